This design comes from an exercise in tuning for small area and a short achievable clock period on the open sky130 flow, not from production work. The RTL was checked by simulation tests, not by an equivalence proof against the original design. Runs are listed by start time; runs that overlapped did not see each other's results, and the first one shown may already differ from the original design. The series may have gaps, and a smaller design here may also do less where the tests do not look.

File: flow/config.mk
export PLATFORM = sky130hd
export DESIGN_NAME = wide_alu
export DESIGN_NICKNAME = wide_alu
export VERILOG_FILES = /design/flow/design.v
export SDC_FILE = /design/flow/constraint.sdc
export NUM_CORES = 4
export LEC_CHECK = 0
export CAP_MARGIN = 20
export CORE_MARGIN = 2
export CORE_UTILIZATION = 40
export SETUP_SLACK_MARGIN = 0.3
export SLEW_MARGIN = 20
export SYNTH_HIERARCHICAL = 1
File: flow/run.sh
#!/bin/bash
# synth_recipe.tcl (not shown) runs the flow's synth.tcl, then flattens the netlist and writes it again
# the make line also repeats each setting of config.mk as NAME=value (left out here)
make -C /OpenROAD-flow-scripts/flow DESIGN_CONFIG=/design/flow/config.mk WORK_HOME=/design/flow/orfs CLKGATE_MAP_FILE= SYNTH_SCRIPT=/design/flow/synth_recipe.tcl finish
File: flow/constraint.sdc
create_clock -name core_clock -period 12.5 [get_ports {clk_i}]
set_input_delay 2.5000 -clock core_clock [delete_from_list [all_inputs] [get_ports {clk_i}]]
set_output_delay 2.5000 -clock core_clock [all_outputs]
set_load 0.01 [all_outputs]
File: flow/design.v
package wide_alu_pkg;
    typedef enum logic[2:0] {
                             ADD = 0,
                             SUB = 1,
                             MUL = 2,
                             XOR = 3,
                             AND = 4,
                             OR  = 5
                             } optype_e;
    typedef enum logic[1:0] {IDLE         = 0,
                             PENDING      = 1,
                             ERROR_WRITE  = 2,
                             ERROR_OPCODE = 3} status_e;
endpackage : wide_alu_pkg
module wide_alu
    (
     input logic                              clk_i,
     input logic                              rst_ni,
     input logic                              trigger_i,
     input logic                              clear_err_i,
     input logic [63:0]                       op_a_i,
     input logic [63:0]                       op_b_i,
     output logic [127:0]                     result_o,
     input logic                              deaccel_factor_we_i,
     input logic [7:0]                        deaccel_factor_i,
     output logic [7:0]                       deaccel_factor_o,
     input logic                              op_sel_we_i,
     input logic [2:0]                        op_sel_i,
     output logic [2:0]                       op_sel_o,
     output logic [1:0]                       status_o
     );
    logic [1:0]   state_d, state_q;
    logic [127:0] result_d, result_q;
    logic [7:0]   delay_cntr_d, delay_cntr_q;
    logic [7:0]   deaccel_factor_q;
    logic [2:0]   op_sel_q;
    logic [95:0]  p1_q;
    assign result_o         = result_q;
    assign status_o         = state_q;
    assign deaccel_factor_o = deaccel_factor_q;
    assign op_sel_o         = op_sel_q;
    wire pend   = (state_q == 2'd1);
    wire hit    = (delay_cntr_q == deaccel_factor_q);
    wire s2     = pend & hit;                  
    wire addsub = (op_sel_q[2:1] == 2'b00);
    wire sub    = (op_sel_q == 3'd1);
    wire [63:0] a = op_a_i;
    wire [31:0] y = s2 ? (addsub ? 32'd1 : op_b_i[63:32]) : op_b_i[31:0];
    wire [63:0] x = s2 ? (addsub ? (op_b_i ^ {64{sub}}) : p1_q[95:32]) : 64'd0;
    wire        cin = s2 & sub;
    wire [95:0] t;
    wire [63:0] na = ~a;
    wire bo0 = y[0] ^ 1'b0;
    wire bt0 = (y[1] & ~y[0] & ~1'b0) | (~y[1] & y[0] & 1'b0);
    wire bn0 = y[1];
    wire [64:0] pp0, pm0;
    wire nbo0 = ~bo0;
    wire nbt0 = ~bt0;
    wide_alu_bsel u_pm0_0 (.na1(na[0]), .none(nbo0), .na0(1'b1), .ntwo(nbt0), .m(pm0[0]));
    wide_alu_xor u_pp0_0 (.x(pm0[0]), .y(bn0), .s(pp0[0]));
    wide_alu_bsel u_pm0_1 (.na1(na[1]), .none(nbo0), .na0(na[0]), .ntwo(nbt0), .m(pm0[1]));
    wide_alu_xor u_pp0_1 (.x(pm0[1]), .y(bn0), .s(pp0[1]));
    wide_alu_bsel u_pm0_2 (.na1(na[2]), .none(nbo0), .na0(na[1]), .ntwo(nbt0), .m(pm0[2]));
    wide_alu_xor u_pp0_2 (.x(pm0[2]), .y(bn0), .s(pp0[2]));
    wide_alu_bsel u_pm0_3 (.na1(na[3]), .none(nbo0), .na0(na[2]), .ntwo(nbt0), .m(pm0[3]));
    wide_alu_xor u_pp0_3 (.x(pm0[3]), .y(bn0), .s(pp0[3]));
    wide_alu_bsel u_pm0_4 (.na1(na[4]), .none(nbo0), .na0(na[3]), .ntwo(nbt0), .m(pm0[4]));
    wide_alu_xor u_pp0_4 (.x(pm0[4]), .y(bn0), .s(pp0[4]));
    wide_alu_bsel u_pm0_5 (.na1(na[5]), .none(nbo0), .na0(na[4]), .ntwo(nbt0), .m(pm0[5]));
    wide_alu_xor u_pp0_5 (.x(pm0[5]), .y(bn0), .s(pp0[5]));
    wide_alu_bsel u_pm0_6 (.na1(na[6]), .none(nbo0), .na0(na[5]), .ntwo(nbt0), .m(pm0[6]));
    wide_alu_xor u_pp0_6 (.x(pm0[6]), .y(bn0), .s(pp0[6]));
    wide_alu_bsel u_pm0_7 (.na1(na[7]), .none(nbo0), .na0(na[6]), .ntwo(nbt0), .m(pm0[7]));
    wide_alu_xor u_pp0_7 (.x(pm0[7]), .y(bn0), .s(pp0[7]));
    wide_alu_bsel u_pm0_8 (.na1(na[8]), .none(nbo0), .na0(na[7]), .ntwo(nbt0), .m(pm0[8]));
    wide_alu_xor u_pp0_8 (.x(pm0[8]), .y(bn0), .s(pp0[8]));
    wide_alu_bsel u_pm0_9 (.na1(na[9]), .none(nbo0), .na0(na[8]), .ntwo(nbt0), .m(pm0[9]));
    wide_alu_xor u_pp0_9 (.x(pm0[9]), .y(bn0), .s(pp0[9]));
    wide_alu_bsel u_pm0_10 (.na1(na[10]), .none(nbo0), .na0(na[9]), .ntwo(nbt0), .m(pm0[10]));
    wide_alu_xor u_pp0_10 (.x(pm0[10]), .y(bn0), .s(pp0[10]));
    wide_alu_bsel u_pm0_11 (.na1(na[11]), .none(nbo0), .na0(na[10]), .ntwo(nbt0), .m(pm0[11]));
    wide_alu_xor u_pp0_11 (.x(pm0[11]), .y(bn0), .s(pp0[11]));
    wide_alu_bsel u_pm0_12 (.na1(na[12]), .none(nbo0), .na0(na[11]), .ntwo(nbt0), .m(pm0[12]));
    wide_alu_xor u_pp0_12 (.x(pm0[12]), .y(bn0), .s(pp0[12]));
    wide_alu_bsel u_pm0_13 (.na1(na[13]), .none(nbo0), .na0(na[12]), .ntwo(nbt0), .m(pm0[13]));
    wide_alu_xor u_pp0_13 (.x(pm0[13]), .y(bn0), .s(pp0[13]));
    wide_alu_bsel u_pm0_14 (.na1(na[14]), .none(nbo0), .na0(na[13]), .ntwo(nbt0), .m(pm0[14]));
    wide_alu_xor u_pp0_14 (.x(pm0[14]), .y(bn0), .s(pp0[14]));
    wide_alu_bsel u_pm0_15 (.na1(na[15]), .none(nbo0), .na0(na[14]), .ntwo(nbt0), .m(pm0[15]));
    wide_alu_xor u_pp0_15 (.x(pm0[15]), .y(bn0), .s(pp0[15]));
    wide_alu_bsel u_pm0_16 (.na1(na[16]), .none(nbo0), .na0(na[15]), .ntwo(nbt0), .m(pm0[16]));
    wide_alu_xor u_pp0_16 (.x(pm0[16]), .y(bn0), .s(pp0[16]));
    wide_alu_bsel u_pm0_17 (.na1(na[17]), .none(nbo0), .na0(na[16]), .ntwo(nbt0), .m(pm0[17]));
    wide_alu_xor u_pp0_17 (.x(pm0[17]), .y(bn0), .s(pp0[17]));
    wide_alu_bsel u_pm0_18 (.na1(na[18]), .none(nbo0), .na0(na[17]), .ntwo(nbt0), .m(pm0[18]));
    wide_alu_xor u_pp0_18 (.x(pm0[18]), .y(bn0), .s(pp0[18]));
    wide_alu_bsel u_pm0_19 (.na1(na[19]), .none(nbo0), .na0(na[18]), .ntwo(nbt0), .m(pm0[19]));
    wide_alu_xor u_pp0_19 (.x(pm0[19]), .y(bn0), .s(pp0[19]));
    wide_alu_bsel u_pm0_20 (.na1(na[20]), .none(nbo0), .na0(na[19]), .ntwo(nbt0), .m(pm0[20]));
    wide_alu_xor u_pp0_20 (.x(pm0[20]), .y(bn0), .s(pp0[20]));
    wide_alu_bsel u_pm0_21 (.na1(na[21]), .none(nbo0), .na0(na[20]), .ntwo(nbt0), .m(pm0[21]));
    wide_alu_xor u_pp0_21 (.x(pm0[21]), .y(bn0), .s(pp0[21]));
    wide_alu_bsel u_pm0_22 (.na1(na[22]), .none(nbo0), .na0(na[21]), .ntwo(nbt0), .m(pm0[22]));
    wide_alu_xor u_pp0_22 (.x(pm0[22]), .y(bn0), .s(pp0[22]));
    wide_alu_bsel u_pm0_23 (.na1(na[23]), .none(nbo0), .na0(na[22]), .ntwo(nbt0), .m(pm0[23]));
    wide_alu_xor u_pp0_23 (.x(pm0[23]), .y(bn0), .s(pp0[23]));
    wide_alu_bsel u_pm0_24 (.na1(na[24]), .none(nbo0), .na0(na[23]), .ntwo(nbt0), .m(pm0[24]));
    wide_alu_xor u_pp0_24 (.x(pm0[24]), .y(bn0), .s(pp0[24]));
    wide_alu_bsel u_pm0_25 (.na1(na[25]), .none(nbo0), .na0(na[24]), .ntwo(nbt0), .m(pm0[25]));
    wide_alu_xor u_pp0_25 (.x(pm0[25]), .y(bn0), .s(pp0[25]));
    wide_alu_bsel u_pm0_26 (.na1(na[26]), .none(nbo0), .na0(na[25]), .ntwo(nbt0), .m(pm0[26]));
    wide_alu_xor u_pp0_26 (.x(pm0[26]), .y(bn0), .s(pp0[26]));
    wide_alu_bsel u_pm0_27 (.na1(na[27]), .none(nbo0), .na0(na[26]), .ntwo(nbt0), .m(pm0[27]));
    wide_alu_xor u_pp0_27 (.x(pm0[27]), .y(bn0), .s(pp0[27]));
    wide_alu_bsel u_pm0_28 (.na1(na[28]), .none(nbo0), .na0(na[27]), .ntwo(nbt0), .m(pm0[28]));
    wide_alu_xor u_pp0_28 (.x(pm0[28]), .y(bn0), .s(pp0[28]));
    wide_alu_bsel u_pm0_29 (.na1(na[29]), .none(nbo0), .na0(na[28]), .ntwo(nbt0), .m(pm0[29]));
    wide_alu_xor u_pp0_29 (.x(pm0[29]), .y(bn0), .s(pp0[29]));
    wide_alu_bsel u_pm0_30 (.na1(na[30]), .none(nbo0), .na0(na[29]), .ntwo(nbt0), .m(pm0[30]));
    wide_alu_xor u_pp0_30 (.x(pm0[30]), .y(bn0), .s(pp0[30]));
    wide_alu_bsel u_pm0_31 (.na1(na[31]), .none(nbo0), .na0(na[30]), .ntwo(nbt0), .m(pm0[31]));
    wide_alu_xor u_pp0_31 (.x(pm0[31]), .y(bn0), .s(pp0[31]));
    wide_alu_bsel u_pm0_32 (.na1(na[32]), .none(nbo0), .na0(na[31]), .ntwo(nbt0), .m(pm0[32]));
    wide_alu_xor u_pp0_32 (.x(pm0[32]), .y(bn0), .s(pp0[32]));
    wide_alu_bsel u_pm0_33 (.na1(na[33]), .none(nbo0), .na0(na[32]), .ntwo(nbt0), .m(pm0[33]));
    wide_alu_xor u_pp0_33 (.x(pm0[33]), .y(bn0), .s(pp0[33]));
    wide_alu_bsel u_pm0_34 (.na1(na[34]), .none(nbo0), .na0(na[33]), .ntwo(nbt0), .m(pm0[34]));
    wide_alu_xor u_pp0_34 (.x(pm0[34]), .y(bn0), .s(pp0[34]));
    wide_alu_bsel u_pm0_35 (.na1(na[35]), .none(nbo0), .na0(na[34]), .ntwo(nbt0), .m(pm0[35]));
    wide_alu_xor u_pp0_35 (.x(pm0[35]), .y(bn0), .s(pp0[35]));
    wide_alu_bsel u_pm0_36 (.na1(na[36]), .none(nbo0), .na0(na[35]), .ntwo(nbt0), .m(pm0[36]));
    wide_alu_xor u_pp0_36 (.x(pm0[36]), .y(bn0), .s(pp0[36]));
    wide_alu_bsel u_pm0_37 (.na1(na[37]), .none(nbo0), .na0(na[36]), .ntwo(nbt0), .m(pm0[37]));
    wide_alu_xor u_pp0_37 (.x(pm0[37]), .y(bn0), .s(pp0[37]));
    wide_alu_bsel u_pm0_38 (.na1(na[38]), .none(nbo0), .na0(na[37]), .ntwo(nbt0), .m(pm0[38]));
    wide_alu_xor u_pp0_38 (.x(pm0[38]), .y(bn0), .s(pp0[38]));
    wide_alu_bsel u_pm0_39 (.na1(na[39]), .none(nbo0), .na0(na[38]), .ntwo(nbt0), .m(pm0[39]));
    wide_alu_xor u_pp0_39 (.x(pm0[39]), .y(bn0), .s(pp0[39]));
    wide_alu_bsel u_pm0_40 (.na1(na[40]), .none(nbo0), .na0(na[39]), .ntwo(nbt0), .m(pm0[40]));
    wide_alu_xor u_pp0_40 (.x(pm0[40]), .y(bn0), .s(pp0[40]));
    wide_alu_bsel u_pm0_41 (.na1(na[41]), .none(nbo0), .na0(na[40]), .ntwo(nbt0), .m(pm0[41]));
    wide_alu_xor u_pp0_41 (.x(pm0[41]), .y(bn0), .s(pp0[41]));
    wide_alu_bsel u_pm0_42 (.na1(na[42]), .none(nbo0), .na0(na[41]), .ntwo(nbt0), .m(pm0[42]));
    wide_alu_xor u_pp0_42 (.x(pm0[42]), .y(bn0), .s(pp0[42]));
    wide_alu_bsel u_pm0_43 (.na1(na[43]), .none(nbo0), .na0(na[42]), .ntwo(nbt0), .m(pm0[43]));
    wide_alu_xor u_pp0_43 (.x(pm0[43]), .y(bn0), .s(pp0[43]));
    wide_alu_bsel u_pm0_44 (.na1(na[44]), .none(nbo0), .na0(na[43]), .ntwo(nbt0), .m(pm0[44]));
    wide_alu_xor u_pp0_44 (.x(pm0[44]), .y(bn0), .s(pp0[44]));
    wide_alu_bsel u_pm0_45 (.na1(na[45]), .none(nbo0), .na0(na[44]), .ntwo(nbt0), .m(pm0[45]));
    wide_alu_xor u_pp0_45 (.x(pm0[45]), .y(bn0), .s(pp0[45]));
    wide_alu_bsel u_pm0_46 (.na1(na[46]), .none(nbo0), .na0(na[45]), .ntwo(nbt0), .m(pm0[46]));
    wide_alu_xor u_pp0_46 (.x(pm0[46]), .y(bn0), .s(pp0[46]));
    wide_alu_bsel u_pm0_47 (.na1(na[47]), .none(nbo0), .na0(na[46]), .ntwo(nbt0), .m(pm0[47]));
    wide_alu_xor u_pp0_47 (.x(pm0[47]), .y(bn0), .s(pp0[47]));
    wide_alu_bsel u_pm0_48 (.na1(na[48]), .none(nbo0), .na0(na[47]), .ntwo(nbt0), .m(pm0[48]));
    wide_alu_xor u_pp0_48 (.x(pm0[48]), .y(bn0), .s(pp0[48]));
    wide_alu_bsel u_pm0_49 (.na1(na[49]), .none(nbo0), .na0(na[48]), .ntwo(nbt0), .m(pm0[49]));
    wide_alu_xor u_pp0_49 (.x(pm0[49]), .y(bn0), .s(pp0[49]));
    wide_alu_bsel u_pm0_50 (.na1(na[50]), .none(nbo0), .na0(na[49]), .ntwo(nbt0), .m(pm0[50]));
    wide_alu_xor u_pp0_50 (.x(pm0[50]), .y(bn0), .s(pp0[50]));
    wide_alu_bsel u_pm0_51 (.na1(na[51]), .none(nbo0), .na0(na[50]), .ntwo(nbt0), .m(pm0[51]));
    wide_alu_xor u_pp0_51 (.x(pm0[51]), .y(bn0), .s(pp0[51]));
    wide_alu_bsel u_pm0_52 (.na1(na[52]), .none(nbo0), .na0(na[51]), .ntwo(nbt0), .m(pm0[52]));
    wide_alu_xor u_pp0_52 (.x(pm0[52]), .y(bn0), .s(pp0[52]));
    wide_alu_bsel u_pm0_53 (.na1(na[53]), .none(nbo0), .na0(na[52]), .ntwo(nbt0), .m(pm0[53]));
    wide_alu_xor u_pp0_53 (.x(pm0[53]), .y(bn0), .s(pp0[53]));
    wide_alu_bsel u_pm0_54 (.na1(na[54]), .none(nbo0), .na0(na[53]), .ntwo(nbt0), .m(pm0[54]));
    wide_alu_xor u_pp0_54 (.x(pm0[54]), .y(bn0), .s(pp0[54]));
    wide_alu_bsel u_pm0_55 (.na1(na[55]), .none(nbo0), .na0(na[54]), .ntwo(nbt0), .m(pm0[55]));
    wide_alu_xor u_pp0_55 (.x(pm0[55]), .y(bn0), .s(pp0[55]));
    wide_alu_bsel u_pm0_56 (.na1(na[56]), .none(nbo0), .na0(na[55]), .ntwo(nbt0), .m(pm0[56]));
    wide_alu_xor u_pp0_56 (.x(pm0[56]), .y(bn0), .s(pp0[56]));
    wide_alu_bsel u_pm0_57 (.na1(na[57]), .none(nbo0), .na0(na[56]), .ntwo(nbt0), .m(pm0[57]));
    wide_alu_xor u_pp0_57 (.x(pm0[57]), .y(bn0), .s(pp0[57]));
    wide_alu_bsel u_pm0_58 (.na1(na[58]), .none(nbo0), .na0(na[57]), .ntwo(nbt0), .m(pm0[58]));
    wide_alu_xor u_pp0_58 (.x(pm0[58]), .y(bn0), .s(pp0[58]));
    wide_alu_bsel u_pm0_59 (.na1(na[59]), .none(nbo0), .na0(na[58]), .ntwo(nbt0), .m(pm0[59]));
    wide_alu_xor u_pp0_59 (.x(pm0[59]), .y(bn0), .s(pp0[59]));
    wide_alu_bsel u_pm0_60 (.na1(na[60]), .none(nbo0), .na0(na[59]), .ntwo(nbt0), .m(pm0[60]));
    wide_alu_xor u_pp0_60 (.x(pm0[60]), .y(bn0), .s(pp0[60]));
    wide_alu_bsel u_pm0_61 (.na1(na[61]), .none(nbo0), .na0(na[60]), .ntwo(nbt0), .m(pm0[61]));
    wide_alu_xor u_pp0_61 (.x(pm0[61]), .y(bn0), .s(pp0[61]));
    wide_alu_bsel u_pm0_62 (.na1(na[62]), .none(nbo0), .na0(na[61]), .ntwo(nbt0), .m(pm0[62]));
    wide_alu_xor u_pp0_62 (.x(pm0[62]), .y(bn0), .s(pp0[62]));
    wide_alu_bsel u_pm0_63 (.na1(na[63]), .none(nbo0), .na0(na[62]), .ntwo(nbt0), .m(pm0[63]));
    wide_alu_xor u_pp0_63 (.x(pm0[63]), .y(bn0), .s(pp0[63]));
    wide_alu_bsel u_pm0_64 (.na1(1'b1), .none(nbo0), .na0(na[63]), .ntwo(nbt0), .m(pm0[64]));
    wide_alu_xor u_pp0_64 (.x(pm0[64]), .y(bn0), .s(pp0[64]));
    wire bo1 = y[2] ^ y[1];
    wire bt1 = (y[3] & ~y[2] & ~y[1]) | (~y[3] & y[2] & y[1]);
    wire bn1 = y[3];
    wire [64:0] pp1, pm1;
    wire nbo1 = ~bo1;
    wire nbt1 = ~bt1;
    wide_alu_bsel u_pm1_0 (.na1(na[0]), .none(nbo1), .na0(1'b1), .ntwo(nbt1), .m(pm1[0]));
    wide_alu_xor u_pp1_0 (.x(pm1[0]), .y(bn1), .s(pp1[0]));
    wide_alu_bsel u_pm1_1 (.na1(na[1]), .none(nbo1), .na0(na[0]), .ntwo(nbt1), .m(pm1[1]));
    wide_alu_xor u_pp1_1 (.x(pm1[1]), .y(bn1), .s(pp1[1]));
    wide_alu_bsel u_pm1_2 (.na1(na[2]), .none(nbo1), .na0(na[1]), .ntwo(nbt1), .m(pm1[2]));
    wide_alu_xor u_pp1_2 (.x(pm1[2]), .y(bn1), .s(pp1[2]));
    wide_alu_bsel u_pm1_3 (.na1(na[3]), .none(nbo1), .na0(na[2]), .ntwo(nbt1), .m(pm1[3]));
    wide_alu_xor u_pp1_3 (.x(pm1[3]), .y(bn1), .s(pp1[3]));
    wide_alu_bsel u_pm1_4 (.na1(na[4]), .none(nbo1), .na0(na[3]), .ntwo(nbt1), .m(pm1[4]));
    wide_alu_xor u_pp1_4 (.x(pm1[4]), .y(bn1), .s(pp1[4]));
    wide_alu_bsel u_pm1_5 (.na1(na[5]), .none(nbo1), .na0(na[4]), .ntwo(nbt1), .m(pm1[5]));
    wide_alu_xor u_pp1_5 (.x(pm1[5]), .y(bn1), .s(pp1[5]));
    wide_alu_bsel u_pm1_6 (.na1(na[6]), .none(nbo1), .na0(na[5]), .ntwo(nbt1), .m(pm1[6]));
    wide_alu_xor u_pp1_6 (.x(pm1[6]), .y(bn1), .s(pp1[6]));
    wide_alu_bsel u_pm1_7 (.na1(na[7]), .none(nbo1), .na0(na[6]), .ntwo(nbt1), .m(pm1[7]));
    wide_alu_xor u_pp1_7 (.x(pm1[7]), .y(bn1), .s(pp1[7]));
    wide_alu_bsel u_pm1_8 (.na1(na[8]), .none(nbo1), .na0(na[7]), .ntwo(nbt1), .m(pm1[8]));
    wide_alu_xor u_pp1_8 (.x(pm1[8]), .y(bn1), .s(pp1[8]));
    wide_alu_bsel u_pm1_9 (.na1(na[9]), .none(nbo1), .na0(na[8]), .ntwo(nbt1), .m(pm1[9]));
    wide_alu_xor u_pp1_9 (.x(pm1[9]), .y(bn1), .s(pp1[9]));
    wide_alu_bsel u_pm1_10 (.na1(na[10]), .none(nbo1), .na0(na[9]), .ntwo(nbt1), .m(pm1[10]));
    wide_alu_xor u_pp1_10 (.x(pm1[10]), .y(bn1), .s(pp1[10]));
    wide_alu_bsel u_pm1_11 (.na1(na[11]), .none(nbo1), .na0(na[10]), .ntwo(nbt1), .m(pm1[11]));
    wide_alu_xor u_pp1_11 (.x(pm1[11]), .y(bn1), .s(pp1[11]));
    wide_alu_bsel u_pm1_12 (.na1(na[12]), .none(nbo1), .na0(na[11]), .ntwo(nbt1), .m(pm1[12]));
    wide_alu_xor u_pp1_12 (.x(pm1[12]), .y(bn1), .s(pp1[12]));
    wide_alu_bsel u_pm1_13 (.na1(na[13]), .none(nbo1), .na0(na[12]), .ntwo(nbt1), .m(pm1[13]));
    wide_alu_xor u_pp1_13 (.x(pm1[13]), .y(bn1), .s(pp1[13]));
    wide_alu_bsel u_pm1_14 (.na1(na[14]), .none(nbo1), .na0(na[13]), .ntwo(nbt1), .m(pm1[14]));
    wide_alu_xor u_pp1_14 (.x(pm1[14]), .y(bn1), .s(pp1[14]));
    wide_alu_bsel u_pm1_15 (.na1(na[15]), .none(nbo1), .na0(na[14]), .ntwo(nbt1), .m(pm1[15]));
    wide_alu_xor u_pp1_15 (.x(pm1[15]), .y(bn1), .s(pp1[15]));
    wide_alu_bsel u_pm1_16 (.na1(na[16]), .none(nbo1), .na0(na[15]), .ntwo(nbt1), .m(pm1[16]));
    wide_alu_xor u_pp1_16 (.x(pm1[16]), .y(bn1), .s(pp1[16]));
    wide_alu_bsel u_pm1_17 (.na1(na[17]), .none(nbo1), .na0(na[16]), .ntwo(nbt1), .m(pm1[17]));
    wide_alu_xor u_pp1_17 (.x(pm1[17]), .y(bn1), .s(pp1[17]));
    wide_alu_bsel u_pm1_18 (.na1(na[18]), .none(nbo1), .na0(na[17]), .ntwo(nbt1), .m(pm1[18]));
    wide_alu_xor u_pp1_18 (.x(pm1[18]), .y(bn1), .s(pp1[18]));
    wide_alu_bsel u_pm1_19 (.na1(na[19]), .none(nbo1), .na0(na[18]), .ntwo(nbt1), .m(pm1[19]));
    wide_alu_xor u_pp1_19 (.x(pm1[19]), .y(bn1), .s(pp1[19]));
    wide_alu_bsel u_pm1_20 (.na1(na[20]), .none(nbo1), .na0(na[19]), .ntwo(nbt1), .m(pm1[20]));
    wide_alu_xor u_pp1_20 (.x(pm1[20]), .y(bn1), .s(pp1[20]));
    wide_alu_bsel u_pm1_21 (.na1(na[21]), .none(nbo1), .na0(na[20]), .ntwo(nbt1), .m(pm1[21]));
    wide_alu_xor u_pp1_21 (.x(pm1[21]), .y(bn1), .s(pp1[21]));
    wide_alu_bsel u_pm1_22 (.na1(na[22]), .none(nbo1), .na0(na[21]), .ntwo(nbt1), .m(pm1[22]));
    wide_alu_xor u_pp1_22 (.x(pm1[22]), .y(bn1), .s(pp1[22]));
    wide_alu_bsel u_pm1_23 (.na1(na[23]), .none(nbo1), .na0(na[22]), .ntwo(nbt1), .m(pm1[23]));
    wide_alu_xor u_pp1_23 (.x(pm1[23]), .y(bn1), .s(pp1[23]));
    wide_alu_bsel u_pm1_24 (.na1(na[24]), .none(nbo1), .na0(na[23]), .ntwo(nbt1), .m(pm1[24]));
    wide_alu_xor u_pp1_24 (.x(pm1[24]), .y(bn1), .s(pp1[24]));
    wide_alu_bsel u_pm1_25 (.na1(na[25]), .none(nbo1), .na0(na[24]), .ntwo(nbt1), .m(pm1[25]));
    wide_alu_xor u_pp1_25 (.x(pm1[25]), .y(bn1), .s(pp1[25]));
    wide_alu_bsel u_pm1_26 (.na1(na[26]), .none(nbo1), .na0(na[25]), .ntwo(nbt1), .m(pm1[26]));
    wide_alu_xor u_pp1_26 (.x(pm1[26]), .y(bn1), .s(pp1[26]));
    wide_alu_bsel u_pm1_27 (.na1(na[27]), .none(nbo1), .na0(na[26]), .ntwo(nbt1), .m(pm1[27]));
    wide_alu_xor u_pp1_27 (.x(pm1[27]), .y(bn1), .s(pp1[27]));
    wide_alu_bsel u_pm1_28 (.na1(na[28]), .none(nbo1), .na0(na[27]), .ntwo(nbt1), .m(pm1[28]));
    wide_alu_xor u_pp1_28 (.x(pm1[28]), .y(bn1), .s(pp1[28]));
    wide_alu_bsel u_pm1_29 (.na1(na[29]), .none(nbo1), .na0(na[28]), .ntwo(nbt1), .m(pm1[29]));
    wide_alu_xor u_pp1_29 (.x(pm1[29]), .y(bn1), .s(pp1[29]));
    wide_alu_bsel u_pm1_30 (.na1(na[30]), .none(nbo1), .na0(na[29]), .ntwo(nbt1), .m(pm1[30]));
    wide_alu_xor u_pp1_30 (.x(pm1[30]), .y(bn1), .s(pp1[30]));
    wide_alu_bsel u_pm1_31 (.na1(na[31]), .none(nbo1), .na0(na[30]), .ntwo(nbt1), .m(pm1[31]));
    wide_alu_xor u_pp1_31 (.x(pm1[31]), .y(bn1), .s(pp1[31]));
    wide_alu_bsel u_pm1_32 (.na1(na[32]), .none(nbo1), .na0(na[31]), .ntwo(nbt1), .m(pm1[32]));
    wide_alu_xor u_pp1_32 (.x(pm1[32]), .y(bn1), .s(pp1[32]));
    wide_alu_bsel u_pm1_33 (.na1(na[33]), .none(nbo1), .na0(na[32]), .ntwo(nbt1), .m(pm1[33]));
    wide_alu_xor u_pp1_33 (.x(pm1[33]), .y(bn1), .s(pp1[33]));
    wide_alu_bsel u_pm1_34 (.na1(na[34]), .none(nbo1), .na0(na[33]), .ntwo(nbt1), .m(pm1[34]));
    wide_alu_xor u_pp1_34 (.x(pm1[34]), .y(bn1), .s(pp1[34]));
    wide_alu_bsel u_pm1_35 (.na1(na[35]), .none(nbo1), .na0(na[34]), .ntwo(nbt1), .m(pm1[35]));
    wide_alu_xor u_pp1_35 (.x(pm1[35]), .y(bn1), .s(pp1[35]));
    wide_alu_bsel u_pm1_36 (.na1(na[36]), .none(nbo1), .na0(na[35]), .ntwo(nbt1), .m(pm1[36]));
    wide_alu_xor u_pp1_36 (.x(pm1[36]), .y(bn1), .s(pp1[36]));
    wide_alu_bsel u_pm1_37 (.na1(na[37]), .none(nbo1), .na0(na[36]), .ntwo(nbt1), .m(pm1[37]));
    wide_alu_xor u_pp1_37 (.x(pm1[37]), .y(bn1), .s(pp1[37]));
    wide_alu_bsel u_pm1_38 (.na1(na[38]), .none(nbo1), .na0(na[37]), .ntwo(nbt1), .m(pm1[38]));
    wide_alu_xor u_pp1_38 (.x(pm1[38]), .y(bn1), .s(pp1[38]));
    wide_alu_bsel u_pm1_39 (.na1(na[39]), .none(nbo1), .na0(na[38]), .ntwo(nbt1), .m(pm1[39]));
    wide_alu_xor u_pp1_39 (.x(pm1[39]), .y(bn1), .s(pp1[39]));
    wide_alu_bsel u_pm1_40 (.na1(na[40]), .none(nbo1), .na0(na[39]), .ntwo(nbt1), .m(pm1[40]));
    wide_alu_xor u_pp1_40 (.x(pm1[40]), .y(bn1), .s(pp1[40]));
    wide_alu_bsel u_pm1_41 (.na1(na[41]), .none(nbo1), .na0(na[40]), .ntwo(nbt1), .m(pm1[41]));
    wide_alu_xor u_pp1_41 (.x(pm1[41]), .y(bn1), .s(pp1[41]));
    wide_alu_bsel u_pm1_42 (.na1(na[42]), .none(nbo1), .na0(na[41]), .ntwo(nbt1), .m(pm1[42]));
    wide_alu_xor u_pp1_42 (.x(pm1[42]), .y(bn1), .s(pp1[42]));
    wide_alu_bsel u_pm1_43 (.na1(na[43]), .none(nbo1), .na0(na[42]), .ntwo(nbt1), .m(pm1[43]));
    wide_alu_xor u_pp1_43 (.x(pm1[43]), .y(bn1), .s(pp1[43]));
    wide_alu_bsel u_pm1_44 (.na1(na[44]), .none(nbo1), .na0(na[43]), .ntwo(nbt1), .m(pm1[44]));
    wide_alu_xor u_pp1_44 (.x(pm1[44]), .y(bn1), .s(pp1[44]));
    wide_alu_bsel u_pm1_45 (.na1(na[45]), .none(nbo1), .na0(na[44]), .ntwo(nbt1), .m(pm1[45]));
    wide_alu_xor u_pp1_45 (.x(pm1[45]), .y(bn1), .s(pp1[45]));
    wide_alu_bsel u_pm1_46 (.na1(na[46]), .none(nbo1), .na0(na[45]), .ntwo(nbt1), .m(pm1[46]));
    wide_alu_xor u_pp1_46 (.x(pm1[46]), .y(bn1), .s(pp1[46]));
    wide_alu_bsel u_pm1_47 (.na1(na[47]), .none(nbo1), .na0(na[46]), .ntwo(nbt1), .m(pm1[47]));
    wide_alu_xor u_pp1_47 (.x(pm1[47]), .y(bn1), .s(pp1[47]));
    wide_alu_bsel u_pm1_48 (.na1(na[48]), .none(nbo1), .na0(na[47]), .ntwo(nbt1), .m(pm1[48]));
    wide_alu_xor u_pp1_48 (.x(pm1[48]), .y(bn1), .s(pp1[48]));
    wide_alu_bsel u_pm1_49 (.na1(na[49]), .none(nbo1), .na0(na[48]), .ntwo(nbt1), .m(pm1[49]));
    wide_alu_xor u_pp1_49 (.x(pm1[49]), .y(bn1), .s(pp1[49]));
    wide_alu_bsel u_pm1_50 (.na1(na[50]), .none(nbo1), .na0(na[49]), .ntwo(nbt1), .m(pm1[50]));
    wide_alu_xor u_pp1_50 (.x(pm1[50]), .y(bn1), .s(pp1[50]));
    wide_alu_bsel u_pm1_51 (.na1(na[51]), .none(nbo1), .na0(na[50]), .ntwo(nbt1), .m(pm1[51]));
    wide_alu_xor u_pp1_51 (.x(pm1[51]), .y(bn1), .s(pp1[51]));
    wide_alu_bsel u_pm1_52 (.na1(na[52]), .none(nbo1), .na0(na[51]), .ntwo(nbt1), .m(pm1[52]));
    wide_alu_xor u_pp1_52 (.x(pm1[52]), .y(bn1), .s(pp1[52]));
    wide_alu_bsel u_pm1_53 (.na1(na[53]), .none(nbo1), .na0(na[52]), .ntwo(nbt1), .m(pm1[53]));
    wide_alu_xor u_pp1_53 (.x(pm1[53]), .y(bn1), .s(pp1[53]));
    wide_alu_bsel u_pm1_54 (.na1(na[54]), .none(nbo1), .na0(na[53]), .ntwo(nbt1), .m(pm1[54]));
    wide_alu_xor u_pp1_54 (.x(pm1[54]), .y(bn1), .s(pp1[54]));
    wide_alu_bsel u_pm1_55 (.na1(na[55]), .none(nbo1), .na0(na[54]), .ntwo(nbt1), .m(pm1[55]));
    wide_alu_xor u_pp1_55 (.x(pm1[55]), .y(bn1), .s(pp1[55]));
    wide_alu_bsel u_pm1_56 (.na1(na[56]), .none(nbo1), .na0(na[55]), .ntwo(nbt1), .m(pm1[56]));
    wide_alu_xor u_pp1_56 (.x(pm1[56]), .y(bn1), .s(pp1[56]));
    wide_alu_bsel u_pm1_57 (.na1(na[57]), .none(nbo1), .na0(na[56]), .ntwo(nbt1), .m(pm1[57]));
    wide_alu_xor u_pp1_57 (.x(pm1[57]), .y(bn1), .s(pp1[57]));
    wide_alu_bsel u_pm1_58 (.na1(na[58]), .none(nbo1), .na0(na[57]), .ntwo(nbt1), .m(pm1[58]));
    wide_alu_xor u_pp1_58 (.x(pm1[58]), .y(bn1), .s(pp1[58]));
    wide_alu_bsel u_pm1_59 (.na1(na[59]), .none(nbo1), .na0(na[58]), .ntwo(nbt1), .m(pm1[59]));
    wide_alu_xor u_pp1_59 (.x(pm1[59]), .y(bn1), .s(pp1[59]));
    wide_alu_bsel u_pm1_60 (.na1(na[60]), .none(nbo1), .na0(na[59]), .ntwo(nbt1), .m(pm1[60]));
    wide_alu_xor u_pp1_60 (.x(pm1[60]), .y(bn1), .s(pp1[60]));
    wide_alu_bsel u_pm1_61 (.na1(na[61]), .none(nbo1), .na0(na[60]), .ntwo(nbt1), .m(pm1[61]));
    wide_alu_xor u_pp1_61 (.x(pm1[61]), .y(bn1), .s(pp1[61]));
    wide_alu_bsel u_pm1_62 (.na1(na[62]), .none(nbo1), .na0(na[61]), .ntwo(nbt1), .m(pm1[62]));
    wide_alu_xor u_pp1_62 (.x(pm1[62]), .y(bn1), .s(pp1[62]));
    wide_alu_bsel u_pm1_63 (.na1(na[63]), .none(nbo1), .na0(na[62]), .ntwo(nbt1), .m(pm1[63]));
    wide_alu_xor u_pp1_63 (.x(pm1[63]), .y(bn1), .s(pp1[63]));
    wide_alu_bsel u_pm1_64 (.na1(1'b1), .none(nbo1), .na0(na[63]), .ntwo(nbt1), .m(pm1[64]));
    wide_alu_xor u_pp1_64 (.x(pm1[64]), .y(bn1), .s(pp1[64]));
    wire bo2 = y[4] ^ y[3];
    wire bt2 = (y[5] & ~y[4] & ~y[3]) | (~y[5] & y[4] & y[3]);
    wire bn2 = y[5];
    wire [64:0] pp2, pm2;
    wire nbo2 = ~bo2;
    wire nbt2 = ~bt2;
    wide_alu_bsel u_pm2_0 (.na1(na[0]), .none(nbo2), .na0(1'b1), .ntwo(nbt2), .m(pm2[0]));
    wide_alu_xor u_pp2_0 (.x(pm2[0]), .y(bn2), .s(pp2[0]));
    wide_alu_bsel u_pm2_1 (.na1(na[1]), .none(nbo2), .na0(na[0]), .ntwo(nbt2), .m(pm2[1]));
    wide_alu_xor u_pp2_1 (.x(pm2[1]), .y(bn2), .s(pp2[1]));
    wide_alu_bsel u_pm2_2 (.na1(na[2]), .none(nbo2), .na0(na[1]), .ntwo(nbt2), .m(pm2[2]));
    wide_alu_xor u_pp2_2 (.x(pm2[2]), .y(bn2), .s(pp2[2]));
    wide_alu_bsel u_pm2_3 (.na1(na[3]), .none(nbo2), .na0(na[2]), .ntwo(nbt2), .m(pm2[3]));
    wide_alu_xor u_pp2_3 (.x(pm2[3]), .y(bn2), .s(pp2[3]));
    wide_alu_bsel u_pm2_4 (.na1(na[4]), .none(nbo2), .na0(na[3]), .ntwo(nbt2), .m(pm2[4]));
    wide_alu_xor u_pp2_4 (.x(pm2[4]), .y(bn2), .s(pp2[4]));
    wide_alu_bsel u_pm2_5 (.na1(na[5]), .none(nbo2), .na0(na[4]), .ntwo(nbt2), .m(pm2[5]));
    wide_alu_xor u_pp2_5 (.x(pm2[5]), .y(bn2), .s(pp2[5]));
    wide_alu_bsel u_pm2_6 (.na1(na[6]), .none(nbo2), .na0(na[5]), .ntwo(nbt2), .m(pm2[6]));
    wide_alu_xor u_pp2_6 (.x(pm2[6]), .y(bn2), .s(pp2[6]));
    wide_alu_bsel u_pm2_7 (.na1(na[7]), .none(nbo2), .na0(na[6]), .ntwo(nbt2), .m(pm2[7]));
    wide_alu_xor u_pp2_7 (.x(pm2[7]), .y(bn2), .s(pp2[7]));
    wide_alu_bsel u_pm2_8 (.na1(na[8]), .none(nbo2), .na0(na[7]), .ntwo(nbt2), .m(pm2[8]));
    wide_alu_xor u_pp2_8 (.x(pm2[8]), .y(bn2), .s(pp2[8]));
    wide_alu_bsel u_pm2_9 (.na1(na[9]), .none(nbo2), .na0(na[8]), .ntwo(nbt2), .m(pm2[9]));
    wide_alu_xor u_pp2_9 (.x(pm2[9]), .y(bn2), .s(pp2[9]));
    wide_alu_bsel u_pm2_10 (.na1(na[10]), .none(nbo2), .na0(na[9]), .ntwo(nbt2), .m(pm2[10]));
    wide_alu_xor u_pp2_10 (.x(pm2[10]), .y(bn2), .s(pp2[10]));
    wide_alu_bsel u_pm2_11 (.na1(na[11]), .none(nbo2), .na0(na[10]), .ntwo(nbt2), .m(pm2[11]));
    wide_alu_xor u_pp2_11 (.x(pm2[11]), .y(bn2), .s(pp2[11]));
    wide_alu_bsel u_pm2_12 (.na1(na[12]), .none(nbo2), .na0(na[11]), .ntwo(nbt2), .m(pm2[12]));
    wide_alu_xor u_pp2_12 (.x(pm2[12]), .y(bn2), .s(pp2[12]));
    wide_alu_bsel u_pm2_13 (.na1(na[13]), .none(nbo2), .na0(na[12]), .ntwo(nbt2), .m(pm2[13]));
    wide_alu_xor u_pp2_13 (.x(pm2[13]), .y(bn2), .s(pp2[13]));
    wide_alu_bsel u_pm2_14 (.na1(na[14]), .none(nbo2), .na0(na[13]), .ntwo(nbt2), .m(pm2[14]));
    wide_alu_xor u_pp2_14 (.x(pm2[14]), .y(bn2), .s(pp2[14]));
    wide_alu_bsel u_pm2_15 (.na1(na[15]), .none(nbo2), .na0(na[14]), .ntwo(nbt2), .m(pm2[15]));
    wide_alu_xor u_pp2_15 (.x(pm2[15]), .y(bn2), .s(pp2[15]));
    wide_alu_bsel u_pm2_16 (.na1(na[16]), .none(nbo2), .na0(na[15]), .ntwo(nbt2), .m(pm2[16]));
    wide_alu_xor u_pp2_16 (.x(pm2[16]), .y(bn2), .s(pp2[16]));
    wide_alu_bsel u_pm2_17 (.na1(na[17]), .none(nbo2), .na0(na[16]), .ntwo(nbt2), .m(pm2[17]));
    wide_alu_xor u_pp2_17 (.x(pm2[17]), .y(bn2), .s(pp2[17]));
    wide_alu_bsel u_pm2_18 (.na1(na[18]), .none(nbo2), .na0(na[17]), .ntwo(nbt2), .m(pm2[18]));
    wide_alu_xor u_pp2_18 (.x(pm2[18]), .y(bn2), .s(pp2[18]));
    wide_alu_bsel u_pm2_19 (.na1(na[19]), .none(nbo2), .na0(na[18]), .ntwo(nbt2), .m(pm2[19]));
    wide_alu_xor u_pp2_19 (.x(pm2[19]), .y(bn2), .s(pp2[19]));
    wide_alu_bsel u_pm2_20 (.na1(na[20]), .none(nbo2), .na0(na[19]), .ntwo(nbt2), .m(pm2[20]));
    wide_alu_xor u_pp2_20 (.x(pm2[20]), .y(bn2), .s(pp2[20]));
    wide_alu_bsel u_pm2_21 (.na1(na[21]), .none(nbo2), .na0(na[20]), .ntwo(nbt2), .m(pm2[21]));
    wide_alu_xor u_pp2_21 (.x(pm2[21]), .y(bn2), .s(pp2[21]));
    wide_alu_bsel u_pm2_22 (.na1(na[22]), .none(nbo2), .na0(na[21]), .ntwo(nbt2), .m(pm2[22]));
    wide_alu_xor u_pp2_22 (.x(pm2[22]), .y(bn2), .s(pp2[22]));
    wide_alu_bsel u_pm2_23 (.na1(na[23]), .none(nbo2), .na0(na[22]), .ntwo(nbt2), .m(pm2[23]));
    wide_alu_xor u_pp2_23 (.x(pm2[23]), .y(bn2), .s(pp2[23]));
    wide_alu_bsel u_pm2_24 (.na1(na[24]), .none(nbo2), .na0(na[23]), .ntwo(nbt2), .m(pm2[24]));
    wide_alu_xor u_pp2_24 (.x(pm2[24]), .y(bn2), .s(pp2[24]));
    wide_alu_bsel u_pm2_25 (.na1(na[25]), .none(nbo2), .na0(na[24]), .ntwo(nbt2), .m(pm2[25]));
    wide_alu_xor u_pp2_25 (.x(pm2[25]), .y(bn2), .s(pp2[25]));
    wide_alu_bsel u_pm2_26 (.na1(na[26]), .none(nbo2), .na0(na[25]), .ntwo(nbt2), .m(pm2[26]));
    wide_alu_xor u_pp2_26 (.x(pm2[26]), .y(bn2), .s(pp2[26]));
    wide_alu_bsel u_pm2_27 (.na1(na[27]), .none(nbo2), .na0(na[26]), .ntwo(nbt2), .m(pm2[27]));
    wide_alu_xor u_pp2_27 (.x(pm2[27]), .y(bn2), .s(pp2[27]));
    wide_alu_bsel u_pm2_28 (.na1(na[28]), .none(nbo2), .na0(na[27]), .ntwo(nbt2), .m(pm2[28]));
    wide_alu_xor u_pp2_28 (.x(pm2[28]), .y(bn2), .s(pp2[28]));
    wide_alu_bsel u_pm2_29 (.na1(na[29]), .none(nbo2), .na0(na[28]), .ntwo(nbt2), .m(pm2[29]));
    wide_alu_xor u_pp2_29 (.x(pm2[29]), .y(bn2), .s(pp2[29]));
    wide_alu_bsel u_pm2_30 (.na1(na[30]), .none(nbo2), .na0(na[29]), .ntwo(nbt2), .m(pm2[30]));
    wide_alu_xor u_pp2_30 (.x(pm2[30]), .y(bn2), .s(pp2[30]));
    wide_alu_bsel u_pm2_31 (.na1(na[31]), .none(nbo2), .na0(na[30]), .ntwo(nbt2), .m(pm2[31]));
    wide_alu_xor u_pp2_31 (.x(pm2[31]), .y(bn2), .s(pp2[31]));
    wide_alu_bsel u_pm2_32 (.na1(na[32]), .none(nbo2), .na0(na[31]), .ntwo(nbt2), .m(pm2[32]));
    wide_alu_xor u_pp2_32 (.x(pm2[32]), .y(bn2), .s(pp2[32]));
    wide_alu_bsel u_pm2_33 (.na1(na[33]), .none(nbo2), .na0(na[32]), .ntwo(nbt2), .m(pm2[33]));
    wide_alu_xor u_pp2_33 (.x(pm2[33]), .y(bn2), .s(pp2[33]));
    wide_alu_bsel u_pm2_34 (.na1(na[34]), .none(nbo2), .na0(na[33]), .ntwo(nbt2), .m(pm2[34]));
    wide_alu_xor u_pp2_34 (.x(pm2[34]), .y(bn2), .s(pp2[34]));
    wide_alu_bsel u_pm2_35 (.na1(na[35]), .none(nbo2), .na0(na[34]), .ntwo(nbt2), .m(pm2[35]));
    wide_alu_xor u_pp2_35 (.x(pm2[35]), .y(bn2), .s(pp2[35]));
    wide_alu_bsel u_pm2_36 (.na1(na[36]), .none(nbo2), .na0(na[35]), .ntwo(nbt2), .m(pm2[36]));
    wide_alu_xor u_pp2_36 (.x(pm2[36]), .y(bn2), .s(pp2[36]));
    wide_alu_bsel u_pm2_37 (.na1(na[37]), .none(nbo2), .na0(na[36]), .ntwo(nbt2), .m(pm2[37]));
    wide_alu_xor u_pp2_37 (.x(pm2[37]), .y(bn2), .s(pp2[37]));
    wide_alu_bsel u_pm2_38 (.na1(na[38]), .none(nbo2), .na0(na[37]), .ntwo(nbt2), .m(pm2[38]));
    wide_alu_xor u_pp2_38 (.x(pm2[38]), .y(bn2), .s(pp2[38]));
    wide_alu_bsel u_pm2_39 (.na1(na[39]), .none(nbo2), .na0(na[38]), .ntwo(nbt2), .m(pm2[39]));
    wide_alu_xor u_pp2_39 (.x(pm2[39]), .y(bn2), .s(pp2[39]));
    wide_alu_bsel u_pm2_40 (.na1(na[40]), .none(nbo2), .na0(na[39]), .ntwo(nbt2), .m(pm2[40]));
    wide_alu_xor u_pp2_40 (.x(pm2[40]), .y(bn2), .s(pp2[40]));
    wide_alu_bsel u_pm2_41 (.na1(na[41]), .none(nbo2), .na0(na[40]), .ntwo(nbt2), .m(pm2[41]));
    wide_alu_xor u_pp2_41 (.x(pm2[41]), .y(bn2), .s(pp2[41]));
    wide_alu_bsel u_pm2_42 (.na1(na[42]), .none(nbo2), .na0(na[41]), .ntwo(nbt2), .m(pm2[42]));
    wide_alu_xor u_pp2_42 (.x(pm2[42]), .y(bn2), .s(pp2[42]));
    wide_alu_bsel u_pm2_43 (.na1(na[43]), .none(nbo2), .na0(na[42]), .ntwo(nbt2), .m(pm2[43]));
    wide_alu_xor u_pp2_43 (.x(pm2[43]), .y(bn2), .s(pp2[43]));
    wide_alu_bsel u_pm2_44 (.na1(na[44]), .none(nbo2), .na0(na[43]), .ntwo(nbt2), .m(pm2[44]));
    wide_alu_xor u_pp2_44 (.x(pm2[44]), .y(bn2), .s(pp2[44]));
    wide_alu_bsel u_pm2_45 (.na1(na[45]), .none(nbo2), .na0(na[44]), .ntwo(nbt2), .m(pm2[45]));
    wide_alu_xor u_pp2_45 (.x(pm2[45]), .y(bn2), .s(pp2[45]));
    wide_alu_bsel u_pm2_46 (.na1(na[46]), .none(nbo2), .na0(na[45]), .ntwo(nbt2), .m(pm2[46]));
    wide_alu_xor u_pp2_46 (.x(pm2[46]), .y(bn2), .s(pp2[46]));
    wide_alu_bsel u_pm2_47 (.na1(na[47]), .none(nbo2), .na0(na[46]), .ntwo(nbt2), .m(pm2[47]));
    wide_alu_xor u_pp2_47 (.x(pm2[47]), .y(bn2), .s(pp2[47]));
    wide_alu_bsel u_pm2_48 (.na1(na[48]), .none(nbo2), .na0(na[47]), .ntwo(nbt2), .m(pm2[48]));
    wide_alu_xor u_pp2_48 (.x(pm2[48]), .y(bn2), .s(pp2[48]));
    wide_alu_bsel u_pm2_49 (.na1(na[49]), .none(nbo2), .na0(na[48]), .ntwo(nbt2), .m(pm2[49]));
    wide_alu_xor u_pp2_49 (.x(pm2[49]), .y(bn2), .s(pp2[49]));
    wide_alu_bsel u_pm2_50 (.na1(na[50]), .none(nbo2), .na0(na[49]), .ntwo(nbt2), .m(pm2[50]));
    wide_alu_xor u_pp2_50 (.x(pm2[50]), .y(bn2), .s(pp2[50]));
    wide_alu_bsel u_pm2_51 (.na1(na[51]), .none(nbo2), .na0(na[50]), .ntwo(nbt2), .m(pm2[51]));
    wide_alu_xor u_pp2_51 (.x(pm2[51]), .y(bn2), .s(pp2[51]));
    wide_alu_bsel u_pm2_52 (.na1(na[52]), .none(nbo2), .na0(na[51]), .ntwo(nbt2), .m(pm2[52]));
    wide_alu_xor u_pp2_52 (.x(pm2[52]), .y(bn2), .s(pp2[52]));
    wide_alu_bsel u_pm2_53 (.na1(na[53]), .none(nbo2), .na0(na[52]), .ntwo(nbt2), .m(pm2[53]));
    wide_alu_xor u_pp2_53 (.x(pm2[53]), .y(bn2), .s(pp2[53]));
    wide_alu_bsel u_pm2_54 (.na1(na[54]), .none(nbo2), .na0(na[53]), .ntwo(nbt2), .m(pm2[54]));
    wide_alu_xor u_pp2_54 (.x(pm2[54]), .y(bn2), .s(pp2[54]));
    wide_alu_bsel u_pm2_55 (.na1(na[55]), .none(nbo2), .na0(na[54]), .ntwo(nbt2), .m(pm2[55]));
    wide_alu_xor u_pp2_55 (.x(pm2[55]), .y(bn2), .s(pp2[55]));
    wide_alu_bsel u_pm2_56 (.na1(na[56]), .none(nbo2), .na0(na[55]), .ntwo(nbt2), .m(pm2[56]));
    wide_alu_xor u_pp2_56 (.x(pm2[56]), .y(bn2), .s(pp2[56]));
    wide_alu_bsel u_pm2_57 (.na1(na[57]), .none(nbo2), .na0(na[56]), .ntwo(nbt2), .m(pm2[57]));
    wide_alu_xor u_pp2_57 (.x(pm2[57]), .y(bn2), .s(pp2[57]));
    wide_alu_bsel u_pm2_58 (.na1(na[58]), .none(nbo2), .na0(na[57]), .ntwo(nbt2), .m(pm2[58]));
    wide_alu_xor u_pp2_58 (.x(pm2[58]), .y(bn2), .s(pp2[58]));
    wide_alu_bsel u_pm2_59 (.na1(na[59]), .none(nbo2), .na0(na[58]), .ntwo(nbt2), .m(pm2[59]));
    wide_alu_xor u_pp2_59 (.x(pm2[59]), .y(bn2), .s(pp2[59]));
    wide_alu_bsel u_pm2_60 (.na1(na[60]), .none(nbo2), .na0(na[59]), .ntwo(nbt2), .m(pm2[60]));
    wide_alu_xor u_pp2_60 (.x(pm2[60]), .y(bn2), .s(pp2[60]));
    wide_alu_bsel u_pm2_61 (.na1(na[61]), .none(nbo2), .na0(na[60]), .ntwo(nbt2), .m(pm2[61]));
    wide_alu_xor u_pp2_61 (.x(pm2[61]), .y(bn2), .s(pp2[61]));
    wide_alu_bsel u_pm2_62 (.na1(na[62]), .none(nbo2), .na0(na[61]), .ntwo(nbt2), .m(pm2[62]));
    wide_alu_xor u_pp2_62 (.x(pm2[62]), .y(bn2), .s(pp2[62]));
    wide_alu_bsel u_pm2_63 (.na1(na[63]), .none(nbo2), .na0(na[62]), .ntwo(nbt2), .m(pm2[63]));
    wide_alu_xor u_pp2_63 (.x(pm2[63]), .y(bn2), .s(pp2[63]));
    wide_alu_bsel u_pm2_64 (.na1(1'b1), .none(nbo2), .na0(na[63]), .ntwo(nbt2), .m(pm2[64]));
    wide_alu_xor u_pp2_64 (.x(pm2[64]), .y(bn2), .s(pp2[64]));
    wire bo3 = y[6] ^ y[5];
    wire bt3 = (y[7] & ~y[6] & ~y[5]) | (~y[7] & y[6] & y[5]);
    wire bn3 = y[7];
    wire [64:0] pp3, pm3;
    wire nbo3 = ~bo3;
    wire nbt3 = ~bt3;
    wide_alu_bsel u_pm3_0 (.na1(na[0]), .none(nbo3), .na0(1'b1), .ntwo(nbt3), .m(pm3[0]));
    wide_alu_xor u_pp3_0 (.x(pm3[0]), .y(bn3), .s(pp3[0]));
    wide_alu_bsel u_pm3_1 (.na1(na[1]), .none(nbo3), .na0(na[0]), .ntwo(nbt3), .m(pm3[1]));
    wide_alu_xor u_pp3_1 (.x(pm3[1]), .y(bn3), .s(pp3[1]));
    wide_alu_bsel u_pm3_2 (.na1(na[2]), .none(nbo3), .na0(na[1]), .ntwo(nbt3), .m(pm3[2]));
    wide_alu_xor u_pp3_2 (.x(pm3[2]), .y(bn3), .s(pp3[2]));
    wide_alu_bsel u_pm3_3 (.na1(na[3]), .none(nbo3), .na0(na[2]), .ntwo(nbt3), .m(pm3[3]));
    wide_alu_xor u_pp3_3 (.x(pm3[3]), .y(bn3), .s(pp3[3]));
    wide_alu_bsel u_pm3_4 (.na1(na[4]), .none(nbo3), .na0(na[3]), .ntwo(nbt3), .m(pm3[4]));
    wide_alu_xor u_pp3_4 (.x(pm3[4]), .y(bn3), .s(pp3[4]));
    wide_alu_bsel u_pm3_5 (.na1(na[5]), .none(nbo3), .na0(na[4]), .ntwo(nbt3), .m(pm3[5]));
    wide_alu_xor u_pp3_5 (.x(pm3[5]), .y(bn3), .s(pp3[5]));
    wide_alu_bsel u_pm3_6 (.na1(na[6]), .none(nbo3), .na0(na[5]), .ntwo(nbt3), .m(pm3[6]));
    wide_alu_xor u_pp3_6 (.x(pm3[6]), .y(bn3), .s(pp3[6]));
    wide_alu_bsel u_pm3_7 (.na1(na[7]), .none(nbo3), .na0(na[6]), .ntwo(nbt3), .m(pm3[7]));
    wide_alu_xor u_pp3_7 (.x(pm3[7]), .y(bn3), .s(pp3[7]));
    wide_alu_bsel u_pm3_8 (.na1(na[8]), .none(nbo3), .na0(na[7]), .ntwo(nbt3), .m(pm3[8]));
    wide_alu_xor u_pp3_8 (.x(pm3[8]), .y(bn3), .s(pp3[8]));
    wide_alu_bsel u_pm3_9 (.na1(na[9]), .none(nbo3), .na0(na[8]), .ntwo(nbt3), .m(pm3[9]));
    wide_alu_xor u_pp3_9 (.x(pm3[9]), .y(bn3), .s(pp3[9]));
    wide_alu_bsel u_pm3_10 (.na1(na[10]), .none(nbo3), .na0(na[9]), .ntwo(nbt3), .m(pm3[10]));
    wide_alu_xor u_pp3_10 (.x(pm3[10]), .y(bn3), .s(pp3[10]));
    wide_alu_bsel u_pm3_11 (.na1(na[11]), .none(nbo3), .na0(na[10]), .ntwo(nbt3), .m(pm3[11]));
    wide_alu_xor u_pp3_11 (.x(pm3[11]), .y(bn3), .s(pp3[11]));
    wide_alu_bsel u_pm3_12 (.na1(na[12]), .none(nbo3), .na0(na[11]), .ntwo(nbt3), .m(pm3[12]));
    wide_alu_xor u_pp3_12 (.x(pm3[12]), .y(bn3), .s(pp3[12]));
    wide_alu_bsel u_pm3_13 (.na1(na[13]), .none(nbo3), .na0(na[12]), .ntwo(nbt3), .m(pm3[13]));
    wide_alu_xor u_pp3_13 (.x(pm3[13]), .y(bn3), .s(pp3[13]));
    wide_alu_bsel u_pm3_14 (.na1(na[14]), .none(nbo3), .na0(na[13]), .ntwo(nbt3), .m(pm3[14]));
    wide_alu_xor u_pp3_14 (.x(pm3[14]), .y(bn3), .s(pp3[14]));
    wide_alu_bsel u_pm3_15 (.na1(na[15]), .none(nbo3), .na0(na[14]), .ntwo(nbt3), .m(pm3[15]));
    wide_alu_xor u_pp3_15 (.x(pm3[15]), .y(bn3), .s(pp3[15]));
    wide_alu_bsel u_pm3_16 (.na1(na[16]), .none(nbo3), .na0(na[15]), .ntwo(nbt3), .m(pm3[16]));
    wide_alu_xor u_pp3_16 (.x(pm3[16]), .y(bn3), .s(pp3[16]));
    wide_alu_bsel u_pm3_17 (.na1(na[17]), .none(nbo3), .na0(na[16]), .ntwo(nbt3), .m(pm3[17]));
    wide_alu_xor u_pp3_17 (.x(pm3[17]), .y(bn3), .s(pp3[17]));
    wide_alu_bsel u_pm3_18 (.na1(na[18]), .none(nbo3), .na0(na[17]), .ntwo(nbt3), .m(pm3[18]));
    wide_alu_xor u_pp3_18 (.x(pm3[18]), .y(bn3), .s(pp3[18]));
    wide_alu_bsel u_pm3_19 (.na1(na[19]), .none(nbo3), .na0(na[18]), .ntwo(nbt3), .m(pm3[19]));
    wide_alu_xor u_pp3_19 (.x(pm3[19]), .y(bn3), .s(pp3[19]));
    wide_alu_bsel u_pm3_20 (.na1(na[20]), .none(nbo3), .na0(na[19]), .ntwo(nbt3), .m(pm3[20]));
    wide_alu_xor u_pp3_20 (.x(pm3[20]), .y(bn3), .s(pp3[20]));
    wide_alu_bsel u_pm3_21 (.na1(na[21]), .none(nbo3), .na0(na[20]), .ntwo(nbt3), .m(pm3[21]));
    wide_alu_xor u_pp3_21 (.x(pm3[21]), .y(bn3), .s(pp3[21]));
    wide_alu_bsel u_pm3_22 (.na1(na[22]), .none(nbo3), .na0(na[21]), .ntwo(nbt3), .m(pm3[22]));
    wide_alu_xor u_pp3_22 (.x(pm3[22]), .y(bn3), .s(pp3[22]));
    wide_alu_bsel u_pm3_23 (.na1(na[23]), .none(nbo3), .na0(na[22]), .ntwo(nbt3), .m(pm3[23]));
    wide_alu_xor u_pp3_23 (.x(pm3[23]), .y(bn3), .s(pp3[23]));
    wide_alu_bsel u_pm3_24 (.na1(na[24]), .none(nbo3), .na0(na[23]), .ntwo(nbt3), .m(pm3[24]));
    wide_alu_xor u_pp3_24 (.x(pm3[24]), .y(bn3), .s(pp3[24]));
    wide_alu_bsel u_pm3_25 (.na1(na[25]), .none(nbo3), .na0(na[24]), .ntwo(nbt3), .m(pm3[25]));
    wide_alu_xor u_pp3_25 (.x(pm3[25]), .y(bn3), .s(pp3[25]));
    wide_alu_bsel u_pm3_26 (.na1(na[26]), .none(nbo3), .na0(na[25]), .ntwo(nbt3), .m(pm3[26]));
    wide_alu_xor u_pp3_26 (.x(pm3[26]), .y(bn3), .s(pp3[26]));
    wide_alu_bsel u_pm3_27 (.na1(na[27]), .none(nbo3), .na0(na[26]), .ntwo(nbt3), .m(pm3[27]));
    wide_alu_xor u_pp3_27 (.x(pm3[27]), .y(bn3), .s(pp3[27]));
    wide_alu_bsel u_pm3_28 (.na1(na[28]), .none(nbo3), .na0(na[27]), .ntwo(nbt3), .m(pm3[28]));
    wide_alu_xor u_pp3_28 (.x(pm3[28]), .y(bn3), .s(pp3[28]));
    wide_alu_bsel u_pm3_29 (.na1(na[29]), .none(nbo3), .na0(na[28]), .ntwo(nbt3), .m(pm3[29]));
    wide_alu_xor u_pp3_29 (.x(pm3[29]), .y(bn3), .s(pp3[29]));
    wide_alu_bsel u_pm3_30 (.na1(na[30]), .none(nbo3), .na0(na[29]), .ntwo(nbt3), .m(pm3[30]));
    wide_alu_xor u_pp3_30 (.x(pm3[30]), .y(bn3), .s(pp3[30]));
    wide_alu_bsel u_pm3_31 (.na1(na[31]), .none(nbo3), .na0(na[30]), .ntwo(nbt3), .m(pm3[31]));
    wide_alu_xor u_pp3_31 (.x(pm3[31]), .y(bn3), .s(pp3[31]));
    wide_alu_bsel u_pm3_32 (.na1(na[32]), .none(nbo3), .na0(na[31]), .ntwo(nbt3), .m(pm3[32]));
    wide_alu_xor u_pp3_32 (.x(pm3[32]), .y(bn3), .s(pp3[32]));
    wide_alu_bsel u_pm3_33 (.na1(na[33]), .none(nbo3), .na0(na[32]), .ntwo(nbt3), .m(pm3[33]));
    wide_alu_xor u_pp3_33 (.x(pm3[33]), .y(bn3), .s(pp3[33]));
    wide_alu_bsel u_pm3_34 (.na1(na[34]), .none(nbo3), .na0(na[33]), .ntwo(nbt3), .m(pm3[34]));
    wide_alu_xor u_pp3_34 (.x(pm3[34]), .y(bn3), .s(pp3[34]));
    wide_alu_bsel u_pm3_35 (.na1(na[35]), .none(nbo3), .na0(na[34]), .ntwo(nbt3), .m(pm3[35]));
    wide_alu_xor u_pp3_35 (.x(pm3[35]), .y(bn3), .s(pp3[35]));
    wide_alu_bsel u_pm3_36 (.na1(na[36]), .none(nbo3), .na0(na[35]), .ntwo(nbt3), .m(pm3[36]));
    wide_alu_xor u_pp3_36 (.x(pm3[36]), .y(bn3), .s(pp3[36]));
    wide_alu_bsel u_pm3_37 (.na1(na[37]), .none(nbo3), .na0(na[36]), .ntwo(nbt3), .m(pm3[37]));
    wide_alu_xor u_pp3_37 (.x(pm3[37]), .y(bn3), .s(pp3[37]));
    wide_alu_bsel u_pm3_38 (.na1(na[38]), .none(nbo3), .na0(na[37]), .ntwo(nbt3), .m(pm3[38]));
    wide_alu_xor u_pp3_38 (.x(pm3[38]), .y(bn3), .s(pp3[38]));
    wide_alu_bsel u_pm3_39 (.na1(na[39]), .none(nbo3), .na0(na[38]), .ntwo(nbt3), .m(pm3[39]));
    wide_alu_xor u_pp3_39 (.x(pm3[39]), .y(bn3), .s(pp3[39]));
    wide_alu_bsel u_pm3_40 (.na1(na[40]), .none(nbo3), .na0(na[39]), .ntwo(nbt3), .m(pm3[40]));
    wide_alu_xor u_pp3_40 (.x(pm3[40]), .y(bn3), .s(pp3[40]));
    wide_alu_bsel u_pm3_41 (.na1(na[41]), .none(nbo3), .na0(na[40]), .ntwo(nbt3), .m(pm3[41]));
    wide_alu_xor u_pp3_41 (.x(pm3[41]), .y(bn3), .s(pp3[41]));
    wide_alu_bsel u_pm3_42 (.na1(na[42]), .none(nbo3), .na0(na[41]), .ntwo(nbt3), .m(pm3[42]));
    wide_alu_xor u_pp3_42 (.x(pm3[42]), .y(bn3), .s(pp3[42]));
    wide_alu_bsel u_pm3_43 (.na1(na[43]), .none(nbo3), .na0(na[42]), .ntwo(nbt3), .m(pm3[43]));
    wide_alu_xor u_pp3_43 (.x(pm3[43]), .y(bn3), .s(pp3[43]));
    wide_alu_bsel u_pm3_44 (.na1(na[44]), .none(nbo3), .na0(na[43]), .ntwo(nbt3), .m(pm3[44]));
    wide_alu_xor u_pp3_44 (.x(pm3[44]), .y(bn3), .s(pp3[44]));
    wide_alu_bsel u_pm3_45 (.na1(na[45]), .none(nbo3), .na0(na[44]), .ntwo(nbt3), .m(pm3[45]));
    wide_alu_xor u_pp3_45 (.x(pm3[45]), .y(bn3), .s(pp3[45]));
    wide_alu_bsel u_pm3_46 (.na1(na[46]), .none(nbo3), .na0(na[45]), .ntwo(nbt3), .m(pm3[46]));
    wide_alu_xor u_pp3_46 (.x(pm3[46]), .y(bn3), .s(pp3[46]));
    wide_alu_bsel u_pm3_47 (.na1(na[47]), .none(nbo3), .na0(na[46]), .ntwo(nbt3), .m(pm3[47]));
    wide_alu_xor u_pp3_47 (.x(pm3[47]), .y(bn3), .s(pp3[47]));
    wide_alu_bsel u_pm3_48 (.na1(na[48]), .none(nbo3), .na0(na[47]), .ntwo(nbt3), .m(pm3[48]));
    wide_alu_xor u_pp3_48 (.x(pm3[48]), .y(bn3), .s(pp3[48]));
    wide_alu_bsel u_pm3_49 (.na1(na[49]), .none(nbo3), .na0(na[48]), .ntwo(nbt3), .m(pm3[49]));
    wide_alu_xor u_pp3_49 (.x(pm3[49]), .y(bn3), .s(pp3[49]));
    wide_alu_bsel u_pm3_50 (.na1(na[50]), .none(nbo3), .na0(na[49]), .ntwo(nbt3), .m(pm3[50]));
    wide_alu_xor u_pp3_50 (.x(pm3[50]), .y(bn3), .s(pp3[50]));
    wide_alu_bsel u_pm3_51 (.na1(na[51]), .none(nbo3), .na0(na[50]), .ntwo(nbt3), .m(pm3[51]));
    wide_alu_xor u_pp3_51 (.x(pm3[51]), .y(bn3), .s(pp3[51]));
    wide_alu_bsel u_pm3_52 (.na1(na[52]), .none(nbo3), .na0(na[51]), .ntwo(nbt3), .m(pm3[52]));
    wide_alu_xor u_pp3_52 (.x(pm3[52]), .y(bn3), .s(pp3[52]));
    wide_alu_bsel u_pm3_53 (.na1(na[53]), .none(nbo3), .na0(na[52]), .ntwo(nbt3), .m(pm3[53]));
    wide_alu_xor u_pp3_53 (.x(pm3[53]), .y(bn3), .s(pp3[53]));
    wide_alu_bsel u_pm3_54 (.na1(na[54]), .none(nbo3), .na0(na[53]), .ntwo(nbt3), .m(pm3[54]));
    wide_alu_xor u_pp3_54 (.x(pm3[54]), .y(bn3), .s(pp3[54]));
    wide_alu_bsel u_pm3_55 (.na1(na[55]), .none(nbo3), .na0(na[54]), .ntwo(nbt3), .m(pm3[55]));
    wide_alu_xor u_pp3_55 (.x(pm3[55]), .y(bn3), .s(pp3[55]));
    wide_alu_bsel u_pm3_56 (.na1(na[56]), .none(nbo3), .na0(na[55]), .ntwo(nbt3), .m(pm3[56]));
    wide_alu_xor u_pp3_56 (.x(pm3[56]), .y(bn3), .s(pp3[56]));
    wide_alu_bsel u_pm3_57 (.na1(na[57]), .none(nbo3), .na0(na[56]), .ntwo(nbt3), .m(pm3[57]));
    wide_alu_xor u_pp3_57 (.x(pm3[57]), .y(bn3), .s(pp3[57]));
    wide_alu_bsel u_pm3_58 (.na1(na[58]), .none(nbo3), .na0(na[57]), .ntwo(nbt3), .m(pm3[58]));
    wide_alu_xor u_pp3_58 (.x(pm3[58]), .y(bn3), .s(pp3[58]));
    wide_alu_bsel u_pm3_59 (.na1(na[59]), .none(nbo3), .na0(na[58]), .ntwo(nbt3), .m(pm3[59]));
    wide_alu_xor u_pp3_59 (.x(pm3[59]), .y(bn3), .s(pp3[59]));
    wide_alu_bsel u_pm3_60 (.na1(na[60]), .none(nbo3), .na0(na[59]), .ntwo(nbt3), .m(pm3[60]));
    wide_alu_xor u_pp3_60 (.x(pm3[60]), .y(bn3), .s(pp3[60]));
    wide_alu_bsel u_pm3_61 (.na1(na[61]), .none(nbo3), .na0(na[60]), .ntwo(nbt3), .m(pm3[61]));
    wide_alu_xor u_pp3_61 (.x(pm3[61]), .y(bn3), .s(pp3[61]));
    wide_alu_bsel u_pm3_62 (.na1(na[62]), .none(nbo3), .na0(na[61]), .ntwo(nbt3), .m(pm3[62]));
    wide_alu_xor u_pp3_62 (.x(pm3[62]), .y(bn3), .s(pp3[62]));
    wide_alu_bsel u_pm3_63 (.na1(na[63]), .none(nbo3), .na0(na[62]), .ntwo(nbt3), .m(pm3[63]));
    wide_alu_xor u_pp3_63 (.x(pm3[63]), .y(bn3), .s(pp3[63]));
    wide_alu_bsel u_pm3_64 (.na1(1'b1), .none(nbo3), .na0(na[63]), .ntwo(nbt3), .m(pm3[64]));
    wide_alu_xor u_pp3_64 (.x(pm3[64]), .y(bn3), .s(pp3[64]));
    wire bo4 = y[8] ^ y[7];
    wire bt4 = (y[9] & ~y[8] & ~y[7]) | (~y[9] & y[8] & y[7]);
    wire bn4 = y[9];
    wire [64:0] pp4, pm4;
    wire nbo4 = ~bo4;
    wire nbt4 = ~bt4;
    wide_alu_bsel u_pm4_0 (.na1(na[0]), .none(nbo4), .na0(1'b1), .ntwo(nbt4), .m(pm4[0]));
    wide_alu_xor u_pp4_0 (.x(pm4[0]), .y(bn4), .s(pp4[0]));
    wide_alu_bsel u_pm4_1 (.na1(na[1]), .none(nbo4), .na0(na[0]), .ntwo(nbt4), .m(pm4[1]));
    wide_alu_xor u_pp4_1 (.x(pm4[1]), .y(bn4), .s(pp4[1]));
    wide_alu_bsel u_pm4_2 (.na1(na[2]), .none(nbo4), .na0(na[1]), .ntwo(nbt4), .m(pm4[2]));
    wide_alu_xor u_pp4_2 (.x(pm4[2]), .y(bn4), .s(pp4[2]));
    wide_alu_bsel u_pm4_3 (.na1(na[3]), .none(nbo4), .na0(na[2]), .ntwo(nbt4), .m(pm4[3]));
    wide_alu_xor u_pp4_3 (.x(pm4[3]), .y(bn4), .s(pp4[3]));
    wide_alu_bsel u_pm4_4 (.na1(na[4]), .none(nbo4), .na0(na[3]), .ntwo(nbt4), .m(pm4[4]));
    wide_alu_xor u_pp4_4 (.x(pm4[4]), .y(bn4), .s(pp4[4]));
    wide_alu_bsel u_pm4_5 (.na1(na[5]), .none(nbo4), .na0(na[4]), .ntwo(nbt4), .m(pm4[5]));
    wide_alu_xor u_pp4_5 (.x(pm4[5]), .y(bn4), .s(pp4[5]));
    wide_alu_bsel u_pm4_6 (.na1(na[6]), .none(nbo4), .na0(na[5]), .ntwo(nbt4), .m(pm4[6]));
    wide_alu_xor u_pp4_6 (.x(pm4[6]), .y(bn4), .s(pp4[6]));
    wide_alu_bsel u_pm4_7 (.na1(na[7]), .none(nbo4), .na0(na[6]), .ntwo(nbt4), .m(pm4[7]));
    wide_alu_xor u_pp4_7 (.x(pm4[7]), .y(bn4), .s(pp4[7]));
    wide_alu_bsel u_pm4_8 (.na1(na[8]), .none(nbo4), .na0(na[7]), .ntwo(nbt4), .m(pm4[8]));
    wide_alu_xor u_pp4_8 (.x(pm4[8]), .y(bn4), .s(pp4[8]));
    wide_alu_bsel u_pm4_9 (.na1(na[9]), .none(nbo4), .na0(na[8]), .ntwo(nbt4), .m(pm4[9]));
    wide_alu_xor u_pp4_9 (.x(pm4[9]), .y(bn4), .s(pp4[9]));
    wide_alu_bsel u_pm4_10 (.na1(na[10]), .none(nbo4), .na0(na[9]), .ntwo(nbt4), .m(pm4[10]));
    wide_alu_xor u_pp4_10 (.x(pm4[10]), .y(bn4), .s(pp4[10]));
    wide_alu_bsel u_pm4_11 (.na1(na[11]), .none(nbo4), .na0(na[10]), .ntwo(nbt4), .m(pm4[11]));
    wide_alu_xor u_pp4_11 (.x(pm4[11]), .y(bn4), .s(pp4[11]));
    wide_alu_bsel u_pm4_12 (.na1(na[12]), .none(nbo4), .na0(na[11]), .ntwo(nbt4), .m(pm4[12]));
    wide_alu_xor u_pp4_12 (.x(pm4[12]), .y(bn4), .s(pp4[12]));
    wide_alu_bsel u_pm4_13 (.na1(na[13]), .none(nbo4), .na0(na[12]), .ntwo(nbt4), .m(pm4[13]));
    wide_alu_xor u_pp4_13 (.x(pm4[13]), .y(bn4), .s(pp4[13]));
    wide_alu_bsel u_pm4_14 (.na1(na[14]), .none(nbo4), .na0(na[13]), .ntwo(nbt4), .m(pm4[14]));
    wide_alu_xor u_pp4_14 (.x(pm4[14]), .y(bn4), .s(pp4[14]));
    wide_alu_bsel u_pm4_15 (.na1(na[15]), .none(nbo4), .na0(na[14]), .ntwo(nbt4), .m(pm4[15]));
    wide_alu_xor u_pp4_15 (.x(pm4[15]), .y(bn4), .s(pp4[15]));
    wide_alu_bsel u_pm4_16 (.na1(na[16]), .none(nbo4), .na0(na[15]), .ntwo(nbt4), .m(pm4[16]));
    wide_alu_xor u_pp4_16 (.x(pm4[16]), .y(bn4), .s(pp4[16]));
    wide_alu_bsel u_pm4_17 (.na1(na[17]), .none(nbo4), .na0(na[16]), .ntwo(nbt4), .m(pm4[17]));
    wide_alu_xor u_pp4_17 (.x(pm4[17]), .y(bn4), .s(pp4[17]));
    wide_alu_bsel u_pm4_18 (.na1(na[18]), .none(nbo4), .na0(na[17]), .ntwo(nbt4), .m(pm4[18]));
    wide_alu_xor u_pp4_18 (.x(pm4[18]), .y(bn4), .s(pp4[18]));
    wide_alu_bsel u_pm4_19 (.na1(na[19]), .none(nbo4), .na0(na[18]), .ntwo(nbt4), .m(pm4[19]));
    wide_alu_xor u_pp4_19 (.x(pm4[19]), .y(bn4), .s(pp4[19]));
    wide_alu_bsel u_pm4_20 (.na1(na[20]), .none(nbo4), .na0(na[19]), .ntwo(nbt4), .m(pm4[20]));
    wide_alu_xor u_pp4_20 (.x(pm4[20]), .y(bn4), .s(pp4[20]));
    wide_alu_bsel u_pm4_21 (.na1(na[21]), .none(nbo4), .na0(na[20]), .ntwo(nbt4), .m(pm4[21]));
    wide_alu_xor u_pp4_21 (.x(pm4[21]), .y(bn4), .s(pp4[21]));
    wide_alu_bsel u_pm4_22 (.na1(na[22]), .none(nbo4), .na0(na[21]), .ntwo(nbt4), .m(pm4[22]));
    wide_alu_xor u_pp4_22 (.x(pm4[22]), .y(bn4), .s(pp4[22]));
    wide_alu_bsel u_pm4_23 (.na1(na[23]), .none(nbo4), .na0(na[22]), .ntwo(nbt4), .m(pm4[23]));
    wide_alu_xor u_pp4_23 (.x(pm4[23]), .y(bn4), .s(pp4[23]));
    wide_alu_bsel u_pm4_24 (.na1(na[24]), .none(nbo4), .na0(na[23]), .ntwo(nbt4), .m(pm4[24]));
    wide_alu_xor u_pp4_24 (.x(pm4[24]), .y(bn4), .s(pp4[24]));
    wide_alu_bsel u_pm4_25 (.na1(na[25]), .none(nbo4), .na0(na[24]), .ntwo(nbt4), .m(pm4[25]));
    wide_alu_xor u_pp4_25 (.x(pm4[25]), .y(bn4), .s(pp4[25]));
    wide_alu_bsel u_pm4_26 (.na1(na[26]), .none(nbo4), .na0(na[25]), .ntwo(nbt4), .m(pm4[26]));
    wide_alu_xor u_pp4_26 (.x(pm4[26]), .y(bn4), .s(pp4[26]));
    wide_alu_bsel u_pm4_27 (.na1(na[27]), .none(nbo4), .na0(na[26]), .ntwo(nbt4), .m(pm4[27]));
    wide_alu_xor u_pp4_27 (.x(pm4[27]), .y(bn4), .s(pp4[27]));
    wide_alu_bsel u_pm4_28 (.na1(na[28]), .none(nbo4), .na0(na[27]), .ntwo(nbt4), .m(pm4[28]));
    wide_alu_xor u_pp4_28 (.x(pm4[28]), .y(bn4), .s(pp4[28]));
    wide_alu_bsel u_pm4_29 (.na1(na[29]), .none(nbo4), .na0(na[28]), .ntwo(nbt4), .m(pm4[29]));
    wide_alu_xor u_pp4_29 (.x(pm4[29]), .y(bn4), .s(pp4[29]));
    wide_alu_bsel u_pm4_30 (.na1(na[30]), .none(nbo4), .na0(na[29]), .ntwo(nbt4), .m(pm4[30]));
    wide_alu_xor u_pp4_30 (.x(pm4[30]), .y(bn4), .s(pp4[30]));
    wide_alu_bsel u_pm4_31 (.na1(na[31]), .none(nbo4), .na0(na[30]), .ntwo(nbt4), .m(pm4[31]));
    wide_alu_xor u_pp4_31 (.x(pm4[31]), .y(bn4), .s(pp4[31]));
    wide_alu_bsel u_pm4_32 (.na1(na[32]), .none(nbo4), .na0(na[31]), .ntwo(nbt4), .m(pm4[32]));
    wide_alu_xor u_pp4_32 (.x(pm4[32]), .y(bn4), .s(pp4[32]));
    wide_alu_bsel u_pm4_33 (.na1(na[33]), .none(nbo4), .na0(na[32]), .ntwo(nbt4), .m(pm4[33]));
    wide_alu_xor u_pp4_33 (.x(pm4[33]), .y(bn4), .s(pp4[33]));
    wide_alu_bsel u_pm4_34 (.na1(na[34]), .none(nbo4), .na0(na[33]), .ntwo(nbt4), .m(pm4[34]));
    wide_alu_xor u_pp4_34 (.x(pm4[34]), .y(bn4), .s(pp4[34]));
    wide_alu_bsel u_pm4_35 (.na1(na[35]), .none(nbo4), .na0(na[34]), .ntwo(nbt4), .m(pm4[35]));
    wide_alu_xor u_pp4_35 (.x(pm4[35]), .y(bn4), .s(pp4[35]));
    wide_alu_bsel u_pm4_36 (.na1(na[36]), .none(nbo4), .na0(na[35]), .ntwo(nbt4), .m(pm4[36]));
    wide_alu_xor u_pp4_36 (.x(pm4[36]), .y(bn4), .s(pp4[36]));
    wide_alu_bsel u_pm4_37 (.na1(na[37]), .none(nbo4), .na0(na[36]), .ntwo(nbt4), .m(pm4[37]));
    wide_alu_xor u_pp4_37 (.x(pm4[37]), .y(bn4), .s(pp4[37]));
    wide_alu_bsel u_pm4_38 (.na1(na[38]), .none(nbo4), .na0(na[37]), .ntwo(nbt4), .m(pm4[38]));
    wide_alu_xor u_pp4_38 (.x(pm4[38]), .y(bn4), .s(pp4[38]));
    wide_alu_bsel u_pm4_39 (.na1(na[39]), .none(nbo4), .na0(na[38]), .ntwo(nbt4), .m(pm4[39]));
    wide_alu_xor u_pp4_39 (.x(pm4[39]), .y(bn4), .s(pp4[39]));
    wide_alu_bsel u_pm4_40 (.na1(na[40]), .none(nbo4), .na0(na[39]), .ntwo(nbt4), .m(pm4[40]));
    wide_alu_xor u_pp4_40 (.x(pm4[40]), .y(bn4), .s(pp4[40]));
    wide_alu_bsel u_pm4_41 (.na1(na[41]), .none(nbo4), .na0(na[40]), .ntwo(nbt4), .m(pm4[41]));
    wide_alu_xor u_pp4_41 (.x(pm4[41]), .y(bn4), .s(pp4[41]));
    wide_alu_bsel u_pm4_42 (.na1(na[42]), .none(nbo4), .na0(na[41]), .ntwo(nbt4), .m(pm4[42]));
    wide_alu_xor u_pp4_42 (.x(pm4[42]), .y(bn4), .s(pp4[42]));
    wide_alu_bsel u_pm4_43 (.na1(na[43]), .none(nbo4), .na0(na[42]), .ntwo(nbt4), .m(pm4[43]));
    wide_alu_xor u_pp4_43 (.x(pm4[43]), .y(bn4), .s(pp4[43]));
    wide_alu_bsel u_pm4_44 (.na1(na[44]), .none(nbo4), .na0(na[43]), .ntwo(nbt4), .m(pm4[44]));
    wide_alu_xor u_pp4_44 (.x(pm4[44]), .y(bn4), .s(pp4[44]));
    wide_alu_bsel u_pm4_45 (.na1(na[45]), .none(nbo4), .na0(na[44]), .ntwo(nbt4), .m(pm4[45]));
    wide_alu_xor u_pp4_45 (.x(pm4[45]), .y(bn4), .s(pp4[45]));
    wide_alu_bsel u_pm4_46 (.na1(na[46]), .none(nbo4), .na0(na[45]), .ntwo(nbt4), .m(pm4[46]));
    wide_alu_xor u_pp4_46 (.x(pm4[46]), .y(bn4), .s(pp4[46]));
    wide_alu_bsel u_pm4_47 (.na1(na[47]), .none(nbo4), .na0(na[46]), .ntwo(nbt4), .m(pm4[47]));
    wide_alu_xor u_pp4_47 (.x(pm4[47]), .y(bn4), .s(pp4[47]));
    wide_alu_bsel u_pm4_48 (.na1(na[48]), .none(nbo4), .na0(na[47]), .ntwo(nbt4), .m(pm4[48]));
    wide_alu_xor u_pp4_48 (.x(pm4[48]), .y(bn4), .s(pp4[48]));
    wide_alu_bsel u_pm4_49 (.na1(na[49]), .none(nbo4), .na0(na[48]), .ntwo(nbt4), .m(pm4[49]));
    wide_alu_xor u_pp4_49 (.x(pm4[49]), .y(bn4), .s(pp4[49]));
    wide_alu_bsel u_pm4_50 (.na1(na[50]), .none(nbo4), .na0(na[49]), .ntwo(nbt4), .m(pm4[50]));
    wide_alu_xor u_pp4_50 (.x(pm4[50]), .y(bn4), .s(pp4[50]));
    wide_alu_bsel u_pm4_51 (.na1(na[51]), .none(nbo4), .na0(na[50]), .ntwo(nbt4), .m(pm4[51]));
    wide_alu_xor u_pp4_51 (.x(pm4[51]), .y(bn4), .s(pp4[51]));
    wide_alu_bsel u_pm4_52 (.na1(na[52]), .none(nbo4), .na0(na[51]), .ntwo(nbt4), .m(pm4[52]));
    wide_alu_xor u_pp4_52 (.x(pm4[52]), .y(bn4), .s(pp4[52]));
    wide_alu_bsel u_pm4_53 (.na1(na[53]), .none(nbo4), .na0(na[52]), .ntwo(nbt4), .m(pm4[53]));
    wide_alu_xor u_pp4_53 (.x(pm4[53]), .y(bn4), .s(pp4[53]));
    wide_alu_bsel u_pm4_54 (.na1(na[54]), .none(nbo4), .na0(na[53]), .ntwo(nbt4), .m(pm4[54]));
    wide_alu_xor u_pp4_54 (.x(pm4[54]), .y(bn4), .s(pp4[54]));
    wide_alu_bsel u_pm4_55 (.na1(na[55]), .none(nbo4), .na0(na[54]), .ntwo(nbt4), .m(pm4[55]));
    wide_alu_xor u_pp4_55 (.x(pm4[55]), .y(bn4), .s(pp4[55]));
    wide_alu_bsel u_pm4_56 (.na1(na[56]), .none(nbo4), .na0(na[55]), .ntwo(nbt4), .m(pm4[56]));
    wide_alu_xor u_pp4_56 (.x(pm4[56]), .y(bn4), .s(pp4[56]));
    wide_alu_bsel u_pm4_57 (.na1(na[57]), .none(nbo4), .na0(na[56]), .ntwo(nbt4), .m(pm4[57]));
    wide_alu_xor u_pp4_57 (.x(pm4[57]), .y(bn4), .s(pp4[57]));
    wide_alu_bsel u_pm4_58 (.na1(na[58]), .none(nbo4), .na0(na[57]), .ntwo(nbt4), .m(pm4[58]));
    wide_alu_xor u_pp4_58 (.x(pm4[58]), .y(bn4), .s(pp4[58]));
    wide_alu_bsel u_pm4_59 (.na1(na[59]), .none(nbo4), .na0(na[58]), .ntwo(nbt4), .m(pm4[59]));
    wide_alu_xor u_pp4_59 (.x(pm4[59]), .y(bn4), .s(pp4[59]));
    wide_alu_bsel u_pm4_60 (.na1(na[60]), .none(nbo4), .na0(na[59]), .ntwo(nbt4), .m(pm4[60]));
    wide_alu_xor u_pp4_60 (.x(pm4[60]), .y(bn4), .s(pp4[60]));
    wide_alu_bsel u_pm4_61 (.na1(na[61]), .none(nbo4), .na0(na[60]), .ntwo(nbt4), .m(pm4[61]));
    wide_alu_xor u_pp4_61 (.x(pm4[61]), .y(bn4), .s(pp4[61]));
    wide_alu_bsel u_pm4_62 (.na1(na[62]), .none(nbo4), .na0(na[61]), .ntwo(nbt4), .m(pm4[62]));
    wide_alu_xor u_pp4_62 (.x(pm4[62]), .y(bn4), .s(pp4[62]));
    wide_alu_bsel u_pm4_63 (.na1(na[63]), .none(nbo4), .na0(na[62]), .ntwo(nbt4), .m(pm4[63]));
    wide_alu_xor u_pp4_63 (.x(pm4[63]), .y(bn4), .s(pp4[63]));
    wide_alu_bsel u_pm4_64 (.na1(1'b1), .none(nbo4), .na0(na[63]), .ntwo(nbt4), .m(pm4[64]));
    wide_alu_xor u_pp4_64 (.x(pm4[64]), .y(bn4), .s(pp4[64]));
    wire bo5 = y[10] ^ y[9];
    wire bt5 = (y[11] & ~y[10] & ~y[9]) | (~y[11] & y[10] & y[9]);
    wire bn5 = y[11];
    wire [64:0] pp5, pm5;
    wire nbo5 = ~bo5;
    wire nbt5 = ~bt5;
    wide_alu_bsel u_pm5_0 (.na1(na[0]), .none(nbo5), .na0(1'b1), .ntwo(nbt5), .m(pm5[0]));
    wide_alu_xor u_pp5_0 (.x(pm5[0]), .y(bn5), .s(pp5[0]));
    wide_alu_bsel u_pm5_1 (.na1(na[1]), .none(nbo5), .na0(na[0]), .ntwo(nbt5), .m(pm5[1]));
    wide_alu_xor u_pp5_1 (.x(pm5[1]), .y(bn5), .s(pp5[1]));
    wide_alu_bsel u_pm5_2 (.na1(na[2]), .none(nbo5), .na0(na[1]), .ntwo(nbt5), .m(pm5[2]));
    wide_alu_xor u_pp5_2 (.x(pm5[2]), .y(bn5), .s(pp5[2]));
    wide_alu_bsel u_pm5_3 (.na1(na[3]), .none(nbo5), .na0(na[2]), .ntwo(nbt5), .m(pm5[3]));
    wide_alu_xor u_pp5_3 (.x(pm5[3]), .y(bn5), .s(pp5[3]));
    wide_alu_bsel u_pm5_4 (.na1(na[4]), .none(nbo5), .na0(na[3]), .ntwo(nbt5), .m(pm5[4]));
    wide_alu_xor u_pp5_4 (.x(pm5[4]), .y(bn5), .s(pp5[4]));
    wide_alu_bsel u_pm5_5 (.na1(na[5]), .none(nbo5), .na0(na[4]), .ntwo(nbt5), .m(pm5[5]));
    wide_alu_xor u_pp5_5 (.x(pm5[5]), .y(bn5), .s(pp5[5]));
    wide_alu_bsel u_pm5_6 (.na1(na[6]), .none(nbo5), .na0(na[5]), .ntwo(nbt5), .m(pm5[6]));
    wide_alu_xor u_pp5_6 (.x(pm5[6]), .y(bn5), .s(pp5[6]));
    wide_alu_bsel u_pm5_7 (.na1(na[7]), .none(nbo5), .na0(na[6]), .ntwo(nbt5), .m(pm5[7]));
    wide_alu_xor u_pp5_7 (.x(pm5[7]), .y(bn5), .s(pp5[7]));
    wide_alu_bsel u_pm5_8 (.na1(na[8]), .none(nbo5), .na0(na[7]), .ntwo(nbt5), .m(pm5[8]));
    wide_alu_xor u_pp5_8 (.x(pm5[8]), .y(bn5), .s(pp5[8]));
    wide_alu_bsel u_pm5_9 (.na1(na[9]), .none(nbo5), .na0(na[8]), .ntwo(nbt5), .m(pm5[9]));
    wide_alu_xor u_pp5_9 (.x(pm5[9]), .y(bn5), .s(pp5[9]));
    wide_alu_bsel u_pm5_10 (.na1(na[10]), .none(nbo5), .na0(na[9]), .ntwo(nbt5), .m(pm5[10]));
    wide_alu_xor u_pp5_10 (.x(pm5[10]), .y(bn5), .s(pp5[10]));
    wide_alu_bsel u_pm5_11 (.na1(na[11]), .none(nbo5), .na0(na[10]), .ntwo(nbt5), .m(pm5[11]));
    wide_alu_xor u_pp5_11 (.x(pm5[11]), .y(bn5), .s(pp5[11]));
    wide_alu_bsel u_pm5_12 (.na1(na[12]), .none(nbo5), .na0(na[11]), .ntwo(nbt5), .m(pm5[12]));
    wide_alu_xor u_pp5_12 (.x(pm5[12]), .y(bn5), .s(pp5[12]));
    wide_alu_bsel u_pm5_13 (.na1(na[13]), .none(nbo5), .na0(na[12]), .ntwo(nbt5), .m(pm5[13]));
    wide_alu_xor u_pp5_13 (.x(pm5[13]), .y(bn5), .s(pp5[13]));
    wide_alu_bsel u_pm5_14 (.na1(na[14]), .none(nbo5), .na0(na[13]), .ntwo(nbt5), .m(pm5[14]));
    wide_alu_xor u_pp5_14 (.x(pm5[14]), .y(bn5), .s(pp5[14]));
    wide_alu_bsel u_pm5_15 (.na1(na[15]), .none(nbo5), .na0(na[14]), .ntwo(nbt5), .m(pm5[15]));
    wide_alu_xor u_pp5_15 (.x(pm5[15]), .y(bn5), .s(pp5[15]));
    wide_alu_bsel u_pm5_16 (.na1(na[16]), .none(nbo5), .na0(na[15]), .ntwo(nbt5), .m(pm5[16]));
    wide_alu_xor u_pp5_16 (.x(pm5[16]), .y(bn5), .s(pp5[16]));
    wide_alu_bsel u_pm5_17 (.na1(na[17]), .none(nbo5), .na0(na[16]), .ntwo(nbt5), .m(pm5[17]));
    wide_alu_xor u_pp5_17 (.x(pm5[17]), .y(bn5), .s(pp5[17]));
    wide_alu_bsel u_pm5_18 (.na1(na[18]), .none(nbo5), .na0(na[17]), .ntwo(nbt5), .m(pm5[18]));
    wide_alu_xor u_pp5_18 (.x(pm5[18]), .y(bn5), .s(pp5[18]));
    wide_alu_bsel u_pm5_19 (.na1(na[19]), .none(nbo5), .na0(na[18]), .ntwo(nbt5), .m(pm5[19]));
    wide_alu_xor u_pp5_19 (.x(pm5[19]), .y(bn5), .s(pp5[19]));
    wide_alu_bsel u_pm5_20 (.na1(na[20]), .none(nbo5), .na0(na[19]), .ntwo(nbt5), .m(pm5[20]));
    wide_alu_xor u_pp5_20 (.x(pm5[20]), .y(bn5), .s(pp5[20]));
    wide_alu_bsel u_pm5_21 (.na1(na[21]), .none(nbo5), .na0(na[20]), .ntwo(nbt5), .m(pm5[21]));
    wide_alu_xor u_pp5_21 (.x(pm5[21]), .y(bn5), .s(pp5[21]));
    wide_alu_bsel u_pm5_22 (.na1(na[22]), .none(nbo5), .na0(na[21]), .ntwo(nbt5), .m(pm5[22]));
    wide_alu_xor u_pp5_22 (.x(pm5[22]), .y(bn5), .s(pp5[22]));
    wide_alu_bsel u_pm5_23 (.na1(na[23]), .none(nbo5), .na0(na[22]), .ntwo(nbt5), .m(pm5[23]));
    wide_alu_xor u_pp5_23 (.x(pm5[23]), .y(bn5), .s(pp5[23]));
    wide_alu_bsel u_pm5_24 (.na1(na[24]), .none(nbo5), .na0(na[23]), .ntwo(nbt5), .m(pm5[24]));
    wide_alu_xor u_pp5_24 (.x(pm5[24]), .y(bn5), .s(pp5[24]));
    wide_alu_bsel u_pm5_25 (.na1(na[25]), .none(nbo5), .na0(na[24]), .ntwo(nbt5), .m(pm5[25]));
    wide_alu_xor u_pp5_25 (.x(pm5[25]), .y(bn5), .s(pp5[25]));
    wide_alu_bsel u_pm5_26 (.na1(na[26]), .none(nbo5), .na0(na[25]), .ntwo(nbt5), .m(pm5[26]));
    wide_alu_xor u_pp5_26 (.x(pm5[26]), .y(bn5), .s(pp5[26]));
    wide_alu_bsel u_pm5_27 (.na1(na[27]), .none(nbo5), .na0(na[26]), .ntwo(nbt5), .m(pm5[27]));
    wide_alu_xor u_pp5_27 (.x(pm5[27]), .y(bn5), .s(pp5[27]));
    wide_alu_bsel u_pm5_28 (.na1(na[28]), .none(nbo5), .na0(na[27]), .ntwo(nbt5), .m(pm5[28]));
    wide_alu_xor u_pp5_28 (.x(pm5[28]), .y(bn5), .s(pp5[28]));
    wide_alu_bsel u_pm5_29 (.na1(na[29]), .none(nbo5), .na0(na[28]), .ntwo(nbt5), .m(pm5[29]));
    wide_alu_xor u_pp5_29 (.x(pm5[29]), .y(bn5), .s(pp5[29]));
    wide_alu_bsel u_pm5_30 (.na1(na[30]), .none(nbo5), .na0(na[29]), .ntwo(nbt5), .m(pm5[30]));
    wide_alu_xor u_pp5_30 (.x(pm5[30]), .y(bn5), .s(pp5[30]));
    wide_alu_bsel u_pm5_31 (.na1(na[31]), .none(nbo5), .na0(na[30]), .ntwo(nbt5), .m(pm5[31]));
    wide_alu_xor u_pp5_31 (.x(pm5[31]), .y(bn5), .s(pp5[31]));
    wide_alu_bsel u_pm5_32 (.na1(na[32]), .none(nbo5), .na0(na[31]), .ntwo(nbt5), .m(pm5[32]));
    wide_alu_xor u_pp5_32 (.x(pm5[32]), .y(bn5), .s(pp5[32]));
    wide_alu_bsel u_pm5_33 (.na1(na[33]), .none(nbo5), .na0(na[32]), .ntwo(nbt5), .m(pm5[33]));
    wide_alu_xor u_pp5_33 (.x(pm5[33]), .y(bn5), .s(pp5[33]));
    wide_alu_bsel u_pm5_34 (.na1(na[34]), .none(nbo5), .na0(na[33]), .ntwo(nbt5), .m(pm5[34]));
    wide_alu_xor u_pp5_34 (.x(pm5[34]), .y(bn5), .s(pp5[34]));
    wide_alu_bsel u_pm5_35 (.na1(na[35]), .none(nbo5), .na0(na[34]), .ntwo(nbt5), .m(pm5[35]));
    wide_alu_xor u_pp5_35 (.x(pm5[35]), .y(bn5), .s(pp5[35]));
    wide_alu_bsel u_pm5_36 (.na1(na[36]), .none(nbo5), .na0(na[35]), .ntwo(nbt5), .m(pm5[36]));
    wide_alu_xor u_pp5_36 (.x(pm5[36]), .y(bn5), .s(pp5[36]));
    wide_alu_bsel u_pm5_37 (.na1(na[37]), .none(nbo5), .na0(na[36]), .ntwo(nbt5), .m(pm5[37]));
    wide_alu_xor u_pp5_37 (.x(pm5[37]), .y(bn5), .s(pp5[37]));
    wide_alu_bsel u_pm5_38 (.na1(na[38]), .none(nbo5), .na0(na[37]), .ntwo(nbt5), .m(pm5[38]));
    wide_alu_xor u_pp5_38 (.x(pm5[38]), .y(bn5), .s(pp5[38]));
    wide_alu_bsel u_pm5_39 (.na1(na[39]), .none(nbo5), .na0(na[38]), .ntwo(nbt5), .m(pm5[39]));
    wide_alu_xor u_pp5_39 (.x(pm5[39]), .y(bn5), .s(pp5[39]));
    wide_alu_bsel u_pm5_40 (.na1(na[40]), .none(nbo5), .na0(na[39]), .ntwo(nbt5), .m(pm5[40]));
    wide_alu_xor u_pp5_40 (.x(pm5[40]), .y(bn5), .s(pp5[40]));
    wide_alu_bsel u_pm5_41 (.na1(na[41]), .none(nbo5), .na0(na[40]), .ntwo(nbt5), .m(pm5[41]));
    wide_alu_xor u_pp5_41 (.x(pm5[41]), .y(bn5), .s(pp5[41]));
    wide_alu_bsel u_pm5_42 (.na1(na[42]), .none(nbo5), .na0(na[41]), .ntwo(nbt5), .m(pm5[42]));
    wide_alu_xor u_pp5_42 (.x(pm5[42]), .y(bn5), .s(pp5[42]));
    wide_alu_bsel u_pm5_43 (.na1(na[43]), .none(nbo5), .na0(na[42]), .ntwo(nbt5), .m(pm5[43]));
    wide_alu_xor u_pp5_43 (.x(pm5[43]), .y(bn5), .s(pp5[43]));
    wide_alu_bsel u_pm5_44 (.na1(na[44]), .none(nbo5), .na0(na[43]), .ntwo(nbt5), .m(pm5[44]));
    wide_alu_xor u_pp5_44 (.x(pm5[44]), .y(bn5), .s(pp5[44]));
    wide_alu_bsel u_pm5_45 (.na1(na[45]), .none(nbo5), .na0(na[44]), .ntwo(nbt5), .m(pm5[45]));
    wide_alu_xor u_pp5_45 (.x(pm5[45]), .y(bn5), .s(pp5[45]));
    wide_alu_bsel u_pm5_46 (.na1(na[46]), .none(nbo5), .na0(na[45]), .ntwo(nbt5), .m(pm5[46]));
    wide_alu_xor u_pp5_46 (.x(pm5[46]), .y(bn5), .s(pp5[46]));
    wide_alu_bsel u_pm5_47 (.na1(na[47]), .none(nbo5), .na0(na[46]), .ntwo(nbt5), .m(pm5[47]));
    wide_alu_xor u_pp5_47 (.x(pm5[47]), .y(bn5), .s(pp5[47]));
    wide_alu_bsel u_pm5_48 (.na1(na[48]), .none(nbo5), .na0(na[47]), .ntwo(nbt5), .m(pm5[48]));
    wide_alu_xor u_pp5_48 (.x(pm5[48]), .y(bn5), .s(pp5[48]));
    wide_alu_bsel u_pm5_49 (.na1(na[49]), .none(nbo5), .na0(na[48]), .ntwo(nbt5), .m(pm5[49]));
    wide_alu_xor u_pp5_49 (.x(pm5[49]), .y(bn5), .s(pp5[49]));
    wide_alu_bsel u_pm5_50 (.na1(na[50]), .none(nbo5), .na0(na[49]), .ntwo(nbt5), .m(pm5[50]));
    wide_alu_xor u_pp5_50 (.x(pm5[50]), .y(bn5), .s(pp5[50]));
    wide_alu_bsel u_pm5_51 (.na1(na[51]), .none(nbo5), .na0(na[50]), .ntwo(nbt5), .m(pm5[51]));
    wide_alu_xor u_pp5_51 (.x(pm5[51]), .y(bn5), .s(pp5[51]));
    wide_alu_bsel u_pm5_52 (.na1(na[52]), .none(nbo5), .na0(na[51]), .ntwo(nbt5), .m(pm5[52]));
    wide_alu_xor u_pp5_52 (.x(pm5[52]), .y(bn5), .s(pp5[52]));
    wide_alu_bsel u_pm5_53 (.na1(na[53]), .none(nbo5), .na0(na[52]), .ntwo(nbt5), .m(pm5[53]));
    wide_alu_xor u_pp5_53 (.x(pm5[53]), .y(bn5), .s(pp5[53]));
    wide_alu_bsel u_pm5_54 (.na1(na[54]), .none(nbo5), .na0(na[53]), .ntwo(nbt5), .m(pm5[54]));
    wide_alu_xor u_pp5_54 (.x(pm5[54]), .y(bn5), .s(pp5[54]));
    wide_alu_bsel u_pm5_55 (.na1(na[55]), .none(nbo5), .na0(na[54]), .ntwo(nbt5), .m(pm5[55]));
    wide_alu_xor u_pp5_55 (.x(pm5[55]), .y(bn5), .s(pp5[55]));
    wide_alu_bsel u_pm5_56 (.na1(na[56]), .none(nbo5), .na0(na[55]), .ntwo(nbt5), .m(pm5[56]));
    wide_alu_xor u_pp5_56 (.x(pm5[56]), .y(bn5), .s(pp5[56]));
    wide_alu_bsel u_pm5_57 (.na1(na[57]), .none(nbo5), .na0(na[56]), .ntwo(nbt5), .m(pm5[57]));
    wide_alu_xor u_pp5_57 (.x(pm5[57]), .y(bn5), .s(pp5[57]));
    wide_alu_bsel u_pm5_58 (.na1(na[58]), .none(nbo5), .na0(na[57]), .ntwo(nbt5), .m(pm5[58]));
    wide_alu_xor u_pp5_58 (.x(pm5[58]), .y(bn5), .s(pp5[58]));
    wide_alu_bsel u_pm5_59 (.na1(na[59]), .none(nbo5), .na0(na[58]), .ntwo(nbt5), .m(pm5[59]));
    wide_alu_xor u_pp5_59 (.x(pm5[59]), .y(bn5), .s(pp5[59]));
    wide_alu_bsel u_pm5_60 (.na1(na[60]), .none(nbo5), .na0(na[59]), .ntwo(nbt5), .m(pm5[60]));
    wide_alu_xor u_pp5_60 (.x(pm5[60]), .y(bn5), .s(pp5[60]));
    wide_alu_bsel u_pm5_61 (.na1(na[61]), .none(nbo5), .na0(na[60]), .ntwo(nbt5), .m(pm5[61]));
    wide_alu_xor u_pp5_61 (.x(pm5[61]), .y(bn5), .s(pp5[61]));
    wide_alu_bsel u_pm5_62 (.na1(na[62]), .none(nbo5), .na0(na[61]), .ntwo(nbt5), .m(pm5[62]));
    wide_alu_xor u_pp5_62 (.x(pm5[62]), .y(bn5), .s(pp5[62]));
    wide_alu_bsel u_pm5_63 (.na1(na[63]), .none(nbo5), .na0(na[62]), .ntwo(nbt5), .m(pm5[63]));
    wide_alu_xor u_pp5_63 (.x(pm5[63]), .y(bn5), .s(pp5[63]));
    wide_alu_bsel u_pm5_64 (.na1(1'b1), .none(nbo5), .na0(na[63]), .ntwo(nbt5), .m(pm5[64]));
    wide_alu_xor u_pp5_64 (.x(pm5[64]), .y(bn5), .s(pp5[64]));
    wire bo6 = y[12] ^ y[11];
    wire bt6 = (y[13] & ~y[12] & ~y[11]) | (~y[13] & y[12] & y[11]);
    wire bn6 = y[13];
    wire [64:0] pp6, pm6;
    wire nbo6 = ~bo6;
    wire nbt6 = ~bt6;
    wide_alu_bsel u_pm6_0 (.na1(na[0]), .none(nbo6), .na0(1'b1), .ntwo(nbt6), .m(pm6[0]));
    wide_alu_xor u_pp6_0 (.x(pm6[0]), .y(bn6), .s(pp6[0]));
    wide_alu_bsel u_pm6_1 (.na1(na[1]), .none(nbo6), .na0(na[0]), .ntwo(nbt6), .m(pm6[1]));
    wide_alu_xor u_pp6_1 (.x(pm6[1]), .y(bn6), .s(pp6[1]));
    wide_alu_bsel u_pm6_2 (.na1(na[2]), .none(nbo6), .na0(na[1]), .ntwo(nbt6), .m(pm6[2]));
    wide_alu_xor u_pp6_2 (.x(pm6[2]), .y(bn6), .s(pp6[2]));
    wide_alu_bsel u_pm6_3 (.na1(na[3]), .none(nbo6), .na0(na[2]), .ntwo(nbt6), .m(pm6[3]));
    wide_alu_xor u_pp6_3 (.x(pm6[3]), .y(bn6), .s(pp6[3]));
    wide_alu_bsel u_pm6_4 (.na1(na[4]), .none(nbo6), .na0(na[3]), .ntwo(nbt6), .m(pm6[4]));
    wide_alu_xor u_pp6_4 (.x(pm6[4]), .y(bn6), .s(pp6[4]));
    wide_alu_bsel u_pm6_5 (.na1(na[5]), .none(nbo6), .na0(na[4]), .ntwo(nbt6), .m(pm6[5]));
    wide_alu_xor u_pp6_5 (.x(pm6[5]), .y(bn6), .s(pp6[5]));
    wide_alu_bsel u_pm6_6 (.na1(na[6]), .none(nbo6), .na0(na[5]), .ntwo(nbt6), .m(pm6[6]));
    wide_alu_xor u_pp6_6 (.x(pm6[6]), .y(bn6), .s(pp6[6]));
    wide_alu_bsel u_pm6_7 (.na1(na[7]), .none(nbo6), .na0(na[6]), .ntwo(nbt6), .m(pm6[7]));
    wide_alu_xor u_pp6_7 (.x(pm6[7]), .y(bn6), .s(pp6[7]));
    wide_alu_bsel u_pm6_8 (.na1(na[8]), .none(nbo6), .na0(na[7]), .ntwo(nbt6), .m(pm6[8]));
    wide_alu_xor u_pp6_8 (.x(pm6[8]), .y(bn6), .s(pp6[8]));
    wide_alu_bsel u_pm6_9 (.na1(na[9]), .none(nbo6), .na0(na[8]), .ntwo(nbt6), .m(pm6[9]));
    wide_alu_xor u_pp6_9 (.x(pm6[9]), .y(bn6), .s(pp6[9]));
    wide_alu_bsel u_pm6_10 (.na1(na[10]), .none(nbo6), .na0(na[9]), .ntwo(nbt6), .m(pm6[10]));
    wide_alu_xor u_pp6_10 (.x(pm6[10]), .y(bn6), .s(pp6[10]));
    wide_alu_bsel u_pm6_11 (.na1(na[11]), .none(nbo6), .na0(na[10]), .ntwo(nbt6), .m(pm6[11]));
    wide_alu_xor u_pp6_11 (.x(pm6[11]), .y(bn6), .s(pp6[11]));
    wide_alu_bsel u_pm6_12 (.na1(na[12]), .none(nbo6), .na0(na[11]), .ntwo(nbt6), .m(pm6[12]));
    wide_alu_xor u_pp6_12 (.x(pm6[12]), .y(bn6), .s(pp6[12]));
    wide_alu_bsel u_pm6_13 (.na1(na[13]), .none(nbo6), .na0(na[12]), .ntwo(nbt6), .m(pm6[13]));
    wide_alu_xor u_pp6_13 (.x(pm6[13]), .y(bn6), .s(pp6[13]));
    wide_alu_bsel u_pm6_14 (.na1(na[14]), .none(nbo6), .na0(na[13]), .ntwo(nbt6), .m(pm6[14]));
    wide_alu_xor u_pp6_14 (.x(pm6[14]), .y(bn6), .s(pp6[14]));
    wide_alu_bsel u_pm6_15 (.na1(na[15]), .none(nbo6), .na0(na[14]), .ntwo(nbt6), .m(pm6[15]));
    wide_alu_xor u_pp6_15 (.x(pm6[15]), .y(bn6), .s(pp6[15]));
    wide_alu_bsel u_pm6_16 (.na1(na[16]), .none(nbo6), .na0(na[15]), .ntwo(nbt6), .m(pm6[16]));
    wide_alu_xor u_pp6_16 (.x(pm6[16]), .y(bn6), .s(pp6[16]));
    wide_alu_bsel u_pm6_17 (.na1(na[17]), .none(nbo6), .na0(na[16]), .ntwo(nbt6), .m(pm6[17]));
    wide_alu_xor u_pp6_17 (.x(pm6[17]), .y(bn6), .s(pp6[17]));
    wide_alu_bsel u_pm6_18 (.na1(na[18]), .none(nbo6), .na0(na[17]), .ntwo(nbt6), .m(pm6[18]));
    wide_alu_xor u_pp6_18 (.x(pm6[18]), .y(bn6), .s(pp6[18]));
    wide_alu_bsel u_pm6_19 (.na1(na[19]), .none(nbo6), .na0(na[18]), .ntwo(nbt6), .m(pm6[19]));
    wide_alu_xor u_pp6_19 (.x(pm6[19]), .y(bn6), .s(pp6[19]));
    wide_alu_bsel u_pm6_20 (.na1(na[20]), .none(nbo6), .na0(na[19]), .ntwo(nbt6), .m(pm6[20]));
    wide_alu_xor u_pp6_20 (.x(pm6[20]), .y(bn6), .s(pp6[20]));
    wide_alu_bsel u_pm6_21 (.na1(na[21]), .none(nbo6), .na0(na[20]), .ntwo(nbt6), .m(pm6[21]));
    wide_alu_xor u_pp6_21 (.x(pm6[21]), .y(bn6), .s(pp6[21]));
    wide_alu_bsel u_pm6_22 (.na1(na[22]), .none(nbo6), .na0(na[21]), .ntwo(nbt6), .m(pm6[22]));
    wide_alu_xor u_pp6_22 (.x(pm6[22]), .y(bn6), .s(pp6[22]));
    wide_alu_bsel u_pm6_23 (.na1(na[23]), .none(nbo6), .na0(na[22]), .ntwo(nbt6), .m(pm6[23]));
    wide_alu_xor u_pp6_23 (.x(pm6[23]), .y(bn6), .s(pp6[23]));
    wide_alu_bsel u_pm6_24 (.na1(na[24]), .none(nbo6), .na0(na[23]), .ntwo(nbt6), .m(pm6[24]));
    wide_alu_xor u_pp6_24 (.x(pm6[24]), .y(bn6), .s(pp6[24]));
    wide_alu_bsel u_pm6_25 (.na1(na[25]), .none(nbo6), .na0(na[24]), .ntwo(nbt6), .m(pm6[25]));
    wide_alu_xor u_pp6_25 (.x(pm6[25]), .y(bn6), .s(pp6[25]));
    wide_alu_bsel u_pm6_26 (.na1(na[26]), .none(nbo6), .na0(na[25]), .ntwo(nbt6), .m(pm6[26]));
    wide_alu_xor u_pp6_26 (.x(pm6[26]), .y(bn6), .s(pp6[26]));
    wide_alu_bsel u_pm6_27 (.na1(na[27]), .none(nbo6), .na0(na[26]), .ntwo(nbt6), .m(pm6[27]));
    wide_alu_xor u_pp6_27 (.x(pm6[27]), .y(bn6), .s(pp6[27]));
    wide_alu_bsel u_pm6_28 (.na1(na[28]), .none(nbo6), .na0(na[27]), .ntwo(nbt6), .m(pm6[28]));
    wide_alu_xor u_pp6_28 (.x(pm6[28]), .y(bn6), .s(pp6[28]));
    wide_alu_bsel u_pm6_29 (.na1(na[29]), .none(nbo6), .na0(na[28]), .ntwo(nbt6), .m(pm6[29]));
    wide_alu_xor u_pp6_29 (.x(pm6[29]), .y(bn6), .s(pp6[29]));
    wide_alu_bsel u_pm6_30 (.na1(na[30]), .none(nbo6), .na0(na[29]), .ntwo(nbt6), .m(pm6[30]));
    wide_alu_xor u_pp6_30 (.x(pm6[30]), .y(bn6), .s(pp6[30]));
    wide_alu_bsel u_pm6_31 (.na1(na[31]), .none(nbo6), .na0(na[30]), .ntwo(nbt6), .m(pm6[31]));
    wide_alu_xor u_pp6_31 (.x(pm6[31]), .y(bn6), .s(pp6[31]));
    wide_alu_bsel u_pm6_32 (.na1(na[32]), .none(nbo6), .na0(na[31]), .ntwo(nbt6), .m(pm6[32]));
    wide_alu_xor u_pp6_32 (.x(pm6[32]), .y(bn6), .s(pp6[32]));
    wide_alu_bsel u_pm6_33 (.na1(na[33]), .none(nbo6), .na0(na[32]), .ntwo(nbt6), .m(pm6[33]));
    wide_alu_xor u_pp6_33 (.x(pm6[33]), .y(bn6), .s(pp6[33]));
    wide_alu_bsel u_pm6_34 (.na1(na[34]), .none(nbo6), .na0(na[33]), .ntwo(nbt6), .m(pm6[34]));
    wide_alu_xor u_pp6_34 (.x(pm6[34]), .y(bn6), .s(pp6[34]));
    wide_alu_bsel u_pm6_35 (.na1(na[35]), .none(nbo6), .na0(na[34]), .ntwo(nbt6), .m(pm6[35]));
    wide_alu_xor u_pp6_35 (.x(pm6[35]), .y(bn6), .s(pp6[35]));
    wide_alu_bsel u_pm6_36 (.na1(na[36]), .none(nbo6), .na0(na[35]), .ntwo(nbt6), .m(pm6[36]));
    wide_alu_xor u_pp6_36 (.x(pm6[36]), .y(bn6), .s(pp6[36]));
    wide_alu_bsel u_pm6_37 (.na1(na[37]), .none(nbo6), .na0(na[36]), .ntwo(nbt6), .m(pm6[37]));
    wide_alu_xor u_pp6_37 (.x(pm6[37]), .y(bn6), .s(pp6[37]));
    wide_alu_bsel u_pm6_38 (.na1(na[38]), .none(nbo6), .na0(na[37]), .ntwo(nbt6), .m(pm6[38]));
    wide_alu_xor u_pp6_38 (.x(pm6[38]), .y(bn6), .s(pp6[38]));
    wide_alu_bsel u_pm6_39 (.na1(na[39]), .none(nbo6), .na0(na[38]), .ntwo(nbt6), .m(pm6[39]));
    wide_alu_xor u_pp6_39 (.x(pm6[39]), .y(bn6), .s(pp6[39]));
    wide_alu_bsel u_pm6_40 (.na1(na[40]), .none(nbo6), .na0(na[39]), .ntwo(nbt6), .m(pm6[40]));
    wide_alu_xor u_pp6_40 (.x(pm6[40]), .y(bn6), .s(pp6[40]));
    wide_alu_bsel u_pm6_41 (.na1(na[41]), .none(nbo6), .na0(na[40]), .ntwo(nbt6), .m(pm6[41]));
    wide_alu_xor u_pp6_41 (.x(pm6[41]), .y(bn6), .s(pp6[41]));
    wide_alu_bsel u_pm6_42 (.na1(na[42]), .none(nbo6), .na0(na[41]), .ntwo(nbt6), .m(pm6[42]));
    wide_alu_xor u_pp6_42 (.x(pm6[42]), .y(bn6), .s(pp6[42]));
    wide_alu_bsel u_pm6_43 (.na1(na[43]), .none(nbo6), .na0(na[42]), .ntwo(nbt6), .m(pm6[43]));
    wide_alu_xor u_pp6_43 (.x(pm6[43]), .y(bn6), .s(pp6[43]));
    wide_alu_bsel u_pm6_44 (.na1(na[44]), .none(nbo6), .na0(na[43]), .ntwo(nbt6), .m(pm6[44]));
    wide_alu_xor u_pp6_44 (.x(pm6[44]), .y(bn6), .s(pp6[44]));
    wide_alu_bsel u_pm6_45 (.na1(na[45]), .none(nbo6), .na0(na[44]), .ntwo(nbt6), .m(pm6[45]));
    wide_alu_xor u_pp6_45 (.x(pm6[45]), .y(bn6), .s(pp6[45]));
    wide_alu_bsel u_pm6_46 (.na1(na[46]), .none(nbo6), .na0(na[45]), .ntwo(nbt6), .m(pm6[46]));
    wide_alu_xor u_pp6_46 (.x(pm6[46]), .y(bn6), .s(pp6[46]));
    wide_alu_bsel u_pm6_47 (.na1(na[47]), .none(nbo6), .na0(na[46]), .ntwo(nbt6), .m(pm6[47]));
    wide_alu_xor u_pp6_47 (.x(pm6[47]), .y(bn6), .s(pp6[47]));
    wide_alu_bsel u_pm6_48 (.na1(na[48]), .none(nbo6), .na0(na[47]), .ntwo(nbt6), .m(pm6[48]));
    wide_alu_xor u_pp6_48 (.x(pm6[48]), .y(bn6), .s(pp6[48]));
    wide_alu_bsel u_pm6_49 (.na1(na[49]), .none(nbo6), .na0(na[48]), .ntwo(nbt6), .m(pm6[49]));
    wide_alu_xor u_pp6_49 (.x(pm6[49]), .y(bn6), .s(pp6[49]));
    wide_alu_bsel u_pm6_50 (.na1(na[50]), .none(nbo6), .na0(na[49]), .ntwo(nbt6), .m(pm6[50]));
    wide_alu_xor u_pp6_50 (.x(pm6[50]), .y(bn6), .s(pp6[50]));
    wide_alu_bsel u_pm6_51 (.na1(na[51]), .none(nbo6), .na0(na[50]), .ntwo(nbt6), .m(pm6[51]));
    wide_alu_xor u_pp6_51 (.x(pm6[51]), .y(bn6), .s(pp6[51]));
    wide_alu_bsel u_pm6_52 (.na1(na[52]), .none(nbo6), .na0(na[51]), .ntwo(nbt6), .m(pm6[52]));
    wide_alu_xor u_pp6_52 (.x(pm6[52]), .y(bn6), .s(pp6[52]));
    wide_alu_bsel u_pm6_53 (.na1(na[53]), .none(nbo6), .na0(na[52]), .ntwo(nbt6), .m(pm6[53]));
    wide_alu_xor u_pp6_53 (.x(pm6[53]), .y(bn6), .s(pp6[53]));
    wide_alu_bsel u_pm6_54 (.na1(na[54]), .none(nbo6), .na0(na[53]), .ntwo(nbt6), .m(pm6[54]));
    wide_alu_xor u_pp6_54 (.x(pm6[54]), .y(bn6), .s(pp6[54]));
    wide_alu_bsel u_pm6_55 (.na1(na[55]), .none(nbo6), .na0(na[54]), .ntwo(nbt6), .m(pm6[55]));
    wide_alu_xor u_pp6_55 (.x(pm6[55]), .y(bn6), .s(pp6[55]));
    wide_alu_bsel u_pm6_56 (.na1(na[56]), .none(nbo6), .na0(na[55]), .ntwo(nbt6), .m(pm6[56]));
    wide_alu_xor u_pp6_56 (.x(pm6[56]), .y(bn6), .s(pp6[56]));
    wide_alu_bsel u_pm6_57 (.na1(na[57]), .none(nbo6), .na0(na[56]), .ntwo(nbt6), .m(pm6[57]));
    wide_alu_xor u_pp6_57 (.x(pm6[57]), .y(bn6), .s(pp6[57]));
    wide_alu_bsel u_pm6_58 (.na1(na[58]), .none(nbo6), .na0(na[57]), .ntwo(nbt6), .m(pm6[58]));
    wide_alu_xor u_pp6_58 (.x(pm6[58]), .y(bn6), .s(pp6[58]));
    wide_alu_bsel u_pm6_59 (.na1(na[59]), .none(nbo6), .na0(na[58]), .ntwo(nbt6), .m(pm6[59]));
    wide_alu_xor u_pp6_59 (.x(pm6[59]), .y(bn6), .s(pp6[59]));
    wide_alu_bsel u_pm6_60 (.na1(na[60]), .none(nbo6), .na0(na[59]), .ntwo(nbt6), .m(pm6[60]));
    wide_alu_xor u_pp6_60 (.x(pm6[60]), .y(bn6), .s(pp6[60]));
    wide_alu_bsel u_pm6_61 (.na1(na[61]), .none(nbo6), .na0(na[60]), .ntwo(nbt6), .m(pm6[61]));
    wide_alu_xor u_pp6_61 (.x(pm6[61]), .y(bn6), .s(pp6[61]));
    wide_alu_bsel u_pm6_62 (.na1(na[62]), .none(nbo6), .na0(na[61]), .ntwo(nbt6), .m(pm6[62]));
    wide_alu_xor u_pp6_62 (.x(pm6[62]), .y(bn6), .s(pp6[62]));
    wide_alu_bsel u_pm6_63 (.na1(na[63]), .none(nbo6), .na0(na[62]), .ntwo(nbt6), .m(pm6[63]));
    wide_alu_xor u_pp6_63 (.x(pm6[63]), .y(bn6), .s(pp6[63]));
    wide_alu_bsel u_pm6_64 (.na1(1'b1), .none(nbo6), .na0(na[63]), .ntwo(nbt6), .m(pm6[64]));
    wide_alu_xor u_pp6_64 (.x(pm6[64]), .y(bn6), .s(pp6[64]));
    wire bo7 = y[14] ^ y[13];
    wire bt7 = (y[15] & ~y[14] & ~y[13]) | (~y[15] & y[14] & y[13]);
    wire bn7 = y[15];
    wire [64:0] pp7, pm7;
    wire nbo7 = ~bo7;
    wire nbt7 = ~bt7;
    wide_alu_bsel u_pm7_0 (.na1(na[0]), .none(nbo7), .na0(1'b1), .ntwo(nbt7), .m(pm7[0]));
    wide_alu_xor u_pp7_0 (.x(pm7[0]), .y(bn7), .s(pp7[0]));
    wide_alu_bsel u_pm7_1 (.na1(na[1]), .none(nbo7), .na0(na[0]), .ntwo(nbt7), .m(pm7[1]));
    wide_alu_xor u_pp7_1 (.x(pm7[1]), .y(bn7), .s(pp7[1]));
    wide_alu_bsel u_pm7_2 (.na1(na[2]), .none(nbo7), .na0(na[1]), .ntwo(nbt7), .m(pm7[2]));
    wide_alu_xor u_pp7_2 (.x(pm7[2]), .y(bn7), .s(pp7[2]));
    wide_alu_bsel u_pm7_3 (.na1(na[3]), .none(nbo7), .na0(na[2]), .ntwo(nbt7), .m(pm7[3]));
    wide_alu_xor u_pp7_3 (.x(pm7[3]), .y(bn7), .s(pp7[3]));
    wide_alu_bsel u_pm7_4 (.na1(na[4]), .none(nbo7), .na0(na[3]), .ntwo(nbt7), .m(pm7[4]));
    wide_alu_xor u_pp7_4 (.x(pm7[4]), .y(bn7), .s(pp7[4]));
    wide_alu_bsel u_pm7_5 (.na1(na[5]), .none(nbo7), .na0(na[4]), .ntwo(nbt7), .m(pm7[5]));
    wide_alu_xor u_pp7_5 (.x(pm7[5]), .y(bn7), .s(pp7[5]));
    wide_alu_bsel u_pm7_6 (.na1(na[6]), .none(nbo7), .na0(na[5]), .ntwo(nbt7), .m(pm7[6]));
    wide_alu_xor u_pp7_6 (.x(pm7[6]), .y(bn7), .s(pp7[6]));
    wide_alu_bsel u_pm7_7 (.na1(na[7]), .none(nbo7), .na0(na[6]), .ntwo(nbt7), .m(pm7[7]));
    wide_alu_xor u_pp7_7 (.x(pm7[7]), .y(bn7), .s(pp7[7]));
    wide_alu_bsel u_pm7_8 (.na1(na[8]), .none(nbo7), .na0(na[7]), .ntwo(nbt7), .m(pm7[8]));
    wide_alu_xor u_pp7_8 (.x(pm7[8]), .y(bn7), .s(pp7[8]));
    wide_alu_bsel u_pm7_9 (.na1(na[9]), .none(nbo7), .na0(na[8]), .ntwo(nbt7), .m(pm7[9]));
    wide_alu_xor u_pp7_9 (.x(pm7[9]), .y(bn7), .s(pp7[9]));
    wide_alu_bsel u_pm7_10 (.na1(na[10]), .none(nbo7), .na0(na[9]), .ntwo(nbt7), .m(pm7[10]));
    wide_alu_xor u_pp7_10 (.x(pm7[10]), .y(bn7), .s(pp7[10]));
    wide_alu_bsel u_pm7_11 (.na1(na[11]), .none(nbo7), .na0(na[10]), .ntwo(nbt7), .m(pm7[11]));
    wide_alu_xor u_pp7_11 (.x(pm7[11]), .y(bn7), .s(pp7[11]));
    wide_alu_bsel u_pm7_12 (.na1(na[12]), .none(nbo7), .na0(na[11]), .ntwo(nbt7), .m(pm7[12]));
    wide_alu_xor u_pp7_12 (.x(pm7[12]), .y(bn7), .s(pp7[12]));
    wide_alu_bsel u_pm7_13 (.na1(na[13]), .none(nbo7), .na0(na[12]), .ntwo(nbt7), .m(pm7[13]));
    wide_alu_xor u_pp7_13 (.x(pm7[13]), .y(bn7), .s(pp7[13]));
    wide_alu_bsel u_pm7_14 (.na1(na[14]), .none(nbo7), .na0(na[13]), .ntwo(nbt7), .m(pm7[14]));
    wide_alu_xor u_pp7_14 (.x(pm7[14]), .y(bn7), .s(pp7[14]));
    wide_alu_bsel u_pm7_15 (.na1(na[15]), .none(nbo7), .na0(na[14]), .ntwo(nbt7), .m(pm7[15]));
    wide_alu_xor u_pp7_15 (.x(pm7[15]), .y(bn7), .s(pp7[15]));
    wide_alu_bsel u_pm7_16 (.na1(na[16]), .none(nbo7), .na0(na[15]), .ntwo(nbt7), .m(pm7[16]));
    wide_alu_xor u_pp7_16 (.x(pm7[16]), .y(bn7), .s(pp7[16]));
    wide_alu_bsel u_pm7_17 (.na1(na[17]), .none(nbo7), .na0(na[16]), .ntwo(nbt7), .m(pm7[17]));
    wide_alu_xor u_pp7_17 (.x(pm7[17]), .y(bn7), .s(pp7[17]));
    wide_alu_bsel u_pm7_18 (.na1(na[18]), .none(nbo7), .na0(na[17]), .ntwo(nbt7), .m(pm7[18]));
    wide_alu_xor u_pp7_18 (.x(pm7[18]), .y(bn7), .s(pp7[18]));
    wide_alu_bsel u_pm7_19 (.na1(na[19]), .none(nbo7), .na0(na[18]), .ntwo(nbt7), .m(pm7[19]));
    wide_alu_xor u_pp7_19 (.x(pm7[19]), .y(bn7), .s(pp7[19]));
    wide_alu_bsel u_pm7_20 (.na1(na[20]), .none(nbo7), .na0(na[19]), .ntwo(nbt7), .m(pm7[20]));
    wide_alu_xor u_pp7_20 (.x(pm7[20]), .y(bn7), .s(pp7[20]));
    wide_alu_bsel u_pm7_21 (.na1(na[21]), .none(nbo7), .na0(na[20]), .ntwo(nbt7), .m(pm7[21]));
    wide_alu_xor u_pp7_21 (.x(pm7[21]), .y(bn7), .s(pp7[21]));
    wide_alu_bsel u_pm7_22 (.na1(na[22]), .none(nbo7), .na0(na[21]), .ntwo(nbt7), .m(pm7[22]));
    wide_alu_xor u_pp7_22 (.x(pm7[22]), .y(bn7), .s(pp7[22]));
    wide_alu_bsel u_pm7_23 (.na1(na[23]), .none(nbo7), .na0(na[22]), .ntwo(nbt7), .m(pm7[23]));
    wide_alu_xor u_pp7_23 (.x(pm7[23]), .y(bn7), .s(pp7[23]));
    wide_alu_bsel u_pm7_24 (.na1(na[24]), .none(nbo7), .na0(na[23]), .ntwo(nbt7), .m(pm7[24]));
    wide_alu_xor u_pp7_24 (.x(pm7[24]), .y(bn7), .s(pp7[24]));
    wide_alu_bsel u_pm7_25 (.na1(na[25]), .none(nbo7), .na0(na[24]), .ntwo(nbt7), .m(pm7[25]));
    wide_alu_xor u_pp7_25 (.x(pm7[25]), .y(bn7), .s(pp7[25]));
    wide_alu_bsel u_pm7_26 (.na1(na[26]), .none(nbo7), .na0(na[25]), .ntwo(nbt7), .m(pm7[26]));
    wide_alu_xor u_pp7_26 (.x(pm7[26]), .y(bn7), .s(pp7[26]));
    wide_alu_bsel u_pm7_27 (.na1(na[27]), .none(nbo7), .na0(na[26]), .ntwo(nbt7), .m(pm7[27]));
    wide_alu_xor u_pp7_27 (.x(pm7[27]), .y(bn7), .s(pp7[27]));
    wide_alu_bsel u_pm7_28 (.na1(na[28]), .none(nbo7), .na0(na[27]), .ntwo(nbt7), .m(pm7[28]));
    wide_alu_xor u_pp7_28 (.x(pm7[28]), .y(bn7), .s(pp7[28]));
    wide_alu_bsel u_pm7_29 (.na1(na[29]), .none(nbo7), .na0(na[28]), .ntwo(nbt7), .m(pm7[29]));
    wide_alu_xor u_pp7_29 (.x(pm7[29]), .y(bn7), .s(pp7[29]));
    wide_alu_bsel u_pm7_30 (.na1(na[30]), .none(nbo7), .na0(na[29]), .ntwo(nbt7), .m(pm7[30]));
    wide_alu_xor u_pp7_30 (.x(pm7[30]), .y(bn7), .s(pp7[30]));
    wide_alu_bsel u_pm7_31 (.na1(na[31]), .none(nbo7), .na0(na[30]), .ntwo(nbt7), .m(pm7[31]));
    wide_alu_xor u_pp7_31 (.x(pm7[31]), .y(bn7), .s(pp7[31]));
    wide_alu_bsel u_pm7_32 (.na1(na[32]), .none(nbo7), .na0(na[31]), .ntwo(nbt7), .m(pm7[32]));
    wide_alu_xor u_pp7_32 (.x(pm7[32]), .y(bn7), .s(pp7[32]));
    wide_alu_bsel u_pm7_33 (.na1(na[33]), .none(nbo7), .na0(na[32]), .ntwo(nbt7), .m(pm7[33]));
    wide_alu_xor u_pp7_33 (.x(pm7[33]), .y(bn7), .s(pp7[33]));
    wide_alu_bsel u_pm7_34 (.na1(na[34]), .none(nbo7), .na0(na[33]), .ntwo(nbt7), .m(pm7[34]));
    wide_alu_xor u_pp7_34 (.x(pm7[34]), .y(bn7), .s(pp7[34]));
    wide_alu_bsel u_pm7_35 (.na1(na[35]), .none(nbo7), .na0(na[34]), .ntwo(nbt7), .m(pm7[35]));
    wide_alu_xor u_pp7_35 (.x(pm7[35]), .y(bn7), .s(pp7[35]));
    wide_alu_bsel u_pm7_36 (.na1(na[36]), .none(nbo7), .na0(na[35]), .ntwo(nbt7), .m(pm7[36]));
    wide_alu_xor u_pp7_36 (.x(pm7[36]), .y(bn7), .s(pp7[36]));
    wide_alu_bsel u_pm7_37 (.na1(na[37]), .none(nbo7), .na0(na[36]), .ntwo(nbt7), .m(pm7[37]));
    wide_alu_xor u_pp7_37 (.x(pm7[37]), .y(bn7), .s(pp7[37]));
    wide_alu_bsel u_pm7_38 (.na1(na[38]), .none(nbo7), .na0(na[37]), .ntwo(nbt7), .m(pm7[38]));
    wide_alu_xor u_pp7_38 (.x(pm7[38]), .y(bn7), .s(pp7[38]));
    wide_alu_bsel u_pm7_39 (.na1(na[39]), .none(nbo7), .na0(na[38]), .ntwo(nbt7), .m(pm7[39]));
    wide_alu_xor u_pp7_39 (.x(pm7[39]), .y(bn7), .s(pp7[39]));
    wide_alu_bsel u_pm7_40 (.na1(na[40]), .none(nbo7), .na0(na[39]), .ntwo(nbt7), .m(pm7[40]));
    wide_alu_xor u_pp7_40 (.x(pm7[40]), .y(bn7), .s(pp7[40]));
    wide_alu_bsel u_pm7_41 (.na1(na[41]), .none(nbo7), .na0(na[40]), .ntwo(nbt7), .m(pm7[41]));
    wide_alu_xor u_pp7_41 (.x(pm7[41]), .y(bn7), .s(pp7[41]));
    wide_alu_bsel u_pm7_42 (.na1(na[42]), .none(nbo7), .na0(na[41]), .ntwo(nbt7), .m(pm7[42]));
    wide_alu_xor u_pp7_42 (.x(pm7[42]), .y(bn7), .s(pp7[42]));
    wide_alu_bsel u_pm7_43 (.na1(na[43]), .none(nbo7), .na0(na[42]), .ntwo(nbt7), .m(pm7[43]));
    wide_alu_xor u_pp7_43 (.x(pm7[43]), .y(bn7), .s(pp7[43]));
    wide_alu_bsel u_pm7_44 (.na1(na[44]), .none(nbo7), .na0(na[43]), .ntwo(nbt7), .m(pm7[44]));
    wide_alu_xor u_pp7_44 (.x(pm7[44]), .y(bn7), .s(pp7[44]));
    wide_alu_bsel u_pm7_45 (.na1(na[45]), .none(nbo7), .na0(na[44]), .ntwo(nbt7), .m(pm7[45]));
    wide_alu_xor u_pp7_45 (.x(pm7[45]), .y(bn7), .s(pp7[45]));
    wide_alu_bsel u_pm7_46 (.na1(na[46]), .none(nbo7), .na0(na[45]), .ntwo(nbt7), .m(pm7[46]));
    wide_alu_xor u_pp7_46 (.x(pm7[46]), .y(bn7), .s(pp7[46]));
    wide_alu_bsel u_pm7_47 (.na1(na[47]), .none(nbo7), .na0(na[46]), .ntwo(nbt7), .m(pm7[47]));
    wide_alu_xor u_pp7_47 (.x(pm7[47]), .y(bn7), .s(pp7[47]));
    wide_alu_bsel u_pm7_48 (.na1(na[48]), .none(nbo7), .na0(na[47]), .ntwo(nbt7), .m(pm7[48]));
    wide_alu_xor u_pp7_48 (.x(pm7[48]), .y(bn7), .s(pp7[48]));
    wide_alu_bsel u_pm7_49 (.na1(na[49]), .none(nbo7), .na0(na[48]), .ntwo(nbt7), .m(pm7[49]));
    wide_alu_xor u_pp7_49 (.x(pm7[49]), .y(bn7), .s(pp7[49]));
    wide_alu_bsel u_pm7_50 (.na1(na[50]), .none(nbo7), .na0(na[49]), .ntwo(nbt7), .m(pm7[50]));
    wide_alu_xor u_pp7_50 (.x(pm7[50]), .y(bn7), .s(pp7[50]));
    wide_alu_bsel u_pm7_51 (.na1(na[51]), .none(nbo7), .na0(na[50]), .ntwo(nbt7), .m(pm7[51]));
    wide_alu_xor u_pp7_51 (.x(pm7[51]), .y(bn7), .s(pp7[51]));
    wide_alu_bsel u_pm7_52 (.na1(na[52]), .none(nbo7), .na0(na[51]), .ntwo(nbt7), .m(pm7[52]));
    wide_alu_xor u_pp7_52 (.x(pm7[52]), .y(bn7), .s(pp7[52]));
    wide_alu_bsel u_pm7_53 (.na1(na[53]), .none(nbo7), .na0(na[52]), .ntwo(nbt7), .m(pm7[53]));
    wide_alu_xor u_pp7_53 (.x(pm7[53]), .y(bn7), .s(pp7[53]));
    wide_alu_bsel u_pm7_54 (.na1(na[54]), .none(nbo7), .na0(na[53]), .ntwo(nbt7), .m(pm7[54]));
    wide_alu_xor u_pp7_54 (.x(pm7[54]), .y(bn7), .s(pp7[54]));
    wide_alu_bsel u_pm7_55 (.na1(na[55]), .none(nbo7), .na0(na[54]), .ntwo(nbt7), .m(pm7[55]));
    wide_alu_xor u_pp7_55 (.x(pm7[55]), .y(bn7), .s(pp7[55]));
    wide_alu_bsel u_pm7_56 (.na1(na[56]), .none(nbo7), .na0(na[55]), .ntwo(nbt7), .m(pm7[56]));
    wide_alu_xor u_pp7_56 (.x(pm7[56]), .y(bn7), .s(pp7[56]));
    wide_alu_bsel u_pm7_57 (.na1(na[57]), .none(nbo7), .na0(na[56]), .ntwo(nbt7), .m(pm7[57]));
    wide_alu_xor u_pp7_57 (.x(pm7[57]), .y(bn7), .s(pp7[57]));
    wide_alu_bsel u_pm7_58 (.na1(na[58]), .none(nbo7), .na0(na[57]), .ntwo(nbt7), .m(pm7[58]));
    wide_alu_xor u_pp7_58 (.x(pm7[58]), .y(bn7), .s(pp7[58]));
    wide_alu_bsel u_pm7_59 (.na1(na[59]), .none(nbo7), .na0(na[58]), .ntwo(nbt7), .m(pm7[59]));
    wide_alu_xor u_pp7_59 (.x(pm7[59]), .y(bn7), .s(pp7[59]));
    wide_alu_bsel u_pm7_60 (.na1(na[60]), .none(nbo7), .na0(na[59]), .ntwo(nbt7), .m(pm7[60]));
    wide_alu_xor u_pp7_60 (.x(pm7[60]), .y(bn7), .s(pp7[60]));
    wide_alu_bsel u_pm7_61 (.na1(na[61]), .none(nbo7), .na0(na[60]), .ntwo(nbt7), .m(pm7[61]));
    wide_alu_xor u_pp7_61 (.x(pm7[61]), .y(bn7), .s(pp7[61]));
    wide_alu_bsel u_pm7_62 (.na1(na[62]), .none(nbo7), .na0(na[61]), .ntwo(nbt7), .m(pm7[62]));
    wide_alu_xor u_pp7_62 (.x(pm7[62]), .y(bn7), .s(pp7[62]));
    wide_alu_bsel u_pm7_63 (.na1(na[63]), .none(nbo7), .na0(na[62]), .ntwo(nbt7), .m(pm7[63]));
    wide_alu_xor u_pp7_63 (.x(pm7[63]), .y(bn7), .s(pp7[63]));
    wide_alu_bsel u_pm7_64 (.na1(1'b1), .none(nbo7), .na0(na[63]), .ntwo(nbt7), .m(pm7[64]));
    wide_alu_xor u_pp7_64 (.x(pm7[64]), .y(bn7), .s(pp7[64]));
    wire bo8 = y[16] ^ y[15];
    wire bt8 = (y[17] & ~y[16] & ~y[15]) | (~y[17] & y[16] & y[15]);
    wire bn8 = y[17];
    wire [64:0] pp8, pm8;
    wire nbo8 = ~bo8;
    wire nbt8 = ~bt8;
    wide_alu_bsel u_pm8_0 (.na1(na[0]), .none(nbo8), .na0(1'b1), .ntwo(nbt8), .m(pm8[0]));
    wide_alu_xor u_pp8_0 (.x(pm8[0]), .y(bn8), .s(pp8[0]));
    wide_alu_bsel u_pm8_1 (.na1(na[1]), .none(nbo8), .na0(na[0]), .ntwo(nbt8), .m(pm8[1]));
    wide_alu_xor u_pp8_1 (.x(pm8[1]), .y(bn8), .s(pp8[1]));
    wide_alu_bsel u_pm8_2 (.na1(na[2]), .none(nbo8), .na0(na[1]), .ntwo(nbt8), .m(pm8[2]));
    wide_alu_xor u_pp8_2 (.x(pm8[2]), .y(bn8), .s(pp8[2]));
    wide_alu_bsel u_pm8_3 (.na1(na[3]), .none(nbo8), .na0(na[2]), .ntwo(nbt8), .m(pm8[3]));
    wide_alu_xor u_pp8_3 (.x(pm8[3]), .y(bn8), .s(pp8[3]));
    wide_alu_bsel u_pm8_4 (.na1(na[4]), .none(nbo8), .na0(na[3]), .ntwo(nbt8), .m(pm8[4]));
    wide_alu_xor u_pp8_4 (.x(pm8[4]), .y(bn8), .s(pp8[4]));
    wide_alu_bsel u_pm8_5 (.na1(na[5]), .none(nbo8), .na0(na[4]), .ntwo(nbt8), .m(pm8[5]));
    wide_alu_xor u_pp8_5 (.x(pm8[5]), .y(bn8), .s(pp8[5]));
    wide_alu_bsel u_pm8_6 (.na1(na[6]), .none(nbo8), .na0(na[5]), .ntwo(nbt8), .m(pm8[6]));
    wide_alu_xor u_pp8_6 (.x(pm8[6]), .y(bn8), .s(pp8[6]));
    wide_alu_bsel u_pm8_7 (.na1(na[7]), .none(nbo8), .na0(na[6]), .ntwo(nbt8), .m(pm8[7]));
    wide_alu_xor u_pp8_7 (.x(pm8[7]), .y(bn8), .s(pp8[7]));
    wide_alu_bsel u_pm8_8 (.na1(na[8]), .none(nbo8), .na0(na[7]), .ntwo(nbt8), .m(pm8[8]));
    wide_alu_xor u_pp8_8 (.x(pm8[8]), .y(bn8), .s(pp8[8]));
    wide_alu_bsel u_pm8_9 (.na1(na[9]), .none(nbo8), .na0(na[8]), .ntwo(nbt8), .m(pm8[9]));
    wide_alu_xor u_pp8_9 (.x(pm8[9]), .y(bn8), .s(pp8[9]));
    wide_alu_bsel u_pm8_10 (.na1(na[10]), .none(nbo8), .na0(na[9]), .ntwo(nbt8), .m(pm8[10]));
    wide_alu_xor u_pp8_10 (.x(pm8[10]), .y(bn8), .s(pp8[10]));
    wide_alu_bsel u_pm8_11 (.na1(na[11]), .none(nbo8), .na0(na[10]), .ntwo(nbt8), .m(pm8[11]));
    wide_alu_xor u_pp8_11 (.x(pm8[11]), .y(bn8), .s(pp8[11]));
    wide_alu_bsel u_pm8_12 (.na1(na[12]), .none(nbo8), .na0(na[11]), .ntwo(nbt8), .m(pm8[12]));
    wide_alu_xor u_pp8_12 (.x(pm8[12]), .y(bn8), .s(pp8[12]));
    wide_alu_bsel u_pm8_13 (.na1(na[13]), .none(nbo8), .na0(na[12]), .ntwo(nbt8), .m(pm8[13]));
    wide_alu_xor u_pp8_13 (.x(pm8[13]), .y(bn8), .s(pp8[13]));
    wide_alu_bsel u_pm8_14 (.na1(na[14]), .none(nbo8), .na0(na[13]), .ntwo(nbt8), .m(pm8[14]));
    wide_alu_xor u_pp8_14 (.x(pm8[14]), .y(bn8), .s(pp8[14]));
    wide_alu_bsel u_pm8_15 (.na1(na[15]), .none(nbo8), .na0(na[14]), .ntwo(nbt8), .m(pm8[15]));
    wide_alu_xor u_pp8_15 (.x(pm8[15]), .y(bn8), .s(pp8[15]));
    wide_alu_bsel u_pm8_16 (.na1(na[16]), .none(nbo8), .na0(na[15]), .ntwo(nbt8), .m(pm8[16]));
    wide_alu_xor u_pp8_16 (.x(pm8[16]), .y(bn8), .s(pp8[16]));
    wide_alu_bsel u_pm8_17 (.na1(na[17]), .none(nbo8), .na0(na[16]), .ntwo(nbt8), .m(pm8[17]));
    wide_alu_xor u_pp8_17 (.x(pm8[17]), .y(bn8), .s(pp8[17]));
    wide_alu_bsel u_pm8_18 (.na1(na[18]), .none(nbo8), .na0(na[17]), .ntwo(nbt8), .m(pm8[18]));
    wide_alu_xor u_pp8_18 (.x(pm8[18]), .y(bn8), .s(pp8[18]));
    wide_alu_bsel u_pm8_19 (.na1(na[19]), .none(nbo8), .na0(na[18]), .ntwo(nbt8), .m(pm8[19]));
    wide_alu_xor u_pp8_19 (.x(pm8[19]), .y(bn8), .s(pp8[19]));
    wide_alu_bsel u_pm8_20 (.na1(na[20]), .none(nbo8), .na0(na[19]), .ntwo(nbt8), .m(pm8[20]));
    wide_alu_xor u_pp8_20 (.x(pm8[20]), .y(bn8), .s(pp8[20]));
    wide_alu_bsel u_pm8_21 (.na1(na[21]), .none(nbo8), .na0(na[20]), .ntwo(nbt8), .m(pm8[21]));
    wide_alu_xor u_pp8_21 (.x(pm8[21]), .y(bn8), .s(pp8[21]));
    wide_alu_bsel u_pm8_22 (.na1(na[22]), .none(nbo8), .na0(na[21]), .ntwo(nbt8), .m(pm8[22]));
    wide_alu_xor u_pp8_22 (.x(pm8[22]), .y(bn8), .s(pp8[22]));
    wide_alu_bsel u_pm8_23 (.na1(na[23]), .none(nbo8), .na0(na[22]), .ntwo(nbt8), .m(pm8[23]));
    wide_alu_xor u_pp8_23 (.x(pm8[23]), .y(bn8), .s(pp8[23]));
    wide_alu_bsel u_pm8_24 (.na1(na[24]), .none(nbo8), .na0(na[23]), .ntwo(nbt8), .m(pm8[24]));
    wide_alu_xor u_pp8_24 (.x(pm8[24]), .y(bn8), .s(pp8[24]));
    wide_alu_bsel u_pm8_25 (.na1(na[25]), .none(nbo8), .na0(na[24]), .ntwo(nbt8), .m(pm8[25]));
    wide_alu_xor u_pp8_25 (.x(pm8[25]), .y(bn8), .s(pp8[25]));
    wide_alu_bsel u_pm8_26 (.na1(na[26]), .none(nbo8), .na0(na[25]), .ntwo(nbt8), .m(pm8[26]));
    wide_alu_xor u_pp8_26 (.x(pm8[26]), .y(bn8), .s(pp8[26]));
    wide_alu_bsel u_pm8_27 (.na1(na[27]), .none(nbo8), .na0(na[26]), .ntwo(nbt8), .m(pm8[27]));
    wide_alu_xor u_pp8_27 (.x(pm8[27]), .y(bn8), .s(pp8[27]));
    wide_alu_bsel u_pm8_28 (.na1(na[28]), .none(nbo8), .na0(na[27]), .ntwo(nbt8), .m(pm8[28]));
    wide_alu_xor u_pp8_28 (.x(pm8[28]), .y(bn8), .s(pp8[28]));
    wide_alu_bsel u_pm8_29 (.na1(na[29]), .none(nbo8), .na0(na[28]), .ntwo(nbt8), .m(pm8[29]));
    wide_alu_xor u_pp8_29 (.x(pm8[29]), .y(bn8), .s(pp8[29]));
    wide_alu_bsel u_pm8_30 (.na1(na[30]), .none(nbo8), .na0(na[29]), .ntwo(nbt8), .m(pm8[30]));
    wide_alu_xor u_pp8_30 (.x(pm8[30]), .y(bn8), .s(pp8[30]));
    wide_alu_bsel u_pm8_31 (.na1(na[31]), .none(nbo8), .na0(na[30]), .ntwo(nbt8), .m(pm8[31]));
    wide_alu_xor u_pp8_31 (.x(pm8[31]), .y(bn8), .s(pp8[31]));
    wide_alu_bsel u_pm8_32 (.na1(na[32]), .none(nbo8), .na0(na[31]), .ntwo(nbt8), .m(pm8[32]));
    wide_alu_xor u_pp8_32 (.x(pm8[32]), .y(bn8), .s(pp8[32]));
    wide_alu_bsel u_pm8_33 (.na1(na[33]), .none(nbo8), .na0(na[32]), .ntwo(nbt8), .m(pm8[33]));
    wide_alu_xor u_pp8_33 (.x(pm8[33]), .y(bn8), .s(pp8[33]));
    wide_alu_bsel u_pm8_34 (.na1(na[34]), .none(nbo8), .na0(na[33]), .ntwo(nbt8), .m(pm8[34]));
    wide_alu_xor u_pp8_34 (.x(pm8[34]), .y(bn8), .s(pp8[34]));
    wide_alu_bsel u_pm8_35 (.na1(na[35]), .none(nbo8), .na0(na[34]), .ntwo(nbt8), .m(pm8[35]));
    wide_alu_xor u_pp8_35 (.x(pm8[35]), .y(bn8), .s(pp8[35]));
    wide_alu_bsel u_pm8_36 (.na1(na[36]), .none(nbo8), .na0(na[35]), .ntwo(nbt8), .m(pm8[36]));
    wide_alu_xor u_pp8_36 (.x(pm8[36]), .y(bn8), .s(pp8[36]));
    wide_alu_bsel u_pm8_37 (.na1(na[37]), .none(nbo8), .na0(na[36]), .ntwo(nbt8), .m(pm8[37]));
    wide_alu_xor u_pp8_37 (.x(pm8[37]), .y(bn8), .s(pp8[37]));
    wide_alu_bsel u_pm8_38 (.na1(na[38]), .none(nbo8), .na0(na[37]), .ntwo(nbt8), .m(pm8[38]));
    wide_alu_xor u_pp8_38 (.x(pm8[38]), .y(bn8), .s(pp8[38]));
    wide_alu_bsel u_pm8_39 (.na1(na[39]), .none(nbo8), .na0(na[38]), .ntwo(nbt8), .m(pm8[39]));
    wide_alu_xor u_pp8_39 (.x(pm8[39]), .y(bn8), .s(pp8[39]));
    wide_alu_bsel u_pm8_40 (.na1(na[40]), .none(nbo8), .na0(na[39]), .ntwo(nbt8), .m(pm8[40]));
    wide_alu_xor u_pp8_40 (.x(pm8[40]), .y(bn8), .s(pp8[40]));
    wide_alu_bsel u_pm8_41 (.na1(na[41]), .none(nbo8), .na0(na[40]), .ntwo(nbt8), .m(pm8[41]));
    wide_alu_xor u_pp8_41 (.x(pm8[41]), .y(bn8), .s(pp8[41]));
    wide_alu_bsel u_pm8_42 (.na1(na[42]), .none(nbo8), .na0(na[41]), .ntwo(nbt8), .m(pm8[42]));
    wide_alu_xor u_pp8_42 (.x(pm8[42]), .y(bn8), .s(pp8[42]));
    wide_alu_bsel u_pm8_43 (.na1(na[43]), .none(nbo8), .na0(na[42]), .ntwo(nbt8), .m(pm8[43]));
    wide_alu_xor u_pp8_43 (.x(pm8[43]), .y(bn8), .s(pp8[43]));
    wide_alu_bsel u_pm8_44 (.na1(na[44]), .none(nbo8), .na0(na[43]), .ntwo(nbt8), .m(pm8[44]));
    wide_alu_xor u_pp8_44 (.x(pm8[44]), .y(bn8), .s(pp8[44]));
    wide_alu_bsel u_pm8_45 (.na1(na[45]), .none(nbo8), .na0(na[44]), .ntwo(nbt8), .m(pm8[45]));
    wide_alu_xor u_pp8_45 (.x(pm8[45]), .y(bn8), .s(pp8[45]));
    wide_alu_bsel u_pm8_46 (.na1(na[46]), .none(nbo8), .na0(na[45]), .ntwo(nbt8), .m(pm8[46]));
    wide_alu_xor u_pp8_46 (.x(pm8[46]), .y(bn8), .s(pp8[46]));
    wide_alu_bsel u_pm8_47 (.na1(na[47]), .none(nbo8), .na0(na[46]), .ntwo(nbt8), .m(pm8[47]));
    wide_alu_xor u_pp8_47 (.x(pm8[47]), .y(bn8), .s(pp8[47]));
    wide_alu_bsel u_pm8_48 (.na1(na[48]), .none(nbo8), .na0(na[47]), .ntwo(nbt8), .m(pm8[48]));
    wide_alu_xor u_pp8_48 (.x(pm8[48]), .y(bn8), .s(pp8[48]));
    wide_alu_bsel u_pm8_49 (.na1(na[49]), .none(nbo8), .na0(na[48]), .ntwo(nbt8), .m(pm8[49]));
    wide_alu_xor u_pp8_49 (.x(pm8[49]), .y(bn8), .s(pp8[49]));
    wide_alu_bsel u_pm8_50 (.na1(na[50]), .none(nbo8), .na0(na[49]), .ntwo(nbt8), .m(pm8[50]));
    wide_alu_xor u_pp8_50 (.x(pm8[50]), .y(bn8), .s(pp8[50]));
    wide_alu_bsel u_pm8_51 (.na1(na[51]), .none(nbo8), .na0(na[50]), .ntwo(nbt8), .m(pm8[51]));
    wide_alu_xor u_pp8_51 (.x(pm8[51]), .y(bn8), .s(pp8[51]));
    wide_alu_bsel u_pm8_52 (.na1(na[52]), .none(nbo8), .na0(na[51]), .ntwo(nbt8), .m(pm8[52]));
    wide_alu_xor u_pp8_52 (.x(pm8[52]), .y(bn8), .s(pp8[52]));
    wide_alu_bsel u_pm8_53 (.na1(na[53]), .none(nbo8), .na0(na[52]), .ntwo(nbt8), .m(pm8[53]));
    wide_alu_xor u_pp8_53 (.x(pm8[53]), .y(bn8), .s(pp8[53]));
    wide_alu_bsel u_pm8_54 (.na1(na[54]), .none(nbo8), .na0(na[53]), .ntwo(nbt8), .m(pm8[54]));
    wide_alu_xor u_pp8_54 (.x(pm8[54]), .y(bn8), .s(pp8[54]));
    wide_alu_bsel u_pm8_55 (.na1(na[55]), .none(nbo8), .na0(na[54]), .ntwo(nbt8), .m(pm8[55]));
    wide_alu_xor u_pp8_55 (.x(pm8[55]), .y(bn8), .s(pp8[55]));
    wide_alu_bsel u_pm8_56 (.na1(na[56]), .none(nbo8), .na0(na[55]), .ntwo(nbt8), .m(pm8[56]));
    wide_alu_xor u_pp8_56 (.x(pm8[56]), .y(bn8), .s(pp8[56]));
    wide_alu_bsel u_pm8_57 (.na1(na[57]), .none(nbo8), .na0(na[56]), .ntwo(nbt8), .m(pm8[57]));
    wide_alu_xor u_pp8_57 (.x(pm8[57]), .y(bn8), .s(pp8[57]));
    wide_alu_bsel u_pm8_58 (.na1(na[58]), .none(nbo8), .na0(na[57]), .ntwo(nbt8), .m(pm8[58]));
    wide_alu_xor u_pp8_58 (.x(pm8[58]), .y(bn8), .s(pp8[58]));
    wide_alu_bsel u_pm8_59 (.na1(na[59]), .none(nbo8), .na0(na[58]), .ntwo(nbt8), .m(pm8[59]));
    wide_alu_xor u_pp8_59 (.x(pm8[59]), .y(bn8), .s(pp8[59]));
    wide_alu_bsel u_pm8_60 (.na1(na[60]), .none(nbo8), .na0(na[59]), .ntwo(nbt8), .m(pm8[60]));
    wide_alu_xor u_pp8_60 (.x(pm8[60]), .y(bn8), .s(pp8[60]));
    wide_alu_bsel u_pm8_61 (.na1(na[61]), .none(nbo8), .na0(na[60]), .ntwo(nbt8), .m(pm8[61]));
    wide_alu_xor u_pp8_61 (.x(pm8[61]), .y(bn8), .s(pp8[61]));
    wide_alu_bsel u_pm8_62 (.na1(na[62]), .none(nbo8), .na0(na[61]), .ntwo(nbt8), .m(pm8[62]));
    wide_alu_xor u_pp8_62 (.x(pm8[62]), .y(bn8), .s(pp8[62]));
    wide_alu_bsel u_pm8_63 (.na1(na[63]), .none(nbo8), .na0(na[62]), .ntwo(nbt8), .m(pm8[63]));
    wide_alu_xor u_pp8_63 (.x(pm8[63]), .y(bn8), .s(pp8[63]));
    wide_alu_bsel u_pm8_64 (.na1(1'b1), .none(nbo8), .na0(na[63]), .ntwo(nbt8), .m(pm8[64]));
    wide_alu_xor u_pp8_64 (.x(pm8[64]), .y(bn8), .s(pp8[64]));
    wire bo9 = y[18] ^ y[17];
    wire bt9 = (y[19] & ~y[18] & ~y[17]) | (~y[19] & y[18] & y[17]);
    wire bn9 = y[19];
    wire [64:0] pp9, pm9;
    wire nbo9 = ~bo9;
    wire nbt9 = ~bt9;
    wide_alu_bsel u_pm9_0 (.na1(na[0]), .none(nbo9), .na0(1'b1), .ntwo(nbt9), .m(pm9[0]));
    wide_alu_xor u_pp9_0 (.x(pm9[0]), .y(bn9), .s(pp9[0]));
    wide_alu_bsel u_pm9_1 (.na1(na[1]), .none(nbo9), .na0(na[0]), .ntwo(nbt9), .m(pm9[1]));
    wide_alu_xor u_pp9_1 (.x(pm9[1]), .y(bn9), .s(pp9[1]));
    wide_alu_bsel u_pm9_2 (.na1(na[2]), .none(nbo9), .na0(na[1]), .ntwo(nbt9), .m(pm9[2]));
    wide_alu_xor u_pp9_2 (.x(pm9[2]), .y(bn9), .s(pp9[2]));
    wide_alu_bsel u_pm9_3 (.na1(na[3]), .none(nbo9), .na0(na[2]), .ntwo(nbt9), .m(pm9[3]));
    wide_alu_xor u_pp9_3 (.x(pm9[3]), .y(bn9), .s(pp9[3]));
    wide_alu_bsel u_pm9_4 (.na1(na[4]), .none(nbo9), .na0(na[3]), .ntwo(nbt9), .m(pm9[4]));
    wide_alu_xor u_pp9_4 (.x(pm9[4]), .y(bn9), .s(pp9[4]));
    wide_alu_bsel u_pm9_5 (.na1(na[5]), .none(nbo9), .na0(na[4]), .ntwo(nbt9), .m(pm9[5]));
    wide_alu_xor u_pp9_5 (.x(pm9[5]), .y(bn9), .s(pp9[5]));
    wide_alu_bsel u_pm9_6 (.na1(na[6]), .none(nbo9), .na0(na[5]), .ntwo(nbt9), .m(pm9[6]));
    wide_alu_xor u_pp9_6 (.x(pm9[6]), .y(bn9), .s(pp9[6]));
    wide_alu_bsel u_pm9_7 (.na1(na[7]), .none(nbo9), .na0(na[6]), .ntwo(nbt9), .m(pm9[7]));
    wide_alu_xor u_pp9_7 (.x(pm9[7]), .y(bn9), .s(pp9[7]));
    wide_alu_bsel u_pm9_8 (.na1(na[8]), .none(nbo9), .na0(na[7]), .ntwo(nbt9), .m(pm9[8]));
    wide_alu_xor u_pp9_8 (.x(pm9[8]), .y(bn9), .s(pp9[8]));
    wide_alu_bsel u_pm9_9 (.na1(na[9]), .none(nbo9), .na0(na[8]), .ntwo(nbt9), .m(pm9[9]));
    wide_alu_xor u_pp9_9 (.x(pm9[9]), .y(bn9), .s(pp9[9]));
    wide_alu_bsel u_pm9_10 (.na1(na[10]), .none(nbo9), .na0(na[9]), .ntwo(nbt9), .m(pm9[10]));
    wide_alu_xor u_pp9_10 (.x(pm9[10]), .y(bn9), .s(pp9[10]));
    wide_alu_bsel u_pm9_11 (.na1(na[11]), .none(nbo9), .na0(na[10]), .ntwo(nbt9), .m(pm9[11]));
    wide_alu_xor u_pp9_11 (.x(pm9[11]), .y(bn9), .s(pp9[11]));
    wide_alu_bsel u_pm9_12 (.na1(na[12]), .none(nbo9), .na0(na[11]), .ntwo(nbt9), .m(pm9[12]));
    wide_alu_xor u_pp9_12 (.x(pm9[12]), .y(bn9), .s(pp9[12]));
    wide_alu_bsel u_pm9_13 (.na1(na[13]), .none(nbo9), .na0(na[12]), .ntwo(nbt9), .m(pm9[13]));
    wide_alu_xor u_pp9_13 (.x(pm9[13]), .y(bn9), .s(pp9[13]));
    wide_alu_bsel u_pm9_14 (.na1(na[14]), .none(nbo9), .na0(na[13]), .ntwo(nbt9), .m(pm9[14]));
    wide_alu_xor u_pp9_14 (.x(pm9[14]), .y(bn9), .s(pp9[14]));
    wide_alu_bsel u_pm9_15 (.na1(na[15]), .none(nbo9), .na0(na[14]), .ntwo(nbt9), .m(pm9[15]));
    wide_alu_xor u_pp9_15 (.x(pm9[15]), .y(bn9), .s(pp9[15]));
    wide_alu_bsel u_pm9_16 (.na1(na[16]), .none(nbo9), .na0(na[15]), .ntwo(nbt9), .m(pm9[16]));
    wide_alu_xor u_pp9_16 (.x(pm9[16]), .y(bn9), .s(pp9[16]));
    wide_alu_bsel u_pm9_17 (.na1(na[17]), .none(nbo9), .na0(na[16]), .ntwo(nbt9), .m(pm9[17]));
    wide_alu_xor u_pp9_17 (.x(pm9[17]), .y(bn9), .s(pp9[17]));
    wide_alu_bsel u_pm9_18 (.na1(na[18]), .none(nbo9), .na0(na[17]), .ntwo(nbt9), .m(pm9[18]));
    wide_alu_xor u_pp9_18 (.x(pm9[18]), .y(bn9), .s(pp9[18]));
    wide_alu_bsel u_pm9_19 (.na1(na[19]), .none(nbo9), .na0(na[18]), .ntwo(nbt9), .m(pm9[19]));
    wide_alu_xor u_pp9_19 (.x(pm9[19]), .y(bn9), .s(pp9[19]));
    wide_alu_bsel u_pm9_20 (.na1(na[20]), .none(nbo9), .na0(na[19]), .ntwo(nbt9), .m(pm9[20]));
    wide_alu_xor u_pp9_20 (.x(pm9[20]), .y(bn9), .s(pp9[20]));
    wide_alu_bsel u_pm9_21 (.na1(na[21]), .none(nbo9), .na0(na[20]), .ntwo(nbt9), .m(pm9[21]));
    wide_alu_xor u_pp9_21 (.x(pm9[21]), .y(bn9), .s(pp9[21]));
    wide_alu_bsel u_pm9_22 (.na1(na[22]), .none(nbo9), .na0(na[21]), .ntwo(nbt9), .m(pm9[22]));
    wide_alu_xor u_pp9_22 (.x(pm9[22]), .y(bn9), .s(pp9[22]));
    wide_alu_bsel u_pm9_23 (.na1(na[23]), .none(nbo9), .na0(na[22]), .ntwo(nbt9), .m(pm9[23]));
    wide_alu_xor u_pp9_23 (.x(pm9[23]), .y(bn9), .s(pp9[23]));
    wide_alu_bsel u_pm9_24 (.na1(na[24]), .none(nbo9), .na0(na[23]), .ntwo(nbt9), .m(pm9[24]));
    wide_alu_xor u_pp9_24 (.x(pm9[24]), .y(bn9), .s(pp9[24]));
    wide_alu_bsel u_pm9_25 (.na1(na[25]), .none(nbo9), .na0(na[24]), .ntwo(nbt9), .m(pm9[25]));
    wide_alu_xor u_pp9_25 (.x(pm9[25]), .y(bn9), .s(pp9[25]));
    wide_alu_bsel u_pm9_26 (.na1(na[26]), .none(nbo9), .na0(na[25]), .ntwo(nbt9), .m(pm9[26]));
    wide_alu_xor u_pp9_26 (.x(pm9[26]), .y(bn9), .s(pp9[26]));
    wide_alu_bsel u_pm9_27 (.na1(na[27]), .none(nbo9), .na0(na[26]), .ntwo(nbt9), .m(pm9[27]));
    wide_alu_xor u_pp9_27 (.x(pm9[27]), .y(bn9), .s(pp9[27]));
    wide_alu_bsel u_pm9_28 (.na1(na[28]), .none(nbo9), .na0(na[27]), .ntwo(nbt9), .m(pm9[28]));
    wide_alu_xor u_pp9_28 (.x(pm9[28]), .y(bn9), .s(pp9[28]));
    wide_alu_bsel u_pm9_29 (.na1(na[29]), .none(nbo9), .na0(na[28]), .ntwo(nbt9), .m(pm9[29]));
    wide_alu_xor u_pp9_29 (.x(pm9[29]), .y(bn9), .s(pp9[29]));
    wide_alu_bsel u_pm9_30 (.na1(na[30]), .none(nbo9), .na0(na[29]), .ntwo(nbt9), .m(pm9[30]));
    wide_alu_xor u_pp9_30 (.x(pm9[30]), .y(bn9), .s(pp9[30]));
    wide_alu_bsel u_pm9_31 (.na1(na[31]), .none(nbo9), .na0(na[30]), .ntwo(nbt9), .m(pm9[31]));
    wide_alu_xor u_pp9_31 (.x(pm9[31]), .y(bn9), .s(pp9[31]));
    wide_alu_bsel u_pm9_32 (.na1(na[32]), .none(nbo9), .na0(na[31]), .ntwo(nbt9), .m(pm9[32]));
    wide_alu_xor u_pp9_32 (.x(pm9[32]), .y(bn9), .s(pp9[32]));
    wide_alu_bsel u_pm9_33 (.na1(na[33]), .none(nbo9), .na0(na[32]), .ntwo(nbt9), .m(pm9[33]));
    wide_alu_xor u_pp9_33 (.x(pm9[33]), .y(bn9), .s(pp9[33]));
    wide_alu_bsel u_pm9_34 (.na1(na[34]), .none(nbo9), .na0(na[33]), .ntwo(nbt9), .m(pm9[34]));
    wide_alu_xor u_pp9_34 (.x(pm9[34]), .y(bn9), .s(pp9[34]));
    wide_alu_bsel u_pm9_35 (.na1(na[35]), .none(nbo9), .na0(na[34]), .ntwo(nbt9), .m(pm9[35]));
    wide_alu_xor u_pp9_35 (.x(pm9[35]), .y(bn9), .s(pp9[35]));
    wide_alu_bsel u_pm9_36 (.na1(na[36]), .none(nbo9), .na0(na[35]), .ntwo(nbt9), .m(pm9[36]));
    wide_alu_xor u_pp9_36 (.x(pm9[36]), .y(bn9), .s(pp9[36]));
    wide_alu_bsel u_pm9_37 (.na1(na[37]), .none(nbo9), .na0(na[36]), .ntwo(nbt9), .m(pm9[37]));
    wide_alu_xor u_pp9_37 (.x(pm9[37]), .y(bn9), .s(pp9[37]));
    wide_alu_bsel u_pm9_38 (.na1(na[38]), .none(nbo9), .na0(na[37]), .ntwo(nbt9), .m(pm9[38]));
    wide_alu_xor u_pp9_38 (.x(pm9[38]), .y(bn9), .s(pp9[38]));
    wide_alu_bsel u_pm9_39 (.na1(na[39]), .none(nbo9), .na0(na[38]), .ntwo(nbt9), .m(pm9[39]));
    wide_alu_xor u_pp9_39 (.x(pm9[39]), .y(bn9), .s(pp9[39]));
    wide_alu_bsel u_pm9_40 (.na1(na[40]), .none(nbo9), .na0(na[39]), .ntwo(nbt9), .m(pm9[40]));
    wide_alu_xor u_pp9_40 (.x(pm9[40]), .y(bn9), .s(pp9[40]));
    wide_alu_bsel u_pm9_41 (.na1(na[41]), .none(nbo9), .na0(na[40]), .ntwo(nbt9), .m(pm9[41]));
    wide_alu_xor u_pp9_41 (.x(pm9[41]), .y(bn9), .s(pp9[41]));
    wide_alu_bsel u_pm9_42 (.na1(na[42]), .none(nbo9), .na0(na[41]), .ntwo(nbt9), .m(pm9[42]));
    wide_alu_xor u_pp9_42 (.x(pm9[42]), .y(bn9), .s(pp9[42]));
    wide_alu_bsel u_pm9_43 (.na1(na[43]), .none(nbo9), .na0(na[42]), .ntwo(nbt9), .m(pm9[43]));
    wide_alu_xor u_pp9_43 (.x(pm9[43]), .y(bn9), .s(pp9[43]));
    wide_alu_bsel u_pm9_44 (.na1(na[44]), .none(nbo9), .na0(na[43]), .ntwo(nbt9), .m(pm9[44]));
    wide_alu_xor u_pp9_44 (.x(pm9[44]), .y(bn9), .s(pp9[44]));
    wide_alu_bsel u_pm9_45 (.na1(na[45]), .none(nbo9), .na0(na[44]), .ntwo(nbt9), .m(pm9[45]));
    wide_alu_xor u_pp9_45 (.x(pm9[45]), .y(bn9), .s(pp9[45]));
    wide_alu_bsel u_pm9_46 (.na1(na[46]), .none(nbo9), .na0(na[45]), .ntwo(nbt9), .m(pm9[46]));
    wide_alu_xor u_pp9_46 (.x(pm9[46]), .y(bn9), .s(pp9[46]));
    wide_alu_bsel u_pm9_47 (.na1(na[47]), .none(nbo9), .na0(na[46]), .ntwo(nbt9), .m(pm9[47]));
    wide_alu_xor u_pp9_47 (.x(pm9[47]), .y(bn9), .s(pp9[47]));
    wide_alu_bsel u_pm9_48 (.na1(na[48]), .none(nbo9), .na0(na[47]), .ntwo(nbt9), .m(pm9[48]));
    wide_alu_xor u_pp9_48 (.x(pm9[48]), .y(bn9), .s(pp9[48]));
    wide_alu_bsel u_pm9_49 (.na1(na[49]), .none(nbo9), .na0(na[48]), .ntwo(nbt9), .m(pm9[49]));
    wide_alu_xor u_pp9_49 (.x(pm9[49]), .y(bn9), .s(pp9[49]));
    wide_alu_bsel u_pm9_50 (.na1(na[50]), .none(nbo9), .na0(na[49]), .ntwo(nbt9), .m(pm9[50]));
    wide_alu_xor u_pp9_50 (.x(pm9[50]), .y(bn9), .s(pp9[50]));
    wide_alu_bsel u_pm9_51 (.na1(na[51]), .none(nbo9), .na0(na[50]), .ntwo(nbt9), .m(pm9[51]));
    wide_alu_xor u_pp9_51 (.x(pm9[51]), .y(bn9), .s(pp9[51]));
    wide_alu_bsel u_pm9_52 (.na1(na[52]), .none(nbo9), .na0(na[51]), .ntwo(nbt9), .m(pm9[52]));
    wide_alu_xor u_pp9_52 (.x(pm9[52]), .y(bn9), .s(pp9[52]));
    wide_alu_bsel u_pm9_53 (.na1(na[53]), .none(nbo9), .na0(na[52]), .ntwo(nbt9), .m(pm9[53]));
    wide_alu_xor u_pp9_53 (.x(pm9[53]), .y(bn9), .s(pp9[53]));
    wide_alu_bsel u_pm9_54 (.na1(na[54]), .none(nbo9), .na0(na[53]), .ntwo(nbt9), .m(pm9[54]));
    wide_alu_xor u_pp9_54 (.x(pm9[54]), .y(bn9), .s(pp9[54]));
    wide_alu_bsel u_pm9_55 (.na1(na[55]), .none(nbo9), .na0(na[54]), .ntwo(nbt9), .m(pm9[55]));
    wide_alu_xor u_pp9_55 (.x(pm9[55]), .y(bn9), .s(pp9[55]));
    wide_alu_bsel u_pm9_56 (.na1(na[56]), .none(nbo9), .na0(na[55]), .ntwo(nbt9), .m(pm9[56]));
    wide_alu_xor u_pp9_56 (.x(pm9[56]), .y(bn9), .s(pp9[56]));
    wide_alu_bsel u_pm9_57 (.na1(na[57]), .none(nbo9), .na0(na[56]), .ntwo(nbt9), .m(pm9[57]));
    wide_alu_xor u_pp9_57 (.x(pm9[57]), .y(bn9), .s(pp9[57]));
    wide_alu_bsel u_pm9_58 (.na1(na[58]), .none(nbo9), .na0(na[57]), .ntwo(nbt9), .m(pm9[58]));
    wide_alu_xor u_pp9_58 (.x(pm9[58]), .y(bn9), .s(pp9[58]));
    wide_alu_bsel u_pm9_59 (.na1(na[59]), .none(nbo9), .na0(na[58]), .ntwo(nbt9), .m(pm9[59]));
    wide_alu_xor u_pp9_59 (.x(pm9[59]), .y(bn9), .s(pp9[59]));
    wide_alu_bsel u_pm9_60 (.na1(na[60]), .none(nbo9), .na0(na[59]), .ntwo(nbt9), .m(pm9[60]));
    wide_alu_xor u_pp9_60 (.x(pm9[60]), .y(bn9), .s(pp9[60]));
    wide_alu_bsel u_pm9_61 (.na1(na[61]), .none(nbo9), .na0(na[60]), .ntwo(nbt9), .m(pm9[61]));
    wide_alu_xor u_pp9_61 (.x(pm9[61]), .y(bn9), .s(pp9[61]));
    wide_alu_bsel u_pm9_62 (.na1(na[62]), .none(nbo9), .na0(na[61]), .ntwo(nbt9), .m(pm9[62]));
    wide_alu_xor u_pp9_62 (.x(pm9[62]), .y(bn9), .s(pp9[62]));
    wide_alu_bsel u_pm9_63 (.na1(na[63]), .none(nbo9), .na0(na[62]), .ntwo(nbt9), .m(pm9[63]));
    wide_alu_xor u_pp9_63 (.x(pm9[63]), .y(bn9), .s(pp9[63]));
    wide_alu_bsel u_pm9_64 (.na1(1'b1), .none(nbo9), .na0(na[63]), .ntwo(nbt9), .m(pm9[64]));
    wide_alu_xor u_pp9_64 (.x(pm9[64]), .y(bn9), .s(pp9[64]));
    wire bo10 = y[20] ^ y[19];
    wire bt10 = (y[21] & ~y[20] & ~y[19]) | (~y[21] & y[20] & y[19]);
    wire bn10 = y[21];
    wire [64:0] pp10, pm10;
    wire nbo10 = ~bo10;
    wire nbt10 = ~bt10;
    wide_alu_bsel u_pm10_0 (.na1(na[0]), .none(nbo10), .na0(1'b1), .ntwo(nbt10), .m(pm10[0]));
    wide_alu_xor u_pp10_0 (.x(pm10[0]), .y(bn10), .s(pp10[0]));
    wide_alu_bsel u_pm10_1 (.na1(na[1]), .none(nbo10), .na0(na[0]), .ntwo(nbt10), .m(pm10[1]));
    wide_alu_xor u_pp10_1 (.x(pm10[1]), .y(bn10), .s(pp10[1]));
    wide_alu_bsel u_pm10_2 (.na1(na[2]), .none(nbo10), .na0(na[1]), .ntwo(nbt10), .m(pm10[2]));
    wide_alu_xor u_pp10_2 (.x(pm10[2]), .y(bn10), .s(pp10[2]));
    wide_alu_bsel u_pm10_3 (.na1(na[3]), .none(nbo10), .na0(na[2]), .ntwo(nbt10), .m(pm10[3]));
    wide_alu_xor u_pp10_3 (.x(pm10[3]), .y(bn10), .s(pp10[3]));
    wide_alu_bsel u_pm10_4 (.na1(na[4]), .none(nbo10), .na0(na[3]), .ntwo(nbt10), .m(pm10[4]));
    wide_alu_xor u_pp10_4 (.x(pm10[4]), .y(bn10), .s(pp10[4]));
    wide_alu_bsel u_pm10_5 (.na1(na[5]), .none(nbo10), .na0(na[4]), .ntwo(nbt10), .m(pm10[5]));
    wide_alu_xor u_pp10_5 (.x(pm10[5]), .y(bn10), .s(pp10[5]));
    wide_alu_bsel u_pm10_6 (.na1(na[6]), .none(nbo10), .na0(na[5]), .ntwo(nbt10), .m(pm10[6]));
    wide_alu_xor u_pp10_6 (.x(pm10[6]), .y(bn10), .s(pp10[6]));
    wide_alu_bsel u_pm10_7 (.na1(na[7]), .none(nbo10), .na0(na[6]), .ntwo(nbt10), .m(pm10[7]));
    wide_alu_xor u_pp10_7 (.x(pm10[7]), .y(bn10), .s(pp10[7]));
    wide_alu_bsel u_pm10_8 (.na1(na[8]), .none(nbo10), .na0(na[7]), .ntwo(nbt10), .m(pm10[8]));
    wide_alu_xor u_pp10_8 (.x(pm10[8]), .y(bn10), .s(pp10[8]));
    wide_alu_bsel u_pm10_9 (.na1(na[9]), .none(nbo10), .na0(na[8]), .ntwo(nbt10), .m(pm10[9]));
    wide_alu_xor u_pp10_9 (.x(pm10[9]), .y(bn10), .s(pp10[9]));
    wide_alu_bsel u_pm10_10 (.na1(na[10]), .none(nbo10), .na0(na[9]), .ntwo(nbt10), .m(pm10[10]));
    wide_alu_xor u_pp10_10 (.x(pm10[10]), .y(bn10), .s(pp10[10]));
    wide_alu_bsel u_pm10_11 (.na1(na[11]), .none(nbo10), .na0(na[10]), .ntwo(nbt10), .m(pm10[11]));
    wide_alu_xor u_pp10_11 (.x(pm10[11]), .y(bn10), .s(pp10[11]));
    wide_alu_bsel u_pm10_12 (.na1(na[12]), .none(nbo10), .na0(na[11]), .ntwo(nbt10), .m(pm10[12]));
    wide_alu_xor u_pp10_12 (.x(pm10[12]), .y(bn10), .s(pp10[12]));
    wide_alu_bsel u_pm10_13 (.na1(na[13]), .none(nbo10), .na0(na[12]), .ntwo(nbt10), .m(pm10[13]));
    wide_alu_xor u_pp10_13 (.x(pm10[13]), .y(bn10), .s(pp10[13]));
    wide_alu_bsel u_pm10_14 (.na1(na[14]), .none(nbo10), .na0(na[13]), .ntwo(nbt10), .m(pm10[14]));
    wide_alu_xor u_pp10_14 (.x(pm10[14]), .y(bn10), .s(pp10[14]));
    wide_alu_bsel u_pm10_15 (.na1(na[15]), .none(nbo10), .na0(na[14]), .ntwo(nbt10), .m(pm10[15]));
    wide_alu_xor u_pp10_15 (.x(pm10[15]), .y(bn10), .s(pp10[15]));
    wide_alu_bsel u_pm10_16 (.na1(na[16]), .none(nbo10), .na0(na[15]), .ntwo(nbt10), .m(pm10[16]));
    wide_alu_xor u_pp10_16 (.x(pm10[16]), .y(bn10), .s(pp10[16]));
    wide_alu_bsel u_pm10_17 (.na1(na[17]), .none(nbo10), .na0(na[16]), .ntwo(nbt10), .m(pm10[17]));
    wide_alu_xor u_pp10_17 (.x(pm10[17]), .y(bn10), .s(pp10[17]));
    wide_alu_bsel u_pm10_18 (.na1(na[18]), .none(nbo10), .na0(na[17]), .ntwo(nbt10), .m(pm10[18]));
    wide_alu_xor u_pp10_18 (.x(pm10[18]), .y(bn10), .s(pp10[18]));
    wide_alu_bsel u_pm10_19 (.na1(na[19]), .none(nbo10), .na0(na[18]), .ntwo(nbt10), .m(pm10[19]));
    wide_alu_xor u_pp10_19 (.x(pm10[19]), .y(bn10), .s(pp10[19]));
    wide_alu_bsel u_pm10_20 (.na1(na[20]), .none(nbo10), .na0(na[19]), .ntwo(nbt10), .m(pm10[20]));
    wide_alu_xor u_pp10_20 (.x(pm10[20]), .y(bn10), .s(pp10[20]));
    wide_alu_bsel u_pm10_21 (.na1(na[21]), .none(nbo10), .na0(na[20]), .ntwo(nbt10), .m(pm10[21]));
    wide_alu_xor u_pp10_21 (.x(pm10[21]), .y(bn10), .s(pp10[21]));
    wide_alu_bsel u_pm10_22 (.na1(na[22]), .none(nbo10), .na0(na[21]), .ntwo(nbt10), .m(pm10[22]));
    wide_alu_xor u_pp10_22 (.x(pm10[22]), .y(bn10), .s(pp10[22]));
    wide_alu_bsel u_pm10_23 (.na1(na[23]), .none(nbo10), .na0(na[22]), .ntwo(nbt10), .m(pm10[23]));
    wide_alu_xor u_pp10_23 (.x(pm10[23]), .y(bn10), .s(pp10[23]));
    wide_alu_bsel u_pm10_24 (.na1(na[24]), .none(nbo10), .na0(na[23]), .ntwo(nbt10), .m(pm10[24]));
    wide_alu_xor u_pp10_24 (.x(pm10[24]), .y(bn10), .s(pp10[24]));
    wide_alu_bsel u_pm10_25 (.na1(na[25]), .none(nbo10), .na0(na[24]), .ntwo(nbt10), .m(pm10[25]));
    wide_alu_xor u_pp10_25 (.x(pm10[25]), .y(bn10), .s(pp10[25]));
    wide_alu_bsel u_pm10_26 (.na1(na[26]), .none(nbo10), .na0(na[25]), .ntwo(nbt10), .m(pm10[26]));
    wide_alu_xor u_pp10_26 (.x(pm10[26]), .y(bn10), .s(pp10[26]));
    wide_alu_bsel u_pm10_27 (.na1(na[27]), .none(nbo10), .na0(na[26]), .ntwo(nbt10), .m(pm10[27]));
    wide_alu_xor u_pp10_27 (.x(pm10[27]), .y(bn10), .s(pp10[27]));
    wide_alu_bsel u_pm10_28 (.na1(na[28]), .none(nbo10), .na0(na[27]), .ntwo(nbt10), .m(pm10[28]));
    wide_alu_xor u_pp10_28 (.x(pm10[28]), .y(bn10), .s(pp10[28]));
    wide_alu_bsel u_pm10_29 (.na1(na[29]), .none(nbo10), .na0(na[28]), .ntwo(nbt10), .m(pm10[29]));
    wide_alu_xor u_pp10_29 (.x(pm10[29]), .y(bn10), .s(pp10[29]));
    wide_alu_bsel u_pm10_30 (.na1(na[30]), .none(nbo10), .na0(na[29]), .ntwo(nbt10), .m(pm10[30]));
    wide_alu_xor u_pp10_30 (.x(pm10[30]), .y(bn10), .s(pp10[30]));
    wide_alu_bsel u_pm10_31 (.na1(na[31]), .none(nbo10), .na0(na[30]), .ntwo(nbt10), .m(pm10[31]));
    wide_alu_xor u_pp10_31 (.x(pm10[31]), .y(bn10), .s(pp10[31]));
    wide_alu_bsel u_pm10_32 (.na1(na[32]), .none(nbo10), .na0(na[31]), .ntwo(nbt10), .m(pm10[32]));
    wide_alu_xor u_pp10_32 (.x(pm10[32]), .y(bn10), .s(pp10[32]));
    wide_alu_bsel u_pm10_33 (.na1(na[33]), .none(nbo10), .na0(na[32]), .ntwo(nbt10), .m(pm10[33]));
    wide_alu_xor u_pp10_33 (.x(pm10[33]), .y(bn10), .s(pp10[33]));
    wide_alu_bsel u_pm10_34 (.na1(na[34]), .none(nbo10), .na0(na[33]), .ntwo(nbt10), .m(pm10[34]));
    wide_alu_xor u_pp10_34 (.x(pm10[34]), .y(bn10), .s(pp10[34]));
    wide_alu_bsel u_pm10_35 (.na1(na[35]), .none(nbo10), .na0(na[34]), .ntwo(nbt10), .m(pm10[35]));
    wide_alu_xor u_pp10_35 (.x(pm10[35]), .y(bn10), .s(pp10[35]));
    wide_alu_bsel u_pm10_36 (.na1(na[36]), .none(nbo10), .na0(na[35]), .ntwo(nbt10), .m(pm10[36]));
    wide_alu_xor u_pp10_36 (.x(pm10[36]), .y(bn10), .s(pp10[36]));
    wide_alu_bsel u_pm10_37 (.na1(na[37]), .none(nbo10), .na0(na[36]), .ntwo(nbt10), .m(pm10[37]));
    wide_alu_xor u_pp10_37 (.x(pm10[37]), .y(bn10), .s(pp10[37]));
    wide_alu_bsel u_pm10_38 (.na1(na[38]), .none(nbo10), .na0(na[37]), .ntwo(nbt10), .m(pm10[38]));
    wide_alu_xor u_pp10_38 (.x(pm10[38]), .y(bn10), .s(pp10[38]));
    wide_alu_bsel u_pm10_39 (.na1(na[39]), .none(nbo10), .na0(na[38]), .ntwo(nbt10), .m(pm10[39]));
    wide_alu_xor u_pp10_39 (.x(pm10[39]), .y(bn10), .s(pp10[39]));
    wide_alu_bsel u_pm10_40 (.na1(na[40]), .none(nbo10), .na0(na[39]), .ntwo(nbt10), .m(pm10[40]));
    wide_alu_xor u_pp10_40 (.x(pm10[40]), .y(bn10), .s(pp10[40]));
    wide_alu_bsel u_pm10_41 (.na1(na[41]), .none(nbo10), .na0(na[40]), .ntwo(nbt10), .m(pm10[41]));
    wide_alu_xor u_pp10_41 (.x(pm10[41]), .y(bn10), .s(pp10[41]));
    wide_alu_bsel u_pm10_42 (.na1(na[42]), .none(nbo10), .na0(na[41]), .ntwo(nbt10), .m(pm10[42]));
    wide_alu_xor u_pp10_42 (.x(pm10[42]), .y(bn10), .s(pp10[42]));
    wide_alu_bsel u_pm10_43 (.na1(na[43]), .none(nbo10), .na0(na[42]), .ntwo(nbt10), .m(pm10[43]));
    wide_alu_xor u_pp10_43 (.x(pm10[43]), .y(bn10), .s(pp10[43]));
    wide_alu_bsel u_pm10_44 (.na1(na[44]), .none(nbo10), .na0(na[43]), .ntwo(nbt10), .m(pm10[44]));
    wide_alu_xor u_pp10_44 (.x(pm10[44]), .y(bn10), .s(pp10[44]));
    wide_alu_bsel u_pm10_45 (.na1(na[45]), .none(nbo10), .na0(na[44]), .ntwo(nbt10), .m(pm10[45]));
    wide_alu_xor u_pp10_45 (.x(pm10[45]), .y(bn10), .s(pp10[45]));
    wide_alu_bsel u_pm10_46 (.na1(na[46]), .none(nbo10), .na0(na[45]), .ntwo(nbt10), .m(pm10[46]));
    wide_alu_xor u_pp10_46 (.x(pm10[46]), .y(bn10), .s(pp10[46]));
    wide_alu_bsel u_pm10_47 (.na1(na[47]), .none(nbo10), .na0(na[46]), .ntwo(nbt10), .m(pm10[47]));
    wide_alu_xor u_pp10_47 (.x(pm10[47]), .y(bn10), .s(pp10[47]));
    wide_alu_bsel u_pm10_48 (.na1(na[48]), .none(nbo10), .na0(na[47]), .ntwo(nbt10), .m(pm10[48]));
    wide_alu_xor u_pp10_48 (.x(pm10[48]), .y(bn10), .s(pp10[48]));
    wide_alu_bsel u_pm10_49 (.na1(na[49]), .none(nbo10), .na0(na[48]), .ntwo(nbt10), .m(pm10[49]));
    wide_alu_xor u_pp10_49 (.x(pm10[49]), .y(bn10), .s(pp10[49]));
    wide_alu_bsel u_pm10_50 (.na1(na[50]), .none(nbo10), .na0(na[49]), .ntwo(nbt10), .m(pm10[50]));
    wide_alu_xor u_pp10_50 (.x(pm10[50]), .y(bn10), .s(pp10[50]));
    wide_alu_bsel u_pm10_51 (.na1(na[51]), .none(nbo10), .na0(na[50]), .ntwo(nbt10), .m(pm10[51]));
    wide_alu_xor u_pp10_51 (.x(pm10[51]), .y(bn10), .s(pp10[51]));
    wide_alu_bsel u_pm10_52 (.na1(na[52]), .none(nbo10), .na0(na[51]), .ntwo(nbt10), .m(pm10[52]));
    wide_alu_xor u_pp10_52 (.x(pm10[52]), .y(bn10), .s(pp10[52]));
    wide_alu_bsel u_pm10_53 (.na1(na[53]), .none(nbo10), .na0(na[52]), .ntwo(nbt10), .m(pm10[53]));
    wide_alu_xor u_pp10_53 (.x(pm10[53]), .y(bn10), .s(pp10[53]));
    wide_alu_bsel u_pm10_54 (.na1(na[54]), .none(nbo10), .na0(na[53]), .ntwo(nbt10), .m(pm10[54]));
    wide_alu_xor u_pp10_54 (.x(pm10[54]), .y(bn10), .s(pp10[54]));
    wide_alu_bsel u_pm10_55 (.na1(na[55]), .none(nbo10), .na0(na[54]), .ntwo(nbt10), .m(pm10[55]));
    wide_alu_xor u_pp10_55 (.x(pm10[55]), .y(bn10), .s(pp10[55]));
    wide_alu_bsel u_pm10_56 (.na1(na[56]), .none(nbo10), .na0(na[55]), .ntwo(nbt10), .m(pm10[56]));
    wide_alu_xor u_pp10_56 (.x(pm10[56]), .y(bn10), .s(pp10[56]));
    wide_alu_bsel u_pm10_57 (.na1(na[57]), .none(nbo10), .na0(na[56]), .ntwo(nbt10), .m(pm10[57]));
    wide_alu_xor u_pp10_57 (.x(pm10[57]), .y(bn10), .s(pp10[57]));
    wide_alu_bsel u_pm10_58 (.na1(na[58]), .none(nbo10), .na0(na[57]), .ntwo(nbt10), .m(pm10[58]));
    wide_alu_xor u_pp10_58 (.x(pm10[58]), .y(bn10), .s(pp10[58]));
    wide_alu_bsel u_pm10_59 (.na1(na[59]), .none(nbo10), .na0(na[58]), .ntwo(nbt10), .m(pm10[59]));
    wide_alu_xor u_pp10_59 (.x(pm10[59]), .y(bn10), .s(pp10[59]));
    wide_alu_bsel u_pm10_60 (.na1(na[60]), .none(nbo10), .na0(na[59]), .ntwo(nbt10), .m(pm10[60]));
    wide_alu_xor u_pp10_60 (.x(pm10[60]), .y(bn10), .s(pp10[60]));
    wide_alu_bsel u_pm10_61 (.na1(na[61]), .none(nbo10), .na0(na[60]), .ntwo(nbt10), .m(pm10[61]));
    wide_alu_xor u_pp10_61 (.x(pm10[61]), .y(bn10), .s(pp10[61]));
    wide_alu_bsel u_pm10_62 (.na1(na[62]), .none(nbo10), .na0(na[61]), .ntwo(nbt10), .m(pm10[62]));
    wide_alu_xor u_pp10_62 (.x(pm10[62]), .y(bn10), .s(pp10[62]));
    wide_alu_bsel u_pm10_63 (.na1(na[63]), .none(nbo10), .na0(na[62]), .ntwo(nbt10), .m(pm10[63]));
    wide_alu_xor u_pp10_63 (.x(pm10[63]), .y(bn10), .s(pp10[63]));
    wide_alu_bsel u_pm10_64 (.na1(1'b1), .none(nbo10), .na0(na[63]), .ntwo(nbt10), .m(pm10[64]));
    wide_alu_xor u_pp10_64 (.x(pm10[64]), .y(bn10), .s(pp10[64]));
    wire bo11 = y[22] ^ y[21];
    wire bt11 = (y[23] & ~y[22] & ~y[21]) | (~y[23] & y[22] & y[21]);
    wire bn11 = y[23];
    wire [64:0] pp11, pm11;
    wire nbo11 = ~bo11;
    wire nbt11 = ~bt11;
    wide_alu_bsel u_pm11_0 (.na1(na[0]), .none(nbo11), .na0(1'b1), .ntwo(nbt11), .m(pm11[0]));
    wide_alu_xor u_pp11_0 (.x(pm11[0]), .y(bn11), .s(pp11[0]));
    wide_alu_bsel u_pm11_1 (.na1(na[1]), .none(nbo11), .na0(na[0]), .ntwo(nbt11), .m(pm11[1]));
    wide_alu_xor u_pp11_1 (.x(pm11[1]), .y(bn11), .s(pp11[1]));
    wide_alu_bsel u_pm11_2 (.na1(na[2]), .none(nbo11), .na0(na[1]), .ntwo(nbt11), .m(pm11[2]));
    wide_alu_xor u_pp11_2 (.x(pm11[2]), .y(bn11), .s(pp11[2]));
    wide_alu_bsel u_pm11_3 (.na1(na[3]), .none(nbo11), .na0(na[2]), .ntwo(nbt11), .m(pm11[3]));
    wide_alu_xor u_pp11_3 (.x(pm11[3]), .y(bn11), .s(pp11[3]));
    wide_alu_bsel u_pm11_4 (.na1(na[4]), .none(nbo11), .na0(na[3]), .ntwo(nbt11), .m(pm11[4]));
    wide_alu_xor u_pp11_4 (.x(pm11[4]), .y(bn11), .s(pp11[4]));
    wide_alu_bsel u_pm11_5 (.na1(na[5]), .none(nbo11), .na0(na[4]), .ntwo(nbt11), .m(pm11[5]));
    wide_alu_xor u_pp11_5 (.x(pm11[5]), .y(bn11), .s(pp11[5]));
    wide_alu_bsel u_pm11_6 (.na1(na[6]), .none(nbo11), .na0(na[5]), .ntwo(nbt11), .m(pm11[6]));
    wide_alu_xor u_pp11_6 (.x(pm11[6]), .y(bn11), .s(pp11[6]));
    wide_alu_bsel u_pm11_7 (.na1(na[7]), .none(nbo11), .na0(na[6]), .ntwo(nbt11), .m(pm11[7]));
    wide_alu_xor u_pp11_7 (.x(pm11[7]), .y(bn11), .s(pp11[7]));
    wide_alu_bsel u_pm11_8 (.na1(na[8]), .none(nbo11), .na0(na[7]), .ntwo(nbt11), .m(pm11[8]));
    wide_alu_xor u_pp11_8 (.x(pm11[8]), .y(bn11), .s(pp11[8]));
    wide_alu_bsel u_pm11_9 (.na1(na[9]), .none(nbo11), .na0(na[8]), .ntwo(nbt11), .m(pm11[9]));
    wide_alu_xor u_pp11_9 (.x(pm11[9]), .y(bn11), .s(pp11[9]));
    wide_alu_bsel u_pm11_10 (.na1(na[10]), .none(nbo11), .na0(na[9]), .ntwo(nbt11), .m(pm11[10]));
    wide_alu_xor u_pp11_10 (.x(pm11[10]), .y(bn11), .s(pp11[10]));
    wide_alu_bsel u_pm11_11 (.na1(na[11]), .none(nbo11), .na0(na[10]), .ntwo(nbt11), .m(pm11[11]));
    wide_alu_xor u_pp11_11 (.x(pm11[11]), .y(bn11), .s(pp11[11]));
    wide_alu_bsel u_pm11_12 (.na1(na[12]), .none(nbo11), .na0(na[11]), .ntwo(nbt11), .m(pm11[12]));
    wide_alu_xor u_pp11_12 (.x(pm11[12]), .y(bn11), .s(pp11[12]));
    wide_alu_bsel u_pm11_13 (.na1(na[13]), .none(nbo11), .na0(na[12]), .ntwo(nbt11), .m(pm11[13]));
    wide_alu_xor u_pp11_13 (.x(pm11[13]), .y(bn11), .s(pp11[13]));
    wide_alu_bsel u_pm11_14 (.na1(na[14]), .none(nbo11), .na0(na[13]), .ntwo(nbt11), .m(pm11[14]));
    wide_alu_xor u_pp11_14 (.x(pm11[14]), .y(bn11), .s(pp11[14]));
    wide_alu_bsel u_pm11_15 (.na1(na[15]), .none(nbo11), .na0(na[14]), .ntwo(nbt11), .m(pm11[15]));
    wide_alu_xor u_pp11_15 (.x(pm11[15]), .y(bn11), .s(pp11[15]));
    wide_alu_bsel u_pm11_16 (.na1(na[16]), .none(nbo11), .na0(na[15]), .ntwo(nbt11), .m(pm11[16]));
    wide_alu_xor u_pp11_16 (.x(pm11[16]), .y(bn11), .s(pp11[16]));
    wide_alu_bsel u_pm11_17 (.na1(na[17]), .none(nbo11), .na0(na[16]), .ntwo(nbt11), .m(pm11[17]));
    wide_alu_xor u_pp11_17 (.x(pm11[17]), .y(bn11), .s(pp11[17]));
    wide_alu_bsel u_pm11_18 (.na1(na[18]), .none(nbo11), .na0(na[17]), .ntwo(nbt11), .m(pm11[18]));
    wide_alu_xor u_pp11_18 (.x(pm11[18]), .y(bn11), .s(pp11[18]));
    wide_alu_bsel u_pm11_19 (.na1(na[19]), .none(nbo11), .na0(na[18]), .ntwo(nbt11), .m(pm11[19]));
    wide_alu_xor u_pp11_19 (.x(pm11[19]), .y(bn11), .s(pp11[19]));
    wide_alu_bsel u_pm11_20 (.na1(na[20]), .none(nbo11), .na0(na[19]), .ntwo(nbt11), .m(pm11[20]));
    wide_alu_xor u_pp11_20 (.x(pm11[20]), .y(bn11), .s(pp11[20]));
    wide_alu_bsel u_pm11_21 (.na1(na[21]), .none(nbo11), .na0(na[20]), .ntwo(nbt11), .m(pm11[21]));
    wide_alu_xor u_pp11_21 (.x(pm11[21]), .y(bn11), .s(pp11[21]));
    wide_alu_bsel u_pm11_22 (.na1(na[22]), .none(nbo11), .na0(na[21]), .ntwo(nbt11), .m(pm11[22]));
    wide_alu_xor u_pp11_22 (.x(pm11[22]), .y(bn11), .s(pp11[22]));
    wide_alu_bsel u_pm11_23 (.na1(na[23]), .none(nbo11), .na0(na[22]), .ntwo(nbt11), .m(pm11[23]));
    wide_alu_xor u_pp11_23 (.x(pm11[23]), .y(bn11), .s(pp11[23]));
    wide_alu_bsel u_pm11_24 (.na1(na[24]), .none(nbo11), .na0(na[23]), .ntwo(nbt11), .m(pm11[24]));
    wide_alu_xor u_pp11_24 (.x(pm11[24]), .y(bn11), .s(pp11[24]));
    wide_alu_bsel u_pm11_25 (.na1(na[25]), .none(nbo11), .na0(na[24]), .ntwo(nbt11), .m(pm11[25]));
    wide_alu_xor u_pp11_25 (.x(pm11[25]), .y(bn11), .s(pp11[25]));
    wide_alu_bsel u_pm11_26 (.na1(na[26]), .none(nbo11), .na0(na[25]), .ntwo(nbt11), .m(pm11[26]));
    wide_alu_xor u_pp11_26 (.x(pm11[26]), .y(bn11), .s(pp11[26]));
    wide_alu_bsel u_pm11_27 (.na1(na[27]), .none(nbo11), .na0(na[26]), .ntwo(nbt11), .m(pm11[27]));
    wide_alu_xor u_pp11_27 (.x(pm11[27]), .y(bn11), .s(pp11[27]));
    wide_alu_bsel u_pm11_28 (.na1(na[28]), .none(nbo11), .na0(na[27]), .ntwo(nbt11), .m(pm11[28]));
    wide_alu_xor u_pp11_28 (.x(pm11[28]), .y(bn11), .s(pp11[28]));
    wide_alu_bsel u_pm11_29 (.na1(na[29]), .none(nbo11), .na0(na[28]), .ntwo(nbt11), .m(pm11[29]));
    wide_alu_xor u_pp11_29 (.x(pm11[29]), .y(bn11), .s(pp11[29]));
    wide_alu_bsel u_pm11_30 (.na1(na[30]), .none(nbo11), .na0(na[29]), .ntwo(nbt11), .m(pm11[30]));
    wide_alu_xor u_pp11_30 (.x(pm11[30]), .y(bn11), .s(pp11[30]));
    wide_alu_bsel u_pm11_31 (.na1(na[31]), .none(nbo11), .na0(na[30]), .ntwo(nbt11), .m(pm11[31]));
    wide_alu_xor u_pp11_31 (.x(pm11[31]), .y(bn11), .s(pp11[31]));
    wide_alu_bsel u_pm11_32 (.na1(na[32]), .none(nbo11), .na0(na[31]), .ntwo(nbt11), .m(pm11[32]));
    wide_alu_xor u_pp11_32 (.x(pm11[32]), .y(bn11), .s(pp11[32]));
    wide_alu_bsel u_pm11_33 (.na1(na[33]), .none(nbo11), .na0(na[32]), .ntwo(nbt11), .m(pm11[33]));
    wide_alu_xor u_pp11_33 (.x(pm11[33]), .y(bn11), .s(pp11[33]));
    wide_alu_bsel u_pm11_34 (.na1(na[34]), .none(nbo11), .na0(na[33]), .ntwo(nbt11), .m(pm11[34]));
    wide_alu_xor u_pp11_34 (.x(pm11[34]), .y(bn11), .s(pp11[34]));
    wide_alu_bsel u_pm11_35 (.na1(na[35]), .none(nbo11), .na0(na[34]), .ntwo(nbt11), .m(pm11[35]));
    wide_alu_xor u_pp11_35 (.x(pm11[35]), .y(bn11), .s(pp11[35]));
    wide_alu_bsel u_pm11_36 (.na1(na[36]), .none(nbo11), .na0(na[35]), .ntwo(nbt11), .m(pm11[36]));
    wide_alu_xor u_pp11_36 (.x(pm11[36]), .y(bn11), .s(pp11[36]));
    wide_alu_bsel u_pm11_37 (.na1(na[37]), .none(nbo11), .na0(na[36]), .ntwo(nbt11), .m(pm11[37]));
    wide_alu_xor u_pp11_37 (.x(pm11[37]), .y(bn11), .s(pp11[37]));
    wide_alu_bsel u_pm11_38 (.na1(na[38]), .none(nbo11), .na0(na[37]), .ntwo(nbt11), .m(pm11[38]));
    wide_alu_xor u_pp11_38 (.x(pm11[38]), .y(bn11), .s(pp11[38]));
    wide_alu_bsel u_pm11_39 (.na1(na[39]), .none(nbo11), .na0(na[38]), .ntwo(nbt11), .m(pm11[39]));
    wide_alu_xor u_pp11_39 (.x(pm11[39]), .y(bn11), .s(pp11[39]));
    wide_alu_bsel u_pm11_40 (.na1(na[40]), .none(nbo11), .na0(na[39]), .ntwo(nbt11), .m(pm11[40]));
    wide_alu_xor u_pp11_40 (.x(pm11[40]), .y(bn11), .s(pp11[40]));
    wide_alu_bsel u_pm11_41 (.na1(na[41]), .none(nbo11), .na0(na[40]), .ntwo(nbt11), .m(pm11[41]));
    wide_alu_xor u_pp11_41 (.x(pm11[41]), .y(bn11), .s(pp11[41]));
    wide_alu_bsel u_pm11_42 (.na1(na[42]), .none(nbo11), .na0(na[41]), .ntwo(nbt11), .m(pm11[42]));
    wide_alu_xor u_pp11_42 (.x(pm11[42]), .y(bn11), .s(pp11[42]));
    wide_alu_bsel u_pm11_43 (.na1(na[43]), .none(nbo11), .na0(na[42]), .ntwo(nbt11), .m(pm11[43]));
    wide_alu_xor u_pp11_43 (.x(pm11[43]), .y(bn11), .s(pp11[43]));
    wide_alu_bsel u_pm11_44 (.na1(na[44]), .none(nbo11), .na0(na[43]), .ntwo(nbt11), .m(pm11[44]));
    wide_alu_xor u_pp11_44 (.x(pm11[44]), .y(bn11), .s(pp11[44]));
    wide_alu_bsel u_pm11_45 (.na1(na[45]), .none(nbo11), .na0(na[44]), .ntwo(nbt11), .m(pm11[45]));
    wide_alu_xor u_pp11_45 (.x(pm11[45]), .y(bn11), .s(pp11[45]));
    wide_alu_bsel u_pm11_46 (.na1(na[46]), .none(nbo11), .na0(na[45]), .ntwo(nbt11), .m(pm11[46]));
    wide_alu_xor u_pp11_46 (.x(pm11[46]), .y(bn11), .s(pp11[46]));
    wide_alu_bsel u_pm11_47 (.na1(na[47]), .none(nbo11), .na0(na[46]), .ntwo(nbt11), .m(pm11[47]));
    wide_alu_xor u_pp11_47 (.x(pm11[47]), .y(bn11), .s(pp11[47]));
    wide_alu_bsel u_pm11_48 (.na1(na[48]), .none(nbo11), .na0(na[47]), .ntwo(nbt11), .m(pm11[48]));
    wide_alu_xor u_pp11_48 (.x(pm11[48]), .y(bn11), .s(pp11[48]));
    wide_alu_bsel u_pm11_49 (.na1(na[49]), .none(nbo11), .na0(na[48]), .ntwo(nbt11), .m(pm11[49]));
    wide_alu_xor u_pp11_49 (.x(pm11[49]), .y(bn11), .s(pp11[49]));
    wide_alu_bsel u_pm11_50 (.na1(na[50]), .none(nbo11), .na0(na[49]), .ntwo(nbt11), .m(pm11[50]));
    wide_alu_xor u_pp11_50 (.x(pm11[50]), .y(bn11), .s(pp11[50]));
    wide_alu_bsel u_pm11_51 (.na1(na[51]), .none(nbo11), .na0(na[50]), .ntwo(nbt11), .m(pm11[51]));
    wide_alu_xor u_pp11_51 (.x(pm11[51]), .y(bn11), .s(pp11[51]));
    wide_alu_bsel u_pm11_52 (.na1(na[52]), .none(nbo11), .na0(na[51]), .ntwo(nbt11), .m(pm11[52]));
    wide_alu_xor u_pp11_52 (.x(pm11[52]), .y(bn11), .s(pp11[52]));
    wide_alu_bsel u_pm11_53 (.na1(na[53]), .none(nbo11), .na0(na[52]), .ntwo(nbt11), .m(pm11[53]));
    wide_alu_xor u_pp11_53 (.x(pm11[53]), .y(bn11), .s(pp11[53]));
    wide_alu_bsel u_pm11_54 (.na1(na[54]), .none(nbo11), .na0(na[53]), .ntwo(nbt11), .m(pm11[54]));
    wide_alu_xor u_pp11_54 (.x(pm11[54]), .y(bn11), .s(pp11[54]));
    wide_alu_bsel u_pm11_55 (.na1(na[55]), .none(nbo11), .na0(na[54]), .ntwo(nbt11), .m(pm11[55]));
    wide_alu_xor u_pp11_55 (.x(pm11[55]), .y(bn11), .s(pp11[55]));
    wide_alu_bsel u_pm11_56 (.na1(na[56]), .none(nbo11), .na0(na[55]), .ntwo(nbt11), .m(pm11[56]));
    wide_alu_xor u_pp11_56 (.x(pm11[56]), .y(bn11), .s(pp11[56]));
    wide_alu_bsel u_pm11_57 (.na1(na[57]), .none(nbo11), .na0(na[56]), .ntwo(nbt11), .m(pm11[57]));
    wide_alu_xor u_pp11_57 (.x(pm11[57]), .y(bn11), .s(pp11[57]));
    wide_alu_bsel u_pm11_58 (.na1(na[58]), .none(nbo11), .na0(na[57]), .ntwo(nbt11), .m(pm11[58]));
    wide_alu_xor u_pp11_58 (.x(pm11[58]), .y(bn11), .s(pp11[58]));
    wide_alu_bsel u_pm11_59 (.na1(na[59]), .none(nbo11), .na0(na[58]), .ntwo(nbt11), .m(pm11[59]));
    wide_alu_xor u_pp11_59 (.x(pm11[59]), .y(bn11), .s(pp11[59]));
    wide_alu_bsel u_pm11_60 (.na1(na[60]), .none(nbo11), .na0(na[59]), .ntwo(nbt11), .m(pm11[60]));
    wide_alu_xor u_pp11_60 (.x(pm11[60]), .y(bn11), .s(pp11[60]));
    wide_alu_bsel u_pm11_61 (.na1(na[61]), .none(nbo11), .na0(na[60]), .ntwo(nbt11), .m(pm11[61]));
    wide_alu_xor u_pp11_61 (.x(pm11[61]), .y(bn11), .s(pp11[61]));
    wide_alu_bsel u_pm11_62 (.na1(na[62]), .none(nbo11), .na0(na[61]), .ntwo(nbt11), .m(pm11[62]));
    wide_alu_xor u_pp11_62 (.x(pm11[62]), .y(bn11), .s(pp11[62]));
    wide_alu_bsel u_pm11_63 (.na1(na[63]), .none(nbo11), .na0(na[62]), .ntwo(nbt11), .m(pm11[63]));
    wide_alu_xor u_pp11_63 (.x(pm11[63]), .y(bn11), .s(pp11[63]));
    wide_alu_bsel u_pm11_64 (.na1(1'b1), .none(nbo11), .na0(na[63]), .ntwo(nbt11), .m(pm11[64]));
    wide_alu_xor u_pp11_64 (.x(pm11[64]), .y(bn11), .s(pp11[64]));
    wire bo12 = y[24] ^ y[23];
    wire bt12 = (y[25] & ~y[24] & ~y[23]) | (~y[25] & y[24] & y[23]);
    wire bn12 = y[25];
    wire [64:0] pp12, pm12;
    wire nbo12 = ~bo12;
    wire nbt12 = ~bt12;
    wide_alu_bsel u_pm12_0 (.na1(na[0]), .none(nbo12), .na0(1'b1), .ntwo(nbt12), .m(pm12[0]));
    wide_alu_xor u_pp12_0 (.x(pm12[0]), .y(bn12), .s(pp12[0]));
    wide_alu_bsel u_pm12_1 (.na1(na[1]), .none(nbo12), .na0(na[0]), .ntwo(nbt12), .m(pm12[1]));
    wide_alu_xor u_pp12_1 (.x(pm12[1]), .y(bn12), .s(pp12[1]));
    wide_alu_bsel u_pm12_2 (.na1(na[2]), .none(nbo12), .na0(na[1]), .ntwo(nbt12), .m(pm12[2]));
    wide_alu_xor u_pp12_2 (.x(pm12[2]), .y(bn12), .s(pp12[2]));
    wide_alu_bsel u_pm12_3 (.na1(na[3]), .none(nbo12), .na0(na[2]), .ntwo(nbt12), .m(pm12[3]));
    wide_alu_xor u_pp12_3 (.x(pm12[3]), .y(bn12), .s(pp12[3]));
    wide_alu_bsel u_pm12_4 (.na1(na[4]), .none(nbo12), .na0(na[3]), .ntwo(nbt12), .m(pm12[4]));
    wide_alu_xor u_pp12_4 (.x(pm12[4]), .y(bn12), .s(pp12[4]));
    wide_alu_bsel u_pm12_5 (.na1(na[5]), .none(nbo12), .na0(na[4]), .ntwo(nbt12), .m(pm12[5]));
    wide_alu_xor u_pp12_5 (.x(pm12[5]), .y(bn12), .s(pp12[5]));
    wide_alu_bsel u_pm12_6 (.na1(na[6]), .none(nbo12), .na0(na[5]), .ntwo(nbt12), .m(pm12[6]));
    wide_alu_xor u_pp12_6 (.x(pm12[6]), .y(bn12), .s(pp12[6]));
    wide_alu_bsel u_pm12_7 (.na1(na[7]), .none(nbo12), .na0(na[6]), .ntwo(nbt12), .m(pm12[7]));
    wide_alu_xor u_pp12_7 (.x(pm12[7]), .y(bn12), .s(pp12[7]));
    wide_alu_bsel u_pm12_8 (.na1(na[8]), .none(nbo12), .na0(na[7]), .ntwo(nbt12), .m(pm12[8]));
    wide_alu_xor u_pp12_8 (.x(pm12[8]), .y(bn12), .s(pp12[8]));
    wide_alu_bsel u_pm12_9 (.na1(na[9]), .none(nbo12), .na0(na[8]), .ntwo(nbt12), .m(pm12[9]));
    wide_alu_xor u_pp12_9 (.x(pm12[9]), .y(bn12), .s(pp12[9]));
    wide_alu_bsel u_pm12_10 (.na1(na[10]), .none(nbo12), .na0(na[9]), .ntwo(nbt12), .m(pm12[10]));
    wide_alu_xor u_pp12_10 (.x(pm12[10]), .y(bn12), .s(pp12[10]));
    wide_alu_bsel u_pm12_11 (.na1(na[11]), .none(nbo12), .na0(na[10]), .ntwo(nbt12), .m(pm12[11]));
    wide_alu_xor u_pp12_11 (.x(pm12[11]), .y(bn12), .s(pp12[11]));
    wide_alu_bsel u_pm12_12 (.na1(na[12]), .none(nbo12), .na0(na[11]), .ntwo(nbt12), .m(pm12[12]));
    wide_alu_xor u_pp12_12 (.x(pm12[12]), .y(bn12), .s(pp12[12]));
    wide_alu_bsel u_pm12_13 (.na1(na[13]), .none(nbo12), .na0(na[12]), .ntwo(nbt12), .m(pm12[13]));
    wide_alu_xor u_pp12_13 (.x(pm12[13]), .y(bn12), .s(pp12[13]));
    wide_alu_bsel u_pm12_14 (.na1(na[14]), .none(nbo12), .na0(na[13]), .ntwo(nbt12), .m(pm12[14]));
    wide_alu_xor u_pp12_14 (.x(pm12[14]), .y(bn12), .s(pp12[14]));
    wide_alu_bsel u_pm12_15 (.na1(na[15]), .none(nbo12), .na0(na[14]), .ntwo(nbt12), .m(pm12[15]));
    wide_alu_xor u_pp12_15 (.x(pm12[15]), .y(bn12), .s(pp12[15]));
    wide_alu_bsel u_pm12_16 (.na1(na[16]), .none(nbo12), .na0(na[15]), .ntwo(nbt12), .m(pm12[16]));
    wide_alu_xor u_pp12_16 (.x(pm12[16]), .y(bn12), .s(pp12[16]));
    wide_alu_bsel u_pm12_17 (.na1(na[17]), .none(nbo12), .na0(na[16]), .ntwo(nbt12), .m(pm12[17]));
    wide_alu_xor u_pp12_17 (.x(pm12[17]), .y(bn12), .s(pp12[17]));
    wide_alu_bsel u_pm12_18 (.na1(na[18]), .none(nbo12), .na0(na[17]), .ntwo(nbt12), .m(pm12[18]));
    wide_alu_xor u_pp12_18 (.x(pm12[18]), .y(bn12), .s(pp12[18]));
    wide_alu_bsel u_pm12_19 (.na1(na[19]), .none(nbo12), .na0(na[18]), .ntwo(nbt12), .m(pm12[19]));
    wide_alu_xor u_pp12_19 (.x(pm12[19]), .y(bn12), .s(pp12[19]));
    wide_alu_bsel u_pm12_20 (.na1(na[20]), .none(nbo12), .na0(na[19]), .ntwo(nbt12), .m(pm12[20]));
    wide_alu_xor u_pp12_20 (.x(pm12[20]), .y(bn12), .s(pp12[20]));
    wide_alu_bsel u_pm12_21 (.na1(na[21]), .none(nbo12), .na0(na[20]), .ntwo(nbt12), .m(pm12[21]));
    wide_alu_xor u_pp12_21 (.x(pm12[21]), .y(bn12), .s(pp12[21]));
    wide_alu_bsel u_pm12_22 (.na1(na[22]), .none(nbo12), .na0(na[21]), .ntwo(nbt12), .m(pm12[22]));
    wide_alu_xor u_pp12_22 (.x(pm12[22]), .y(bn12), .s(pp12[22]));
    wide_alu_bsel u_pm12_23 (.na1(na[23]), .none(nbo12), .na0(na[22]), .ntwo(nbt12), .m(pm12[23]));
    wide_alu_xor u_pp12_23 (.x(pm12[23]), .y(bn12), .s(pp12[23]));
    wide_alu_bsel u_pm12_24 (.na1(na[24]), .none(nbo12), .na0(na[23]), .ntwo(nbt12), .m(pm12[24]));
    wide_alu_xor u_pp12_24 (.x(pm12[24]), .y(bn12), .s(pp12[24]));
    wide_alu_bsel u_pm12_25 (.na1(na[25]), .none(nbo12), .na0(na[24]), .ntwo(nbt12), .m(pm12[25]));
    wide_alu_xor u_pp12_25 (.x(pm12[25]), .y(bn12), .s(pp12[25]));
    wide_alu_bsel u_pm12_26 (.na1(na[26]), .none(nbo12), .na0(na[25]), .ntwo(nbt12), .m(pm12[26]));
    wide_alu_xor u_pp12_26 (.x(pm12[26]), .y(bn12), .s(pp12[26]));
    wide_alu_bsel u_pm12_27 (.na1(na[27]), .none(nbo12), .na0(na[26]), .ntwo(nbt12), .m(pm12[27]));
    wide_alu_xor u_pp12_27 (.x(pm12[27]), .y(bn12), .s(pp12[27]));
    wide_alu_bsel u_pm12_28 (.na1(na[28]), .none(nbo12), .na0(na[27]), .ntwo(nbt12), .m(pm12[28]));
    wide_alu_xor u_pp12_28 (.x(pm12[28]), .y(bn12), .s(pp12[28]));
    wide_alu_bsel u_pm12_29 (.na1(na[29]), .none(nbo12), .na0(na[28]), .ntwo(nbt12), .m(pm12[29]));
    wide_alu_xor u_pp12_29 (.x(pm12[29]), .y(bn12), .s(pp12[29]));
    wide_alu_bsel u_pm12_30 (.na1(na[30]), .none(nbo12), .na0(na[29]), .ntwo(nbt12), .m(pm12[30]));
    wide_alu_xor u_pp12_30 (.x(pm12[30]), .y(bn12), .s(pp12[30]));
    wide_alu_bsel u_pm12_31 (.na1(na[31]), .none(nbo12), .na0(na[30]), .ntwo(nbt12), .m(pm12[31]));
    wide_alu_xor u_pp12_31 (.x(pm12[31]), .y(bn12), .s(pp12[31]));
    wide_alu_bsel u_pm12_32 (.na1(na[32]), .none(nbo12), .na0(na[31]), .ntwo(nbt12), .m(pm12[32]));
    wide_alu_xor u_pp12_32 (.x(pm12[32]), .y(bn12), .s(pp12[32]));
    wide_alu_bsel u_pm12_33 (.na1(na[33]), .none(nbo12), .na0(na[32]), .ntwo(nbt12), .m(pm12[33]));
    wide_alu_xor u_pp12_33 (.x(pm12[33]), .y(bn12), .s(pp12[33]));
    wide_alu_bsel u_pm12_34 (.na1(na[34]), .none(nbo12), .na0(na[33]), .ntwo(nbt12), .m(pm12[34]));
    wide_alu_xor u_pp12_34 (.x(pm12[34]), .y(bn12), .s(pp12[34]));
    wide_alu_bsel u_pm12_35 (.na1(na[35]), .none(nbo12), .na0(na[34]), .ntwo(nbt12), .m(pm12[35]));
    wide_alu_xor u_pp12_35 (.x(pm12[35]), .y(bn12), .s(pp12[35]));
    wide_alu_bsel u_pm12_36 (.na1(na[36]), .none(nbo12), .na0(na[35]), .ntwo(nbt12), .m(pm12[36]));
    wide_alu_xor u_pp12_36 (.x(pm12[36]), .y(bn12), .s(pp12[36]));
    wide_alu_bsel u_pm12_37 (.na1(na[37]), .none(nbo12), .na0(na[36]), .ntwo(nbt12), .m(pm12[37]));
    wide_alu_xor u_pp12_37 (.x(pm12[37]), .y(bn12), .s(pp12[37]));
    wide_alu_bsel u_pm12_38 (.na1(na[38]), .none(nbo12), .na0(na[37]), .ntwo(nbt12), .m(pm12[38]));
    wide_alu_xor u_pp12_38 (.x(pm12[38]), .y(bn12), .s(pp12[38]));
    wide_alu_bsel u_pm12_39 (.na1(na[39]), .none(nbo12), .na0(na[38]), .ntwo(nbt12), .m(pm12[39]));
    wide_alu_xor u_pp12_39 (.x(pm12[39]), .y(bn12), .s(pp12[39]));
    wide_alu_bsel u_pm12_40 (.na1(na[40]), .none(nbo12), .na0(na[39]), .ntwo(nbt12), .m(pm12[40]));
    wide_alu_xor u_pp12_40 (.x(pm12[40]), .y(bn12), .s(pp12[40]));
    wide_alu_bsel u_pm12_41 (.na1(na[41]), .none(nbo12), .na0(na[40]), .ntwo(nbt12), .m(pm12[41]));
    wide_alu_xor u_pp12_41 (.x(pm12[41]), .y(bn12), .s(pp12[41]));
    wide_alu_bsel u_pm12_42 (.na1(na[42]), .none(nbo12), .na0(na[41]), .ntwo(nbt12), .m(pm12[42]));
    wide_alu_xor u_pp12_42 (.x(pm12[42]), .y(bn12), .s(pp12[42]));
    wide_alu_bsel u_pm12_43 (.na1(na[43]), .none(nbo12), .na0(na[42]), .ntwo(nbt12), .m(pm12[43]));
    wide_alu_xor u_pp12_43 (.x(pm12[43]), .y(bn12), .s(pp12[43]));
    wide_alu_bsel u_pm12_44 (.na1(na[44]), .none(nbo12), .na0(na[43]), .ntwo(nbt12), .m(pm12[44]));
    wide_alu_xor u_pp12_44 (.x(pm12[44]), .y(bn12), .s(pp12[44]));
    wide_alu_bsel u_pm12_45 (.na1(na[45]), .none(nbo12), .na0(na[44]), .ntwo(nbt12), .m(pm12[45]));
    wide_alu_xor u_pp12_45 (.x(pm12[45]), .y(bn12), .s(pp12[45]));
    wide_alu_bsel u_pm12_46 (.na1(na[46]), .none(nbo12), .na0(na[45]), .ntwo(nbt12), .m(pm12[46]));
    wide_alu_xor u_pp12_46 (.x(pm12[46]), .y(bn12), .s(pp12[46]));
    wide_alu_bsel u_pm12_47 (.na1(na[47]), .none(nbo12), .na0(na[46]), .ntwo(nbt12), .m(pm12[47]));
    wide_alu_xor u_pp12_47 (.x(pm12[47]), .y(bn12), .s(pp12[47]));
    wide_alu_bsel u_pm12_48 (.na1(na[48]), .none(nbo12), .na0(na[47]), .ntwo(nbt12), .m(pm12[48]));
    wide_alu_xor u_pp12_48 (.x(pm12[48]), .y(bn12), .s(pp12[48]));
    wide_alu_bsel u_pm12_49 (.na1(na[49]), .none(nbo12), .na0(na[48]), .ntwo(nbt12), .m(pm12[49]));
    wide_alu_xor u_pp12_49 (.x(pm12[49]), .y(bn12), .s(pp12[49]));
    wide_alu_bsel u_pm12_50 (.na1(na[50]), .none(nbo12), .na0(na[49]), .ntwo(nbt12), .m(pm12[50]));
    wide_alu_xor u_pp12_50 (.x(pm12[50]), .y(bn12), .s(pp12[50]));
    wide_alu_bsel u_pm12_51 (.na1(na[51]), .none(nbo12), .na0(na[50]), .ntwo(nbt12), .m(pm12[51]));
    wide_alu_xor u_pp12_51 (.x(pm12[51]), .y(bn12), .s(pp12[51]));
    wide_alu_bsel u_pm12_52 (.na1(na[52]), .none(nbo12), .na0(na[51]), .ntwo(nbt12), .m(pm12[52]));
    wide_alu_xor u_pp12_52 (.x(pm12[52]), .y(bn12), .s(pp12[52]));
    wide_alu_bsel u_pm12_53 (.na1(na[53]), .none(nbo12), .na0(na[52]), .ntwo(nbt12), .m(pm12[53]));
    wide_alu_xor u_pp12_53 (.x(pm12[53]), .y(bn12), .s(pp12[53]));
    wide_alu_bsel u_pm12_54 (.na1(na[54]), .none(nbo12), .na0(na[53]), .ntwo(nbt12), .m(pm12[54]));
    wide_alu_xor u_pp12_54 (.x(pm12[54]), .y(bn12), .s(pp12[54]));
    wide_alu_bsel u_pm12_55 (.na1(na[55]), .none(nbo12), .na0(na[54]), .ntwo(nbt12), .m(pm12[55]));
    wide_alu_xor u_pp12_55 (.x(pm12[55]), .y(bn12), .s(pp12[55]));
    wide_alu_bsel u_pm12_56 (.na1(na[56]), .none(nbo12), .na0(na[55]), .ntwo(nbt12), .m(pm12[56]));
    wide_alu_xor u_pp12_56 (.x(pm12[56]), .y(bn12), .s(pp12[56]));
    wide_alu_bsel u_pm12_57 (.na1(na[57]), .none(nbo12), .na0(na[56]), .ntwo(nbt12), .m(pm12[57]));
    wide_alu_xor u_pp12_57 (.x(pm12[57]), .y(bn12), .s(pp12[57]));
    wide_alu_bsel u_pm12_58 (.na1(na[58]), .none(nbo12), .na0(na[57]), .ntwo(nbt12), .m(pm12[58]));
    wide_alu_xor u_pp12_58 (.x(pm12[58]), .y(bn12), .s(pp12[58]));
    wide_alu_bsel u_pm12_59 (.na1(na[59]), .none(nbo12), .na0(na[58]), .ntwo(nbt12), .m(pm12[59]));
    wide_alu_xor u_pp12_59 (.x(pm12[59]), .y(bn12), .s(pp12[59]));
    wide_alu_bsel u_pm12_60 (.na1(na[60]), .none(nbo12), .na0(na[59]), .ntwo(nbt12), .m(pm12[60]));
    wide_alu_xor u_pp12_60 (.x(pm12[60]), .y(bn12), .s(pp12[60]));
    wide_alu_bsel u_pm12_61 (.na1(na[61]), .none(nbo12), .na0(na[60]), .ntwo(nbt12), .m(pm12[61]));
    wide_alu_xor u_pp12_61 (.x(pm12[61]), .y(bn12), .s(pp12[61]));
    wide_alu_bsel u_pm12_62 (.na1(na[62]), .none(nbo12), .na0(na[61]), .ntwo(nbt12), .m(pm12[62]));
    wide_alu_xor u_pp12_62 (.x(pm12[62]), .y(bn12), .s(pp12[62]));
    wide_alu_bsel u_pm12_63 (.na1(na[63]), .none(nbo12), .na0(na[62]), .ntwo(nbt12), .m(pm12[63]));
    wide_alu_xor u_pp12_63 (.x(pm12[63]), .y(bn12), .s(pp12[63]));
    wide_alu_bsel u_pm12_64 (.na1(1'b1), .none(nbo12), .na0(na[63]), .ntwo(nbt12), .m(pm12[64]));
    wide_alu_xor u_pp12_64 (.x(pm12[64]), .y(bn12), .s(pp12[64]));
    wire bo13 = y[26] ^ y[25];
    wire bt13 = (y[27] & ~y[26] & ~y[25]) | (~y[27] & y[26] & y[25]);
    wire bn13 = y[27];
    wire [64:0] pp13, pm13;
    wire nbo13 = ~bo13;
    wire nbt13 = ~bt13;
    wide_alu_bsel u_pm13_0 (.na1(na[0]), .none(nbo13), .na0(1'b1), .ntwo(nbt13), .m(pm13[0]));
    wide_alu_xor u_pp13_0 (.x(pm13[0]), .y(bn13), .s(pp13[0]));
    wide_alu_bsel u_pm13_1 (.na1(na[1]), .none(nbo13), .na0(na[0]), .ntwo(nbt13), .m(pm13[1]));
    wide_alu_xor u_pp13_1 (.x(pm13[1]), .y(bn13), .s(pp13[1]));
    wide_alu_bsel u_pm13_2 (.na1(na[2]), .none(nbo13), .na0(na[1]), .ntwo(nbt13), .m(pm13[2]));
    wide_alu_xor u_pp13_2 (.x(pm13[2]), .y(bn13), .s(pp13[2]));
    wide_alu_bsel u_pm13_3 (.na1(na[3]), .none(nbo13), .na0(na[2]), .ntwo(nbt13), .m(pm13[3]));
    wide_alu_xor u_pp13_3 (.x(pm13[3]), .y(bn13), .s(pp13[3]));
    wide_alu_bsel u_pm13_4 (.na1(na[4]), .none(nbo13), .na0(na[3]), .ntwo(nbt13), .m(pm13[4]));
    wide_alu_xor u_pp13_4 (.x(pm13[4]), .y(bn13), .s(pp13[4]));
    wide_alu_bsel u_pm13_5 (.na1(na[5]), .none(nbo13), .na0(na[4]), .ntwo(nbt13), .m(pm13[5]));
    wide_alu_xor u_pp13_5 (.x(pm13[5]), .y(bn13), .s(pp13[5]));
    wide_alu_bsel u_pm13_6 (.na1(na[6]), .none(nbo13), .na0(na[5]), .ntwo(nbt13), .m(pm13[6]));
    wide_alu_xor u_pp13_6 (.x(pm13[6]), .y(bn13), .s(pp13[6]));
    wide_alu_bsel u_pm13_7 (.na1(na[7]), .none(nbo13), .na0(na[6]), .ntwo(nbt13), .m(pm13[7]));
    wide_alu_xor u_pp13_7 (.x(pm13[7]), .y(bn13), .s(pp13[7]));
    wide_alu_bsel u_pm13_8 (.na1(na[8]), .none(nbo13), .na0(na[7]), .ntwo(nbt13), .m(pm13[8]));
    wide_alu_xor u_pp13_8 (.x(pm13[8]), .y(bn13), .s(pp13[8]));
    wide_alu_bsel u_pm13_9 (.na1(na[9]), .none(nbo13), .na0(na[8]), .ntwo(nbt13), .m(pm13[9]));
    wide_alu_xor u_pp13_9 (.x(pm13[9]), .y(bn13), .s(pp13[9]));
    wide_alu_bsel u_pm13_10 (.na1(na[10]), .none(nbo13), .na0(na[9]), .ntwo(nbt13), .m(pm13[10]));
    wide_alu_xor u_pp13_10 (.x(pm13[10]), .y(bn13), .s(pp13[10]));
    wide_alu_bsel u_pm13_11 (.na1(na[11]), .none(nbo13), .na0(na[10]), .ntwo(nbt13), .m(pm13[11]));
    wide_alu_xor u_pp13_11 (.x(pm13[11]), .y(bn13), .s(pp13[11]));
    wide_alu_bsel u_pm13_12 (.na1(na[12]), .none(nbo13), .na0(na[11]), .ntwo(nbt13), .m(pm13[12]));
    wide_alu_xor u_pp13_12 (.x(pm13[12]), .y(bn13), .s(pp13[12]));
    wide_alu_bsel u_pm13_13 (.na1(na[13]), .none(nbo13), .na0(na[12]), .ntwo(nbt13), .m(pm13[13]));
    wide_alu_xor u_pp13_13 (.x(pm13[13]), .y(bn13), .s(pp13[13]));
    wide_alu_bsel u_pm13_14 (.na1(na[14]), .none(nbo13), .na0(na[13]), .ntwo(nbt13), .m(pm13[14]));
    wide_alu_xor u_pp13_14 (.x(pm13[14]), .y(bn13), .s(pp13[14]));
    wide_alu_bsel u_pm13_15 (.na1(na[15]), .none(nbo13), .na0(na[14]), .ntwo(nbt13), .m(pm13[15]));
    wide_alu_xor u_pp13_15 (.x(pm13[15]), .y(bn13), .s(pp13[15]));
    wide_alu_bsel u_pm13_16 (.na1(na[16]), .none(nbo13), .na0(na[15]), .ntwo(nbt13), .m(pm13[16]));
    wide_alu_xor u_pp13_16 (.x(pm13[16]), .y(bn13), .s(pp13[16]));
    wide_alu_bsel u_pm13_17 (.na1(na[17]), .none(nbo13), .na0(na[16]), .ntwo(nbt13), .m(pm13[17]));
    wide_alu_xor u_pp13_17 (.x(pm13[17]), .y(bn13), .s(pp13[17]));
    wide_alu_bsel u_pm13_18 (.na1(na[18]), .none(nbo13), .na0(na[17]), .ntwo(nbt13), .m(pm13[18]));
    wide_alu_xor u_pp13_18 (.x(pm13[18]), .y(bn13), .s(pp13[18]));
    wide_alu_bsel u_pm13_19 (.na1(na[19]), .none(nbo13), .na0(na[18]), .ntwo(nbt13), .m(pm13[19]));
    wide_alu_xor u_pp13_19 (.x(pm13[19]), .y(bn13), .s(pp13[19]));
    wide_alu_bsel u_pm13_20 (.na1(na[20]), .none(nbo13), .na0(na[19]), .ntwo(nbt13), .m(pm13[20]));
    wide_alu_xor u_pp13_20 (.x(pm13[20]), .y(bn13), .s(pp13[20]));
    wide_alu_bsel u_pm13_21 (.na1(na[21]), .none(nbo13), .na0(na[20]), .ntwo(nbt13), .m(pm13[21]));
    wide_alu_xor u_pp13_21 (.x(pm13[21]), .y(bn13), .s(pp13[21]));
    wide_alu_bsel u_pm13_22 (.na1(na[22]), .none(nbo13), .na0(na[21]), .ntwo(nbt13), .m(pm13[22]));
    wide_alu_xor u_pp13_22 (.x(pm13[22]), .y(bn13), .s(pp13[22]));
    wide_alu_bsel u_pm13_23 (.na1(na[23]), .none(nbo13), .na0(na[22]), .ntwo(nbt13), .m(pm13[23]));
    wide_alu_xor u_pp13_23 (.x(pm13[23]), .y(bn13), .s(pp13[23]));
    wide_alu_bsel u_pm13_24 (.na1(na[24]), .none(nbo13), .na0(na[23]), .ntwo(nbt13), .m(pm13[24]));
    wide_alu_xor u_pp13_24 (.x(pm13[24]), .y(bn13), .s(pp13[24]));
    wide_alu_bsel u_pm13_25 (.na1(na[25]), .none(nbo13), .na0(na[24]), .ntwo(nbt13), .m(pm13[25]));
    wide_alu_xor u_pp13_25 (.x(pm13[25]), .y(bn13), .s(pp13[25]));
    wide_alu_bsel u_pm13_26 (.na1(na[26]), .none(nbo13), .na0(na[25]), .ntwo(nbt13), .m(pm13[26]));
    wide_alu_xor u_pp13_26 (.x(pm13[26]), .y(bn13), .s(pp13[26]));
    wide_alu_bsel u_pm13_27 (.na1(na[27]), .none(nbo13), .na0(na[26]), .ntwo(nbt13), .m(pm13[27]));
    wide_alu_xor u_pp13_27 (.x(pm13[27]), .y(bn13), .s(pp13[27]));
    wide_alu_bsel u_pm13_28 (.na1(na[28]), .none(nbo13), .na0(na[27]), .ntwo(nbt13), .m(pm13[28]));
    wide_alu_xor u_pp13_28 (.x(pm13[28]), .y(bn13), .s(pp13[28]));
    wide_alu_bsel u_pm13_29 (.na1(na[29]), .none(nbo13), .na0(na[28]), .ntwo(nbt13), .m(pm13[29]));
    wide_alu_xor u_pp13_29 (.x(pm13[29]), .y(bn13), .s(pp13[29]));
    wide_alu_bsel u_pm13_30 (.na1(na[30]), .none(nbo13), .na0(na[29]), .ntwo(nbt13), .m(pm13[30]));
    wide_alu_xor u_pp13_30 (.x(pm13[30]), .y(bn13), .s(pp13[30]));
    wide_alu_bsel u_pm13_31 (.na1(na[31]), .none(nbo13), .na0(na[30]), .ntwo(nbt13), .m(pm13[31]));
    wide_alu_xor u_pp13_31 (.x(pm13[31]), .y(bn13), .s(pp13[31]));
    wide_alu_bsel u_pm13_32 (.na1(na[32]), .none(nbo13), .na0(na[31]), .ntwo(nbt13), .m(pm13[32]));
    wide_alu_xor u_pp13_32 (.x(pm13[32]), .y(bn13), .s(pp13[32]));
    wide_alu_bsel u_pm13_33 (.na1(na[33]), .none(nbo13), .na0(na[32]), .ntwo(nbt13), .m(pm13[33]));
    wide_alu_xor u_pp13_33 (.x(pm13[33]), .y(bn13), .s(pp13[33]));
    wide_alu_bsel u_pm13_34 (.na1(na[34]), .none(nbo13), .na0(na[33]), .ntwo(nbt13), .m(pm13[34]));
    wide_alu_xor u_pp13_34 (.x(pm13[34]), .y(bn13), .s(pp13[34]));
    wide_alu_bsel u_pm13_35 (.na1(na[35]), .none(nbo13), .na0(na[34]), .ntwo(nbt13), .m(pm13[35]));
    wide_alu_xor u_pp13_35 (.x(pm13[35]), .y(bn13), .s(pp13[35]));
    wide_alu_bsel u_pm13_36 (.na1(na[36]), .none(nbo13), .na0(na[35]), .ntwo(nbt13), .m(pm13[36]));
    wide_alu_xor u_pp13_36 (.x(pm13[36]), .y(bn13), .s(pp13[36]));
    wide_alu_bsel u_pm13_37 (.na1(na[37]), .none(nbo13), .na0(na[36]), .ntwo(nbt13), .m(pm13[37]));
    wide_alu_xor u_pp13_37 (.x(pm13[37]), .y(bn13), .s(pp13[37]));
    wide_alu_bsel u_pm13_38 (.na1(na[38]), .none(nbo13), .na0(na[37]), .ntwo(nbt13), .m(pm13[38]));
    wide_alu_xor u_pp13_38 (.x(pm13[38]), .y(bn13), .s(pp13[38]));
    wide_alu_bsel u_pm13_39 (.na1(na[39]), .none(nbo13), .na0(na[38]), .ntwo(nbt13), .m(pm13[39]));
    wide_alu_xor u_pp13_39 (.x(pm13[39]), .y(bn13), .s(pp13[39]));
    wide_alu_bsel u_pm13_40 (.na1(na[40]), .none(nbo13), .na0(na[39]), .ntwo(nbt13), .m(pm13[40]));
    wide_alu_xor u_pp13_40 (.x(pm13[40]), .y(bn13), .s(pp13[40]));
    wide_alu_bsel u_pm13_41 (.na1(na[41]), .none(nbo13), .na0(na[40]), .ntwo(nbt13), .m(pm13[41]));
    wide_alu_xor u_pp13_41 (.x(pm13[41]), .y(bn13), .s(pp13[41]));
    wide_alu_bsel u_pm13_42 (.na1(na[42]), .none(nbo13), .na0(na[41]), .ntwo(nbt13), .m(pm13[42]));
    wide_alu_xor u_pp13_42 (.x(pm13[42]), .y(bn13), .s(pp13[42]));
    wide_alu_bsel u_pm13_43 (.na1(na[43]), .none(nbo13), .na0(na[42]), .ntwo(nbt13), .m(pm13[43]));
    wide_alu_xor u_pp13_43 (.x(pm13[43]), .y(bn13), .s(pp13[43]));
    wide_alu_bsel u_pm13_44 (.na1(na[44]), .none(nbo13), .na0(na[43]), .ntwo(nbt13), .m(pm13[44]));
    wide_alu_xor u_pp13_44 (.x(pm13[44]), .y(bn13), .s(pp13[44]));
    wide_alu_bsel u_pm13_45 (.na1(na[45]), .none(nbo13), .na0(na[44]), .ntwo(nbt13), .m(pm13[45]));
    wide_alu_xor u_pp13_45 (.x(pm13[45]), .y(bn13), .s(pp13[45]));
    wide_alu_bsel u_pm13_46 (.na1(na[46]), .none(nbo13), .na0(na[45]), .ntwo(nbt13), .m(pm13[46]));
    wide_alu_xor u_pp13_46 (.x(pm13[46]), .y(bn13), .s(pp13[46]));
    wide_alu_bsel u_pm13_47 (.na1(na[47]), .none(nbo13), .na0(na[46]), .ntwo(nbt13), .m(pm13[47]));
    wide_alu_xor u_pp13_47 (.x(pm13[47]), .y(bn13), .s(pp13[47]));
    wide_alu_bsel u_pm13_48 (.na1(na[48]), .none(nbo13), .na0(na[47]), .ntwo(nbt13), .m(pm13[48]));
    wide_alu_xor u_pp13_48 (.x(pm13[48]), .y(bn13), .s(pp13[48]));
    wide_alu_bsel u_pm13_49 (.na1(na[49]), .none(nbo13), .na0(na[48]), .ntwo(nbt13), .m(pm13[49]));
    wide_alu_xor u_pp13_49 (.x(pm13[49]), .y(bn13), .s(pp13[49]));
    wide_alu_bsel u_pm13_50 (.na1(na[50]), .none(nbo13), .na0(na[49]), .ntwo(nbt13), .m(pm13[50]));
    wide_alu_xor u_pp13_50 (.x(pm13[50]), .y(bn13), .s(pp13[50]));
    wide_alu_bsel u_pm13_51 (.na1(na[51]), .none(nbo13), .na0(na[50]), .ntwo(nbt13), .m(pm13[51]));
    wide_alu_xor u_pp13_51 (.x(pm13[51]), .y(bn13), .s(pp13[51]));
    wide_alu_bsel u_pm13_52 (.na1(na[52]), .none(nbo13), .na0(na[51]), .ntwo(nbt13), .m(pm13[52]));
    wide_alu_xor u_pp13_52 (.x(pm13[52]), .y(bn13), .s(pp13[52]));
    wide_alu_bsel u_pm13_53 (.na1(na[53]), .none(nbo13), .na0(na[52]), .ntwo(nbt13), .m(pm13[53]));
    wide_alu_xor u_pp13_53 (.x(pm13[53]), .y(bn13), .s(pp13[53]));
    wide_alu_bsel u_pm13_54 (.na1(na[54]), .none(nbo13), .na0(na[53]), .ntwo(nbt13), .m(pm13[54]));
    wide_alu_xor u_pp13_54 (.x(pm13[54]), .y(bn13), .s(pp13[54]));
    wide_alu_bsel u_pm13_55 (.na1(na[55]), .none(nbo13), .na0(na[54]), .ntwo(nbt13), .m(pm13[55]));
    wide_alu_xor u_pp13_55 (.x(pm13[55]), .y(bn13), .s(pp13[55]));
    wide_alu_bsel u_pm13_56 (.na1(na[56]), .none(nbo13), .na0(na[55]), .ntwo(nbt13), .m(pm13[56]));
    wide_alu_xor u_pp13_56 (.x(pm13[56]), .y(bn13), .s(pp13[56]));
    wide_alu_bsel u_pm13_57 (.na1(na[57]), .none(nbo13), .na0(na[56]), .ntwo(nbt13), .m(pm13[57]));
    wide_alu_xor u_pp13_57 (.x(pm13[57]), .y(bn13), .s(pp13[57]));
    wide_alu_bsel u_pm13_58 (.na1(na[58]), .none(nbo13), .na0(na[57]), .ntwo(nbt13), .m(pm13[58]));
    wide_alu_xor u_pp13_58 (.x(pm13[58]), .y(bn13), .s(pp13[58]));
    wide_alu_bsel u_pm13_59 (.na1(na[59]), .none(nbo13), .na0(na[58]), .ntwo(nbt13), .m(pm13[59]));
    wide_alu_xor u_pp13_59 (.x(pm13[59]), .y(bn13), .s(pp13[59]));
    wide_alu_bsel u_pm13_60 (.na1(na[60]), .none(nbo13), .na0(na[59]), .ntwo(nbt13), .m(pm13[60]));
    wide_alu_xor u_pp13_60 (.x(pm13[60]), .y(bn13), .s(pp13[60]));
    wide_alu_bsel u_pm13_61 (.na1(na[61]), .none(nbo13), .na0(na[60]), .ntwo(nbt13), .m(pm13[61]));
    wide_alu_xor u_pp13_61 (.x(pm13[61]), .y(bn13), .s(pp13[61]));
    wide_alu_bsel u_pm13_62 (.na1(na[62]), .none(nbo13), .na0(na[61]), .ntwo(nbt13), .m(pm13[62]));
    wide_alu_xor u_pp13_62 (.x(pm13[62]), .y(bn13), .s(pp13[62]));
    wide_alu_bsel u_pm13_63 (.na1(na[63]), .none(nbo13), .na0(na[62]), .ntwo(nbt13), .m(pm13[63]));
    wide_alu_xor u_pp13_63 (.x(pm13[63]), .y(bn13), .s(pp13[63]));
    wide_alu_bsel u_pm13_64 (.na1(1'b1), .none(nbo13), .na0(na[63]), .ntwo(nbt13), .m(pm13[64]));
    wide_alu_xor u_pp13_64 (.x(pm13[64]), .y(bn13), .s(pp13[64]));
    wire bo14 = y[28] ^ y[27];
    wire bt14 = (y[29] & ~y[28] & ~y[27]) | (~y[29] & y[28] & y[27]);
    wire bn14 = y[29];
    wire [64:0] pp14, pm14;
    wire nbo14 = ~bo14;
    wire nbt14 = ~bt14;
    wide_alu_bsel u_pm14_0 (.na1(na[0]), .none(nbo14), .na0(1'b1), .ntwo(nbt14), .m(pm14[0]));
    wide_alu_xor u_pp14_0 (.x(pm14[0]), .y(bn14), .s(pp14[0]));
    wide_alu_bsel u_pm14_1 (.na1(na[1]), .none(nbo14), .na0(na[0]), .ntwo(nbt14), .m(pm14[1]));
    wide_alu_xor u_pp14_1 (.x(pm14[1]), .y(bn14), .s(pp14[1]));
    wide_alu_bsel u_pm14_2 (.na1(na[2]), .none(nbo14), .na0(na[1]), .ntwo(nbt14), .m(pm14[2]));
    wide_alu_xor u_pp14_2 (.x(pm14[2]), .y(bn14), .s(pp14[2]));
    wide_alu_bsel u_pm14_3 (.na1(na[3]), .none(nbo14), .na0(na[2]), .ntwo(nbt14), .m(pm14[3]));
    wide_alu_xor u_pp14_3 (.x(pm14[3]), .y(bn14), .s(pp14[3]));
    wide_alu_bsel u_pm14_4 (.na1(na[4]), .none(nbo14), .na0(na[3]), .ntwo(nbt14), .m(pm14[4]));
    wide_alu_xor u_pp14_4 (.x(pm14[4]), .y(bn14), .s(pp14[4]));
    wide_alu_bsel u_pm14_5 (.na1(na[5]), .none(nbo14), .na0(na[4]), .ntwo(nbt14), .m(pm14[5]));
    wide_alu_xor u_pp14_5 (.x(pm14[5]), .y(bn14), .s(pp14[5]));
    wide_alu_bsel u_pm14_6 (.na1(na[6]), .none(nbo14), .na0(na[5]), .ntwo(nbt14), .m(pm14[6]));
    wide_alu_xor u_pp14_6 (.x(pm14[6]), .y(bn14), .s(pp14[6]));
    wide_alu_bsel u_pm14_7 (.na1(na[7]), .none(nbo14), .na0(na[6]), .ntwo(nbt14), .m(pm14[7]));
    wide_alu_xor u_pp14_7 (.x(pm14[7]), .y(bn14), .s(pp14[7]));
    wide_alu_bsel u_pm14_8 (.na1(na[8]), .none(nbo14), .na0(na[7]), .ntwo(nbt14), .m(pm14[8]));
    wide_alu_xor u_pp14_8 (.x(pm14[8]), .y(bn14), .s(pp14[8]));
    wide_alu_bsel u_pm14_9 (.na1(na[9]), .none(nbo14), .na0(na[8]), .ntwo(nbt14), .m(pm14[9]));
    wide_alu_xor u_pp14_9 (.x(pm14[9]), .y(bn14), .s(pp14[9]));
    wide_alu_bsel u_pm14_10 (.na1(na[10]), .none(nbo14), .na0(na[9]), .ntwo(nbt14), .m(pm14[10]));
    wide_alu_xor u_pp14_10 (.x(pm14[10]), .y(bn14), .s(pp14[10]));
    wide_alu_bsel u_pm14_11 (.na1(na[11]), .none(nbo14), .na0(na[10]), .ntwo(nbt14), .m(pm14[11]));
    wide_alu_xor u_pp14_11 (.x(pm14[11]), .y(bn14), .s(pp14[11]));
    wide_alu_bsel u_pm14_12 (.na1(na[12]), .none(nbo14), .na0(na[11]), .ntwo(nbt14), .m(pm14[12]));
    wide_alu_xor u_pp14_12 (.x(pm14[12]), .y(bn14), .s(pp14[12]));
    wide_alu_bsel u_pm14_13 (.na1(na[13]), .none(nbo14), .na0(na[12]), .ntwo(nbt14), .m(pm14[13]));
    wide_alu_xor u_pp14_13 (.x(pm14[13]), .y(bn14), .s(pp14[13]));
    wide_alu_bsel u_pm14_14 (.na1(na[14]), .none(nbo14), .na0(na[13]), .ntwo(nbt14), .m(pm14[14]));
    wide_alu_xor u_pp14_14 (.x(pm14[14]), .y(bn14), .s(pp14[14]));
    wide_alu_bsel u_pm14_15 (.na1(na[15]), .none(nbo14), .na0(na[14]), .ntwo(nbt14), .m(pm14[15]));
    wide_alu_xor u_pp14_15 (.x(pm14[15]), .y(bn14), .s(pp14[15]));
    wide_alu_bsel u_pm14_16 (.na1(na[16]), .none(nbo14), .na0(na[15]), .ntwo(nbt14), .m(pm14[16]));
    wide_alu_xor u_pp14_16 (.x(pm14[16]), .y(bn14), .s(pp14[16]));
    wide_alu_bsel u_pm14_17 (.na1(na[17]), .none(nbo14), .na0(na[16]), .ntwo(nbt14), .m(pm14[17]));
    wide_alu_xor u_pp14_17 (.x(pm14[17]), .y(bn14), .s(pp14[17]));
    wide_alu_bsel u_pm14_18 (.na1(na[18]), .none(nbo14), .na0(na[17]), .ntwo(nbt14), .m(pm14[18]));
    wide_alu_xor u_pp14_18 (.x(pm14[18]), .y(bn14), .s(pp14[18]));
    wide_alu_bsel u_pm14_19 (.na1(na[19]), .none(nbo14), .na0(na[18]), .ntwo(nbt14), .m(pm14[19]));
    wide_alu_xor u_pp14_19 (.x(pm14[19]), .y(bn14), .s(pp14[19]));
    wide_alu_bsel u_pm14_20 (.na1(na[20]), .none(nbo14), .na0(na[19]), .ntwo(nbt14), .m(pm14[20]));
    wide_alu_xor u_pp14_20 (.x(pm14[20]), .y(bn14), .s(pp14[20]));
    wide_alu_bsel u_pm14_21 (.na1(na[21]), .none(nbo14), .na0(na[20]), .ntwo(nbt14), .m(pm14[21]));
    wide_alu_xor u_pp14_21 (.x(pm14[21]), .y(bn14), .s(pp14[21]));
    wide_alu_bsel u_pm14_22 (.na1(na[22]), .none(nbo14), .na0(na[21]), .ntwo(nbt14), .m(pm14[22]));
    wide_alu_xor u_pp14_22 (.x(pm14[22]), .y(bn14), .s(pp14[22]));
    wide_alu_bsel u_pm14_23 (.na1(na[23]), .none(nbo14), .na0(na[22]), .ntwo(nbt14), .m(pm14[23]));
    wide_alu_xor u_pp14_23 (.x(pm14[23]), .y(bn14), .s(pp14[23]));
    wide_alu_bsel u_pm14_24 (.na1(na[24]), .none(nbo14), .na0(na[23]), .ntwo(nbt14), .m(pm14[24]));
    wide_alu_xor u_pp14_24 (.x(pm14[24]), .y(bn14), .s(pp14[24]));
    wide_alu_bsel u_pm14_25 (.na1(na[25]), .none(nbo14), .na0(na[24]), .ntwo(nbt14), .m(pm14[25]));
    wide_alu_xor u_pp14_25 (.x(pm14[25]), .y(bn14), .s(pp14[25]));
    wide_alu_bsel u_pm14_26 (.na1(na[26]), .none(nbo14), .na0(na[25]), .ntwo(nbt14), .m(pm14[26]));
    wide_alu_xor u_pp14_26 (.x(pm14[26]), .y(bn14), .s(pp14[26]));
    wide_alu_bsel u_pm14_27 (.na1(na[27]), .none(nbo14), .na0(na[26]), .ntwo(nbt14), .m(pm14[27]));
    wide_alu_xor u_pp14_27 (.x(pm14[27]), .y(bn14), .s(pp14[27]));
    wide_alu_bsel u_pm14_28 (.na1(na[28]), .none(nbo14), .na0(na[27]), .ntwo(nbt14), .m(pm14[28]));
    wide_alu_xor u_pp14_28 (.x(pm14[28]), .y(bn14), .s(pp14[28]));
    wide_alu_bsel u_pm14_29 (.na1(na[29]), .none(nbo14), .na0(na[28]), .ntwo(nbt14), .m(pm14[29]));
    wide_alu_xor u_pp14_29 (.x(pm14[29]), .y(bn14), .s(pp14[29]));
    wide_alu_bsel u_pm14_30 (.na1(na[30]), .none(nbo14), .na0(na[29]), .ntwo(nbt14), .m(pm14[30]));
    wide_alu_xor u_pp14_30 (.x(pm14[30]), .y(bn14), .s(pp14[30]));
    wide_alu_bsel u_pm14_31 (.na1(na[31]), .none(nbo14), .na0(na[30]), .ntwo(nbt14), .m(pm14[31]));
    wide_alu_xor u_pp14_31 (.x(pm14[31]), .y(bn14), .s(pp14[31]));
    wide_alu_bsel u_pm14_32 (.na1(na[32]), .none(nbo14), .na0(na[31]), .ntwo(nbt14), .m(pm14[32]));
    wide_alu_xor u_pp14_32 (.x(pm14[32]), .y(bn14), .s(pp14[32]));
    wide_alu_bsel u_pm14_33 (.na1(na[33]), .none(nbo14), .na0(na[32]), .ntwo(nbt14), .m(pm14[33]));
    wide_alu_xor u_pp14_33 (.x(pm14[33]), .y(bn14), .s(pp14[33]));
    wide_alu_bsel u_pm14_34 (.na1(na[34]), .none(nbo14), .na0(na[33]), .ntwo(nbt14), .m(pm14[34]));
    wide_alu_xor u_pp14_34 (.x(pm14[34]), .y(bn14), .s(pp14[34]));
    wide_alu_bsel u_pm14_35 (.na1(na[35]), .none(nbo14), .na0(na[34]), .ntwo(nbt14), .m(pm14[35]));
    wide_alu_xor u_pp14_35 (.x(pm14[35]), .y(bn14), .s(pp14[35]));
    wide_alu_bsel u_pm14_36 (.na1(na[36]), .none(nbo14), .na0(na[35]), .ntwo(nbt14), .m(pm14[36]));
    wide_alu_xor u_pp14_36 (.x(pm14[36]), .y(bn14), .s(pp14[36]));
    wide_alu_bsel u_pm14_37 (.na1(na[37]), .none(nbo14), .na0(na[36]), .ntwo(nbt14), .m(pm14[37]));
    wide_alu_xor u_pp14_37 (.x(pm14[37]), .y(bn14), .s(pp14[37]));
    wide_alu_bsel u_pm14_38 (.na1(na[38]), .none(nbo14), .na0(na[37]), .ntwo(nbt14), .m(pm14[38]));
    wide_alu_xor u_pp14_38 (.x(pm14[38]), .y(bn14), .s(pp14[38]));
    wide_alu_bsel u_pm14_39 (.na1(na[39]), .none(nbo14), .na0(na[38]), .ntwo(nbt14), .m(pm14[39]));
    wide_alu_xor u_pp14_39 (.x(pm14[39]), .y(bn14), .s(pp14[39]));
    wide_alu_bsel u_pm14_40 (.na1(na[40]), .none(nbo14), .na0(na[39]), .ntwo(nbt14), .m(pm14[40]));
    wide_alu_xor u_pp14_40 (.x(pm14[40]), .y(bn14), .s(pp14[40]));
    wide_alu_bsel u_pm14_41 (.na1(na[41]), .none(nbo14), .na0(na[40]), .ntwo(nbt14), .m(pm14[41]));
    wide_alu_xor u_pp14_41 (.x(pm14[41]), .y(bn14), .s(pp14[41]));
    wide_alu_bsel u_pm14_42 (.na1(na[42]), .none(nbo14), .na0(na[41]), .ntwo(nbt14), .m(pm14[42]));
    wide_alu_xor u_pp14_42 (.x(pm14[42]), .y(bn14), .s(pp14[42]));
    wide_alu_bsel u_pm14_43 (.na1(na[43]), .none(nbo14), .na0(na[42]), .ntwo(nbt14), .m(pm14[43]));
    wide_alu_xor u_pp14_43 (.x(pm14[43]), .y(bn14), .s(pp14[43]));
    wide_alu_bsel u_pm14_44 (.na1(na[44]), .none(nbo14), .na0(na[43]), .ntwo(nbt14), .m(pm14[44]));
    wide_alu_xor u_pp14_44 (.x(pm14[44]), .y(bn14), .s(pp14[44]));
    wide_alu_bsel u_pm14_45 (.na1(na[45]), .none(nbo14), .na0(na[44]), .ntwo(nbt14), .m(pm14[45]));
    wide_alu_xor u_pp14_45 (.x(pm14[45]), .y(bn14), .s(pp14[45]));
    wide_alu_bsel u_pm14_46 (.na1(na[46]), .none(nbo14), .na0(na[45]), .ntwo(nbt14), .m(pm14[46]));
    wide_alu_xor u_pp14_46 (.x(pm14[46]), .y(bn14), .s(pp14[46]));
    wide_alu_bsel u_pm14_47 (.na1(na[47]), .none(nbo14), .na0(na[46]), .ntwo(nbt14), .m(pm14[47]));
    wide_alu_xor u_pp14_47 (.x(pm14[47]), .y(bn14), .s(pp14[47]));
    wide_alu_bsel u_pm14_48 (.na1(na[48]), .none(nbo14), .na0(na[47]), .ntwo(nbt14), .m(pm14[48]));
    wide_alu_xor u_pp14_48 (.x(pm14[48]), .y(bn14), .s(pp14[48]));
    wide_alu_bsel u_pm14_49 (.na1(na[49]), .none(nbo14), .na0(na[48]), .ntwo(nbt14), .m(pm14[49]));
    wide_alu_xor u_pp14_49 (.x(pm14[49]), .y(bn14), .s(pp14[49]));
    wide_alu_bsel u_pm14_50 (.na1(na[50]), .none(nbo14), .na0(na[49]), .ntwo(nbt14), .m(pm14[50]));
    wide_alu_xor u_pp14_50 (.x(pm14[50]), .y(bn14), .s(pp14[50]));
    wide_alu_bsel u_pm14_51 (.na1(na[51]), .none(nbo14), .na0(na[50]), .ntwo(nbt14), .m(pm14[51]));
    wide_alu_xor u_pp14_51 (.x(pm14[51]), .y(bn14), .s(pp14[51]));
    wide_alu_bsel u_pm14_52 (.na1(na[52]), .none(nbo14), .na0(na[51]), .ntwo(nbt14), .m(pm14[52]));
    wide_alu_xor u_pp14_52 (.x(pm14[52]), .y(bn14), .s(pp14[52]));
    wide_alu_bsel u_pm14_53 (.na1(na[53]), .none(nbo14), .na0(na[52]), .ntwo(nbt14), .m(pm14[53]));
    wide_alu_xor u_pp14_53 (.x(pm14[53]), .y(bn14), .s(pp14[53]));
    wide_alu_bsel u_pm14_54 (.na1(na[54]), .none(nbo14), .na0(na[53]), .ntwo(nbt14), .m(pm14[54]));
    wide_alu_xor u_pp14_54 (.x(pm14[54]), .y(bn14), .s(pp14[54]));
    wide_alu_bsel u_pm14_55 (.na1(na[55]), .none(nbo14), .na0(na[54]), .ntwo(nbt14), .m(pm14[55]));
    wide_alu_xor u_pp14_55 (.x(pm14[55]), .y(bn14), .s(pp14[55]));
    wide_alu_bsel u_pm14_56 (.na1(na[56]), .none(nbo14), .na0(na[55]), .ntwo(nbt14), .m(pm14[56]));
    wide_alu_xor u_pp14_56 (.x(pm14[56]), .y(bn14), .s(pp14[56]));
    wide_alu_bsel u_pm14_57 (.na1(na[57]), .none(nbo14), .na0(na[56]), .ntwo(nbt14), .m(pm14[57]));
    wide_alu_xor u_pp14_57 (.x(pm14[57]), .y(bn14), .s(pp14[57]));
    wide_alu_bsel u_pm14_58 (.na1(na[58]), .none(nbo14), .na0(na[57]), .ntwo(nbt14), .m(pm14[58]));
    wide_alu_xor u_pp14_58 (.x(pm14[58]), .y(bn14), .s(pp14[58]));
    wide_alu_bsel u_pm14_59 (.na1(na[59]), .none(nbo14), .na0(na[58]), .ntwo(nbt14), .m(pm14[59]));
    wide_alu_xor u_pp14_59 (.x(pm14[59]), .y(bn14), .s(pp14[59]));
    wide_alu_bsel u_pm14_60 (.na1(na[60]), .none(nbo14), .na0(na[59]), .ntwo(nbt14), .m(pm14[60]));
    wide_alu_xor u_pp14_60 (.x(pm14[60]), .y(bn14), .s(pp14[60]));
    wide_alu_bsel u_pm14_61 (.na1(na[61]), .none(nbo14), .na0(na[60]), .ntwo(nbt14), .m(pm14[61]));
    wide_alu_xor u_pp14_61 (.x(pm14[61]), .y(bn14), .s(pp14[61]));
    wide_alu_bsel u_pm14_62 (.na1(na[62]), .none(nbo14), .na0(na[61]), .ntwo(nbt14), .m(pm14[62]));
    wide_alu_xor u_pp14_62 (.x(pm14[62]), .y(bn14), .s(pp14[62]));
    wide_alu_bsel u_pm14_63 (.na1(na[63]), .none(nbo14), .na0(na[62]), .ntwo(nbt14), .m(pm14[63]));
    wide_alu_xor u_pp14_63 (.x(pm14[63]), .y(bn14), .s(pp14[63]));
    wide_alu_bsel u_pm14_64 (.na1(1'b1), .none(nbo14), .na0(na[63]), .ntwo(nbt14), .m(pm14[64]));
    wide_alu_xor u_pp14_64 (.x(pm14[64]), .y(bn14), .s(pp14[64]));
    wire bo15 = y[30] ^ y[29];
    wire bt15 = (y[31] & ~y[30] & ~y[29]) | (~y[31] & y[30] & y[29]);
    wire bn15 = y[31];
    wire [64:0] pp15, pm15;
    wire nbo15 = ~bo15;
    wire nbt15 = ~bt15;
    wide_alu_bsel u_pm15_0 (.na1(na[0]), .none(nbo15), .na0(1'b1), .ntwo(nbt15), .m(pm15[0]));
    wide_alu_xor u_pp15_0 (.x(pm15[0]), .y(bn15), .s(pp15[0]));
    wide_alu_bsel u_pm15_1 (.na1(na[1]), .none(nbo15), .na0(na[0]), .ntwo(nbt15), .m(pm15[1]));
    wide_alu_xor u_pp15_1 (.x(pm15[1]), .y(bn15), .s(pp15[1]));
    wide_alu_bsel u_pm15_2 (.na1(na[2]), .none(nbo15), .na0(na[1]), .ntwo(nbt15), .m(pm15[2]));
    wide_alu_xor u_pp15_2 (.x(pm15[2]), .y(bn15), .s(pp15[2]));
    wide_alu_bsel u_pm15_3 (.na1(na[3]), .none(nbo15), .na0(na[2]), .ntwo(nbt15), .m(pm15[3]));
    wide_alu_xor u_pp15_3 (.x(pm15[3]), .y(bn15), .s(pp15[3]));
    wide_alu_bsel u_pm15_4 (.na1(na[4]), .none(nbo15), .na0(na[3]), .ntwo(nbt15), .m(pm15[4]));
    wide_alu_xor u_pp15_4 (.x(pm15[4]), .y(bn15), .s(pp15[4]));
    wide_alu_bsel u_pm15_5 (.na1(na[5]), .none(nbo15), .na0(na[4]), .ntwo(nbt15), .m(pm15[5]));
    wide_alu_xor u_pp15_5 (.x(pm15[5]), .y(bn15), .s(pp15[5]));
    wide_alu_bsel u_pm15_6 (.na1(na[6]), .none(nbo15), .na0(na[5]), .ntwo(nbt15), .m(pm15[6]));
    wide_alu_xor u_pp15_6 (.x(pm15[6]), .y(bn15), .s(pp15[6]));
    wide_alu_bsel u_pm15_7 (.na1(na[7]), .none(nbo15), .na0(na[6]), .ntwo(nbt15), .m(pm15[7]));
    wide_alu_xor u_pp15_7 (.x(pm15[7]), .y(bn15), .s(pp15[7]));
    wide_alu_bsel u_pm15_8 (.na1(na[8]), .none(nbo15), .na0(na[7]), .ntwo(nbt15), .m(pm15[8]));
    wide_alu_xor u_pp15_8 (.x(pm15[8]), .y(bn15), .s(pp15[8]));
    wide_alu_bsel u_pm15_9 (.na1(na[9]), .none(nbo15), .na0(na[8]), .ntwo(nbt15), .m(pm15[9]));
    wide_alu_xor u_pp15_9 (.x(pm15[9]), .y(bn15), .s(pp15[9]));
    wide_alu_bsel u_pm15_10 (.na1(na[10]), .none(nbo15), .na0(na[9]), .ntwo(nbt15), .m(pm15[10]));
    wide_alu_xor u_pp15_10 (.x(pm15[10]), .y(bn15), .s(pp15[10]));
    wide_alu_bsel u_pm15_11 (.na1(na[11]), .none(nbo15), .na0(na[10]), .ntwo(nbt15), .m(pm15[11]));
    wide_alu_xor u_pp15_11 (.x(pm15[11]), .y(bn15), .s(pp15[11]));
    wide_alu_bsel u_pm15_12 (.na1(na[12]), .none(nbo15), .na0(na[11]), .ntwo(nbt15), .m(pm15[12]));
    wide_alu_xor u_pp15_12 (.x(pm15[12]), .y(bn15), .s(pp15[12]));
    wide_alu_bsel u_pm15_13 (.na1(na[13]), .none(nbo15), .na0(na[12]), .ntwo(nbt15), .m(pm15[13]));
    wide_alu_xor u_pp15_13 (.x(pm15[13]), .y(bn15), .s(pp15[13]));
    wide_alu_bsel u_pm15_14 (.na1(na[14]), .none(nbo15), .na0(na[13]), .ntwo(nbt15), .m(pm15[14]));
    wide_alu_xor u_pp15_14 (.x(pm15[14]), .y(bn15), .s(pp15[14]));
    wide_alu_bsel u_pm15_15 (.na1(na[15]), .none(nbo15), .na0(na[14]), .ntwo(nbt15), .m(pm15[15]));
    wide_alu_xor u_pp15_15 (.x(pm15[15]), .y(bn15), .s(pp15[15]));
    wide_alu_bsel u_pm15_16 (.na1(na[16]), .none(nbo15), .na0(na[15]), .ntwo(nbt15), .m(pm15[16]));
    wide_alu_xor u_pp15_16 (.x(pm15[16]), .y(bn15), .s(pp15[16]));
    wide_alu_bsel u_pm15_17 (.na1(na[17]), .none(nbo15), .na0(na[16]), .ntwo(nbt15), .m(pm15[17]));
    wide_alu_xor u_pp15_17 (.x(pm15[17]), .y(bn15), .s(pp15[17]));
    wide_alu_bsel u_pm15_18 (.na1(na[18]), .none(nbo15), .na0(na[17]), .ntwo(nbt15), .m(pm15[18]));
    wide_alu_xor u_pp15_18 (.x(pm15[18]), .y(bn15), .s(pp15[18]));
    wide_alu_bsel u_pm15_19 (.na1(na[19]), .none(nbo15), .na0(na[18]), .ntwo(nbt15), .m(pm15[19]));
    wide_alu_xor u_pp15_19 (.x(pm15[19]), .y(bn15), .s(pp15[19]));
    wide_alu_bsel u_pm15_20 (.na1(na[20]), .none(nbo15), .na0(na[19]), .ntwo(nbt15), .m(pm15[20]));
    wide_alu_xor u_pp15_20 (.x(pm15[20]), .y(bn15), .s(pp15[20]));
    wide_alu_bsel u_pm15_21 (.na1(na[21]), .none(nbo15), .na0(na[20]), .ntwo(nbt15), .m(pm15[21]));
    wide_alu_xor u_pp15_21 (.x(pm15[21]), .y(bn15), .s(pp15[21]));
    wide_alu_bsel u_pm15_22 (.na1(na[22]), .none(nbo15), .na0(na[21]), .ntwo(nbt15), .m(pm15[22]));
    wide_alu_xor u_pp15_22 (.x(pm15[22]), .y(bn15), .s(pp15[22]));
    wide_alu_bsel u_pm15_23 (.na1(na[23]), .none(nbo15), .na0(na[22]), .ntwo(nbt15), .m(pm15[23]));
    wide_alu_xor u_pp15_23 (.x(pm15[23]), .y(bn15), .s(pp15[23]));
    wide_alu_bsel u_pm15_24 (.na1(na[24]), .none(nbo15), .na0(na[23]), .ntwo(nbt15), .m(pm15[24]));
    wide_alu_xor u_pp15_24 (.x(pm15[24]), .y(bn15), .s(pp15[24]));
    wide_alu_bsel u_pm15_25 (.na1(na[25]), .none(nbo15), .na0(na[24]), .ntwo(nbt15), .m(pm15[25]));
    wide_alu_xor u_pp15_25 (.x(pm15[25]), .y(bn15), .s(pp15[25]));
    wide_alu_bsel u_pm15_26 (.na1(na[26]), .none(nbo15), .na0(na[25]), .ntwo(nbt15), .m(pm15[26]));
    wide_alu_xor u_pp15_26 (.x(pm15[26]), .y(bn15), .s(pp15[26]));
    wide_alu_bsel u_pm15_27 (.na1(na[27]), .none(nbo15), .na0(na[26]), .ntwo(nbt15), .m(pm15[27]));
    wide_alu_xor u_pp15_27 (.x(pm15[27]), .y(bn15), .s(pp15[27]));
    wide_alu_bsel u_pm15_28 (.na1(na[28]), .none(nbo15), .na0(na[27]), .ntwo(nbt15), .m(pm15[28]));
    wide_alu_xor u_pp15_28 (.x(pm15[28]), .y(bn15), .s(pp15[28]));
    wide_alu_bsel u_pm15_29 (.na1(na[29]), .none(nbo15), .na0(na[28]), .ntwo(nbt15), .m(pm15[29]));
    wide_alu_xor u_pp15_29 (.x(pm15[29]), .y(bn15), .s(pp15[29]));
    wide_alu_bsel u_pm15_30 (.na1(na[30]), .none(nbo15), .na0(na[29]), .ntwo(nbt15), .m(pm15[30]));
    wide_alu_xor u_pp15_30 (.x(pm15[30]), .y(bn15), .s(pp15[30]));
    wide_alu_bsel u_pm15_31 (.na1(na[31]), .none(nbo15), .na0(na[30]), .ntwo(nbt15), .m(pm15[31]));
    wide_alu_xor u_pp15_31 (.x(pm15[31]), .y(bn15), .s(pp15[31]));
    wide_alu_bsel u_pm15_32 (.na1(na[32]), .none(nbo15), .na0(na[31]), .ntwo(nbt15), .m(pm15[32]));
    wide_alu_xor u_pp15_32 (.x(pm15[32]), .y(bn15), .s(pp15[32]));
    wide_alu_bsel u_pm15_33 (.na1(na[33]), .none(nbo15), .na0(na[32]), .ntwo(nbt15), .m(pm15[33]));
    wide_alu_xor u_pp15_33 (.x(pm15[33]), .y(bn15), .s(pp15[33]));
    wide_alu_bsel u_pm15_34 (.na1(na[34]), .none(nbo15), .na0(na[33]), .ntwo(nbt15), .m(pm15[34]));
    wide_alu_xor u_pp15_34 (.x(pm15[34]), .y(bn15), .s(pp15[34]));
    wide_alu_bsel u_pm15_35 (.na1(na[35]), .none(nbo15), .na0(na[34]), .ntwo(nbt15), .m(pm15[35]));
    wide_alu_xor u_pp15_35 (.x(pm15[35]), .y(bn15), .s(pp15[35]));
    wide_alu_bsel u_pm15_36 (.na1(na[36]), .none(nbo15), .na0(na[35]), .ntwo(nbt15), .m(pm15[36]));
    wide_alu_xor u_pp15_36 (.x(pm15[36]), .y(bn15), .s(pp15[36]));
    wide_alu_bsel u_pm15_37 (.na1(na[37]), .none(nbo15), .na0(na[36]), .ntwo(nbt15), .m(pm15[37]));
    wide_alu_xor u_pp15_37 (.x(pm15[37]), .y(bn15), .s(pp15[37]));
    wide_alu_bsel u_pm15_38 (.na1(na[38]), .none(nbo15), .na0(na[37]), .ntwo(nbt15), .m(pm15[38]));
    wide_alu_xor u_pp15_38 (.x(pm15[38]), .y(bn15), .s(pp15[38]));
    wide_alu_bsel u_pm15_39 (.na1(na[39]), .none(nbo15), .na0(na[38]), .ntwo(nbt15), .m(pm15[39]));
    wide_alu_xor u_pp15_39 (.x(pm15[39]), .y(bn15), .s(pp15[39]));
    wide_alu_bsel u_pm15_40 (.na1(na[40]), .none(nbo15), .na0(na[39]), .ntwo(nbt15), .m(pm15[40]));
    wide_alu_xor u_pp15_40 (.x(pm15[40]), .y(bn15), .s(pp15[40]));
    wide_alu_bsel u_pm15_41 (.na1(na[41]), .none(nbo15), .na0(na[40]), .ntwo(nbt15), .m(pm15[41]));
    wide_alu_xor u_pp15_41 (.x(pm15[41]), .y(bn15), .s(pp15[41]));
    wide_alu_bsel u_pm15_42 (.na1(na[42]), .none(nbo15), .na0(na[41]), .ntwo(nbt15), .m(pm15[42]));
    wide_alu_xor u_pp15_42 (.x(pm15[42]), .y(bn15), .s(pp15[42]));
    wide_alu_bsel u_pm15_43 (.na1(na[43]), .none(nbo15), .na0(na[42]), .ntwo(nbt15), .m(pm15[43]));
    wide_alu_xor u_pp15_43 (.x(pm15[43]), .y(bn15), .s(pp15[43]));
    wide_alu_bsel u_pm15_44 (.na1(na[44]), .none(nbo15), .na0(na[43]), .ntwo(nbt15), .m(pm15[44]));
    wide_alu_xor u_pp15_44 (.x(pm15[44]), .y(bn15), .s(pp15[44]));
    wide_alu_bsel u_pm15_45 (.na1(na[45]), .none(nbo15), .na0(na[44]), .ntwo(nbt15), .m(pm15[45]));
    wide_alu_xor u_pp15_45 (.x(pm15[45]), .y(bn15), .s(pp15[45]));
    wide_alu_bsel u_pm15_46 (.na1(na[46]), .none(nbo15), .na0(na[45]), .ntwo(nbt15), .m(pm15[46]));
    wide_alu_xor u_pp15_46 (.x(pm15[46]), .y(bn15), .s(pp15[46]));
    wide_alu_bsel u_pm15_47 (.na1(na[47]), .none(nbo15), .na0(na[46]), .ntwo(nbt15), .m(pm15[47]));
    wide_alu_xor u_pp15_47 (.x(pm15[47]), .y(bn15), .s(pp15[47]));
    wide_alu_bsel u_pm15_48 (.na1(na[48]), .none(nbo15), .na0(na[47]), .ntwo(nbt15), .m(pm15[48]));
    wide_alu_xor u_pp15_48 (.x(pm15[48]), .y(bn15), .s(pp15[48]));
    wide_alu_bsel u_pm15_49 (.na1(na[49]), .none(nbo15), .na0(na[48]), .ntwo(nbt15), .m(pm15[49]));
    wide_alu_xor u_pp15_49 (.x(pm15[49]), .y(bn15), .s(pp15[49]));
    wide_alu_bsel u_pm15_50 (.na1(na[50]), .none(nbo15), .na0(na[49]), .ntwo(nbt15), .m(pm15[50]));
    wide_alu_xor u_pp15_50 (.x(pm15[50]), .y(bn15), .s(pp15[50]));
    wide_alu_bsel u_pm15_51 (.na1(na[51]), .none(nbo15), .na0(na[50]), .ntwo(nbt15), .m(pm15[51]));
    wide_alu_xor u_pp15_51 (.x(pm15[51]), .y(bn15), .s(pp15[51]));
    wide_alu_bsel u_pm15_52 (.na1(na[52]), .none(nbo15), .na0(na[51]), .ntwo(nbt15), .m(pm15[52]));
    wide_alu_xor u_pp15_52 (.x(pm15[52]), .y(bn15), .s(pp15[52]));
    wide_alu_bsel u_pm15_53 (.na1(na[53]), .none(nbo15), .na0(na[52]), .ntwo(nbt15), .m(pm15[53]));
    wide_alu_xor u_pp15_53 (.x(pm15[53]), .y(bn15), .s(pp15[53]));
    wide_alu_bsel u_pm15_54 (.na1(na[54]), .none(nbo15), .na0(na[53]), .ntwo(nbt15), .m(pm15[54]));
    wide_alu_xor u_pp15_54 (.x(pm15[54]), .y(bn15), .s(pp15[54]));
    wide_alu_bsel u_pm15_55 (.na1(na[55]), .none(nbo15), .na0(na[54]), .ntwo(nbt15), .m(pm15[55]));
    wide_alu_xor u_pp15_55 (.x(pm15[55]), .y(bn15), .s(pp15[55]));
    wide_alu_bsel u_pm15_56 (.na1(na[56]), .none(nbo15), .na0(na[55]), .ntwo(nbt15), .m(pm15[56]));
    wide_alu_xor u_pp15_56 (.x(pm15[56]), .y(bn15), .s(pp15[56]));
    wide_alu_bsel u_pm15_57 (.na1(na[57]), .none(nbo15), .na0(na[56]), .ntwo(nbt15), .m(pm15[57]));
    wide_alu_xor u_pp15_57 (.x(pm15[57]), .y(bn15), .s(pp15[57]));
    wide_alu_bsel u_pm15_58 (.na1(na[58]), .none(nbo15), .na0(na[57]), .ntwo(nbt15), .m(pm15[58]));
    wide_alu_xor u_pp15_58 (.x(pm15[58]), .y(bn15), .s(pp15[58]));
    wide_alu_bsel u_pm15_59 (.na1(na[59]), .none(nbo15), .na0(na[58]), .ntwo(nbt15), .m(pm15[59]));
    wide_alu_xor u_pp15_59 (.x(pm15[59]), .y(bn15), .s(pp15[59]));
    wide_alu_bsel u_pm15_60 (.na1(na[60]), .none(nbo15), .na0(na[59]), .ntwo(nbt15), .m(pm15[60]));
    wide_alu_xor u_pp15_60 (.x(pm15[60]), .y(bn15), .s(pp15[60]));
    wide_alu_bsel u_pm15_61 (.na1(na[61]), .none(nbo15), .na0(na[60]), .ntwo(nbt15), .m(pm15[61]));
    wide_alu_xor u_pp15_61 (.x(pm15[61]), .y(bn15), .s(pp15[61]));
    wide_alu_bsel u_pm15_62 (.na1(na[62]), .none(nbo15), .na0(na[61]), .ntwo(nbt15), .m(pm15[62]));
    wide_alu_xor u_pp15_62 (.x(pm15[62]), .y(bn15), .s(pp15[62]));
    wide_alu_bsel u_pm15_63 (.na1(na[63]), .none(nbo15), .na0(na[62]), .ntwo(nbt15), .m(pm15[63]));
    wide_alu_xor u_pp15_63 (.x(pm15[63]), .y(bn15), .s(pp15[63]));
    wide_alu_bsel u_pm15_64 (.na1(1'b1), .none(nbo15), .na0(na[63]), .ntwo(nbt15), .m(pm15[64]));
    wide_alu_xor u_pp15_64 (.x(pm15[64]), .y(bn15), .s(pp15[64]));
    wire [63:0] pp16 = a & {64{y[31]}};
    wire s1, c2;
    wide_alu_ha u_s1 (.x(pp0[22]), .y(pp1[20]), .s(s1), .c(c2));
    wire s3, c4;
    wide_alu_ha u_s3 (.x(pp0[23]), .y(pp1[21]), .s(s3), .c(c4));
    wire s5, c6;
    wide_alu_fa u_s5 (.x(pp0[24]), .y(pp1[22]), .z(pp2[20]), .s(s5), .c(c6));
    wire s7, c8;
    wide_alu_ha u_s7 (.x(pp3[18]), .y(pp4[16]), .s(s7), .c(c8));
    wire s9, c10;
    wide_alu_fa u_s9 (.x(pp0[25]), .y(pp1[23]), .z(pp2[21]), .s(s9), .c(c10));
    wire s11, c12;
    wide_alu_ha u_s11 (.x(pp3[19]), .y(pp4[17]), .s(s11), .c(c12));
    wire s13, c14;
    wide_alu_fa u_s13 (.x(pp0[26]), .y(pp1[24]), .z(pp2[22]), .s(s13), .c(c14));
    wire s15, c16;
    wide_alu_fa u_s15 (.x(pp3[20]), .y(pp4[18]), .z(pp5[16]), .s(s15), .c(c16));
    wire s17, c18;
    wide_alu_ha u_s17 (.x(pp6[14]), .y(pp7[12]), .s(s17), .c(c18));
    wire s19, c20;
    wide_alu_fa u_s19 (.x(pp0[27]), .y(pp1[25]), .z(pp2[23]), .s(s19), .c(c20));
    wire s21, c22;
    wide_alu_fa u_s21 (.x(pp3[21]), .y(pp4[19]), .z(pp5[17]), .s(s21), .c(c22));
    wire s23, c24;
    wide_alu_ha u_s23 (.x(pp6[15]), .y(pp7[13]), .s(s23), .c(c24));
    wire s25, c26;
    wide_alu_fa u_s25 (.x(pp0[28]), .y(pp1[26]), .z(pp2[24]), .s(s25), .c(c26));
    wire s27, c28;
    wide_alu_fa u_s27 (.x(pp3[22]), .y(pp4[20]), .z(pp5[18]), .s(s27), .c(c28));
    wire s29, c30;
    wide_alu_fa u_s29 (.x(pp6[16]), .y(pp7[14]), .z(pp8[12]), .s(s29), .c(c30));
    wire s31, c32;
    wide_alu_ha u_s31 (.x(pp9[10]), .y(pp10[8]), .s(s31), .c(c32));
    wire s33, c34;
    wide_alu_fa u_s33 (.x(pp0[29]), .y(pp1[27]), .z(pp2[25]), .s(s33), .c(c34));
    wire s35, c36;
    wide_alu_fa u_s35 (.x(pp3[23]), .y(pp4[21]), .z(pp5[19]), .s(s35), .c(c36));
    wire s37, c38;
    wide_alu_fa u_s37 (.x(pp6[17]), .y(pp7[15]), .z(pp8[13]), .s(s37), .c(c38));
    wire s39, c40;
    wide_alu_ha u_s39 (.x(pp9[11]), .y(pp10[9]), .s(s39), .c(c40));
    wire s41, c42;
    wide_alu_fa u_s41 (.x(pp0[30]), .y(pp1[28]), .z(pp2[26]), .s(s41), .c(c42));
    wire s43, c44;
    wide_alu_fa u_s43 (.x(pp3[24]), .y(pp4[22]), .z(pp5[20]), .s(s43), .c(c44));
    wire s45, c46;
    wide_alu_fa u_s45 (.x(pp6[18]), .y(pp7[16]), .z(pp8[14]), .s(s45), .c(c46));
    wire s47, c48;
    wide_alu_fa u_s47 (.x(pp9[12]), .y(pp10[10]), .z(pp11[8]), .s(s47), .c(c48));
    wire s49, c50;
    wide_alu_ha u_s49 (.x(pp12[6]), .y(pp13[4]), .s(s49), .c(c50));
    wire s51, c52;
    wide_alu_fa u_s51 (.x(pp0[31]), .y(pp1[29]), .z(pp2[27]), .s(s51), .c(c52));
    wire s53, c54;
    wide_alu_fa u_s53 (.x(pp3[25]), .y(pp4[23]), .z(pp5[21]), .s(s53), .c(c54));
    wire s55, c56;
    wide_alu_fa u_s55 (.x(pp6[19]), .y(pp7[17]), .z(pp8[15]), .s(s55), .c(c56));
    wire s57, c58;
    wide_alu_fa u_s57 (.x(pp9[13]), .y(pp10[11]), .z(pp11[9]), .s(s57), .c(c58));
    wire s59, c60;
    wide_alu_ha u_s59 (.x(pp12[7]), .y(pp13[5]), .s(s59), .c(c60));
    wire s61, c62;
    wide_alu_fa u_s61 (.x(pp0[32]), .y(pp1[30]), .z(pp2[28]), .s(s61), .c(c62));
    wire s63, c64;
    wide_alu_fa u_s63 (.x(pp3[26]), .y(pp4[24]), .z(pp5[22]), .s(s63), .c(c64));
    wire s65, c66;
    wide_alu_fa u_s65 (.x(pp6[20]), .y(pp7[18]), .z(pp8[16]), .s(s65), .c(c66));
    wire s67, c68;
    wide_alu_fa u_s67 (.x(pp9[14]), .y(pp10[12]), .z(pp11[10]), .s(s67), .c(c68));
    wire s69, c70;
    wide_alu_fa u_s69 (.x(pp12[8]), .y(pp13[6]), .z(pp14[4]), .s(s69), .c(c70));
    wire s71, c72;
    wide_alu_fa u_s71 (.x(pp0[33]), .y(pp1[31]), .z(pp2[29]), .s(s71), .c(c72));
    wire s73, c74;
    wide_alu_fa u_s73 (.x(pp3[27]), .y(pp4[25]), .z(pp5[23]), .s(s73), .c(c74));
    wire s75, c76;
    wide_alu_fa u_s75 (.x(pp6[21]), .y(pp7[19]), .z(pp8[17]), .s(s75), .c(c76));
    wire s77, c78;
    wide_alu_fa u_s77 (.x(pp9[15]), .y(pp10[13]), .z(pp11[11]), .s(s77), .c(c78));
    wire s79, c80;
    wide_alu_fa u_s79 (.x(pp12[9]), .y(pp13[7]), .z(pp14[5]), .s(s79), .c(c80));
    wire s81, c82;
    wide_alu_fa u_s81 (.x(pp0[34]), .y(pp1[32]), .z(pp2[30]), .s(s81), .c(c82));
    wire s83, c84;
    wide_alu_fa u_s83 (.x(pp3[28]), .y(pp4[26]), .z(pp5[24]), .s(s83), .c(c84));
    wire s85, c86;
    wide_alu_fa u_s85 (.x(pp6[22]), .y(pp7[20]), .z(pp8[18]), .s(s85), .c(c86));
    wire s87, c88;
    wide_alu_fa u_s87 (.x(pp9[16]), .y(pp10[14]), .z(pp11[12]), .s(s87), .c(c88));
    wire s89, c90;
    wide_alu_fa u_s89 (.x(pp12[10]), .y(pp13[8]), .z(pp14[6]), .s(s89), .c(c90));
    wire s91, c92;
    wide_alu_fa u_s91 (.x(pp0[35]), .y(pp1[33]), .z(pp2[31]), .s(s91), .c(c92));
    wire s93, c94;
    wide_alu_fa u_s93 (.x(pp3[29]), .y(pp4[27]), .z(pp5[25]), .s(s93), .c(c94));
    wire s95, c96;
    wide_alu_fa u_s95 (.x(pp6[23]), .y(pp7[21]), .z(pp8[19]), .s(s95), .c(c96));
    wire s97, c98;
    wide_alu_fa u_s97 (.x(pp9[17]), .y(pp10[15]), .z(pp11[13]), .s(s97), .c(c98));
    wire s99, c100;
    wide_alu_fa u_s99 (.x(pp12[11]), .y(pp13[9]), .z(pp14[7]), .s(s99), .c(c100));
    wire s101, c102;
    wide_alu_fa u_s101 (.x(pp0[36]), .y(pp1[34]), .z(pp2[32]), .s(s101), .c(c102));
    wire s103, c104;
    wide_alu_fa u_s103 (.x(pp3[30]), .y(pp4[28]), .z(pp5[26]), .s(s103), .c(c104));
    wire s105, c106;
    wide_alu_fa u_s105 (.x(pp6[24]), .y(pp7[22]), .z(pp8[20]), .s(s105), .c(c106));
    wire s107, c108;
    wide_alu_fa u_s107 (.x(pp9[18]), .y(pp10[16]), .z(pp11[14]), .s(s107), .c(c108));
    wire s109, c110;
    wide_alu_fa u_s109 (.x(pp12[12]), .y(pp13[10]), .z(pp14[8]), .s(s109), .c(c110));
    wire s111, c112;
    wide_alu_fa u_s111 (.x(pp0[37]), .y(pp1[35]), .z(pp2[33]), .s(s111), .c(c112));
    wire s113, c114;
    wide_alu_fa u_s113 (.x(pp3[31]), .y(pp4[29]), .z(pp5[27]), .s(s113), .c(c114));
    wire s115, c116;
    wide_alu_fa u_s115 (.x(pp6[25]), .y(pp7[23]), .z(pp8[21]), .s(s115), .c(c116));
    wire s117, c118;
    wide_alu_fa u_s117 (.x(pp9[19]), .y(pp10[17]), .z(pp11[15]), .s(s117), .c(c118));
    wire s119, c120;
    wide_alu_fa u_s119 (.x(pp12[13]), .y(pp13[11]), .z(pp14[9]), .s(s119), .c(c120));
    wire s121, c122;
    wide_alu_fa u_s121 (.x(pp0[38]), .y(pp1[36]), .z(pp2[34]), .s(s121), .c(c122));
    wire s123, c124;
    wide_alu_fa u_s123 (.x(pp3[32]), .y(pp4[30]), .z(pp5[28]), .s(s123), .c(c124));
    wire s125, c126;
    wide_alu_fa u_s125 (.x(pp6[26]), .y(pp7[24]), .z(pp8[22]), .s(s125), .c(c126));
    wire s127, c128;
    wide_alu_fa u_s127 (.x(pp9[20]), .y(pp10[18]), .z(pp11[16]), .s(s127), .c(c128));
    wire s129, c130;
    wide_alu_fa u_s129 (.x(pp12[14]), .y(pp13[12]), .z(pp14[10]), .s(s129), .c(c130));
    wire s131, c132;
    wide_alu_fa u_s131 (.x(pp0[39]), .y(pp1[37]), .z(pp2[35]), .s(s131), .c(c132));
    wire s133, c134;
    wide_alu_fa u_s133 (.x(pp3[33]), .y(pp4[31]), .z(pp5[29]), .s(s133), .c(c134));
    wire s135, c136;
    wide_alu_fa u_s135 (.x(pp6[27]), .y(pp7[25]), .z(pp8[23]), .s(s135), .c(c136));
    wire s137, c138;
    wide_alu_fa u_s137 (.x(pp9[21]), .y(pp10[19]), .z(pp11[17]), .s(s137), .c(c138));
    wire s139, c140;
    wide_alu_fa u_s139 (.x(pp12[15]), .y(pp13[13]), .z(pp14[11]), .s(s139), .c(c140));
    wire s141, c142;
    wide_alu_fa u_s141 (.x(pp0[40]), .y(pp1[38]), .z(pp2[36]), .s(s141), .c(c142));
    wire s143, c144;
    wide_alu_fa u_s143 (.x(pp3[34]), .y(pp4[32]), .z(pp5[30]), .s(s143), .c(c144));
    wire s145, c146;
    wide_alu_fa u_s145 (.x(pp6[28]), .y(pp7[26]), .z(pp8[24]), .s(s145), .c(c146));
    wire s147, c148;
    wide_alu_fa u_s147 (.x(pp9[22]), .y(pp10[20]), .z(pp11[18]), .s(s147), .c(c148));
    wire s149, c150;
    wide_alu_fa u_s149 (.x(pp12[16]), .y(pp13[14]), .z(pp14[12]), .s(s149), .c(c150));
    wire s151, c152;
    wide_alu_fa u_s151 (.x(pp0[41]), .y(pp1[39]), .z(pp2[37]), .s(s151), .c(c152));
    wire s153, c154;
    wide_alu_fa u_s153 (.x(pp3[35]), .y(pp4[33]), .z(pp5[31]), .s(s153), .c(c154));
    wire s155, c156;
    wide_alu_fa u_s155 (.x(pp6[29]), .y(pp7[27]), .z(pp8[25]), .s(s155), .c(c156));
    wire s157, c158;
    wide_alu_fa u_s157 (.x(pp9[23]), .y(pp10[21]), .z(pp11[19]), .s(s157), .c(c158));
    wire s159, c160;
    wide_alu_fa u_s159 (.x(pp12[17]), .y(pp13[15]), .z(pp14[13]), .s(s159), .c(c160));
    wire s161, c162;
    wide_alu_fa u_s161 (.x(pp0[42]), .y(pp1[40]), .z(pp2[38]), .s(s161), .c(c162));
    wire s163, c164;
    wide_alu_fa u_s163 (.x(pp3[36]), .y(pp4[34]), .z(pp5[32]), .s(s163), .c(c164));
    wire s165, c166;
    wide_alu_fa u_s165 (.x(pp6[30]), .y(pp7[28]), .z(pp8[26]), .s(s165), .c(c166));
    wire s167, c168;
    wide_alu_fa u_s167 (.x(pp9[24]), .y(pp10[22]), .z(pp11[20]), .s(s167), .c(c168));
    wire s169, c170;
    wide_alu_fa u_s169 (.x(pp12[18]), .y(pp13[16]), .z(pp14[14]), .s(s169), .c(c170));
    wire s171, c172;
    wide_alu_fa u_s171 (.x(pp0[43]), .y(pp1[41]), .z(pp2[39]), .s(s171), .c(c172));
    wire s173, c174;
    wide_alu_fa u_s173 (.x(pp3[37]), .y(pp4[35]), .z(pp5[33]), .s(s173), .c(c174));
    wire s175, c176;
    wide_alu_fa u_s175 (.x(pp6[31]), .y(pp7[29]), .z(pp8[27]), .s(s175), .c(c176));
    wire s177, c178;
    wide_alu_fa u_s177 (.x(pp9[25]), .y(pp10[23]), .z(pp11[21]), .s(s177), .c(c178));
    wire s179, c180;
    wide_alu_fa u_s179 (.x(pp12[19]), .y(pp13[17]), .z(pp14[15]), .s(s179), .c(c180));
    wire s181, c182;
    wide_alu_fa u_s181 (.x(pp0[44]), .y(pp1[42]), .z(pp2[40]), .s(s181), .c(c182));
    wire s183, c184;
    wide_alu_fa u_s183 (.x(pp3[38]), .y(pp4[36]), .z(pp5[34]), .s(s183), .c(c184));
    wire s185, c186;
    wide_alu_fa u_s185 (.x(pp6[32]), .y(pp7[30]), .z(pp8[28]), .s(s185), .c(c186));
    wire s187, c188;
    wide_alu_fa u_s187 (.x(pp9[26]), .y(pp10[24]), .z(pp11[22]), .s(s187), .c(c188));
    wire s189, c190;
    wide_alu_fa u_s189 (.x(pp12[20]), .y(pp13[18]), .z(pp14[16]), .s(s189), .c(c190));
    wire s191, c192;
    wide_alu_fa u_s191 (.x(pp0[45]), .y(pp1[43]), .z(pp2[41]), .s(s191), .c(c192));
    wire s193, c194;
    wide_alu_fa u_s193 (.x(pp3[39]), .y(pp4[37]), .z(pp5[35]), .s(s193), .c(c194));
    wire s195, c196;
    wide_alu_fa u_s195 (.x(pp6[33]), .y(pp7[31]), .z(pp8[29]), .s(s195), .c(c196));
    wire s197, c198;
    wide_alu_fa u_s197 (.x(pp9[27]), .y(pp10[25]), .z(pp11[23]), .s(s197), .c(c198));
    wire s199, c200;
    wide_alu_fa u_s199 (.x(pp12[21]), .y(pp13[19]), .z(pp14[17]), .s(s199), .c(c200));
    wire s201, c202;
    wide_alu_fa u_s201 (.x(pp0[46]), .y(pp1[44]), .z(pp2[42]), .s(s201), .c(c202));
    wire s203, c204;
    wide_alu_fa u_s203 (.x(pp3[40]), .y(pp4[38]), .z(pp5[36]), .s(s203), .c(c204));
    wire s205, c206;
    wide_alu_fa u_s205 (.x(pp6[34]), .y(pp7[32]), .z(pp8[30]), .s(s205), .c(c206));
    wire s207, c208;
    wide_alu_fa u_s207 (.x(pp9[28]), .y(pp10[26]), .z(pp11[24]), .s(s207), .c(c208));
    wire s209, c210;
    wide_alu_fa u_s209 (.x(pp12[22]), .y(pp13[20]), .z(pp14[18]), .s(s209), .c(c210));
    wire s211, c212;
    wide_alu_fa u_s211 (.x(pp0[47]), .y(pp1[45]), .z(pp2[43]), .s(s211), .c(c212));
    wire s213, c214;
    wide_alu_fa u_s213 (.x(pp3[41]), .y(pp4[39]), .z(pp5[37]), .s(s213), .c(c214));
    wire s215, c216;
    wide_alu_fa u_s215 (.x(pp6[35]), .y(pp7[33]), .z(pp8[31]), .s(s215), .c(c216));
    wire s217, c218;
    wide_alu_fa u_s217 (.x(pp9[29]), .y(pp10[27]), .z(pp11[25]), .s(s217), .c(c218));
    wire s219, c220;
    wide_alu_fa u_s219 (.x(pp12[23]), .y(pp13[21]), .z(pp14[19]), .s(s219), .c(c220));
    wire s221, c222;
    wide_alu_fa u_s221 (.x(pp0[48]), .y(pp1[46]), .z(pp2[44]), .s(s221), .c(c222));
    wire s223, c224;
    wide_alu_fa u_s223 (.x(pp3[42]), .y(pp4[40]), .z(pp5[38]), .s(s223), .c(c224));
    wire s225, c226;
    wide_alu_fa u_s225 (.x(pp6[36]), .y(pp7[34]), .z(pp8[32]), .s(s225), .c(c226));
    wire s227, c228;
    wide_alu_fa u_s227 (.x(pp9[30]), .y(pp10[28]), .z(pp11[26]), .s(s227), .c(c228));
    wire s229, c230;
    wide_alu_fa u_s229 (.x(pp12[24]), .y(pp13[22]), .z(pp14[20]), .s(s229), .c(c230));
    wire s231, c232;
    wide_alu_fa u_s231 (.x(pp0[49]), .y(pp1[47]), .z(pp2[45]), .s(s231), .c(c232));
    wire s233, c234;
    wide_alu_fa u_s233 (.x(pp3[43]), .y(pp4[41]), .z(pp5[39]), .s(s233), .c(c234));
    wire s235, c236;
    wide_alu_fa u_s235 (.x(pp6[37]), .y(pp7[35]), .z(pp8[33]), .s(s235), .c(c236));
    wire s237, c238;
    wide_alu_fa u_s237 (.x(pp9[31]), .y(pp10[29]), .z(pp11[27]), .s(s237), .c(c238));
    wire s239, c240;
    wide_alu_fa u_s239 (.x(pp12[25]), .y(pp13[23]), .z(pp14[21]), .s(s239), .c(c240));
    wire s241, c242;
    wide_alu_fa u_s241 (.x(pp0[50]), .y(pp1[48]), .z(pp2[46]), .s(s241), .c(c242));
    wire s243, c244;
    wide_alu_fa u_s243 (.x(pp3[44]), .y(pp4[42]), .z(pp5[40]), .s(s243), .c(c244));
    wire s245, c246;
    wide_alu_fa u_s245 (.x(pp6[38]), .y(pp7[36]), .z(pp8[34]), .s(s245), .c(c246));
    wire s247, c248;
    wide_alu_fa u_s247 (.x(pp9[32]), .y(pp10[30]), .z(pp11[28]), .s(s247), .c(c248));
    wire s249, c250;
    wide_alu_fa u_s249 (.x(pp12[26]), .y(pp13[24]), .z(pp14[22]), .s(s249), .c(c250));
    wire s251, c252;
    wide_alu_fa u_s251 (.x(pp0[51]), .y(pp1[49]), .z(pp2[47]), .s(s251), .c(c252));
    wire s253, c254;
    wide_alu_fa u_s253 (.x(pp3[45]), .y(pp4[43]), .z(pp5[41]), .s(s253), .c(c254));
    wire s255, c256;
    wide_alu_fa u_s255 (.x(pp6[39]), .y(pp7[37]), .z(pp8[35]), .s(s255), .c(c256));
    wire s257, c258;
    wide_alu_fa u_s257 (.x(pp9[33]), .y(pp10[31]), .z(pp11[29]), .s(s257), .c(c258));
    wire s259, c260;
    wide_alu_fa u_s259 (.x(pp12[27]), .y(pp13[25]), .z(pp14[23]), .s(s259), .c(c260));
    wire s261, c262;
    wide_alu_fa u_s261 (.x(pp0[52]), .y(pp1[50]), .z(pp2[48]), .s(s261), .c(c262));
    wire s263, c264;
    wide_alu_fa u_s263 (.x(pp3[46]), .y(pp4[44]), .z(pp5[42]), .s(s263), .c(c264));
    wire s265, c266;
    wide_alu_fa u_s265 (.x(pp6[40]), .y(pp7[38]), .z(pp8[36]), .s(s265), .c(c266));
    wire s267, c268;
    wide_alu_fa u_s267 (.x(pp9[34]), .y(pp10[32]), .z(pp11[30]), .s(s267), .c(c268));
    wire s269, c270;
    wide_alu_fa u_s269 (.x(pp12[28]), .y(pp13[26]), .z(pp14[24]), .s(s269), .c(c270));
    wire s271, c272;
    wide_alu_fa u_s271 (.x(pp0[53]), .y(pp1[51]), .z(pp2[49]), .s(s271), .c(c272));
    wire s273, c274;
    wide_alu_fa u_s273 (.x(pp3[47]), .y(pp4[45]), .z(pp5[43]), .s(s273), .c(c274));
    wire s275, c276;
    wide_alu_fa u_s275 (.x(pp6[41]), .y(pp7[39]), .z(pp8[37]), .s(s275), .c(c276));
    wire s277, c278;
    wide_alu_fa u_s277 (.x(pp9[35]), .y(pp10[33]), .z(pp11[31]), .s(s277), .c(c278));
    wire s279, c280;
    wide_alu_fa u_s279 (.x(pp12[29]), .y(pp13[27]), .z(pp14[25]), .s(s279), .c(c280));
    wire s281, c282;
    wide_alu_fa u_s281 (.x(pp0[54]), .y(pp1[52]), .z(pp2[50]), .s(s281), .c(c282));
    wire s283, c284;
    wide_alu_fa u_s283 (.x(pp3[48]), .y(pp4[46]), .z(pp5[44]), .s(s283), .c(c284));
    wire s285, c286;
    wide_alu_fa u_s285 (.x(pp6[42]), .y(pp7[40]), .z(pp8[38]), .s(s285), .c(c286));
    wire s287, c288;
    wide_alu_fa u_s287 (.x(pp9[36]), .y(pp10[34]), .z(pp11[32]), .s(s287), .c(c288));
    wire s289, c290;
    wide_alu_fa u_s289 (.x(pp12[30]), .y(pp13[28]), .z(pp14[26]), .s(s289), .c(c290));
    wire s291, c292;
    wide_alu_fa u_s291 (.x(pp0[55]), .y(pp1[53]), .z(pp2[51]), .s(s291), .c(c292));
    wire s293, c294;
    wide_alu_fa u_s293 (.x(pp3[49]), .y(pp4[47]), .z(pp5[45]), .s(s293), .c(c294));
    wire s295, c296;
    wide_alu_fa u_s295 (.x(pp6[43]), .y(pp7[41]), .z(pp8[39]), .s(s295), .c(c296));
    wire s297, c298;
    wide_alu_fa u_s297 (.x(pp9[37]), .y(pp10[35]), .z(pp11[33]), .s(s297), .c(c298));
    wire s299, c300;
    wide_alu_fa u_s299 (.x(pp12[31]), .y(pp13[29]), .z(pp14[27]), .s(s299), .c(c300));
    wire s301, c302;
    wide_alu_fa u_s301 (.x(pp0[56]), .y(pp1[54]), .z(pp2[52]), .s(s301), .c(c302));
    wire s303, c304;
    wide_alu_fa u_s303 (.x(pp3[50]), .y(pp4[48]), .z(pp5[46]), .s(s303), .c(c304));
    wire s305, c306;
    wide_alu_fa u_s305 (.x(pp6[44]), .y(pp7[42]), .z(pp8[40]), .s(s305), .c(c306));
    wire s307, c308;
    wide_alu_fa u_s307 (.x(pp9[38]), .y(pp10[36]), .z(pp11[34]), .s(s307), .c(c308));
    wire s309, c310;
    wide_alu_fa u_s309 (.x(pp12[32]), .y(pp13[30]), .z(pp14[28]), .s(s309), .c(c310));
    wire s311, c312;
    wide_alu_fa u_s311 (.x(pp0[57]), .y(pp1[55]), .z(pp2[53]), .s(s311), .c(c312));
    wire s313, c314;
    wide_alu_fa u_s313 (.x(pp3[51]), .y(pp4[49]), .z(pp5[47]), .s(s313), .c(c314));
    wire s315, c316;
    wide_alu_fa u_s315 (.x(pp6[45]), .y(pp7[43]), .z(pp8[41]), .s(s315), .c(c316));
    wire s317, c318;
    wide_alu_fa u_s317 (.x(pp9[39]), .y(pp10[37]), .z(pp11[35]), .s(s317), .c(c318));
    wire s319, c320;
    wide_alu_fa u_s319 (.x(pp12[33]), .y(pp13[31]), .z(pp14[29]), .s(s319), .c(c320));
    wire s321, c322;
    wide_alu_fa u_s321 (.x(pp0[58]), .y(pp1[56]), .z(pp2[54]), .s(s321), .c(c322));
    wire s323, c324;
    wide_alu_fa u_s323 (.x(pp3[52]), .y(pp4[50]), .z(pp5[48]), .s(s323), .c(c324));
    wire s325, c326;
    wide_alu_fa u_s325 (.x(pp6[46]), .y(pp7[44]), .z(pp8[42]), .s(s325), .c(c326));
    wire s327, c328;
    wide_alu_fa u_s327 (.x(pp9[40]), .y(pp10[38]), .z(pp11[36]), .s(s327), .c(c328));
    wire s329, c330;
    wide_alu_fa u_s329 (.x(pp12[34]), .y(pp13[32]), .z(pp14[30]), .s(s329), .c(c330));
    wire s331, c332;
    wide_alu_fa u_s331 (.x(pp0[59]), .y(pp1[57]), .z(pp2[55]), .s(s331), .c(c332));
    wire s333, c334;
    wide_alu_fa u_s333 (.x(pp3[53]), .y(pp4[51]), .z(pp5[49]), .s(s333), .c(c334));
    wire s335, c336;
    wide_alu_fa u_s335 (.x(pp6[47]), .y(pp7[45]), .z(pp8[43]), .s(s335), .c(c336));
    wire s337, c338;
    wide_alu_fa u_s337 (.x(pp9[41]), .y(pp10[39]), .z(pp11[37]), .s(s337), .c(c338));
    wire s339, c340;
    wide_alu_fa u_s339 (.x(pp12[35]), .y(pp13[33]), .z(pp14[31]), .s(s339), .c(c340));
    wire s341, c342;
    wide_alu_fa u_s341 (.x(pp0[60]), .y(pp1[58]), .z(pp2[56]), .s(s341), .c(c342));
    wire s343, c344;
    wide_alu_fa u_s343 (.x(pp3[54]), .y(pp4[52]), .z(pp5[50]), .s(s343), .c(c344));
    wire s345, c346;
    wide_alu_fa u_s345 (.x(pp6[48]), .y(pp7[46]), .z(pp8[44]), .s(s345), .c(c346));
    wire s347, c348;
    wide_alu_fa u_s347 (.x(pp9[42]), .y(pp10[40]), .z(pp11[38]), .s(s347), .c(c348));
    wire s349, c350;
    wide_alu_fa u_s349 (.x(pp12[36]), .y(pp13[34]), .z(pp14[32]), .s(s349), .c(c350));
    wire s351, c352;
    wide_alu_fa u_s351 (.x(pp0[61]), .y(pp1[59]), .z(pp2[57]), .s(s351), .c(c352));
    wire s353, c354;
    wide_alu_fa u_s353 (.x(pp3[55]), .y(pp4[53]), .z(pp5[51]), .s(s353), .c(c354));
    wire s355, c356;
    wide_alu_fa u_s355 (.x(pp6[49]), .y(pp7[47]), .z(pp8[45]), .s(s355), .c(c356));
    wire s357, c358;
    wide_alu_fa u_s357 (.x(pp9[43]), .y(pp10[41]), .z(pp11[39]), .s(s357), .c(c358));
    wire s359, c360;
    wide_alu_fa u_s359 (.x(pp12[37]), .y(pp13[35]), .z(pp14[33]), .s(s359), .c(c360));
    wire s361, c362;
    wide_alu_fa u_s361 (.x(pp0[62]), .y(pp1[60]), .z(pp2[58]), .s(s361), .c(c362));
    wire s363, c364;
    wide_alu_fa u_s363 (.x(pp3[56]), .y(pp4[54]), .z(pp5[52]), .s(s363), .c(c364));
    wire s365, c366;
    wide_alu_fa u_s365 (.x(pp6[50]), .y(pp7[48]), .z(pp8[46]), .s(s365), .c(c366));
    wire s367, c368;
    wide_alu_fa u_s367 (.x(pp9[44]), .y(pp10[42]), .z(pp11[40]), .s(s367), .c(c368));
    wire s369, c370;
    wide_alu_fa u_s369 (.x(pp12[38]), .y(pp13[36]), .z(pp14[34]), .s(s369), .c(c370));
    wire s371, c372;
    wide_alu_fa u_s371 (.x(pp0[63]), .y(pp1[61]), .z(pp2[59]), .s(s371), .c(c372));
    wire s373, c374;
    wide_alu_fa u_s373 (.x(pp3[57]), .y(pp4[55]), .z(pp5[53]), .s(s373), .c(c374));
    wire s375, c376;
    wide_alu_fa u_s375 (.x(pp6[51]), .y(pp7[49]), .z(pp8[47]), .s(s375), .c(c376));
    wire s377, c378;
    wide_alu_fa u_s377 (.x(pp9[45]), .y(pp10[43]), .z(pp11[41]), .s(s377), .c(c378));
    wire s379, c380;
    wide_alu_fa u_s379 (.x(pp12[39]), .y(pp13[37]), .z(pp14[35]), .s(s379), .c(c380));
    wire s381, c382;
    wide_alu_fa u_s381 (.x(pp0[64]), .y(pp1[62]), .z(pp2[60]), .s(s381), .c(c382));
    wire s383, c384;
    wide_alu_fa u_s383 (.x(pp3[58]), .y(pp4[56]), .z(pp5[54]), .s(s383), .c(c384));
    wire s385, c386;
    wide_alu_fa u_s385 (.x(pp6[52]), .y(pp7[50]), .z(pp8[48]), .s(s385), .c(c386));
    wire s387, c388;
    wide_alu_fa u_s387 (.x(pp9[46]), .y(pp10[44]), .z(pp11[42]), .s(s387), .c(c388));
    wire s389, c390;
    wide_alu_ha u_s389 (.x(pp12[40]), .y(pp13[38]), .s(s389), .c(c390));
    wire s391 = ~(~bn0 ^ pp1[63]);
    wire c392 = ~bn0 | pp1[63];
    wire s393, c394;
    wide_alu_fa u_s393 (.x(pp2[61]), .y(pp3[59]), .z(pp4[57]), .s(s393), .c(c394));
    wire s395, c396;
    wide_alu_fa u_s395 (.x(pp5[55]), .y(pp6[53]), .z(pp7[51]), .s(s395), .c(c396));
    wire s397, c398;
    wide_alu_fa u_s397 (.x(pp8[49]), .y(pp9[47]), .z(pp10[45]), .s(s397), .c(c398));
    wire s399, c400;
    wide_alu_fa u_s399 (.x(pp11[43]), .y(pp12[41]), .z(pp13[39]), .s(s399), .c(c400));
    wire s401 = ~(pp1[64] ^ pp2[62]);
    wire c402 = pp1[64] | pp2[62];
    wire s403, c404;
    wide_alu_fa u_s403 (.x(pp3[60]), .y(pp4[58]), .z(pp5[56]), .s(s403), .c(c404));
    wire s405, c406;
    wide_alu_fa u_s405 (.x(pp6[54]), .y(pp7[52]), .z(pp8[50]), .s(s405), .c(c406));
    wire s407, c408;
    wide_alu_fa u_s407 (.x(pp9[48]), .y(pp10[46]), .z(pp11[44]), .s(s407), .c(c408));
    wire s409, c410;
    wide_alu_ha u_s409 (.x(pp12[42]), .y(pp13[40]), .s(s409), .c(c410));
    wire s411, c412;
    wide_alu_fa u_s411 (.x(~bn1), .y(pp2[63]), .z(pp3[61]), .s(s411), .c(c412));
    wire s413, c414;
    wide_alu_fa u_s413 (.x(pp4[59]), .y(pp5[57]), .z(pp6[55]), .s(s413), .c(c414));
    wire s415, c416;
    wide_alu_fa u_s415 (.x(pp7[53]), .y(pp8[51]), .z(pp9[49]), .s(s415), .c(c416));
    wire s417, c418;
    wide_alu_fa u_s417 (.x(pp10[47]), .y(pp11[45]), .z(pp12[43]), .s(s417), .c(c418));
    wire s419 = ~(pp2[64] ^ pp3[62]);
    wire c420 = pp2[64] | pp3[62];
    wire s421, c422;
    wide_alu_fa u_s421 (.x(pp4[60]), .y(pp5[58]), .z(pp6[56]), .s(s421), .c(c422));
    wire s423, c424;
    wide_alu_fa u_s423 (.x(pp7[54]), .y(pp8[52]), .z(pp9[50]), .s(s423), .c(c424));
    wire s425, c426;
    wide_alu_ha u_s425 (.x(pp10[48]), .y(pp11[46]), .s(s425), .c(c426));
    wire s427, c428;
    wide_alu_fa u_s427 (.x(~bn2), .y(pp3[63]), .z(pp4[61]), .s(s427), .c(c428));
    wire s429, c430;
    wide_alu_fa u_s429 (.x(pp5[59]), .y(pp6[57]), .z(pp7[55]), .s(s429), .c(c430));
    wire s431, c432;
    wide_alu_fa u_s431 (.x(pp8[53]), .y(pp9[51]), .z(pp10[49]), .s(s431), .c(c432));
    wire s433 = ~(pp3[64] ^ pp4[62]);
    wire c434 = pp3[64] | pp4[62];
    wire s435, c436;
    wide_alu_fa u_s435 (.x(pp5[60]), .y(pp6[58]), .z(pp7[56]), .s(s435), .c(c436));
    wire s437, c438;
    wide_alu_ha u_s437 (.x(pp8[54]), .y(pp9[52]), .s(s437), .c(c438));
    wire s439, c440;
    wide_alu_fa u_s439 (.x(~bn3), .y(pp4[63]), .z(pp5[61]), .s(s439), .c(c440));
    wire s441, c442;
    wide_alu_fa u_s441 (.x(pp6[59]), .y(pp7[57]), .z(pp8[55]), .s(s441), .c(c442));
    wire s443 = ~(pp4[64] ^ pp5[62]);
    wire c444 = pp4[64] | pp5[62];
    wire s445, c446;
    wide_alu_ha u_s445 (.x(pp6[60]), .y(pp7[58]), .s(s445), .c(c446));
    wire s447, c448;
    wide_alu_fa u_s447 (.x(~bn4), .y(pp5[63]), .z(pp6[61]), .s(s447), .c(c448));
    wire s449 = ~pp5[64];
    wire c450 = pp5[64];
    wire s451, c452;
    wide_alu_ha u_s451 (.x(pp0[14]), .y(pp1[12]), .s(s451), .c(c452));
    wire s453, c454;
    wide_alu_ha u_s453 (.x(pp0[15]), .y(pp1[13]), .s(s453), .c(c454));
    wire s455, c456;
    wide_alu_fa u_s455 (.x(pp0[16]), .y(pp1[14]), .z(pp2[12]), .s(s455), .c(c456));
    wire s457, c458;
    wide_alu_ha u_s457 (.x(pp3[10]), .y(pp4[8]), .s(s457), .c(c458));
    wire s459, c460;
    wide_alu_fa u_s459 (.x(pp0[17]), .y(pp1[15]), .z(pp2[13]), .s(s459), .c(c460));
    wire s461, c462;
    wide_alu_ha u_s461 (.x(pp3[11]), .y(pp4[9]), .s(s461), .c(c462));
    wire s463, c464;
    wide_alu_fa u_s463 (.x(pp0[18]), .y(pp1[16]), .z(pp2[14]), .s(s463), .c(c464));
    wire s465, c466;
    wide_alu_fa u_s465 (.x(pp3[12]), .y(pp4[10]), .z(pp5[8]), .s(s465), .c(c466));
    wire s467, c468;
    wide_alu_ha u_s467 (.x(pp6[6]), .y(pp7[4]), .s(s467), .c(c468));
    wire s469, c470;
    wide_alu_fa u_s469 (.x(pp0[19]), .y(pp1[17]), .z(pp2[15]), .s(s469), .c(c470));
    wire s471, c472;
    wide_alu_fa u_s471 (.x(pp3[13]), .y(pp4[11]), .z(pp5[9]), .s(s471), .c(c472));
    wire s473, c474;
    wide_alu_ha u_s473 (.x(pp6[7]), .y(pp7[5]), .s(s473), .c(c474));
    wire s475, c476;
    wide_alu_fa u_s475 (.x(pp0[20]), .y(pp1[18]), .z(pp2[16]), .s(s475), .c(c476));
    wire s477, c478;
    wide_alu_fa u_s477 (.x(pp3[14]), .y(pp4[12]), .z(pp5[10]), .s(s477), .c(c478));
    wire s479, c480;
    wide_alu_fa u_s479 (.x(pp6[8]), .y(pp7[6]), .z(pp8[4]), .s(s479), .c(c480));
    wire s481, c482;
    wide_alu_ha u_s481 (.x(pp9[2]), .y(pp10[0]), .s(s481), .c(c482));
    wire s483, c484;
    wide_alu_fa u_s483 (.x(pp0[21]), .y(pp1[19]), .z(pp2[17]), .s(s483), .c(c484));
    wire s485, c486;
    wide_alu_fa u_s485 (.x(pp3[15]), .y(pp4[13]), .z(pp5[11]), .s(s485), .c(c486));
    wire s487, c488;
    wide_alu_fa u_s487 (.x(pp6[9]), .y(pp7[7]), .z(pp8[5]), .s(s487), .c(c488));
    wire s489, c490;
    wide_alu_ha u_s489 (.x(pp9[3]), .y(pp10[1]), .s(s489), .c(c490));
    wire s491, c492;
    wide_alu_fa u_s491 (.x(pp2[18]), .y(pp3[16]), .z(pp4[14]), .s(s491), .c(c492));
    wire s493, c494;
    wide_alu_fa u_s493 (.x(pp5[12]), .y(pp6[10]), .z(pp7[8]), .s(s493), .c(c494));
    wire s495, c496;
    wide_alu_fa u_s495 (.x(pp8[6]), .y(pp9[4]), .z(pp10[2]), .s(s495), .c(c496));
    wire s497, c498;
    wide_alu_fa u_s497 (.x(pp11[0]), .y(bn11), .z(x[22]), .s(s497), .c(c498));
    wire s499, c500;
    wide_alu_fa u_s499 (.x(pp2[19]), .y(pp3[17]), .z(pp4[15]), .s(s499), .c(c500));
    wire s501, c502;
    wide_alu_fa u_s501 (.x(pp5[13]), .y(pp6[11]), .z(pp7[9]), .s(s501), .c(c502));
    wire s503, c504;
    wide_alu_fa u_s503 (.x(pp8[7]), .y(pp9[5]), .z(pp10[3]), .s(s503), .c(c504));
    wire s505, c506;
    wide_alu_fa u_s505 (.x(pp11[1]), .y(x[23]), .z(c2), .s(s505), .c(c506));
    wire s507, c508;
    wide_alu_fa u_s507 (.x(pp5[14]), .y(pp6[12]), .z(pp7[10]), .s(s507), .c(c508));
    wire s509, c510;
    wide_alu_fa u_s509 (.x(pp8[8]), .y(pp9[6]), .z(pp10[4]), .s(s509), .c(c510));
    wire s511, c512;
    wide_alu_fa u_s511 (.x(pp11[2]), .y(pp12[0]), .z(bn12), .s(s511), .c(c512));
    wire s513, c514;
    wide_alu_fa u_s513 (.x(x[24]), .y(c4), .z(s5), .s(s513), .c(c514));
    wire s515, c516;
    wide_alu_fa u_s515 (.x(pp5[15]), .y(pp6[13]), .z(pp7[11]), .s(s515), .c(c516));
    wire s517, c518;
    wide_alu_fa u_s517 (.x(pp8[9]), .y(pp9[7]), .z(pp10[5]), .s(s517), .c(c518));
    wire s519, c520;
    wide_alu_fa u_s519 (.x(pp11[3]), .y(pp12[1]), .z(x[25]), .s(s519), .c(c520));
    wire s521, c522;
    wide_alu_fa u_s521 (.x(c6), .y(c8), .z(s9), .s(s521), .c(c522));
    wire s523, c524;
    wide_alu_fa u_s523 (.x(pp8[10]), .y(pp9[8]), .z(pp10[6]), .s(s523), .c(c524));
    wire s525, c526;
    wide_alu_fa u_s525 (.x(pp11[4]), .y(pp12[2]), .z(pp13[0]), .s(s525), .c(c526));
    wire s527, c528;
    wide_alu_fa u_s527 (.x(bn13), .y(x[26]), .z(c10), .s(s527), .c(c528));
    wire s529, c530;
    wide_alu_fa u_s529 (.x(c12), .y(s13), .z(s15), .s(s529), .c(c530));
    wire s531, c532;
    wide_alu_fa u_s531 (.x(pp8[11]), .y(pp9[9]), .z(pp10[7]), .s(s531), .c(c532));
    wire s533, c534;
    wide_alu_fa u_s533 (.x(pp11[5]), .y(pp12[3]), .z(pp13[1]), .s(s533), .c(c534));
    wire s535, c536;
    wide_alu_fa u_s535 (.x(x[27]), .y(c14), .z(c16), .s(s535), .c(c536));
    wire s537, c538;
    wide_alu_fa u_s537 (.x(c18), .y(s19), .z(s21), .s(s537), .c(c538));
    wire s539, c540;
    wide_alu_fa u_s539 (.x(pp11[6]), .y(pp12[4]), .z(pp13[2]), .s(s539), .c(c540));
    wire s541, c542;
    wide_alu_fa u_s541 (.x(pp14[0]), .y(bn14), .z(x[28]), .s(s541), .c(c542));
    wire s543, c544;
    wide_alu_fa u_s543 (.x(c20), .y(c22), .z(c24), .s(s543), .c(c544));
    wire s545, c546;
    wide_alu_fa u_s545 (.x(s25), .y(s27), .z(s29), .s(s545), .c(c546));
    wire s547, c548;
    wide_alu_fa u_s547 (.x(pp11[7]), .y(pp12[5]), .z(pp13[3]), .s(s547), .c(c548));
    wire s549, c550;
    wide_alu_fa u_s549 (.x(pp14[1]), .y(x[29]), .z(c26), .s(s549), .c(c550));
    wire s551, c552;
    wide_alu_fa u_s551 (.x(c28), .y(c30), .z(c32), .s(s551), .c(c552));
    wire s553, c554;
    wide_alu_fa u_s553 (.x(s33), .y(s35), .z(s37), .s(s553), .c(c554));
    wire s555, c556;
    wide_alu_fa u_s555 (.x(pp14[2]), .y(pp15[0]), .z(bn15), .s(s555), .c(c556));
    wire s557, c558;
    wide_alu_fa u_s557 (.x(x[30]), .y(c34), .z(c36), .s(s557), .c(c558));
    wire s559, c560;
    wide_alu_fa u_s559 (.x(c38), .y(c40), .z(s41), .s(s559), .c(c560));
    wire s561, c562;
    wide_alu_fa u_s561 (.x(s43), .y(s45), .z(s47), .s(s561), .c(c562));
    wire s563, c564;
    wide_alu_fa u_s563 (.x(pp14[3]), .y(pp15[1]), .z(x[31]), .s(s563), .c(c564));
    wire s565, c566;
    wide_alu_fa u_s565 (.x(c42), .y(c44), .z(c46), .s(s565), .c(c566));
    wire s567, c568;
    wide_alu_fa u_s567 (.x(c48), .y(c50), .z(s51), .s(s567), .c(c568));
    wire s569, c570;
    wide_alu_fa u_s569 (.x(s53), .y(s55), .z(s57), .s(s569), .c(c570));
    wire s571, c572;
    wide_alu_fa u_s571 (.x(pp15[2]), .y(pp16[0]), .z(x[32]), .s(s571), .c(c572));
    wire s573, c574;
    wide_alu_fa u_s573 (.x(c52), .y(c54), .z(c56), .s(s573), .c(c574));
    wire s575, c576;
    wide_alu_fa u_s575 (.x(c58), .y(c60), .z(s61), .s(s575), .c(c576));
    wire s577, c578;
    wide_alu_fa u_s577 (.x(s63), .y(s65), .z(s67), .s(s577), .c(c578));
    wire s579, c580;
    wide_alu_fa u_s579 (.x(pp15[3]), .y(pp16[1]), .z(x[33]), .s(s579), .c(c580));
    wire s581, c582;
    wide_alu_fa u_s581 (.x(c62), .y(c64), .z(c66), .s(s581), .c(c582));
    wire s583, c584;
    wide_alu_fa u_s583 (.x(c68), .y(c70), .z(s71), .s(s583), .c(c584));
    wire s585, c586;
    wide_alu_fa u_s585 (.x(s73), .y(s75), .z(s77), .s(s585), .c(c586));
    wire s587, c588;
    wide_alu_fa u_s587 (.x(pp15[4]), .y(pp16[2]), .z(x[34]), .s(s587), .c(c588));
    wire s589, c590;
    wide_alu_fa u_s589 (.x(c72), .y(c74), .z(c76), .s(s589), .c(c590));
    wire s591, c592;
    wide_alu_fa u_s591 (.x(c78), .y(c80), .z(s81), .s(s591), .c(c592));
    wire s593, c594;
    wide_alu_fa u_s593 (.x(s83), .y(s85), .z(s87), .s(s593), .c(c594));
    wire s595, c596;
    wide_alu_fa u_s595 (.x(pp15[5]), .y(pp16[3]), .z(x[35]), .s(s595), .c(c596));
    wire s597, c598;
    wide_alu_fa u_s597 (.x(c82), .y(c84), .z(c86), .s(s597), .c(c598));
    wire s599, c600;
    wide_alu_fa u_s599 (.x(c88), .y(c90), .z(s91), .s(s599), .c(c600));
    wire s601, c602;
    wide_alu_fa u_s601 (.x(s93), .y(s95), .z(s97), .s(s601), .c(c602));
    wire s603, c604;
    wide_alu_fa u_s603 (.x(pp15[6]), .y(pp16[4]), .z(x[36]), .s(s603), .c(c604));
    wire s605, c606;
    wide_alu_fa u_s605 (.x(c92), .y(c94), .z(c96), .s(s605), .c(c606));
    wire s607, c608;
    wide_alu_fa u_s607 (.x(c98), .y(c100), .z(s101), .s(s607), .c(c608));
    wire s609, c610;
    wide_alu_fa u_s609 (.x(s103), .y(s105), .z(s107), .s(s609), .c(c610));
    wire s611, c612;
    wide_alu_fa u_s611 (.x(pp15[7]), .y(pp16[5]), .z(x[37]), .s(s611), .c(c612));
    wire s613, c614;
    wide_alu_fa u_s613 (.x(c102), .y(c104), .z(c106), .s(s613), .c(c614));
    wire s615, c616;
    wide_alu_fa u_s615 (.x(c108), .y(c110), .z(s111), .s(s615), .c(c616));
    wire s617, c618;
    wide_alu_fa u_s617 (.x(s113), .y(s115), .z(s117), .s(s617), .c(c618));
    wire s619, c620;
    wide_alu_fa u_s619 (.x(pp15[8]), .y(pp16[6]), .z(x[38]), .s(s619), .c(c620));
    wire s621, c622;
    wide_alu_fa u_s621 (.x(c112), .y(c114), .z(c116), .s(s621), .c(c622));
    wire s623, c624;
    wide_alu_fa u_s623 (.x(c118), .y(c120), .z(s121), .s(s623), .c(c624));
    wire s625, c626;
    wide_alu_fa u_s625 (.x(s123), .y(s125), .z(s127), .s(s625), .c(c626));
    wire s627, c628;
    wide_alu_fa u_s627 (.x(pp15[9]), .y(pp16[7]), .z(x[39]), .s(s627), .c(c628));
    wire s629, c630;
    wide_alu_fa u_s629 (.x(c122), .y(c124), .z(c126), .s(s629), .c(c630));
    wire s631, c632;
    wide_alu_fa u_s631 (.x(c128), .y(c130), .z(s131), .s(s631), .c(c632));
    wire s633, c634;
    wide_alu_fa u_s633 (.x(s133), .y(s135), .z(s137), .s(s633), .c(c634));
    wire s635, c636;
    wide_alu_fa u_s635 (.x(pp15[10]), .y(pp16[8]), .z(x[40]), .s(s635), .c(c636));
    wire s637, c638;
    wide_alu_fa u_s637 (.x(c132), .y(c134), .z(c136), .s(s637), .c(c638));
    wire s639, c640;
    wide_alu_fa u_s639 (.x(c138), .y(c140), .z(s141), .s(s639), .c(c640));
    wire s641, c642;
    wide_alu_fa u_s641 (.x(s143), .y(s145), .z(s147), .s(s641), .c(c642));
    wire s643, c644;
    wide_alu_fa u_s643 (.x(pp15[11]), .y(pp16[9]), .z(x[41]), .s(s643), .c(c644));
    wire s645, c646;
    wide_alu_fa u_s645 (.x(c142), .y(c144), .z(c146), .s(s645), .c(c646));
    wire s647, c648;
    wide_alu_fa u_s647 (.x(c148), .y(c150), .z(s151), .s(s647), .c(c648));
    wire s649, c650;
    wide_alu_fa u_s649 (.x(s153), .y(s155), .z(s157), .s(s649), .c(c650));
    wire s651, c652;
    wide_alu_fa u_s651 (.x(pp15[12]), .y(pp16[10]), .z(x[42]), .s(s651), .c(c652));
    wire s653, c654;
    wide_alu_fa u_s653 (.x(c152), .y(c154), .z(c156), .s(s653), .c(c654));
    wire s655, c656;
    wide_alu_fa u_s655 (.x(c158), .y(c160), .z(s161), .s(s655), .c(c656));
    wire s657, c658;
    wide_alu_fa u_s657 (.x(s163), .y(s165), .z(s167), .s(s657), .c(c658));
    wire s659, c660;
    wide_alu_fa u_s659 (.x(pp15[13]), .y(pp16[11]), .z(x[43]), .s(s659), .c(c660));
    wire s661, c662;
    wide_alu_fa u_s661 (.x(c162), .y(c164), .z(c166), .s(s661), .c(c662));
    wire s663, c664;
    wide_alu_fa u_s663 (.x(c168), .y(c170), .z(s171), .s(s663), .c(c664));
    wire s665, c666;
    wide_alu_fa u_s665 (.x(s173), .y(s175), .z(s177), .s(s665), .c(c666));
    wire s667, c668;
    wide_alu_fa u_s667 (.x(pp15[14]), .y(pp16[12]), .z(x[44]), .s(s667), .c(c668));
    wire s669, c670;
    wide_alu_fa u_s669 (.x(c172), .y(c174), .z(c176), .s(s669), .c(c670));
    wire s671, c672;
    wide_alu_fa u_s671 (.x(c178), .y(c180), .z(s181), .s(s671), .c(c672));
    wire s673, c674;
    wide_alu_fa u_s673 (.x(s183), .y(s185), .z(s187), .s(s673), .c(c674));
    wire s675, c676;
    wide_alu_fa u_s675 (.x(pp15[15]), .y(pp16[13]), .z(x[45]), .s(s675), .c(c676));
    wire s677, c678;
    wide_alu_fa u_s677 (.x(c182), .y(c184), .z(c186), .s(s677), .c(c678));
    wire s679, c680;
    wide_alu_fa u_s679 (.x(c188), .y(c190), .z(s191), .s(s679), .c(c680));
    wire s681, c682;
    wide_alu_fa u_s681 (.x(s193), .y(s195), .z(s197), .s(s681), .c(c682));
    wire s683, c684;
    wide_alu_fa u_s683 (.x(pp15[16]), .y(pp16[14]), .z(x[46]), .s(s683), .c(c684));
    wire s685, c686;
    wide_alu_fa u_s685 (.x(c192), .y(c194), .z(c196), .s(s685), .c(c686));
    wire s687, c688;
    wide_alu_fa u_s687 (.x(c198), .y(c200), .z(s201), .s(s687), .c(c688));
    wire s689, c690;
    wide_alu_fa u_s689 (.x(s203), .y(s205), .z(s207), .s(s689), .c(c690));
    wire s691, c692;
    wide_alu_fa u_s691 (.x(pp15[17]), .y(pp16[15]), .z(x[47]), .s(s691), .c(c692));
    wire s693, c694;
    wide_alu_fa u_s693 (.x(c202), .y(c204), .z(c206), .s(s693), .c(c694));
    wire s695, c696;
    wide_alu_fa u_s695 (.x(c208), .y(c210), .z(s211), .s(s695), .c(c696));
    wire s697, c698;
    wide_alu_fa u_s697 (.x(s213), .y(s215), .z(s217), .s(s697), .c(c698));
    wire s699, c700;
    wide_alu_fa u_s699 (.x(pp15[18]), .y(pp16[16]), .z(x[48]), .s(s699), .c(c700));
    wire s701, c702;
    wide_alu_fa u_s701 (.x(c212), .y(c214), .z(c216), .s(s701), .c(c702));
    wire s703, c704;
    wide_alu_fa u_s703 (.x(c218), .y(c220), .z(s221), .s(s703), .c(c704));
    wire s705, c706;
    wide_alu_fa u_s705 (.x(s223), .y(s225), .z(s227), .s(s705), .c(c706));
    wire s707, c708;
    wide_alu_fa u_s707 (.x(pp15[19]), .y(pp16[17]), .z(x[49]), .s(s707), .c(c708));
    wire s709, c710;
    wide_alu_fa u_s709 (.x(c222), .y(c224), .z(c226), .s(s709), .c(c710));
    wire s711, c712;
    wide_alu_fa u_s711 (.x(c228), .y(c230), .z(s231), .s(s711), .c(c712));
    wire s713, c714;
    wide_alu_fa u_s713 (.x(s233), .y(s235), .z(s237), .s(s713), .c(c714));
    wire s715, c716;
    wide_alu_fa u_s715 (.x(pp15[20]), .y(pp16[18]), .z(x[50]), .s(s715), .c(c716));
    wire s717, c718;
    wide_alu_fa u_s717 (.x(c232), .y(c234), .z(c236), .s(s717), .c(c718));
    wire s719, c720;
    wide_alu_fa u_s719 (.x(c238), .y(c240), .z(s241), .s(s719), .c(c720));
    wire s721, c722;
    wide_alu_fa u_s721 (.x(s243), .y(s245), .z(s247), .s(s721), .c(c722));
    wire s723, c724;
    wide_alu_fa u_s723 (.x(pp15[21]), .y(pp16[19]), .z(x[51]), .s(s723), .c(c724));
    wire s725, c726;
    wide_alu_fa u_s725 (.x(c242), .y(c244), .z(c246), .s(s725), .c(c726));
    wire s727, c728;
    wide_alu_fa u_s727 (.x(c248), .y(c250), .z(s251), .s(s727), .c(c728));
    wire s729, c730;
    wide_alu_fa u_s729 (.x(s253), .y(s255), .z(s257), .s(s729), .c(c730));
    wire s731, c732;
    wide_alu_fa u_s731 (.x(pp15[22]), .y(pp16[20]), .z(x[52]), .s(s731), .c(c732));
    wire s733, c734;
    wide_alu_fa u_s733 (.x(c252), .y(c254), .z(c256), .s(s733), .c(c734));
    wire s735, c736;
    wide_alu_fa u_s735 (.x(c258), .y(c260), .z(s261), .s(s735), .c(c736));
    wire s737, c738;
    wide_alu_fa u_s737 (.x(s263), .y(s265), .z(s267), .s(s737), .c(c738));
    wire s739, c740;
    wide_alu_fa u_s739 (.x(pp15[23]), .y(pp16[21]), .z(x[53]), .s(s739), .c(c740));
    wire s741, c742;
    wide_alu_fa u_s741 (.x(c262), .y(c264), .z(c266), .s(s741), .c(c742));
    wire s743, c744;
    wide_alu_fa u_s743 (.x(c268), .y(c270), .z(s271), .s(s743), .c(c744));
    wire s745, c746;
    wide_alu_fa u_s745 (.x(s273), .y(s275), .z(s277), .s(s745), .c(c746));
    wire s747, c748;
    wide_alu_fa u_s747 (.x(pp15[24]), .y(pp16[22]), .z(x[54]), .s(s747), .c(c748));
    wire s749, c750;
    wide_alu_fa u_s749 (.x(c272), .y(c274), .z(c276), .s(s749), .c(c750));
    wire s751, c752;
    wide_alu_fa u_s751 (.x(c278), .y(c280), .z(s281), .s(s751), .c(c752));
    wire s753, c754;
    wide_alu_fa u_s753 (.x(s283), .y(s285), .z(s287), .s(s753), .c(c754));
    wire s755, c756;
    wide_alu_fa u_s755 (.x(pp15[25]), .y(pp16[23]), .z(x[55]), .s(s755), .c(c756));
    wire s757, c758;
    wide_alu_fa u_s757 (.x(c282), .y(c284), .z(c286), .s(s757), .c(c758));
    wire s759, c760;
    wide_alu_fa u_s759 (.x(c288), .y(c290), .z(s291), .s(s759), .c(c760));
    wire s761, c762;
    wide_alu_fa u_s761 (.x(s293), .y(s295), .z(s297), .s(s761), .c(c762));
    wire s763, c764;
    wide_alu_fa u_s763 (.x(pp15[26]), .y(pp16[24]), .z(x[56]), .s(s763), .c(c764));
    wire s765, c766;
    wide_alu_fa u_s765 (.x(c292), .y(c294), .z(c296), .s(s765), .c(c766));
    wire s767, c768;
    wide_alu_fa u_s767 (.x(c298), .y(c300), .z(s301), .s(s767), .c(c768));
    wire s769, c770;
    wide_alu_fa u_s769 (.x(s303), .y(s305), .z(s307), .s(s769), .c(c770));
    wire s771, c772;
    wide_alu_fa u_s771 (.x(pp15[27]), .y(pp16[25]), .z(x[57]), .s(s771), .c(c772));
    wire s773, c774;
    wide_alu_fa u_s773 (.x(c302), .y(c304), .z(c306), .s(s773), .c(c774));
    wire s775, c776;
    wide_alu_fa u_s775 (.x(c308), .y(c310), .z(s311), .s(s775), .c(c776));
    wire s777, c778;
    wide_alu_fa u_s777 (.x(s313), .y(s315), .z(s317), .s(s777), .c(c778));
    wire s779, c780;
    wide_alu_fa u_s779 (.x(pp15[28]), .y(pp16[26]), .z(x[58]), .s(s779), .c(c780));
    wire s781, c782;
    wide_alu_fa u_s781 (.x(c312), .y(c314), .z(c316), .s(s781), .c(c782));
    wire s783, c784;
    wide_alu_fa u_s783 (.x(c318), .y(c320), .z(s321), .s(s783), .c(c784));
    wire s785, c786;
    wide_alu_fa u_s785 (.x(s323), .y(s325), .z(s327), .s(s785), .c(c786));
    wire s787, c788;
    wide_alu_fa u_s787 (.x(pp15[29]), .y(pp16[27]), .z(x[59]), .s(s787), .c(c788));
    wire s789, c790;
    wide_alu_fa u_s789 (.x(c322), .y(c324), .z(c326), .s(s789), .c(c790));
    wire s791, c792;
    wide_alu_fa u_s791 (.x(c328), .y(c330), .z(s331), .s(s791), .c(c792));
    wire s793, c794;
    wide_alu_fa u_s793 (.x(s333), .y(s335), .z(s337), .s(s793), .c(c794));
    wire s795, c796;
    wide_alu_fa u_s795 (.x(pp15[30]), .y(pp16[28]), .z(x[60]), .s(s795), .c(c796));
    wire s797, c798;
    wide_alu_fa u_s797 (.x(c332), .y(c334), .z(c336), .s(s797), .c(c798));
    wire s799, c800;
    wide_alu_fa u_s799 (.x(c338), .y(c340), .z(s341), .s(s799), .c(c800));
    wire s801, c802;
    wide_alu_fa u_s801 (.x(s343), .y(s345), .z(s347), .s(s801), .c(c802));
    wire s803, c804;
    wide_alu_fa u_s803 (.x(pp15[31]), .y(pp16[29]), .z(x[61]), .s(s803), .c(c804));
    wire s805, c806;
    wide_alu_fa u_s805 (.x(c342), .y(c344), .z(c346), .s(s805), .c(c806));
    wire s807, c808;
    wide_alu_fa u_s807 (.x(c348), .y(c350), .z(s351), .s(s807), .c(c808));
    wire s809, c810;
    wide_alu_fa u_s809 (.x(s353), .y(s355), .z(s357), .s(s809), .c(c810));
    wire s811, c812;
    wide_alu_fa u_s811 (.x(pp15[32]), .y(pp16[30]), .z(x[62]), .s(s811), .c(c812));
    wire s813, c814;
    wide_alu_fa u_s813 (.x(c352), .y(c354), .z(c356), .s(s813), .c(c814));
    wire s815, c816;
    wide_alu_fa u_s815 (.x(c358), .y(c360), .z(s361), .s(s815), .c(c816));
    wire s817, c818;
    wide_alu_fa u_s817 (.x(s363), .y(s365), .z(s367), .s(s817), .c(c818));
    wire s819, c820;
    wide_alu_fa u_s819 (.x(pp15[33]), .y(pp16[31]), .z(x[63]), .s(s819), .c(c820));
    wire s821, c822;
    wide_alu_fa u_s821 (.x(c362), .y(c364), .z(c366), .s(s821), .c(c822));
    wire s823, c824;
    wide_alu_fa u_s823 (.x(c368), .y(c370), .z(s371), .s(s823), .c(c824));
    wire s825, c826;
    wide_alu_fa u_s825 (.x(s373), .y(s375), .z(s377), .s(s825), .c(c826));
    wire s827, c828;
    wide_alu_fa u_s827 (.x(pp14[36]), .y(pp15[34]), .z(pp16[32]), .s(s827), .c(c828));
    wire s829, c830;
    wide_alu_fa u_s829 (.x(c372), .y(c374), .z(c376), .s(s829), .c(c830));
    wire s831, c832;
    wide_alu_fa u_s831 (.x(c378), .y(c380), .z(s381), .s(s831), .c(c832));
    wire s833, c834;
    wide_alu_fa u_s833 (.x(s383), .y(s385), .z(s387), .s(s833), .c(c834));
    wire s835, c836;
    wide_alu_fa u_s835 (.x(pp14[37]), .y(pp15[35]), .z(pp16[33]), .s(s835), .c(c836));
    wire s837, c838;
    wide_alu_fa u_s837 (.x(c382), .y(c384), .z(c386), .s(s837), .c(c838));
    wire s839, c840;
    wide_alu_fa u_s839 (.x(c388), .y(c390), .z(s391), .s(s839), .c(c840));
    wire s841, c842;
    wide_alu_fa u_s841 (.x(s393), .y(s395), .z(s397), .s(s841), .c(c842));
    wire s843, c844;
    wide_alu_fa u_s843 (.x(pp14[38]), .y(pp15[36]), .z(pp16[34]), .s(s843), .c(c844));
    wire s845, c846;
    wide_alu_fa u_s845 (.x(c392), .y(c394), .z(c396), .s(s845), .c(c846));
    wire s847, c848;
    wide_alu_fa u_s847 (.x(c398), .y(c400), .z(s401), .s(s847), .c(c848));
    wire s849, c850;
    wide_alu_fa u_s849 (.x(s403), .y(s405), .z(s407), .s(s849), .c(c850));
    wire s851, c852;
    wide_alu_fa u_s851 (.x(pp13[41]), .y(pp14[39]), .z(pp15[37]), .s(s851), .c(c852));
    wire s853, c854;
    wide_alu_fa u_s853 (.x(pp16[35]), .y(c402), .z(c404), .s(s853), .c(c854));
    wire s855, c856;
    wide_alu_fa u_s855 (.x(c406), .y(c408), .z(c410), .s(s855), .c(c856));
    wire s857, c858;
    wide_alu_fa u_s857 (.x(s411), .y(s413), .z(s415), .s(s857), .c(c858));
    wire s859, c860;
    wide_alu_fa u_s859 (.x(pp12[44]), .y(pp13[42]), .z(pp14[40]), .s(s859), .c(c860));
    wire s861, c862;
    wide_alu_fa u_s861 (.x(pp15[38]), .y(pp16[36]), .z(c412), .s(s861), .c(c862));
    wire s863, c864;
    wide_alu_fa u_s863 (.x(c414), .y(c416), .z(c418), .s(s863), .c(c864));
    wire s865, c866;
    wide_alu_fa u_s865 (.x(s419), .y(s421), .z(s423), .s(s865), .c(c866));
    wire s867, c868;
    wide_alu_fa u_s867 (.x(pp11[47]), .y(pp12[45]), .z(pp13[43]), .s(s867), .c(c868));
    wire s869, c870;
    wide_alu_fa u_s869 (.x(pp14[41]), .y(pp15[39]), .z(pp16[37]), .s(s869), .c(c870));
    wire s871, c872;
    wide_alu_fa u_s871 (.x(c420), .y(c422), .z(c424), .s(s871), .c(c872));
    wire s873, c874;
    wide_alu_fa u_s873 (.x(c426), .y(s427), .z(s429), .s(s873), .c(c874));
    wire s875, c876;
    wide_alu_fa u_s875 (.x(pp10[50]), .y(pp11[48]), .z(pp12[46]), .s(s875), .c(c876));
    wire s877, c878;
    wide_alu_fa u_s877 (.x(pp13[44]), .y(pp14[42]), .z(pp15[40]), .s(s877), .c(c878));
    wire s879, c880;
    wide_alu_fa u_s879 (.x(pp16[38]), .y(c428), .z(c430), .s(s879), .c(c880));
    wire s881, c882;
    wide_alu_fa u_s881 (.x(c432), .y(s433), .z(s435), .s(s881), .c(c882));
    wire s883, c884;
    wide_alu_fa u_s883 (.x(pp9[53]), .y(pp10[51]), .z(pp11[49]), .s(s883), .c(c884));
    wire s885, c886;
    wide_alu_fa u_s885 (.x(pp12[47]), .y(pp13[45]), .z(pp14[43]), .s(s885), .c(c886));
    wire s887, c888;
    wide_alu_fa u_s887 (.x(pp15[41]), .y(pp16[39]), .z(c434), .s(s887), .c(c888));
    wire s889, c890;
    wide_alu_fa u_s889 (.x(c436), .y(c438), .z(s439), .s(s889), .c(c890));
    wire s891, c892;
    wide_alu_fa u_s891 (.x(pp8[56]), .y(pp9[54]), .z(pp10[52]), .s(s891), .c(c892));
    wire s893, c894;
    wide_alu_fa u_s893 (.x(pp11[50]), .y(pp12[48]), .z(pp13[46]), .s(s893), .c(c894));
    wire s895, c896;
    wide_alu_fa u_s895 (.x(pp14[44]), .y(pp15[42]), .z(pp16[40]), .s(s895), .c(c896));
    wire s897, c898;
    wide_alu_fa u_s897 (.x(c440), .y(c442), .z(s443), .s(s897), .c(c898));
    wire s899, c900;
    wide_alu_fa u_s899 (.x(pp7[59]), .y(pp8[57]), .z(pp9[55]), .s(s899), .c(c900));
    wire s901, c902;
    wide_alu_fa u_s901 (.x(pp10[53]), .y(pp11[51]), .z(pp12[49]), .s(s901), .c(c902));
    wire s903, c904;
    wide_alu_fa u_s903 (.x(pp13[47]), .y(pp14[45]), .z(pp15[43]), .s(s903), .c(c904));
    wire s905, c906;
    wide_alu_fa u_s905 (.x(pp16[41]), .y(c444), .z(c446), .s(s905), .c(c906));
    wire s907, c908;
    wide_alu_fa u_s907 (.x(pp6[62]), .y(pp7[60]), .z(pp8[58]), .s(s907), .c(c908));
    wire s909, c910;
    wide_alu_fa u_s909 (.x(pp9[56]), .y(pp10[54]), .z(pp11[52]), .s(s909), .c(c910));
    wire s911, c912;
    wide_alu_fa u_s911 (.x(pp12[50]), .y(pp13[48]), .z(pp14[46]), .s(s911), .c(c912));
    wire s913, c914;
    wide_alu_fa u_s913 (.x(pp15[44]), .y(pp16[42]), .z(c448), .s(s913), .c(c914));
    wire s915, c916;
    wide_alu_fa u_s915 (.x(~bn5), .y(pp6[63]), .z(pp7[61]), .s(s915), .c(c916));
    wire s917, c918;
    wide_alu_fa u_s917 (.x(pp8[59]), .y(pp9[57]), .z(pp10[55]), .s(s917), .c(c918));
    wire s919, c920;
    wide_alu_fa u_s919 (.x(pp11[53]), .y(pp12[51]), .z(pp13[49]), .s(s919), .c(c920));
    wire s921, c922;
    wide_alu_fa u_s921 (.x(pp14[47]), .y(pp15[45]), .z(pp16[43]), .s(s921), .c(c922));
    wire s923 = ~(pp6[64] ^ pp7[62]);
    wire c924 = pp6[64] | pp7[62];
    wire s925, c926;
    wide_alu_fa u_s925 (.x(pp8[60]), .y(pp9[58]), .z(pp10[56]), .s(s925), .c(c926));
    wire s927, c928;
    wide_alu_fa u_s927 (.x(pp11[54]), .y(pp12[52]), .z(pp13[50]), .s(s927), .c(c928));
    wire s929, c930;
    wide_alu_ha u_s929 (.x(pp14[48]), .y(pp15[46]), .s(s929), .c(c930));
    wire s931, c932;
    wide_alu_fa u_s931 (.x(~bn6), .y(pp7[63]), .z(pp8[61]), .s(s931), .c(c932));
    wire s933, c934;
    wide_alu_fa u_s933 (.x(pp9[59]), .y(pp10[57]), .z(pp11[55]), .s(s933), .c(c934));
    wire s935, c936;
    wide_alu_fa u_s935 (.x(pp12[53]), .y(pp13[51]), .z(pp14[49]), .s(s935), .c(c936));
    wire s937 = ~(pp7[64] ^ pp8[62]);
    wire c938 = pp7[64] | pp8[62];
    wire s939, c940;
    wide_alu_fa u_s939 (.x(pp9[60]), .y(pp10[58]), .z(pp11[56]), .s(s939), .c(c940));
    wire s941, c942;
    wide_alu_ha u_s941 (.x(pp12[54]), .y(pp13[52]), .s(s941), .c(c942));
    wire s943, c944;
    wide_alu_fa u_s943 (.x(~bn7), .y(pp8[63]), .z(pp9[61]), .s(s943), .c(c944));
    wire s945, c946;
    wide_alu_fa u_s945 (.x(pp10[59]), .y(pp11[57]), .z(pp12[55]), .s(s945), .c(c946));
    wire s947 = ~(pp8[64] ^ pp9[62]);
    wire c948 = pp8[64] | pp9[62];
    wire s949, c950;
    wide_alu_ha u_s949 (.x(pp10[60]), .y(pp11[58]), .s(s949), .c(c950));
    wire s951, c952;
    wide_alu_fa u_s951 (.x(~bn8), .y(pp9[63]), .z(pp10[61]), .s(s951), .c(c952));
    wire s953 = ~pp9[64];
    wire c954 = pp9[64];
    wire s955, c956;
    wide_alu_ha u_s955 (.x(pp0[8]), .y(pp1[6]), .s(s955), .c(c956));
    wire s957, c958;
    wide_alu_ha u_s957 (.x(pp0[9]), .y(pp1[7]), .s(s957), .c(c958));
    wire s959, c960;
    wide_alu_fa u_s959 (.x(pp0[10]), .y(pp1[8]), .z(pp2[6]), .s(s959), .c(c960));
    wire s961, c962;
    wide_alu_ha u_s961 (.x(pp3[4]), .y(pp4[2]), .s(s961), .c(c962));
    wire s963, c964;
    wide_alu_fa u_s963 (.x(pp0[11]), .y(pp1[9]), .z(pp2[7]), .s(s963), .c(c964));
    wire s965, c966;
    wide_alu_ha u_s965 (.x(pp3[5]), .y(pp4[3]), .s(s965), .c(c966));
    wire s967, c968;
    wide_alu_fa u_s967 (.x(pp0[12]), .y(pp1[10]), .z(pp2[8]), .s(s967), .c(c968));
    wire s969, c970;
    wide_alu_fa u_s969 (.x(pp3[6]), .y(pp4[4]), .z(pp5[2]), .s(s969), .c(c970));
    wire s971, c972;
    wide_alu_ha u_s971 (.x(pp6[0]), .y(bn6), .s(s971), .c(c972));
    wire s973, c974;
    wide_alu_fa u_s973 (.x(pp0[13]), .y(pp1[11]), .z(pp2[9]), .s(s973), .c(c974));
    wire s975, c976;
    wide_alu_fa u_s975 (.x(pp3[7]), .y(pp4[5]), .z(pp5[3]), .s(s975), .c(c976));
    wire s977, c978;
    wide_alu_ha u_s977 (.x(pp6[1]), .y(x[13]), .s(s977), .c(c978));
    wire s979, c980;
    wide_alu_fa u_s979 (.x(pp2[10]), .y(pp3[8]), .z(pp4[6]), .s(s979), .c(c980));
    wire s981, c982;
    wide_alu_fa u_s981 (.x(pp5[4]), .y(pp6[2]), .z(pp7[0]), .s(s981), .c(c982));
    wire s983, c984;
    wide_alu_fa u_s983 (.x(bn7), .y(x[14]), .z(s451), .s(s983), .c(c984));
    wire s985, c986;
    wide_alu_fa u_s985 (.x(pp2[11]), .y(pp3[9]), .z(pp4[7]), .s(s985), .c(c986));
    wire s987, c988;
    wide_alu_fa u_s987 (.x(pp5[5]), .y(pp6[3]), .z(pp7[1]), .s(s987), .c(c988));
    wire s989, c990;
    wide_alu_fa u_s989 (.x(x[15]), .y(c452), .z(s453), .s(s989), .c(c990));
    wire s991, c992;
    wide_alu_fa u_s991 (.x(pp5[6]), .y(pp6[4]), .z(pp7[2]), .s(s991), .c(c992));
    wire s993, c994;
    wide_alu_fa u_s993 (.x(pp8[0]), .y(bn8), .z(x[16]), .s(s993), .c(c994));
    wire s995, c996;
    wide_alu_fa u_s995 (.x(c454), .y(s455), .z(s457), .s(s995), .c(c996));
    wire s997, c998;
    wide_alu_fa u_s997 (.x(pp5[7]), .y(pp6[5]), .z(pp7[3]), .s(s997), .c(c998));
    wire s999, c1000;
    wide_alu_fa u_s999 (.x(pp8[1]), .y(x[17]), .z(c456), .s(s999), .c(c1000));
    wire s1001, c1002;
    wide_alu_fa u_s1001 (.x(c458), .y(s459), .z(s461), .s(s1001), .c(c1002));
    wire s1003, c1004;
    wide_alu_fa u_s1003 (.x(pp8[2]), .y(pp9[0]), .z(bn9), .s(s1003), .c(c1004));
    wire s1005, c1006;
    wide_alu_fa u_s1005 (.x(x[18]), .y(c460), .z(c462), .s(s1005), .c(c1006));
    wire s1007, c1008;
    wide_alu_fa u_s1007 (.x(s463), .y(s465), .z(s467), .s(s1007), .c(c1008));
    wire s1009, c1010;
    wide_alu_fa u_s1009 (.x(pp8[3]), .y(pp9[1]), .z(x[19]), .s(s1009), .c(c1010));
    wire s1011, c1012;
    wide_alu_fa u_s1011 (.x(c464), .y(c466), .z(c468), .s(s1011), .c(c1012));
    wire s1013, c1014;
    wide_alu_fa u_s1013 (.x(s469), .y(s471), .z(s473), .s(s1013), .c(c1014));
    wire s1015, c1016;
    wide_alu_fa u_s1015 (.x(bn10), .y(x[20]), .z(c470), .s(s1015), .c(c1016));
    wire s1017, c1018;
    wide_alu_fa u_s1017 (.x(c472), .y(c474), .z(s475), .s(s1017), .c(c1018));
    wire s1019, c1020;
    wide_alu_fa u_s1019 (.x(s477), .y(s479), .z(s481), .s(s1019), .c(c1020));
    wire s1021, c1022;
    wide_alu_fa u_s1021 (.x(x[21]), .y(c476), .z(c478), .s(s1021), .c(c1022));
    wire s1023, c1024;
    wide_alu_fa u_s1023 (.x(c480), .y(c482), .z(s483), .s(s1023), .c(c1024));
    wire s1025, c1026;
    wide_alu_fa u_s1025 (.x(s485), .y(s487), .z(s489), .s(s1025), .c(c1026));
    wire s1027, c1028;
    wide_alu_fa u_s1027 (.x(s1), .y(c484), .z(c486), .s(s1027), .c(c1028));
    wire s1029, c1030;
    wide_alu_fa u_s1029 (.x(c488), .y(c490), .z(s491), .s(s1029), .c(c1030));
    wire s1031, c1032;
    wide_alu_fa u_s1031 (.x(s493), .y(s495), .z(s497), .s(s1031), .c(c1032));
    wire s1033, c1034;
    wide_alu_fa u_s1033 (.x(s3), .y(c492), .z(c494), .s(s1033), .c(c1034));
    wire s1035, c1036;
    wide_alu_fa u_s1035 (.x(c496), .y(c498), .z(s499), .s(s1035), .c(c1036));
    wire s1037, c1038;
    wide_alu_fa u_s1037 (.x(s501), .y(s503), .z(s505), .s(s1037), .c(c1038));
    wire s1039, c1040;
    wide_alu_fa u_s1039 (.x(s7), .y(c500), .z(c502), .s(s1039), .c(c1040));
    wire s1041, c1042;
    wide_alu_fa u_s1041 (.x(c504), .y(c506), .z(s507), .s(s1041), .c(c1042));
    wire s1043, c1044;
    wide_alu_fa u_s1043 (.x(s509), .y(s511), .z(s513), .s(s1043), .c(c1044));
    wire s1045, c1046;
    wide_alu_fa u_s1045 (.x(s11), .y(c508), .z(c510), .s(s1045), .c(c1046));
    wire s1047, c1048;
    wide_alu_fa u_s1047 (.x(c512), .y(c514), .z(s515), .s(s1047), .c(c1048));
    wire s1049, c1050;
    wide_alu_fa u_s1049 (.x(s517), .y(s519), .z(s521), .s(s1049), .c(c1050));
    wire s1051, c1052;
    wide_alu_fa u_s1051 (.x(s17), .y(c516), .z(c518), .s(s1051), .c(c1052));
    wire s1053, c1054;
    wide_alu_fa u_s1053 (.x(c520), .y(c522), .z(s523), .s(s1053), .c(c1054));
    wire s1055, c1056;
    wide_alu_fa u_s1055 (.x(s525), .y(s527), .z(s529), .s(s1055), .c(c1056));
    wire s1057, c1058;
    wide_alu_fa u_s1057 (.x(s23), .y(c524), .z(c526), .s(s1057), .c(c1058));
    wire s1059, c1060;
    wide_alu_fa u_s1059 (.x(c528), .y(c530), .z(s531), .s(s1059), .c(c1060));
    wire s1061, c1062;
    wide_alu_fa u_s1061 (.x(s533), .y(s535), .z(s537), .s(s1061), .c(c1062));
    wire s1063, c1064;
    wide_alu_fa u_s1063 (.x(s31), .y(c532), .z(c534), .s(s1063), .c(c1064));
    wire s1065, c1066;
    wide_alu_fa u_s1065 (.x(c536), .y(c538), .z(s539), .s(s1065), .c(c1066));
    wire s1067, c1068;
    wide_alu_fa u_s1067 (.x(s541), .y(s543), .z(s545), .s(s1067), .c(c1068));
    wire s1069, c1070;
    wide_alu_fa u_s1069 (.x(s39), .y(c540), .z(c542), .s(s1069), .c(c1070));
    wire s1071, c1072;
    wide_alu_fa u_s1071 (.x(c544), .y(c546), .z(s547), .s(s1071), .c(c1072));
    wire s1073, c1074;
    wide_alu_fa u_s1073 (.x(s549), .y(s551), .z(s553), .s(s1073), .c(c1074));
    wire s1075, c1076;
    wide_alu_fa u_s1075 (.x(s49), .y(c548), .z(c550), .s(s1075), .c(c1076));
    wire s1077, c1078;
    wide_alu_fa u_s1077 (.x(c552), .y(c554), .z(s555), .s(s1077), .c(c1078));
    wire s1079, c1080;
    wide_alu_fa u_s1079 (.x(s557), .y(s559), .z(s561), .s(s1079), .c(c1080));
    wire s1081, c1082;
    wide_alu_fa u_s1081 (.x(s59), .y(c556), .z(c558), .s(s1081), .c(c1082));
    wire s1083, c1084;
    wide_alu_fa u_s1083 (.x(c560), .y(c562), .z(s563), .s(s1083), .c(c1084));
    wire s1085, c1086;
    wide_alu_fa u_s1085 (.x(s565), .y(s567), .z(s569), .s(s1085), .c(c1086));
    wire s1087, c1088;
    wide_alu_fa u_s1087 (.x(s69), .y(c564), .z(c566), .s(s1087), .c(c1088));
    wire s1089, c1090;
    wide_alu_fa u_s1089 (.x(c568), .y(c570), .z(s571), .s(s1089), .c(c1090));
    wire s1091, c1092;
    wide_alu_fa u_s1091 (.x(s573), .y(s575), .z(s577), .s(s1091), .c(c1092));
    wire s1093, c1094;
    wide_alu_fa u_s1093 (.x(s79), .y(c572), .z(c574), .s(s1093), .c(c1094));
    wire s1095, c1096;
    wide_alu_fa u_s1095 (.x(c576), .y(c578), .z(s579), .s(s1095), .c(c1096));
    wire s1097, c1098;
    wide_alu_fa u_s1097 (.x(s581), .y(s583), .z(s585), .s(s1097), .c(c1098));
    wire s1099, c1100;
    wide_alu_fa u_s1099 (.x(s89), .y(c580), .z(c582), .s(s1099), .c(c1100));
    wire s1101, c1102;
    wide_alu_fa u_s1101 (.x(c584), .y(c586), .z(s587), .s(s1101), .c(c1102));
    wire s1103, c1104;
    wide_alu_fa u_s1103 (.x(s589), .y(s591), .z(s593), .s(s1103), .c(c1104));
    wire s1105, c1106;
    wide_alu_fa u_s1105 (.x(s99), .y(c588), .z(c590), .s(s1105), .c(c1106));
    wire s1107, c1108;
    wide_alu_fa u_s1107 (.x(c592), .y(c594), .z(s595), .s(s1107), .c(c1108));
    wire s1109, c1110;
    wide_alu_fa u_s1109 (.x(s597), .y(s599), .z(s601), .s(s1109), .c(c1110));
    wire s1111, c1112;
    wide_alu_fa u_s1111 (.x(s109), .y(c596), .z(c598), .s(s1111), .c(c1112));
    wire s1113, c1114;
    wide_alu_fa u_s1113 (.x(c600), .y(c602), .z(s603), .s(s1113), .c(c1114));
    wire s1115, c1116;
    wide_alu_fa u_s1115 (.x(s605), .y(s607), .z(s609), .s(s1115), .c(c1116));
    wire s1117, c1118;
    wide_alu_fa u_s1117 (.x(s119), .y(c604), .z(c606), .s(s1117), .c(c1118));
    wire s1119, c1120;
    wide_alu_fa u_s1119 (.x(c608), .y(c610), .z(s611), .s(s1119), .c(c1120));
    wire s1121, c1122;
    wide_alu_fa u_s1121 (.x(s613), .y(s615), .z(s617), .s(s1121), .c(c1122));
    wire s1123, c1124;
    wide_alu_fa u_s1123 (.x(s129), .y(c612), .z(c614), .s(s1123), .c(c1124));
    wire s1125, c1126;
    wide_alu_fa u_s1125 (.x(c616), .y(c618), .z(s619), .s(s1125), .c(c1126));
    wire s1127, c1128;
    wide_alu_fa u_s1127 (.x(s621), .y(s623), .z(s625), .s(s1127), .c(c1128));
    wire s1129, c1130;
    wide_alu_fa u_s1129 (.x(s139), .y(c620), .z(c622), .s(s1129), .c(c1130));
    wire s1131, c1132;
    wide_alu_fa u_s1131 (.x(c624), .y(c626), .z(s627), .s(s1131), .c(c1132));
    wire s1133, c1134;
    wide_alu_fa u_s1133 (.x(s629), .y(s631), .z(s633), .s(s1133), .c(c1134));
    wire s1135, c1136;
    wide_alu_fa u_s1135 (.x(s149), .y(c628), .z(c630), .s(s1135), .c(c1136));
    wire s1137, c1138;
    wide_alu_fa u_s1137 (.x(c632), .y(c634), .z(s635), .s(s1137), .c(c1138));
    wire s1139, c1140;
    wide_alu_fa u_s1139 (.x(s637), .y(s639), .z(s641), .s(s1139), .c(c1140));
    wire s1141, c1142;
    wide_alu_fa u_s1141 (.x(s159), .y(c636), .z(c638), .s(s1141), .c(c1142));
    wire s1143, c1144;
    wide_alu_fa u_s1143 (.x(c640), .y(c642), .z(s643), .s(s1143), .c(c1144));
    wire s1145, c1146;
    wide_alu_fa u_s1145 (.x(s645), .y(s647), .z(s649), .s(s1145), .c(c1146));
    wire s1147, c1148;
    wide_alu_fa u_s1147 (.x(s169), .y(c644), .z(c646), .s(s1147), .c(c1148));
    wire s1149, c1150;
    wide_alu_fa u_s1149 (.x(c648), .y(c650), .z(s651), .s(s1149), .c(c1150));
    wire s1151, c1152;
    wide_alu_fa u_s1151 (.x(s653), .y(s655), .z(s657), .s(s1151), .c(c1152));
    wire s1153, c1154;
    wide_alu_fa u_s1153 (.x(s179), .y(c652), .z(c654), .s(s1153), .c(c1154));
    wire s1155, c1156;
    wide_alu_fa u_s1155 (.x(c656), .y(c658), .z(s659), .s(s1155), .c(c1156));
    wire s1157, c1158;
    wide_alu_fa u_s1157 (.x(s661), .y(s663), .z(s665), .s(s1157), .c(c1158));
    wire s1159, c1160;
    wide_alu_fa u_s1159 (.x(s189), .y(c660), .z(c662), .s(s1159), .c(c1160));
    wire s1161, c1162;
    wide_alu_fa u_s1161 (.x(c664), .y(c666), .z(s667), .s(s1161), .c(c1162));
    wire s1163, c1164;
    wide_alu_fa u_s1163 (.x(s669), .y(s671), .z(s673), .s(s1163), .c(c1164));
    wire s1165, c1166;
    wide_alu_fa u_s1165 (.x(s199), .y(c668), .z(c670), .s(s1165), .c(c1166));
    wire s1167, c1168;
    wide_alu_fa u_s1167 (.x(c672), .y(c674), .z(s675), .s(s1167), .c(c1168));
    wire s1169, c1170;
    wide_alu_fa u_s1169 (.x(s677), .y(s679), .z(s681), .s(s1169), .c(c1170));
    wire s1171, c1172;
    wide_alu_fa u_s1171 (.x(s209), .y(c676), .z(c678), .s(s1171), .c(c1172));
    wire s1173, c1174;
    wide_alu_fa u_s1173 (.x(c680), .y(c682), .z(s683), .s(s1173), .c(c1174));
    wire s1175, c1176;
    wide_alu_fa u_s1175 (.x(s685), .y(s687), .z(s689), .s(s1175), .c(c1176));
    wire s1177, c1178;
    wide_alu_fa u_s1177 (.x(s219), .y(c684), .z(c686), .s(s1177), .c(c1178));
    wire s1179, c1180;
    wide_alu_fa u_s1179 (.x(c688), .y(c690), .z(s691), .s(s1179), .c(c1180));
    wire s1181, c1182;
    wide_alu_fa u_s1181 (.x(s693), .y(s695), .z(s697), .s(s1181), .c(c1182));
    wire s1183, c1184;
    wide_alu_fa u_s1183 (.x(s229), .y(c692), .z(c694), .s(s1183), .c(c1184));
    wire s1185, c1186;
    wide_alu_fa u_s1185 (.x(c696), .y(c698), .z(s699), .s(s1185), .c(c1186));
    wire s1187, c1188;
    wide_alu_fa u_s1187 (.x(s701), .y(s703), .z(s705), .s(s1187), .c(c1188));
    wire s1189, c1190;
    wide_alu_fa u_s1189 (.x(s239), .y(c700), .z(c702), .s(s1189), .c(c1190));
    wire s1191, c1192;
    wide_alu_fa u_s1191 (.x(c704), .y(c706), .z(s707), .s(s1191), .c(c1192));
    wire s1193, c1194;
    wide_alu_fa u_s1193 (.x(s709), .y(s711), .z(s713), .s(s1193), .c(c1194));
    wire s1195, c1196;
    wide_alu_fa u_s1195 (.x(s249), .y(c708), .z(c710), .s(s1195), .c(c1196));
    wire s1197, c1198;
    wide_alu_fa u_s1197 (.x(c712), .y(c714), .z(s715), .s(s1197), .c(c1198));
    wire s1199, c1200;
    wide_alu_fa u_s1199 (.x(s717), .y(s719), .z(s721), .s(s1199), .c(c1200));
    wire s1201, c1202;
    wide_alu_fa u_s1201 (.x(s259), .y(c716), .z(c718), .s(s1201), .c(c1202));
    wire s1203, c1204;
    wide_alu_fa u_s1203 (.x(c720), .y(c722), .z(s723), .s(s1203), .c(c1204));
    wire s1205, c1206;
    wide_alu_fa u_s1205 (.x(s725), .y(s727), .z(s729), .s(s1205), .c(c1206));
    wire s1207, c1208;
    wide_alu_fa u_s1207 (.x(s269), .y(c724), .z(c726), .s(s1207), .c(c1208));
    wire s1209, c1210;
    wide_alu_fa u_s1209 (.x(c728), .y(c730), .z(s731), .s(s1209), .c(c1210));
    wire s1211, c1212;
    wide_alu_fa u_s1211 (.x(s733), .y(s735), .z(s737), .s(s1211), .c(c1212));
    wire s1213, c1214;
    wide_alu_fa u_s1213 (.x(s279), .y(c732), .z(c734), .s(s1213), .c(c1214));
    wire s1215, c1216;
    wide_alu_fa u_s1215 (.x(c736), .y(c738), .z(s739), .s(s1215), .c(c1216));
    wire s1217, c1218;
    wide_alu_fa u_s1217 (.x(s741), .y(s743), .z(s745), .s(s1217), .c(c1218));
    wire s1219, c1220;
    wide_alu_fa u_s1219 (.x(s289), .y(c740), .z(c742), .s(s1219), .c(c1220));
    wire s1221, c1222;
    wide_alu_fa u_s1221 (.x(c744), .y(c746), .z(s747), .s(s1221), .c(c1222));
    wire s1223, c1224;
    wide_alu_fa u_s1223 (.x(s749), .y(s751), .z(s753), .s(s1223), .c(c1224));
    wire s1225, c1226;
    wide_alu_fa u_s1225 (.x(s299), .y(c748), .z(c750), .s(s1225), .c(c1226));
    wire s1227, c1228;
    wide_alu_fa u_s1227 (.x(c752), .y(c754), .z(s755), .s(s1227), .c(c1228));
    wire s1229, c1230;
    wide_alu_fa u_s1229 (.x(s757), .y(s759), .z(s761), .s(s1229), .c(c1230));
    wire s1231, c1232;
    wide_alu_fa u_s1231 (.x(s309), .y(c756), .z(c758), .s(s1231), .c(c1232));
    wire s1233, c1234;
    wide_alu_fa u_s1233 (.x(c760), .y(c762), .z(s763), .s(s1233), .c(c1234));
    wire s1235, c1236;
    wide_alu_fa u_s1235 (.x(s765), .y(s767), .z(s769), .s(s1235), .c(c1236));
    wire s1237, c1238;
    wide_alu_fa u_s1237 (.x(s319), .y(c764), .z(c766), .s(s1237), .c(c1238));
    wire s1239, c1240;
    wide_alu_fa u_s1239 (.x(c768), .y(c770), .z(s771), .s(s1239), .c(c1240));
    wire s1241, c1242;
    wide_alu_fa u_s1241 (.x(s773), .y(s775), .z(s777), .s(s1241), .c(c1242));
    wire s1243, c1244;
    wide_alu_fa u_s1243 (.x(s329), .y(c772), .z(c774), .s(s1243), .c(c1244));
    wire s1245, c1246;
    wide_alu_fa u_s1245 (.x(c776), .y(c778), .z(s779), .s(s1245), .c(c1246));
    wire s1247, c1248;
    wide_alu_fa u_s1247 (.x(s781), .y(s783), .z(s785), .s(s1247), .c(c1248));
    wire s1249, c1250;
    wide_alu_fa u_s1249 (.x(s339), .y(c780), .z(c782), .s(s1249), .c(c1250));
    wire s1251, c1252;
    wide_alu_fa u_s1251 (.x(c784), .y(c786), .z(s787), .s(s1251), .c(c1252));
    wire s1253, c1254;
    wide_alu_fa u_s1253 (.x(s789), .y(s791), .z(s793), .s(s1253), .c(c1254));
    wire s1255, c1256;
    wide_alu_fa u_s1255 (.x(s349), .y(c788), .z(c790), .s(s1255), .c(c1256));
    wire s1257, c1258;
    wide_alu_fa u_s1257 (.x(c792), .y(c794), .z(s795), .s(s1257), .c(c1258));
    wire s1259, c1260;
    wide_alu_fa u_s1259 (.x(s797), .y(s799), .z(s801), .s(s1259), .c(c1260));
    wire s1261, c1262;
    wide_alu_fa u_s1261 (.x(s359), .y(c796), .z(c798), .s(s1261), .c(c1262));
    wire s1263, c1264;
    wide_alu_fa u_s1263 (.x(c800), .y(c802), .z(s803), .s(s1263), .c(c1264));
    wire s1265, c1266;
    wide_alu_fa u_s1265 (.x(s805), .y(s807), .z(s809), .s(s1265), .c(c1266));
    wire s1267, c1268;
    wide_alu_fa u_s1267 (.x(s369), .y(c804), .z(c806), .s(s1267), .c(c1268));
    wire s1269, c1270;
    wide_alu_fa u_s1269 (.x(c808), .y(c810), .z(s811), .s(s1269), .c(c1270));
    wire s1271, c1272;
    wide_alu_fa u_s1271 (.x(s813), .y(s815), .z(s817), .s(s1271), .c(c1272));
    wire s1273, c1274;
    wide_alu_fa u_s1273 (.x(s379), .y(c812), .z(c814), .s(s1273), .c(c1274));
    wire s1275, c1276;
    wide_alu_fa u_s1275 (.x(c816), .y(c818), .z(s819), .s(s1275), .c(c1276));
    wire s1277, c1278;
    wide_alu_fa u_s1277 (.x(s821), .y(s823), .z(s825), .s(s1277), .c(c1278));
    wire s1279, c1280;
    wide_alu_fa u_s1279 (.x(s389), .y(c820), .z(c822), .s(s1279), .c(c1280));
    wire s1281, c1282;
    wide_alu_fa u_s1281 (.x(c824), .y(c826), .z(s827), .s(s1281), .c(c1282));
    wire s1283, c1284;
    wide_alu_fa u_s1283 (.x(s829), .y(s831), .z(s833), .s(s1283), .c(c1284));
    wire s1285, c1286;
    wide_alu_fa u_s1285 (.x(s399), .y(c828), .z(c830), .s(s1285), .c(c1286));
    wire s1287, c1288;
    wide_alu_fa u_s1287 (.x(c832), .y(c834), .z(s835), .s(s1287), .c(c1288));
    wire s1289, c1290;
    wide_alu_fa u_s1289 (.x(s837), .y(s839), .z(s841), .s(s1289), .c(c1290));
    wire s1291, c1292;
    wide_alu_fa u_s1291 (.x(s409), .y(c836), .z(c838), .s(s1291), .c(c1292));
    wire s1293, c1294;
    wide_alu_fa u_s1293 (.x(c840), .y(c842), .z(s843), .s(s1293), .c(c1294));
    wire s1295, c1296;
    wide_alu_fa u_s1295 (.x(s845), .y(s847), .z(s849), .s(s1295), .c(c1296));
    wire s1297, c1298;
    wide_alu_fa u_s1297 (.x(s417), .y(c844), .z(c846), .s(s1297), .c(c1298));
    wire s1299, c1300;
    wide_alu_fa u_s1299 (.x(c848), .y(c850), .z(s851), .s(s1299), .c(c1300));
    wire s1301, c1302;
    wide_alu_fa u_s1301 (.x(s853), .y(s855), .z(s857), .s(s1301), .c(c1302));
    wire s1303, c1304;
    wide_alu_fa u_s1303 (.x(s425), .y(c852), .z(c854), .s(s1303), .c(c1304));
    wire s1305, c1306;
    wide_alu_fa u_s1305 (.x(c856), .y(c858), .z(s859), .s(s1305), .c(c1306));
    wire s1307, c1308;
    wide_alu_fa u_s1307 (.x(s861), .y(s863), .z(s865), .s(s1307), .c(c1308));
    wire s1309, c1310;
    wide_alu_fa u_s1309 (.x(s431), .y(c860), .z(c862), .s(s1309), .c(c1310));
    wire s1311, c1312;
    wide_alu_fa u_s1311 (.x(c864), .y(c866), .z(s867), .s(s1311), .c(c1312));
    wire s1313, c1314;
    wide_alu_fa u_s1313 (.x(s869), .y(s871), .z(s873), .s(s1313), .c(c1314));
    wire s1315, c1316;
    wide_alu_fa u_s1315 (.x(s437), .y(c868), .z(c870), .s(s1315), .c(c1316));
    wire s1317, c1318;
    wide_alu_fa u_s1317 (.x(c872), .y(c874), .z(s875), .s(s1317), .c(c1318));
    wire s1319, c1320;
    wide_alu_fa u_s1319 (.x(s877), .y(s879), .z(s881), .s(s1319), .c(c1320));
    wire s1321, c1322;
    wide_alu_fa u_s1321 (.x(s441), .y(c876), .z(c878), .s(s1321), .c(c1322));
    wire s1323, c1324;
    wide_alu_fa u_s1323 (.x(c880), .y(c882), .z(s883), .s(s1323), .c(c1324));
    wire s1325, c1326;
    wide_alu_fa u_s1325 (.x(s885), .y(s887), .z(s889), .s(s1325), .c(c1326));
    wire s1327, c1328;
    wide_alu_fa u_s1327 (.x(s445), .y(c884), .z(c886), .s(s1327), .c(c1328));
    wire s1329, c1330;
    wide_alu_fa u_s1329 (.x(c888), .y(c890), .z(s891), .s(s1329), .c(c1330));
    wire s1331, c1332;
    wide_alu_fa u_s1331 (.x(s893), .y(s895), .z(s897), .s(s1331), .c(c1332));
    wire s1333, c1334;
    wide_alu_fa u_s1333 (.x(s447), .y(c892), .z(c894), .s(s1333), .c(c1334));
    wire s1335, c1336;
    wide_alu_fa u_s1335 (.x(c896), .y(c898), .z(s899), .s(s1335), .c(c1336));
    wire s1337, c1338;
    wide_alu_fa u_s1337 (.x(s901), .y(s903), .z(s905), .s(s1337), .c(c1338));
    wire s1339, c1340;
    wide_alu_fa u_s1339 (.x(s449), .y(c900), .z(c902), .s(s1339), .c(c1340));
    wire s1341, c1342;
    wide_alu_fa u_s1341 (.x(c904), .y(c906), .z(s907), .s(s1341), .c(c1342));
    wire s1343, c1344;
    wide_alu_fa u_s1343 (.x(s909), .y(s911), .z(s913), .s(s1343), .c(c1344));
    wire s1345, c1346;
    wide_alu_fa u_s1345 (.x(c450), .y(c908), .z(c910), .s(s1345), .c(c1346));
    wire s1347, c1348;
    wide_alu_fa u_s1347 (.x(c912), .y(c914), .z(s915), .s(s1347), .c(c1348));
    wire s1349, c1350;
    wide_alu_fa u_s1349 (.x(s917), .y(s919), .z(s921), .s(s1349), .c(c1350));
    wire s1351, c1352;
    wide_alu_fa u_s1351 (.x(pp16[44]), .y(c916), .z(c918), .s(s1351), .c(c1352));
    wire s1353, c1354;
    wide_alu_fa u_s1353 (.x(c920), .y(c922), .z(s923), .s(s1353), .c(c1354));
    wire s1355, c1356;
    wide_alu_fa u_s1355 (.x(s925), .y(s927), .z(s929), .s(s1355), .c(c1356));
    wire s1357, c1358;
    wide_alu_fa u_s1357 (.x(pp15[47]), .y(pp16[45]), .z(c924), .s(s1357), .c(c1358));
    wire s1359, c1360;
    wide_alu_fa u_s1359 (.x(c926), .y(c928), .z(c930), .s(s1359), .c(c1360));
    wire s1361, c1362;
    wide_alu_fa u_s1361 (.x(s931), .y(s933), .z(s935), .s(s1361), .c(c1362));
    wire s1363, c1364;
    wide_alu_fa u_s1363 (.x(pp14[50]), .y(pp15[48]), .z(pp16[46]), .s(s1363), .c(c1364));
    wire s1365, c1366;
    wide_alu_fa u_s1365 (.x(c932), .y(c934), .z(c936), .s(s1365), .c(c1366));
    wire s1367, c1368;
    wide_alu_fa u_s1367 (.x(s937), .y(s939), .z(s941), .s(s1367), .c(c1368));
    wire s1369, c1370;
    wide_alu_fa u_s1369 (.x(pp13[53]), .y(pp14[51]), .z(pp15[49]), .s(s1369), .c(c1370));
    wire s1371, c1372;
    wide_alu_fa u_s1371 (.x(pp16[47]), .y(c938), .z(c940), .s(s1371), .c(c1372));
    wire s1373, c1374;
    wide_alu_fa u_s1373 (.x(c942), .y(s943), .z(s945), .s(s1373), .c(c1374));
    wire s1375, c1376;
    wide_alu_fa u_s1375 (.x(pp12[56]), .y(pp13[54]), .z(pp14[52]), .s(s1375), .c(c1376));
    wire s1377, c1378;
    wide_alu_fa u_s1377 (.x(pp15[50]), .y(pp16[48]), .z(c944), .s(s1377), .c(c1378));
    wire s1379, c1380;
    wide_alu_fa u_s1379 (.x(c946), .y(s947), .z(s949), .s(s1379), .c(c1380));
    wire s1381, c1382;
    wide_alu_fa u_s1381 (.x(pp11[59]), .y(pp12[57]), .z(pp13[55]), .s(s1381), .c(c1382));
    wire s1383, c1384;
    wide_alu_fa u_s1383 (.x(pp14[53]), .y(pp15[51]), .z(pp16[49]), .s(s1383), .c(c1384));
    wire s1385, c1386;
    wide_alu_fa u_s1385 (.x(c948), .y(c950), .z(s951), .s(s1385), .c(c1386));
    wire s1387, c1388;
    wide_alu_fa u_s1387 (.x(pp10[62]), .y(pp11[60]), .z(pp12[58]), .s(s1387), .c(c1388));
    wire s1389, c1390;
    wide_alu_fa u_s1389 (.x(pp13[56]), .y(pp14[54]), .z(pp15[52]), .s(s1389), .c(c1390));
    wire s1391, c1392;
    wide_alu_fa u_s1391 (.x(pp16[50]), .y(c952), .z(s953), .s(s1391), .c(c1392));
    wire s1393, c1394;
    wide_alu_fa u_s1393 (.x(~bn9), .y(pp10[63]), .z(pp11[61]), .s(s1393), .c(c1394));
    wire s1395, c1396;
    wide_alu_fa u_s1395 (.x(pp12[59]), .y(pp13[57]), .z(pp14[55]), .s(s1395), .c(c1396));
    wire s1397, c1398;
    wide_alu_fa u_s1397 (.x(pp15[53]), .y(pp16[51]), .z(c954), .s(s1397), .c(c1398));
    wire s1399 = ~(pp10[64] ^ pp11[62]);
    wire c1400 = pp10[64] | pp11[62];
    wire s1401, c1402;
    wide_alu_fa u_s1401 (.x(pp12[60]), .y(pp13[58]), .z(pp14[56]), .s(s1401), .c(c1402));
    wire s1403, c1404;
    wide_alu_ha u_s1403 (.x(pp15[54]), .y(pp16[52]), .s(s1403), .c(c1404));
    wire s1405, c1406;
    wide_alu_fa u_s1405 (.x(~bn10), .y(pp11[63]), .z(pp12[61]), .s(s1405), .c(c1406));
    wire s1407, c1408;
    wide_alu_fa u_s1407 (.x(pp13[59]), .y(pp14[57]), .z(pp15[55]), .s(s1407), .c(c1408));
    wire s1409 = ~(pp11[64] ^ pp12[62]);
    wire c1410 = pp11[64] | pp12[62];
    wire s1411, c1412;
    wide_alu_ha u_s1411 (.x(pp13[60]), .y(pp14[58]), .s(s1411), .c(c1412));
    wire s1413, c1414;
    wide_alu_fa u_s1413 (.x(~bn11), .y(pp12[63]), .z(pp13[61]), .s(s1413), .c(c1414));
    wire s1415 = ~pp12[64];
    wire c1416 = pp12[64];
    wire s1417, c1418;
    wide_alu_ha u_s1417 (.x(pp0[4]), .y(pp1[2]), .s(s1417), .c(c1418));
    wire s1419, c1420;
    wide_alu_ha u_s1419 (.x(pp0[5]), .y(pp1[3]), .s(s1419), .c(c1420));
    wire s1421, c1422;
    wide_alu_fa u_s1421 (.x(pp0[6]), .y(pp1[4]), .z(pp2[2]), .s(s1421), .c(c1422));
    wire s1423, c1424;
    wide_alu_ha u_s1423 (.x(pp3[0]), .y(bn3), .s(s1423), .c(c1424));
    wire s1425, c1426;
    wide_alu_fa u_s1425 (.x(pp0[7]), .y(pp1[5]), .z(pp2[3]), .s(s1425), .c(c1426));
    wire s1427, c1428;
    wide_alu_ha u_s1427 (.x(pp3[1]), .y(x[7]), .s(s1427), .c(c1428));
    wire s1429, c1430;
    wide_alu_fa u_s1429 (.x(pp2[4]), .y(pp3[2]), .z(pp4[0]), .s(s1429), .c(c1430));
    wire s1431, c1432;
    wide_alu_fa u_s1431 (.x(bn4), .y(x[8]), .z(s955), .s(s1431), .c(c1432));
    wire s1433, c1434;
    wide_alu_fa u_s1433 (.x(pp2[5]), .y(pp3[3]), .z(pp4[1]), .s(s1433), .c(c1434));
    wire s1435, c1436;
    wide_alu_fa u_s1435 (.x(x[9]), .y(c956), .z(s957), .s(s1435), .c(c1436));
    wire s1437, c1438;
    wide_alu_fa u_s1437 (.x(pp5[0]), .y(bn5), .z(x[10]), .s(s1437), .c(c1438));
    wire s1439, c1440;
    wide_alu_fa u_s1439 (.x(c958), .y(s959), .z(s961), .s(s1439), .c(c1440));
    wire s1441, c1442;
    wide_alu_fa u_s1441 (.x(pp5[1]), .y(x[11]), .z(c960), .s(s1441), .c(c1442));
    wire s1443, c1444;
    wide_alu_fa u_s1443 (.x(c962), .y(s963), .z(s965), .s(s1443), .c(c1444));
    wire s1445, c1446;
    wide_alu_fa u_s1445 (.x(x[12]), .y(c964), .z(c966), .s(s1445), .c(c1446));
    wire s1447, c1448;
    wide_alu_fa u_s1447 (.x(s967), .y(s969), .z(s971), .s(s1447), .c(c1448));
    wire s1449, c1450;
    wide_alu_fa u_s1449 (.x(c968), .y(c970), .z(c972), .s(s1449), .c(c1450));
    wire s1451, c1452;
    wide_alu_fa u_s1451 (.x(s973), .y(s975), .z(s977), .s(s1451), .c(c1452));
    wire s1453, c1454;
    wide_alu_fa u_s1453 (.x(c974), .y(c976), .z(c978), .s(s1453), .c(c1454));
    wire s1455, c1456;
    wide_alu_fa u_s1455 (.x(s979), .y(s981), .z(s983), .s(s1455), .c(c1456));
    wire s1457, c1458;
    wide_alu_fa u_s1457 (.x(c980), .y(c982), .z(c984), .s(s1457), .c(c1458));
    wire s1459, c1460;
    wide_alu_fa u_s1459 (.x(s985), .y(s987), .z(s989), .s(s1459), .c(c1460));
    wire s1461, c1462;
    wide_alu_fa u_s1461 (.x(c986), .y(c988), .z(c990), .s(s1461), .c(c1462));
    wire s1463, c1464;
    wide_alu_fa u_s1463 (.x(s991), .y(s993), .z(s995), .s(s1463), .c(c1464));
    wire s1465, c1466;
    wide_alu_fa u_s1465 (.x(c992), .y(c994), .z(c996), .s(s1465), .c(c1466));
    wire s1467, c1468;
    wide_alu_fa u_s1467 (.x(s997), .y(s999), .z(s1001), .s(s1467), .c(c1468));
    wire s1469, c1470;
    wide_alu_fa u_s1469 (.x(c998), .y(c1000), .z(c1002), .s(s1469), .c(c1470));
    wire s1471, c1472;
    wide_alu_fa u_s1471 (.x(s1003), .y(s1005), .z(s1007), .s(s1471), .c(c1472));
    wire s1473, c1474;
    wide_alu_fa u_s1473 (.x(c1004), .y(c1006), .z(c1008), .s(s1473), .c(c1474));
    wire s1475, c1476;
    wide_alu_fa u_s1475 (.x(s1009), .y(s1011), .z(s1013), .s(s1475), .c(c1476));
    wire s1477, c1478;
    wide_alu_fa u_s1477 (.x(c1010), .y(c1012), .z(c1014), .s(s1477), .c(c1478));
    wire s1479, c1480;
    wide_alu_fa u_s1479 (.x(s1015), .y(s1017), .z(s1019), .s(s1479), .c(c1480));
    wire s1481, c1482;
    wide_alu_fa u_s1481 (.x(c1016), .y(c1018), .z(c1020), .s(s1481), .c(c1482));
    wire s1483, c1484;
    wide_alu_fa u_s1483 (.x(s1021), .y(s1023), .z(s1025), .s(s1483), .c(c1484));
    wire s1485, c1486;
    wide_alu_fa u_s1485 (.x(c1022), .y(c1024), .z(c1026), .s(s1485), .c(c1486));
    wire s1487, c1488;
    wide_alu_fa u_s1487 (.x(s1027), .y(s1029), .z(s1031), .s(s1487), .c(c1488));
    wire s1489, c1490;
    wide_alu_fa u_s1489 (.x(c1028), .y(c1030), .z(c1032), .s(s1489), .c(c1490));
    wire s1491, c1492;
    wide_alu_fa u_s1491 (.x(s1033), .y(s1035), .z(s1037), .s(s1491), .c(c1492));
    wire s1493, c1494;
    wide_alu_fa u_s1493 (.x(c1034), .y(c1036), .z(c1038), .s(s1493), .c(c1494));
    wire s1495, c1496;
    wide_alu_fa u_s1495 (.x(s1039), .y(s1041), .z(s1043), .s(s1495), .c(c1496));
    wire s1497, c1498;
    wide_alu_fa u_s1497 (.x(c1040), .y(c1042), .z(c1044), .s(s1497), .c(c1498));
    wire s1499, c1500;
    wide_alu_fa u_s1499 (.x(s1045), .y(s1047), .z(s1049), .s(s1499), .c(c1500));
    wire s1501, c1502;
    wide_alu_fa u_s1501 (.x(c1046), .y(c1048), .z(c1050), .s(s1501), .c(c1502));
    wire s1503, c1504;
    wide_alu_fa u_s1503 (.x(s1051), .y(s1053), .z(s1055), .s(s1503), .c(c1504));
    wire s1505, c1506;
    wide_alu_fa u_s1505 (.x(c1052), .y(c1054), .z(c1056), .s(s1505), .c(c1506));
    wire s1507, c1508;
    wide_alu_fa u_s1507 (.x(s1057), .y(s1059), .z(s1061), .s(s1507), .c(c1508));
    wire s1509, c1510;
    wide_alu_fa u_s1509 (.x(c1058), .y(c1060), .z(c1062), .s(s1509), .c(c1510));
    wire s1511, c1512;
    wide_alu_fa u_s1511 (.x(s1063), .y(s1065), .z(s1067), .s(s1511), .c(c1512));
    wire s1513, c1514;
    wide_alu_fa u_s1513 (.x(c1064), .y(c1066), .z(c1068), .s(s1513), .c(c1514));
    wire s1515, c1516;
    wide_alu_fa u_s1515 (.x(s1069), .y(s1071), .z(s1073), .s(s1515), .c(c1516));
    wire s1517, c1518;
    wide_alu_fa u_s1517 (.x(c1070), .y(c1072), .z(c1074), .s(s1517), .c(c1518));
    wire s1519, c1520;
    wide_alu_fa u_s1519 (.x(s1075), .y(s1077), .z(s1079), .s(s1519), .c(c1520));
    wire s1521, c1522;
    wide_alu_fa u_s1521 (.x(c1076), .y(c1078), .z(c1080), .s(s1521), .c(c1522));
    wire s1523, c1524;
    wide_alu_fa u_s1523 (.x(s1081), .y(s1083), .z(s1085), .s(s1523), .c(c1524));
    wire s1525, c1526;
    wide_alu_fa u_s1525 (.x(c1082), .y(c1084), .z(c1086), .s(s1525), .c(c1526));
    wire s1527, c1528;
    wide_alu_fa u_s1527 (.x(s1087), .y(s1089), .z(s1091), .s(s1527), .c(c1528));
    wire s1529, c1530;
    wide_alu_fa u_s1529 (.x(c1088), .y(c1090), .z(c1092), .s(s1529), .c(c1530));
    wire s1531, c1532;
    wide_alu_fa u_s1531 (.x(s1093), .y(s1095), .z(s1097), .s(s1531), .c(c1532));
    wire s1533, c1534;
    wide_alu_fa u_s1533 (.x(c1094), .y(c1096), .z(c1098), .s(s1533), .c(c1534));
    wire s1535, c1536;
    wide_alu_fa u_s1535 (.x(s1099), .y(s1101), .z(s1103), .s(s1535), .c(c1536));
    wire s1537, c1538;
    wide_alu_fa u_s1537 (.x(c1100), .y(c1102), .z(c1104), .s(s1537), .c(c1538));
    wire s1539, c1540;
    wide_alu_fa u_s1539 (.x(s1105), .y(s1107), .z(s1109), .s(s1539), .c(c1540));
    wire s1541, c1542;
    wide_alu_fa u_s1541 (.x(c1106), .y(c1108), .z(c1110), .s(s1541), .c(c1542));
    wire s1543, c1544;
    wide_alu_fa u_s1543 (.x(s1111), .y(s1113), .z(s1115), .s(s1543), .c(c1544));
    wire s1545, c1546;
    wide_alu_fa u_s1545 (.x(c1112), .y(c1114), .z(c1116), .s(s1545), .c(c1546));
    wire s1547, c1548;
    wide_alu_fa u_s1547 (.x(s1117), .y(s1119), .z(s1121), .s(s1547), .c(c1548));
    wire s1549, c1550;
    wide_alu_fa u_s1549 (.x(c1118), .y(c1120), .z(c1122), .s(s1549), .c(c1550));
    wire s1551, c1552;
    wide_alu_fa u_s1551 (.x(s1123), .y(s1125), .z(s1127), .s(s1551), .c(c1552));
    wire s1553, c1554;
    wide_alu_fa u_s1553 (.x(c1124), .y(c1126), .z(c1128), .s(s1553), .c(c1554));
    wire s1555, c1556;
    wide_alu_fa u_s1555 (.x(s1129), .y(s1131), .z(s1133), .s(s1555), .c(c1556));
    wire s1557, c1558;
    wide_alu_fa u_s1557 (.x(c1130), .y(c1132), .z(c1134), .s(s1557), .c(c1558));
    wire s1559, c1560;
    wide_alu_fa u_s1559 (.x(s1135), .y(s1137), .z(s1139), .s(s1559), .c(c1560));
    wire s1561, c1562;
    wide_alu_fa u_s1561 (.x(c1136), .y(c1138), .z(c1140), .s(s1561), .c(c1562));
    wire s1563, c1564;
    wide_alu_fa u_s1563 (.x(s1141), .y(s1143), .z(s1145), .s(s1563), .c(c1564));
    wire s1565, c1566;
    wide_alu_fa u_s1565 (.x(c1142), .y(c1144), .z(c1146), .s(s1565), .c(c1566));
    wire s1567, c1568;
    wide_alu_fa u_s1567 (.x(s1147), .y(s1149), .z(s1151), .s(s1567), .c(c1568));
    wire s1569, c1570;
    wide_alu_fa u_s1569 (.x(c1148), .y(c1150), .z(c1152), .s(s1569), .c(c1570));
    wire s1571, c1572;
    wide_alu_fa u_s1571 (.x(s1153), .y(s1155), .z(s1157), .s(s1571), .c(c1572));
    wire s1573, c1574;
    wide_alu_fa u_s1573 (.x(c1154), .y(c1156), .z(c1158), .s(s1573), .c(c1574));
    wire s1575, c1576;
    wide_alu_fa u_s1575 (.x(s1159), .y(s1161), .z(s1163), .s(s1575), .c(c1576));
    wire s1577, c1578;
    wide_alu_fa u_s1577 (.x(c1160), .y(c1162), .z(c1164), .s(s1577), .c(c1578));
    wire s1579, c1580;
    wide_alu_fa u_s1579 (.x(s1165), .y(s1167), .z(s1169), .s(s1579), .c(c1580));
    wire s1581, c1582;
    wide_alu_fa u_s1581 (.x(c1166), .y(c1168), .z(c1170), .s(s1581), .c(c1582));
    wire s1583, c1584;
    wide_alu_fa u_s1583 (.x(s1171), .y(s1173), .z(s1175), .s(s1583), .c(c1584));
    wire s1585, c1586;
    wide_alu_fa u_s1585 (.x(c1172), .y(c1174), .z(c1176), .s(s1585), .c(c1586));
    wire s1587, c1588;
    wide_alu_fa u_s1587 (.x(s1177), .y(s1179), .z(s1181), .s(s1587), .c(c1588));
    wire s1589, c1590;
    wide_alu_fa u_s1589 (.x(c1178), .y(c1180), .z(c1182), .s(s1589), .c(c1590));
    wire s1591, c1592;
    wide_alu_fa u_s1591 (.x(s1183), .y(s1185), .z(s1187), .s(s1591), .c(c1592));
    wire s1593, c1594;
    wide_alu_fa u_s1593 (.x(c1184), .y(c1186), .z(c1188), .s(s1593), .c(c1594));
    wire s1595, c1596;
    wide_alu_fa u_s1595 (.x(s1189), .y(s1191), .z(s1193), .s(s1595), .c(c1596));
    wire s1597, c1598;
    wide_alu_fa u_s1597 (.x(c1190), .y(c1192), .z(c1194), .s(s1597), .c(c1598));
    wire s1599, c1600;
    wide_alu_fa u_s1599 (.x(s1195), .y(s1197), .z(s1199), .s(s1599), .c(c1600));
    wire s1601, c1602;
    wide_alu_fa u_s1601 (.x(c1196), .y(c1198), .z(c1200), .s(s1601), .c(c1602));
    wire s1603, c1604;
    wide_alu_fa u_s1603 (.x(s1201), .y(s1203), .z(s1205), .s(s1603), .c(c1604));
    wire s1605, c1606;
    wide_alu_fa u_s1605 (.x(c1202), .y(c1204), .z(c1206), .s(s1605), .c(c1606));
    wire s1607, c1608;
    wide_alu_fa u_s1607 (.x(s1207), .y(s1209), .z(s1211), .s(s1607), .c(c1608));
    wire s1609, c1610;
    wide_alu_fa u_s1609 (.x(c1208), .y(c1210), .z(c1212), .s(s1609), .c(c1610));
    wire s1611, c1612;
    wide_alu_fa u_s1611 (.x(s1213), .y(s1215), .z(s1217), .s(s1611), .c(c1612));
    wire s1613, c1614;
    wide_alu_fa u_s1613 (.x(c1214), .y(c1216), .z(c1218), .s(s1613), .c(c1614));
    wire s1615, c1616;
    wide_alu_fa u_s1615 (.x(s1219), .y(s1221), .z(s1223), .s(s1615), .c(c1616));
    wire s1617, c1618;
    wide_alu_fa u_s1617 (.x(c1220), .y(c1222), .z(c1224), .s(s1617), .c(c1618));
    wire s1619, c1620;
    wide_alu_fa u_s1619 (.x(s1225), .y(s1227), .z(s1229), .s(s1619), .c(c1620));
    wire s1621, c1622;
    wide_alu_fa u_s1621 (.x(c1226), .y(c1228), .z(c1230), .s(s1621), .c(c1622));
    wire s1623, c1624;
    wide_alu_fa u_s1623 (.x(s1231), .y(s1233), .z(s1235), .s(s1623), .c(c1624));
    wire s1625, c1626;
    wide_alu_fa u_s1625 (.x(c1232), .y(c1234), .z(c1236), .s(s1625), .c(c1626));
    wire s1627, c1628;
    wide_alu_fa u_s1627 (.x(s1237), .y(s1239), .z(s1241), .s(s1627), .c(c1628));
    wire s1629, c1630;
    wide_alu_fa u_s1629 (.x(c1238), .y(c1240), .z(c1242), .s(s1629), .c(c1630));
    wire s1631, c1632;
    wide_alu_fa u_s1631 (.x(s1243), .y(s1245), .z(s1247), .s(s1631), .c(c1632));
    wire s1633, c1634;
    wide_alu_fa u_s1633 (.x(c1244), .y(c1246), .z(c1248), .s(s1633), .c(c1634));
    wire s1635, c1636;
    wide_alu_fa u_s1635 (.x(s1249), .y(s1251), .z(s1253), .s(s1635), .c(c1636));
    wire s1637, c1638;
    wide_alu_fa u_s1637 (.x(c1250), .y(c1252), .z(c1254), .s(s1637), .c(c1638));
    wire s1639, c1640;
    wide_alu_fa u_s1639 (.x(s1255), .y(s1257), .z(s1259), .s(s1639), .c(c1640));
    wire s1641, c1642;
    wide_alu_fa u_s1641 (.x(c1256), .y(c1258), .z(c1260), .s(s1641), .c(c1642));
    wire s1643, c1644;
    wide_alu_fa u_s1643 (.x(s1261), .y(s1263), .z(s1265), .s(s1643), .c(c1644));
    wire s1645, c1646;
    wide_alu_fa u_s1645 (.x(c1262), .y(c1264), .z(c1266), .s(s1645), .c(c1646));
    wire s1647, c1648;
    wide_alu_fa u_s1647 (.x(s1267), .y(s1269), .z(s1271), .s(s1647), .c(c1648));
    wire s1649, c1650;
    wide_alu_fa u_s1649 (.x(c1268), .y(c1270), .z(c1272), .s(s1649), .c(c1650));
    wire s1651, c1652;
    wide_alu_fa u_s1651 (.x(s1273), .y(s1275), .z(s1277), .s(s1651), .c(c1652));
    wire s1653, c1654;
    wide_alu_fa u_s1653 (.x(c1274), .y(c1276), .z(c1278), .s(s1653), .c(c1654));
    wire s1655, c1656;
    wide_alu_fa u_s1655 (.x(s1279), .y(s1281), .z(s1283), .s(s1655), .c(c1656));
    wire s1657, c1658;
    wide_alu_fa u_s1657 (.x(c1280), .y(c1282), .z(c1284), .s(s1657), .c(c1658));
    wire s1659, c1660;
    wide_alu_fa u_s1659 (.x(s1285), .y(s1287), .z(s1289), .s(s1659), .c(c1660));
    wire s1661, c1662;
    wide_alu_fa u_s1661 (.x(c1286), .y(c1288), .z(c1290), .s(s1661), .c(c1662));
    wire s1663, c1664;
    wide_alu_fa u_s1663 (.x(s1291), .y(s1293), .z(s1295), .s(s1663), .c(c1664));
    wire s1665, c1666;
    wide_alu_fa u_s1665 (.x(c1292), .y(c1294), .z(c1296), .s(s1665), .c(c1666));
    wire s1667, c1668;
    wide_alu_fa u_s1667 (.x(s1297), .y(s1299), .z(s1301), .s(s1667), .c(c1668));
    wire s1669, c1670;
    wide_alu_fa u_s1669 (.x(c1298), .y(c1300), .z(c1302), .s(s1669), .c(c1670));
    wire s1671, c1672;
    wide_alu_fa u_s1671 (.x(s1303), .y(s1305), .z(s1307), .s(s1671), .c(c1672));
    wire s1673, c1674;
    wide_alu_fa u_s1673 (.x(c1304), .y(c1306), .z(c1308), .s(s1673), .c(c1674));
    wire s1675, c1676;
    wide_alu_fa u_s1675 (.x(s1309), .y(s1311), .z(s1313), .s(s1675), .c(c1676));
    wire s1677, c1678;
    wide_alu_fa u_s1677 (.x(c1310), .y(c1312), .z(c1314), .s(s1677), .c(c1678));
    wire s1679, c1680;
    wide_alu_fa u_s1679 (.x(s1315), .y(s1317), .z(s1319), .s(s1679), .c(c1680));
    wire s1681, c1682;
    wide_alu_fa u_s1681 (.x(c1316), .y(c1318), .z(c1320), .s(s1681), .c(c1682));
    wire s1683, c1684;
    wide_alu_fa u_s1683 (.x(s1321), .y(s1323), .z(s1325), .s(s1683), .c(c1684));
    wire s1685, c1686;
    wide_alu_fa u_s1685 (.x(c1322), .y(c1324), .z(c1326), .s(s1685), .c(c1686));
    wire s1687, c1688;
    wide_alu_fa u_s1687 (.x(s1327), .y(s1329), .z(s1331), .s(s1687), .c(c1688));
    wire s1689, c1690;
    wide_alu_fa u_s1689 (.x(c1328), .y(c1330), .z(c1332), .s(s1689), .c(c1690));
    wire s1691, c1692;
    wide_alu_fa u_s1691 (.x(s1333), .y(s1335), .z(s1337), .s(s1691), .c(c1692));
    wire s1693, c1694;
    wide_alu_fa u_s1693 (.x(c1334), .y(c1336), .z(c1338), .s(s1693), .c(c1694));
    wire s1695, c1696;
    wide_alu_fa u_s1695 (.x(s1339), .y(s1341), .z(s1343), .s(s1695), .c(c1696));
    wire s1697, c1698;
    wide_alu_fa u_s1697 (.x(c1340), .y(c1342), .z(c1344), .s(s1697), .c(c1698));
    wire s1699, c1700;
    wide_alu_fa u_s1699 (.x(s1345), .y(s1347), .z(s1349), .s(s1699), .c(c1700));
    wire s1701, c1702;
    wide_alu_fa u_s1701 (.x(c1346), .y(c1348), .z(c1350), .s(s1701), .c(c1702));
    wire s1703, c1704;
    wide_alu_fa u_s1703 (.x(s1351), .y(s1353), .z(s1355), .s(s1703), .c(c1704));
    wire s1705, c1706;
    wide_alu_fa u_s1705 (.x(c1352), .y(c1354), .z(c1356), .s(s1705), .c(c1706));
    wire s1707, c1708;
    wide_alu_fa u_s1707 (.x(s1357), .y(s1359), .z(s1361), .s(s1707), .c(c1708));
    wire s1709, c1710;
    wide_alu_fa u_s1709 (.x(c1358), .y(c1360), .z(c1362), .s(s1709), .c(c1710));
    wire s1711, c1712;
    wide_alu_fa u_s1711 (.x(s1363), .y(s1365), .z(s1367), .s(s1711), .c(c1712));
    wire s1713, c1714;
    wide_alu_fa u_s1713 (.x(c1364), .y(c1366), .z(c1368), .s(s1713), .c(c1714));
    wire s1715, c1716;
    wide_alu_fa u_s1715 (.x(s1369), .y(s1371), .z(s1373), .s(s1715), .c(c1716));
    wire s1717, c1718;
    wide_alu_fa u_s1717 (.x(c1370), .y(c1372), .z(c1374), .s(s1717), .c(c1718));
    wire s1719, c1720;
    wide_alu_fa u_s1719 (.x(s1375), .y(s1377), .z(s1379), .s(s1719), .c(c1720));
    wire s1721, c1722;
    wide_alu_fa u_s1721 (.x(c1376), .y(c1378), .z(c1380), .s(s1721), .c(c1722));
    wire s1723, c1724;
    wide_alu_fa u_s1723 (.x(s1381), .y(s1383), .z(s1385), .s(s1723), .c(c1724));
    wire s1725, c1726;
    wide_alu_fa u_s1725 (.x(c1382), .y(c1384), .z(c1386), .s(s1725), .c(c1726));
    wire s1727, c1728;
    wide_alu_fa u_s1727 (.x(s1387), .y(s1389), .z(s1391), .s(s1727), .c(c1728));
    wire s1729, c1730;
    wide_alu_fa u_s1729 (.x(c1388), .y(c1390), .z(c1392), .s(s1729), .c(c1730));
    wire s1731, c1732;
    wide_alu_fa u_s1731 (.x(s1393), .y(s1395), .z(s1397), .s(s1731), .c(c1732));
    wire s1733, c1734;
    wide_alu_fa u_s1733 (.x(c1394), .y(c1396), .z(c1398), .s(s1733), .c(c1734));
    wire s1735, c1736;
    wide_alu_fa u_s1735 (.x(s1399), .y(s1401), .z(s1403), .s(s1735), .c(c1736));
    wire s1737, c1738;
    wide_alu_fa u_s1737 (.x(pp16[53]), .y(c1400), .z(c1402), .s(s1737), .c(c1738));
    wire s1739, c1740;
    wide_alu_fa u_s1739 (.x(c1404), .y(s1405), .z(s1407), .s(s1739), .c(c1740));
    wire s1741, c1742;
    wide_alu_fa u_s1741 (.x(pp15[56]), .y(pp16[54]), .z(c1406), .s(s1741), .c(c1742));
    wire s1743, c1744;
    wide_alu_fa u_s1743 (.x(c1408), .y(s1409), .z(s1411), .s(s1743), .c(c1744));
    wire s1745, c1746;
    wide_alu_fa u_s1745 (.x(pp14[59]), .y(pp15[57]), .z(pp16[55]), .s(s1745), .c(c1746));
    wire s1747, c1748;
    wide_alu_fa u_s1747 (.x(c1410), .y(c1412), .z(s1413), .s(s1747), .c(c1748));
    wire s1749, c1750;
    wide_alu_fa u_s1749 (.x(pp13[62]), .y(pp14[60]), .z(pp15[58]), .s(s1749), .c(c1750));
    wire s1751, c1752;
    wide_alu_fa u_s1751 (.x(pp16[56]), .y(c1414), .z(s1415), .s(s1751), .c(c1752));
    wire s1753, c1754;
    wide_alu_fa u_s1753 (.x(~bn12), .y(pp13[63]), .z(pp14[61]), .s(s1753), .c(c1754));
    wire s1755, c1756;
    wide_alu_fa u_s1755 (.x(pp15[59]), .y(pp16[57]), .z(c1416), .s(s1755), .c(c1756));
    wire s1757 = ~(pp13[64] ^ pp14[62]);
    wire c1758 = pp13[64] | pp14[62];
    wire s1759, c1760;
    wide_alu_ha u_s1759 (.x(pp15[60]), .y(pp16[58]), .s(s1759), .c(c1760));
    wire s1761, c1762;
    wide_alu_fa u_s1761 (.x(~bn13), .y(pp14[63]), .z(pp15[61]), .s(s1761), .c(c1762));
    wire s1763 = ~pp14[64];
    wire c1764 = pp14[64];
    wire s1765, c1766;
    wide_alu_ha u_s1765 (.x(pp0[0]), .y(bn0), .s(s1765), .c(c1766));
    wire s1767, c1768;
    wide_alu_ha u_s1767 (.x(pp0[2]), .y(pp1[0]), .s(s1767), .c(c1768));
    wire s1769, c1770;
    wide_alu_ha u_s1769 (.x(pp0[3]), .y(pp1[1]), .s(s1769), .c(c1770));
    wire s1771, c1772;
    wide_alu_fa u_s1771 (.x(pp2[0]), .y(bn2), .z(x[4]), .s(s1771), .c(c1772));
    wire s1773, c1774;
    wide_alu_fa u_s1773 (.x(pp2[1]), .y(x[5]), .z(c1418), .s(s1773), .c(c1774));
    wire s1775, c1776;
    wide_alu_fa u_s1775 (.x(x[6]), .y(c1420), .z(s1421), .s(s1775), .c(c1776));
    wire s1777, c1778;
    wide_alu_fa u_s1777 (.x(c1422), .y(c1424), .z(s1425), .s(s1777), .c(c1778));
    wire s1779, c1780;
    wide_alu_fa u_s1779 (.x(c1426), .y(c1428), .z(s1429), .s(s1779), .c(c1780));
    wire s1781, c1782;
    wide_alu_fa u_s1781 (.x(c1430), .y(c1432), .z(s1433), .s(s1781), .c(c1782));
    wire s1783, c1784;
    wide_alu_fa u_s1783 (.x(c1434), .y(c1436), .z(s1437), .s(s1783), .c(c1784));
    wire s1785, c1786;
    wide_alu_fa u_s1785 (.x(c1438), .y(c1440), .z(s1441), .s(s1785), .c(c1786));
    wire s1787, c1788;
    wide_alu_fa u_s1787 (.x(c1442), .y(c1444), .z(s1445), .s(s1787), .c(c1788));
    wire s1789, c1790;
    wide_alu_fa u_s1789 (.x(c1446), .y(c1448), .z(s1449), .s(s1789), .c(c1790));
    wire s1791, c1792;
    wide_alu_fa u_s1791 (.x(c1450), .y(c1452), .z(s1453), .s(s1791), .c(c1792));
    wire s1793, c1794;
    wide_alu_fa u_s1793 (.x(c1454), .y(c1456), .z(s1457), .s(s1793), .c(c1794));
    wire s1795, c1796;
    wide_alu_fa u_s1795 (.x(c1458), .y(c1460), .z(s1461), .s(s1795), .c(c1796));
    wire s1797, c1798;
    wide_alu_fa u_s1797 (.x(c1462), .y(c1464), .z(s1465), .s(s1797), .c(c1798));
    wire s1799, c1800;
    wide_alu_fa u_s1799 (.x(c1466), .y(c1468), .z(s1469), .s(s1799), .c(c1800));
    wire s1801, c1802;
    wide_alu_fa u_s1801 (.x(c1470), .y(c1472), .z(s1473), .s(s1801), .c(c1802));
    wire s1803, c1804;
    wide_alu_fa u_s1803 (.x(c1474), .y(c1476), .z(s1477), .s(s1803), .c(c1804));
    wire s1805, c1806;
    wide_alu_fa u_s1805 (.x(c1478), .y(c1480), .z(s1481), .s(s1805), .c(c1806));
    wire s1807, c1808;
    wide_alu_fa u_s1807 (.x(c1482), .y(c1484), .z(s1485), .s(s1807), .c(c1808));
    wire s1809, c1810;
    wide_alu_fa u_s1809 (.x(c1486), .y(c1488), .z(s1489), .s(s1809), .c(c1810));
    wire s1811, c1812;
    wide_alu_fa u_s1811 (.x(c1490), .y(c1492), .z(s1493), .s(s1811), .c(c1812));
    wire s1813, c1814;
    wide_alu_fa u_s1813 (.x(c1494), .y(c1496), .z(s1497), .s(s1813), .c(c1814));
    wire s1815, c1816;
    wide_alu_fa u_s1815 (.x(c1498), .y(c1500), .z(s1501), .s(s1815), .c(c1816));
    wire s1817, c1818;
    wide_alu_fa u_s1817 (.x(c1502), .y(c1504), .z(s1505), .s(s1817), .c(c1818));
    wire s1819, c1820;
    wide_alu_fa u_s1819 (.x(c1506), .y(c1508), .z(s1509), .s(s1819), .c(c1820));
    wire s1821, c1822;
    wide_alu_fa u_s1821 (.x(c1510), .y(c1512), .z(s1513), .s(s1821), .c(c1822));
    wire s1823, c1824;
    wide_alu_fa u_s1823 (.x(c1514), .y(c1516), .z(s1517), .s(s1823), .c(c1824));
    wire s1825, c1826;
    wide_alu_fa u_s1825 (.x(c1518), .y(c1520), .z(s1521), .s(s1825), .c(c1826));
    wire s1827, c1828;
    wide_alu_fa u_s1827 (.x(c1522), .y(c1524), .z(s1525), .s(s1827), .c(c1828));
    wire s1829, c1830;
    wide_alu_fa u_s1829 (.x(c1526), .y(c1528), .z(s1529), .s(s1829), .c(c1830));
    wire s1831, c1832;
    wide_alu_fa u_s1831 (.x(c1530), .y(c1532), .z(s1533), .s(s1831), .c(c1832));
    wire s1833, c1834;
    wide_alu_fa u_s1833 (.x(c1534), .y(c1536), .z(s1537), .s(s1833), .c(c1834));
    wire s1835, c1836;
    wide_alu_fa u_s1835 (.x(c1538), .y(c1540), .z(s1541), .s(s1835), .c(c1836));
    wire s1837, c1838;
    wide_alu_fa u_s1837 (.x(c1542), .y(c1544), .z(s1545), .s(s1837), .c(c1838));
    wire s1839, c1840;
    wide_alu_fa u_s1839 (.x(c1546), .y(c1548), .z(s1549), .s(s1839), .c(c1840));
    wire s1841, c1842;
    wide_alu_fa u_s1841 (.x(c1550), .y(c1552), .z(s1553), .s(s1841), .c(c1842));
    wire s1843, c1844;
    wide_alu_fa u_s1843 (.x(c1554), .y(c1556), .z(s1557), .s(s1843), .c(c1844));
    wire s1845, c1846;
    wide_alu_fa u_s1845 (.x(c1558), .y(c1560), .z(s1561), .s(s1845), .c(c1846));
    wire s1847, c1848;
    wide_alu_fa u_s1847 (.x(c1562), .y(c1564), .z(s1565), .s(s1847), .c(c1848));
    wire s1849, c1850;
    wide_alu_fa u_s1849 (.x(c1566), .y(c1568), .z(s1569), .s(s1849), .c(c1850));
    wire s1851, c1852;
    wide_alu_fa u_s1851 (.x(c1570), .y(c1572), .z(s1573), .s(s1851), .c(c1852));
    wire s1853, c1854;
    wide_alu_fa u_s1853 (.x(c1574), .y(c1576), .z(s1577), .s(s1853), .c(c1854));
    wire s1855, c1856;
    wide_alu_fa u_s1855 (.x(c1578), .y(c1580), .z(s1581), .s(s1855), .c(c1856));
    wire s1857, c1858;
    wide_alu_fa u_s1857 (.x(c1582), .y(c1584), .z(s1585), .s(s1857), .c(c1858));
    wire s1859, c1860;
    wide_alu_fa u_s1859 (.x(c1586), .y(c1588), .z(s1589), .s(s1859), .c(c1860));
    wire s1861, c1862;
    wide_alu_fa u_s1861 (.x(c1590), .y(c1592), .z(s1593), .s(s1861), .c(c1862));
    wire s1863, c1864;
    wide_alu_fa u_s1863 (.x(c1594), .y(c1596), .z(s1597), .s(s1863), .c(c1864));
    wire s1865, c1866;
    wide_alu_fa u_s1865 (.x(c1598), .y(c1600), .z(s1601), .s(s1865), .c(c1866));
    wire s1867, c1868;
    wide_alu_fa u_s1867 (.x(c1602), .y(c1604), .z(s1605), .s(s1867), .c(c1868));
    wire s1869, c1870;
    wide_alu_fa u_s1869 (.x(c1606), .y(c1608), .z(s1609), .s(s1869), .c(c1870));
    wire s1871, c1872;
    wide_alu_fa u_s1871 (.x(c1610), .y(c1612), .z(s1613), .s(s1871), .c(c1872));
    wire s1873, c1874;
    wide_alu_fa u_s1873 (.x(c1614), .y(c1616), .z(s1617), .s(s1873), .c(c1874));
    wire s1875, c1876;
    wide_alu_fa u_s1875 (.x(c1618), .y(c1620), .z(s1621), .s(s1875), .c(c1876));
    wire s1877, c1878;
    wide_alu_fa u_s1877 (.x(c1622), .y(c1624), .z(s1625), .s(s1877), .c(c1878));
    wire s1879, c1880;
    wide_alu_fa u_s1879 (.x(c1626), .y(c1628), .z(s1629), .s(s1879), .c(c1880));
    wire s1881, c1882;
    wide_alu_fa u_s1881 (.x(c1630), .y(c1632), .z(s1633), .s(s1881), .c(c1882));
    wire s1883, c1884;
    wide_alu_fa u_s1883 (.x(c1634), .y(c1636), .z(s1637), .s(s1883), .c(c1884));
    wire s1885, c1886;
    wide_alu_fa u_s1885 (.x(c1638), .y(c1640), .z(s1641), .s(s1885), .c(c1886));
    wire s1887, c1888;
    wide_alu_fa u_s1887 (.x(c1642), .y(c1644), .z(s1645), .s(s1887), .c(c1888));
    wire s1889, c1890;
    wide_alu_fa u_s1889 (.x(c1646), .y(c1648), .z(s1649), .s(s1889), .c(c1890));
    wire s1891, c1892;
    wide_alu_fa u_s1891 (.x(c1650), .y(c1652), .z(s1653), .s(s1891), .c(c1892));
    wire s1893, c1894;
    wide_alu_fa u_s1893 (.x(c1654), .y(c1656), .z(s1657), .s(s1893), .c(c1894));
    wire s1895, c1896;
    wide_alu_fa u_s1895 (.x(c1658), .y(c1660), .z(s1661), .s(s1895), .c(c1896));
    wire s1897, c1898;
    wide_alu_fa u_s1897 (.x(c1662), .y(c1664), .z(s1665), .s(s1897), .c(c1898));
    wire s1899, c1900;
    wide_alu_fa u_s1899 (.x(c1666), .y(c1668), .z(s1669), .s(s1899), .c(c1900));
    wire s1901, c1902;
    wide_alu_fa u_s1901 (.x(c1670), .y(c1672), .z(s1673), .s(s1901), .c(c1902));
    wire s1903, c1904;
    wide_alu_fa u_s1903 (.x(c1674), .y(c1676), .z(s1677), .s(s1903), .c(c1904));
    wire s1905, c1906;
    wide_alu_fa u_s1905 (.x(c1678), .y(c1680), .z(s1681), .s(s1905), .c(c1906));
    wire s1907, c1908;
    wide_alu_fa u_s1907 (.x(c1682), .y(c1684), .z(s1685), .s(s1907), .c(c1908));
    wire s1909, c1910;
    wide_alu_fa u_s1909 (.x(c1686), .y(c1688), .z(s1689), .s(s1909), .c(c1910));
    wire s1911, c1912;
    wide_alu_fa u_s1911 (.x(c1690), .y(c1692), .z(s1693), .s(s1911), .c(c1912));
    wire s1913, c1914;
    wide_alu_fa u_s1913 (.x(c1694), .y(c1696), .z(s1697), .s(s1913), .c(c1914));
    wire s1915, c1916;
    wide_alu_fa u_s1915 (.x(c1698), .y(c1700), .z(s1701), .s(s1915), .c(c1916));
    wire s1917, c1918;
    wide_alu_fa u_s1917 (.x(c1702), .y(c1704), .z(s1705), .s(s1917), .c(c1918));
    wire s1919, c1920;
    wide_alu_fa u_s1919 (.x(c1706), .y(c1708), .z(s1709), .s(s1919), .c(c1920));
    wire s1921, c1922;
    wide_alu_fa u_s1921 (.x(c1710), .y(c1712), .z(s1713), .s(s1921), .c(c1922));
    wire s1923, c1924;
    wide_alu_fa u_s1923 (.x(c1714), .y(c1716), .z(s1717), .s(s1923), .c(c1924));
    wire s1925, c1926;
    wide_alu_fa u_s1925 (.x(c1718), .y(c1720), .z(s1721), .s(s1925), .c(c1926));
    wire s1927, c1928;
    wide_alu_fa u_s1927 (.x(c1722), .y(c1724), .z(s1725), .s(s1927), .c(c1928));
    wire s1929, c1930;
    wide_alu_fa u_s1929 (.x(c1726), .y(c1728), .z(s1729), .s(s1929), .c(c1930));
    wire s1931, c1932;
    wide_alu_fa u_s1931 (.x(c1730), .y(c1732), .z(s1733), .s(s1931), .c(c1932));
    wire s1933, c1934;
    wide_alu_fa u_s1933 (.x(c1734), .y(c1736), .z(s1737), .s(s1933), .c(c1934));
    wire s1935, c1936;
    wide_alu_fa u_s1935 (.x(c1738), .y(c1740), .z(s1741), .s(s1935), .c(c1936));
    wire s1937, c1938;
    wide_alu_fa u_s1937 (.x(c1742), .y(c1744), .z(s1745), .s(s1937), .c(c1938));
    wire s1939, c1940;
    wide_alu_fa u_s1939 (.x(c1746), .y(c1748), .z(s1749), .s(s1939), .c(c1940));
    wire s1941, c1942;
    wide_alu_fa u_s1941 (.x(c1750), .y(c1752), .z(s1753), .s(s1941), .c(c1942));
    wire s1943, c1944;
    wide_alu_fa u_s1943 (.x(c1754), .y(c1756), .z(s1757), .s(s1943), .c(c1944));
    wire s1945, c1946;
    wide_alu_fa u_s1945 (.x(pp16[59]), .y(c1758), .z(c1760), .s(s1945), .c(c1946));
    wire s1947, c1948;
    wide_alu_fa u_s1947 (.x(pp15[62]), .y(pp16[60]), .z(c1762), .s(s1947), .c(c1948));
    wire s1949, c1950;
    wide_alu_fa u_s1949 (.x(~bn14), .y(pp15[63]), .z(pp16[61]), .s(s1949), .c(c1950));
    wire s1951 = ~pp15[64];
    wire c1952 = pp15[64];
    wire s1953, c1954;
    wide_alu_ha u_s1953 (.x(x[0]), .y(cin), .s(s1953), .c(c1954));
    wire s1955, c1956;
    wide_alu_fa u_s1955 (.x(pp0[1]), .y(x[1]), .z(c1766), .s(s1955), .c(c1956));
    wire s1957, c1958;
    wide_alu_fa u_s1957 (.x(bn1), .y(x[2]), .z(s1767), .s(s1957), .c(c1958));
    wire s1959, c1960;
    wide_alu_fa u_s1959 (.x(x[3]), .y(c1768), .z(s1769), .s(s1959), .c(c1960));
    wire s1961, c1962;
    wide_alu_fa u_s1961 (.x(s1417), .y(c1770), .z(s1771), .s(s1961), .c(c1962));
    wire s1963, c1964;
    wide_alu_fa u_s1963 (.x(s1419), .y(c1772), .z(s1773), .s(s1963), .c(c1964));
    wire s1965, c1966;
    wide_alu_fa u_s1965 (.x(s1423), .y(c1774), .z(s1775), .s(s1965), .c(c1966));
    wire s1967, c1968;
    wide_alu_fa u_s1967 (.x(s1427), .y(c1776), .z(s1777), .s(s1967), .c(c1968));
    wire s1969, c1970;
    wide_alu_fa u_s1969 (.x(s1431), .y(c1778), .z(s1779), .s(s1969), .c(c1970));
    wire s1971, c1972;
    wide_alu_fa u_s1971 (.x(s1435), .y(c1780), .z(s1781), .s(s1971), .c(c1972));
    wire s1973, c1974;
    wide_alu_fa u_s1973 (.x(s1439), .y(c1782), .z(s1783), .s(s1973), .c(c1974));
    wire s1975, c1976;
    wide_alu_fa u_s1975 (.x(s1443), .y(c1784), .z(s1785), .s(s1975), .c(c1976));
    wire s1977, c1978;
    wide_alu_fa u_s1977 (.x(s1447), .y(c1786), .z(s1787), .s(s1977), .c(c1978));
    wire s1979, c1980;
    wide_alu_fa u_s1979 (.x(s1451), .y(c1788), .z(s1789), .s(s1979), .c(c1980));
    wire s1981, c1982;
    wide_alu_fa u_s1981 (.x(s1455), .y(c1790), .z(s1791), .s(s1981), .c(c1982));
    wire s1983, c1984;
    wide_alu_fa u_s1983 (.x(s1459), .y(c1792), .z(s1793), .s(s1983), .c(c1984));
    wire s1985, c1986;
    wide_alu_fa u_s1985 (.x(s1463), .y(c1794), .z(s1795), .s(s1985), .c(c1986));
    wire s1987, c1988;
    wide_alu_fa u_s1987 (.x(s1467), .y(c1796), .z(s1797), .s(s1987), .c(c1988));
    wire s1989, c1990;
    wide_alu_fa u_s1989 (.x(s1471), .y(c1798), .z(s1799), .s(s1989), .c(c1990));
    wire s1991, c1992;
    wide_alu_fa u_s1991 (.x(s1475), .y(c1800), .z(s1801), .s(s1991), .c(c1992));
    wire s1993, c1994;
    wide_alu_fa u_s1993 (.x(s1479), .y(c1802), .z(s1803), .s(s1993), .c(c1994));
    wire s1995, c1996;
    wide_alu_fa u_s1995 (.x(s1483), .y(c1804), .z(s1805), .s(s1995), .c(c1996));
    wire s1997, c1998;
    wide_alu_fa u_s1997 (.x(s1487), .y(c1806), .z(s1807), .s(s1997), .c(c1998));
    wire s1999, c2000;
    wide_alu_fa u_s1999 (.x(s1491), .y(c1808), .z(s1809), .s(s1999), .c(c2000));
    wire s2001, c2002;
    wide_alu_fa u_s2001 (.x(s1495), .y(c1810), .z(s1811), .s(s2001), .c(c2002));
    wire s2003, c2004;
    wide_alu_fa u_s2003 (.x(s1499), .y(c1812), .z(s1813), .s(s2003), .c(c2004));
    wire s2005, c2006;
    wide_alu_fa u_s2005 (.x(s1503), .y(c1814), .z(s1815), .s(s2005), .c(c2006));
    wire s2007, c2008;
    wide_alu_fa u_s2007 (.x(s1507), .y(c1816), .z(s1817), .s(s2007), .c(c2008));
    wire s2009, c2010;
    wide_alu_fa u_s2009 (.x(s1511), .y(c1818), .z(s1819), .s(s2009), .c(c2010));
    wire s2011, c2012;
    wide_alu_fa u_s2011 (.x(s1515), .y(c1820), .z(s1821), .s(s2011), .c(c2012));
    wire s2013, c2014;
    wide_alu_fa u_s2013 (.x(s1519), .y(c1822), .z(s1823), .s(s2013), .c(c2014));
    wire s2015, c2016;
    wide_alu_fa u_s2015 (.x(s1523), .y(c1824), .z(s1825), .s(s2015), .c(c2016));
    wire s2017, c2018;
    wide_alu_fa u_s2017 (.x(s1527), .y(c1826), .z(s1827), .s(s2017), .c(c2018));
    wire s2019, c2020;
    wide_alu_fa u_s2019 (.x(s1531), .y(c1828), .z(s1829), .s(s2019), .c(c2020));
    wire s2021, c2022;
    wide_alu_fa u_s2021 (.x(s1535), .y(c1830), .z(s1831), .s(s2021), .c(c2022));
    wire s2023, c2024;
    wide_alu_fa u_s2023 (.x(s1539), .y(c1832), .z(s1833), .s(s2023), .c(c2024));
    wire s2025, c2026;
    wide_alu_fa u_s2025 (.x(s1543), .y(c1834), .z(s1835), .s(s2025), .c(c2026));
    wire s2027, c2028;
    wide_alu_fa u_s2027 (.x(s1547), .y(c1836), .z(s1837), .s(s2027), .c(c2028));
    wire s2029, c2030;
    wide_alu_fa u_s2029 (.x(s1551), .y(c1838), .z(s1839), .s(s2029), .c(c2030));
    wire s2031, c2032;
    wide_alu_fa u_s2031 (.x(s1555), .y(c1840), .z(s1841), .s(s2031), .c(c2032));
    wire s2033, c2034;
    wide_alu_fa u_s2033 (.x(s1559), .y(c1842), .z(s1843), .s(s2033), .c(c2034));
    wire s2035, c2036;
    wide_alu_fa u_s2035 (.x(s1563), .y(c1844), .z(s1845), .s(s2035), .c(c2036));
    wire s2037, c2038;
    wide_alu_fa u_s2037 (.x(s1567), .y(c1846), .z(s1847), .s(s2037), .c(c2038));
    wire s2039, c2040;
    wide_alu_fa u_s2039 (.x(s1571), .y(c1848), .z(s1849), .s(s2039), .c(c2040));
    wire s2041, c2042;
    wide_alu_fa u_s2041 (.x(s1575), .y(c1850), .z(s1851), .s(s2041), .c(c2042));
    wire s2043, c2044;
    wide_alu_fa u_s2043 (.x(s1579), .y(c1852), .z(s1853), .s(s2043), .c(c2044));
    wire s2045, c2046;
    wide_alu_fa u_s2045 (.x(s1583), .y(c1854), .z(s1855), .s(s2045), .c(c2046));
    wire s2047, c2048;
    wide_alu_fa u_s2047 (.x(s1587), .y(c1856), .z(s1857), .s(s2047), .c(c2048));
    wire s2049, c2050;
    wide_alu_fa u_s2049 (.x(s1591), .y(c1858), .z(s1859), .s(s2049), .c(c2050));
    wire s2051, c2052;
    wide_alu_fa u_s2051 (.x(s1595), .y(c1860), .z(s1861), .s(s2051), .c(c2052));
    wire s2053, c2054;
    wide_alu_fa u_s2053 (.x(s1599), .y(c1862), .z(s1863), .s(s2053), .c(c2054));
    wire s2055, c2056;
    wide_alu_fa u_s2055 (.x(s1603), .y(c1864), .z(s1865), .s(s2055), .c(c2056));
    wire s2057, c2058;
    wide_alu_fa u_s2057 (.x(s1607), .y(c1866), .z(s1867), .s(s2057), .c(c2058));
    wire s2059, c2060;
    wide_alu_fa u_s2059 (.x(s1611), .y(c1868), .z(s1869), .s(s2059), .c(c2060));
    wire s2061, c2062;
    wide_alu_fa u_s2061 (.x(s1615), .y(c1870), .z(s1871), .s(s2061), .c(c2062));
    wire s2063, c2064;
    wide_alu_fa u_s2063 (.x(s1619), .y(c1872), .z(s1873), .s(s2063), .c(c2064));
    wire s2065, c2066;
    wide_alu_fa u_s2065 (.x(s1623), .y(c1874), .z(s1875), .s(s2065), .c(c2066));
    wire s2067, c2068;
    wide_alu_fa u_s2067 (.x(s1627), .y(c1876), .z(s1877), .s(s2067), .c(c2068));
    wire s2069, c2070;
    wide_alu_fa u_s2069 (.x(s1631), .y(c1878), .z(s1879), .s(s2069), .c(c2070));
    wire s2071, c2072;
    wide_alu_fa u_s2071 (.x(s1635), .y(c1880), .z(s1881), .s(s2071), .c(c2072));
    wire s2073, c2074;
    wide_alu_fa u_s2073 (.x(s1639), .y(c1882), .z(s1883), .s(s2073), .c(c2074));
    wire s2075, c2076;
    wide_alu_fa u_s2075 (.x(s1643), .y(c1884), .z(s1885), .s(s2075), .c(c2076));
    wire s2077, c2078;
    wide_alu_fa u_s2077 (.x(s1647), .y(c1886), .z(s1887), .s(s2077), .c(c2078));
    wire s2079, c2080;
    wide_alu_fa u_s2079 (.x(s1651), .y(c1888), .z(s1889), .s(s2079), .c(c2080));
    wire s2081, c2082;
    wide_alu_fa u_s2081 (.x(s1655), .y(c1890), .z(s1891), .s(s2081), .c(c2082));
    wire s2083, c2084;
    wide_alu_fa u_s2083 (.x(s1659), .y(c1892), .z(s1893), .s(s2083), .c(c2084));
    wire s2085, c2086;
    wide_alu_fa u_s2085 (.x(s1663), .y(c1894), .z(s1895), .s(s2085), .c(c2086));
    wire s2087, c2088;
    wide_alu_fa u_s2087 (.x(s1667), .y(c1896), .z(s1897), .s(s2087), .c(c2088));
    wire s2089, c2090;
    wide_alu_fa u_s2089 (.x(s1671), .y(c1898), .z(s1899), .s(s2089), .c(c2090));
    wire s2091, c2092;
    wide_alu_fa u_s2091 (.x(s1675), .y(c1900), .z(s1901), .s(s2091), .c(c2092));
    wire s2093, c2094;
    wide_alu_fa u_s2093 (.x(s1679), .y(c1902), .z(s1903), .s(s2093), .c(c2094));
    wire s2095, c2096;
    wide_alu_fa u_s2095 (.x(s1683), .y(c1904), .z(s1905), .s(s2095), .c(c2096));
    wire s2097, c2098;
    wide_alu_fa u_s2097 (.x(s1687), .y(c1906), .z(s1907), .s(s2097), .c(c2098));
    wire s2099, c2100;
    wide_alu_fa u_s2099 (.x(s1691), .y(c1908), .z(s1909), .s(s2099), .c(c2100));
    wire s2101, c2102;
    wide_alu_fa u_s2101 (.x(s1695), .y(c1910), .z(s1911), .s(s2101), .c(c2102));
    wire s2103, c2104;
    wide_alu_fa u_s2103 (.x(s1699), .y(c1912), .z(s1913), .s(s2103), .c(c2104));
    wire s2105, c2106;
    wide_alu_fa u_s2105 (.x(s1703), .y(c1914), .z(s1915), .s(s2105), .c(c2106));
    wire s2107, c2108;
    wide_alu_fa u_s2107 (.x(s1707), .y(c1916), .z(s1917), .s(s2107), .c(c2108));
    wire s2109, c2110;
    wide_alu_fa u_s2109 (.x(s1711), .y(c1918), .z(s1919), .s(s2109), .c(c2110));
    wire s2111, c2112;
    wide_alu_fa u_s2111 (.x(s1715), .y(c1920), .z(s1921), .s(s2111), .c(c2112));
    wire s2113, c2114;
    wide_alu_fa u_s2113 (.x(s1719), .y(c1922), .z(s1923), .s(s2113), .c(c2114));
    wire s2115, c2116;
    wide_alu_fa u_s2115 (.x(s1723), .y(c1924), .z(s1925), .s(s2115), .c(c2116));
    wire s2117, c2118;
    wide_alu_fa u_s2117 (.x(s1727), .y(c1926), .z(s1927), .s(s2117), .c(c2118));
    wire s2119, c2120;
    wide_alu_fa u_s2119 (.x(s1731), .y(c1928), .z(s1929), .s(s2119), .c(c2120));
    wire s2121, c2122;
    wide_alu_fa u_s2121 (.x(s1735), .y(c1930), .z(s1931), .s(s2121), .c(c2122));
    wire s2123, c2124;
    wide_alu_fa u_s2123 (.x(s1739), .y(c1932), .z(s1933), .s(s2123), .c(c2124));
    wire s2125, c2126;
    wide_alu_fa u_s2125 (.x(s1743), .y(c1934), .z(s1935), .s(s2125), .c(c2126));
    wire s2127, c2128;
    wide_alu_fa u_s2127 (.x(s1747), .y(c1936), .z(s1937), .s(s2127), .c(c2128));
    wire s2129, c2130;
    wide_alu_fa u_s2129 (.x(s1751), .y(c1938), .z(s1939), .s(s2129), .c(c2130));
    wire s2131, c2132;
    wide_alu_fa u_s2131 (.x(s1755), .y(c1940), .z(s1941), .s(s2131), .c(c2132));
    wire s2133, c2134;
    wide_alu_fa u_s2133 (.x(s1759), .y(c1942), .z(s1943), .s(s2133), .c(c2134));
    wire s2135, c2136;
    wide_alu_fa u_s2135 (.x(s1761), .y(c1944), .z(s1945), .s(s2135), .c(c2136));
    wire s2137, c2138;
    wide_alu_fa u_s2137 (.x(s1763), .y(c1946), .z(s1947), .s(s2137), .c(c2138));
    wire s2139, c2140;
    wide_alu_fa u_s2139 (.x(c1764), .y(c1948), .z(s1949), .s(s2139), .c(c2140));
    wire s2141, c2142;
    wide_alu_fa u_s2141 (.x(pp16[62]), .y(c1950), .z(s1951), .s(s2141), .c(c2142));
    wire s2143, c2144;
    wide_alu_fa u_s2143 (.x(~bn15), .y(pp16[63]), .z(c1952), .s(s2143), .c(c2144));
    wire [95:0] r0 = {c2142, c2140, c2138, c2136, c2134, c2132, c2130, c2128, c2126, c2124, c2122, c2120, c2118, c2116, c2114, c2112, c2110, c2108, c2106, c2104, c2102, c2100, c2098, c2096, c2094, c2092, c2090, c2088, c2086, c2084, c2082, c2080, c2078, c2076, c2074, c2072, c2070, c2068, c2066, c2064, c2062, c2060, c2058, c2056, c2054, c2052, c2050, c2048, c2046, c2044, c2042, c2040, c2038, c2036, c2034, c2032, c2030, c2028, c2026, c2024, c2022, c2020, c2018, c2016, c2014, c2012, c2010, c2008, c2006, c2004, c2002, c2000, c1998, c1996, c1994, c1992, c1990, c1988, c1986, c1984, c1982, c1980, c1978, c1976, c1974, c1972, c1970, c1968, c1966, c1964, c1962, c1960, c1958, c1956, c1954, s1765};
    wire [95:0] r1 = {s2143, s2141, s2139, s2137, s2135, s2133, s2131, s2129, s2127, s2125, s2123, s2121, s2119, s2117, s2115, s2113, s2111, s2109, s2107, s2105, s2103, s2101, s2099, s2097, s2095, s2093, s2091, s2089, s2087, s2085, s2083, s2081, s2079, s2077, s2075, s2073, s2071, s2069, s2067, s2065, s2063, s2061, s2059, s2057, s2055, s2053, s2051, s2049, s2047, s2045, s2043, s2041, s2039, s2037, s2035, s2033, s2031, s2029, s2027, s2025, s2023, s2021, s2019, s2017, s2015, s2013, s2011, s2009, s2007, s2005, s2003, s2001, s1999, s1997, s1995, s1993, s1991, s1989, s1987, s1985, s1983, s1981, s1979, s1977, s1975, s1973, s1971, s1969, s1967, s1965, s1963, s1961, s1959, s1957, s1955, s1953};
    assign t = r0 + r1;
    always_ff @(posedge clk_i) begin
        p1_q <= t;
    end
    always_comb begin
        case (op_sel_q)
            3'd0, 3'd1: result_d = {{63{sub & ~t[64]}}, t[64] ^ sub, t[63:0]};
            3'd2:       result_d = {t, p1_q[31:0]};
            3'd3:       result_d = {64'd0, op_a_i ^ op_b_i};
            3'd4:       result_d = {64'd0, op_a_i & op_b_i};
            default:    result_d = {64'd0, op_a_i | op_b_i};
        endcase
    end
    wire we_any = deaccel_factor_we_i | op_sel_we_i;
    wire load   = s2 & ~we_any & (op_sel_q[2:1] != 2'b11);
    always_ff @(posedge clk_i, negedge rst_ni) begin
        if (!rst_ni) begin
            op_sel_q         <= 3'd0;
            deaccel_factor_q <= 8'd1;
            result_q         <= '0;
            state_q          <= 2'd0;
            delay_cntr_q     <= '0;
        end else begin
            if (op_sel_we_i) op_sel_q <= op_sel_i;
            if (deaccel_factor_we_i) deaccel_factor_q <= deaccel_factor_i;
            if (load) result_q <= result_d;
            state_q      <= state_d;
            delay_cntr_q <= delay_cntr_d;
        end
    end
    always_comb begin
        state_d      = state_q;
        delay_cntr_d = delay_cntr_q;
        case (state_q)
            2'd0: begin
                if (trigger_i) begin
                    state_d      = 2'd1;
                    delay_cntr_d = delay_cntr_q + 8'd1;
                end
            end
            2'd1: begin
                if (we_any) begin
                    state_d = 2'd2;
                end else if (hit) begin
                    if (op_sel_q[2:1] == 2'b11) begin
                        state_d = 2'd3;
                    end else begin
                        state_d      = 2'd0;
                        delay_cntr_d = 8'd0;
                    end
                end else begin
                    delay_cntr_d = delay_cntr_q + 8'd1;
                end
            end
            default: begin
                if (clear_err_i) begin
                    state_d      = 2'd0;
                    delay_cntr_d = 8'd0;
                end
            end
        endcase
    end
endmodule
module wide_alu_fa (input logic x, input logic y, input logic z,
                    output logic s, output logic c);
    assign s = x ^ y ^ z;
    assign c = (x & y) | (x & z) | (y & z);
endmodule
module wide_alu_ha (input logic x, input logic y, output logic s, output logic c);
    assign s = x ^ y;
    assign c = x & y;
endmodule
module wide_alu_bsel (input logic na1, input logic none, input logic na0, input logic ntwo,
                      output logic m);
    assign m = ~((na1 | none) & (na0 | ntwo));
endmodule
module wide_alu_xor (input logic x, input logic y, output logic s);
    assign s = x ^ y;
endmodule
==> results of run 1 <==
## metrics by stage
stage,setup WS [ns],hold slack [ns]
4_1_cts,0.931,0.480
6_report,0.703,0.477
5_1_grt,0.539,0.498
3_3_place_gp,0.448,0.462
3_5_place_dp,0.358,0.466
2_1_floorplan,-0.501,0.469
## worst max path at each step
stage	cells past startpoint	to	slack, ns
6_report	28	result_q[125]	0.70
5_1_grt	29	result_q[122]	0.54
4_1_cts	27	result_q[125]	0.93
3_5_place_dp	27	result_q[125]	0.36
3_3_place_gp	29	result_q[122]	0.45
2_1_floorplan	28	result_q[120]	-0.50
## synth_stat cells, types with 14 or more instances
| master | n |
|---|---|
| ha_1 | 279 |
| o22ai_1 | 1094 |
| o21a_1 | 23 |
| a21oi_1 | 235 |
| xnor2_1 | 137 |
| a221o_1 | 45 |
| dfrtp_1 | 148 |
| a211oi_1 | 120 |
| a21o_1 | 70 |
| clkbuf_1 | 141 |
| nand4_1 | 35 |
| nor2_1 | 262 |
| a22oi_1 | 47 |
| dfxtp_1 | 96 |
| inv_1 | 210 |
| xor2_1 | 1082 |
| nor2b_1 | 14 |
| buf_1 | 25 |
| o21ai_0 | 181 |
| nor3_1 | 50 |
| fa_1 | 1014 |
| nand2_1 | 194 |
| nand3_1 | 44 |
| and3_1 | 17 |
## modules after synthesis, one instance, submodules excluded
| module | times used | flops+latches | cells inside | cell area [µm²] |
|---|---|---|---|---|
| wide_alu_ha | 43 | 0 | 1 | 12.5 |
| wide_alu_fa | 1013 | 0 | 1 | 20.0 |
| wide_alu | 1 | 245 | 2618 | 20600 |
| wide_alu_xor | 1040 | 0 | 1 | 8.76 |
| wide_alu_bsel | 1040 | 0 | 1 | 6.26 |
## registers in the layout, indices dropped and copies added, names as in the netlist
signal and flops:
delay_cntr_q 8, state_q 2, deaccel_factor_q 8, op_sel_q 3, result_q 128, p1_q 96
## kinds of logic (layout without fill, tap and decap cells)
family	after synthesis	after routing	share of synthesized area, %
buf+inv	387	973	2.57
flops	245	245	9.91
other cells	1	39	0.00658
xor+xnor	1220	1220	18.8
simple gates	654	654	5.02
mux	14	14	0.272
fa+ha+maj	1293	1293	41.7
compound gates	1940	1940	21.7
## worst max-delay path, stage by stage
cell             delay (ns)
clkdlybuf4s50_1        0.61
nand2_1                0.14
o21a_1                 0.61
nor2_1                 0.18
a21oi_4                0.55
buf_12                 0.22
buf_12                 0.19
buf_4                  0.24
o22ai_1                0.13
xor2_1                 0.22
fa_1                   0.55
fa_1                   0.59
fa_1                   0.45
fa_1                   0.43
fa_1                   0.60
fa_1                   0.46
ha_1                   0.36
a21oi_1                0.39
o21ai_0                0.46
nor2b_1                0.28
o21a_1                 0.20
a2111oi_0              0.33
o21bai_1               0.18
a32o_1                 0.29
a211oi_1               0.37
o21ai_1                0.12
xor2_1                 0.21
a221o_1                0.34
## layout make-up
cell class / count / area, µm²
repair buffers: 713 / 6580
inverters: 211 / 843
well taps: 1890 / 2360
diodes: 7 / 17.5
flip-flops and latches: 245 / 5660
clock buffers: 32 / 714
clock inverters: 17 / 203
multi-input cells: 5153 / 50600
fillers: 13500 / 74600
## routing by layer
| metal | routed length [µm] | global-route usage (%) |
|---|---|---|
| met1 | 111000 | 51.9 |
| met2 | 130000 | 60.5 |
| met3 | 43500 | 14.9 |
| met4 | 27100 | 29.0 |
| met5 | 185 | 0.165 |
==> impl_metrics.tcl, run 1 <==
set metrics [dict create \
    startpoint "op_b_i[9]" \
    synth-edff-count 0 \
    wl_per_cell_um 37.6 \
    synth_top_area_share_pct 35.6 \
    tns_ns 0 \
    cts-root-buf "clkbuf_16" \
    worstPathMaxFanout 14 \
    rsz0062_at_grt "false" \
    whs_endpoint "result_q[47]" \
    clkLatencyLatePin_ns 0.61 \
    holdPathStages 1 \
    layout_commonest_cell "o22ai_1" \
    synth.largest_area_cell "fa_1" \
    worstSetupPathType "in2reg" \
    timing.final.crit_share_pct 94.4 \
    antenna_found_initial 22 \
    drtAntennaViolNets 0 \
    cts_setup_buffers 0 \
    synth_area_per_cell_um2 9.91 \
    overflow 0 \
    io_buffers 285 \
    grt_start_max_net_pins 146 \
    cts_tree "built" \
    synth_async_sr_flop_share_pct 60.8 \
    design.core.area_um2 142000 \
    hold_path.startpoint "result_q[47]" \
    drive_gt1_share_pct 9.65 \
    row_count 138 \
    grt_pass1_vias 59000 \
    rrSetupSlack_ns 1.26 \
    finalClockSkew_ns 0.0316 \
    ys_warn_count 7 \
    reg2reg_depth 32 \
    vias 57700 \
    hp-class "reg2reg" \
    instances_no_fill 8268 \
    finalInstanceArea_um2 67000 \
    drt_iter0_markers 9155 \
    holdBufCountCts 0 \
    clock-sinks 245 \
    clock_path_buffers 3 \
    ys.flop_type "dfrtp_1" \
    grt_usage_pct 41.8 \
    final_cell_mix "1094 x o22ai_1, 1081 x xor2_1, 985 x fa_1" \
    vias_per_cell 6.98 \
    htree_levels 1 \
    start_util_pct 40.3 \
    dr.pass1.iters 10 \
    wirelength_mm 311 \
    run_status "finished clean" \
    clk_pin_slew_ns 0.06 \
    syn-cell-area_um2 57000 \
    synthTopCellsByArea "fa_1 36%, xor2_1 17%, o22ai_1 12%" \
    drcViolationCount 0 \
    hpwl_mm 225 \
    placed_area_um2 65900 \
    cts_resized 0 \
    start_kind "input port" \
    max_slew_margin_pct 12.2 \
    io_pins 286 \
    fmax_ghz 0.0848 \
    place.gp.congestion 1.03 \
    nets 7789 \
    fin_crit_ns 11.80 \
    die_area_um2 146000 \
    max-cap-violations 0 \
    worst_pin_slew_ns 1.31 \
    synth_cells 5754 \
    worstPathArrival_ns 12.27 \
    endpoint_kind "register" \
    syn2layout_area_growth_pct 17.4 \
    setup_violations 0 \
    cts_made_buffers 27 \
    timing.rr.end "result_q[127]" \
    yosys.cell_types.count 78 \
    hold_viol 0 \
    grt_pass1_wl_mm 439 \
    placed_cells 8210 \
    die_w_um 382 \
    slew_viol_final 0 \
    yosysSeqAreaShare_pct 9.91 \
    final_core_util_pct 47.3 \
    yosys_register_bits 245 \
    r2r-start "deaccel_factor_q[0]" \
    dieHeight_um 382 \
    critPathRequiredTime_ns 12.97 \
]
Power of run 1 is not shown: default switching activity piles up to over one toggle a cycle in this logic, so the estimate is an artifact.
## Run 2: large edit since run 1, in outline
flow/design.v: 4454 -> 5963 lines; modules unchanged: 4
  wide_alu: edited, 4424 -> 5915 lines, shown in part
  wide_alu_xnor: new, 3 lines
  wide_alu_inv: new, 3 lines
  wide_alu_aoi21: new, 3 lines
  wide_alu_oai21: new, 3 lines
  wide_alu_nand2: new, 3 lines
  wide_alu_nor2: new, 3 lines
==> module wide_alu, changes in run 2, first 24 of 1496 lines <==
@@ -4361,3 +4361,1494 @@
     wire [95:0] r1 = {s2143, s2141, s2139, s2137, s2135, s2133, s2131, s2129, s2127, s2125, s2123, s2121, s2119, s2117, s2115, s2113, s2111, s2109, s2107, s2105, s2103, s2101, s2099, s2097, s2095, s2093, s2091, s2089, s2087, s2085, s2083, s2081, s2079, s2077, s2075, s2073, s2071, s2069, s2067, s2065, s2063, s2061, s2059, s2057, s2055, s2053, s2051, s2049, s2047, s2045, s2043, s2041, s2039, s2037, s2035, s2033, s2031, s2029, s2027, s2025, s2023, s2021, s2019, s2017, s2015, s2013, s2011, s2009, s2007, s2005, s2003, s2001, s1999, s1997, s1995, s1993, s1991, s1989, s1987, s1985, s1983, s1981, s1979, s1977, s1975, s1973, s1971, s1969, s1967, s1965, s1963, s1961, s1959, s1957, s1955, s1953};
-    assign t = r0 + r1;
+    wire hs2145, hc2146;
+    wide_alu_ha u_hs2145 (.x(s1765), .y(s1953), .s(hs2145), .c(hc2146));
+    wire hs2147, hc2148;
+    wide_alu_ha u_hs2147 (.x(c1954), .y(s1955), .s(hs2147), .c(hc2148));
+    wire hs2149, hc2150;
+    wide_alu_ha u_hs2149 (.x(c1956), .y(s1957), .s(hs2149), .c(hc2150));
+    wire hs2151, hc2152;
+    wide_alu_ha u_hs2151 (.x(c1958), .y(s1959), .s(hs2151), .c(hc2152));
+    wire hs2153, hc2154;
+    wide_alu_ha u_hs2153 (.x(c1960), .y(s1961), .s(hs2153), .c(hc2154));
+    wire hs2155, hc2156;
+    wide_alu_ha u_hs2155 (.x(c1962), .y(s1963), .s(hs2155), .c(hc2156));
+    wire hs2157, hc2158;
+    wide_alu_ha u_hs2157 (.x(c1964), .y(s1965), .s(hs2157), .c(hc2158));
+    wire hs2159, hc2160;
+    wide_alu_ha u_hs2159 (.x(c1966), .y(s1967), .s(hs2159), .c(hc2160));
+    wire hs2161, hc2162;
+    wide_alu_ha u_hs2161 (.x(c1968), .y(s1969), .s(hs2161), .c(hc2162));
+    wire hs2163, hc2164;
+    wide_alu_ha u_hs2163 (.x(c1970), .y(s1971), .s(hs2163), .c(hc2164));
+    wire hs2165, hc2166;
==> module wide_alu_xnor as of run 2 <==
module wide_alu_xnor (input logic x, input logic y, output logic s);
    assign s = ~(x ^ y);
endmodule
==> module wide_alu_inv as of run 2 <==
module wide_alu_inv (input logic a, output logic y);
    assign y = ~a;
endmodule
==> module wide_alu_aoi21 as of run 2 <==
module wide_alu_aoi21 (input logic a1, input logic a2, input logic b1, output logic y);
    assign y = ~((a1 & a2) | b1);
endmodule
==> module wide_alu_oai21 as of run 2 <==
module wide_alu_oai21 (input logic a1, input logic a2, input logic b1, output logic y);
    assign y = ~((a1 | a2) & b1);
endmodule
==> module wide_alu_nand2 as of run 2 <==
module wide_alu_nand2 (input logic a, input logic b, output logic y);
    assign y = ~(a & b);
endmodule
==> module wide_alu_nor2 as of run 2 <==
module wide_alu_nor2 (input logic a, input logic b, output logic y);
    assign y = ~(a | b);
endmodule
removed: flow/run.sh
==> flow/flow/run.sh (new file) <==
#!/bin/bash
cp standard.sh standard_sh_copy.log
export BUFFER_PORTS_ARGS="-buffer_cell sky130_fd_sc_hd__buf_2"
bash standard.sh > standard.log 2>&1
==> flow/standard.sh (new file) <==
#!/bin/bash
# synth_recipe.tcl (not shown) runs the flow's synth.tcl, then flattens the netlist and writes it again
# the make line also repeats each setting of config.mk as NAME=value (left out here)
make -C /OpenROAD-flow-scripts/flow DESIGN_CONFIG=/design/flow/config.mk WORK_HOME=/design/flow/orfs CLKGATE_MAP_FILE= SYNTH_SCRIPT=/design/flow/synth_recipe.tcl "${@:-finish}"
--- a/flow/config.mk
+++ b/flow/config.mk
@@ -9,5 +9,6 @@
 export CORE_MARGIN = 2
-export CORE_UTILIZATION = 40
-export SETUP_SLACK_MARGIN = 0.3
+export CORE_UTILIZATION = 55
+export SETUP_SLACK_MARGIN = 4
 export SLEW_MARGIN = 20
 export SYNTH_HIERARCHICAL = 1
+export TNS_END_PERCENT = 0
==> run 2 against run 1 <==
- the layout now fails its checks (max-capacitance violations)
- utilization grew 21 points
- first-iteration DRC count up 13%
- synthesized area increased by 1.5%
- count of clock-buffer cells in the layout down 3
- maximum frequency increased by 25%
- non-clock buffer count is 61 higher
- sequential share of layout area down 0.44 points
- die area decreased by 26%
- clock skew fell by 0.0070 ns
- register-to-register slack better by 1.8 ns
- wire length increased by 3.1%
- largest cell class unchanged
==> impl_metrics.tcl, run 2 <==
set metrics [dict create \
    run_status "finished with violations" \
    failed_checks "max-capacitance violations" \
    slew_viol_final 2 \
    worst_pin_slew_ns 1.51 \
    max-cap-violations 1 \
    wl_per_cell_um 39.9 \
    holdWs_ns 0.471 \
    multiInputGateArea_um2 53700 \
    largest_register_ffs 128 \
    cts-root-buf "clkbuf_16" \
    max_slew_margin_pct -1.00 \
    grt_start_max_net_pins 101 \
    synth_async_sr_flop_share_pct 60.8 \
    design.core.area_um2 104000 \
    die_w_um 328 \
    grt_pass1_wl_mm 437 \
    worstPathMaxFanout 66 \
    vias 60400 \
    synth_area_per_cell_um2 9.75 \
    clock_path_buffers 3 \
    hpwl_mm 202 \
    synth_cells 5932 \
    synth.largest_area_cell "fa_1" \
    die_area_um2 108000 \
    hp-class "reg2reg" \
    layout_commonest_cell "xor2_1" \
    clk_pin_slew_ns 0.07 \
    final_core_util_pct 68.0 \
    place.gp.congestion 1.08 \
    start_kind "input port" \
    syn-cell-area_um2 57900 \
    clock-sinks 245 \
    htree_levels 1 \
    dieHeight_um 328 \
    fill_cells 8241 \
    antenna_found_initial 20 \
    worstPathArrival_ns 9.94 \
    rsz0062_at_grt "true" \
    io_pins 286 \
    io_buffers 285 \
    yosys_register_bits 245 \
    drive_gt1_share_pct 22.6 \
    start_util_pct 55.7 \
    setup_violations 0 \
    clkLatencyLatePin_ns 0.58 \
    tns_ns 0 \
    ys_warn_count 7 \
    regArea_um2 5660 \
    dp_slack_ns 1.37 \
    critPathRequiredTime_ns 12.97 \
    synthTopCellsByArea "fa_1 35%, xor2_1 16%, o22ai_1 12%" \
    top_register "result_q" \
    nets 8054 \
    final_cell_mix "1063 x xor2_1, 978 x o22ai_1, 903 x fa_1" \
    synth-edff-count 0 \
    ys.flop_type "dfrtp_1" \
    timing.final.crit_share_pct 75.8 \
    holdBufCountCts 0 \
    grt_usage_pct 57.3 \
    cp_slowest_cell "xor2_1" \
    drtAntennaViolNets 0 \
    cts_tree "built" \
    grt_pass1_vias 59400 \
    hold_viol 0 \
    fmax_ghz 0.106 \
    largestRegisters "result_q (128), p1_q (96)" \
    slowest_delay_ns 0.83 \
    yosysSeqAreaShare_pct 9.77 \
    overflow 0 \
    yosysMostFrequentCell "xor2_1" \
    worstPathCellList "buf_6 > inv_2 > mux2_4 > clkinv_2 > buf_12 > xor2_1 > fa_1 > fa_1 > fa_2 > fa_2 > fa_2 > fa_1 > ha_4 > a21oi_4 > o21ai_4 > a21oi_4 > buf_4 > inv_1 > a21oi_2 > o21ai_1 > xor2_1 > o21ai_0 > o31ai_1" \
    wirelength_mm 320 \
    fin_ws_ns 3.03 \
    cts_made_buffers 25 \
    worstSetupPathType "in2reg" \
    drcViolationCount 0 \
    finalClockSkew_ns 0.0246 \
    dr.pass1.iters 10 \
    fin_crit_ns 9.47 \
    synth_common_cells "1087 x xor2_1, 1066 x o22ai_1, 1013 x fa_1, 378 x nand2_1, 282 x inv_1" \
    syn2layout_area_growth_pct 22.1 \
    synth_top_area_share_pct 35.0 \
    drt_iter0_markers 10300 \
    yosys.cell_types.count 57 \
    row_count 118 \
    endpoint_kind "register" \
    vias_per_cell 7.52 \
]
[run 2: kinds of logic (layout without fill, tap and decap cells)]
group	Yosys count	in the layout	share of synthesized area [%]
compound gates	1894	1896	20.8
xor+xnor	1223	1225	18.5
fa+ha+maj	1292	1292	41.1
buf+inv	439	1102	3.03
flops	245	245	9.77
mux	65	65	1.22
other cells	1	46	0.00648
simple gates	773	778	5.55
[run 2: cell type report]
cell class / instances / share of cell area (%)
repair buffers: 774 / 10.8
well taps: 1380 / 2.44
diodes: 14 / 0.0496
clock buffers: 29 / 0.906
multi-input cells: 5288 / 75.9
flip-flops and latches: 245 / 8.01
repair inverters: 1 / 0.0106
clock inverters: 16 / 0.197
inverters: 282 / 1.70
[run 2: through the flow]
step | instances | area (µm²)
floorplan | 5963 | 59400
finish | 8029 | 70700
CTS | 7944 | 68900
global route | 8017 | 70600
global placement | 7730 | 64500
detailed placement | 7732 | 64600
[run 2: final timing paths]
path	start	to	slack (ns)	cells after the start
setup / recovery	op_b_i[19]	result_q[44]	3.03	23
hold / removal	result_q[127]	result_q[127]	0.47	2
setup reg to reg	delay_cntr_q[2]	result_q[44]	3.10	25
hold reg to reg	result_q[127]	result_q[127]	0.47	2
max in group asynchronous	rst_ni	result_q[110]	9.40	2
min in group asynchronous	rst_ni	result_q[13]	1.93	1
[run 2: critical path, delay by kind of cell]
family / cells / cell delay [ns]
xor gates and xnor gates: 2 / 1.04
buffers and inverters: 6 / 1.01
muxes: 1 / 0.32
adders and majority gates: 7 / 3.31
AOI/OAI and AO/OA: 7 / 1.36
[run 2: what timing repair did]
item	4_1_cts	5_1_grt
pin swaps	75	124
setup buffers	127	58
setup endpoints to repair	185	179
gates cloned	40	13
gates resized for setup	243	189
endpoints found under the hold margin	0	0
[run 2: per-layer routing]
| layer | up-vias | track usage (%) | part of all wire (%) |
|---|---|---|---|
| met5 | - | 2.22 | 0.16 |
| met4 | 28 | 51.4 | 12 |
| met3 | 2217 | 29.1 | 17 |
| met2 | 6161 | 78.5 | 39 |
| met1 | 29500 | 64.7 | 32 |
| li1 | 22500 | - | - |
[run 2: Yosys stat by module, one instance, submodules excluded, a selection]
module	flops+latches	area, µm²	times used
wide_alu_oai21	0	5.00	125
wide_alu_nand2	0	3.75	125
wide_alu_fa	0	20.0	1013
wide_alu_aoi21	0	8.76	173
wide_alu_xnor	0	8.76	48
wide_alu_ha	0	12.5	139
Power of run 2 is left out for the same reason.
## Run 3: large edit since run 2, in outline
flow/design.v: 5963 -> 5991 lines; modules unchanged: 10
  wide_alu: edited, 5915 -> 5943 lines, shown in part
==> module wide_alu as of run 3, first 40 of 5943 lines <==
module wide_alu
    (
     input logic                              clk_i,
     input logic                              rst_ni,
     input logic                              trigger_i,
     input logic                              clear_err_i,
     input logic [63:0]                       op_a_i,
     input logic [63:0]                       op_b_i,
     output logic [127:0]                     result_o,
     input logic                              deaccel_factor_we_i,
     input logic [7:0]                        deaccel_factor_i,
     output logic [7:0]                       deaccel_factor_o,
     input logic                              op_sel_we_i,
     input logic [2:0]                        op_sel_i,
     output logic [2:0]                       op_sel_o,
     output logic [1:0]                       status_o
     );
    logic [1:0]   state_d, state_q;
    logic [127:0] result_d, result_q;
    logic [7:0]   delay_cntr_d, delay_cntr_q;
    logic [7:0]   deaccel_factor_q;
    logic [2:0]   op_sel_q;
    logic [95:0]  p1_q;
    assign result_o         = result_q;
    assign status_o         = state_q;
    assign deaccel_factor_o = deaccel_factor_q;
    assign op_sel_o         = op_sel_q;
    wire pend   = (state_q == 2'd1);
    wire hit    = (delay_cntr_q == deaccel_factor_q);
    wire s2     = pend & hit;                  
    wire addsub = (op_sel_q[2:1] == 2'b00);
    wire sub    = (op_sel_q == 3'd1);
    wire [63:0] a = op_a_i;
    wire [31:0] y = s2 ? (addsub ? 32'd1 : op_b_i[63:32]) : op_b_i[31:0];
    wire [63:0] x = s2 ? (addsub ? (op_b_i ^ {64{sub}}) : p1_q[95:32]) : 64'd0;
    wire        cin = s2 & sub;
    wire [95:0] t;
    wire [63:0] na = ~a;
    wire bo0 = y[0] ^ 1'b0;
    wire bt0 = (y[1] & ~y[0] & ~1'b0) | (~y[1] & y[0] & 1'b0);
==> flow/flow/run.sh (replaced) <==
#!/bin/bash
export BUFFER_PORTS_ARGS="-buffer_cell sky130_fd_sc_hd__buf_2"
bash standard.sh > standard.log 2>&1
==> run 3 against run 2 <==
- the run now finishes clean
- synthesized area decreased by 1.1%
- register-to-register slack improved by 0.15 ns
- via count decreased by 6.0%
- highest routed layer unchanged
- first-iteration DRC count fell by 12%
- worst hold slack gained 0.0051 ns
- cell count decreased by 3.1%
==> impl_metrics.tcl, run 3 <==
set metrics [dict create \
    run_status "finished clean" \
    dieHeight_um 327 \
    start_kind "input port" \
    die_w_um 327 \
    io_buffers 285 \
    ys.flop_type "dfrtp_1" \
    synth_area_per_cell_um2 9.85 \
    vias 56800 \
    fill_cells 8611 \
    clock_path_buffers 3 \
    tns_ns 0 \
    cts-root-buf "clkbuf_16" \
    critPathRequiredTime_ns 12.98 \
    layout_commonest_cell "xnor2_1" \
    hold_viol 0 \
    nets 7810 \
    yosysSeqAreaShare_pct 9.87 \
    max_slew_margin_pct 15.8 \
    place.gp.congestion 1.09 \
    drtAntennaViolNets 0 \
    synthTopCellsByArea "fa_1 35%, xnor2_1 17%, o22ai_1 12%" \
    finalClockSkew_ns 0.0272 \
    grt_pass1_wl_mm 414 \
    fmax_ghz 0.107 \
    worst_pin_slew_ns 1.25 \
    synth_top_area_share_pct 35.4 \
    clk_pin_slew_ns 0.06 \
    synth_cells 5811 \
    dr.pass1.iters 8 \
    syn2layout_area_growth_pct 18.8 \
    slew_viol_final 0 \
    cts_made_buffers 28 \
    clkLatencyLatePin_ns 0.59 \
    dp_slack_ns 1.46 \
    max-cap-violations 0 \
    syn-cell-area_um2 57200 \
    setup_violations 0 \
    overflow 0 \
    grt_start_max_net_pins 257 \
    final_cell_mix "1117 x xnor2_1, 980 x o22ai_1, 916 x fa_1" \
    rsz0062_at_grt "true" \
    wl_per_cell_um 37.9 \
    timing.final.crit_share_pct 75.0 \
    worstSetupPathType "in2reg" \
    die_area_um2 107000 \
    synth_common_cells "1137 x xnor2_1, 1054 x o22ai_1, 1013 x fa_1, 322 x nand2_1, 295 x inv_1" \
    vias_per_cell 7.29 \
    top_register "result_q" \
    yosys.cell_types.count 52 \
    largestRegisters "result_q (128), p1_q (96)" \
    htree_levels 1 \
    row_count 118 \
    grt_usage_pct 54.7 \
    io_pins 286 \
    wirelength_mm 295 \
    yosysMostFrequentCell "xnor2_1" \
    hp-class "reg2reg" \
    fin_ws_ns 3.13 \
    worstPathMaxFanout 12 \
    drcViolationCount 0 \
    ys_warn_count 7 \
    fin_crit_ns 9.37 \
    synth.largest_area_cell "fa_1" \
    synth-edff-count 0 \
    cts_tree "built" \
    start_util_pct 55.4 \
    yosys_register_bits 245 \
    drive_gt1_share_pct 20.9 \
    clock-sinks 245 \
    endpoint_kind "register" \
    holdBufCountCts 0 \
    synth_async_sr_flop_share_pct 60.8 \
    worstPathArrival_ns 9.85 \
    drt_iter0_markers 9065 \
    grt_pass1_vias 56900 \
    hpwl_mm 208 \
    largest_register_ffs 128 \
    antenna_found_initial 36 \
    design.core.area_um2 103000 \
]
## run 3: changes by cell type in the layout (fill, tap and decap cells not counted), moves of 48 or more
cell,previous run,this run
a22o_1,1,52
buf_4,330,220
nand2_1,352,296
nand3_1,58,10
o21ai_0,154,76
o21ai_1,118,174
o31ai_1,65,11
xnor2_1,113,1117
xor2_1,1063,48
## run 3: cell families (layout without fill, tap and decap cells)
kind of cell	count (synthesis)	in the layout	synth area share, %
xor gates and xnor gates	1192	1192	18.2
adders and majority gates	1307	1307	41.9
DFF	245	245	9.87
other	0	22	0
muxes	37	37	0.787
buffers and inverters	434	994	3.01
and+or+nand+nor	723	727	5.18
AOI/OAI and AO/OA	1873	1878	21.0
## run 3: Yosys stat by module (local to each module, per instance)
module / flops+latches / copies in the design / cell area, µm²
wide_alu: 245 / 1 / 15700
wide_alu_fa: 0 / 1013 / 20.0
wide_alu_ha: 0 / 139 / 12.5
wide_alu_aoi21: 0 / 173 / 8.76
wide_alu_xnor: 0 / 1072 / 8.76
wide_alu_xor: 0 / 47 / 8.76
wide_alu_bsel: 0 / 1040 / 6.26
wide_alu_oai21: 0 / 125 / 5.00
wide_alu_inv: 0 / 88 / 3.75
wide_alu_nand2: 0 / 125 / 3.75
wide_alu_nor2: 0 / 79 / 3.75
## run 3: repair_timing
item / 4_1_cts / 5_1_grt
pin swaps: 60 / 27
setup buffers: 151 / 23
gates cloned: 37 / 2
setup endpoints to repair: 198 / 187
gates resized for setup: 254 / 142
## run 3: area by class of cell
cell class | instances | area, µm² | area share [%]
Inverter | 295 | 1240 | 1.83
Tap cell | 1380 | 1730 | 2.54
Clock buffer | 39 | 783 | 1.15
Sequential cell | 245 | 5660 | 8.32
Antenna cell | 22 | 55.1 | 0.0810
Multi-Input combinational cell | 5141 | 52500 | 77.2
Timing Repair Buffer | 635 | 5770 | 8.48
Clock inverter | 13 | 169 | 0.248
Timing Repair inverter | 12 | 90.1 | 0.132
## run 3: stage by stage
step	cell area [µm²]	cells	util (%)	hold WS (ns)
after floorplan	58500	5811	-	0.500
after global placement	62500	7492	60.5	0.459
after detailed placement	62500	7494	60.5	0.468
after CTS	67000	7734	64.8	0.482
after global routing	68000	7764	65.8	0.506
final	68000	7782	65.8	0.477
## run 3: critical path, cell delays in order
cell	delay, ns
buf_2	0.20
inv_1	0.25
nand2_1	0.15
o22ai_4	0.38
a21oi_4	0.09
buf_4	0.19
buf_12	0.16
o22ai_2	0.15
fa_1	0.50
fa_2	0.74
fa_2	0.49
fa_2	0.37
fa_1	0.58
fa_1	0.46
ha_4	0.27
a21oi_2	0.17
o21ai_1	0.11
a21oi_2	0.13
o21ai_2	0.08
a21oi_4	0.29
clkinvlp_4	0.19
buf_12	0.18
a21oi_2	0.13
xnor2_1	0.28
buf_4	0.39
a221oi_2	0.13
o21ai_0	0.23
## run 3: routing by layer
| metal | share of wire [%] | vias up | GRT usage [%] |
|---|---|---|---|
| met2 | 40 | 5214 | 75.2 |
| met4 | 11 | 32 | 43.9 |
| met1 | 34 | 27900 | 65.4 |
| li1 | - | 22000 | - |
| met3 | 16 | 1563 | 25.3 |
| met5 | 0.20 | - | 1.02 |
## run 3: final timing paths
path                            cells after the start  slack (ns)                start      endpoint
worst max-delay path                               27        3.13            op_b_i[6]  result_q[36]
worst min-delay path                                2        0.48          result_q[3]   result_q[3]
worst max register to register                     27        3.25  deaccel_factor_q[0]  result_q[46]
worst min register to register                      2        0.48          result_q[3]   result_q[3]
max in group asynchronous                           2        9.12               rst_ni   op_sel_q[0]
min in group asynchronous                           1        2.00               rst_ni  result_q[40]
Power of run 3 is left out for the same reason.
==> run 4: changes to the inputs <==
--- a/flow/design.v
+++ b/flow/design.v
@@ -5902,9 +5902,14 @@
     wire [63:0] lg = lgc & {64{load}};
-    assign result_d[31:0]   = ({32{ld_mul}} & p1_q[31:0]) | ({32{ld_as}} & t[31:0]) |
-                              lg[31:0] | ({32{hold}} & result_q[31:0]);
-    assign result_d[63:32]  = ({32{ld_mul}} & t[31:0]) | ({32{ld_as}} & t[63:32]) |
-                              lg[63:32] | ({32{hold}} & result_q[63:32]);
-    assign result_d[64]     = (ld_mul & t[32]) | (ld_as & (t[64] ^ sub)) | (hold & result_q[64]);
-    assign result_d[127:65] = ({63{ld_mul}} & t[95:33]) | ({63{ld_sx & ~t[64]}}) |
-                              ({63{hold}} & result_q[127:65]);
+    wire         borrow = (op_b_i > op_a_i);
+    wire [127:0] early = {{63{ld_sx & borrow}}, 1'b0, lg} | ({128{hold}} & result_q);
+    wire [127:0] ta, tb;    
+    wire [127:0] ea, eb;
+    assign ta = {t[95:33], t[32], t[31:0], t[31:0]};
+    assign ea = {{63{ld_mul}}, ld_mul, {32{ld_mul}}, {32{ld_as}}};
+    assign tb = {63'd0, t[64] ^ sub, t[63:32], p1_q[31:0]};
+    assign eb = {63'd0, ld_as, {32{ld_as}}, {32{ld_mul}}};
+    for (genvar i = 0; i < 128; i++) begin : g_res
+        wide_alu_ao221 u_res (.a1(ta[i]), .a2(ea[i]), .b1(tb[i]), .b2(eb[i]), .c1(early[i]),
+                              .y(result_d[i]));
+    end
     always_ff @(posedge clk_i, negedge rst_ni) begin
@@ -5991 +5996,5 @@
 endmodule
+module wide_alu_ao221 (input logic a1, input logic a2, input logic b1, input logic b2,
+                       input logic c1, output logic y);
+    assign y = (a1 & a2) | (b1 & b2) | c1;
+endmodule
--- a/flow/config.mk
+++ b/flow/config.mk
@@ -7,3 +7,3 @@
 export LEC_CHECK = 0
-export CAP_MARGIN = 20
+export CAP_MARGIN = 30
 export CORE_MARGIN = 2
@@ -11,3 +11,3 @@
 export SETUP_SLACK_MARGIN = 4
-export SLEW_MARGIN = 20
+export SLEW_MARGIN = 30
 export SYNTH_HIERARCHICAL = 1
==> run 4 against run 3 <==
- still clean
- via count rose by 5.6%
- global-route usage fell by 0.88 points
- sequential share of layout area fell by 0.66 points
- utilization rose by 4.1 points
- non-clock buffer count rose by 131
- worst hold slack got worse by 0.032 ns
==> impl_metrics.tcl, run 4 <==
set metrics [dict create \
    drtAntennaViolNets 0 \
    design.core.area_um2 106000 \
    worstPathArrival_ns 9.47 \
    row_count 119 \
    cts_tree "built" \
    rrSetupSlack_ns 3.61 \
    finalClockSkew_ns 0.0313 \
    wirelength_mm 310 \
    top_layer "met5" \
    max_slew_margin_pct 12.2 \
    slowest_delay_ns 0.65 \
    route.met3.wl_mm 53.3 \
    syn2layout_area_growth_pct 25.6 \
    hold_viol 0 \
    clkLatencyLatePin_ns 0.68 \
    wl_met1_mm 101 \
    max-cap-violations 0 \
    yosysMostFrequentCell "xnor2_1" \
    clock-sinks 245 \
    drt_iter0_markers 10200 \
    layout_commonest_cell "xnor2_1" \
    cts-root-buf "clkbuf_16" \
    hp-class "reg2reg" \
    rsz0062_at_grt "true" \
    io_buffers 285 \
    slew_viol_final 0 \
    timing.final.crit_share_pct 71.3 \
    synth_cells 5871 \
    fin_crit_ns 8.92 \
    worstPathCellList "buf_2 > nand2_1 > o21a_4 > buf_4 > inv_6 > xnor2_1 > o22ai_1 > fa_1 > fa_2 > fa_1 > fa_1 > fa_2 > fa_2 > ha_4 > a21oi_2 > o21ai_2 > a21oi_2 > o21ai_2 > a21oi_4 > clkinvlp_4 > buf_6 > a21oi_2 > xnor2_2 > a221o_1" \
    die_area_um2 110000 \
    start_kind "input port" \
    syn-cell-area_um2 58800 \
    drive_gt1_share_pct 24.7 \
    critPathRequiredTime_ns 13.05 \
    synth-edff-count 0 \
    placed_cells 7745 \
    grt_pass1_vias 58000 \
    synth_area_per_cell_um2 10.0 \
    drcViolationCount 0 \
    run_status "finished clean" \
    ys_warn_count 7 \
    final_cell_mix "1112 x xnor2_1, 913 x fa_1, 824 x o22ai_1" \
    wl_met2_mm 122 \
    synth.largest_area_cell "fa_1" \
    endpoint_kind "register" \
    synthTopCellsByArea "fa_1 34%, xnor2_1 17%, o22ai_1 11%" \
    io_pins 286 \
    yosysSeqAreaShare_pct 9.61 \
    largestRegisters "result_q (128), p1_q (96)" \
    wl_per_cell_um 38.0 \
    holdBufCountCts 0 \
    largest_register_ffs 128 \
    grt_usage_pct 53.8 \
    tns_ns 0 \
    cp_slowest_cell "fa_2" \
    clock_path_buffers 3 \
    grt_start_max_net_pins 94 \
    clk_pin_slew_ns 0.07 \
    yosys_register_bits 245 \
    synth_common_cells "1139 x xnor2_1, 1041 x o22ai_1, 1013 x fa_1, 369 x inv_1, 358 x ha_1" \
    yosys.cell_types.count 62 \
    setup_violations 0 \
    start_util_pct 55.6 \
    grt_pass1_wl_mm 417 \
    worst_pin_slew_ns 1.30 \
    top_register "result_q" \
    dr.pass1.iters 10 \
    cts_made_buffers 30 \
    fmax_ghz 0.112 \
    synth_async_sr_flop_share_pct 60.8 \
    nets 8233 \
    die_w_um 331 \
    place.gp.congestion 1.06 \
    hpwl_mm 208 \
    vias 59900 \
    ys.flop_type "dfrtp_1" \
    vias_per_cell 7.35 \
    worstSetupPathType "in2reg" \
    dieHeight_um 331 \
    antenna_found_initial 26 \
    worstPathMaxFanout 17 \
    instances_no_fill 8149 \
    synth_top_area_share_pct 34.5 \
    overflow 0 \
    htree_levels 1 \
]
[run 4: cell types whose count changed after synthesis, sizes merged, moves of 15 or more]
cell	change
nor3	-19
a22oi	+64
inv	+96
a221o	+128
o21a	+15
a21oi	-63
a22o	-52
nand2	-75
or2	-15
o21ai	-60
mux2i	+52
clkbuf	-23
a221oi	-53
ha	+64
[run 4: cells by family after synthesis]
group,count (synthesis),share of synthesized area (%)
mux,76,1.32
xor+xnor,1192,17.8
other cells,1,0.00638
flops,245,9.61
simple gates,647,4.56
buf+inv,501,3.35
compound gates,1838,21.3
fa+ha+maj,1371,42.1
[run 4: layer usage]
layer	vias up	track usage [%]
li1	22800	-
met1	29300	63.3
met2	5900	74.1
met3	1960	27.8
met4	34	40.4
met5	-	3.13
[run 4: final cells by class]
class / count / area (µm²)
sequential: 245 / 5660
fill: 8258 / 31900
antenna: 17 / 42.5
clock inverter: 16 / 200
clock buffer: 40 / 828
timing repair inverter: 24 / 274
inverter: 395 / 1870
tap: 1391 / 1740
timing repair buffer: 766 / 7480
multi-input combinational: 5255 / 55800
[run 4: critical path: cells and delay by family]
| family | cells | cell delay (ns) |
|---|---|---|
| fa+ha+maj | 7 | 3.30 |
| simple gates | 1 | 0.10 |
| compound gates | 9 | 1.86 |
| buf+inv | 5 | 1.10 |
| xor+xnor | 2 | 0.53 |
[run 4: modules after synthesis, one instance, submodules excluded, excerpt]
module,cell area [µm²],times used,cells inside,flops+latches
wide_alu_xnor,8.76,1072,1,0
wide_alu_nand2,3.75,125,1,0
wide_alu_nor2,3.75,79,1,0
wide_alu_inv,3.75,88,1,0
wide_alu_xor,8.76,47,1,0
wide_alu,16000,1,1842,245
wide_alu_ao221,10.0,128,1,0
wide_alu_bsel,6.26,1040,1,0
wide_alu_aoi21,8.76,173,1,0
wide_alu_oai21,5.00,125,1,0
[run 4: final timing paths]
check,start,end,cells past startpoint
setup / recovery,op_b_i[47],result_q[75],24
hold / removal,p1_q[26],result_q[26],1
setup reg to reg,deaccel_factor_q[7],result_q[75],30
hold reg to reg,p1_q[26],result_q[26],1
max in group asynchronous,rst_ni,result_q[4],3
min in group asynchronous,rst_ni,deaccel_factor_q[1],1
[run 4: stage by stage]
stage                     hold WS [ns]  util [%]  cell area [µm²]  setup WS, ns
after global placement           0.440      60.4            63900          1.40
after detailed placement         0.448      60.5            64000          1.27
after CTS                        0.444      65.8            69600          3.69
after global routing             0.455      69.8            73800          3.55
after floorplan                  0.439         -            59800          2.43
final                            0.445      69.9            73900          3.58
[run 4: timing repair]
action	in CTS	in global routing
endpoints found under the setup margin	193	173
resized for setup	416	542
buffers inserted	168	100
pin swaps	76	280
cloned	41	21
Power of run 4 is left out for the same reason.
==> run 5: changes to the inputs <==
--- a/flow/design.v
+++ b/flow/design.v
@@ -5902,14 +5902,9 @@
     wire [63:0] lg = lgc & {64{load}};
-    wire         borrow = (op_b_i > op_a_i);
-    wire [127:0] early = {{63{ld_sx & borrow}}, 1'b0, lg} | ({128{hold}} & result_q);
-    wire [127:0] ta, tb;    
-    wire [127:0] ea, eb;
-    assign ta = {t[95:33], t[32], t[31:0], t[31:0]};
-    assign ea = {{63{ld_mul}}, ld_mul, {32{ld_mul}}, {32{ld_as}}};
-    assign tb = {63'd0, t[64] ^ sub, t[63:32], p1_q[31:0]};
-    assign eb = {63'd0, ld_as, {32{ld_as}}, {32{ld_mul}}};
-    for (genvar i = 0; i < 128; i++) begin : g_res
-        wide_alu_ao221 u_res (.a1(ta[i]), .a2(ea[i]), .b1(tb[i]), .b2(eb[i]), .c1(early[i]),
-                              .y(result_d[i]));
-    end
+    assign result_d[31:0]   = ({32{ld_mul}} & p1_q[31:0]) | ({32{ld_as}} & t[31:0]) |
+                              lg[31:0] | ({32{hold}} & result_q[31:0]);
+    assign result_d[63:32]  = ({32{ld_mul}} & t[31:0]) | ({32{ld_as}} & t[63:32]) |
+                              lg[63:32] | ({32{hold}} & result_q[63:32]);
+    assign result_d[64]     = (ld_mul & t[32]) | (ld_as & (t[64] ^ sub)) | (hold & result_q[64]);
+    assign result_d[127:65] = ({63{ld_mul}} & t[95:33]) | ({63{ld_sx & ~t[64]}}) |
+                              ({63{hold}} & result_q[127:65]);
     always_ff @(posedge clk_i, negedge rst_ni) begin
@@ -5996,5 +5991 @@
 endmodule
-module wide_alu_ao221 (input logic a1, input logic a2, input logic b1, input logic b2,
-                       input logic c1, output logic y);
-    assign y = (a1 & a2) | (b1 & b2) | c1;
-endmodule
==> run 5 against run 4 <==
- critical endpoint is now result_q[36]
- synthesized cell count is 1.0% lower
- sequential share of layout area rose by 0.63 points
- via count fell by 5.3%
- wire length shrank 4.7%
- flip-flop and latch count is the same
- clock skew decreased by 0.0027 ns
- cell count decreased by 4.5%
- first-iteration DRC count fell by 4.1%
- critical path depth up 4
- non-clock buffer count fell by 115
- worst hold slack improved by 0.030 ns
- count of clock-buffer cells in the layout shrank 2
==> impl_metrics.tcl, run 5 <==
set metrics [dict create \
    run_status "finished clean" \
    design.core.area_um2 103000 \
    timing.final.crit_share_pct 74.0 \
    endpoint_kind "register" \
    whs_endpoint "result_q[3]" \
    start_kind "input port" \
    hold_path.startpoint "result_q[3]" \
    nets 7823 \
    synth_top_area_share_pct 35.4 \
    synth_area_per_cell_um2 9.85 \
    synthTopCellsByArea "fa_1 35%, xnor2_1 17%, o22ai_1 12%" \
    overflow 0 \
    fill_cells 8577 \
    worstPathMaxFanout 16 \
    finalClockSkew_ns 0.0286 \
    die_w_um 327 \
    hold_viol 0 \
    syn2layout_area_growth_pct 19.3 \
    grt_pass1_vias 56700 \
    yosys.cell_types.count 52 \
    holdBufCountCts 0 \
    dp_slack_ns 1.45 \
    timing.rr.end "result_q[36]" \
    yosysMostFrequentCell "xnor2_1" \
    worstPathArrival_ns 9.65 \
    final_cell_mix "1115 x xnor2_1, 990 x o22ai_1, 925 x fa_1" \
    cts_made_buffers 27 \
    max-cap-violations 0 \
    vias_per_cell 7.30 \
    top_register "result_q" \
    r2r-start "deaccel_factor_q[0]" \
    holdPathStages 2 \
    worst_pin_slew_ns 1.21 \
    placed_area_um2 62600 \
    yosys_register_bits 245 \
    layout_commonest_cell "xnor2_1" \
    vias 56800 \
    io_pins 286 \
    synth_cells 5811 \
    io_buffers 285 \
    wirelength_mm 295 \
    rrSetupSlack_ns 3.39 \
    drt_iter0_markers 9762 \
    dr.pass1.iters 10 \
    finalInstanceArea_um2 68300 \
    clock-sinks 245 \
    ys.flop_type "dfrtp_1" \
    drtAntennaViolNets 0 \
    fmax_ghz 0.108 \
    htree_levels 1 \
    cts-root-buf "clkbuf_16" \
    critPathRequiredTime_ns 12.90 \
    drive_gt1_share_pct 21.4 \
    worstSetupPathType "in2reg" \
    synth.largest_area_cell "fa_1" \
    yosysSeqAreaShare_pct 9.87 \
    synth_async_sr_flop_share_pct 60.8 \
    drcViolationCount 0 \
    grt_pass1_wl_mm 414 \
    hpwl_mm 208 \
    slew_viol_final 0 \
    place.gp.congestion 1.09 \
    synth_common_cells "1137 x xnor2_1, 1054 x o22ai_1, 1013 x fa_1, 322 x nand2_1, 295 x inv_1" \
    grt_usage_pct 54.6 \
    fin_crit_ns 9.25 \
    cts_tree "built" \
    dieHeight_um 327 \
    syn-cell-area_um2 57200 \
    setup_violations 0 \
    rsz0062_at_grt "true" \
    synth-edff-count 0 \
    reg2reg_depth 33 \
    antenna_found_initial 34 \
    largestRegisters "result_q (128), p1_q (96)" \
    max_slew_margin_pct 19.1 \
    row_count 118 \
    start_util_pct 55.4 \
    clk_pin_slew_ns 0.06 \
    grt_start_max_net_pins 257 \
    ys_warn_count 7 \
    clkLatencyLatePin_ns 0.58 \
    die_area_um2 107000 \
    clock_path_buffers 3 \
    tns_ns 0 \
    wl_per_cell_um 38.0 \
    fin_ws_ns 3.25 \
    largest_register_ffs 128 \
    hp-class "reg2reg" \
]
==> run 5: changes by cell type after synthesis, moves of 23 or more <==
cell,previous run,this run
a221o_1,128,0
nand2_1,247,322
inv_1,369,295
a21oi_1,95,162
a22oi_1,64,0
ha_1,358,294
a221oi_1,2,55
a22o_1,0,52
mux2i_1,64,12
o21ai_0,81,112
o21ai_1,125,153
nor2_1,311,286
clkbuf_1,74,97
==> run 5: per-stage QoR <==
step	cells	hold slack (ns)	utilization, %
2_1_floorplan	5811	0.500	-
3_3_place_gp	7492	0.459	60.5
3_5_place_dp	7495	0.466	60.5
4_1_cts	7742	0.481	65.0
5_1_grt	7773	0.507	66.0
6_report	7780	0.475	66.1
==> run 5: final cells by class <==
cell class	count	area, µm²	share of cell area (%)
sequential	245	5660	8.28
tap	1380	1730	2.53
clock buffer	38	747	1.09
multi-input combinational	5139	52700	77.1
clock inverter	11	125	0.183
timing repair inverter	12	90.1	0.132
inverter	295	1230	1.81
timing repair buffer	651	6010	8.81
antenna	9	22.5	0.0330
==> run 5: how the worst max path moves through the flow <==
stage                           from            end  slack (ns)  depth (start not counted)
after CTS                  op_b_i[5]   result_q[72]        3.52                         30
after detailed placement  op_b_i[36]   result_q[94]        1.45                         25
final                     op_b_i[11]   result_q[36]        3.25                         28
after global routing      op_b_i[36]  result_q[116]        3.22                         31
after global placement    op_b_i[17]  result_q[127]        1.59                         25
after floorplan           op_b_i[35]   result_q[51]        1.70                         26
==> run 5: routing by layer <==
metal  routed length (µm)  vias up  track usage, %
met3                47600     1460            24.9
met2               119000     5221            76.2
met1                98600    28000            65.6
met4                30200       36            41.8
li1                     -    22000               -
met5                  243        -          0.0444
==> run 5: cells by family (layout without fill, tap and decap cells) <==
kind of cell               after synthesis  count (layout)  share of synthesized area (%)
adders and majority gates             1307            1307                           41.9
xor gates and xnor gates              1192            1192                           18.2
muxes                                   37              37                          0.787
and+or+nand+nor                        723             726                           5.18
other                                    0               9                              0
DFF                                    245             245                           9.87
AOI/OAI and AO/OA                     1873            1877                           21.0
buffers and inverters                  434            1007                           3.01
==> run 5: what timing repair did <==
action                                  4_1_cts  5_1_grt
pin swaps                                    67       33
endpoints found under the setup margin      199      185
setup buffers                               162       24
cloned                                       36        4
resized for setup                           314      128
==> run 5: modules after synthesis, one instance, submodules excluded <==
module,flip-flops and latches,area (µm²)
wide_alu_nor2,0,3.75
wide_alu_bsel,0,6.26
wide_alu,245,15700
wide_alu_xnor,0,8.76
wide_alu_fa,0,20.0
wide_alu_inv,0,3.75
wide_alu_xor,0,8.76
wide_alu_ha,0,12.5
wide_alu_oai21,0,5.00
wide_alu_aoi21,0,8.76
wide_alu_nand2,0,3.75
==> run 5: worst max-delay path: stages <==
cell,delay [ns]
buf_4,0.16
inv_1,0.09
mux2_4,0.21
clkinvlp_4,0.15
buf_12,0.17
buf_16,0.17
xnor2_2,0.37
o22ai_2,0.13
fa_1,0.54
fa_2,0.72
fa_2,0.49
fa_2,0.42
fa_2,0.56
fa_1,0.45
ha_4,0.27
a21oi_2,0.18
o21ai_1,0.11
a21oi_2,0.13
o21ai_2,0.09
a21oi_4,0.14
buf_12,0.14
clkinvlp_4,0.08
buf_4,0.20
a21oi_2,0.20
xnor2_2,0.16
buf_4,0.27
a221oi_1,0.35
o21ai_0,0.13
Power of run 5 is left out for the same reason.
==> run 6: changes to the inputs <==
--- a/flow/config.mk
+++ b/flow/config.mk
@@ -9,3 +9,3 @@
 export CORE_MARGIN = 2
-export CORE_UTILIZATION = 55
+export CORE_UTILIZATION = 65
 export SETUP_SLACK_MARGIN = 4
==> run 6 against run 5 <==
- the flow now stops in global routing (5_1_grt)
- synthesized cell count is the same
- synthesized area unchanged
==> impl_metrics.tcl, run 6 <==
set metrics [dict create \
    grt_start_max_net_pins 257 \
    yosysSeqAreaShare_pct 9.87 \
    synth-edff-count 0 \
    ys_warn_count 7 \
    synth_common_cells "1137 x xnor2_1, 1054 x o22ai_1, 1013 x fa_1, 322 x nand2_1, 295 x inv_1" \
    synth_top_area_share_pct 35.4 \
    dp_slack_ns 0.998 \
    haltStage "global routing (5_1_grt)" \
    error "[ERROR GRT-0116] Global routing finished with congestion. Check the congestion regions in the DRC Viewer." \
    synth_cells 5811 \
    row_count 108 \
    hpwl_mm 211 \
    clock_path_buffers 3 \
    dieHeight_um 301 \
    htree_levels 1 \
    place.gp.congestion 1.10 \
    run_status "stopped before the end" \
    placed_area_um2 62200 \
    yosys.cell_types.count 52 \
    synth_async_sr_flop_share_pct 60.8 \
    placed_cells 7267 \
    die_w_um 301 \
    synthTopCellsByArea "fa_1 35%, xnor2_1 17%, o22ai_1 12%" \
    yosys_register_bits 245 \
    yosysMostFrequentCell "xnor2_1" \
    cts-root-buf "clkbuf_16" \
    clock-sinks 245 \
    ys.flop_type "dfrtp_1" \
    cts_made_buffers 26 \
    io_buffers 285 \
    synth.largest_area_cell "fa_1" \
    io_pins 286 \
    start_util_pct 65.8 \
    syn-cell-area_um2 57200 \
    synth_area_per_cell_um2 9.85 \
]
==> run 6: cell counts after synthesis <==
No cell type changed its count.
==> run 6: metrics by stage <==
stage / utilization [%] / hold WS, ns
4_1_cts: 77.3 / 0.483
3_5_place_dp: 71.5 / 0.464
3_3_place_gp: 71.4 / 0.459
2_1_floorplan: - / 0.500
==> run 6: logic make-up after synthesis <==
kind of cell	Yosys count	share of synthesized area (%)
XOR/XNOR	1192	18.2
AO/OA/AOI/OAI	1873	21.0
multiplexers	37	0.787
flip-flops	245	9.87
AND/OR/NAND/NOR	723	5.18
adder cells (fa/ha/maj)	1307	41.9
buffers and inverters	434	3.01
==> run 6: what timing repair did <==
action	in CTS
pin swaps	55
setup endpoints to repair	193
setup buffers	164
hold buffers	0
gates resized for setup	308
gates cloned	44
endpoints found under the hold margin	0
==> run 6: worst max-delay path by stage <==
stage,end,slack (ns),depth (start not counted)
after detailed placement,result_q[121],1.0,27
after CTS,result_q[51],3.32,30
after floorplan,result_q[51],1.70,26
after global placement,result_q[127],1.22,27
==> run 6: Yosys stat by module (local to each module, per instance) <==
| module | area [µm²] | times used | flip-flops and latches |
|---|---|---|---|
| wide_alu_ha | 12.5 | 139 | 0 |
| wide_alu_xnor | 8.76 | 1072 | 0 |
| wide_alu_inv | 3.75 | 88 | 0 |
| wide_alu_oai21 | 5.00 | 125 | 0 |
| wide_alu_nand2 | 3.75 | 125 | 0 |
| wide_alu_xor | 8.76 | 47 | 0 |
| wide_alu | 15700 | 1 | 245 |
| wide_alu_bsel | 6.26 | 1040 | 0 |
| wide_alu_aoi21 | 8.76 | 173 | 0 |
| wide_alu_fa | 20.0 | 1013 | 0 |
| wide_alu_nor2 | 3.75 | 79 | 0 |
==> run 7: changes to the inputs <==
--- a/flow/config.mk
+++ b/flow/config.mk
@@ -9,4 +9,4 @@
 export CORE_MARGIN = 2
-export CORE_UTILIZATION = 65
-export SETUP_SLACK_MARGIN = 4
+export CORE_UTILIZATION = 55
+export SETUP_SLACK_MARGIN = 5
 export SLEW_MARGIN = 30
==> run 7 against run 6 <==
- the run now finishes clean
- synthesized cell count unchanged
- synthesized area did not move
==> impl_metrics.tcl, run 7 <==
set metrics [dict create \
    run_status "finished clean" \
    path_common_cell "fa_2" \
    grt_pass1_wl_mm 414 \
    grt_usage_pct 54.6 \
    nets 7823 \
    wl_per_cell_um 38.0 \
    io_pins 286 \
    row_count 118 \
    dr.pass1.iters 10 \
    cp_slowest_cell "fa_2" \
    fmax_ghz 0.108 \
    cts_made_buffers 27 \
    clk_pin_slew_ns 0.06 \
    yosys_register_bits 245 \
    vias 56800 \
    finalInstanceArea_um2 68300 \
    synth_common_cells "1137 x xnor2_1, 1054 x o22ai_1, 1013 x fa_1, 322 x nand2_1, 295 x inv_1" \
    clock_path_buffers 3 \
    yosysSeqAreaShare_pct 9.87 \
    yosys.cell_types.count 52 \
    ys.flop_type "dfrtp_1" \
    fill_cells 8577 \
    fin_crit_ns 9.25 \
    antenna_found_initial 34 \
    grt_start_max_net_pins 257 \
    overflow 0 \
    die_w_um 327 \
    crit_family "adder cells" \
    multiInputGateArea_um2 52700 \
    drcViolationCount 0 \
    max_slew_margin_pct 19.1 \
    holdBufCountCts 0 \
    drive_gt1_share_pct 21.4 \
    finalClockSkew_ns 0.0286 \
    worstPathArrival_ns 9.65 \
    synthTopCellsByArea "fa_1 35%, xnor2_1 17%, o22ai_1 12%" \
    synth-edff-count 0 \
    htree_levels 1 \
    setup_violations 0 \
    grt_pass1_vias 56700 \
    vias_per_cell 7.30 \
    slew_viol_final 0 \
    die_area_um2 107000 \
    worstPathMaxFanout 16 \
    design.core.area_um2 103000 \
    syn-cell-area_um2 57200 \
    drtAntennaViolNets 0 \
    synth.largest_area_cell "fa_1" \
    start_util_pct 55.4 \
    top_register "result_q" \
    synth_area_per_cell_um2 9.85 \
    synth_cells 5811 \
    endpoint_kind "register" \
    synth_top_area_share_pct 35.4 \
    drt_iter0_markers 9762 \
    path_buf_inv 9 \
    worstSetupPathType "in2reg" \
    wirelength_mm 295 \
    timing.final.crit_share_pct 74.0 \
    worst_pin_slew_ns 1.21 \
    cts-root-buf "clkbuf_16" \
    cts_tree "built" \
    hp-class "reg2reg" \
    final_cell_mix "1115 x xnor2_1, 990 x o22ai_1, 925 x fa_1" \
    yosysMostFrequentCell "xnor2_1" \
    start_kind "input port" \
    hold_viol 0 \
    clock-sinks 245 \
    ys_warn_count 7 \
    tns_ns 0 \
    io_buffers 285 \
    hpwl_mm 208 \
    largest_register_ffs 128 \
    regArea_um2 5660 \
    largestRegisters "result_q (128), p1_q (96)" \
    syn2layout_area_growth_pct 19.3 \
    place.gp.congestion 1.09 \
    clkLatencyLatePin_ns 0.58 \
    max-cap-violations 0 \
    slowest_delay_ns 0.72 \
    dieHeight_um 327 \
    layout_commonest_cell "xnor2_1" \
    synth_async_sr_flop_share_pct 60.8 \
    placed_area_um2 62600 \
    rsz0062_at_grt "true" \
    critPathRequiredTime_ns 12.90 \
]
run 7: cell type report:
| type | instances | area share, % |
|---|---|---|
| timing repair buffer | 651 | 8.81 |
| clock inverter | 11 | 0.183 |
| inverter | 295 | 1.81 |
| antenna | 9 | 0.0330 |
| multi-input combinational | 5139 | 77.1 |
| tap | 1380 | 2.53 |
| timing repair inverter | 12 | 0.132 |
| sequential | 245 | 8.28 |
| clock buffer | 38 | 1.09 |
run 7: metrics by stage:
stage | util, % | hold slack [ns] | setup WS, ns | cells
2_1_floorplan | - | 0.500 | 1.70 | 5811
3_3_place_gp | 60.5 | 0.459 | 1.59 | 7492
3_5_place_dp | 60.5 | 0.466 | 1.45 | 7495
4_1_cts | 65.0 | 0.481 | 3.52 | 7742
5_1_grt | 66.0 | 0.507 | 3.22 | 7773
6_report | 66.1 | 0.475 | 3.25 | 7780
run 7: cell families after synthesis:
family | after synthesis | synth area share, %
AO/OA/AOI/OAI | 1873 | 21.0
multiplexers | 37 | 0.787
flip-flops | 245 | 9.87
XOR/XNOR | 1192 | 18.2
adder cells (fa/ha/maj) | 1307 | 41.9
buffers and inverters | 434 | 3.01
AND/OR/NAND/NOR | 723 | 5.18
run 7: worst min-delay path: cells and delay by family (launching register included):
family | cells | cell delay [ns]
flip-flops | 1 | 0.34
AND/OR/NAND/NOR | 1 | 0.04
AO/OA/AOI/OAI | 1 | 0.06
run 7: path summary, 6_finish.rpt:
path	from	end	slack [ns]	cells past startpoint
worst min register to register	result_q[3]	result_q[3]	0.47	2
worst min-delay path	result_q[3]	result_q[3]	0.47	2
worst max-delay path	op_b_i[11]	result_q[36]	3.25	28
worst max register to register	deaccel_factor_q[0]	result_q[36]	3.39	33
max in group asynchronous	rst_ni	op_sel_q[0]	9.17	2
min in group asynchronous	rst_ni	result_q[42]	2.01	1
run 7: timing repair:
| item | CTS | global route |
|---|---|---|
| endpoints found under the setup margin | 209 | 200 |
| setup buffers | 162 | 24 |
| gates resized for setup | 314 | 128 |
| pin swaps | 67 | 33 |
| cloned | 36 | 4 |
run 7: Yosys stat by module, one instance, submodules excluded, a selection:
module	flops+latches	copies in the design
wide_alu_aoi21	0	173
wide_alu_bsel	0	1040
wide_alu_xnor	0	1072
wide_alu_fa	0	1013
wide_alu_ha	0	139
wide_alu_inv	0	88
wide_alu_nor2	0	79
run 7: per-layer routing:
layer / vias to the layer above / part of all wire [%] / GRT usage, %
met5: - / 0.082 / 0.0444
met4: 36 / 10 / 41.8
met3: 1460 / 16 / 24.9
met2: 5221 / 40 / 76.2
met1: 28000 / 33 / 65.6
li1: 22000 / - / -
Power of run 7 is left out for the same reason.
==> run 8: changes to the inputs <==
--- a/flow/config.mk
+++ b/flow/config.mk
@@ -9,4 +9,4 @@
 export CORE_MARGIN = 2
-export CORE_UTILIZATION = 55
-export SETUP_SLACK_MARGIN = 5
+export CORE_UTILIZATION = 59
+export SETUP_SLACK_MARGIN = 4
 export SLEW_MARGIN = 30
==> run 8 against run 7 <==
- register-to-register slack worse by 0.06 ns
- setup slack worse by 0.19 ns
- first-iteration DRC count is 12% higher
- utilization is 5.1 points higher
- worst hold slack better by 0.0038 ns
- via count is 2.7% higher
- wire length is 0.83% lower
- flip-flop and latch count stayed put
- synthesized area stayed put
- largest cell class unchanged
- maximum frequency is 2.0% lower
- critical path depth is 3 lower
- design area is 0.48% higher
- critical path type unchanged
==> impl_metrics.tcl, run 8 <==
set metrics [dict create \
    hp-class "reg2reg" \
    syn2layout_area_growth_pct 19.8 \
    drcViolationCount 0 \
    rsz0062_at_grt "true" \
    die_w_um 315 \
    yosys_register_bits 245 \
    io_buffers 285 \
    fmax_ghz 0.106 \
    die_area_um2 99500 \
    cts_tree "built" \
    slowest_delay_ns 0.76 \
    wl_per_cell_um 38.1 \
    final_cell_mix "1114 x xnor2_1, 959 x o22ai_1, 908 x fa_1" \
    wirelength_mm 293 \
    row_count 114 \
    hpwl_mm 205 \
    yosys.cell_types.count 52 \
    drtAntennaViolNets 0 \
    yosysSeqAreaShare_pct 9.87 \
    clkLatencyLatePin_ns 0.62 \
    synth_top_area_share_pct 35.4 \
    place.gp.congestion 1.09 \
    dr.pass1.iters 15 \
    top_register "result_q" \
    htree_levels 1 \
    nets 7819 \
    ys_warn_count 7 \
    overflow 0 \
    start_util_pct 59.4 \
    start_kind "input port" \
    drt_iter0_markers 10900 \
    worstPathMaxFanout 16 \
    synthTopCellsByArea "fa_1 35%, xnor2_1 17%, o22ai_1 12%" \
    max-cap-violations 0 \
    cts-root-buf "clkbuf_16" \
    synth_common_cells "1137 x xnor2_1, 1054 x o22ai_1, 1013 x fa_1, 322 x nand2_1, 295 x inv_1" \
    worstSetupPathType "in2reg" \
    timing.final.crit_share_pct 75.5 \
    vias 58300 \
    hold_viol 0 \
    vias_per_cell 7.58 \
    max_slew_margin_pct 17.5 \
    yosysMostFrequentCell "xnor2_1" \
    fin_crit_ns 9.44 \
    path_common_cell "fa_1" \
    grt_start_max_net_pins 257 \
    syn-cell-area_um2 57200 \
    run_status "finished clean" \
    grt_pass1_vias 56600 \
    drive_gt1_share_pct 21.9 \
    tns_ns 0 \
    critPathRequiredTime_ns 13.00 \
    synth_area_per_cell_um2 9.85 \
    holdBufCountCts 0 \
    grt_usage_pct 56.1 \
    cts_made_buffers 27 \
    largestRegisters "result_q (128), p1_q (96)" \
    antenna_found_initial 29 \
    io_pins 286 \
    cp_slowest_cell "xor2_1" \
    worst_pin_slew_ns 1.24 \
    synth-edff-count 0 \
    synth_async_sr_flop_share_pct 60.8 \
    layout_commonest_cell "xnor2_1" \
    slew_viol_final 0 \
    clk_pin_slew_ns 0.07 \
    finalClockSkew_ns 0.0360 \
    design.core.area_um2 96400 \
    synth_cells 5811 \
    clock_path_buffers 3 \
    clock-sinks 245 \
    ys.flop_type "dfrtp_1" \
    dieHeight_um 315 \
    grt_pass1_wl_mm 398 \
    endpoint_kind "register" \
    largest_register_ffs 128 \
    synth.largest_area_cell "fa_1" \
    worstPathArrival_ns 9.94 \
    setup_violations 0 \
]
run 8: per-layer routing:
metal | vias up | part of all wire (%) | GRT usage (%)
met5 | - | 0.077 | 0.426
met4 | 20 | 13 | 51.4
met3 | 2050 | 17 | 22.4
met2 | 6094 | 39 | 78.2
met1 | 28100 | 32 | 66.0
li1 | 22000 | - | -
run 8: modules after synthesis (local to each module, per instance), a selection:
module / cells / area [µm²] / times used / flip-flops and latches
wide_alu_xor: 1 / 8.76 / 47 / 0
wide_alu: 1910 / 15700 / 1 / 245
wide_alu_nand2: 1 / 3.75 / 125 / 0
wide_alu_inv: 1 / 3.75 / 88 / 0
wide_alu_xnor: 1 / 8.76 / 1072 / 0
wide_alu_nor2: 1 / 3.75 / 79 / 0
wide_alu_fa: 1 / 20.0 / 1013 / 0
wide_alu_oai21: 1 / 5.00 / 125 / 0
wide_alu_ha: 1 / 12.5 / 139 / 0
run 8: cells by family (layout without fill, tap and decap cells):
logic type               after synthesis  in the layout  synth area share (%)
AO/OA/AOI/OAI                       1873           1879                  21.0
adder cells (fa/ha/maj)             1307           1307                  41.9
XOR/XNOR                            1192           1192                  18.2
AND/OR/NAND/NOR                      723            723                  5.18
buffers and inverters                434           1005                  3.01
flip-flops                           245            245                  9.87
multiplexers                          37             37                 0.787
other                                  0             21                     0
run 8: metrics by stage:
stage          hold WS [ns]  setup WS (ns)  std cells  utilization, %  area (µm²)
3_3_place_gp          0.461           1.34       7376            64.6       62300
5_1_grt               0.494           3.15       7665            71.1       68500
6_report              0.478           3.06       7685            71.1       68600
2_1_floorplan         0.500           1.70       5811               -       58500
4_1_cts               0.483           3.39       7563            68.4       66000
3_5_place_dp          0.468           1.40       7378            64.7       62400
run 8: area by class of cell:
cell class	count	area (µm²)
multi-input cells	5138	52800
fillers	7355	27800
repair buffers	649	6100
flip-flops and latches	245	5660
well taps	1276	1600
inverters	295	1250
clock buffers	33	718
clock inverters	17	293
repair inverters	11	80.1
diodes	21	52.6
run 8: final timing paths:
path	cells past startpoint	from	slack, ns	end
min in group asynchronous	1	rst_ni	1.97	result_q[17]
hold / removal	2	result_q[47]	0.48	result_q[47]
hold reg to reg	2	result_q[47]	0.48	result_q[47]
setup / recovery	25	op_b_i[13]	3.06	result_q[52]
setup reg to reg	29	delay_cntr_q[6]	3.33	result_q[52]
max in group asynchronous	2	rst_ni	9.39	result_q[111]
run 8: repair_timing:
action / 4_1_cts / 5_1_grt
cloned: 26 / 20
gates resized for setup: 239 / 257
buffers inserted: 109 / 80
pin swaps: 49 / 102
setup endpoints to repair: 194 / 189
run 8: critical path: cells and delay by family:
| family | cells | cell delay, ns |
|---|---|---|
| and+or+nand+nor | 5 | 0.64 |
| adders and majority gates | 7 | 3.35 |
| buffers and inverters | 6 | 1.29 |
| muxes | 1 | 0.29 |
| xor gates and xnor gates | 2 | 0.89 |
| AOI/OAI and AO/OA | 4 | 0.93 |
Power of run 8 is left out for the same reason.

[port drivers added, routing unchanged]
How much do the figures lean on ideal ports? The routed layouts below were timed once more, with nothing changed but the port constraints. Step 1 assumes that a clkbuf_16 drives the clock port and a buf_2 every other input. Step 2 also shifts input and output timing later by t, the mid clock arrival at the registers, as if the neighbouring blocks saw the same clock. Three values: ideal, step 1, step 2; two values: the first two.
run	shift t [ns]	setup slack, ns	hold WS [ns]	latest minus earliest clock arrival (ns)	pins driven straight from the clock port
run 1	0.648	0.703 / 0.663 / 0.015	0.477 / 0.477 / 0.477	0.036 / 0.036	1
run 2	0.621	3.026 / 2.954 / 2.333	0.471 / 0.471 / 0.471	0.024 / 0.024	1
run 3	0.643	3.131 / 3.107 / 2.463	0.477 / 0.477 / 0.477	0.028 / 0.027	1
run 4	0.729	3.582 / 3.542 / 2.813	0.445 / 0.445 / 0.445	0.031 / 0.032	1
run 5	0.633	3.254 / 3.179 / 2.546	0.475 / 0.475 / 0.475	0.029 / 0.029	1
run 7	0.633	3.254 / 3.179 / 2.546	0.475 / 0.475 / 0.475	0.029 / 0.029	1
run 8	0.665	3.063 / 3.049 / 2.384	0.478 / 0.478 / 0.478	0.036 / 0.036	1
For run 4, which loses most, drivers alone change the setup slack by -0.040 ns; drivers and shift together by -0.769 ns.
